This design comes from an exercise in tuning for small area and a short achievable clock period on the open sky130 flow, not from production work. At most, simulation tests tie the RTL to the original design; equivalence was not proved. Order is by start time. A run may have started before the one above it ended, and the first run may already hold edits. The series may have gaps, and a smaller design here may also do less where the tests do not look. Only the layout flow was run in runs 2 to 4, 7, 8, 16 to 24, 26, 29, 30, 40, 44, 54 to 56, 59 to 64, 68 to 71, 76 to 79 and 87; the RTL was not checked for function there. No activity file was given, so power comes from the tool's default toggle rates.

File: flow/design.v
module gca_dlnv(
    input [31:0]    coord0,
    input [31:0]    coord1,
    input           ld,
    input           step,
    input           CLK,
    output          FC,
    output [20:0]   ADDR
);
    reg         [15:0] x0;
    reg         [15:0] y0;
    wire        [15:0] x1;
    wire        [15:0] y1;
    reg  signed [15:0] dx, dy;
    reg  signed [15:0] sx, sy;
    reg  signed [15:0] error;
    wire signed [15:0] e2;
    assign x1 = {5'b0, coord1[10:0]};
    assign y1 = {6'b0, coord1[20:11]};
    assign e2 = error <<< 1;
    assign ADDR = {y0[9:0], x0[10:0]};
    assign FC = !ld && (x0 == x1 && y0 == y1 || e2 >= dy && x0 == x1 || e2 <= dx && y0 == y1);
    always @(posedge CLK) begin
        if(ld) begin
            x0 <= {5'b0, coord0[10:0]};
            y0 <= {6'b0, coord0[20:11]};
            sx <= (x0 > x1) ? -16'd1 : 16'd1;
            sy <= (y0 > y1) ? -16'd1 : 16'd1;
            dx <= (x0 < x1) ? (x1 - x0) : (x0 - x1);
            dy <= (y1 < y0) ? (y1 - y0) : (y0 - y1);
            error <= dx + dy;
        end
        if(step && !ld) begin
            if(e2 >= dy) x0 <= x0 + sx;
            if(e2 <= dx) y0 <= y0 + sy;
            if(e2 >= dy && e2 <= dx)
                error <= error + dx + dy;
            else if(e2 >= dy)
                error <= error + dy;
            else if(e2 <= dx)
                error <= error + dx;
        end
    end
endmodule
File: flow/run.sh
#!/bin/bash
# synth_recipe.tcl (not shown) runs the flow's synth.tcl, then flattens the netlist and writes it again
# the make line also repeats each setting of config.mk as NAME=value (left out here)
make -C /OpenROAD-flow-scripts/flow DESIGN_CONFIG=/design/flow/config.mk WORK_HOME=/design/flow/orfs CLKGATE_MAP_FILE= SYNTH_SCRIPT=/design/flow/synth_recipe.tcl finish
File: flow/config.mk
export PLATFORM = sky130hd
export DESIGN_NAME = gca_dlnv
export DESIGN_NICKNAME = gca_dlnv
export VERILOG_FILES = /design/flow/design.v
export SDC_FILE = /design/flow/constraint.sdc
export NUM_CORES = 4
export LEC_CHECK = 0
export CAP_MARGIN = 20
export CORE_MARGIN = 2
export CORE_UTILIZATION = 40
export SLEW_MARGIN = 20
File: flow/constraint.sdc
create_clock -name core_clock -period 5.0 [get_ports {CLK}]
set_input_delay 1.0000 -clock core_clock [delete_from_list [all_inputs] [get_ports {CLK}]]
set_output_delay 1.0000 -clock core_clock [all_outputs]
set_load 0.01 [all_outputs]
==> results.sh, run 1 <==
export IMPL_hold_violations=0
export IMPL_n_fill_cell=2504
export IMPL_synth_seq_cells=81
export IMPL_ys_seq_area_frac=0.189
export IMPL_path_class="primary input to output port"
export IMPL_clock_sinks=81
export IMPL_crit_cells=10
export IMPL_hold_path_startpoint="x0[15]$_DFF_P_"
export IMPL_numCtsBuffers=9
export IMPL_ant_nets=0
export IMPL_r2r_end="error[14]$_DFF_P_"
export IMPL_die_h_microns=165
export IMPL_reg2reg_depth=17
export IMPL_slowest_delay_ns=0.56
export IMPL_r2r_slack_ns=0.65
export IMPL_yosysTopAreaCellShare=0.191
export IMPL_routabilityCongestion=0.874
export IMPL_drv_slew=0
export IMPL_worst_pin_slew_ns=0.737
export IMPL_num_rows=58
export IMPL_finalNetCount=1541
export IMPL_synth_cell_types=85
export IMPL_start_kind="primary input"
export IMPL_dp_hpwl_microns=21900
export IMPL_arrival_ns=3.53
export IMPL_crit_path_end_kind="output port"
export IMPL_wirelength_microns=27200
export IMPL_synth_most_common_cell="ha_1"
export IMPL_async_reset_ff_frac=0
export IMPL_layout_drive_gt1_share=0.0511
export IMPL_status="no timing/DRC/antenna violations"
export IMPL_crit_required_ns=4.00
export IMPL_synth_top_cell_by_area="ha_1"
export IMPL_grt_setup_unrepaired="no"
export IMPL_grt_max_degree=40
export IMPL_crit_slowest_cell="clkdlybuf4s50_1"
export IMPL_min_to="x0[15]$_DFF_P_"
export IMPL_antenna_found_initial=0
export IMPL_grt_overflow=0
export IMPL_wl_per_cell_microns=16.5
export IMPL_setup_violations_final=0
export IMPL_hp_class="flip-flop to flip-flop"
export IMPL_multiInputGateArea_sq_mm=0.00769
export IMPL_avgSynthCellArea_sq_um=8.20
export IMPL_ys_flop_type="dfxtp_1"
export IMPL_ff_latch_area_sq_mm=0.00196
export IMPL_use_met2=0.341
export IMPL_yosys_top_cells_area="ha_1 (19%), edfxtp_1 (9.9%), dfxtp_1 (9.1%), xnor2_1 (4.9%), a21oi_1 (4.6%)"
export IMPL_first_iter_violations=594
export IMPL_viasPerCell=5.59
export IMPL_ys_warn_count=1
export IMPL_grt_pass1_wl_microns=44900
export IMPL_hold_buffers=0
export IMPL_drcViolationCount=0
export IMPL_synth_edff_count=34
export IMPL_cp_common_cell="clkdlybuf4s50_1"
export IMPL_postCtsSetupRepairBufs=0
export IMPL_r2r_start="dx[0]$_DFFE_PP_"
export IMPL_synth_area_sq_mm=0.0104
export IMPL_syn_to_final_growth_pct=11.9
export IMPL_clkTransAtPathRegs_ns=0.07
export IMPL_tritoncts="yes"
export IMPL_groute_usage_overall=0.208
export IMPL_num_vias=9167
export IMPL_cts_max_level=3
export IMPL_gr_usage_met1=0.288
export IMPL_portBuffers=66
export IMPL_worstPathMaxFanout=7
export IMPL_clock_skew_ns=0.0124
export IMPL_yosys_top_cells_count="ha_1 (158), inv_1 (102), a21oi_1 (95), nor2_1 (83), nand2_1 (79)"
export IMPL_drv_cap=0
export IMPL_clk_latency_ns=0.36
export IMPL_hold_depth=2
export IMPL_critical_path_top_delay_family="buffers and inverters"
export IMPL_start_util=0.409
export IMPL_path_buf_inv=3
export IMPL_dieArea_sq_mm=0.0272
export IMPL_die_w_microns=165
export IMPL_syn_nets=1498
export IMPL_busiest_layer="met2"
export IMPL_relSlewSlack=0.508
export IMPL_io_pins=89
export IMPL_grt_pass1_vias=8880
export IMPL_fmax_mhz=221
export IMPL_ctsResizeCount=0
export IMPL_dr_pass1_iters=5
export IMPL_insertedDiodeCount=0
export IMPL_layout_min_cycle_time_ns=4.53
export IMPL_cts_root_buf="clkbuf_16"
export IMPL_core_area_sq_mm=0.0253
export IMPL_globalRouteMet3Util=0.0236
export IMPL_syn_inst=1263
export IMPL_cts_buffer_depth=2
export IMPL_finalCritPeriodShare=0.906
export IMPL_crit_path_cell_trace="clkdlybuf4s50_1 -> ha_1 -> and3_1 -> nand4_1 -> nor3_1 -> inv_1 -> nand2_1 -> a22oi_1 -> nor2_1 -> clkdlybuf4s50_1"
export IMPL_tns_ns=0
-- state kept, by name, indices dropped and copies added (netlist names) --
name   count
sx         1
sy         1
error     15
dy        16
dx        16
x0        16
y0        16
-- worst min-delay path: cells and delay by family, from the launching register on --
family             cells  cell delay [ns]
DFF                    1             0.35
AOI/OAI and AO/OA      2             0.14
-- layer usage --
metal / share of wire / routed length, microns / up-vias
met1: 0.50 / 13500 / 4250
met5: 0 / 0 / -
met4: 0.019 / 507 / 0
met2: 0.45 / 12200 / 195
met3: 0.036 / 965 / 32
li1: - / - / 4690
-- area by class of cell --
class	instances	area share
clock buffers	12	0.0231
clock inverters	4	0.00270
inverters	104	0.0337
multi-input cells	1022	0.664
flip-flops and latches	81	0.169
well taps	330	0.0356
repair buffers	88	0.0711
-- through the flow --
step / util / instances / cell area, sq um / hold WS [ns] / setup slack [ns]
after CTS: 0.457 / 1641 / 11600 / 0.533 / 0.484
final: 0.457 / 1641 / 11600 / 0.530 / 0.470
after global placement: 0.446 / 1625 / 11300 / 0.520 / 0.468
after floorplan: - / 1263 / 10400 / 0.487 / 1.24
after global routing: 0.457 / 1641 / 11600 / 0.594 / 0.308
after detailed placement: 0.446 / 1625 / 11300 / 0.523 / 0.484
-- how the worst max path moves through the flow --
stage | startpoint | to
detailed placement | coord1[16] | FC
finish | coord1[16] | FC
global placement | coord1[16] | FC
global route | coord1[16] | FC
floorplan | dx[0]$_DFFE_PP_ | error[14]$_DFF_P_
CTS | coord1[16] | FC
-- logic make-up after synthesis --
group                    count (synthesis)  share of synthesized area
multiplexers                            42                     0.0421
flip-flops                              81                      0.189
XOR/XNOR                                92                     0.0792
adder cells (fa/ha/maj)                168                      0.210
AND/OR/NAND/NOR                        323                      0.158
AO/OA/AOI/OAI                          397                      0.253
buffers and inverters                  160                     0.0682
-- cells in the final DEF, fill, tap and decap left out, types with 12 or more instances in the layout --
cell	instances
a21oi_1	95
nor2_1	83
buf_4	23
nand2_1	79
o21a_1	22
nor3_1	33
xor2_1	33
a31oi_1	12
nand3_1	15
clkdlybuf4s50_1	65
a211oi_1	23
edfxtp_1	34
dfxtp_1	47
o21bai_1	14
mux2i_1	38
ha_1	158
xnor2_1	58
a21o_1	51
inv_1	102
o21ai_1	37
nor2b_1	22
o21ai_0	54
nand2b_1	16
Power of run 1 is not shown: default switching activity piles up to over one toggle a cycle in this logic, so the estimate is an artifact.
==> run 2: changes to the inputs <==
==> flow/design.v (replaced) <==
module gca_dlnv(
    input [31:0]    coord0,
    input [31:0]    coord1,
    input           ld,
    input           step,
    input           CLK,
    output          FC,
    output [20:0]   ADDR
);
    wire [10:0] xs = coord0[10:0];
    wire [9:0]  ys = coord0[20:11];
    wire [10:0] x1 = coord1[10:0];
    wire [9:0]  y1 = coord1[20:11];
    reg  [10:0] x;
    reg  [9:0]  y;
    reg         sx, sy;      
    reg  [10:0] dx;          
    reg  [9:0]  dy;          
    reg  [12:0] err;         
    reg         eqx, eqy;    
    wire [13:0] e2 = {err, 1'b0};
    wire [13:0] t1 = e2 + {4'b0, dy};    
    wire [13:0] t2 = {3'b0, dx} - e2;    
    wire c1 = ~t1[13];
    wire c2 = ~t2[13];
    wire mx = step & c1;
    wire my = step & c2;
    wire [10:0] xn = ld ? xs : mx ? (sx ? x - 11'd1 : x + 11'd1) : x;
    wire [9:0]  yn = ld ? ys : my ? (sy ? y - 10'd1 : y + 10'd1) : y;
    assign ADDR = {y, x};
    assign FC = !ld && (eqx && (eqy || c1) || eqy && c2);
    always @(posedge CLK) begin
        x <= xn;
        y <= yn;
        eqx <= xn == x1;
        eqy <= yn == y1;
        if (ld) begin
            sx <= x > x1;
            sy <= y > y1;
            dx <= (x > x1) ? x - x1 : x1 - x;
            dy <= (y > y1) ? y - y1 : y1 - y;
            err <= {2'b0, dx} - {3'b0, dy};
        end else if (step) begin
            err <= err + (c1 ? -{3'b0, dy} : 13'd0) + (c2 ? {2'b0, dx} : 13'd0);
        end
    end
endmodule
==> run 2 against run 1 <==
Against the previous run:
- design area down 26%
- sequential cell count down 22
- sequential share of layout area is 1.1 points higher
- clock skew down 0.0056 ns
- highest routed layer unchanged
- critical path type is now flip-flop to flip-flop
- critical path depth up 9
- still clean on timing, DRC and antenna
- worst setup slack lost 0.24 ns
- clock-buffer cell count is 1 higher
- register-to-register slack got worse by 0.42 ns
- first-iteration DRC count shrank 56%
- hold slack improved by 0.12 ns
- non-clock buffer count down 3
==> results.sh, run 2 <==
export IMPL_status="no timing/DRC/antenna violations"
export IMPL_hold_depth=2
export IMPL_final_cell_area_sq_mm=0.00854
export IMPL_synth_area_sq_mm=0.00723
export IMPL_antenna_found_initial=0
export IMPL_drv_cap=0
export IMPL_hold_path_startpoint="x[2]$_DFF_P_"
export IMPL_clk_latency_ns=0.34
export IMPL_wirelength_microns=19600
export IMPL_utilization=0.479
export IMPL_ys_seq_area_frac=0.213
export IMPL_routabilityCongestion=0.901
export IMPL_die_w_microns=138
export IMPL_cts_max_level=3
export IMPL_largest_reg_flops=13
export IMPL_crit_path_cell_trace="buf_4 -> ha_1 -> nand4_1 -> a211oi_1 -> o21ai_2 -> buf_4 -> xnor2_1 -> a211oi_1 -> fa_1 -> ha_1 -> nor2b_1 -> o21ai_0 -> a21oi_1 -> o21ai_0 -> nand2b_1 -> a31oi_1 -> o21ai_1 -> xor2_1 -> a22o_1"
export IMPL_tritoncts="yes"
export IMPL_final_cell_mix="ha_1 (97), inv_1 (88), clkdlybuf4s50_1 (65)"
export IMPL_crit_slowest_cell="fa_1"
export IMPL_final_common_cell="ha_1"
export IMPL_whs_ns=0.651
export IMPL_r2r_end="err[11]$_DFFE_PP_"
export IMPL_insertedDiodeCount=0
export IMPL_grt_overflow=0
export IMPL_ys_warn_count=1
export IMPL_postCtsSetupRepairBufs=0
export IMPL_fin_cells=1152
export IMPL_n_fill_cell=1736
export IMPL_crit_required_ns=5.08
export IMPL_relSlewSlack=0.387
export IMPL_regMostFlops="err"
export IMPL_hold_buffers=0
export IMPL_finalWorstSetupSlack_ns=0.230
export IMPL_clock_skew_ns=0.00686
==> run 2: worst max-delay path by stage <==
stage | from | endpoint | slack, ns
after global placement | err[1]$_DFFE_PP_ | err[11]$_DFFE_PP_ | 0.19
after CTS | err[1]$_DFFE_PP_ | err[11]$_DFFE_PP_ | 0.07
final | err[7]$_DFFE_PP_ | err[11]$_DFFE_PP_ | 0.23
after floorplan | err[1]$_DFFE_PP_ | err[11]$_DFFE_PP_ | 0.64
after global routing | err[7]$_DFFE_PP_ | err[11]$_DFFE_PP_ | 0.03
after detailed placement | err[1]$_DFFE_PP_ | err[11]$_DFFE_PP_ | 0.12
==> run 2: kinds of logic after synthesis <==
kind of cell / synth area share
muxes: 0.0511
xor gates and xnor gates: 0.107
adders and majority gates: 0.221
AOI/OAI and AO/OA: 0.214
and+or+nand+nor: 0.137
DFF: 0.213
buffers and inverters: 0.0573
==> run 2: area by class of cell <==
class,count,area share
repair buffers,85,0.0935
clock buffers,13,0.0330
well taps,229,0.0335
flip-flops and latches,59,0.180
inverters,88,0.0387
multi-input cells,675,0.619
clock inverters,3,0.00220
Power of run 2 is not shown: the default activity estimate is doubtful for this run.
==> run 3: changes to the inputs <==
==> flow/design.v (replaced) <==
module gca_dlnv(
    input [31:0]    coord0,
    input [31:0]    coord1,
    input           ld,
    input           step,
    input           CLK,
    output          FC,
    output [20:0]   ADDR
);
    wire [10:0] xs = coord0[10:0];
    wire [9:0]  ys = coord0[20:11];
    wire [10:0] x1 = coord1[10:0];
    wire [9:0]  y1 = coord1[20:11];
    reg  [10:0] x;
    reg  [9:0]  y;
    reg         sx, sy;      
    reg  [10:0] dx;          
    reg  [9:0]  dy;          
    reg         xmaj;        
    reg  [11:0] h;           
    reg         eqx, eqy;    
    wire c = ~h[11];
    wire [10:0] msx = {11{sx}};
    wire [9:0]  msy = {10{sy}};
    wire [10:0] adx = (x1 ^ msx) + ~(x ^ msx) + 11'd1;
    wire [9:0]  ady = (y1 ^ msy) + ~(y ^ msy) + 10'd1;
    wire        cmp = dx >= {1'b0, dy};
    wire        sel = ld ? cmp : xmaj;
    wire [11:0] mn  = sel ? {2'b0, dy} : {1'b0, dx};    
    wire [11:0] mj  = sel ? {1'b0, dx} : {2'b0, dy};    
    wire [11:0] op1 = ld ? 12'd0 : h;
    wire [11:0] op3 = ld ? {1'b0, mj[11:1]} : (c ? mj : 12'd0);
    wire        cin = ld ? ~mj[0] : 1'b1;
    wire [11:0] hn  = op1 + mn + ~op3 + {11'd0, cin};
    wire mx = step & (xmaj | c);
    wire my = step & (~xmaj | c);
    wire [10:0] xn = ld ? xs : mx ? x + (sx ? 11'h7ff : 11'h001) : x;
    wire [9:0]  yn = ld ? ys : my ? y + (sy ? 10'h3ff : 10'h001) : y;
    assign ADDR = {y, x};
    assign FC = ~ld & (xmaj ? (eqx | (eqy & c)) : (eqy | (eqx & c)));
    always @(posedge CLK) begin
        x <= xn;
        y <= yn;
        eqx <= xn == x1;
        eqy <= yn == y1;
        if (ld) begin
            sx <= xs > x1;
            sy <= ys > y1;
            dx <= adx;
            dy <= ady;
            xmaj <= cmp;
        end
        if (ld | step)
            h <= hn;
    end
endmodule
==> run 3 against run 2 <==
Against the previous run:
- still clean on timing, DRC and antenna
- utilization up 1.1 points
- die area is 15% lower
- critical path depth rose by 3
- design area shrank 14%
- synthesized area down 16%
- sequential share of layout area is 2.8 points higher
- clock-buffer cell count decreased by 1
- hold slack lost 0.056 ns
- first-iteration DRC count decreased by 21%
- sequential cell count unchanged
- via count is 19% lower
- critical path type unchanged
- highest routed layer unchanged
==> results.sh, run 3 <==
export IMPL_grt_pass1_wl_microns=23200
export IMPL_reg2reg_depth=22
export IMPL_crit_path_end_kind="flip-flop"
export IMPL_ys_seq_area_frac=0.252
export IMPL_hold_buffers=0
export IMPL_num_rows=45
export IMPL_seq_cells=59
export IMPL_crit_path_cell_trace="inv_1 -> ha_1 -> nand2b_1 -> a21o_1 -> a21oi_1 -> o21ai_0 -> o31a_1 -> o21ai_2 -> inv_2 -> mux2i_2 -> o22ai_1 -> fa_1 -> inv_1 -> ha_1 -> a21o_1 -> a21oi_2 -> o21ai_0 -> a21oi_2 -> o21a_1 -> o21ai_1 -> o41ai_2 -> xnor2_1"
export IMPL_r2r_start="dx[0]$_DFFE_PP_"
export IMPL_regMostFlops="h"
export IMPL_wirelength_microns=14100
export IMPL_fmax_mhz=211
export IMPL_buf_share=0.108
export IMPL_first_iter_violations=206
export IMPL_clkTransAtPathRegs_ns=0.05
export IMPL_synth_compound_area_frac=0.170
export IMPL_hold_violations=0
export IMPL_finalCritPeriodShare=0.949
export IMPL_final_cell_mix="inv_1 (89), ha_1 (76), clkdlybuf4s50_1 (65)"
export IMPL_async_reset_ff_frac=0
export IMPL_yosys_top_cells_area="edfxtp_1 (17%), ha_1 (16%), dfxtp_1 (7.9%), xnor2_1 (7.1%), inv_1 (5.6%)"
export IMPL_postCtsSetupRepairBufs=0
export IMPL_multi_input_area_share=0.568
export IMPL_nClkBuffers=12
export IMPL_r2r_slack_ns=0.25
export IMPL_ys_flop_type="edfxtp_1"
export IMPL_whs_ns=0.595
export IMPL_synth_top_cell_by_area="edfxtp_1"
export IMPL_cts_root_buf="clkbuf_16"
export IMPL_relSlewSlack=0.354
export IMPL_path_buf_inv=3
export IMPL_clock_sinks=59
export IMPL_utilization=0.489
export IMPL_status="no timing/DRC/antenna violations"
-- run 3: per-layer routing --
| metal | up-vias | share of wire | GRT usage |
|---|---|---|---|
| li1 | 2605 | - | - |
| met5 | - | 0 | 0 |
| met3 | 20 | 0.037 | 0.0214 |
| met2 | 114 | 0.48 | 0.294 |
| met4 | 0 | 0.021 | 0.0711 |
| met1 | 2368 | 0.47 | 0.239 |
-- run 3: how the worst max path moves through the flow --
| stage | slack (ns) | cells past startpoint | start | end |
|---|---|---|---|---|
| final | 0.25 | 22 | dx[0]$_DFFE_PP_ | h[11]$_DFFE_PP_ |
| after global routing | 0.01 | 21 | dy[0]$_DFFE_PP_ | h[11]$_DFFE_PP_ |
| after CTS | 0.06 | 24 | dx[0]$_DFFE_PP_ | h[10]$_DFFE_PP_ |
| after detailed placement | -0.27 | 20 | ld | h[11]$_DFFE_PP_ |
| after global placement | -0.14 | 20 | ld | h[11]$_DFFE_PP_ |
| after floorplan | 0.02 | 19 | ld | h[11]$_DFFE_PP_ |
Power of run 3 is not shown: the default activity estimate is doubtful for this run.
==> run 4: changes to the inputs <==
--- a/flow/config.mk
+++ b/flow/config.mk
@@ -5,7 +5,9 @@
 export SDC_FILE = /design/flow/constraint.sdc
 export NUM_CORES = 4
 export LEC_CHECK = 0
+export ABC_CLOCK_PERIOD_IN_PS = 2500
 export CAP_MARGIN = 20
 export CORE_MARGIN = 2
 export CORE_UTILIZATION = 40
+export SETUP_SLACK_MARGIN = 2.5
 export SLEW_MARGIN = 20
==> run 4 against run 3 <==
Against the previous run:
- critical path depth is 1 lower
- first-iteration DRC count is 52% higher
- still clean on timing, DRC and antenna
- design area is 16% higher
- cell count is 4.9% higher
- die area stayed put
- worst setup slack better by 0.31 ns
- via count is 6.1% higher
- hold slack worse by 0.019 ns
==> results.sh, run 4 <==
export IMPL_first_iter_violations=313
export IMPL_largest_reg_flops=12
export IMPL_worst_pin_slew_ns=0.568
export IMPL_drv_cap=0
export IMPL_routabilityCongestion=0.864
export IMPL_drcViolationCount=0
export IMPL_cts_root_buf="clkbuf_16"
export IMPL_syn_nets=866
export IMPL_reg_top3="h (12), dx (11), x (11)"
export IMPL_yosys_top_cells_count="inv_1 (90), ha_1 (76), nand2_1 (57), xnor2_1 (49), o21ai_0 (46)"
export IMPL_utilization=0.566
export IMPL_whs_ns=0.576
export IMPL_regMostFlops="h"
export IMPL_fin_cells=1024
export IMPL_final_cell_area_sq_mm=0.00851
export IMPL_tap_cell_count=188
export IMPL_dieArea_sq_mm=0.0162
export IMPL_die_h_microns=127
export IMPL_gr_usage_met1=0.247
export IMPL_n_fill_cell=1285
export IMPL_worstPathMaxFanout=3
export IMPL_buf_share=0.156
export IMPL_synth_area_sq_mm=0.00608
export IMPL_num_vias=5421
export IMPL_hold_path_startpoint="y[5]$_DFF_P_"
export IMPL_grt_pass1_wl_microns=25400
export IMPL_r2r_start="dy[0]$_DFFE_PP_"
export IMPL_drv_slew=0
export IMPL_grt_pass1_vias=5433
export IMPL_crit_required_ns=5.08
export IMPL_yosysTopAreaCellShare=0.173
export IMPL_seq_share=0.180
export IMPL_dp_hpwl_microns=11500
export IMPL_status="no timing/DRC/antenna violations"
export IMPL_grt_overflow=0
export IMPL_synth_top_cell_by_area="edfxtp_1"
export IMPL_path_class="flip-flop to flip-flop"
export IMPL_synth_most_common_cell="inv_1"
export IMPL_clock_sinks=59
export IMPL_multiInputGateArea_sq_mm=0.00478
export IMPL_clkTransAtPathRegs_ns=0.05
export IMPL_start_kind="flip-flop"
export IMPL_slowest_delay_ns=0.55
export IMPL_place_ws_ns=0.0448
export IMPL_dr_pass1_iters=6
export IMPL_avgSynthCellArea_sq_um=8.61
export IMPL_crit_cells=21
export IMPL_groute_usage_overall=0.196
export IMPL_nClkBuffers=10
## run 4: cell types whose count changed in the layout (fill, tap and decap cells not counted), sizes merged
cell	before	now
dlygate4sd2	0	8
clkinv	3	4
clkdlybuf4s50	65	43
buf	20	74
dlymetal6s2s	0	3
clkdlybuf4s15	0	2
bufbuf	0	3
inv	90	89
clkinvlp	0	2
clkbuf	12	10
## run 4: kinds of logic (layout without fill, tap and decap cells)
kind of cell | Yosys count | in the layout | synth area share
AND/OR/NAND/NOR | 175 | 175 | 0.138
buffers and inverters | 110 | 239 | 0.0681
multiplexers | 25 | 25 | 0.0411
XOR/XNOR | 83 | 83 | 0.122
flip-flops | 59 | 59 | 0.252
adder cells (fa/ha/maj) | 92 | 92 | 0.209
AO/OA/AOI/OAI | 163 | 163 | 0.170
## run 4: what timing repair did
item,CTS,global route
pin swaps,60,52
buffers inserted,40,15
setup endpoints to repair,38,31
gates resized for setup,125,79
cloned,3,0
hold buffers,0,0
Power of run 4 is not shown: the default activity estimate is doubtful for this run.
==> run 5: changes to the inputs <==
==> flow/design.v (replaced) <==
module gca_dlnv(
    input [31:0]    coord0,
    input [31:0]    coord1,
    input           ld,
    input           step,
    input           CLK,
    output          FC,
    output [20:0]   ADDR
);
    wire [10:0] xs = coord0[10:0];
    wire [9:0]  ys = coord0[20:11];
    wire [10:0] x1 = coord1[10:0];
    wire [9:0]  y1 = coord1[20:11];
    reg  [10:0] x;
    reg  [9:0]  y;
    reg         sx, sy;      
    reg  [10:0] dx;          
    reg  [9:0]  dy;          
    reg         xmaj;        
    reg  [11:0] h;           
    reg         eqx, eqy;    
    wire c = ~h[11];
    wire [11:0] px = {1'b0, x1} - {1'b0, xs};
    wire [11:0] nx = {1'b0, xs} - {1'b0, x1};
    wire [10:0] py = {1'b0, y1} - {1'b0, ys};
    wire [10:0] ny = {1'b0, ys} - {1'b0, y1};
    wire [11:0] mn = xmaj ? {2'b0, dy} : {1'b0, dx};
    wire [11:0] mj = xmaj ? {1'b0, dx} : {2'b0, dy};
    wire [11:0] h0 = mn + ~{1'b0, mj[11:1]} + {11'd0, ~mj[0]};
    wire [11:0] hs = h + mn - (c ? mj : 12'd0);
    wire mx = step & (xmaj | c);
    wire my = step & (~xmaj | c);
    wire [10:0] xn = ld ? xs : mx ? x + (sx ? 11'h7ff : 11'h001) : x;
    wire [9:0]  yn = ld ? ys : my ? y + (sy ? 10'h3ff : 10'h001) : y;
    assign ADDR = {y, x};
    assign FC = ~ld & (xmaj ? eqx : eqy);
    always @(posedge CLK) begin
        x <= xn;
        y <= yn;
        eqx <= xn == x1;
        eqy <= yn == y1;
        if (ld) begin
            sx <= px[11];
            sy <= py[10];
            dx <= px[11] ? nx[10:0] : px[10:0];
            dy <= py[10] ? ny[9:0] : py[9:0];
            xmaj <= dx >= {1'b0, dy};
            h <= h0;
        end else if (step) begin
            h <= hs;
        end
    end
endmodule
==> flow/config.mk (replaced) <==
export PLATFORM = sky130hd
export DESIGN_NAME = gca_dlnv
export DESIGN_NICKNAME = gca_dlnv
export VERILOG_FILES = /design/flow/design.v
export SDC_FILE = /design/flow/constraint.sdc
export NUM_CORES = 4
export LEC_CHECK = 0
export CAP_MARGIN = 20
export CORE_MARGIN = 2
export CORE_UTILIZATION = 40
export SLEW_MARGIN = 20
==> run 5 against run 4 <==
Against the previous run:
- first-iteration DRC count down 10%
- register-to-register slack better by 0.38 ns
- synthesized area up 13%
- cell count up 5.2%
- largest cell class unchanged
- highest routed layer unchanged
- still clean on timing, DRC and antenna
- sequential share of layout area up 1.2 points
- non-clock buffer count down 61
- critical path depth down 9
- via count up 1.7%
- global-route usage down 1.5 points
==> results.sh, run 5 <==
export IMPL_status="no timing/DRC/antenna violations"
export IMPL_async_reset_ff_frac=0
export IMPL_r2r_end="h[11]$_DFFE_PP_"
export IMPL_start_util=0.404
export IMPL_synth_cell_types=73
export IMPL_wl_met2_microns=7300
export IMPL_groute_usage_overall=0.182
export IMPL_r2r_slack_ns=0.95
export IMPL_avgSynthCellArea_sq_um=8.73
export IMPL_crit_path_cell_trace="clkdlybuf4s50_1 -> inv_1 -> ha_1 -> nor2b_1 -> o31ai_1 -> a21oi_2 -> a31o_2 -> inv_6 -> mux2_1 -> a31oi_1 -> o221ai_1 -> a21o_1"
export IMPL_num_vias=5514
export IMPL_cts_buffer_depth=2
export IMPL_reg_top3="h (12), dx (11), x (11)"
export IMPL_synth_top_cell_by_area="ha_1"
export IMPL_final_common_cell="inv_1"
export IMPL_ys_seq_area_frac=0.224
export IMPL_top_layer="met4"
export IMPL_die_h_microns=135
export IMPL_slowest_delay_ns=0.60
export IMPL_ys_warn_count=1
export IMPL_synth_compound_area_frac=0.224
export IMPL_final_cell_mix="inv_1 (111), ha_1 (88), clkdlybuf4s50_1 (65)"
export IMPL_postCtsSetupRepairBufs=0
export IMPL_drv_cap=0
export IMPL_reg2reg_depth=15
export IMPL_insertedDiodeCount=0
export IMPL_muxShareOfSynthArea=0.0653
export IMPL_tns_ns=0
export IMPL_crit_path_end_kind="flip-flop"
export IMPL_crit_required_ns=5.09
export IMPL_first_iter_violations=281
export IMPL_synthAdderAreaFrac=0.215
export IMPL_grt_overflow=0
export IMPL_utilization=0.469
-- run 5: layout make-up --
type / count / area (sq um) / share of cell area
Inverter: 113 / 434 / 0.0542
Timing Repair Buffer: 72 / 701 / 0.0875
Clock inverter: 5 / 27.5 / 0.00344
Multi-Input combinational cell: 592 / 4780 / 0.597
Sequential cell: 59 / 1540 / 0.193
Clock buffer: 11 / 243 / 0.0303
Tap cell: 225 / 282 / 0.0352
-- run 5: power by group --
group,internal (uW),switching [uW]
sequential,721,109
clock,346,224
combinational,1270,1420
total,2340,1750
-- run 5: per-stage QoR --
| stage | hold slack (ns) | cells | setup WS (ns) | instance area [sq um] |
|---|---|---|---|---|
| floorplan | 0.544 | 790 | 1.02 | 6900 |
| global placement | 0.549 | 1061 | 0.609 | 7740 |
| detailed placement | 0.547 | 1061 | 0.585 | 7740 |
| CTS | 0.553 | 1077 | 0.845 | 8010 |
| global route | 0.595 | 1077 | 0.575 | 8010 |
| finish | 0.558 | 1077 | 0.945 | 8010 |
-- run 5: kinds of logic after synthesis --
logic type / Yosys count
compound gates: 233
mux: 44
simple gates: 140
flops: 59
fa+ha+maj: 107
buf+inv: 139
xor+xnor: 68
==> run 6: changes to the inputs <==
==> flow/flow/run.sh (new file) <==
#!/bin/bash
# Own layout flow: the standard ORFS flow (standard.sh) with
#  - ORFS's full/half-adder extraction turned off, so ABC maps the adders
#  - plain buffers on the ports instead of the delay cells ORFS picks
set -euo pipefail
export ADDER_MAP_FILE=
export BUFFER_PORTS_ARGS="-buffer_cell sky130_fd_sc_hd__buf_2"
bash standard.sh > standard.log 2>&1
==> flow/standard.sh (new file) <==
#!/bin/bash
# synth_recipe.tcl (not shown) runs the flow's synth.tcl, then flattens the netlist and writes it again
# the make line also repeats each setting of config.mk as NAME=value (left out here)
make -C /OpenROAD-flow-scripts/flow DESIGN_CONFIG=/design/flow/config.mk WORK_HOME=/design/flow/orfs CLKGATE_MAP_FILE= SYNTH_SCRIPT=/design/flow/synth_recipe.tcl "${@:-finish}"
removed: flow/run.sh
==> run 6 against run 5 <==
Against the previous run:
- via count increased by 23%
- register-to-register slack better by 0.42 ns
- design area grew 0.58%
- clock power up 9.1%
- worst setup slack better by 0.43 ns
- global-route usage increased by 1.3 points
==> results.sh, run 6 <==
export IMPL_regMostFlops="h"
export IMPL_seq_share=0.191
export IMPL_wl_per_cell_microns=15.4
export IMPL_slowest_delay_ns=0.58
export IMPL_async_reset_ff_frac=0
export IMPL_tap_cell_count=229
export IMPL_hp_class="flip-flop to flip-flop"
export IMPL_antenna_found_initial=0
export IMPL_die_h_microns=140
export IMPL_swShare=0.449
export IMPL_io_pins=89
export IMPL_postCtsSetupRepairBufs=0
export IMPL_yosys_top_cells_area="edfxtp_1 (15%), xnor2_1 (10%), dfxtp_1 (6.2%), nand2_1 (5.1%), o21ai_0 (4.3%)"
export IMPL_finalWorstSetupSlack_ns=1.37
export IMPL_drcViolationCount=0
export IMPL_num_vias=6757
export IMPL_portBuffers=66
export IMPL_status="no timing/DRC/antenna violations"
export IMPL_utilization=0.445
export IMPL_power_clock_uw=623
export IMPL_drv_cap=0
export IMPL_layout_min_cycle_time_ns=3.63
export IMPL_reg_top3="h (12), dx (11), x (11)"
export IMPL_start_kind="flip-flop"
export IMPL_ctsResizeCount=0
export IMPL_synth_edff_count=36
export IMPL_finalCritPeriodShare=0.725
export IMPL_first_iter_violations=421
export IMPL_ys_seq_area_frac=0.207
export IMPL_crit_path_end_kind="flip-flop"
export IMPL_ys_flop_type="edfxtp_1"
export IMPL_core_area_sq_mm=0.0181
export IMPL_fmax_mhz=276
export IMPL_use_met2=0.310
export IMPL_routabilityCongestion=0.863
export IMPL_relSlewSlack=0.379
export IMPL_pwr_share_clk=0.160
export IMPL_wl_met2_microns=8490
export IMPL_reg2reg_depth=11
export IMPL_synth_seq_cells=59
export IMPL_pg_comb_uw=2290
export IMPL_intPower_uw=2140
export IMPL_crit_slowest_cell="edfxtp_1"
export IMPL_final_cell_area_sq_mm=0.00805
export IMPL_grt_pass1_vias=6253
export IMPL_start_util=0.411
export IMPL_drv_slew=0
export IMPL_num_rows=49
export IMPL_viasPerCell=5.57
==> run 6: cell types whose count changed in the layout (fill, tap and decap cells not counted), moves of 18 or more <==
cell,before,now
xor2_1,13,31
o21ai_0,44,64
xnor2_1,53,87
nor2_1,29,85
nor2b_1,14,34
a21o_1,38,2
inv_1,111,40
nand2_1,45,101
clkdlybuf4s50_1,65,0
buf_2,1,65
maj3_1,0,24
fa_1,19,0
ha_1,88,0
==> run 6: worst paths after layout <==
path,start,end,slack [ns]
worst max-delay path,xmaj$_DFFE_PP_,h[11]$_DFFE_PP_,1.37
worst min-delay path,x[10]$_DFF_P_,x[10]$_DFF_P_,0.63
worst max register to register,xmaj$_DFFE_PP_,h[11]$_DFFE_PP_,1.37
worst min register to register,x[10]$_DFF_P_,x[10]$_DFF_P_,0.63
==> run 6: cell families after synthesis <==
| group | Yosys count | synth area share |
|---|---|---|
| AND/OR/NAND/NOR | 339 | 0.226 |
| AO/OA/AOI/OAI | 264 | 0.253 |
| XOR/XNOR | 119 | 0.141 |
| buffers and inverters | 104 | 0.0672 |
| flip-flops | 59 | 0.207 |
| multiplexers | 42 | 0.0641 |
| adder cells (fa/ha/maj) | 30 | 0.0414 |
==> run 7: changes to the inputs <==
--- a/flow/design.v
+++ b/flow/design.v
@@ -20,10 +20,10 @@
     reg  [11:0] h;           
     reg         eqx, eqy;    
     wire c = ~h[11];
-    wire [11:0] px = {1'b0, x1} - {1'b0, xs};
-    wire [11:0] nx = {1'b0, xs} - {1'b0, x1};
-    wire [10:0] py = {1'b0, y1} - {1'b0, ys};
-    wire [10:0] ny = {1'b0, ys} - {1'b0, y1};
+    wire [11:0] tx = {1'b0, x1} + {1'b0, ~xs};
+    wire [10:0] ty = {1'b0, y1} + {1'b0, ~ys};
+    wire [10:0] adx = tx[11] ? tx[10:0] + 11'd1 : ~tx[10:0];
+    wire [9:0]  ady = ty[10] ? ty[9:0] + 10'd1 : ~ty[9:0];
     wire [11:0] mn = xmaj ? {2'b0, dy} : {1'b0, dx};
     wire [11:0] mj = xmaj ? {1'b0, dx} : {2'b0, dy};
     wire [11:0] h0 = mn + ~{1'b0, mj[11:1]} + {11'd0, ~mj[0]};
@@ -40,10 +40,10 @@
         eqx <= xn == x1;
         eqy <= yn == y1;
         if (ld) begin
-            sx <= px[11];
-            sy <= py[10];
-            dx <= px[11] ? nx[10:0] : px[10:0];
-            dy <= py[10] ? ny[9:0] : py[9:0];
+            sx <= ~tx[11];
+            sy <= ~ty[10];
+            dx <= adx;
+            dy <= ady;
             xmaj <= dx >= {1'b0, dy};
             h <= h0;
         end else if (step) begin
--- a/flow/config.mk
+++ b/flow/config.mk
@@ -8,4 +8,6 @@
 export CAP_MARGIN = 20
 export CORE_MARGIN = 2
 export CORE_UTILIZATION = 40
+export CTS_BUF_LIST = sky130_fd_sc_hd__clkbuf_4 sky130_fd_sc_hd__clkbuf_8
+export SETUP_SLACK_MARGIN = 2.3
 export SLEW_MARGIN = 20
==> run 7 against run 6 <==
Against the previous run:
- still clean on timing, DRC and antenna
- non-clock buffer count increased by 81
- critical path type is now primary input to flip-flop
- clock skew decreased by 0.0042 ns
- design area is 7.5% higher
- sequential share of layout area fell by 1.3 points
- highest routed layer unchanged
- maximum frequency increased by 9.1%
- via count decreased by 6.8%
==> results.sh, run 7 <==
export IMPL_hold_violations=0
export IMPL_start_util=0.407
export IMPL_dieArea_sq_mm=0.0171
export IMPL_synthAdderAreaFrac=0.0449
export IMPL_hold_buffers=0
export IMPL_utilization=0.547
export IMPL_placed_cells=1082
export IMPL_arrival_ns=3.44
export IMPL_status="no timing/DRC/antenna violations"
export IMPL_synth_most_common_cell="xnor2_1"
export IMPL_use_met2=0.347
export IMPL_n_fill_cell=1438
export IMPL_multiInputGateArea_sq_mm=0.00531
export IMPL_antenna_found_initial=0
export IMPL_syn_inst=837
export IMPL_muxShareOfSynthArea=0.0600
export IMPL_insertedDiodeCount=0
export IMPL_ctsResizeCount=80
export IMPL_r2r_end="h[11]$_DFFE_PP_"
export IMPL_ant_nets=0
export IMPL_place_area_sq_mm=0.00714
export IMPL_synth_top_family_by_area="simple AND/OR/NAND/NOR gates"
export IMPL_final_cell_area_sq_mm=0.00866
export IMPL_viasPerCell=5.34
export IMPL_groute_usage_overall=0.206
export IMPL_start_kind="primary input"
export IMPL_grt_pass1_wl_microns=28000
export IMPL_routabilityCongestion=0.821
export IMPL_postCtsSetupRepairBufs=62
export IMPL_clkTransAtPathRegs_ns=0.08
export IMPL_hold_path_startpoint="y[8]$_DFF_P_"
export IMPL_portBuffers=66
export IMPL_drv_slew=0
export IMPL_finalCritPeriodShare=0.665
export IMPL_ys_flop_type="edfxtp_1"
export IMPL_synth_edff_count=36
export IMPL_setup_violations_final=0
export IMPL_clk_latency_ns=0.37
export IMPL_tns_ns=0
export IMPL_final_common_cell="xnor2_1"
export IMPL_wl_per_cell_microns=14.7
export IMPL_grt_overflow=0
export IMPL_seq_cells=59
export IMPL_buf_share=0.132
export IMPL_ys_seq_area_frac=0.239
export IMPL_r2r_slack_ns=1.68
export IMPL_multi_input_area_share=0.613
export IMPL_drcViolationCount=0
export IMPL_dp_hpwl_microns=11500
## run 7: cell types whose count changed after synthesis, moves of 9 or more
cell      delta
clkbuf_1     +9
o22ai_1     +10
nand3_1     -12
nand2_1     -22
nor2b_1     -19
buf_2       -14
o21ai_0     -18
a21oi_1     -17
## run 7: worst max path at each step
stage                          from               to  cells past startpoint
final                     coord0[0]  dx[9]$_DFFE_PP_                     14
after global routing      coord0[0]  dx[9]$_DFFE_PP_                     14
after CTS                 coord1[0]  dx[5]$_DFFE_PP_                     12
after detailed placement  coord0[0]  dx[5]$_DFFE_PP_                     12
after global placement    coord0[0]  dx[5]$_DFFE_PP_                     12
after floorplan           coord0[0]  dx[5]$_DFFE_PP_                     12
## run 7: report_power, final
part	leakage, uW	internal, uW	switching, uW
clock	0.000116	313	229
combinational	0.00279	1450	1390
sequential	0.000550	693	195
## run 7: critical path, stage by stage
cell       delay, ns
buf_6           0.09
and2b_4         0.29
nand2_4         0.08
a41oi_4         0.21
o2111ai_4       0.20
a31oi_4         0.28
nor3_2          0.07
a221oi_2        0.32
maj3_2          0.31
a21oi_4         0.11
buf_6           0.14
buf_6           0.12
nor2_2          0.11
xnor2_1         0.10
==> run 8: changes to the inputs <==
--- a/flow/config.mk
+++ b/flow/config.mk
@@ -8,6 +8,4 @@
 export CAP_MARGIN = 20
 export CORE_MARGIN = 2
 export CORE_UTILIZATION = 40
-export CTS_BUF_LIST = sky130_fd_sc_hd__clkbuf_4 sky130_fd_sc_hd__clkbuf_8
-export SETUP_SLACK_MARGIN = 2.3
 export SLEW_MARGIN = 20
==> run 8 against run 7 <==
Against the previous run:
- still clean
- sequential cell count did not move
- utilization fell by 9.1 points
- synthesized cell count did not move
- sequential share of layout area rose by 3.5 points
- worst setup slack got worse by 0.60 ns
- wire length fell by 12%
- clock skew rose by 0.0015 ns
- critical path depth fell by 2
- maximum frequency fell by 15%
- first-iteration DRC count fell by 21%
- global-route usage fell by 2.0 points
- via count fell by 8.1%
- critical path type unchanged
==> results.sh, run 8 <==
export IMPL_status="no timing/DRC/antenna violations"
export IMPL_wl_met2_microns=6730
export IMPL_yosys_top_cells_area="edfxtp_1 (17%), xnor2_1 (13%), dfxtp_1 (7.1%), nor2_1 (5.2%), xor2_1 (5.0%)"
export IMPL_start_kind="primary input"
export IMPL_ctsResizeCount=0
export IMPL_synth_xor_area_frac=0.175
export IMPL_clock_sinks=59
export IMPL_swShare=0.429
export IMPL_tritoncts="yes"
export IMPL_r2r_start="xmaj$_DFFE_PP_"
export IMPL_numCtsBuffers=9
export IMPL_ys_seq_area_frac=0.239
export IMPL_pg_comb_uw=2030
export IMPL_portBuffers=66
export IMPL_clkCellAreaFrac=0.0416
export IMPL_wirelength_microns=15300
export IMPL_start_util=0.407
export IMPL_syn_to_final_growth_pct=12.1
export IMPL_top_layer="met4"
export IMPL_synth_simple_area_share=0.223
export IMPL_path_class="primary input to flip-flop"
export IMPL_synth_area_sq_mm=0.00644
export IMPL_worst_pin_slew_ns=0.871
export IMPL_drcViolationCount=0
export IMPL_largest_reg_flops=12
export IMPL_antenna_found_initial=0
export IMPL_seq_cells=59
export IMPL_groute_usage_overall=0.186
export IMPL_synth_top_cell_by_area="edfxtp_1"
export IMPL_multiInputGateArea_sq_mm=0.00457
export IMPL_cts_buffer_depth=2
export IMPL_ys_flop_type="edfxtp_1"
export IMPL_synth_most_common_cell="xnor2_1"
export IMPL_tns_ns=0
export IMPL_clock_skew_ns=0.0123
export IMPL_core_area_sq_mm=0.0158
export IMPL_wl_met3_microns=522
export IMPL_reg_top3="h (12), dx (11), x (11)"
export IMPL_synth_seq_cells=59
export IMPL_grt_max_degree=51
export IMPL_largestClassByArea="multi-input combinational cells"
export IMPL_finalNetCount=945
export IMPL_final_common_cell="xnor2_1"
export IMPL_crit_slowest_cell="maj3_1"
export IMPL_regMostFlops="h"
export IMPL_nClkBuffers=13
export IMPL_pwr_share_clk=0.175
export IMPL_layout_min_cycle_time_ns=3.92
export IMPL_dieArea_sq_mm=0.0171
==> run 8: worst max path at each step <==
stage / to / slack [ns] / cells after the start
6_report: dx[5]$_DFFE_PP_ / 1.08 / 12
5_1_grt: h[11]$_DFFE_PP_ / 0.72 / 12
4_1_cts: h[11]$_DFFE_PP_ / 1.08 / 11
3_5_place_dp: dx[5]$_DFFE_PP_ / 0.75 / 12
3_3_place_gp: dx[5]$_DFFE_PP_ / 0.77 / 12
2_1_floorplan: dy[6]$_DFFE_PP_ / 1.17 / 12
==> run 8: per-stage QoR <==
step / std cells / worst slack, ns / hold slack, ns / instance area, sq um / util
2_1_floorplan: 837 / 1.17 / 0.639 / 6440 / -
3_3_place_gp: 1083 / 0.767 / 0.638 / 6920 / 0.437
3_5_place_dp: 1083 / 0.748 / 0.649 / 6920 / 0.437
4_1_cts: 1099 / 1.08 / 0.662 / 7220 / 0.456
5_1_grt: 1099 / 0.723 / 0.686 / 7220 / 0.456
6_report: 1099 / 1.08 / 0.667 / 7220 / 0.456
==> run 9: changes to the inputs <==
--- a/flow/design.v
+++ b/flow/design.v
@@ -20,10 +20,12 @@
     reg  [11:0] h;           
     reg         eqx, eqy;    
     wire c = ~h[11];
-    wire [11:0] tx = {1'b0, x1} + {1'b0, ~xs};
-    wire [10:0] ty = {1'b0, y1} + {1'b0, ~ys};
-    wire [10:0] adx = tx[11] ? tx[10:0] + 11'd1 : ~tx[10:0];
-    wire [9:0]  ady = ty[10] ? ty[9:0] + 10'd1 : ~ty[9:0];
+    wire [11:0] tx  = {1'b0, x1} + {1'b0, ~xs};
+    wire [10:0] ty  = {1'b0, y1} + {1'b0, ~ys};
+    wire [10:0] tx1 = x1 + ~xs + 11'd1;
+    wire [9:0]  ty1 = y1 + ~ys + 10'd1;
+    wire [10:0] adx = tx[11] ? tx1 : ~tx[10:0];
+    wire [9:0]  ady = ty[10] ? ty1 : ~ty[9:0];
     wire [11:0] mn = xmaj ? {2'b0, dy} : {1'b0, dx};
     wire [11:0] mj = xmaj ? {1'b0, dx} : {2'b0, dy};
     wire [11:0] h0 = mn + ~{1'b0, mj[11:1]} + {11'd0, ~mj[0]};
--- a/flow/config.mk
+++ b/flow/config.mk
@@ -8,4 +8,5 @@
 export CAP_MARGIN = 20
 export CORE_MARGIN = 2
 export CORE_UTILIZATION = 40
+export CTS_BUF_LIST = sky130_fd_sc_hd__clkbuf_4 sky130_fd_sc_hd__clkbuf_8
 export SLEW_MARGIN = 20
==> run 9 against run 8 <==
Against the previous run:
- global-route usage is 0.23 points higher
- sequential cell count stayed put
- design area grew 0.26%
- critical path type is now flip-flop to flip-flop
- wire length grew 8.5%
- still clean
- combinational power rose by 2%
- synthesized area increased by 3.2%
- clock power shrank 37%
- largest power group unchanged
==> results.sh, run 9 <==
export IMPL_status="no timing/DRC/antenna violations"
export IMPL_wirelength_microns=16600
export IMPL_cts_root_buf="clkbuf_8"
export IMPL_synth_cell_types=69
export IMPL_worstPathMaxFanout=19
export IMPL_routabilityCongestion=0.838
export IMPL_die_h_microns=133
export IMPL_crit_start="xmaj$_DFFE_PP_"
export IMPL_yosys_top_cells_count="xnor2_1 (91), nand2_1 (73), nor2_1 (71), o21ai_0 (54), a21oi_1 (45)"
export IMPL_gr_usage_met1=0.262
export IMPL_synth_compound_area_frac=0.229
export IMPL_min_to="x[10]$_DFF_P_"
export IMPL_portBuffers=66
export IMPL_reg2reg_depth=11
export IMPL_layout_drive_gt1_share=0.131
export IMPL_grt_overflow=0
export IMPL_ctsResizeCount=0
export IMPL_dieArea_sq_mm=0.0177
export IMPL_place_area_sq_mm=0.00707
export IMPL_globalRouteMet3Util=0.0253
export IMPL_core_area_sq_mm=0.0164
export IMPL_hp_class="flip-flop to flip-flop"
export IMPL_drv_cap=0
export IMPL_slowest_delay_ns=0.78
export IMPL_avgSynthCellArea_sq_um=7.85
export IMPL_cts_buffer_depth=2
export IMPL_finalCritPeriodShare=0.799
export IMPL_fmax_mhz=250
export IMPL_regMostFlops="h"
export IMPL_placed_cells=1089
export IMPL_clk_latency_ns=0.36
export IMPL_insertedDiodeCount=0
export IMPL_ys_warn_count=1
export IMPL_grt_max_degree=35
export IMPL_grt_setup_unrepaired="no"
export IMPL_finalNetCount=947
export IMPL_ys_seq_area_frac=0.232
export IMPL_num_rows=47
export IMPL_r2r_end="h[11]$_DFFE_PP_"
export IMPL_cp_common_cell="o31a_1"
export IMPL_hold_violations=0
export IMPL_num_vias=6069
export IMPL_tns_ns=0
export IMPL_arrival_ns=4.10
export IMPL_yosys_top_cells_area="edfxtp_1 (16%), xnor2_1 (12%), dfxtp_1 (6.9%), mux2i_1 (5.1%), xor2_1 (5.0%)"
export IMPL_critical_path_endpoint="h[11]$_DFFE_PP_"
export IMPL_final_cell_mix="xnor2_1 (91), nand2_1 (73), nor2_1 (71)"
export IMPL_clock_sinks=59
export IMPL_layout_min_cycle_time_ns=3.99
==> run 9: cell count changes after synthesis, moves of 7 or more <==
| cell | delta |
|---|---|
| nand2b_1 | -9 |
| nor2b_1 | +10 |
| buf_2 | +10 |
| nor2_1 | -18 |
| mux2i_1 | +10 |
| o21ai_0 | +8 |
| o22ai_1 | -7 |
==> run 9: cell type report <==
class | count | area, sq um
fillers | 1680 | 9170
multi-input cells | 695 | 4720
flip-flops and latches | 59 | 1540
repair buffers | 72 | 375
well taps | 220 | 275
inverters | 43 | 161
clock buffers | 9 | 124
clock inverters | 7 | 43.8
==> run 9: report_power, final <==
group          internal [uW]  switching (uW)  total, uW
clock                    178             219        397
sequential               686             226        912
combinational            935            1130       2070
total                   1800            1580       3380
==> run 9: critical path, delay by kind of cell (launching register included) <==
| kind | cells | cell delay [ns] |
|---|---|---|
| XOR/XNOR | 1 | 0.35 |
| AO/OA/AOI/OAI | 7 | 2.00 |
| multiplexers | 1 | 0.32 |
| flip-flops | 1 | 0.78 |
| AND/OR/NAND/NOR | 2 | 0.28 |
==> run 10: changes to the inputs <==
--- a/flow/config.mk
+++ b/flow/config.mk
@@ -9,4 +9,5 @@
 export CORE_MARGIN = 2
 export CORE_UTILIZATION = 40
 export CTS_BUF_LIST = sky130_fd_sc_hd__clkbuf_4 sky130_fd_sc_hd__clkbuf_8
+export SETUP_SLACK_MARGIN = 2.2
 export SLEW_MARGIN = 20
==> run 10 against run 9 <==
Against the previous run:
- global-route usage grew 1.6 points
- design area grew 17%
- critical path depth grew 2
- register-to-register slack gained 0.61 ns
- largest power group unchanged
==> results.sh, run 10 <==
export IMPL_num_vias=6437
export IMPL_arrival_ns=3.52
export IMPL_core_area_sq_mm=0.0164
export IMPL_fmax_mhz=294
export IMPL_grt_overflow=0
export IMPL_status="no timing/DRC/antenna violations"
export IMPL_clk_latency_ns=0.36
export IMPL_wirelength_microns=18300
export IMPL_synth_compound_area_frac=0.229
export IMPL_tns_ns=0
export IMPL_hp_class="flip-flop to flip-flop"
export IMPL_largest_reg_flops=12
export IMPL_critical_path_endpoint="dx[3]$_DFFE_PP_"
export IMPL_syn_nets=913
export IMPL_path_buf_inv=2
export IMPL_first_iter_violations=365
export IMPL_nClkBuffers=9
export IMPL_synth_simple_area_share=0.193
export IMPL_cts_root_buf="clkbuf_8"
export IMPL_crit_slowest_cell="maj3_2"
export IMPL_synth_cell_types=69
export IMPL_ff_latch_area_sq_mm=0.00154
export IMPL_grt_pass1_wl_microns=29600
export IMPL_min_to="x[10]$_DFF_P_"
export IMPL_yosys_top_cells_area="edfxtp_1 (16%), xnor2_1 (12%), dfxtp_1 (6.9%), mux2i_1 (5.1%), xor2_1 (5.0%)"
export IMPL_path_class="primary input to flip-flop"
export IMPL_syn_inst=846
export IMPL_viasPerCell=5.47
export IMPL_r2r_slack_ns=1.62
export IMPL_globalRouteMet3Util=0.0257
export IMPL_ant_nets=0
export IMPL_multiInputGateArea_sq_mm=0.00527
export IMPL_wl_per_cell_microns=15.6
export IMPL_final_cell_area_sq_mm=0.00850
[run 10: cell counts after synthesis]
Identical to the previous run, type by type.
[run 10: power breakdown]
group	total (uW)	internal (uW)	leakage (uW)	switching, uW
clock network	452	223	0.0000862	229
registers	884	685	0.000550	199
logic	2600	1260	0.00266	1340
[run 10: routing by layer]
layer  share of wire  up-vias  wire length [microns]
met1            0.46     3025                   8500
met5               0        -                      0
met4          0.0097        0                    178
met2            0.48      139                   8880
li1                -     3257                      -
met3           0.042       16                    762
[run 10: repair_timing]
| item | CTS | global route |
|---|---|---|
| hold buffers | 0 | 0 |
| resized for setup | 84 | 51 |
| gates cloned | 1 | 0 |
| setup buffers | 48 | 24 |
| hold endpoints to repair | 0 | 0 |
| setup endpoints to repair | 33 | 32 |
| pin swaps | 58 | 32 |
[run 10: per-stage QoR]
stage / utilization / std cells / hold WS, ns
3_5_place_dp: 0.440 / 1089 / 0.629
5_1_grt: 0.518 / 1177 / 0.690
6_report: 0.518 / 1177 / 0.647
2_1_floorplan: - / 846 / 0.636
4_1_cts: 0.494 / 1153 / 0.648
3_3_place_gp: 0.440 / 1089 / 0.624
==> run 11: changes to the inputs <==
==> flow/flow/run.sh (replaced) <==
#!/bin/bash
# Own layout flow: the standard ORFS flow (standard.sh) with
#  - ORFS's full/half-adder extraction turned off, so ABC maps the adders
#  - a shorter ABC mapping script (structural choices, then delay mapping)
#  - plain buffers on the ports instead of the delay cells ORFS picks
set -euo pipefail
here=$(pwd)
rm -rf "$here/scripts_mod"
cp -r "$FLOW_HOME/scripts" "$here/scripts_mod"
cp "$here/flow/abc_speed.script" "$here/scripts_mod/abc_speed.script"
export SCRIPTS_DIR="$here/scripts_mod"
export ADDER_MAP_FILE=
export BUFFER_PORTS_ARGS="-buffer_cell sky130_fd_sc_hd__buf_2"
bash standard.sh > standard.log 2>&1
==> flow/flow/abc_speed.script (new file) <==
&get -n
&st
&dch
&nf
&put
--- a/flow/config.mk
+++ b/flow/config.mk
@@ -9,5 +9,4 @@
 export CORE_MARGIN = 2
 export CORE_UTILIZATION = 40
 export CTS_BUF_LIST = sky130_fd_sc_hd__clkbuf_4 sky130_fd_sc_hd__clkbuf_8
-export SETUP_SLACK_MARGIN = 2.2
 export SLEW_MARGIN = 20
==> run 11 against run 10 <==
Against the previous run:
- non-clock buffer count shrank 73
- still clean on timing, DRC and antenna
- sequential share of layout area grew 5.3 points
- largest cell class unchanged
- utilization shrank 4.8 points
- hold slack lost 0.0098 ns
- global-route usage shrank 0.94 points
- synthesized area shrank 13%
- total power shrank 3.9%
- combinational power shrank 6%
- via count shrank 16%
- sequential power shrank 1%
- die area shrank 13%
- largest power group unchanged
- design area shrank 23%
==> results.sh, run 11 <==
export IMPL_dieArea_sq_mm=0.0154
export IMPL_synth_compound_area_frac=0.222
export IMPL_largest_reg_flops=12
export IMPL_wl_per_cell_microns=15.4
export IMPL_clock_skew_ns=0.0137
export IMPL_dp_hpwl_microns=11700
export IMPL_status="no timing/DRC/antenna violations"
export IMPL_insertedDiodeCount=0
export IMPL_ys_flop_type="edfxtp_1"
export IMPL_synth_cell_types=48
export IMPL_regMostFlops="h"
export IMPL_clkTransAtPathRegs_ns=0.08
export IMPL_final_cell_mix="o21ai_0 (78), nand2_1 (73), xnor2_1 (67)"
export IMPL_final_cell_area_sq_mm=0.00658
export IMPL_synth_edff_count=36
export IMPL_yosys_top_cells_count="o21ai_0 (79), nand2_1 (73), xnor2_1 (67), xor2_1 (63), a21oi_1 (61)"
export IMPL_crit_required_ns=5.11
export IMPL_wirelength_microns=15000
export IMPL_seq_cells=59
export IMPL_syn_nets=770
export IMPL_syn_to_final_growth_pct=13.7
export IMPL_yosysTopAreaCellShare=0.187
export IMPL_critical_path_top_delay_family="flip-flops"
export IMPL_crit_slowest_cell="edfxtp_1"
export IMPL_cts_buffer_depth=2
export IMPL_grt_pass1_wl_microns=24900
export IMPL_crit_path_cell_trace="buf_4 -> mux2i_1 -> xnor3_1 -> xor2_1 -> nand4_1 -> o221ai_1 -> a21oi_1 -> xnor2_1 -> mux2_1"
export IMPL_path_buf_inv=1
export IMPL_die_h_microns=124
export IMPL_hold_path_startpoint="x[10]$_DFF_P_"
export IMPL_num_vias=5407
export IMPL_inverters_excl_clock=25
export IMPL_ys_seq_area_frac=0.266
export IMPL_hold_depth=2
[run 11: cell count changes after synthesis, moves of 12 or more]
cell      change
a21oi_1      +16
buf_2        -15
clkbuf_1     -28
clkinv_1     +24
inv_1        -42
maj3_1       -14
nor2_1       -25
o21a_1       +12
o21ai_0      +25
xnor2_1      -24
xor2_1       +25
[run 11: layer usage]
metal  vias to the layer above  wire [microns]
met4                         0             240
li1                       2712               -
met3                        17             568
met5                         -               0
met1                      2541            7110
met2                       137            7030
[run 11: worst max path at each step]
stage	cells after the start	startpoint	endpoint	slack [ns]
2_1_floorplan	9	xmaj$_DFFE_PP_	h[10]$_DFFE_PP_	1.60
3_3_place_gp	8	coord0[8]	dx[8]$_DFFE_PP_	1.24
3_5_place_dp	9	coord0[1]	dx[8]$_DFFE_PP_	1.12
4_1_cts	9	xmaj$_DFFE_PP_	h[10]$_DFFE_PP_	1.33
5_1_grt	9	xmaj$_DFFE_PP_	h[10]$_DFFE_PP_	1.03
6_report	9	xmaj$_DFFE_PP_	h[10]$_DFFE_PP_	1.29
[run 11: power breakdown]
part	total, uW	switching, uW	internal [uW]
Sequential	875	166	709
Clock	466	219	247
Combinational	2440	1400	1040
==> run 12: changes to the inputs <==
--- a/flow/config.mk
+++ b/flow/config.mk
@@ -9,4 +9,5 @@
 export CORE_MARGIN = 2
 export CORE_UTILIZATION = 40
 export CTS_BUF_LIST = sky130_fd_sc_hd__clkbuf_4 sky130_fd_sc_hd__clkbuf_8
+export SETUP_SLACK_MARGIN = 2.3
 export SLEW_MARGIN = 20
==> run 12 against run 11 <==
Against the previous run:
- design area up 26%
- maximum frequency up 27%
- sequential cell count unchanged
- combinational power up 57%
- synthesized cell count unchanged
- first-iteration DRC count down 24%
- die area unchanged
- largest cell class unchanged
==> results.sh, run 12 <==
export IMPL_status="no timing/DRC/antenna violations"
export IMPL_ctsResizeCount=50
export IMPL_start_util=0.414
export IMPL_hold_path_startpoint="y[8]$_DFF_P_"
export IMPL_reg2reg_depth=11
export IMPL_syn_to_final_growth_pct=42.8
export IMPL_yosys_top_cells_count="o21ai_0 (79), nand2_1 (73), xnor2_1 (67), xor2_1 (63), a21oi_1 (61)"
export IMPL_layout_drive_gt1_share=0.324
export IMPL_use_met2=0.346
export IMPL_relSlewSlack=0.264
export IMPL_portBuffers=66
export IMPL_worst_pin_slew_ns=1.10
export IMPL_ys_warn_count=1
export IMPL_clock_sinks=59
export IMPL_groute_usage_overall=0.202
export IMPL_syn_inst=703
export IMPL_clkTransAtPathRegs_ns=0.07
export IMPL_drv_cap=0
export IMPL_r2r_end="h[10]$_DFFE_PP_"
export IMPL_hp_class="flip-flop to flip-flop"
export IMPL_met1Wirelength_microns=7880
export IMPL_cts_buffer_depth=2
export IMPL_ant_nets=0
export IMPL_slowest_delay_ns=0.42
export IMPL_die_w_microns=124
export IMPL_busiest_layer="met2"
export IMPL_wl_met3_microns=435
export IMPL_drv_slew=0
export IMPL_grt_pass1_vias=5405
export IMPL_grt_setup_unrepaired="yes"
export IMPL_min_to="y[8]$_DFF_P_"
export IMPL_ys_flop_type="edfxtp_1"
export IMPL_grt_pass1_wl_microns=25800
export IMPL_tritoncts="yes"
export IMPL_grt_max_degree=62
export IMPL_synth_most_common_cell="o21ai_0"
export IMPL_first_iter_violations=303
export IMPL_critical_path_top_delay_family="XOR/XNOR gates"
export IMPL_clk_latency_ns=0.36
export IMPL_largest_reg_flops=12
export IMPL_die_h_microns=124
export IMPL_layout_min_cycle_time_ns=2.93
export IMPL_num_vias=5662
export IMPL_worstPathMaxFanout=6
export IMPL_core_area_sq_mm=0.0140
export IMPL_regMostFlops="h"
export IMPL_postCtsSetupRepairBufs=16
export IMPL_hold_violations=0
export IMPL_drcViolationCount=0
-- run 12: cells by family after synthesis --
family                     count (synthesis)  synth area share
buffers and inverters                     25            0.0162
DFF                                       59             0.266
muxes                                     35            0.0618
xor gates and xnor gates                 139             0.232
and+or+nand+nor                          218             0.183
AOI/OAI and AO/OA                        216             0.222
adders and majority gates                 11            0.0190
-- run 12: metrics by stage --
stage	utilization	cells	worst slack [ns]	cell area, sq um	hold WS, ns
3_3_place_gp	0.479	953	1.89	6710	0.600
6_report	0.591	1031	2.07	8260	0.651
2_1_floorplan	-	703	1.72	6120	0.575
4_1_cts	0.527	986	2.14	7370	0.645
5_1_grt	0.591	1031	1.95	8260	0.708
3_5_place_dp	0.479	953	1.86	6710	0.620
-- run 12: layout make-up --
class	count	area, sq um	share of cell area
clock buffer	9	124	0.0150
clock inverter	7	90.1	0.0109
inverter	25	97.6	0.0118
multi-input combinational	621	5220	0.632
sequential	59	1540	0.187
tap	180	225	0.0273
timing repair buffer	130	962	0.116
-- run 12: power breakdown --
group,switching (uW),internal [uW],leakage (uW)
Sequential,161,710,0.000550
Combinational,1980,1840,0.00243
Clock,222,279,0.000110
Total,2360,2830,0.00309
==> run 13: changes to the inputs <==
--- a/flow/config.mk
+++ b/flow/config.mk
@@ -9,5 +9,5 @@
 export CORE_MARGIN = 2
 export CORE_UTILIZATION = 40
 export CTS_BUF_LIST = sky130_fd_sc_hd__clkbuf_4 sky130_fd_sc_hd__clkbuf_8
-export SETUP_SLACK_MARGIN = 2.3
+export SETUP_SLACK_MARGIN = 2.6
 export SLEW_MARGIN = 20
==> run 13 against run 12 <==
Against the previous run:
- worst setup slack improved by 0.070 ns
- synthesized cell count did not move
- global-route usage up 0.97 points
- cell count is 1.6% higher
- sequential power about the same
- non-clock buffer count rose by 17
- sequential cell count unchanged
- hold slack worse by 0.036 ns
==> results.sh, run 13 <==
export IMPL_status="no timing/DRC/antenna violations"
export IMPL_tritoncts="yes"
export IMPL_seq_share=0.175
export IMPL_intPower_uw=2620
export IMPL_clock_sinks=59
export IMPL_globalRouteMet3Util=0.0253
export IMPL_p_sw_uw=2190
export IMPL_drcViolationCount=0
export IMPL_layout_min_cycle_time_ns=2.86
export IMPL_gr_usage_met1=0.283
export IMPL_buffers=147
export IMPL_clk_latency_ns=0.35
export IMPL_core_area_sq_mm=0.0140
export IMPL_ys_warn_count=1
export IMPL_power_leader="combinational cells"
export IMPL_synth_top_family_by_area="XOR/XNOR gates"
export IMPL_clkTransAtPathRegs_ns=0.07
export IMPL_buf_share=0.139
export IMPL_crit_path_cell_trace="buf_12 -> mux2_4 -> nor3_4 -> nand2b_4 -> nand2_2 -> maj3_2 -> o221ai_2 -> a21oi_1 -> xnor2_1 -> mux2_1"
export IMPL_crit_required_ns=5.10
export IMPL_num_vias=5914
export IMPL_grt_max_degree=38
export IMPL_num_rows=43
export IMPL_grt_pass1_vias=5603
export IMPL_cts_root_buf="clkbuf_8"
export IMPL_slowest_delay_ns=0.43
export IMPL_wl_met3_microns=737
export IMPL_first_iter_violations=360
export IMPL_synth_most_common_cell="o21ai_0"
export IMPL_grt_pass1_wl_microns=27100
export IMPL_power_clock_uw=485
export IMPL_viasPerCell=5.65
export IMPL_setup_violations_final=0
export IMPL_ff_latch_area_sq_mm=0.00154
export IMPL_utilization=0.629
export IMPL_ys_flop_type="edfxtp_1"
export IMPL_regMostFlops="h"
export IMPL_tap_cell_count=180
export IMPL_finalCritPeriodShare=0.571
export IMPL_yosys_top_cells_area="edfxtp_1 (19%), xnor2_1 (10%), xor2_1 (9.5%), dfxtp_1 (8.0%), o21ai_0 (6.8%)"
export IMPL_hold_violations=0
export IMPL_path_buf_inv=1
export IMPL_use_met2=0.353
export IMPL_top_layer="met4"
export IMPL_hold_buffers=0
export IMPL_reg_top3="h (12), dx (11), x (11)"
export IMPL_comb_power_share=0.718
export IMPL_seq_cells=59
export IMPL_synth_xor_area_frac=0.232
[run 13: cell counts after synthesis]
Identical to the previous run, type by type.
[run 13: through the flow]
| stage | instance area [sq um] | total power (uW) | setup slack, ns | hold slack (ns) | std cells |
|---|---|---|---|---|---|
| after CTS | 8020 | 4480 | 2.17 | 0.609 | 1025 |
| after detailed placement | 6830 | 3470 | 1.28 | 0.601 | 952 |
| after global routing | 8800 | 5150 | 2.03 | 0.652 | 1047 |
| after global placement | 6830 | 3440 | 1.37 | 0.594 | 952 |
| final | 8800 | 4820 | 2.14 | 0.616 | 1047 |
| after floorplan | 6260 | 2940 | 1.72 | 0.575 | 703 |
[run 13: final timing paths]
| check | from | endpoint | slack [ns] | cells after the start |
|---|---|---|---|---|
| max | xmaj$_DFFE_PP_ | h[10]$_DFFE_PP_ | 2.14 | 10 |
| min | x[10]$_DFF_P_ | x[10]$_DFF_P_ | 0.62 | 2 |
| max reg2reg | xmaj$_DFFE_PP_ | h[10]$_DFFE_PP_ | 2.14 | 10 |
| min reg2reg | x[10]$_DFF_P_ | x[10]$_DFF_P_ | 0.62 | 2 |
==> run 14: changes to the inputs <==
--- a/flow/config.mk
+++ b/flow/config.mk
@@ -9,5 +9,5 @@
 export CORE_MARGIN = 2
 export CORE_UTILIZATION = 40
 export CTS_BUF_LIST = sky130_fd_sc_hd__clkbuf_4 sky130_fd_sc_hd__clkbuf_8
-export SETUP_SLACK_MARGIN = 2.6
+export SETUP_SLACK_MARGIN = 1.8
 export SLEW_MARGIN = 20
==> run 14 against run 13 <==
Against the previous run:
- clock skew is 0.0021 ns higher
- via count shrank 8.8%
- highest routed layer unchanged
- sequential share of layout area grew 5.2 points
- synthesized cell count is the same
- non-clock buffer count decreased by 70
- critical endpoint is now dx[8]$_DFFE_PP_
- synthesized area did not move
- utilization is 14 points lower
- sequential power shrank 2%
- register-to-register slack got worse by 0.17 ns
- cell count fell by 6.8%
==> results.sh, run 14 <==
export IMPL_start_kind="primary input"
export IMPL_hold_path_startpoint="x[10]$_DFF_P_"
export IMPL_tap_cell_count=180
export IMPL_relSlewSlack=0.303
export IMPL_met1Wirelength_microns=7090
export IMPL_dieArea_sq_mm=0.0154
export IMPL_largestClassByArea="multi-input combinational cells"
export IMPL_portBuffers=66
export IMPL_reg2reg_depth=9
export IMPL_status="no timing/DRC/antenna violations"
export IMPL_yosys_top_cells_count="o21ai_0 (79), nand2_1 (73), xnor2_1 (67), xor2_1 (63), a21oi_1 (61)"
export IMPL_finalWorstSetupSlack_ns=1.92
export IMPL_seq_cells=59
export IMPL_drcViolationCount=0
export IMPL_fmax_mhz=325
export IMPL_insertedDiodeCount=0
export IMPL_crit_required_ns=5.09
export IMPL_syn_nets=770
export IMPL_clock_skew_ns=0.0108
export IMPL_ctsResizeCount=1
export IMPL_ant_nets=0
export IMPL_finalNetCount=858
export IMPL_tritoncts="yes"
export IMPL_ys_seq_area_frac=0.266
export IMPL_num_rows=43
export IMPL_crit_path_end_kind="flip-flop"
export IMPL_clock_sinks=59
export IMPL_tns_ns=0
export IMPL_synth_most_common_cell="o21ai_0"
export IMPL_whs_ns=0.636
export IMPL_synth_cell_types=48
export IMPL_wl_met2_microns=7210
export IMPL_hold_depth=2
export IMPL_inverters_excl_clock=25
## run 14: cell types whose count changed in the layout (fill, tap and decap cells not counted), sizes merged
cell | before | now
clkbuf | 11 | 9
o2bb2ai | 2 | 1
clkinvlp | 0 | 1
clkinv | 29 | 28
buf | 145 | 77
## run 14: cells by family (layout without fill, tap and decap cells)
| kind of cell | count (synthesis) | count (layout) | synth area share |
|---|---|---|---|
| multiplexers | 35 | 35 | 0.0618 |
| AND/OR/NAND/NOR | 218 | 218 | 0.183 |
| adder cells (fa/ha/maj) | 11 | 11 | 0.0190 |
| AO/OA/AOI/OAI | 216 | 216 | 0.222 |
| flip-flops | 59 | 59 | 0.266 |
| buffers and inverters | 25 | 118 | 0.0162 |
| XOR/XNOR | 139 | 139 | 0.232 |
## run 14: worst max-delay path: stages
cell	delay, ns
buf_2	0.12
xnor2_1	0.54
nand4_1	0.22
nor4bb_1	0.39
or2_4	0.29
mux2_1	0.35
a21oi_1	0.15
xor2_1	0.10
## run 14: power breakdown
| part | switching [uW] | total [uW] | internal (uW) |
|---|---|---|---|
| Clock | 228 | 508 | 280 |
| Combinational | 1480 | 2600 | 1120 |
| Sequential | 147 | 856 | 709 |
==> run 15: changes to the inputs <==
--- a/flow/config.mk
+++ b/flow/config.mk
@@ -9,5 +9,5 @@
 export CORE_MARGIN = 2
 export CORE_UTILIZATION = 40
 export CTS_BUF_LIST = sky130_fd_sc_hd__clkbuf_4 sky130_fd_sc_hd__clkbuf_8
-export SETUP_SLACK_MARGIN = 1.8
+export SETUP_SLACK_MARGIN = 2.0
 export SLEW_MARGIN = 20
==> run 15 against run 14 <==
Against the previous run:
- still clean on timing, DRC and antenna
- clock skew is 0.0032 ns lower
- cell count is 1.5% higher
- synthesized cell count stayed put
- die area stayed put
- register-to-register slack better by 0.07 ns
- clock-buffer cell count is 3 higher
- combinational power is 13% higher
- hold slack worse by 0.019 ns
- utilization is 3.2 points higher
- global-route usage is 0.18 points lower
- sequential power is 0.6% higher
- critical path type is now flip-flop to flip-flop
- largest cell class unchanged
- highest routed layer unchanged
==> results.sh, run 15 <==
export IMPL_wl_met2_microns=7460
export IMPL_arrival_ns=3.07
export IMPL_final_common_cell="nand2_1"
export IMPL_total_power_uw=4410
export IMPL_synth_top_cell_by_area="edfxtp_1"
export IMPL_crit_path_cell_trace="buf_4 -> clkbuf_16 -> mux2i_4 -> xnor3_1 -> xor2_4 -> nand4_1 -> o221ai_2 -> a21oi_1 -> xnor2_1 -> mux2_1"
export IMPL_gr_usage_met1=0.262
export IMPL_muxShareOfSynthArea=0.0618
export IMPL_hold_path_startpoint="x[10]$_DFF_P_"
export IMPL_clk_latency_ns=0.36
export IMPL_status="no timing/DRC/antenna violations"
export IMPL_critical_path_top_delay_family="XOR/XNOR gates"
export IMPL_r2r_slack_ns=2.04
export IMPL_tns_ns=0
export IMPL_synth_area_sq_mm=0.00579
export IMPL_crit_start="xmaj$_DFFE_PP_"
export IMPL_dr_pass1_iters=5
export IMPL_place_area_sq_mm=0.00649
export IMPL_synth_top_family_by_area="XOR/XNOR gates"
export IMPL_yosys_top_cells_count="o21ai_0 (79), nand2_1 (73), xnor2_1 (67), xor2_1 (63), a21oi_1 (61)"
export IMPL_cts_buffer_depth=2
export IMPL_clock_sinks=59
export IMPL_reg_top3="h (12), dx (11), x (11)"
export IMPL_ctsResizeCount=5
export IMPL_wl_per_cell_microns=15.8
export IMPL_dp_hpwl_microns=11600
export IMPL_fmax_mhz=338
export IMPL_syn_inst=703
export IMPL_min_to="x[10]$_DFF_P_"
export IMPL_crit_path_end_kind="flip-flop"
export IMPL_final_cell_mix="nand2_1 (72), o21ai_0 (70), buf_2 (66)"
export IMPL_largest_reg_flops=12
export IMPL_cts_root_buf="clkbuf_8"
export IMPL_insertedDiodeCount=0
## run 15: cell counts after synthesis
No cell type changed its count.
## run 15: cell families after synthesis
logic type | after synthesis
xor gates and xnor gates | 139
AOI/OAI and AO/OA | 216
adders and majority gates | 11
and+or+nand+nor | 218
buffers and inverters | 25
DFF | 59
muxes | 35
## run 15: layout make-up
| type | instances | area (sq um) |
|---|---|---|
| fillers | 1366 | 6750 |
| flip-flops and latches | 59 | 1540 |
| well taps | 180 | 225 |
| clock buffers | 12 | 165 |
| repair buffers | 92 | 589 |
| multi-input cells | 619 | 4530 |
| inverters | 25 | 93.8 |
| clock inverters | 4 | 95.1 |
## run 15: metrics by stage
step | setup WS, ns | std cells | hold WS, ns
after floorplan | 1.72 | 703 | 0.575
after global placement | 1.58 | 953 | 0.600
after detailed placement | 1.55 | 953 | 0.613
after CTS | 1.94 | 974 | 0.627
after global routing | 1.93 | 991 | 0.659
final | 2.04 | 991 | 0.617
## run 15: power breakdown
part           switching [uW]  internal [uW]
logic                    1610           1340
registers                 152            709
clock network             222            372
total                    1990           2420
==> run 16: changes to the inputs <==
==> flow/design.v (replaced) <==
module gca_dlnv(
    input [31:0]    coord0,
    input [31:0]    coord1,
    input           ld,
    input           step,
    input           CLK,
    output          FC,
    output [20:0]   ADDR
);
    wire [10:0] xs = coord0[10:0];
    wire [9:0]  ys = coord0[20:11];
    wire [10:0] x1 = coord1[10:0];
    wire [9:0]  y1 = coord1[20:11];
    reg  [10:0] x;
    reg  [9:0]  y;
    reg         sx, sy;      
    reg  [10:0] dx;          
    reg  [9:0]  dy;          
    reg         xmaj;        
    reg         xmaj_n;      
    reg         xmaj_m;      
    reg  [11:0] h;           
    reg         eqx, eqy;    
    wire c = ~h[11];
    wire [11:0] tx  = {1'b0, x1} + {1'b0, ~xs};
    wire [10:0] ty  = {1'b0, y1} + {1'b0, ~ys};
    wire [10:0] tx1 = x1 + ~xs + 11'd1;
    wire [9:0]  ty1 = y1 + ~ys + 10'd1;
    wire [10:0] adx = tx[11] ? tx1 : ~tx[10:0];
    wire [9:0]  ady = ty[10] ? ty1 : ~ty[9:0];
    wire        cmp = dx >= {1'b0, dy};
    wire [11:0] mn = xmaj_m ? {2'b0, dy} : {1'b0, dx};
    wire [11:0] mj = xmaj_n ? {2'b0, dy} : {1'b0, dx};
    wire [11:0] h0 = mn + ~{1'b0, mj[11:1]} + {11'd0, ~mj[0]};
    wire        cxa = c & ~xmaj_n;
    wire        cxb = c & xmaj_n;
    wire [11:0] nm  = ~(({12{cxa}} & {1'b0, dx}) | ({12{cxb}} & {2'b0, dy}));
    wire [11:0] cs  = h ^ mn ^ nm;
    wire [11:0] cc  = (h & mn) | (h & nm) | (mn & nm);
    wire [11:0] hs  = cs + {cc[10:0], 1'b1};
    wire mx = step & ~ld & (xmaj | c);
    wire my = step & ~ld & (~xmaj | c);
    wire [10:0] wx = x ^ {11{sx}};
    wire [9:0]  wy = y ^ {10{sy}};
    wire [10:0] fx;
    wire [9:0]  fy;
    assign fx[0] = 1'b1;
    assign fy[0] = 1'b1;
    genvar i;
    generate
        for (i = 1; i < 11; i = i + 1) begin : gfx
            assign fx[i] = &wx[i-1:0];
        end
        for (i = 1; i < 10; i = i + 1) begin : gfy
            assign fy[i] = &wy[i-1:0];
        end
    endgenerate
    wire [10:0] ex = x ^ x1;
    wire [9:0]  ey = y ^ y1;
    wire eqx_hold = ~|ex;
    wire eqy_hold = ~|ey;
    wire eqx_step = ex == fx;
    wire eqy_step = ey == fy;
    assign ADDR = {y, x};
    assign FC = ~ld & (xmaj ? eqx : eqy);
    always @(posedge CLK) begin
        x <= ld ? xs : x ^ ({11{mx}} & fx);
        y <= ld ? ys : y ^ ({10{my}} & fy);
        eqx <= mx ? eqx_step : eqx_hold;
        eqy <= my ? eqy_step : eqy_hold;
        if (ld) begin
            sx <= ~tx[11];
            sy <= ~ty[10];
            dx <= adx;
            dy <= ady;
            xmaj <= cmp;
            xmaj_n <= ~cmp;
            xmaj_m <= cmp;
            h <= h0;
        end else if (step) begin
            h <= hs;
        end
    end
endmodule
--- a/flow/config.mk
+++ b/flow/config.mk
@@ -9,5 +9,5 @@
 export CORE_MARGIN = 2
 export CORE_UTILIZATION = 40
 export CTS_BUF_LIST = sky130_fd_sc_hd__clkbuf_4 sky130_fd_sc_hd__clkbuf_8
-export SETUP_SLACK_MARGIN = 2.0
+export SETUP_SLACK_MARGIN = 1.8
 export SLEW_MARGIN = 20
==> run 16 against run 15 <==
Against the previous run:
- maximum frequency down 5.9%
- synthesized cell count grew 2.8%
- cell count up 1.2%
- combinational power down 13%
- non-clock buffer count shrank 8
- sequential power decreased by 2.3%
- largest cell class unchanged
- utilization down 3.2 points
- worst setup slack worse by 0.19 ns
- first-iteration DRC count shrank 42%
- global-route usage fell by 0.19 points
- die area decreased by 1.7%
- register-to-register slack got worse by 0.19 ns
==> results.sh, run 16 <==
export IMPL_ys_warn_count=1
export IMPL_final_cell_area_sq_mm=0.00674
export IMPL_synth_cell_types=42
export IMPL_portBuffers=66
export IMPL_grt_setup_unrepaired="yes"
export IMPL_p_sw_uw=1840
export IMPL_seq_cells=60
export IMPL_cts_buffer_depth=2
export IMPL_place_area_sq_mm=0.00628
export IMPL_first_iter_violations=204
export IMPL_numCtsBuffers=9
export IMPL_layout_drive_gt1_share=0.152
export IMPL_wl_met2_microns=6740
export IMPL_path_class="flip-flop to flip-flop"
export IMPL_crit_start="xmaj_m$_DFFE_PP_"
export IMPL_swShare=0.482
export IMPL_wirelength_microns=14300
export IMPL_viasPerCell=5.28
export IMPL_total_power_uw=3810
export IMPL_placed_cells=970
export IMPL_seq_share=0.233
export IMPL_async_reset_ff_frac=0
export IMPL_crit_cells=9
export IMPL_setup_violations_final=0
export IMPL_num_rows=43
export IMPL_ff_latch_area_sq_mm=0.00157
export IMPL_worst_pin_slew_ns=1.03
export IMPL_status="no timing/DRC/antenna violations"
export IMPL_reg_top3="h (12), dx (11), x (11)"
export IMPL_regMostFlops="h"
export IMPL_crit_path_cell_trace="mux2_1 -> o22ai_1 -> a21boi_0 -> xnor2_1 -> nor4_1 -> clkinv_1 -> o211ai_1 -> xnor2_1 -> o21ai_0"
export IMPL_dp_hpwl_microns=11100
export IMPL_comb_power_share=0.673
export IMPL_busiest_layer="met2"
[run 16: cell count changes in the layout (fill, tap and decap cells not counted), moves of 5 or more]
cell,change
xnor2_1,+44
xnor3_1,-5
nand4_1,-5
o21a_1,-13
mux2i_4,-7
mux2_1,+6
nor2_1,+43
nand2_1,+20
nor2b_1,-11
mux2i_2,-6
a21oi_1,-17
[run 16: power by group through the flow]
stage	clock, uW	sequential, uW	combinational, uW
4_1_cts	420	843	2370
3_3_place_gp	0	852	2280
2_1_floorplan	0	831	1830
3_5_place_dp	0	861	2320
5_1_grt	437	861	2850
6_report	403	841	2570
[run 16: worst min-delay path by stage]
stage	end	slack [ns]
5_1_grt	y[9]$_DFF_P_	0.62
4_1_cts	y[9]$_DFF_P_	0.59
2_1_floorplan	xmaj_m$_DFFE_PP_	0.58
3_3_place_gp	y[9]$_DFF_P_	0.57
6_report	y[9]$_DFF_P_	0.58
3_5_place_dp	y[9]$_DFF_P_	0.58
[run 16: what timing repair did]
action,CTS,global route
endpoints found under the hold margin,0,0
gates cloned,0,0
endpoints found under the setup margin,12,26
pin swaps,2,2
setup buffers,13,4
resized for setup,1,27
==> run 17: changes to the inputs <==
--- a/flow/config.mk
+++ b/flow/config.mk
@@ -9,5 +9,5 @@
 export CORE_MARGIN = 2
 export CORE_UTILIZATION = 40
 export CTS_BUF_LIST = sky130_fd_sc_hd__clkbuf_4 sky130_fd_sc_hd__clkbuf_8
-export SETUP_SLACK_MARGIN = 1.8
+export SETUP_SLACK_MARGIN = 2.2
 export SLEW_MARGIN = 20
==> run 17 against run 16 <==
Against the previous run:
- sequential cell count unchanged
- register-to-register slack improved by 0.35 ns
- clock-buffer cell count decreased by 1
- utilization increased by 8.3 points
- synthesized area unchanged
- clock power increased by 11%
- critical path type unchanged
- highest routed layer unchanged
==> results.sh, run 17 <==
export IMPL_start_util=0.409
export IMPL_die_h_microns=123
export IMPL_pwr_share_clk=0.092
export IMPL_synth_compound_area_frac=0.169
export IMPL_syn_nets=790
export IMPL_status="no timing/DRC/antenna violations"
export IMPL_wl_met2_microns=7720
export IMPL_utilization=0.569
export IMPL_hp_class="flip-flop to flip-flop"
export IMPL_grt_overflow=0
export IMPL_fmax_mhz=357
export IMPL_hold_buffers=0
export IMPL_drv_cap=0
export IMPL_syn_inst=723
export IMPL_n_fill_cell=1274
export IMPL_reg_top3="h (12), dx (11), x (11)"
export IMPL_grt_pass1_vias=5164
export IMPL_crit_path_cell_trace="buf_4 -> mux2i_4 -> nor2_2 -> maj3_2 -> xnor2_4 -> nor2_1 -> a21o_1 -> a31oi_2 -> xnor2_1 -> o21ai_0"
export IMPL_io_pins=89
export IMPL_comb_power_share=0.734
export IMPL_die_w_microns=123
export IMPL_grt_max_degree=53
export IMPL_multiInputGateArea_sq_mm=0.00504
export IMPL_p_sw_uw=2330
export IMPL_met1Wirelength_microns=7050
export IMPL_portBuffers=66
export IMPL_power_leader="combinational cells"
export IMPL_regMostFlops="h"
export IMPL_avgSynthCellArea_sq_um=7.86
export IMPL_crit_start="xmaj_n$_DFFE_PP_"
export IMPL_tritoncts="yes"
export IMPL_use_met2=0.340
export IMPL_clock_skew_ns=0.00689
export IMPL_r2r_end="h[8]$_DFFE_PP_"
==> run 17: cell counts after synthesis <==
Identical to the previous run, type by type.
==> run 17: through the flow <==
stage | cell area [sq um] | power (uW) | hold WS, ns | setup slack, ns | cells
6_report | 7890 | 4890 | 0.596 | 2.20 | 1031
5_1_grt | 7890 | 5170 | 0.654 | 2.06 | 1031
4_1_cts | 7080 | 4090 | 0.598 | 2.10 | 1009
3_5_place_dp | 6460 | 3240 | 0.588 | 1.48 | 971
3_3_place_gp | 6460 | 3190 | 0.569 | 1.53 | 971
2_1_floorplan | 5890 | 2720 | 0.579 | 1.96 | 723
==> run 17: cell families (layout without fill, tap and decap cells) <==
kind of cell,after synthesis,in the layout
buf+inv,24,152
fa+ha+maj,4,4
compound gates,168,168
flops,60,60
simple gates,261,261
xor+xnor,176,176
mux,30,30
==> run 17: final cells by class <==
| type | count | area share |
|---|---|---|
| clock buffer | 12 | 0.0185 |
| inverter | 24 | 0.0114 |
| clock inverter | 3 | 0.00491 |
| timing repair buffer | 113 | 0.0986 |
| tap | 180 | 0.0285 |
| multi-input combinational | 639 | 0.639 |
| sequential | 60 | 0.199 |
==> run 18: changes to the inputs <==
--- a/flow/config.mk
+++ b/flow/config.mk
@@ -7,7 +7,8 @@
 export LEC_CHECK = 0
 export CAP_MARGIN = 20
 export CORE_MARGIN = 2
-export CORE_UTILIZATION = 40
+export CORE_UTILIZATION = 65
 export CTS_BUF_LIST = sky130_fd_sc_hd__clkbuf_4 sky130_fd_sc_hd__clkbuf_8
+export GPL_TIMING_DRIVEN = 1
 export SETUP_SLACK_MARGIN = 2.2
 export SLEW_MARGIN = 20
==> run 18 against run 17 <==
Against the previous run:
- die area is 37% lower
- still clean
- synthesized cell count stayed put
- hold slack better by 0.0030 ns
- via count rose by 22%
- non-clock buffer count increased by 18
- combinational power increased by 13%
- synthesized area unchanged
- utilization up 36 points
- clock-buffer cell count unchanged
- largest cell class unchanged
==> results.sh, run 18 <==
export IMPL_seq_cells=60
export IMPL_power_leader="combinational cells"
export IMPL_synth_most_common_cell="xnor2_1"
export IMPL_worst_pin_slew_ns=1.06
export IMPL_ys_flop_type="edfxtp_1"
export IMPL_first_iter_violations=998
export IMPL_cts_buffer_depth=2
export IMPL_groute_usage_overall=0.338
export IMPL_crit_cells=10
export IMPL_synth_seq_cells=60
export IMPL_ff_latch_area_sq_mm=0.00157
export IMPL_clock_sinks=60
export IMPL_synth_xor_area_frac=0.271
export IMPL_die_h_microns=97.5
export IMPL_ctsResizeCount=92
export IMPL_pg_comb_uw=4060
export IMPL_drv_cap=0
export IMPL_comb_power_share=0.730
export IMPL_multi_input_area_share=0.627
export IMPL_synth_area_sq_mm=0.00568
export IMPL_crit_path_cell_trace="buf_6 -> mux2i_2 -> nor2_2 -> xnor2_2 -> xnor2_2 -> o21ai_0 -> a21oi_1 -> o211ai_1 -> xnor2_1 -> o21ai_0"
export IMPL_syn_to_final_growth_pct=40.6
export IMPL_layout_min_cycle_time_ns=3.15
export IMPL_grt_setup_unrepaired="yes"
export IMPL_hold_buffers=0
export IMPL_intPower_uw=2810
export IMPL_num_vias=6690
export IMPL_largest_reg_flops=12
export IMPL_synth_top_cell_by_area="edfxtp_1"
export IMPL_clock_skew_ns=0.0164
export IMPL_seq_share=0.197
export IMPL_powerSeq_uw=865
export IMPL_critical_path_endpoint="h[9]$_DFFE_PP_"
export IMPL_cts_max_level=3
export IMPL_wirelength_microns=21800
export IMPL_numCtsBuffers=9
export IMPL_crit_required_ns=5.07
export IMPL_final_cell_mix="xnor2_1 (92), nand2_1 (90), nor2_1 (65)"
export IMPL_wl_per_cell_microns=22.3
export IMPL_start_util=0.661
export IMPL_grt_overflow=0
export IMPL_r2r_start="xmaj_n$_DFFE_PP_"
export IMPL_busiest_layer="met2"
export IMPL_viasPerCell=6.83
export IMPL_finalNetCount=933
export IMPL_clkCellAreaFrac=0.0349
export IMPL_reg2reg_depth=10
export IMPL_status="no timing/DRC/antenna violations"
export IMPL_dr_pass1_iters=8
-- run 18: metrics by stage --
stage                     worst slack (ns)  total power (uW)  hold slack (ns)  area (sq um)   util
after detailed placement              1.52              3220            0.580          6360  0.740
after global placement                1.52              3140            0.571          6360  0.740
after global routing                  1.78              5780            0.642          7990  0.930
after floorplan                       1.96              2720            0.579          5890      -
after CTS                             2.18              4450            0.596          7340  0.854
final                                 1.85              5570            0.599          7990  0.930
-- run 18: how the worst min path moves through the flow --
| stage | start | endpoint | slack [ns] | depth (start not counted) |
|---|---|---|---|---|
| 3_5_place_dp | x[10]$_DFF_P_ | x[10]$_DFF_P_ | 0.58 | 2 |
| 6_report | x[10]$_DFF_P_ | x[10]$_DFF_P_ | 0.60 | 2 |
| 3_3_place_gp | y[9]$_DFF_P_ | y[9]$_DFF_P_ | 0.57 | 2 |
| 2_1_floorplan | dx[10]$_DFFE_PP_ | xmaj_m$_DFFE_PP_ | 0.58 | 2 |
| 4_1_cts | y[9]$_DFF_P_ | y[9]$_DFF_P_ | 0.60 | 2 |
| 5_1_grt | y[9]$_DFF_P_ | y[9]$_DFF_P_ | 0.64 | 2 |
==> run 19: changes to the inputs <==
--- a/flow/design.v
+++ b/flow/design.v
@@ -21,7 +21,6 @@
     reg         xmaj_m;      
     reg  [11:0] h;           
     reg         eqx, eqy;    
-    wire c = ~h[11];
     wire [11:0] tx  = {1'b0, x1} + {1'b0, ~xs};
     wire [10:0] ty  = {1'b0, y1} + {1'b0, ~ys};
     wire [10:0] tx1 = x1 + ~xs + 11'd1;
@@ -29,17 +28,19 @@
     wire [10:0] adx = tx[11] ? tx1 : ~tx[10:0];
     wire [9:0]  ady = ty[10] ? ty1 : ~ty[9:0];
     wire        cmp = dx >= {1'b0, dy};
-    wire [11:0] mn = xmaj_m ? {2'b0, dy} : {1'b0, dx};
-    wire [11:0] mj = xmaj_n ? {2'b0, dy} : {1'b0, dx};
-    wire [11:0] h0 = mn + ~{1'b0, mj[11:1]} + {11'd0, ~mj[0]};
-    wire        cxa = c & ~xmaj_n;
-    wire        cxb = c & xmaj_n;
-    wire [11:0] nm  = ~(({12{cxa}} & {1'b0, dx}) | ({12{cxb}} & {2'b0, dy}));
-    wire [11:0] cs  = h ^ mn ^ nm;
-    wire [11:0] cc  = (h & mn) | (h & nm) | (mn & nm);
-    wire [11:0] hs  = cs + {cc[10:0], 1'b1};
-    wire mx = step & ~ld & (xmaj | c);
-    wire my = step & ~ld & (~xmaj | c);
+    wire gox = xmaj | h[11];         
+    wire goy = xmaj_n | ~h[11];      
+    wire [11:0] sa  = xmaj_m ? {2'b0, dy} : {3'b0, dy[9:1]};
+    wire [11:0] sb  = xmaj_m ? ~{2'b0, dx[10:1]} : ~{1'b0, dx};
+    wire        sci = xmaj_m ? ~dx[0] : dy[0];
+    wire [11:0] h0  = sa + sb + {11'd0, sci};
+    wire [11:0] pa = {2'b0, dy & {10{gox}}};
+    wire [11:0] pb = ~{1'b0, dx & {11{goy}}};
+    wire [11:0] cs = h ^ pa ^ pb;
+    wire [11:0] cc = (h & pa) | (h & pb) | (pa & pb);
+    wire [11:0] hs = cs + {cc[10:0], 1'b1};
+    wire mx = step & ~ld & gox;
+    wire my = step & ~ld & goy;
     wire [10:0] wx = x ^ {11{sx}};
     wire [9:0]  wy = y ^ {10{sy}};
     wire [10:0] fx;
--- a/flow/config.mk
+++ b/flow/config.mk
@@ -7,8 +7,7 @@
 export LEC_CHECK = 0
 export CAP_MARGIN = 20
 export CORE_MARGIN = 2
-export CORE_UTILIZATION = 65
+export CORE_UTILIZATION = 40
 export CTS_BUF_LIST = sky130_fd_sc_hd__clkbuf_4 sky130_fd_sc_hd__clkbuf_8
-export GPL_TIMING_DRIVEN = 1
-export SETUP_SLACK_MARGIN = 2.2
+export SETUP_SLACK_MARGIN = 1.8
 export SLEW_MARGIN = 20
==> run 19 against run 18 <==
Against the previous run:
- sequential power fell by 5.7%
- clock power down 32%
- maximum frequency is 1.6% higher
- non-clock buffer count shrank 53
- design area fell by 15%
- sequential cell count unchanged
- total power fell by 34%
- global-route usage is 15 points lower
- critical path depth shrank 1
- sequential share of layout area is 3.4 points higher
- cell count is 4.2% higher
- critical endpoint is now h[11]$_DFFE_PP_
==> results.sh, run 19 <==
export IMPL_synth_top_cell_by_area="edfxtp_1"
export IMPL_async_reset_ff_frac=0
export IMPL_crit_start="xmaj_m$_DFFE_PP_"
export IMPL_ff_latch_area_sq_mm=0.00157
export IMPL_hold_depth=2
export IMPL_final_common_cell="xnor2_1"
export IMPL_finalNetCount=898
export IMPL_reg_top3="h (12), dx (11), x (11)"
export IMPL_multiInputGateArea_sq_mm=0.00431
export IMPL_cts_root_buf="clkbuf_8"
export IMPL_insertedDiodeCount=0
export IMPL_avgSynthCellArea_sq_um=7.94
export IMPL_start_kind="flip-flop"
export IMPL_whs_ns=0.597
export IMPL_drcViolationCount=0
export IMPL_grt_pass1_wl_microns=24100
export IMPL_seq_cells=60
export IMPL_syn_inst=742
export IMPL_wirelength_microns=14700
export IMPL_multi_input_area_share=0.632
export IMPL_yosys_top_cells_area="edfxtp_1 (19%), xnor2_1 (18%), dfxtp_1 (7.8%), xor2_1 (7.7%), o21ai_0 (6.6%)"
export IMPL_dieArea_sq_mm=0.0157
export IMPL_r2r_slack_ns=1.90
export IMPL_syn_nets=809
export IMPL_yosys_top_cells_count="xnor2_1 (118), nand2_1 (89), o21ai_0 (78), nor2_1 (58), a21oi_1 (56)"
export IMPL_dp_hpwl_microns=11500
export IMPL_synth_seq_cells=60
export IMPL_num_rows=44
export IMPL_crit_required_ns=5.07
export IMPL_buf_share=0.0646
export IMPL_min_to="x[10]$_DFF_P_"
export IMPL_status="no timing/DRC/antenna violations"
export IMPL_portBuffers=66
export IMPL_tritoncts="yes"
-- run 19: cell count changes after synthesis, moves of 10 or more --
cell and delta:
mux2_1 -10, nor2_1 -29, nand2b_1 -10, mux2i_1 +10, a21oi_1 +15, nand3_1 +10, xor2_1 -11, nor2b_1 +14
-- run 19: power breakdown --
group,internal [uW],switching (uW)
registers,695,121
clock network,231,206
logic,995,1440
total,1920,1770
-- run 19: layer usage --
metal	part of all wire	up-vias	GRT usage	routed length, microns
li1	-	2828	-	-
met1	0.50	2485	0.253	7400
met2	0.46	93	0.305	6690
met3	0.027	15	0.0261	391
met4	0.013	0	0.0516	192
met5	0	-	0	0
-- run 19: metrics by stage --
stage | std cells | setup WS [ns]
finish | 1020 | 1.90
global route | 1020 | 1.77
CTS | 1013 | 1.80
detailed placement | 997 | 1.41
global placement | 997 | 1.40
floorplan | 742 | 1.79
-- run 19: worst max-delay path: stages (launching register included) --
cell	delay (ns)
edfxtp_1	0.54
buf_4	0.21
buf_4	0.23
or2_0	0.34
a31oi_1	0.41
xnor2_1	0.24
nor2_1	0.07
a211o_1	0.32
nor4_1	0.35
o31ai_1	0.12
==> run 20: changes to the inputs <==
--- a/flow/config.mk
+++ b/flow/config.mk
@@ -9,5 +9,5 @@
 export CORE_MARGIN = 2
 export CORE_UTILIZATION = 40
 export CTS_BUF_LIST = sky130_fd_sc_hd__clkbuf_4 sky130_fd_sc_hd__clkbuf_8
-export SETUP_SLACK_MARGIN = 1.8
+export SETUP_SLACK_MARGIN = 2.0
 export SLEW_MARGIN = 20
==> run 20 against run 19 <==
Against the previous run:
- synthesized area did not move
- wire length rose by 2.3%
- sequential power barely moved
- cell count rose by 2.4%
- sequential share of layout area fell by 1.1 points
- total power rose by 12%
- combinational power rose by 16%
- still clean
- maximum frequency rose by 3.0%
- critical path depth did not move
- via count rose by 2.2%
- die area did not move
- global-route usage barely moved
==> results.sh, run 20 <==
export IMPL_start_kind="flip-flop"
export IMPL_wl_per_cell_microns=14.4
export IMPL_path_class="flip-flop to flip-flop"
export IMPL_hold_buffers=0
export IMPL_die_w_microns=125
export IMPL_wirelength_microns=15000
export IMPL_finalNetCount=922
export IMPL_first_iter_violations=283
export IMPL_nClkBuffers=10
export IMPL_yosysTopAreaCellShare=0.188
export IMPL_cts_root_buf="clkbuf_8"
export IMPL_synth_compound_area_frac=0.199
export IMPL_portBuffers=66
export IMPL_final_common_cell="xnor2_1"
export IMPL_synth_most_common_cell="xnor2_1"
export IMPL_multiInputGateArea_sq_mm=0.00448
export IMPL_clock_skew_ns=0.0105
export IMPL_clock_sinks=60
export IMPL_synthAdderAreaFrac=0.0102
export IMPL_ys_warn_count=1
export IMPL_status="no timing/DRC/antenna violations"
export IMPL_finalCritPeriodShare=0.602
export IMPL_drv_cap=0
export IMPL_final_cell_mix="xnor2_1 (106), nand2_1 (89), buf_2 (65)"
export IMPL_io_pins=89
export IMPL_ys_flop_type="edfxtp_1"
export IMPL_globalRouteMet3Util=0.0223
export IMPL_top_layer="met4"
export IMPL_synth_cell_types=51
export IMPL_pg_comb_uw=2840
export IMPL_crit_path_end_kind="flip-flop"
export IMPL_buf_share=0.0841
export IMPL_use_met2=0.306
export IMPL_avgSynthCellArea_sq_um=7.94
export IMPL_synth_top_family_by_area="XOR/XNOR gates"
export IMPL_multi_input_cells=662
export IMPL_utilization=0.495
export IMPL_intPower_uw=2220
export IMPL_yosys_top_cells_area="edfxtp_1 (19%), xnor2_1 (18%), dfxtp_1 (7.8%), xor2_1 (7.7%), o21ai_0 (6.6%)"
export IMPL_tap_cell_count=184
export IMPL_crit_required_ns=5.08
export IMPL_drcViolationCount=0
export IMPL_muxShareOfSynthArea=0.0512
export IMPL_core_area_sq_mm=0.0145
export IMPL_path_buf_inv=1
export IMPL_clkCellAreaFrac=0.0295
export IMPL_grt_pass1_wl_microns=23900
export IMPL_multi_input_area_share=0.624
export IMPL_routabilityCongestion=0.836
run 20: cell types whose count changed in the layout (fill, tap and decap cells not counted), sizes merged:
| cell | change |
|---|---|
| clkinv | -1 |
| nand2b | +1 |
| bufinv | +1 |
| buf | +23 |
run 20: metrics by stage:
step                power [uW]  instance area [sq um]
floorplan                 2720                   5980
global placement          3230                   6580
detailed placement        3240                   6580
CTS                       3780                   6890
global route              4460                   7170
finish                    4140                   7170
run 20: path summary, 6_finish.rpt:
path / slack [ns] / end / startpoint / cells past startpoint
worst max-delay path: 1.99 / h[9]$_DFFE_PP_ / h[11]$_DFFE_PP_ / 9
worst min-delay path: 0.60 / x[10]$_DFF_P_ / x[10]$_DFF_P_ / 2
worst max register to register: 1.99 / h[9]$_DFFE_PP_ / h[11]$_DFFE_PP_ / 9
worst min register to register: 0.60 / x[10]$_DFF_P_ / x[10]$_DFF_P_ / 2
run 20: what timing repair did:
item	4_1_cts	5_1_grt
gates cloned	0	1
buffers inserted	9	21
gates resized for setup	7	27
pin swaps	0	3
endpoints found under the setup margin	19	26
endpoints found under the hold margin	0	0
==> run 21: changes to the inputs <==
--- a/flow/design.v
+++ b/flow/design.v
@@ -18,21 +18,16 @@
     reg  [9:0]  dy;          
     reg         xmaj;        
     reg         xmaj_n;      
-    reg         xmaj_m;      
     reg  [11:0] h;           
     reg         eqx, eqy;    
-    wire [11:0] tx  = {1'b0, x1} + {1'b0, ~xs};
-    wire [10:0] ty  = {1'b0, y1} + {1'b0, ~ys};
-    wire [10:0] tx1 = x1 + ~xs + 11'd1;
-    wire [9:0]  ty1 = y1 + ~ys + 10'd1;
-    wire [10:0] adx = tx[11] ? tx1 : ~tx[10:0];
-    wire [9:0]  ady = ty[10] ? ty1 : ~ty[9:0];
+    wire [11:0] tx = {1'b0, xs} + {1'b0, ~x1} + {11'd0, sx};
+    wire [10:0] ty = {1'b0, ys} + {1'b0, ~y1} + {10'd0, sy};
     wire        cmp = dx >= {1'b0, dy};
     wire gox = xmaj | h[11];         
     wire goy = xmaj_n | ~h[11];      
-    wire [11:0] sa  = xmaj_m ? {2'b0, dy} : {3'b0, dy[9:1]};
-    wire [11:0] sb  = xmaj_m ? ~{2'b0, dx[10:1]} : ~{1'b0, dx};
-    wire        sci = xmaj_m ? ~dx[0] : dy[0];
+    wire [11:0] sa  = cmp ? {2'b0, dy} : {3'b0, dy[9:1]};
+    wire [11:0] sb  = cmp ? ~{2'b0, dx[10:1]} : ~{1'b0, dx};
+    wire        sci = cmp ? ~dx[0] : dy[0];
     wire [11:0] h0  = sa + sb + {11'd0, sci};
     wire [11:0] pa = {2'b0, dy & {10{gox}}};
     wire [11:0] pb = ~{1'b0, dx & {11{goy}}};
@@ -70,13 +65,12 @@
         eqx <= mx ? eqx_step : eqx_hold;
         eqy <= my ? eqy_step : eqy_hold;
         if (ld) begin
-            sx <= ~tx[11];
-            sy <= ~ty[10];
-            dx <= adx;
-            dy <= ady;
+            sx <= tx[11];
+            sy <= ty[10];
+            dx <= tx[10:0] ^ {11{~sx}};
+            dy <= ty[9:0] ^ {10{~sy}};
             xmaj <= cmp;
             xmaj_n <= ~cmp;
-            xmaj_m <= cmp;
             h <= h0;
         end else if (step) begin
             h <= hs;
--- a/flow/config.mk
+++ b/flow/config.mk
@@ -9,5 +9,5 @@
 export CORE_MARGIN = 2
 export CORE_UTILIZATION = 40
 export CTS_BUF_LIST = sky130_fd_sc_hd__clkbuf_4 sky130_fd_sc_hd__clkbuf_8
-export SETUP_SLACK_MARGIN = 2.0
+export SETUP_SLACK_MARGIN = 1.8
 export SLEW_MARGIN = 20
==> run 21 against run 20 <==
Against the previous run:
- clock skew down 0.00085 ns
- synthesized cell count down 14%
- register-to-register slack worse by 0.24 ns
- sequential cell count unchanged
- critical endpoint is now h[10]$_DFFE_PP_
- still clean
- highest routed layer unchanged
- die area down 9.1%
==> results.sh, run 21 <==
export IMPL_tns_ns=0
export IMPL_comb_power_share=0.682
export IMPL_numCtsBuffers=9
export IMPL_clk_latency_ns=0.36
export IMPL_setup_violations_final=0
export IMPL_synth_edff_count=37
export IMPL_status="no timing/DRC/antenna violations"
export IMPL_cts_buffer_depth=2
export IMPL_yosys_top_cells_count="xnor2_1 (126), nand2_1 (77), xor2_1 (65), o21ai_0 (60), nor2_1 (42)"
export IMPL_use_met2=0.331
export IMPL_yosysTopAreaCellShare=0.208
export IMPL_wl_per_cell_microns=14.2
export IMPL_crit_slowest_cell="edfxtp_1"
export IMPL_groute_usage_overall=0.192
export IMPL_total_power_uw=3790
export IMPL_powerSeq_uw=813
export IMPL_p_sw_uw=1670
export IMPL_multiInputGateArea_sq_mm=0.00405
export IMPL_crit_required_ns=5.21
export IMPL_regMostFlops="h"
export IMPL_avgSynthCellArea_sq_um=8.41
export IMPL_grt_setup_unrepaired="yes"
export IMPL_hold_violations=0
export IMPL_yosys_top_cells_area="edfxtp_1 (21%), xnor2_1 (21%), xor2_1 (11%), dfxtp_1 (8.6%), o21ai_0 (5.6%)"
export IMPL_wirelength_microns=13600
export IMPL_syn_to_final_growth_pct=30.4
export IMPL_multi_input_area_share=0.581
export IMPL_muxShareOfSynthArea=0.0356
export IMPL_synthAdderAreaFrac=0.0206
export IMPL_worstPathMaxFanout=7
export IMPL_inverters_excl_clock=20
export IMPL_synth_most_common_cell="xnor2_1"
export IMPL_syn_inst=635
export IMPL_async_reset_ff_frac=0
export IMPL_grt_max_degree=59
export IMPL_synth_top_cell_by_area="edfxtp_1"
export IMPL_hold_buffers=0
export IMPL_multi_input_cells=555
export IMPL_dr_pass1_iters=4
export IMPL_globalRouteMet3Util=0.0309
export IMPL_synth_cell_types=42
export IMPL_fin_cells=955
export IMPL_largest_reg_flops=12
export IMPL_viasPerCell=5.06
export IMPL_antenna_found_initial=0
export IMPL_layout_drive_gt1_share=0.259
export IMPL_worst_pin_slew_ns=1.02
export IMPL_io_pins=89
export IMPL_p_seq_frac=0.215
[run 21: final timing paths]
check,from,end,slack [ns],cells after the start
max reg2reg,dx[0]$_DFFE_PP_,h[10]$_DFFE_PP_,1.75,13
min reg2reg,y[9]$_DFF_P_,y[9]$_DFF_P_,0.61,2
min,y[9]$_DFF_P_,y[9]$_DFF_P_,0.61,2
max,dx[0]$_DFFE_PP_,h[10]$_DFFE_PP_,1.75,13
[run 21: kinds of logic (layout without fill, tap and decap cells)]
family / Yosys count / after routing
simple gates: 208 / 208
xor+xnor: 191 / 191
compound gates: 127 / 127
flops: 60 / 60
buf+inv: 20 / 164
mux: 18 / 18
fa+ha+maj: 11 / 11
[run 21: repair_timing]
item                       in CTS  in global routing
setup endpoints to repair      10                 20
cloned                          2                  0
pin swaps                      23                 19
gates resized for setup        38                 35
setup buffers                  42                 12
hold endpoints to repair        0                  0
[run 21: layer usage]
layer,wire length [microns],part of all wire,up-vias
li1,-,-,2461
met2,6580,0.48,120
met4,359,0.026,0
met1,6140,0.45,2227
met3,520,0.038,29
met5,0,0,-
==> run 22: changes to the inputs <==
--- a/flow/flow/run.sh
+++ b/flow/flow/run.sh
@@ -10,5 +10,5 @@
 cp "$here/flow/abc_speed.script" "$here/scripts_mod/abc_speed.script"
 export SCRIPTS_DIR="$here/scripts_mod"
 export ADDER_MAP_FILE=
-export BUFFER_PORTS_ARGS="-buffer_cell sky130_fd_sc_hd__buf_2"
+export BUFFER_PORTS_ARGS="-buffer_cell sky130_fd_sc_hd__buf_1"
 bash standard.sh > standard.log 2>&1
==> run 22 against run 21 <==
Against the previous run:
- sequential power down 1%
- clock-buffer cell count up 3
- global-route usage down 0.86 points
- total power down 1.3%
- cell count down 1.2%
- clock power up 46%
- die area unchanged
- design area down 3.7%
- first-iteration DRC count down 24%
- critical path depth unchanged
==> results.sh, run 22 <==
export IMPL_status="no timing/DRC/antenna violations"
export IMPL_wl_met2_microns=6270
export IMPL_syn_to_final_growth_pct=25.6
export IMPL_intPower_uw=2170
export IMPL_powerSeq_uw=804
export IMPL_top_layer="met4"
export IMPL_groute_usage_overall=0.183
export IMPL_num_vias=4739
export IMPL_synth_top_family_by_area="XOR/XNOR gates"
export IMPL_gr_usage_met1=0.230
export IMPL_utilization=0.511
export IMPL_arrival_ns=3.49
export IMPL_crit_path_cell_trace="xnor2_2 -> nand4_1 -> a311oi_2 -> a211oi_4 -> buf_12 -> mux2_4 -> xor2_2 -> a22o_1 -> a31oi_4 -> o31a_1 -> o21ai_2 -> a211o_1 -> o21ai_1"
export IMPL_grt_max_degree=49
export IMPL_synth_simple_area_share=0.187
export IMPL_grt_pass1_vias=4600
export IMPL_regMostFlops="h"
export IMPL_path_class="flip-flop to flip-flop"
export IMPL_tritoncts="yes"
export IMPL_grt_overflow=0
export IMPL_dr_pass1_iters=4
export IMPL_hold_violations=0
export IMPL_wl_met3_microns=346
export IMPL_setup_violations_final=0
export IMPL_final_cell_mix="xnor2_1 (119), nand2_1 (77), buf_1 (63)"
export IMPL_drv_cap=0
export IMPL_synthAdderAreaFrac=0.0206
export IMPL_whs_ns=0.603
export IMPL_async_reset_ff_frac=0
export IMPL_start_util=0.406
export IMPL_io_pins=89
export IMPL_hp_class="flip-flop to flip-flop"
export IMPL_worstPathMaxFanout=10
export IMPL_start_kind="flip-flop"
export IMPL_syn_nets=702
export IMPL_finalCritPeriodShare=0.655
export IMPL_busiest_layer="met2"
export IMPL_dp_hpwl_microns=9600
export IMPL_power_clock_uw=571
export IMPL_p_sw_uw=1570
export IMPL_clkTransAtPathRegs_ns=0.07
export IMPL_ant_nets=0
export IMPL_placed_cells=884
export IMPL_first_iter_violations=180
export IMPL_synth_area_sq_mm=0.00534
export IMPL_comb_power_share=0.633
export IMPL_portBuffers=66
export IMPL_power_leader="combinational cells"
export IMPL_p_seq_frac=0.215
-- run 22: cell counts after synthesis --
Identical to the previous run, type by type.
-- run 22: timing repair --
item,CTS,global route
hold endpoints to repair,0,0
buffers inserted,35,9
pin swaps,15,12
resized for setup,22,17
hold buffers,0,0
gates cloned,0,0
setup endpoints to repair,13,17
-- run 22: final cells by class --
type | count | area (sq um)
Fill cell | 1261 | 6430
Timing Repair Buffer | 117 | 677
Sequential cell | 60 | 1570
Multi-Input combinational cell | 555 | 3910
Tap cell | 176 | 220
Clock buffer | 12 | 159
Clock inverter | 4 | 95.1
Inverter | 20 | 77.6
-- run 22: worst paths after layout --
check                                       end             from  cells past startpoint  slack [ns]
worst max-delay path            h[11]$_DFFE_PP_  dy[6]$_DFFE_PP_                     13        1.72
worst min-delay path              x[10]$_DFF_P_    x[10]$_DFF_P_                      2        0.60
worst max register to register  h[11]$_DFFE_PP_  dy[6]$_DFFE_PP_                     13        1.72
worst min register to register    x[10]$_DFF_P_    x[10]$_DFF_P_                      2        0.60
==> run 23: changes to the inputs <==
--- a/flow/design.v
+++ b/flow/design.v
@@ -18,16 +18,21 @@
     reg  [9:0]  dy;          
     reg         xmaj;        
     reg         xmaj_n;      
+    reg         xmaj_m;      
     reg  [11:0] h;           
     reg         eqx, eqy;    
-    wire [11:0] tx = {1'b0, xs} + {1'b0, ~x1} + {11'd0, sx};
-    wire [10:0] ty = {1'b0, ys} + {1'b0, ~y1} + {10'd0, sy};
+    wire [11:0] tx  = {1'b0, x1} + {1'b0, ~xs};
+    wire [10:0] ty  = {1'b0, y1} + {1'b0, ~ys};
+    wire [10:0] tx1 = x1 + ~xs + 11'd1;
+    wire [9:0]  ty1 = y1 + ~ys + 10'd1;
+    wire [10:0] adx = tx[11] ? tx1 : ~tx[10:0];
+    wire [9:0]  ady = ty[10] ? ty1 : ~ty[9:0];
     wire        cmp = dx >= {1'b0, dy};
     wire gox = xmaj | h[11];         
     wire goy = xmaj_n | ~h[11];      
-    wire [11:0] sa  = cmp ? {2'b0, dy} : {3'b0, dy[9:1]};
-    wire [11:0] sb  = cmp ? ~{2'b0, dx[10:1]} : ~{1'b0, dx};
-    wire        sci = cmp ? ~dx[0] : dy[0];
+    wire [11:0] sa  = xmaj_m ? {2'b0, dy} : {3'b0, dy[9:1]};
+    wire [11:0] sb  = xmaj_m ? ~{2'b0, dx[10:1]} : ~{1'b0, dx};
+    wire        sci = xmaj_m ? ~dx[0] : dy[0];
     wire [11:0] h0  = sa + sb + {11'd0, sci};
     wire [11:0] pa = {2'b0, dy & {10{gox}}};
     wire [11:0] pb = ~{1'b0, dx & {11{goy}}};
@@ -64,13 +69,14 @@
         y <= ld ? ys : y ^ ({10{my}} & fy);
         eqx <= mx ? eqx_step : eqx_hold;
         eqy <= my ? eqy_step : eqy_hold;
+        sx <= ~tx[11];
+        sy <= ~ty[10];
+        dx <= adx;
+        dy <= ady;
+        xmaj <= cmp;
+        xmaj_n <= ~cmp;
+        xmaj_m <= cmp;
         if (ld) begin
-            sx <= tx[11];
-            sy <= ty[10];
-            dx <= tx[10:0] ^ {11{~sx}};
-            dy <= ty[9:0] ^ {10{~sy}};
-            xmaj <= cmp;
-            xmaj_n <= ~cmp;
             h <= h0;
         end else if (step) begin
             h <= hs;
==> run 23 against run 22 <==
Against the previous run:
- design area decreased by 3.5%
- maximum frequency grew 6.1%
- worst setup slack better by 0.19 ns
- clock power down 26%
- register-to-register slack better by 0.19 ns
- synthesized cell count grew 17%
- critical endpoint unchanged
- via count up 13%
- sequential share of layout area fell by 3.0 points
- highest routed layer unchanged
- still clean on timing, DRC and antenna
- hold slack got worse by 0.0061 ns
- global-route usage increased by 1.2 points
- first-iteration DRC count up 52%
==> results.sh, run 23 <==
export IMPL_cts_max_level=3
export IMPL_start_kind="flip-flop"
export IMPL_placed_cells=993
export IMPL_slowest_delay_ns=0.74
export IMPL_status="no timing/DRC/antenna violations"
export IMPL_intPower_uw=2200
export IMPL_synth_cell_types=51
export IMPL_tritoncts="yes"
export IMPL_multi_input_area_share=0.667
export IMPL_crit_path_cell_trace="buf_12 -> nand2b_4 -> buf_4 -> a21oi_1 -> o21ai_0 -> xor2_2 -> a2111oi_0 -> o21a_1 -> o31a_1 -> o31ai_1"
export IMPL_die_h_microns=123
export IMPL_fmax_mhz=324
export IMPL_viasPerCell=5.29
export IMPL_layout_min_cycle_time_ns=3.09
export IMPL_grt_pass1_vias=4978
export IMPL_core_area_sq_mm=0.0138
export IMPL_tap_cell_count=180
export IMPL_clkTransAtPathRegs_ns=0.07
export IMPL_power_clock_uw=422
export IMPL_seq_share=0.205
export IMPL_tns_ns=0
export IMPL_groute_usage_overall=0.196
export IMPL_grt_pass1_wl_microns=23600
export IMPL_synth_edff_count=12
export IMPL_p_seq_frac=0.191
export IMPL_buf_share=0.0526
export IMPL_syn_inst=742
export IMPL_layout_drive_gt1_share=0.0444
export IMPL_power_leader="combinational cells"
export IMPL_crit_path_end_kind="flip-flop"
export IMPL_routabilityCongestion=0.856
export IMPL_setup_violations_final=0
export IMPL_largestClassByArea="multi-input combinational cells"
export IMPL_wirelength_microns=14200
export IMPL_synth_seq_cells=60
export IMPL_wl_per_cell_microns=14.0
export IMPL_powerSeq_uw=851
export IMPL_seq_cells=60
export IMPL_drv_cap=0
export IMPL_start_util=0.408
export IMPL_hold_violations=0
export IMPL_portBuffers=66
export IMPL_total_power_uw=4450
export IMPL_crit_required_ns=5.10
export IMPL_arrival_ns=3.18
export IMPL_ff_latch_area_sq_mm=0.00133
export IMPL_die_w_microns=123
export IMPL_inverters_excl_clock=21
export IMPL_drcViolationCount=0
run 23: changes by cell type after synthesis, sizes merged, moves of 6 or more:
| cell | before | now |
|---|---|---|
| edfxtp | 37 | 12 |
| a21oi | 29 | 56 |
| nor2 | 42 | 58 |
| nor4 | 2 | 13 |
| dfxtp | 23 | 48 |
| xnor2 | 126 | 118 |
| xor2 | 65 | 52 |
| mux2i | 10 | 29 |
| nand3 | 10 | 18 |
| o21ai | 60 | 78 |
| mux2 | 8 | 1 |
| nor2b | 21 | 27 |
| nand2 | 77 | 89 |
run 23: logic make-up after synthesis:
group	Yosys count	synth area share
AOI/OAI and AO/OA	198	0.208
adders and majority gates	6	0.0106
DFF	60	0.234
xor gates and xnor gates	170	0.264
buffers and inverters	21	0.0140
and+or+nand+nor	257	0.216
muxes	30	0.0534
run 23: metal layers:
metal	wire length, microns	vias up	GRT usage
met1	7040	2457	0.268
met5	0	-	0
li1	-	2806	-
met3	372	13	0.0214
met4	193	0	0.0625
met2	6630	90	0.321
run 23: what timing repair did:
action,in CTS,in global routing
buffers inserted,0,5
resized for setup,7,11
pin swaps,0,0
endpoints found under the setup margin,7,14
==> run 24: changes to the inputs <==
--- a/flow/flow/run.sh
+++ b/flow/flow/run.sh
@@ -10,5 +10,5 @@
 cp "$here/flow/abc_speed.script" "$here/scripts_mod/abc_speed.script"
 export SCRIPTS_DIR="$here/scripts_mod"
 export ADDER_MAP_FILE=
-export BUFFER_PORTS_ARGS="-buffer_cell sky130_fd_sc_hd__buf_1"
+export BUFFER_PORTS_ARGS="-buffer_cell sky130_fd_sc_hd__buf_2"
 bash standard.sh > standard.log 2>&1
==> run 24 against run 23 <==
Against the previous run:
- still clean
- hold slack better by 0.0026 ns
- total power is 2.2% higher
- non-clock buffer count is 1 lower
- clock-buffer cell count is 3 lower
- cell count hardly changed
- sequential cell count stayed put
- global-route usage is 0.059 points lower
- largest power group unchanged
- highest routed layer unchanged
==> results.sh, run 24 <==
export IMPL_finalNetCount=895
export IMPL_synth_xor_area_frac=0.264
export IMPL_relSlewSlack=0.426
export IMPL_comb_power_share=0.702
export IMPL_layout_min_cycle_time_ns=3.11
export IMPL_yosys_top_cells_count="xnor2_1 (118), nand2_1 (89), o21ai_0 (78), nor2_1 (58), a21oi_1 (56)"
export IMPL_crit_slowest_cell="edfxtp_1"
export IMPL_status="no timing/DRC/antenna violations"
export IMPL_r2r_slack_ns=1.89
export IMPL_synth_top_family_by_area="XOR/XNOR gates"
export IMPL_dieArea_sq_mm=0.0151
export IMPL_layout_drive_gt1_share=0.121
export IMPL_synth_cell_types=51
export IMPL_r2r_start="h[11]$_DFFE_PP_"
export IMPL_synth_edff_count=12
export IMPL_setup_violations_final=0
export IMPL_clk_latency_ns=0.35
export IMPL_synthAdderAreaFrac=0.0106
export IMPL_wl_per_cell_microns=14.2
export IMPL_grt_setup_unrepaired="yes"
export IMPL_syn_to_final_growth_pct=16.7
export IMPL_insertedDiodeCount=0
export IMPL_p_sw_uw=2260
export IMPL_placed_cells=993
export IMPL_die_w_microns=123
export IMPL_path_class="flip-flop to flip-flop"
export IMPL_numCtsBuffers=9
export IMPL_ys_warn_count=1
export IMPL_clock_skew_ns=0.00467
export IMPL_tns_ns=0
export IMPL_avgSynthCellArea_sq_um=7.61
export IMPL_pg_comb_uw=3190
export IMPL_ant_nets=0
export IMPL_routabilityCongestion=0.865
==> run 24: worst max path at each step <==
stage | from | to | slack [ns] | cells past startpoint
finish | h[11]$_DFFE_PP_ | h[9]$_DFFE_PP_ | 1.89 | 10
global route | xmaj_m$_DFF_P_ | h[9]$_DFFE_PP_ | 1.76 | 9
CTS | h[11]$_DFFE_PP_ | h[9]$_DFFE_PP_ | 1.83 | 8
detailed placement | h[11]$_DFFE_PP_ | h[10]$_DFFE_PP_ | 1.50 | 9
global placement | h[11]$_DFFE_PP_ | h[10]$_DFFE_PP_ | 1.51 | 9
floorplan | h[11]$_DFFE_PP_ | h[6]$_DFFE_PP_ | 1.96 | 8
==> run 24: repair_timing <==
item	CTS	global route
resized for setup	7	11
endpoints found under the hold margin	0	0
setup endpoints to repair	7	14
buffers inserted	0	4
hold buffers	0	0
==> run 24: worst min-delay path, delay by kind of cell (launching register included) <==
kind	cells	cell delay [ns]
flip-flops	1	0.34
AO/OA/AOI/OAI	1	0.07
XOR/XNOR	1	0.14
==> run 24: layer usage <==
metal  share of wire  track usage  wire [microns]
met3           0.030       0.0274             433
met4           0.018       0.0618             252
met5               0            0               0
met2            0.45        0.315            6550
met1            0.50        0.268            7170
==> run 25: changes to the inputs <==
--- a/flow/design.v
+++ b/flow/design.v
@@ -56,19 +56,15 @@
             assign fy[i] = &wy[i-1:0];
         end
     endgenerate
-    wire [10:0] ex = x ^ x1;
-    wire [9:0]  ey = y ^ y1;
-    wire eqx_hold = ~|ex;
-    wire eqy_hold = ~|ey;
-    wire eqx_step = ex == fx;
-    wire eqy_step = ey == fy;
+    wire [10:0] xn = ld ? xs : x ^ ({11{mx}} & fx);
+    wire [9:0]  yn = ld ? ys : y ^ ({10{my}} & fy);
     assign ADDR = {y, x};
     assign FC = ~ld & (xmaj ? eqx : eqy);
     always @(posedge CLK) begin
-        x <= ld ? xs : x ^ ({11{mx}} & fx);
-        y <= ld ? ys : y ^ ({10{my}} & fy);
-        eqx <= mx ? eqx_step : eqx_hold;
-        eqy <= my ? eqy_step : eqy_hold;
+        x <= xn;
+        y <= yn;
+        eqx <= xn == x1;
+        eqy <= yn == y1;
         sx <= ~tx[11];
         sy <= ~ty[10];
         dx <= adx;
--- a/flow/flow/run.sh
+++ b/flow/flow/run.sh
@@ -10,5 +10,5 @@
 cp "$here/flow/abc_speed.script" "$here/scripts_mod/abc_speed.script"
 export SCRIPTS_DIR="$here/scripts_mod"
 export ADDER_MAP_FILE=
-export BUFFER_PORTS_ARGS="-buffer_cell sky130_fd_sc_hd__buf_2"
+export BUFFER_PORTS_ARGS="-buffer_cell sky130_fd_sc_hd__buf_1"
 bash standard.sh > standard.log 2>&1
==> run 25 against run 24 <==
Against the previous run:
- still clean
- global-route usage rose by 0.31 points
- utilization down 0.32 points
- critical path depth did not move
- sequential cell count did not move
- total power down 1.2%
- synthesized area shrank 4.2%
- combinational power barely moved
- first-iteration DRC count increased by 6.0%
- synthesized cell count shrank 8.1%
- clock-buffer cell count did not move
- non-clock buffer count increased by 2
- largest power group unchanged
==> results.sh, run 25 <==
export IMPL_crit_slowest_cell="edfxtp_1"
export IMPL_grt_pass1_wl_microns=23300
export IMPL_synth_area_sq_mm=0.00541
export IMPL_syn_nets=749
export IMPL_finalCritPeriodShare=0.614
export IMPL_yosys_top_cells_count="xnor2_1 (95), o21ai_0 (64), xor2_1 (60), nand2_1 (59), nor2_1 (49)"
export IMPL_syn_to_final_growth_pct=15.8
export IMPL_groute_usage_overall=0.198
export IMPL_ys_seq_area_frac=0.244
export IMPL_start_kind="flip-flop"
export IMPL_relSlewSlack=0.378
export IMPL_fmax_mhz=326
export IMPL_tap_cell_count=176
export IMPL_buf_share=0.0527
export IMPL_finalNetCount=837
export IMPL_top_layer="met4"
export IMPL_arrival_ns=3.14
export IMPL_yosysTopAreaCellShare=0.178
export IMPL_tritoncts="yes"
export IMPL_p_seq_frac=0.194
export IMPL_wirelength_microns=13800
export IMPL_seq_share=0.212
export IMPL_layout_min_cycle_time_ns=3.07
export IMPL_antenna_found_initial=0
export IMPL_synth_seq_cells=60
export IMPL_setup_violations_final=0
export IMPL_multi_input_area_share=0.653
export IMPL_wl_per_cell_microns=14.5
export IMPL_synth_cell_types=48
export IMPL_seq_cells=60
export IMPL_intPower_uw=2300
export IMPL_worstPathMaxFanout=8
export IMPL_status="no timing/DRC/antenna violations"
export IMPL_num_rows=42
## run 25: path summary, 6_finish.rpt
check | start | end | cells after the start
worst max register to register | h[11]$_DFFE_PP_ | h[7]$_DFFE_PP_ | 10
worst min register to register | dx[10]$_DFF_P_ | xmaj_m$_DFF_P_ | 2
worst min-delay path | dx[10]$_DFF_P_ | xmaj_m$_DFF_P_ | 2
worst max-delay path | h[11]$_DFFE_PP_ | h[7]$_DFFE_PP_ | 10
## run 25: stage by stage
stage               power [uW]  hold WS, ns  utilization
finish                    4490        0.607        0.473
detailed placement        3890        0.592        0.448
floorplan                 3260        0.483            -
global route              4920        0.624        0.473
CTS                       4390        0.615        0.466
global placement          3860        0.590        0.448
## run 25: repair_timing
action | in CTS | in global routing
gates resized for setup | 4 | 22
buffers inserted | 5 | 0
setup endpoints to repair | 12 | 11
hold buffers | 0 | 0
pin swaps | 0 | 3
## run 25: cell families after synthesis
kind of cell / Yosys count / share of synthesized area
AOI/OAI and AO/OA: 172 / 0.192
buffers and inverters: 29 / 0.0201
adders and majority gates: 11 / 0.0204
xor gates and xnor gates: 155 / 0.251
DFF: 60 / 0.244
muxes: 41 / 0.0789
and+or+nand+nor: 214 / 0.194
==> run 26: changes to the inputs <==
--- a/flow/design.v
+++ b/flow/design.v
@@ -56,15 +56,19 @@
             assign fy[i] = &wy[i-1:0];
         end
     endgenerate
-    wire [10:0] xn = ld ? xs : x ^ ({11{mx}} & fx);
-    wire [9:0]  yn = ld ? ys : y ^ ({10{my}} & fy);
+    wire [10:0] ex = x ^ x1;
+    wire [9:0]  ey = y ^ y1;
+    wire eqx_hold = ~|ex;
+    wire eqy_hold = ~|ey;
+    wire eqx_step = ex == fx;
+    wire eqy_step = ey == fy;
     assign ADDR = {y, x};
     assign FC = ~ld & (xmaj ? eqx : eqy);
     always @(posedge CLK) begin
-        x <= xn;
-        y <= yn;
-        eqx <= xn == x1;
-        eqy <= yn == y1;
+        x <= ld ? xs : x ^ ({11{mx}} & fx);
+        y <= ld ? ys : y ^ ({10{my}} & fy);
+        eqx <= mx ? eqx_step : eqx_hold;
+        eqy <= my ? eqy_step : eqy_hold;
         sx <= ~tx[11];
         sy <= ~ty[10];
         dx <= adx;
--- a/flow/config.mk
+++ b/flow/config.mk
@@ -9,5 +9,5 @@
 export CORE_MARGIN = 2
 export CORE_UTILIZATION = 40
 export CTS_BUF_LIST = sky130_fd_sc_hd__clkbuf_4 sky130_fd_sc_hd__clkbuf_8
-export SETUP_SLACK_MARGIN = 1.8
+export SETUP_SLACK_MARGIN = 2.0
 export SLEW_MARGIN = 20
==> run 26 against run 25 <==
Against the previous run:
- first-iteration DRC count grew 4.7%
- clock power grew 9.7%
- sequential cell count is the same
- synthesized area grew 4.4%
- combinational power grew 8.2%
- wire length grew 3.4%
==> results.sh, run 26 <==
export IMPL_status="no timing/DRC/antenna violations"
export IMPL_place_ws_ns=1.38
export IMPL_synth_most_common_cell="xnor2_1"
export IMPL_wirelength_microns=14300
export IMPL_numCtsBuffers=9
export IMPL_swShare=0.492
export IMPL_synth_compound_area_frac=0.208
export IMPL_groute_usage_overall=0.198
export IMPL_worstPathMaxFanout=16
export IMPL_first_iter_violations=222
export IMPL_grt_pass1_wl_microns=23800
export IMPL_ys_seq_area_frac=0.234
export IMPL_crit_cells=9
export IMPL_synth_edff_count=12
export IMPL_insertedDiodeCount=0
export IMPL_dr_pass1_iters=5
export IMPL_p_seq_frac=0.179
export IMPL_synth_cell_types=51
export IMPL_cts_max_level=3
export IMPL_tritoncts="yes"
export IMPL_critical_path_top_delay_family="simple AND/OR/NAND/NOR gates"
export IMPL_num_rows=43
export IMPL_yosysTopAreaCellShare=0.183
export IMPL_io_pins=89
export IMPL_clock_sinks=60
export IMPL_fmax_mhz=341
export IMPL_yosys_top_cells_count="xnor2_1 (118), nand2_1 (89), o21ai_0 (78), nor2_1 (58), a21oi_1 (56)"
export IMPL_antenna_found_initial=0
export IMPL_powerSeq_uw=853
export IMPL_drcViolationCount=0
export IMPL_critical_path_endpoint="h[9]$_DFFE_PP_"
export IMPL_ys_warn_count=1
export IMPL_clkTransAtPathRegs_ns=0.07
export IMPL_path_class="flip-flop to flip-flop"
export IMPL_synth_area_sq_mm=0.00564
export IMPL_intPower_uw=2420
export IMPL_hp_class="flip-flop to flip-flop"
export IMPL_async_reset_ff_frac=0
export IMPL_ff_latch_area_sq_mm=0.00133
export IMPL_crit_required_ns=5.16
export IMPL_reg2reg_depth=9
export IMPL_final_common_cell="xnor2_1"
export IMPL_hold_path_startpoint="y[9]$_DFF_P_"
export IMPL_tns_ns=0
export IMPL_synthAdderAreaFrac=0.0106
export IMPL_clock_skew_ns=0.00779
export IMPL_start_kind="flip-flop"
export IMPL_whs_ns=0.594
export IMPL_p_sw_uw=2340
run 26: changes by cell type in the layout (fill, tap and decap cells not counted), sizes merged, moves of 9 or more:
cell / previous run / this run
o21ai: 64 / 78
nand2b: 29 / 15
nor2b: 16 / 27
clkinv: 32 / 23
nor2: 49 / 58
xnor2: 95 / 118
mux2: 13 / 1
nand2: 59 / 89
run 26: layout make-up:
class	instances	area share
clock buffers	10	0.0198
clock inverters	5	0.0117
inverters	21	0.0119
multi-input cells	661	0.672
flip-flops and latches	60	0.200
well taps	180	0.0339
repair buffers	76	0.0513
run 26: metrics by stage:
step	total power, uW	utilization	cell area, sq um
after CTS	4460	0.468	6470
final	4770	0.480	6640
after global routing	5190	0.480	6640
after detailed placement	3830	0.446	6160
after floorplan	3190	-	5660
after global placement	3820	0.446	6160
run 26: routing by layer:
layer | wire, microns | GRT usage | up-vias
li1 | - | - | 2798
met1 | 6960 | 0.270 | 2465
met2 | 6460 | 0.319 | 119
met3 | 521 | 0.0223 | 20
met4 | 348 | 0.0776 | 0
met5 | 0 | 0 | -
run 26: repair_timing:
item,in CTS,in global routing
buffers inserted,3,3
pin swaps,0,3
gates resized for setup,19,32
endpoints found under the setup margin,15,22
==> run 27: changes to the inputs <==
--- a/flow/design.v
+++ b/flow/design.v
@@ -56,19 +56,15 @@
             assign fy[i] = &wy[i-1:0];
         end
     endgenerate
-    wire [10:0] ex = x ^ x1;
-    wire [9:0]  ey = y ^ y1;
-    wire eqx_hold = ~|ex;
-    wire eqy_hold = ~|ey;
-    wire eqx_step = ex == fx;
-    wire eqy_step = ey == fy;
+    wire [10:0] xn = ld ? xs : x ^ ({11{mx}} & fx);
+    wire [9:0]  yn = ld ? ys : y ^ ({10{my}} & fy);
     assign ADDR = {y, x};
     assign FC = ~ld & (xmaj ? eqx : eqy);
     always @(posedge CLK) begin
-        x <= ld ? xs : x ^ ({11{mx}} & fx);
-        y <= ld ? ys : y ^ ({10{my}} & fy);
-        eqx <= mx ? eqx_step : eqx_hold;
-        eqy <= my ? eqy_step : eqy_hold;
+        x <= xn;
+        y <= yn;
+        eqx <= xn == x1;
+        eqy <= yn == y1;
         sx <= ~tx[11];
         sy <= ~ty[10];
         dx <= adx;
--- a/flow/flow/run.sh
+++ b/flow/flow/run.sh
@@ -3,6 +3,7 @@
 #  - ORFS's full/half-adder extraction turned off, so ABC maps the adders
 #  - a shorter ABC mapping script (structural choices, then delay mapping)
 #  - plain buffers on the ports instead of the delay cells ORFS picks
+#  - a clock tree with larger sink clusters and no dummy loads
 set -euo pipefail
 here=$(pwd)
 rm -rf "$here/scripts_mod"
@@ -11,4 +12,5 @@
 export SCRIPTS_DIR="$here/scripts_mod"
 export ADDER_MAP_FILE=
 export BUFFER_PORTS_ARGS="-buffer_cell sky130_fd_sc_hd__buf_1"
+export CTS_ARGS="-sink_clustering_enable -repair_clock_nets -dont_use_dummy_load -sink_clustering_size ${CTS_SINKS:-20} -buf_list {sky130_fd_sc_hd__clkbuf_4 sky130_fd_sc_hd__clkbuf_8}"
 bash standard.sh > standard.log 2>&1
--- a/flow/config.mk
+++ b/flow/config.mk
@@ -8,6 +8,5 @@
 export CAP_MARGIN = 20
 export CORE_MARGIN = 2
 export CORE_UTILIZATION = 40
-export CTS_BUF_LIST = sky130_fd_sc_hd__clkbuf_4 sky130_fd_sc_hd__clkbuf_8
-export SETUP_SLACK_MARGIN = 2.0
+export SETUP_SLACK_MARGIN = 1.8
 export SLEW_MARGIN = 20
==> run 27 against run 26 <==
Against the previous run:
- still clean
- non-clock buffer count unchanged
- via count decreased by 7.1%
- clock skew increased by 0.014 ns
==> results.sh, run 27 <==
export IMPL_wirelength_microns=13800
export IMPL_worst_pin_slew_ns=0.928
export IMPL_synth_top_cell_by_area="dfxtp_1"
export IMPL_crit_required_ns=5.05
export IMPL_final_cell_mix="xnor2_1 (90), buf_1 (66), o21ai_0 (62)"
export IMPL_arrival_ns=3.14
export IMPL_muxShareOfSynthArea=0.0789
export IMPL_cts_root_buf="clkbuf_8"
export IMPL_core_area_sq_mm=0.0132
export IMPL_io_pins=89
export IMPL_whs_ns=0.607
export IMPL_intPower_uw=2210
export IMPL_ys_warn_count=1
export IMPL_worstPathMaxFanout=10
export IMPL_groute_usage_overall=0.198
export IMPL_die_w_microns=120
export IMPL_place_ws_ns=1.30
export IMPL_yosysTopAreaCellShare=0.178
export IMPL_pwr_share_clk=0.076
export IMPL_ys_seq_area_frac=0.244
export IMPL_layout_drive_gt1_share=0.0495
export IMPL_synth_most_common_cell="xnor2_1"
export IMPL_ff_latch_area_sq_mm=0.00133
export IMPL_syn_nets=749
export IMPL_n_fill_cell=1359
export IMPL_syn_inst=682
export IMPL_utilization=0.467
export IMPL_drv_cap=0
export IMPL_wl_per_cell_microns=14.6
export IMPL_met1Wirelength_microns=6420
export IMPL_yosys_top_cells_count="xnor2_1 (95), o21ai_0 (64), xor2_1 (60), nand2_1 (59), nor2_1 (49)"
export IMPL_die_h_microns=120
export IMPL_cts_max_level=3
export IMPL_inverters_excl_clock=29
export IMPL_antenna_found_initial=0
export IMPL_multi_input_cells=593
export IMPL_finalCritPeriodShare=0.618
export IMPL_hold_violations=0
export IMPL_synth_seq_cells=60
export IMPL_final_cell_area_sq_mm=0.00619
export IMPL_tap_cell_count=176
export IMPL_synth_area_sq_mm=0.00541
export IMPL_first_iter_violations=196
export IMPL_routabilityCongestion=0.875
export IMPL_dp_hpwl_microns=10900
export IMPL_status="no timing/DRC/antenna violations"
export IMPL_multiInputGateArea_sq_mm=0.00409
export IMPL_synth_edff_count=12
export IMPL_clkCellAreaFrac=0.0200
[run 27: critical path: stages (launching register included)]
cell and delay (ns):
edfxtp_1 0.51, buf_4 0.23, o21a_1 0.20, xnor2_1 0.13, xnor2_1 0.28, xor2_2 0.18
a31o_1 0.30, or2_0 0.30, a311oi_1 0.37, xnor2_1 0.20, o21ai_0 0.10
[run 27: power by group through the flow]
stage | Combinational (uW) | Sequential, uW | Clock [uW]
2_1_floorplan | 2400 | 856 | 0
3_3_place_gp | 2990 | 875 | 0
3_5_place_dp | 3010 | 880 | 0
4_1_cts | 3070 | 862 | 345
5_1_grt | 3550 | 890 | 365
6_report | 3180 | 865 | 333
[run 27: path summary, 6_finish.rpt]
path	startpoint	endpoint	slack [ns]	cells past startpoint
setup / recovery	h[11]$_DFFE_PP_	h[7]$_DFFE_PP_	1.91	10
hold / removal	dx[10]$_DFF_P_	xmaj_m$_DFF_P_	0.61	2
setup reg to reg	h[11]$_DFFE_PP_	h[7]$_DFFE_PP_	1.91	10
hold reg to reg	dx[10]$_DFF_P_	xmaj_m$_DFF_P_	0.61	2
==> run 28: changes to the inputs <==
--- a/flow/config.mk
+++ b/flow/config.mk
@@ -8,5 +8,5 @@
 export CAP_MARGIN = 20
 export CORE_MARGIN = 2
 export CORE_UTILIZATION = 40
-export SETUP_SLACK_MARGIN = 1.8
+export SETUP_SLACK_MARGIN = 2.0
 export SLEW_MARGIN = 20
==> run 28 against run 27 <==
Against the previous run:
- utilization rose by 1.8 points
- synthesized cell count unchanged
- register-to-register slack improved by 0.15 ns
- total power is 5.1% higher
- design area grew 3.9%
- wire length is 1.6% higher
- via count up 2.2%
- sequential share of layout area decreased by 0.81 points
- critical endpoint unchanged
==> results.sh, run 28 <==
export IMPL_finalNetCount=843
export IMPL_busiest_layer="met2"
export IMPL_critical_path_top_delay_family="compound AO/OA/AOI/OAI gates"
export IMPL_die_w_microns=120
export IMPL_clock_skew_ns=0.0136
export IMPL_antenna_found_initial=0
export IMPL_worst_pin_slew_ns=0.953
export IMPL_syn_nets=749
export IMPL_cts_max_level=3
export IMPL_arrival_ns=3.02
export IMPL_layout_drive_gt1_share=0.0866
export IMPL_grt_max_degree=26
export IMPL_status="no timing/DRC/antenna violations"
export IMPL_syn_inst=682
export IMPL_wirelength_microns=14000
export IMPL_cp_common_cell="xnor2_1"
export IMPL_clock_sinks=60
export IMPL_worstPathMaxFanout=10
export IMPL_clk_latency_ns=0.35
export IMPL_layout_min_cycle_time_ns=2.94
export IMPL_wl_met3_microns=452
export IMPL_synth_compound_area_frac=0.192
export IMPL_place_area_sq_mm=0.00594
export IMPL_yosys_top_cells_area="dfxtp_1 (18%), xnor2_1 (15%), xor2_1 (9.7%), edfxtp_1 (6.7%), o21ai_0 (5.9%)"
export IMPL_io_pins=89
export IMPL_ys_flop_type="dfxtp_1"
export IMPL_grt_pass1_vias=5135
export IMPL_path_buf_inv=2
export IMPL_ctsResizeCount=15
export IMPL_drv_cap=0
export IMPL_hold_buffers=0
export IMPL_hp_class="flip-flop to flip-flop"
export IMPL_final_cell_area_sq_mm=0.00643
export IMPL_synth_edff_count=12
export IMPL_grt_overflow=0
export IMPL_postCtsSetupRepairBufs=5
export IMPL_muxShareOfSynthArea=0.0789
export IMPL_drcViolationCount=0
export IMPL_path_class="flip-flop to flip-flop"
export IMPL_synthAdderAreaFrac=0.0204
export IMPL_ys_seq_area_frac=0.244
export IMPL_regMostFlops="h"
export IMPL_fin_cells=950
export IMPL_synth_xor_area_frac=0.251
export IMPL_synth_area_sq_mm=0.00541
export IMPL_start_util=0.408
export IMPL_num_rows=42
export IMPL_finalCritPeriodShare=0.588
export IMPL_crit_path_end_kind="flip-flop"
run 28: cell counts after synthesis:
No cell type changed its count.
run 28: where the power goes:
part,switching [uW],internal (uW)
Sequential,148,700
Combinational,1940,1470
Clock,181,160
Total,2270,2330
run 28: worst paths after layout:
kind	from	to	cells past startpoint
hold reg to reg	dx[10]$_DFF_P_	xmaj_m$_DFF_P_	2
hold / removal	dx[10]$_DFF_P_	xmaj_m$_DFF_P_	2
setup reg to reg	h[11]$_DFFE_PP_	h[7]$_DFFE_PP_	11
setup / recovery	h[11]$_DFFE_PP_	h[7]$_DFFE_PP_	11
run 28: stage by stage:
stage          setup slack, ns  total power, uW  hold slack (ns)   util
3_5_place_dp              1.23             3890            0.603  0.448
5_1_grt                   1.93             5010            0.645  0.486
3_3_place_gp              1.23             3870            0.586  0.448
6_report                  2.06             4600            0.615  0.486
4_1_cts                   1.93             4310            0.624  0.466
2_1_floorplan             1.93             3260            0.483      -
run 28: final cells by class:
cell class	count	area (sq um)
Clock buffer	9	124
Fill cell	1354	6810
Inverter	29	109
Multi-Input combinational cell	594	4260
Sequential cell	60	1330
Tap cell	176	220
Timing Repair Buffer	82	392
==> run 29: changes to the inputs <==
--- a/flow/design.v
+++ b/flow/design.v
@@ -21,12 +21,29 @@
     reg         xmaj_m;      
     reg  [11:0] h;           
     reg         eqx, eqy;    
-    wire [11:0] tx  = {1'b0, x1} + {1'b0, ~xs};
-    wire [10:0] ty  = {1'b0, y1} + {1'b0, ~ys};
-    wire [10:0] tx1 = x1 + ~xs + 11'd1;
-    wire [9:0]  ty1 = y1 + ~ys + 10'd1;
-    wire [10:0] adx = tx[11] ? tx1 : ~tx[10:0];
-    wire [9:0]  ady = ty[10] ? ty1 : ~ty[9:0];
+    wire [10:0] px = ~(x1 ^ xs), gx = x1 & ~xs;
+    wire [9:0]  py = ~(y1 ^ ys), gy = y1 & ~ys;
+    wire [11:0] c0x, c1x;
+    wire [10:0] c0y, c1y;
+    assign c0x[0] = 1'b0;
+    assign c1x[0] = 1'b1;
+    assign c0y[0] = 1'b0;
+    assign c1y[0] = 1'b1;
+    genvar k;
+    generate
+        for (k = 0; k < 11; k = k + 1) begin : gcx
+            assign c0x[k+1] = gx[k] | (px[k] & c0x[k]);
+            assign c1x[k+1] = gx[k] | (px[k] & c1x[k]);
+        end
+        for (k = 0; k < 10; k = k + 1) begin : gcy
+            assign c0y[k+1] = gy[k] | (py[k] & c0y[k]);
+            assign c1y[k+1] = gy[k] | (py[k] & c1y[k]);
+        end
+    endgenerate
+    wire [10:0] adx = px ^ (c0x[11] ? c1x[10:0] : ~c0x[10:0]);
+    wire [9:0]  ady = py ^ (c0y[10] ? c1y[9:0] : ~c0y[9:0]);
+    wire [11:0] tx = {c0x[11], 11'd0};
+    wire [10:0] ty = {c0y[10], 10'd0};
     wire        cmp = dx >= {1'b0, dy};
     wire gox = xmaj | h[11];         
     wire goy = xmaj_n | ~h[11];      
==> run 29 against run 28 <==
Against the previous run:
- hold slack got worse by 0.0067 ns
- maximum frequency fell by 7.4%
- critical path depth rose by 1
- sequential power rose by 2%
- register-to-register slack got worse by 0.06 ns
- die area fell by 8.1%
- critical path type is now primary input to flip-flop
- critical endpoint is now dy[3]$_DFF_P_
==> results.sh, run 29 <==
export IMPL_status="no timing/DRC/antenna violations"
export IMPL_syn_nets=657
export IMPL_clk_latency_ns=0.35
export IMPL_reg2reg_depth=13
export IMPL_syn_to_final_growth_pct=37.3
export IMPL_cts_max_level=3
export IMPL_synth_compound_area_frac=0.161
export IMPL_start_util=0.411
export IMPL_core_area_sq_mm=0.0121
export IMPL_clkCellAreaFrac=0.0182
export IMPL_p_sw_uw=2080
export IMPL_tns_ns=0
export IMPL_first_iter_violations=170
export IMPL_clkTransAtPathRegs_ns=0.06
export IMPL_drv_cap=0
export IMPL_synthAdderAreaFrac=0.0202
export IMPL_async_reset_ff_frac=0
export IMPL_numCtsBuffers=9
export IMPL_fmax_mhz=315
export IMPL_multi_input_area_share=0.621
export IMPL_n_fill_cell=1065
export IMPL_layout_drive_gt1_share=0.254
export IMPL_worst_pin_slew_ns=0.954
export IMPL_path_class="primary input to flip-flop"
export IMPL_synth_top_family_by_area="XOR/XNOR gates"
export IMPL_synth_area_sq_mm=0.00496
export IMPL_yosys_top_cells_area="dfxtp_1 (19%), xnor2_1 (15%), xor2_1 (8.5%), mux2i_1 (7.9%), edfxtp_1 (7.3%)"
export IMPL_finalCritPeriodShare=0.635
export IMPL_grt_pass1_vias=4339
export IMPL_grt_overflow=0
export IMPL_buffers=124
export IMPL_largestClassByArea="multi-input combinational cells"
export IMPL_ys_seq_area_frac=0.267
export IMPL_synth_seq_cells=60
export IMPL_layout_min_cycle_time_ns=3.17
export IMPL_slowest_delay_ns=0.34
export IMPL_reg_top3="h (12), dx (11), x (11)"
export IMPL_viasPerCell=5.18
export IMPL_arrival_ns=3.40
export IMPL_die_w_microns=115
export IMPL_ys_flop_type="dfxtp_1"
export IMPL_syn_inst=590
export IMPL_num_rows=40
export IMPL_routabilityCongestion=0.799
export IMPL_io_pins=89
export IMPL_die_h_microns=115
export IMPL_synth_cell_types=44
export IMPL_multiInputGateArea_sq_mm=0.00423
export IMPL_groute_usage_overall=0.186
==> run 29: worst paths after layout <==
path,slack (ns),end,start
setup / recovery,1.83,dy[3]$_DFF_P_,coord0[11]
hold / removal,0.61,y[2]$_DFF_P_,y[2]$_DFF_P_
setup reg to reg,2.00,h[7]$_DFFE_PP_,h[11]$_DFFE_PP_
hold reg to reg,0.61,y[2]$_DFF_P_,y[2]$_DFF_P_
==> run 29: stage by stage <==
step,utilization,instance area (sq um),setup WS (ns)
2_1_floorplan,-,5090,1.82
5_1_grt,0.564,6800,1.77
3_5_place_dp,0.462,5570,1.29
6_report,0.564,6800,1.83
4_1_cts,0.497,6000,1.82
3_3_place_gp,0.462,5570,1.29
==> run 29: layer usage <==
metal  share of wire  global-route usage  vias up  wire length [microns]
met5               0                   0        -                      0
met4           0.019              0.0675        0                    253
met3           0.032              0.0295       21                    418
met2            0.50               0.319       85                   6570
met1            0.45               0.236     2190                   5880
li1                -                   -     2331                      -
==> run 29: repair_timing <==
action / CTS / global route
endpoints found under the setup margin: 29 / 30
gates resized for setup: 34 / 128
endpoints found under the hold margin: 0 / 0
gates cloned: 2 / 2
setup buffers: 21 / 33
pin swaps: 22 / 48
==> run 30: changes to the inputs <==
--- a/flow/design.v
+++ b/flow/design.v
@@ -23,23 +23,29 @@
     reg         eqx, eqy;    
     wire [10:0] px = ~(x1 ^ xs), gx = x1 & ~xs;
     wire [9:0]  py = ~(y1 ^ ys), gy = y1 & ~ys;
-    wire [11:0] c0x, c1x;
-    wire [10:0] c0y, c1y;
-    assign c0x[0] = 1'b0;
-    assign c1x[0] = 1'b1;
-    assign c0y[0] = 1'b0;
-    assign c1y[0] = 1'b1;
-    genvar k;
-    generate
-        for (k = 0; k < 11; k = k + 1) begin : gcx
-            assign c0x[k+1] = gx[k] | (px[k] & c0x[k]);
-            assign c1x[k+1] = gx[k] | (px[k] & c1x[k]);
+    function automatic [21:0] prefix11;
+        input [10:0] g, p;
+        reg   [10:0] G, P;
+        integer l, i, j;
+        begin
+            G = g;
+            P = p;
+            for (l = 0; l < 4; l = l + 1)
+                for (i = 10; i >= 0; i = i - 1)
+                    if ((i >> l) & 1) begin
+                        j = ((i >> l) << l) - 1;
+                        G[i] = G[i] | (P[i] & G[j]);
+                        P[i] = P[i] & P[j];
+                    end
+            prefix11 = {G, P};
         end
-        for (k = 0; k < 10; k = k + 1) begin : gcy
-            assign c0y[k+1] = gy[k] | (py[k] & c0y[k]);
-            assign c1y[k+1] = gy[k] | (py[k] & c1y[k]);
-        end
-    endgenerate
+    endfunction
+    wire [21:0] qx = prefix11(gx, px);
+    wire [21:0] qy = prefix11({1'b0, gy}, {1'b0, py});
+    wire [11:0] c0x = {qx[21:11], 1'b0};
+    wire [11:0] c1x = {qx[21:11] | qx[10:0], 1'b1};
+    wire [10:0] c0y = {qy[20:11], 1'b0};
+    wire [10:0] c1y = {qy[20:11] | qy[9:0], 1'b1};
     wire [10:0] adx = px ^ (c0x[11] ? c1x[10:0] : ~c0x[10:0]);
     wire [9:0]  ady = py ^ (c0y[10] ? c1y[9:0] : ~c0y[9:0]);
     wire [11:0] tx = {c0x[11], 11'd0};
==> run 30 against run 29 <==
Against the previous run:
- non-clock buffer count shrank 17
- highest routed layer unchanged
- critical path type unchanged
- wire length shrank 1.5%
- hold slack worse by 0.049 ns
- design area down 3.2%
- clock-buffer cell count unchanged
- register-to-register slack better by 0.06 ns
- die area up 3.8%
- maximum frequency increased by 7.4%
- sequential cell count stayed put
==> results.sh, run 30 <==
export IMPL_synth_area_sq_mm=0.00515
export IMPL_muxShareOfSynthArea=0.110
export IMPL_ys_seq_area_frac=0.256
export IMPL_place_ws_ns=1.37
export IMPL_wl_per_cell_microns=14.1
export IMPL_critical_path_top_delay_family="adder cells"
export IMPL_largest_reg_flops=12
export IMPL_syn_to_final_growth_pct=27.8
export IMPL_routabilityCongestion=0.877
export IMPL_worstPathMaxFanout=8
export IMPL_setup_violations_final=0
export IMPL_final_cell_area_sq_mm=0.00658
export IMPL_crit_slowest_cell="maj3_4"
export IMPL_finalCritPeriodShare=0.591
export IMPL_fmax_mhz=338
export IMPL_num_vias=4696
export IMPL_ant_nets=0
export IMPL_finalWorstSetupSlack_ns=2.05
export IMPL_place_area_sq_mm=0.00573
export IMPL_core_area_sq_mm=0.0126
export IMPL_whs_ns=0.560
export IMPL_ctsResizeCount=19
export IMPL_dp_hpwl_microns=9680
export IMPL_layout_drive_gt1_share=0.167
export IMPL_yosys_top_cells_count="xnor2_1 (102), nand2_1 (65), o21ai_0 (50), xor2_1 (50), dfxtp_1 (48)"
export IMPL_relSlewSlack=0.416
export IMPL_grt_pass1_vias=4505
export IMPL_postCtsSetupRepairBufs=11
export IMPL_final_common_cell="xnor2_1"
export IMPL_drv_slew=0
export IMPL_antenna_found_initial=0
export IMPL_slowest_delay_ns=0.41
export IMPL_synth_edff_count=12
export IMPL_hp_class="flip-flop to flip-flop"
export IMPL_grt_max_degree=50
export IMPL_die_h_microns=117
export IMPL_synthAdderAreaFrac=0.0291
export IMPL_synth_xor_area_frac=0.258
export IMPL_tritoncts="yes"
export IMPL_yosysTopAreaCellShare=0.187
export IMPL_synth_simple_area_share=0.176
export IMPL_placed_cells=872
export IMPL_clock_sinks=60
export IMPL_start_kind="primary input"
export IMPL_clk_latency_ns=0.34
export IMPL_worst_pin_slew_ns=0.876
export IMPL_groute_usage_overall=0.181
export IMPL_status="no timing/DRC/antenna violations"
export IMPL_ys_warn_count=1
run 30: changes by cell type in the layout (fill, tap and decap cells not counted), sizes merged, moves of 8 or more:
cell    before  now
o21ai       42   50
clkinv      24   32
a21oi       35   26
nor2        35   43
buf        121  104
nor2b       32   15
xnor2       84  102
nand2       44   65
run 30: cell type report:
| class | instances | area (sq um) | area share |
|---|---|---|---|
| multi-input cells | 539 | 4170 | 0.633 |
| flip-flops and latches | 60 | 1330 | 0.202 |
| repair buffers | 107 | 623 | 0.0946 |
| well taps | 172 | 215 | 0.0327 |
| clock buffers | 9 | 124 | 0.0188 |
| inverters | 33 | 124 | 0.0188 |
run 30: path summary, 6_finish.rpt:
| path | endpoint | from | slack [ns] | depth (start not counted) |
|---|---|---|---|---|
| max | dy[2]$_DFF_P_ | coord1[14] | 2.05 | 10 |
| min | xmaj_m$_DFF_P_ | dx[10]$_DFF_P_ | 0.56 | 2 |
| max reg2reg | h[9]$_DFFE_PP_ | h[11]$_DFFE_PP_ | 2.06 | 10 |
| min reg2reg | xmaj_m$_DFF_P_ | dx[10]$_DFF_P_ | 0.56 | 2 |
Power of run 30 is not shown: the default activity estimate is doubtful for this run.
==> run 31: changes to the inputs <==
--- a/flow/design.v
+++ b/flow/design.v
@@ -21,35 +21,12 @@
     reg         xmaj_m;      
     reg  [11:0] h;           
     reg         eqx, eqy;    
-    wire [10:0] px = ~(x1 ^ xs), gx = x1 & ~xs;
-    wire [9:0]  py = ~(y1 ^ ys), gy = y1 & ~ys;
-    function automatic [21:0] prefix11;
-        input [10:0] g, p;
-        reg   [10:0] G, P;
-        integer l, i, j;
-        begin
-            G = g;
-            P = p;
-            for (l = 0; l < 4; l = l + 1)
-                for (i = 10; i >= 0; i = i - 1)
-                    if ((i >> l) & 1) begin
-                        j = ((i >> l) << l) - 1;
-                        G[i] = G[i] | (P[i] & G[j]);
-                        P[i] = P[i] & P[j];
-                    end
-            prefix11 = {G, P};
-        end
-    endfunction
-    wire [21:0] qx = prefix11(gx, px);
-    wire [21:0] qy = prefix11({1'b0, gy}, {1'b0, py});
-    wire [11:0] c0x = {qx[21:11], 1'b0};
-    wire [11:0] c1x = {qx[21:11] | qx[10:0], 1'b1};
-    wire [10:0] c0y = {qy[20:11], 1'b0};
-    wire [10:0] c1y = {qy[20:11] | qy[9:0], 1'b1};
-    wire [10:0] adx = px ^ (c0x[11] ? c1x[10:0] : ~c0x[10:0]);
-    wire [9:0]  ady = py ^ (c0y[10] ? c1y[9:0] : ~c0y[9:0]);
-    wire [11:0] tx = {c0x[11], 11'd0};
-    wire [10:0] ty = {c0y[10], 10'd0};
+    wire [11:0] tx  = {1'b0, x1} + {1'b0, ~xs};
+    wire [10:0] ty  = {1'b0, y1} + {1'b0, ~ys};
+    wire [10:0] tx1 = x1 + ~xs + 11'd1;
+    wire [9:0]  ty1 = y1 + ~ys + 10'd1;
+    wire [10:0] adx = tx[11] ? tx1 : ~tx[10:0];
+    wire [9:0]  ady = ty[10] ? ty1 : ~ty[9:0];
     wire        cmp = dx >= {1'b0, dy};
     wire gox = xmaj | h[11];         
     wire goy = xmaj_n | ~h[11];      
--- a/flow/config.mk
+++ b/flow/config.mk
@@ -8,5 +8,5 @@
 export CAP_MARGIN = 20
 export CORE_MARGIN = 2
 export CORE_UTILIZATION = 40
-export SETUP_SLACK_MARGIN = 2.0
+export SETUP_SLACK_MARGIN = 2.2
 export SLEW_MARGIN = 20
==> run 31 against run 30 <==
Against the previous run:
- still clean
- first-iteration DRC count down 10%
- synthesized area up 5.0%
- worst setup slack better by 0.060 ns
- utilization down 0.70 points
- maximum frequency up 2.1%
- wire length up 13%
- die area up 4.8%
- clock-buffer cell count unchanged
- hold slack better by 0.045 ns
==> results.sh, run 31 <==
export IMPL_relSlewSlack=0.401
export IMPL_syn_nets=749
export IMPL_syn_to_final_growth_pct=26.1
export IMPL_r2r_slack_ns=2.18
export IMPL_die_h_microns=120
export IMPL_ctsResizeCount=38
export IMPL_viasPerCell=5.34
export IMPL_postCtsSetupRepairBufs=8
export IMPL_yosys_top_cells_area="dfxtp_1 (18%), xnor2_1 (15%), xor2_1 (9.7%), edfxtp_1 (6.7%), o21ai_0 (5.9%)"
export IMPL_critical_path_endpoint="eqx$_DFF_P_"
export IMPL_dr_pass1_iters=4
export IMPL_num_rows=42
export IMPL_hold_path_startpoint="y[2]$_DFF_P_"
export IMPL_tns_ns=0
export IMPL_ys_warn_count=1
export IMPL_worstPathMaxFanout=3
export IMPL_synth_xor_area_frac=0.251
export IMPL_synthAdderAreaFrac=0.0204
export IMPL_grt_pass1_vias=4919
export IMPL_crit_path_end_kind="flip-flop"
export IMPL_globalRouteMet3Util=0.0208
export IMPL_first_iter_violations=233
export IMPL_reg2reg_depth=12
export IMPL_drcViolationCount=0
export IMPL_synth_simple_area_share=0.194
export IMPL_clock_skew_ns=0.0134
export IMPL_core_area_sq_mm=0.0132
export IMPL_wl_per_cell_microns=15.2
export IMPL_clk_latency_ns=0.35
export IMPL_num_vias=5148
export IMPL_cts_buffer_depth=2
export IMPL_layout_min_cycle_time_ns=2.90
export IMPL_insertedDiodeCount=0
export IMPL_cts_root_buf="clkbuf_8"
export IMPL_busiest_layer="met2"
export IMPL_arrival_ns=3.15
export IMPL_ys_seq_area_frac=0.244
export IMPL_worst_pin_slew_ns=0.899
export IMPL_synth_seq_cells=60
export IMPL_die_w_microns=120
export IMPL_grt_max_degree=26
export IMPL_drv_cap=0
export IMPL_ys_flop_type="dfxtp_1"
export IMPL_final_cell_area_sq_mm=0.00682
export IMPL_utilization=0.515
export IMPL_clkTransAtPathRegs_ns=0.06
export IMPL_muxShareOfSynthArea=0.0789
export IMPL_status="no timing/DRC/antenna violations"
export IMPL_regMostFlops="h"
==> run 31: cell type report <==
class	instances	area, sq um	area share
sequential	60	1330	0.195
clock buffer	9	124	0.0182
tap	176	220	0.0323
timing repair buffer	94	507	0.0743
inverter	29	109	0.0160
multi-input combinational	596	4530	0.665
==> run 31: metal layers <==
| metal | part of all wire | wire length, microns | vias to the layer above |
|---|---|---|---|
| met5 | 0 | 0 | - |
| met4 | 0.022 | 316 | 0 |
| met3 | 0.031 | 452 | 22 |
| met2 | 0.49 | 7150 | 107 |
| met1 | 0.46 | 6730 | 2402 |
| li1 | - | - | 2617 |
==> run 31: critical path, cell delays in order <==
cell,delay [ns]
buf_1,0.09
buf_6,0.14
nor2b_4,0.13
o21ai_2,0.08
or4_4,0.49
xnor2_1,0.15
mux2_4,0.27
xor2_1,0.15
nor4_2,0.29
nand4_1,0.17
nor4_1,0.19
==> run 31: metrics by stage <==
stage,setup slack [ns],cells
3_5_place_dp,1.49,927
2_1_floorplan,2.17,682
3_3_place_gp,1.52,927
4_1_cts,2.09,946
6_report,2.10,964
5_1_grt,2.01,964
Power of run 31 is not shown: the default activity estimate is doubtful for this run.
==> run 32: changes to the inputs <==
--- a/flow/config.mk
+++ b/flow/config.mk
@@ -8,5 +8,5 @@
 export CAP_MARGIN = 20
 export CORE_MARGIN = 2
 export CORE_UTILIZATION = 40
-export SETUP_SLACK_MARGIN = 2.2
+export SETUP_SLACK_MARGIN = 2.4
 export SLEW_MARGIN = 20
==> run 32 against run 31 <==
Against the previous run:
- sequential cell count did not move
- die area did not move
- global-route usage rose by 2.0 points
- utilization rose by 6.1 points
- design area rose by 12%
- synthesized cell count did not move
- cell count rose by 3.9%
- register-to-register slack barely moved
- critical endpoint is now h[7]$_DFFE_PP_
- highest routed layer unchanged
==> results.sh, run 32 <==
export IMPL_status="no timing/DRC/antenna violations"
export IMPL_ant_nets=0
export IMPL_synth_simple_area_share=0.194
export IMPL_syn_to_final_growth_pct=40.9
export IMPL_cts_max_level=3
export IMPL_synth_most_common_cell="xnor2_1"
export IMPL_yosysTopAreaCellShare=0.178
export IMPL_dr_pass1_iters=5
export IMPL_dp_hpwl_microns=11000
export IMPL_crit_path_end_kind="flip-flop"
export IMPL_routabilityCongestion=0.890
export IMPL_viasPerCell=5.42
export IMPL_whs_ns=0.623
export IMPL_first_iter_violations=276
export IMPL_num_rows=42
export IMPL_die_w_microns=120
export IMPL_postCtsSetupRepairBufs=41
export IMPL_ctsResizeCount=99
export IMPL_core_area_sq_mm=0.0132
export IMPL_hp_class="flip-flop to flip-flop"
export IMPL_clk_latency_ns=0.35
export IMPL_grt_setup_unrepaired="yes"
export IMPL_groute_usage_overall=0.220
export IMPL_fin_cells=1002
export IMPL_drv_slew=0
export IMPL_insertedDiodeCount=0
export IMPL_layout_drive_gt1_share=0.287
export IMPL_regMostFlops="h"
export IMPL_synth_compound_area_frac=0.192
export IMPL_reg_top3="h (12), dx (11), x (11)"
export IMPL_synth_top_cell_by_area="dfxtp_1"
export IMPL_cts_root_buf="clkbuf_8"
export IMPL_grt_pass1_wl_microns=25600
export IMPL_numCtsBuffers=9
export IMPL_crit_start="h[11]$_DFFE_PP_"
export IMPL_clock_sinks=60
export IMPL_num_vias=5431
export IMPL_worst_pin_slew_ns=0.956
export IMPL_wl_per_cell_microns=16.2
export IMPL_place_ws_ns=1.30
export IMPL_ys_flop_type="dfxtp_1"
export IMPL_tns_ns=0
export IMPL_synth_area_sq_mm=0.00541
export IMPL_finalNetCount=895
export IMPL_antenna_found_initial=0
export IMPL_grt_max_degree=26
export IMPL_arrival_ns=2.92
export IMPL_ys_seq_area_frac=0.244
export IMPL_muxShareOfSynthArea=0.0789
-- run 32: worst paths after layout --
check / to / slack, ns / depth (start not counted)
max: h[7]$_DFFE_PP_ / 2.17 / 11
min: y[2]$_DFF_P_ / 0.62 / 2
max reg2reg: h[7]$_DFFE_PP_ / 2.17 / 11
min reg2reg: y[2]$_DFF_P_ / 0.62 / 2
-- run 32: layout make-up --
cell class | instances | area [sq um]
Sequential cell | 60 | 1330
Inverter | 29 | 111
Timing Repair Buffer | 133 | 886
Clock buffer | 9 | 124
Multi-Input combinational cell | 595 | 4950
Fill cell | 1187 | 5620
Tap cell | 176 | 220
-- run 32: critical path, cell delays in order (launching register included) --
cell      delay [ns]
edfxtp_1        0.44
buf_6           0.18
buf_6           0.12
o21a_1          0.19
xnor2_2         0.15
xnor2_2         0.16
xor2_2          0.19
a31o_1          0.30
or2_4           0.28
a311oi_2        0.28
xnor2_1         0.20
o21ai_1         0.08
-- run 32: routing by layer --
metal | vias up | routed length [microns] | track usage
met2 | 123 | 8030 | 0.378
met5 | - | 0 | 0
met3 | 39 | 519 | 0.0335
met4 | 0 | 352 | 0.0770
met1 | 2575 | 7300 | 0.281
li1 | 2694 | - | -
Power of run 32 is not shown: the default activity estimate is doubtful for this run.
==> run 33: changes to the inputs <==
==> flow/flow/abc_speed.script (replaced) <==
&get -n
&st
&dch
&nf
&put
buffer -c
topo
stime -c
upsize -c
dnsize -c
--- a/flow/config.mk
+++ b/flow/config.mk
@@ -8,5 +8,5 @@
 export CAP_MARGIN = 20
 export CORE_MARGIN = 2
 export CORE_UTILIZATION = 40
-export SETUP_SLACK_MARGIN = 2.4
+export SETUP_SLACK_MARGIN = 2.0
 export SLEW_MARGIN = 20
==> run 33 against run 32 <==
Against the previous run:
- critical path type is now primary input to flip-flop
- sequential share of layout area increased by 3.2 points
- synthesized cell count up 2.5%
- global-route usage decreased by 2.2 points
- largest cell class unchanged
- via count shrank 6.2%
- hold slack lost 0.075 ns
- design area is 16% lower
- clock-buffer cell count unchanged
- utilization is 11 points lower
- first-iteration DRC count decreased by 29%
- highest routed layer unchanged
==> results.sh, run 33 <==
export IMPL_status="no timing/DRC/antenna violations"
export IMPL_synth_most_common_cell="xnor2_1"
export IMPL_first_iter_violations=197
export IMPL_synth_compound_area_frac=0.190
export IMPL_synth_cell_types=66
export IMPL_largest_reg_flops=12
export IMPL_finalCritPeriodShare=0.584
export IMPL_utilization=0.466
export IMPL_grt_pass1_wl_microns=23800
export IMPL_final_cell_mix="xnor2_1 (82), buf_1 (66), nand2_1 (59)"
export IMPL_hold_violations=0
export IMPL_crit_required_ns=5.23
export IMPL_ctsResizeCount=11
export IMPL_fin_cells=947
export IMPL_grt_max_degree=40
export IMPL_worstPathMaxFanout=11
export IMPL_worst_pin_slew_ns=0.607
export IMPL_synth_top_cell_by_area="dfxtp_1"
export IMPL_routabilityCongestion=0.881
export IMPL_ys_seq_area_frac=0.235
export IMPL_synth_edff_count=12
export IMPL_synth_xor_area_frac=0.251
export IMPL_swShare=0.490
export IMPL_cts_max_level=3
export IMPL_placed_cells=931
export IMPL_dieArea_sq_mm=0.0150
export IMPL_clock_skew_ns=0.0159
export IMPL_cts_root_buf="clkbuf_8"
export IMPL_hold_buffers=0
export IMPL_avgSynthCellArea_sq_um=8.03
export IMPL_whs_ns=0.547
export IMPL_slowest_delay_ns=0.46
export IMPL_viasPerCell=5.38
export IMPL_yosys_top_cells_count="xnor2_1 (88), xor2_1 (60), nand2_1 (59), nor2_1 (49)"
[run 33: power groups by stage]
stage	logic (uW)	clock network (uW)	registers, uW
floorplan	2710	0	810
global placement	3160	0	908
detailed placement	3200	0	916
CTS	3300	350	884
global route	3850	370	886
finish	3490	341	869
[run 33: metal layers]
metal  vias to the layer above  wire length [microns]
met5                         -                      0
met4                         0                    295
met3                        23                    498
met2                       128                   6910
met1                      2376                   6780
li1                       2567                      -
[run 33: layout make-up]
class | count | share of cell area
inverters | 29 | 0.0174
well taps | 180 | 0.0351
multi-input cells | 593 | 0.666
flip-flops and latches | 60 | 0.207
clock buffers | 9 | 0.0193
repair buffers | 76 | 0.0554
[run 33: path summary, 6_finish.rpt]
check	from	end	depth (start not counted)
min reg2reg	dx[10]$_DFF_P_	xmaj_m$_DFF_P_	2
min	dx[10]$_DFF_P_	xmaj_m$_DFF_P_	2
max reg2reg	h[11]$_DFFE_PP_	h[7]$_DFFE_PP_	11
max	coord0[8]	dx[9]$_DFF_P_	10
[run 33: worst max-delay path, delay by kind of cell]
kind            cells  cell delay [ns]
compound gates      5             1.01
xor+xnor            2             0.61
buf+inv             2             0.41
simple gates        1             0.12
==> run 34: changes to the inputs <==
==> flow/flow/abc_speed.script (replaced) <==
&get -n
&st
&syn2
&dch
&nf
&put
==> run 34 against run 33 <==
Against the previous run:
- hold slack gained 0.075 ns
- cell count is 8.3% higher
- wire length grew 1.5%
- highest routed layer unchanged
- first-iteration DRC count rose by 36%
- non-clock buffer count up 6
- critical path depth is the same
- design area is 3.3% higher
- via count up 8.2%
- worst setup slack worse by 0.042 ns
- total power fell by 11%
==> results.sh, run 34 <==
export IMPL_status="no timing/DRC/antenna violations"
export IMPL_layout_drive_gt1_share=0.0674
export IMPL_final_common_cell="nand2_1"
export IMPL_postCtsSetupRepairBufs=4
export IMPL_synth_cell_types=58
export IMPL_relSlewSlack=0.277
export IMPL_grt_max_degree=63
export IMPL_grt_pass1_vias=5111
export IMPL_core_area_sq_mm=0.0139
export IMPL_use_met2=0.324
export IMPL_hold_buffers=0
export IMPL_dr_pass1_iters=5
export IMPL_cts_max_level=3
export IMPL_hp_class="flip-flop to flip-flop"
export IMPL_r2r_end="h[10]$_DFFE_PP_"
export IMPL_synth_edff_count=12
export IMPL_antenna_found_initial=0
export IMPL_clk_latency_ns=0.36
export IMPL_min_to="x[9]$_DFF_P_"
export IMPL_start_util=0.411
export IMPL_final_cell_mix="nand2_1 (93), xnor2_1 (70), buf_1 (65)"
export IMPL_wl_met3_microns=496
export IMPL_clock_skew_ns=0.0119
export IMPL_tritoncts="yes"
export IMPL_synth_seq_cells=60
export IMPL_reg_top3="h (12), dx (11), x (11)"
export IMPL_worstPathMaxFanout=13
export IMPL_fin_cells=1026
export IMPL_hold_violations=0
export IMPL_crit_cells=10
export IMPL_grt_setup_unrepaired="yes"
export IMPL_hold_path_startpoint="x[9]$_DFF_P_"
export IMPL_globalRouteMet3Util=0.0268
export IMPL_avgSynthCellArea_sq_um=7.56
export IMPL_place_ws_ns=1.31
export IMPL_hold_depth=2
export IMPL_slowest_delay_ns=0.42
export IMPL_start_kind="flip-flop"
export IMPL_crit_required_ns=5.10
export IMPL_portBuffers=66
export IMPL_finalCritPeriodShare=0.593
export IMPL_die_h_microns=123
export IMPL_top_layer="met4"
export IMPL_numCtsBuffers=9
export IMPL_drv_slew=0
export IMPL_placed_cells=1003
export IMPL_async_reset_ff_frac=0
export IMPL_gr_usage_met1=0.275
export IMPL_reg2reg_depth=10
[run 34: power by group]
| part | switching, uW | internal [uW] | total [uW] | leakage (uW) |
|---|---|---|---|---|
| sequential | 218 | 688 | 906 | 0.000526 |
| combinational | 1630 | 1290 | 2930 | 0.00182 |
| clock | 191 | 160 | 352 | 0.0000647 |
[run 34: final cells by class]
type	instances	share of cell area
tap	180	0.0340
sequential	60	0.201
clock buffer	9	0.0187
timing repair buffer	82	0.0588
inverter	23	0.0132
multi-input combinational	672	0.675
[run 34: cell families (layout without fill, tap and decap cells)]
logic type	Yosys count	in the layout	synth area share
buffers and inverters	23	114	0.0151
multiplexers	21	21	0.0373
XOR/XNOR	128	128	0.202
AND/OR/NAND/NOR	302	302	0.262
AO/OA/AOI/OAI	210	210	0.233
adder cells (fa/ha/maj)	11	11	0.0193
flip-flops	60	60	0.232
[run 34: metrics by stage]
step	utilization	instance area (sq um)	hold WS, ns	total power [uW]
floorplan	-	5720	0.643	2950
global placement	0.447	6210	0.627	3470
global route	0.477	6620	0.682	4540
CTS	0.465	6460	0.646	4020
finish	0.477	6620	0.623	4180
detailed placement	0.447	6210	0.631	3490
==> run 35: changes to the inputs <==
==> flow/design.v (replaced) <==
module gca_dlnv(
    input [31:0]    coord0,
    input [31:0]    coord1,
    input           ld,
    input           step,
    input           CLK,
    output          FC,
    output [20:0]   ADDR
);
    wire [10:0] xs = coord0[10:0];
    wire [9:0]  ys = coord0[20:11];
    wire [10:0] x1 = coord1[10:0];
    wire [9:0]  y1 = coord1[20:11];
    reg  [10:0] x;
    reg  [9:0]  y;
    reg         sx, sy;      
    reg  [10:0] dx;          
    reg  [9:0]  dy;          
    reg  [11:0] q;           
    reg         xmaj_n;      
    reg  [11:0] h;           
    reg         eqx, eqy;    
    wire xmaj = q[11];
    wire [11:0] tx  = {1'b0, x1} + {1'b0, ~xs};
    wire [10:0] ty  = {1'b0, y1} + {1'b0, ~ys};
    wire [10:0] tx1 = x1 + ~xs + 11'd1;
    wire [9:0]  ty1 = y1 + ~ys + 10'd1;
    wire [10:0] adx = tx[11] ? tx1 : ~tx[10:0];
    wire [9:0]  ady = ty[10] ? ty1 : ~ty[9:0];
    wire [11:0] qn = {2'b0, dy} - {1'b0, dx};
    wire [11:0] h0 = q + (xmaj_n ? ~{3'b0, dy[9:1]} : {2'b0, dx[10:1]});
    wire gox = xmaj | h[11];         
    wire goy = xmaj_n | ~h[11];      
    wire both = gox & goy;
    wire [11:0] sa = xmaj ? {2'b0, dy} : ~{1'b0, dx};
    wire [11:0] hs = h + (both ? q : sa) + {11'd0, ~both & xmaj_n};
    wire mx = step & gox;
    wire my = step & goy;
    wire [10:0] wx = x ^ {11{sx}};
    wire [9:0]  wy = y ^ {10{sy}};
    wire [10:0] fx;
    wire [9:0]  fy;
    assign fx[0] = 1'b1;
    assign fy[0] = 1'b1;
    genvar i;
    generate
        for (i = 1; i < 11; i = i + 1) begin : gfx
            assign fx[i] = &wx[i-1:0];
        end
        for (i = 1; i < 10; i = i + 1) begin : gfy
            assign fy[i] = &wy[i-1:0];
        end
    endgenerate
    wire [10:0] ex = x ^ x1;
    wire [9:0]  ey = y ^ y1;
    wire eqx_hold = ~|ex;
    wire eqy_hold = ~|ey;
    wire eqx_step = ex == fx;
    wire eqy_step = ey == fy;
    assign ADDR = {y, x};
    assign FC = ~ld & (xmaj ? eqx : eqy);
    always @(posedge CLK) begin
        x <= ld ? xs : x ^ ({11{mx}} & fx);
        y <= ld ? ys : y ^ ({10{my}} & fy);
        eqx <= (mx & ~ld) ? eqx_step : eqx_hold;
        eqy <= (my & ~ld) ? eqy_step : eqy_hold;
        sx <= ~tx[11];
        sy <= ~ty[10];
        dx <= adx;
        dy <= ady;
        q <= qn;
        xmaj_n <= ~qn[11];
        if (ld) begin
            h <= h0;
        end else if (step) begin
            h <= hs;
        end
    end
endmodule
==> flow/flow/abc_speed.script (replaced) <==
&get -n
&st
&dch
&nf
&put
==> run 35 against run 34 <==
Against the previous run:
- hold slack lost 0.15 ns
- still clean on timing, DRC and antenna
- synthesized cell count decreased by 1.5%
- first-iteration DRC count down 16%
- clock skew increased by 0.00056 ns
- clock-buffer cell count is the same
- sequential power rose by 15%
- global-route usage fell by 1.7 points
- non-clock buffer count rose by 2
- worst setup slack improved by 0.092 ns
- cell count fell by 0.78%
- wire length decreased by 9.2%
- sequential share of layout area grew 3.5 points
==> results.sh, run 35 <==
export IMPL_status="no timing/DRC/antenna violations"
export IMPL_intPower_uw=2160
export IMPL_fmax_mhz=348
export IMPL_place_ws_ns=1.39
export IMPL_die_h_microns=123
export IMPL_hold_path_startpoint="dy[0]$_DFF_P_"
export IMPL_drv_slew=0
export IMPL_clock_sinks=71
export IMPL_start_util=0.409
export IMPL_insertedDiodeCount=0
export IMPL_hold_violations=0
export IMPL_hold_depth=1
export IMPL_io_pins=89
export IMPL_reg_top3="h (12), q (12)"
export IMPL_num_rows=43
export IMPL_met1Wirelength_microns=6670
export IMPL_synth_most_common_cell="xnor2_1"
export IMPL_ys_flop_type="dfxtp_1"
export IMPL_crit_required_ns=5.27
export IMPL_final_cell_mix="xnor2_1 (103), nand2_1 (87), o21ai_0 (80)"
export IMPL_synth_seq_cells=71
export IMPL_dp_hpwl_microns=10400
export IMPL_r2r_slack_ns=2.20
export IMPL_use_met2=0.296
export IMPL_yosys_top_cells_area="dfxtp_1 (21%), xnor2_1 (16%), xor2_1 (10%), o21ai_0 (7.6%), edfxtp_1 (6.3%)"
export IMPL_globalRouteMet3Util=0.0244
export IMPL_drv_cap=0
export IMPL_dr_pass1_iters=6
export IMPL_r2r_start="h[11]$_DFFE_PP_"
export IMPL_portBuffers=66
export IMPL_syn_to_final_growth_pct=15.7
export IMPL_multiInputGateArea_sq_mm=0.00420
export IMPL_die_w_microns=123
export IMPL_clock_skew_ns=0.0124
export IMPL_synth_edff_count=12
export IMPL_synth_xor_area_frac=0.265
export IMPL_swShare=0.465
export IMPL_p_seq_frac=0.258
export IMPL_async_reset_ff_frac=0
export IMPL_yosysTopAreaCellShare=0.208
export IMPL_cts_root_buf="clkbuf_8"
export IMPL_synth_area_sq_mm=0.00568
export IMPL_r2r_end="h[11]$_DFFE_PP_"
export IMPL_comb_power_share=0.653
export IMPL_grt_pass1_vias=4841
export IMPL_antenna_found_initial=0
export IMPL_min_to="q[0]$_DFF_P_"
export IMPL_start_kind="primary input"
export IMPL_ctsResizeCount=10
run 35: cell count changes after synthesis, sizes merged, moves of 10 or more:
| cell | delta |
|---|---|
| dfxtp | +11 |
| xor2 | +14 |
| xnor2 | +32 |
| mux2i | -12 |
| o21ai | +24 |
| nor2 | +10 |
run 35: area by class of cell:
| class | count | share of cell area |
|---|---|---|
| multi-input combinational | 655 | 0.640 |
| tap | 180 | 0.0343 |
| clock buffer | 9 | 0.0189 |
| sequential | 71 | 0.236 |
| inverter | 19 | 0.0109 |
| timing repair buffer | 84 | 0.0604 |
run 35: worst max-delay path by stage:
stage | startpoint | cells after the start | end
final | coord1[11] | 10 | dy[8]$_DFF_P_
after global placement | h[11]$_DFFE_PP_ | 9 | h[11]$_DFFE_PP_
after CTS | h[11]$_DFFE_PP_ | 9 | h[11]$_DFFE_PP_
after global routing | coord1[11] | 10 | dy[8]$_DFF_P_
after detailed placement | h[11]$_DFFE_PP_ | 9 | h[11]$_DFFE_PP_
after floorplan | xmaj_n$_DFF_P_ | 9 | h[11]$_DFFE_PP_
==> run 36: changes to the inputs <==
--- a/flow/config.mk
+++ b/flow/config.mk
@@ -8,5 +8,5 @@
 export CAP_MARGIN = 20
 export CORE_MARGIN = 2
 export CORE_UTILIZATION = 40
-export SETUP_SLACK_MARGIN = 2.0
+export SETUP_SLACK_MARGIN = 2.5
 export SLEW_MARGIN = 20
==> run 36 against run 35 <==
Against the previous run:
- wire length rose by 18%
- clock-buffer cell count is the same
- register-to-register slack better by 0.13 ns
==> results.sh, run 36 <==
export IMPL_critical_path_top_delay_family="compound AO/OA/AOI/OAI gates"
export IMPL_clock_sinks=71
export IMPL_slowest_delay_ns=0.52
export IMPL_io_pins=89
export IMPL_ys_seq_area_frac=0.271
export IMPL_intPower_uw=2610
export IMPL_grt_pass1_vias=5437
export IMPL_pwr_share_clk=0.075
export IMPL_ys_warn_count=1
export IMPL_wl_met2_microns=8000
export IMPL_tns_ns=0
export IMPL_cts_root_buf="clkbuf_8"
export IMPL_p_sw_uw=2260
export IMPL_worstPathMaxFanout=5
export IMPL_syn_inst=744
export IMPL_die_w_microns=123
export IMPL_final_cell_area_sq_mm=0.00788
export IMPL_cts_max_level=3
export IMPL_syn_nets=811
export IMPL_avgSynthCellArea_sq_um=7.63
export IMPL_layout_min_cycle_time_ns=2.67
export IMPL_status="no timing/DRC/antenna violations"
export IMPL_drv_slew=0
export IMPL_synth_xor_area_frac=0.265
export IMPL_ys_flop_type="dfxtp_1"
export IMPL_power_clock_uw=366
export IMPL_hold_path_startpoint="dy[0]$_DFF_P_"
export IMPL_whs_ns=0.483
export IMPL_top_layer="met4"
export IMPL_async_reset_ff_frac=0
export IMPL_viasPerCell=5.34
export IMPL_gr_usage_met1=0.262
export IMPL_finalNetCount=957
export IMPL_swShare=0.463
export IMPL_wl_per_cell_microns=14.8
export IMPL_n_fill_cell=1264
export IMPL_dieArea_sq_mm=0.0152
export IMPL_hold_violations=0
export IMPL_place_ws_ns=1.67
export IMPL_synth_compound_area_frac=0.202
export IMPL_synth_cell_types=42
export IMPL_hp_class="flip-flop to flip-flop"
export IMPL_portBuffers=66
export IMPL_fin_cells=1068
export IMPL_path_class="flip-flop to flip-flop"
export IMPL_crit_slowest_cell="edfxtp_1"
export IMPL_layout_drive_gt1_share=0.249
export IMPL_total_power_uw=4870
export IMPL_num_vias=5699
[run 36: layout make-up]
cell class / count / area, sq um / area share
timing repair buffer: 134 / 1010 / 0.128
multi-input combinational: 655 / 4890 / 0.621
sequential: 71 / 1560 / 0.197
clock buffer: 9 / 124 / 0.0157
inverter: 19 / 75.1 / 0.00953
tap: 180 / 225 / 0.0286
[run 36: what timing repair did]
action,in CTS,in global routing
setup buffers,51,11
pin swaps,45,49
resized for setup,115,93
gates cloned,3,0
endpoints found under the hold margin,0,0
setup endpoints to repair,38,39
hold buffers,0,0
[run 36: cell families after synthesis]
logic type | after synthesis
XOR/XNOR | 172
AND/OR/NAND/NOR | 267
adder cells (fa/ha/maj) | 7
multiplexers | 9
flip-flops | 71
AO/OA/AOI/OAI | 199
buffers and inverters | 19
[run 36: worst paths after layout]
check                    end  slack (ns)  cells after the start
max          h[11]$_DFFE_PP_        2.33                      9
min             q[0]$_DFF_P_        0.48                      1
max reg2reg  h[11]$_DFFE_PP_        2.33                      9
min reg2reg     q[0]$_DFF_P_        0.48                      1
==> run 37: changes to the inputs <==
--- a/flow/config.mk
+++ b/flow/config.mk
@@ -8,5 +8,5 @@
 export CAP_MARGIN = 20
 export CORE_MARGIN = 2
 export CORE_UTILIZATION = 40
-export SETUP_SLACK_MARGIN = 2.5
+export SETUP_SLACK_MARGIN = 2.7
 export SLEW_MARGIN = 20
==> run 37 against run 36 <==
Against the previous run:
- sequential share of layout area down 0.40 points
- global-route usage fell by 0.25 points
- cell count is 0.75% higher
- wire length rose by 0.35%
- first-iteration DRC count decreased by 4.2%
- clock-buffer cell count did not move
- total power grew 6.3%
- sequential cell count did not move
- synthesized area stayed put
- maximum frequency decreased by 1.9%
- combinational power grew 9.0%
- sequential power about the same
==> results.sh, run 37 <==
export IMPL_ant_nets=0
export IMPL_intPower_uw=2800
export IMPL_hp_class="flip-flop to flip-flop"
export IMPL_synth_seq_cells=71
export IMPL_dieArea_sq_mm=0.0152
export IMPL_fmax_mhz=368
export IMPL_num_vias=5680
export IMPL_hold_violations=0
export IMPL_synth_compound_area_frac=0.202
export IMPL_crit_start="coord1[16]"
export IMPL_reg2reg_depth=11
export IMPL_drv_slew=0
export IMPL_ys_flop_type="dfxtp_1"
export IMPL_worst_pin_slew_ns=0.851
export IMPL_multi_input_area_share=0.622
export IMPL_nClkBuffers=9
export IMPL_grt_pass1_vias=5466
export IMPL_buffers=142
export IMPL_core_area_sq_mm=0.0139
export IMPL_final_cell_area_sq_mm=0.00806
export IMPL_power_clock_uw=357
export IMPL_status="no timing/DRC/antenna violations"
export IMPL_tap_cell_count=180
export IMPL_synth_edff_count=12
export IMPL_antenna_found_initial=0
export IMPL_place_area_sq_mm=0.00645
export IMPL_hold_buffers=0
export IMPL_syn_inst=744
export IMPL_ys_warn_count=1
export IMPL_fin_cells=1076
export IMPL_hold_path_startpoint="dy[0]$_DFF_P_"
export IMPL_pg_comb_uw=3750
export IMPL_insertedDiodeCount=0
export IMPL_yosys_top_cells_count="xnor2_1 (104), nand2_1 (87), o21ai_0 (86), nor2_1 (72), xor2_1 (68)"
## run 37: cell types whose count changed in the layout (fill, tap and decap cells not counted), sizes merged
cell      before  now
buf          129  139
bufbuf         1    0
clkbuf        13   12
clkinvlp       1    0
inv            0    1
## run 37: worst register-to-register path: stages (launching register included)
cell      delay (ns)
edfxtp_1        0.41
buf_6           0.15
buf_6           0.11
mux2_4          0.34
and2_4          0.19
o21ai_4         0.15
o21ai_4         0.10
a21o_1          0.23
a221oi_4        0.34
o21ai_1         0.12
xnor2_1         0.21
o21ai_1         0.08
## run 37: how the worst max path moves through the flow
stage	endpoint	slack, ns
5_1_grt	h[11]$_DFFE_PP_	2.22
6_report	dy[7]$_DFF_P_	2.28
2_1_floorplan	dx[6]$_DFF_P_	2.25
3_3_place_gp	dx[6]$_DFF_P_	1.70
3_5_place_dp	dx[6]$_DFF_P_	1.62
4_1_cts	h[6]$_DFFE_PP_	2.39
## run 37: metal layers
metal | global-route usage | vias up | routed length (microns)
met4 | 0.0668 | 0 | 340
met1 | 0.262 | 2648 | 7240
met5 | 0 | - | 0
met3 | 0.0281 | 29 | 505
li1 | - | 2882 | -
met2 | 0.360 | 121 | 7790
==> run 38: changes to the inputs <==
--- a/flow/config.mk
+++ b/flow/config.mk
@@ -8,5 +8,5 @@
 export CAP_MARGIN = 20
 export CORE_MARGIN = 2
 export CORE_UTILIZATION = 40
-export SETUP_SLACK_MARGIN = 2.7
+export SETUP_SLACK_MARGIN = 2.3
 export SLEW_MARGIN = 20
==> run 38 against run 37 <==
Against the previous run:
- cell count down 4.0%
- critical path depth decreased by 1
- register-to-register slack gained 0.03 ns
- clock skew shrank 0.0018 ns
- maximum frequency rose by 3.1%
- global-route usage shrank 1.1 points
- wire length down 10%
- sequential power about the same
- clock power is 4% higher
- largest power group unchanged
==> results.sh, run 38 <==
export IMPL_p_seq_frac=0.245
export IMPL_groute_usage_overall=0.195
export IMPL_powerSeq_uw=1070
export IMPL_worst_pin_slew_ns=0.999
export IMPL_io_pins=89
export IMPL_multiInputGateArea_sq_mm=0.00440
export IMPL_drv_slew=0
export IMPL_multi_input_area_share=0.635
export IMPL_path_class="primary input to flip-flop"
export IMPL_routabilityCongestion=0.919
export IMPL_whs_ns=0.481
export IMPL_ant_nets=0
export IMPL_comb_power_share=0.670
export IMPL_reg_top3="h (12), q (12)"
export IMPL_core_area_sq_mm=0.0139
export IMPL_yosys_top_cells_count="xnor2_1 (104), nand2_1 (87), o21ai_0 (86), nor2_1 (72), xor2_1 (68)"
export IMPL_synth_seq_cells=71
export IMPL_total_power_uw=4360
export IMPL_antenna_found_initial=0
export IMPL_syn_nets=811
export IMPL_swShare=0.465
export IMPL_avgSynthCellArea_sq_um=7.63
export IMPL_cts_buffer_depth=2
export IMPL_seq_share=0.224
export IMPL_status="no timing/DRC/antenna violations"
export IMPL_insertedDiodeCount=0
export IMPL_numCtsBuffers=9
export IMPL_seq_cells=71
export IMPL_drcViolationCount=0
export IMPL_hold_violations=0
export IMPL_viasPerCell=5.29
export IMPL_power_clock_uw=370
export IMPL_first_iter_violations=246
export IMPL_crit_path_end_kind="flip-flop"
export IMPL_n_fill_cell=1391
export IMPL_cts_root_buf="clkbuf_8"
export IMPL_synth_compound_area_frac=0.202
export IMPL_dp_hpwl_microns=10800
export IMPL_drv_cap=0
export IMPL_synth_xor_area_frac=0.265
export IMPL_relSlewSlack=0.334
export IMPL_async_reset_ff_frac=0
export IMPL_tns_ns=0
export IMPL_ff_latch_area_sq_mm=0.00155
export IMPL_pg_comb_uw=2920
export IMPL_critical_path_top_delay_family="compound AO/OA/AOI/OAI gates"
export IMPL_crit_slowest_cell="a211oi_2"
export IMPL_finalNetCount=922
export IMPL_final_cell_mix="xnor2_1 (101), nand2_1 (87), o21ai_0 (72)"
-- run 38: changes by cell type in the layout (fill, tap and decap cells not counted), sizes merged --
cell	previous run	this run
clkinv	18	19
mux2	3	2
buf	139	87
clkbuf	12	22
inv	1	0
-- run 38: final timing paths --
kind / end / depth (start not counted) / start
max: dy[9]$_DFF_P_ / 11 / coord1[14]
min: q[0]$_DFF_P_ / 1 / dy[0]$_DFF_P_
max reg2reg: h[11]$_DFFE_PP_ / 11 / h[11]$_DFFE_PP_
min reg2reg: q[0]$_DFF_P_ / 1 / dy[0]$_DFF_P_
-- run 38: per-layer routing --
metal  track usage  routed length (microns)
met5             0                        0
met4        0.0923                      323
met3        0.0263                      512
met2         0.333                     6780
met1         0.242                     6660
-- run 38: timing repair --
item,4_1_cts,5_1_grt
gates cloned,0,0
endpoints found under the setup margin,29,30
endpoints found under the hold margin,0,0
pin swaps,8,24
gates resized for setup,19,46
buffers inserted,17,13
-- run 38: per-stage QoR --
step                 util  instances
floorplan               -        744
global placement    0.457        994
detailed placement  0.457        994
CTS                 0.483       1020
global route        0.500       1033
finish              0.500       1033
==> run 39: changes to the inputs <==
--- a/flow/config.mk
+++ b/flow/config.mk
@@ -8,5 +8,5 @@
 export CAP_MARGIN = 20
 export CORE_MARGIN = 2
 export CORE_UTILIZATION = 40
-export SETUP_SLACK_MARGIN = 2.3
+export SETUP_SLACK_MARGIN = 2.2
 export SLEW_MARGIN = 20
==> run 39 against run 38 <==
Against the previous run:
- worst setup slack got worse by 0.098 ns
- utilization shrank 0.41 points
- clock-buffer cell count did not move
- design area shrank 0.81%
- non-clock buffer count is 2 lower
- still clean
==> results.sh, run 39 <==
export IMPL_cts_root_buf="clkbuf_8"
export IMPL_avgSynthCellArea_sq_um=7.63
export IMPL_ys_flop_type="dfxtp_1"
export IMPL_synth_top_family_by_area="XOR/XNOR gates"
export IMPL_final_cell_area_sq_mm=0.00688
export IMPL_core_area_sq_mm=0.0139
export IMPL_final_common_cell="xnor2_1"
export IMPL_r2r_start="h[11]$_DFFE_PP_"
export IMPL_pg_comb_uw=3010
export IMPL_comb_power_share=0.678
export IMPL_syn_inst=744
export IMPL_synth_edff_count=12
export IMPL_powerSeq_uw=1070
export IMPL_pwr_share_clk=0.080
export IMPL_relSlewSlack=0.429
export IMPL_seq_cells=71
export IMPL_status="no timing/DRC/antenna violations"
export IMPL_multiInputGateArea_sq_mm=0.00438
export IMPL_p_sw_uw=2060
export IMPL_viasPerCell=5.07
export IMPL_drcViolationCount=0
export IMPL_muxShareOfSynthArea=0.0163
export IMPL_routabilityCongestion=0.858
export IMPL_worst_pin_slew_ns=0.856
export IMPL_num_vias=5223
export IMPL_crit_required_ns=5.09
export IMPL_nClkBuffers=9
export IMPL_start_util=0.409
export IMPL_multi_input_area_share=0.636
export IMPL_cts_max_level=3
export IMPL_yosys_top_cells_area="dfxtp_1 (21%), xnor2_1 (16%), xor2_1 (10%), o21ai_0 (7.6%), edfxtp_1 (6.3%)"
export IMPL_reg_top3="h (12), q (12)"
export IMPL_swShare=0.465
export IMPL_grt_setup_unrepaired="yes"
export IMPL_tritoncts="yes"
export IMPL_final_cell_mix="xnor2_1 (103), nand2_1 (85), o21ai_0 (74)"
export IMPL_critical_path_top_delay_family="compound AO/OA/AOI/OAI gates"
export IMPL_power_clock_uw=356
export IMPL_synth_simple_area_share=0.220
export IMPL_clock_skew_ns=0.0211
export IMPL_synth_cell_types=42
export IMPL_tns_ns=0
export IMPL_r2r_slack_ns=2.27
export IMPL_buffers=98
export IMPL_drv_slew=0
export IMPL_synthAdderAreaFrac=0.0123
export IMPL_hold_buffers=0
export IMPL_crit_slowest_cell="edfxtp_1"
export IMPL_total_power_uw=4440
run 39: cell counts after synthesis:
Identical to the previous run, type by type.
run 39: metal layers:
| layer | up-vias | wire length (microns) | GRT usage |
|---|---|---|---|
| met5 | - | 0 | 0 |
| met4 | 0 | 184 | 0.0597 |
| met3 | 13 | 361 | 0.0212 |
| met2 | 87 | 6120 | 0.296 |
| met1 | 2337 | 6870 | 0.261 |
| li1 | 2786 | - | - |
run 39: path summary, 6_finish.rpt:
path / endpoint / cells after the start
setup / recovery: h[11]$_DFFE_PP_ / 9
hold / removal: q[0]$_DFF_P_ / 1
setup reg to reg: h[11]$_DFFE_PP_ / 9
hold reg to reg: q[0]$_DFF_P_ / 1
run 39: worst register-to-register path, stage by stage, from the launching register on:
cell	delay [ns]
edfxtp_1	0.51
mux2i_4	0.38
o211ai_1	0.17
and3_1	0.22
maj3_1	0.39
a31oi_4	0.23
o311ai_4	0.12
a21oi_2	0.20
xor2_1	0.17
o22ai_1	0.09
run 39: what timing repair did:
action,4_1_cts,5_1_grt
buffers inserted,12,16
resized for setup,22,43
endpoints found under the setup margin,25,23
pin swaps,5,19
==> run 40: changes to the inputs <==
--- a/flow/design.v
+++ b/flow/design.v
@@ -51,19 +51,15 @@
             assign fy[i] = &wy[i-1:0];
         end
     endgenerate
-    wire [10:0] ex = x ^ x1;
-    wire [9:0]  ey = y ^ y1;
-    wire eqx_hold = ~|ex;
-    wire eqy_hold = ~|ey;
-    wire eqx_step = ex == fx;
-    wire eqy_step = ey == fy;
+    wire [10:0] xn = ld ? xs : x ^ ({11{mx}} & fx);
+    wire [9:0]  yn = ld ? ys : y ^ ({10{my}} & fy);
     assign ADDR = {y, x};
     assign FC = ~ld & (xmaj ? eqx : eqy);
     always @(posedge CLK) begin
-        x <= ld ? xs : x ^ ({11{mx}} & fx);
-        y <= ld ? ys : y ^ ({10{my}} & fy);
-        eqx <= (mx & ~ld) ? eqx_step : eqx_hold;
-        eqy <= (my & ~ld) ? eqy_step : eqy_hold;
+        x <= xn;
+        y <= yn;
+        eqx <= xn == x1;
+        eqy <= yn == y1;
         sx <= ~tx[11];
         sy <= ~ty[10];
         dx <= adx;
--- a/flow/config.mk
+++ b/flow/config.mk
@@ -8,5 +8,5 @@
 export CAP_MARGIN = 20
 export CORE_MARGIN = 2
 export CORE_UTILIZATION = 40
-export SETUP_SLACK_MARGIN = 2.2
+export SETUP_SLACK_MARGIN = 2.3
 export SLEW_MARGIN = 20
==> run 40 against run 39 <==
Against the previous run:
- still clean on timing, DRC and antenna
- maximum frequency shrank 3.6%
- sequential power barely moved
- cell count fell by 4.9%
- total power is 0.98% higher
- synthesized cell count is 7.5% lower
- register-to-register slack got worse by 0.10 ns
- non-clock buffer count increased by 7
- design area rose by 2.9%
- critical path type unchanged
==> results.sh, run 40 <==
export IMPL_power_leader="combinational cells"
export IMPL_numCtsBuffers=9
export IMPL_num_rows=42
export IMPL_tritoncts="yes"
export IMPL_hold_depth=1
export IMPL_synth_cell_types=46
export IMPL_synth_compound_area_frac=0.199
export IMPL_arrival_ns=2.93
export IMPL_die_h_microns=122
export IMPL_grt_pass1_vias=4962
export IMPL_finalWorstSetupSlack_ns=2.16
export IMPL_path_buf_inv=2
export IMPL_top_layer="met4"
export IMPL_antenna_found_initial=0
export IMPL_wl_met2_microns=7080
export IMPL_portBuffers=66
export IMPL_hold_violations=0
export IMPL_clk_latency_ns=0.37
export IMPL_final_cell_area_sq_mm=0.00708
export IMPL_die_w_microns=122
export IMPL_ff_latch_area_sq_mm=0.00156
export IMPL_yosys_top_cells_count="xnor2_1 (96), nor2_1 (62), o21ai_0 (61), xor2_1 (60)"
export IMPL_path_class="flip-flop to flip-flop"
export IMPL_grt_pass1_wl_microns=23200
export IMPL_relSlewSlack=0.301
export IMPL_power_clock_uw=372
export IMPL_start_kind="flip-flop"
export IMPL_first_iter_violations=191
export IMPL_drv_cap=0
export IMPL_status="no timing/DRC/antenna violations"
export IMPL_crit_slowest_cell="edfxtp_1"
export IMPL_grt_max_degree=33
export IMPL_dp_hpwl_microns=10500
export IMPL_muxShareOfSynthArea=0.0482
export IMPL_n_fill_cell=1280
export IMPL_worst_pin_slew_ns=1.05
export IMPL_crit_path_end_kind="flip-flop"
export IMPL_cts_buffer_depth=2
export IMPL_layout_min_cycle_time_ns=2.84
export IMPL_critical_path_top_delay_family="compound AO/OA/AOI/OAI gates"
export IMPL_synth_area_sq_mm=0.00553
export IMPL_avgSynthCellArea_sq_um=8.04
export IMPL_insertedDiodeCount=0
export IMPL_syn_nets=755
export IMPL_syn_to_final_growth_pct=28.0
export IMPL_fin_cells=980
export IMPL_dieArea_sq_mm=0.0148
export IMPL_comb_power_share=0.680
export IMPL_hp_class="flip-flop to flip-flop"
## run 40: cell types whose count changed after synthesis, sizes merged, moves of 9 or more
cell / change
mux2: +11
nand2: -28
nor2: -10
nor2b: +9
o21ai: -25
## run 40: what timing repair did
| action | in CTS | in global routing |
|---|---|---|
| setup endpoints to repair | 26 | 28 |
| pin swaps | 8 | 29 |
| gates resized for setup | 33 | 94 |
| setup buffers | 15 | 22 |
| gates cloned | 2 | 1 |
| hold buffers | 0 | 0 |
## run 40: worst min-delay path by stage
stage | from | end | slack, ns
after detailed placement | dy[0]$_DFF_P_ | q[0]$_DFF_P_ | 0.47
after floorplan | dy[0]$_DFF_P_ | q[0]$_DFF_P_ | 0.44
final | dy[0]$_DFF_P_ | q[0]$_DFF_P_ | 0.49
after global routing | dy[0]$_DFF_P_ | q[0]$_DFF_P_ | 0.51
after CTS | dy[0]$_DFF_P_ | q[0]$_DFF_P_ | 0.50
after global placement | dy[0]$_DFF_P_ | q[0]$_DFF_P_ | 0.46
## run 40: area by class of cell
class | count | area share
tap | 176 | 0.0311
clock buffer | 9 | 0.0175
inverter | 21 | 0.0118
sequential | 71 | 0.220
multi-input combinational | 598 | 0.629
timing repair buffer | 105 | 0.0913
==> run 41: changes to the inputs <==
--- a/flow/design.v
+++ b/flow/design.v
@@ -51,15 +51,19 @@
             assign fy[i] = &wy[i-1:0];
         end
     endgenerate
-    wire [10:0] xn = ld ? xs : x ^ ({11{mx}} & fx);
-    wire [9:0]  yn = ld ? ys : y ^ ({10{my}} & fy);
+    wire [10:0] ex = x ^ x1;
+    wire [9:0]  ey = y ^ y1;
+    wire eqx_hold = ~|ex;
+    wire eqy_hold = ~|ey;
+    wire eqx_step = ex == fx;
+    wire eqy_step = ey == fy;
     assign ADDR = {y, x};
     assign FC = ~ld & (xmaj ? eqx : eqy);
     always @(posedge CLK) begin
-        x <= xn;
-        y <= yn;
-        eqx <= xn == x1;
-        eqy <= yn == y1;
+        x <= ld ? xs : x ^ ({11{mx}} & fx);
+        y <= ld ? ys : y ^ ({10{my}} & fy);
+        eqx <= (mx & ~ld) ? eqx_step : eqx_hold;
+        eqy <= (my & ~ld) ? eqy_step : eqy_hold;
         sx <= ~tx[11];
         sy <= ~ty[10];
         dx <= adx;
==> flow/flow/abc_speed.script (replaced) <==
&get -n
&st
&dch
&nf
&put
buffer -c
topo
stime -c
upsize -c
dnsize -c
==> run 41 against run 40 <==
Against the previous run:
- combinational power hardly changed
- hold slack worse by 0.022 ns
- utilization down 3.9 points
- die area is 8.4% higher
- clock skew shrank 0.0072 ns
- largest cell class unchanged
- still clean on timing, DRC and antenna
- highest routed layer unchanged
- synthesized cell count is 11% higher
- critical path type unchanged
==> results.sh, run 41 <==
export IMPL_synth_most_common_cell="xnor2_1"
export IMPL_ys_flop_type="dfxtp_1"
export IMPL_r2r_slack_ns=2.31
export IMPL_final_common_cell="xnor2_1"
export IMPL_arrival_ns=2.79
export IMPL_p_sw_uw=2100
export IMPL_ff_latch_area_sq_mm=0.00155
export IMPL_path_class="flip-flop to flip-flop"
export IMPL_power_clock_uw=368
export IMPL_die_h_microns=127
export IMPL_pg_comb_uw=3070
export IMPL_finalWorstSetupSlack_ns=2.31
export IMPL_clock_skew_ns=0.0119
export IMPL_grt_setup_unrepaired="yes"
export IMPL_layout_min_cycle_time_ns=2.69
export IMPL_tap_cell_count=184
export IMPL_min_to="q[0]$_DFF_P_"
export IMPL_status="no timing/DRC/antenna violations"
export IMPL_comb_power_share=0.683
export IMPL_dp_hpwl_microns=10600
export IMPL_clkCellAreaFrac=0.0173
export IMPL_cts_max_level=3
export IMPL_synth_area_sq_mm=0.00601
export IMPL_core_area_sq_mm=0.0146
export IMPL_power_leader="combinational cells"
export IMPL_cts_buffer_depth=2
export IMPL_place_ws_ns=1.58
export IMPL_dr_pass1_iters=5
export IMPL_clock_sinks=71
export IMPL_die_w_microns=127
export IMPL_first_iter_violations=221
export IMPL_powerSeq_uw=1060
export IMPL_tns_ns=0
export IMPL_synth_seq_cells=71
export IMPL_multi_input_cells=654
export IMPL_multiInputGateArea_sq_mm=0.00455
export IMPL_grt_max_degree=51
export IMPL_whs_ns=0.467
export IMPL_n_fill_cell=1395
export IMPL_pwr_share_clk=0.082
export IMPL_buffers=104
export IMPL_ant_nets=0
export IMPL_yosys_top_cells_area="dfxtp_1 (20%), xnor2_1 (15%), xor2_1 (9.5%), edfxtp_1 (6.0%), nand2_1 (5.3%)"
export IMPL_yosysTopAreaCellShare=0.196
export IMPL_seq_cells=71
export IMPL_avgSynthCellArea_sq_um=7.88
export IMPL_start_kind="flip-flop"
export IMPL_crit_path_end_kind="flip-flop"
export IMPL_synth_top_cell_by_area="dfxtp_1"
## run 41: per-layer routing
metal | vias to the layer above | GRT usage | wire length [microns]
met3 | 21 | 0.0228 | 476
li1 | 2803 | - | -
met5 | - | 0 | 0
met2 | 110 | 0.285 | 6550
met1 | 2416 | 0.241 | 6970
met4 | 0 | 0.0524 | 214
## run 41: worst max-delay path: stages, from the launching register on
cell and delay, ns:
edfxtp_1 0.50, mux2i_4 0.30, buf_12 0.14, o211ai_1 0.12, and3_1 0.22, maj3_2 0.32
a31oi_4 0.23, o311ai_4 0.14, a21oi_2 0.20, xor2_1 0.17, o22ai_1 0.09
## run 41: kinds of logic (layout without fill, tap and decap cells)
| family | after synthesis | in the layout | share of synthesized area |
|---|---|---|---|
| AO/OA/AOI/OAI | 199 | 199 | 0.211 |
| XOR/XNOR | 172 | 172 | 0.255 |
| adder cells (fa/ha/maj) | 7 | 7 | 0.0121 |
| buffers and inverters | 38 | 132 | 0.0314 |
| flip-flops | 71 | 71 | 0.256 |
| multiplexers | 9 | 9 | 0.0181 |
| AND/OR/NAND/NOR | 267 | 267 | 0.215 |
==> run 42: changes to the inputs <==
==> flow/flow/abc_speed.script (replaced) <==
&get -n
&st
&dch
&nf
&put
--- a/flow/config.mk
+++ b/flow/config.mk
@@ -7,6 +7,7 @@
 export LEC_CHECK = 0
 export CAP_MARGIN = 20
 export CORE_MARGIN = 2
-export CORE_UTILIZATION = 40
+export CORE_UTILIZATION = 55
+export PLACE_DENSITY = 0.75
 export SETUP_SLACK_MARGIN = 2.3
 export SLEW_MARGIN = 20
==> run 42 against run 41 <==
Against the previous run:
- combinational power is 6% higher
- total power increased by 4.0%
- die area is 30% lower
- critical endpoint is now h[10]$_DFFE_PP_
- critical path depth is 2 lower
- critical path type unchanged
- global-route usage rose by 8.3 points
- clock power down 3%
- non-clock buffer count increased by 4
==> results.sh, run 42 <==
export IMPL_crit_cells=8
export IMPL_utilization=0.695
export IMPL_synth_top_cell_by_area="dfxtp_1"
export IMPL_fin_cells=998
export IMPL_critical_path_top_delay_family="compound AO/OA/AOI/OAI gates"
export IMPL_path_buf_inv=0
export IMPL_p_sw_uw=2190
export IMPL_finalNetCount=931
export IMPL_critical_path_endpoint="h[10]$_DFFE_PP_"
export IMPL_synth_xor_area_frac=0.265
export IMPL_drcViolationCount=0
export IMPL_r2r_start="h[11]$_DFFE_PP_"
export IMPL_status="no timing/DRC/antenna violations"
export IMPL_intPower_uw=2490
export IMPL_path_class="flip-flop to flip-flop"
export IMPL_start_kind="flip-flop"
export IMPL_reg_top3="h (12), q (12)"
export IMPL_synth_edff_count=12
export IMPL_first_iter_violations=311
export IMPL_relSlewSlack=0.418
export IMPL_swShare=0.468
export IMPL_ys_warn_count=1
export IMPL_antenna_found_initial=0
export IMPL_die_w_microns=106
export IMPL_cts_max_level=3
export IMPL_min_to="q[0]$_DFF_P_"
export IMPL_hold_path_startpoint="dx[0]$_DFF_P_"
export IMPL_layout_drive_gt1_share=0.153
export IMPL_tns_ns=0
export IMPL_worstPathMaxFanout=7
export IMPL_wl_per_cell_microns=14.7
export IMPL_ys_flop_type="dfxtp_1"
export IMPL_ant_nets=0
export IMPL_clkTransAtPathRegs_ns=0.07
[run 42: area by class of cell]
class                      instances  area, sq um  area share
tap                              136          170      0.0241
inverter                          19         71.3      0.0101
multi-input combinational        655         4520       0.640
timing repair buffer             108          632      0.0893
clock buffer                       9          124      0.0175
sequential                        71         1550       0.219
[run 42: what timing repair did]
item	CTS	global route
hold buffers	0	0
endpoints found under the setup margin	26	28
hold endpoints to repair	0	0
setup buffers	13	24
resized for setup	23	66
gates cloned	0	2
pin swaps	8	34
[run 42: through the flow]
step | total power, uW | hold WS, ns | worst slack, ns | cell area, sq um
after floorplan | 3050 | 0.438 | 2.25 | 5830
after global placement | 3480 | 0.452 | 1.73 | 6280
after detailed placement | 3570 | 0.458 | 1.68 | 6280
after CTS | 4140 | 0.468 | 2.26 | 6620
after global routing | 5030 | 0.485 | 2.20 | 7070
final | 4680 | 0.471 | 2.28 | 7070
[run 42: layer usage]
layer	vias to the layer above	global-route usage	part of all wire
met3	35	0.0278	0.040
met4	0	0.121	0.024
met5	-	0	0
met2	173	0.446	0.50
met1	2639	0.321	0.44
li1	2814	-	-
==> run 43: changes to the inputs <==
--- a/flow/flow/run.sh
+++ b/flow/flow/run.sh
@@ -12,5 +12,5 @@
 export SCRIPTS_DIR="$here/scripts_mod"
 export ADDER_MAP_FILE=
 export BUFFER_PORTS_ARGS="-buffer_cell sky130_fd_sc_hd__buf_1"
-export CTS_ARGS="-sink_clustering_enable -repair_clock_nets -dont_use_dummy_load -sink_clustering_size ${CTS_SINKS:-20} -buf_list {sky130_fd_sc_hd__clkbuf_4 sky130_fd_sc_hd__clkbuf_8}"
+export CTS_ARGS="-sink_clustering_enable -repair_clock_nets -dont_use_dummy_load -sink_clustering_size 40 -sink_clustering_max_diameter 150 -buf_list {sky130_fd_sc_hd__clkbuf_4}"
 bash standard.sh > standard.log 2>&1
--- a/flow/config.mk
+++ b/flow/config.mk
@@ -7,7 +7,6 @@
 export LEC_CHECK = 0
 export CAP_MARGIN = 20
 export CORE_MARGIN = 2
-export CORE_UTILIZATION = 55
-export PLACE_DENSITY = 0.75
+export CORE_UTILIZATION = 40
 export SETUP_SLACK_MARGIN = 2.3
 export SLEW_MARGIN = 20
==> run 43 against run 42 <==
Against the previous run:
- total power down 8.2%
- non-clock buffer count down 10
- wire length down 3.1%
- worst setup slack better by 0.075 ns
- clock skew up 0.0051 ns
- via count down 3.8%
- register-to-register slack better by 0.08 ns
- maximum frequency up 2.8%
- still clean on timing, DRC and antenna
- largest cell class unchanged
==> results.sh, run 43 <==
export IMPL_finalCritPeriodShare=0.530
export IMPL_drv_cap=0
export IMPL_total_power_uw=4290
export IMPL_synth_top_cell_by_area="dfxtp_1"
export IMPL_wl_per_cell_microns=13.7
export IMPL_final_common_cell="xnor2_1"
export IMPL_synth_edff_count=12
export IMPL_syn_inst=744
export IMPL_synth_cell_types=42
export IMPL_clkTransAtPathRegs_ns=0.11
export IMPL_inverters_excl_clock=19
export IMPL_pg_comb_uw=2950
export IMPL_final_cell_mix="xnor2_1 (101), nand2_1 (86), o21ai_0 (73)"
export IMPL_finalNetCount=920
export IMPL_hold_path_startpoint="dy[0]$_DFF_P_"
export IMPL_core_area_sq_mm=0.0139
export IMPL_tns_ns=0
export IMPL_crit_cells=10
export IMPL_setup_violations_final=0
export IMPL_ant_nets=0
export IMPL_critical_path_endpoint="h[11]$_DFFE_PP_"
export IMPL_path_buf_inv=1
export IMPL_hold_depth=1
export IMPL_io_pins=89
export IMPL_status="no timing/DRC/antenna violations"
export IMPL_ctsResizeCount=17
export IMPL_portBuffers=66
export IMPL_crit_path_cell_trace="buf_6 -> mux2i_4 -> nor2_1 -> a21oi_2 -> xor2_1 -> a31oi_4 -> o311ai_2 -> a21oi_2 -> xor2_1 -> o22ai_1"
export IMPL_clock_skew_ns=0.0223
export IMPL_multi_input_cells=654
export IMPL_cts_max_level=3
export IMPL_multi_input_area_share=0.641
export IMPL_yosysTopAreaCellShare=0.208
export IMPL_cts_root_buf="clkbuf_4"
==> run 43: cell count changes in the layout (fill, tap and decap cells not counted), moves of 9 or more <==
cell	delta
clkbuf_4	+9
clkbuf_2	-14
buf_1	+14
clkbuf_8	-9
buf_4	-9
==> run 43: logic make-up after synthesis <==
family,after synthesis,share of synthesized area
and+or+nand+nor,267,0.220
adders and majority gates,7,0.0123
buffers and inverters,19,0.0126
muxes,9,0.0163
xor gates and xnor gates,172,0.265
DFF,71,0.271
AOI/OAI and AO/OA,199,0.202
==> run 43: stage by stage <==
step | cells | hold WS [ns] | cell area (sq um) | setup WS, ns
4_1_cts | 1015 | 0.490 | 6600 | 2.24
3_5_place_dp | 994 | 0.475 | 6340 | 1.65
2_1_floorplan | 744 | 0.438 | 5830 | 2.25
5_1_grt | 1032 | 0.509 | 6860 | 2.15
3_3_place_gp | 994 | 0.470 | 6340 | 1.69
6_report | 1032 | 0.486 | 6860 | 2.35
==> run 43: routing by layer <==
metal	track usage	vias up	wire length, microns
met5	0	-	0
met4	0.0909	0	342
met3	0.0244	18	622
met2	0.330	136	6690
met1	0.243	2494	6530
li1	-	2797	-
==> run 44: changes to the inputs <==
--- a/flow/design.v
+++ b/flow/design.v
@@ -17,10 +17,10 @@
     reg  [10:0] dx;          
     reg  [9:0]  dy;          
     reg  [11:0] q;           
-    reg         xmaj_n;      
     reg  [11:0] h;           
     reg         eqx, eqy;    
     wire xmaj = q[11];
+    wire xmaj_n = ~q[11];
     wire [11:0] tx  = {1'b0, x1} + {1'b0, ~xs};
     wire [10:0] ty  = {1'b0, y1} + {1'b0, ~ys};
     wire [10:0] tx1 = x1 + ~xs + 11'd1;
@@ -69,7 +69,6 @@
         dx <= adx;
         dy <= ady;
         q <= qn;
-        xmaj_n <= ~qn[11];
         if (ld) begin
             h <= h0;
         end else if (step) begin
--- a/flow/flow/run.sh
+++ b/flow/flow/run.sh
@@ -12,5 +12,5 @@
 export SCRIPTS_DIR="$here/scripts_mod"
 export ADDER_MAP_FILE=
 export BUFFER_PORTS_ARGS="-buffer_cell sky130_fd_sc_hd__buf_1"
-export CTS_ARGS="-sink_clustering_enable -repair_clock_nets -dont_use_dummy_load -sink_clustering_size 40 -sink_clustering_max_diameter 150 -buf_list {sky130_fd_sc_hd__clkbuf_4}"
+export CTS_ARGS="-sink_clustering_enable -repair_clock_nets -dont_use_dummy_load -sink_clustering_size ${CTS_SINKS:-20} -buf_list {sky130_fd_sc_hd__clkbuf_4 sky130_fd_sc_hd__clkbuf_8}"
 bash standard.sh > standard.log 2>&1
==> run 44 against run 43 <==
Against the previous run:
- still clean
- synthesized area is 0.37% lower
- die area is 0.37% lower
- clock-buffer cell count stayed put
- critical path depth is 1 lower
- maximum frequency is 3.4% lower
- register-to-register slack worse by 0.09 ns
- clock power is 32% higher
- combinational power is 6% higher
- utilization is 2.7 points higher
- non-clock buffer count is 4 higher
- global-route usage is 0.93 points higher
- critical endpoint is now h[10]$_DFFE_PP_
- largest cell class unchanged
==> results.sh, run 44 <==
export IMPL_tritoncts="yes"
export IMPL_r2r_slack_ns=2.26
export IMPL_critical_path_top_delay_family="compound AO/OA/AOI/OAI gates"
export IMPL_grt_max_degree=35
export IMPL_drv_slew=0
export IMPL_clock_sinks=70
export IMPL_whs_ns=0.489
export IMPL_hp_class="flip-flop to flip-flop"
export IMPL_finalCritPeriodShare=0.548
export IMPL_ant_nets=0
export IMPL_arrival_ns=2.85
export IMPL_die_w_microns=123
export IMPL_routabilityCongestion=0.878
export IMPL_total_power_uw=4550
export IMPL_viasPerCell=5.36
export IMPL_hold_buffers=0
export IMPL_final_cell_area_sq_mm=0.00720
export IMPL_gr_usage_met1=0.268
export IMPL_muxShareOfSynthArea=0.0142
export IMPL_synth_top_cell_by_area="dfxtp_1"
export IMPL_die_h_microns=123
export IMPL_drv_cap=0
export IMPL_cts_root_buf="clkbuf_8"
export IMPL_use_met2=0.343
export IMPL_hold_path_startpoint="dy[0]$_DFF_P_"
export IMPL_status="no timing/DRC/antenna violations"
export IMPL_cts_buffer_depth=2
export IMPL_synth_most_common_cell="xnor2_1"
export IMPL_first_iter_violations=214
export IMPL_async_reset_ff_frac=0
export IMPL_postCtsSetupRepairBufs=16
export IMPL_busiest_layer="met2"
export IMPL_hold_depth=1
export IMPL_ys_seq_area_frac=0.269
-- run 44: power by group --
part           internal, uW  switching, uW
Combinational          1500           1640
Clock                   161            207
Sequential              819            231
Total                  2480           2070
-- run 44: area by class of cell --
type                    count  area, sq um  area share
multi-input cells         626         4670       0.649
clock buffers               9          124      0.0172
flip-flops and latches     70         1530       0.212
well taps                 180          225      0.0313
inverters                  18         68.8     0.00956
repair buffers            102          581      0.0807
-- run 44: worst max-delay path by stage --
| stage | start | depth (start not counted) | endpoint | slack (ns) |
|---|---|---|---|---|
| floorplan | coord0[16] | 8 | dy[8]$_DFF_P_ | 2.28 |
| global placement | coord1[16] | 9 | dy[4]$_DFF_P_ | 1.77 |
| detailed placement | h[11]$_DFFE_PP_ | 8 | h[10]$_DFFE_PP_ | 1.78 |
| CTS | h[11]$_DFFE_PP_ | 10 | h[10]$_DFFE_PP_ | 2.24 |
| global route | h[11]$_DFFE_PP_ | 8 | h[10]$_DFFE_PP_ | 2.16 |
| finish | h[11]$_DFFE_PP_ | 9 | h[10]$_DFFE_PP_ | 2.26 |
==> run 45: changes to the inputs <==
--- a/flow/design.v
+++ b/flow/design.v
@@ -17,10 +17,10 @@
     reg  [10:0] dx;          
     reg  [9:0]  dy;          
     reg  [11:0] q;           
+    reg         xmaj_n;      
     reg  [11:0] h;           
     reg         eqx, eqy;    
     wire xmaj = q[11];
-    wire xmaj_n = ~q[11];
     wire [11:0] tx  = {1'b0, x1} + {1'b0, ~xs};
     wire [10:0] ty  = {1'b0, y1} + {1'b0, ~ys};
     wire [10:0] tx1 = x1 + ~xs + 11'd1;
@@ -69,6 +69,7 @@
         dx <= adx;
         dy <= ady;
         q <= qn;
+        xmaj_n <= ~qn[11];
         if (ld) begin
             h <= h0;
         end else if (step) begin
--- a/flow/config.mk
+++ b/flow/config.mk
@@ -10,3 +10,4 @@
 export CORE_UTILIZATION = 40
 export SETUP_SLACK_MARGIN = 2.3
 export SLEW_MARGIN = 20
+export TNS_END_PERCENT = 0
==> run 45 against run 44 <==
Against the previous run:
- still clean on timing, DRC and antenna
- first-iteration DRC count rose by 8.4%
- worst setup slack worse by 0.022 ns
- sequential share of layout area grew 1.6 points
- synthesized cell count rose by 4.3%
- critical path depth up 3
- design area fell by 5.7%
- combinational power is 7.7% lower
- critical endpoint is now dy[7]$_DFF_P_
- largest cell class unchanged
==> results.sh, run 45 <==
export IMPL_fmax_mhz=362
export IMPL_postCtsSetupRepairBufs=10
export IMPL_crit_required_ns=5.27
export IMPL_ant_nets=0
export IMPL_grt_overflow=0
export IMPL_placed_cells=994
export IMPL_ys_warn_count=1
export IMPL_reg2reg_depth=11
export IMPL_busiest_layer="met2"
export IMPL_routabilityCongestion=0.925
export IMPL_n_fill_cell=1401
export IMPL_portBuffers=66
export IMPL_dp_hpwl_microns=11000
export IMPL_power_clock_uw=368
export IMPL_critical_path_endpoint="dy[7]$_DFF_P_"
export IMPL_whs_ns=0.474
export IMPL_layout_drive_gt1_share=0.0889
export IMPL_syn_inst=744
export IMPL_yosys_top_cells_area="dfxtp_1 (21%), xnor2_1 (16%), xor2_1 (10%), o21ai_0 (7.6%), edfxtp_1 (6.3%)"
export IMPL_final_cell_mix="xnor2_1 (102), nand2_1 (87), o21ai_0 (78)"
export IMPL_relSlewSlack=0.326
export IMPL_total_power_uw=4340
export IMPL_place_area_sq_mm=0.00632
export IMPL_p_sw_uw=2040
export IMPL_tns_ns=0
export IMPL_wirelength_microns=14300
export IMPL_pg_comb_uw=2890
export IMPL_tritoncts="yes"
export IMPL_viasPerCell=5.25
export IMPL_die_h_microns=123
export IMPL_p_seq_frac=0.248
export IMPL_setup_violations_final=0
export IMPL_status="no timing/DRC/antenna violations"
export IMPL_utilization=0.489
export IMPL_grt_pass1_vias=5079
export IMPL_finalNetCount=913
export IMPL_synth_top_cell_by_area="dfxtp_1"
export IMPL_gr_usage_met1=0.250
export IMPL_ctsResizeCount=15
export IMPL_finalWorstSetupSlack_ns=2.24
export IMPL_multiInputGateArea_sq_mm=0.00434
export IMPL_use_met2=0.327
export IMPL_numCtsBuffers=9
export IMPL_r2r_end="h[11]$_DFFE_PP_"
export IMPL_ys_seq_area_frac=0.271
export IMPL_drv_slew=0
export IMPL_globalRouteMet3Util=0.0254
export IMPL_synth_edff_count=12
export IMPL_drv_cap=0
[run 45: cell count changes after synthesis, sizes merged, moves of 6 or more]
cell	before	now
o221a	8	0
o21a	12	3
or2	11	3
nor2	59	72
and3	1	8
o21ai	72	86
nand2	81	87
a21oi	35	53
nand2b	16	30
o211ai	3	12
nand3b	8	2
nand4	12	5
[run 45: worst max-delay path: stages]
cell      delay [ns]
buf_1           0.14
xor2_2          0.20
buf_4           0.16
nor2_1          0.17
nand2_1         0.11
o21ai_2         0.17
a211oi_2        0.10
o31ai_4         0.34
buf_12          0.16
mux2i_1         0.17
a31oi_1         0.07
xnor2_1         0.23
[run 45: cell families after synthesis]
kind of cell / count (synthesis) / share of synthesized area
buf+inv: 19 / 0.0126
simple gates: 267 / 0.220
flops: 71 / 0.271
compound gates: 199 / 0.202
xor+xnor: 172 / 0.265
mux: 9 / 0.0163
fa+ha+maj: 7 / 0.0123
[run 45: layout make-up]
cell class	instances	share of cell area
clock buffer	9	0.0182
inverter	19	0.0105
multi-input combinational	654	0.640
sequential	71	0.229
tap	180	0.0332
timing repair buffer	91	0.0697
==> run 46: changes to the inputs <==
--- a/flow/config.mk
+++ b/flow/config.mk
@@ -10,4 +10,4 @@
 export CORE_UTILIZATION = 40
 export SETUP_SLACK_MARGIN = 2.3
 export SLEW_MARGIN = 20
-export TNS_END_PERCENT = 0
+export TNS_END_PERCENT = 30
==> run 46 against run 45 <==
Against the previous run:
- wire length up 2.0%
- still clean on timing, DRC and antenna
- first-iteration DRC count up 22%
- die area unchanged
- sequential share of layout area down 0.98 points
- total power up 6.8%
- non-clock buffer count up 20
- maximum frequency up 1.2%
- sequential power about the same
- synthesized area unchanged
- cell count up 2.1%
- global-route usage up 0.51 points
==> results.sh, run 46 <==
export IMPL_clock_skew_ns=0.0234
export IMPL_reg_top3="h (12), q (12)"
export IMPL_multiInputGateArea_sq_mm=0.00447
export IMPL_tap_cell_count=180
export IMPL_pwr_share_clk=0.079
export IMPL_worst_pin_slew_ns=0.983
export IMPL_seq_cells=71
export IMPL_hp_class="flip-flop to flip-flop"
export IMPL_drcViolationCount=0
export IMPL_worstPathMaxFanout=8
export IMPL_buffers=111
export IMPL_first_iter_violations=283
export IMPL_synth_area_sq_mm=0.00568
export IMPL_io_pins=89
export IMPL_start_util=0.409
export IMPL_crit_required_ns=5.24
export IMPL_place_area_sq_mm=0.00632
export IMPL_intPower_uw=2490
export IMPL_ctsResizeCount=31
export IMPL_synth_edff_count=12
export IMPL_dp_hpwl_microns=11000
export IMPL_r2r_slack_ns=2.28
export IMPL_synth_seq_cells=71
export IMPL_fmax_mhz=366
export IMPL_grt_pass1_wl_microns=23900
export IMPL_gr_usage_met1=0.252
export IMPL_seq_share=0.219
export IMPL_ff_latch_area_sq_mm=0.00155
export IMPL_powerSeq_uw=1080
export IMPL_die_h_microns=123
export IMPL_yosysTopAreaCellShare=0.208
export IMPL_wirelength_microns=14600
export IMPL_total_power_uw=4630
export IMPL_ys_flop_type="dfxtp_1"
export IMPL_num_vias=5472
export IMPL_busiest_layer="met2"
export IMPL_p_sw_uw=2140
export IMPL_final_cell_area_sq_mm=0.00709
export IMPL_layout_min_cycle_time_ns=2.73
export IMPL_cts_root_buf="clkbuf_8"
export IMPL_die_w_microns=123
export IMPL_tns_ns=0
export IMPL_power_leader="combinational cells"
export IMPL_use_met2=0.341
export IMPL_finalNetCount=934
export IMPL_cts_buffer_depth=2
export IMPL_core_area_sq_mm=0.0139
export IMPL_synth_cell_types=42
export IMPL_status="no timing/DRC/antenna violations"
## run 46: changes by cell type in the layout (fill, tap and decap cells not counted), sizes merged
cell,before,now
mux2,2,3
clkbuf,10,17
buf,90,103
## run 46: final timing paths
check / from / to / depth (start not counted)
hold reg to reg: dy[0]$_DFF_P_ / q[0]$_DFF_P_ / 1
hold / removal: dy[0]$_DFF_P_ / q[0]$_DFF_P_ / 1
setup / recovery: coord0[2] / dx[9]$_DFF_P_ / 12
setup reg to reg: h[11]$_DFFE_PP_ / h[11]$_DFFE_PP_ / 11
## run 46: kinds of logic after synthesis
family                     Yosys count  share of synthesized area
AOI/OAI and AO/OA                  199                      0.202
xor gates and xnor gates           172                      0.265
adders and majority gates            7                     0.0123
buffers and inverters               19                     0.0126
DFF                                 71                      0.271
muxes                                9                     0.0163
and+or+nand+nor                    267                      0.220
## run 46: critical path: stages
cell and delay, ns:
buf_1 0.19, xor2_2 0.34, o21ai_2 0.11, a21oi_2 0.18, o21ai_2 0.10, a211oi_2 0.27, o31ai_4 0.09, buf_12 0.15
buf_4 0.16, a211oi_1 0.16, a21oi_1 0.08, xnor2_1 0.13
==> run 47: changes to the inputs <==
--- a/flow/design.v
+++ b/flow/design.v
@@ -21,14 +21,12 @@
     reg  [11:0] h;           
     reg         eqx, eqy;    
     wire xmaj = q[11];
-    wire [11:0] tx  = {1'b0, x1} + {1'b0, ~xs};
-    wire [10:0] ty  = {1'b0, y1} + {1'b0, ~ys};
-    wire [10:0] tx1 = x1 + ~xs + 11'd1;
-    wire [9:0]  ty1 = y1 + ~ys + 10'd1;
-    wire [10:0] adx = tx[11] ? tx1 : ~tx[10:0];
-    wire [9:0]  ady = ty[10] ? ty1 : ~ty[9:0];
-    wire [11:0] qn = {2'b0, dy} - {1'b0, dx};
-    wire [11:0] h0 = q + (xmaj_n ? ~{3'b0, dy[9:1]} : {2'b0, dx[10:1]});
+    wire [11:0] tx = {1'b0, xs} + {1'b0, ~x1} + {11'd0, sx};
+    wire [10:0] ty = {1'b0, ys} + {1'b0, ~y1} + {10'd0, sy};
+    wire [11:0] qn  = {2'b0, dy} - {1'b0, dx};
+    wire [11:0] h0x = {2'b0, dy} + ~{2'b0, dx[10:1]} + {11'd0, ~dx[0]};
+    wire [11:0] h0y = {3'b0, dy[9:1]} + ~{1'b0, dx} + {11'd0, dy[0]};
+    wire [11:0] h0  = qn[11] ? h0x : h0y;
     wire gox = xmaj | h[11];         
     wire goy = xmaj_n | ~h[11];      
     wire both = gox & goy;
@@ -64,10 +62,10 @@
         y <= ld ? ys : y ^ ({10{my}} & fy);
         eqx <= (mx & ~ld) ? eqx_step : eqx_hold;
         eqy <= (my & ~ld) ? eqy_step : eqy_hold;
-        sx <= ~tx[11];
-        sy <= ~ty[10];
-        dx <= adx;
-        dy <= ady;
+        sx <= tx[11];
+        sy <= ty[10];
+        dx <= tx[10:0] ^ {11{~sx}};
+        dy <= ty[9:0] ^ {10{~sy}};
         q <= qn;
         xmaj_n <= ~qn[11];
         if (ld) begin
--- a/flow/config.mk
+++ b/flow/config.mk
@@ -10,4 +10,3 @@
 export CORE_UTILIZATION = 40
 export SETUP_SLACK_MARGIN = 2.3
 export SLEW_MARGIN = 20
-export TNS_END_PERCENT = 30
==> run 47 against run 46 <==
Against the previous run:
- synthesized area is 0.97% higher
- non-clock buffer count decreased by 18
- sequential cell count unchanged
- clock power is 2% lower
- critical path depth fell by 3
- register-to-register slack better by 0.08 ns
- die area rose by 0.94%
- highest routed layer unchanged
==> results.sh, run 47 <==
export IMPL_status="no timing/DRC/antenna violations"
export IMPL_powerSeq_uw=1100
export IMPL_dieArea_sq_mm=0.0153
export IMPL_path_buf_inv=1
export IMPL_arrival_ns=2.74
export IMPL_worstPathMaxFanout=6
export IMPL_die_w_microns=124
export IMPL_relSlewSlack=0.357
export IMPL_start_util=0.412
export IMPL_postCtsSetupRepairBufs=8
export IMPL_p_sw_uw=2140
export IMPL_power_clock_uw=358
export IMPL_grt_overflow=0
export IMPL_async_reset_ff_frac=0
export IMPL_top_layer="met4"
export IMPL_yosys_top_cells_count="xnor2_1 (143), xor2_1 (71), nand2_1 (69), o21ai_0 (66), dfxtp_1 (59)"
export IMPL_layout_drive_gt1_share=0.0993
export IMPL_final_cell_mix="xnor2_1 (141), xor2_1 (69), nand2_1 (68)"
export IMPL_numCtsBuffers=9
export IMPL_finalCritPeriodShare=0.529
export IMPL_ant_nets=0
export IMPL_ys_warn_count=1
export IMPL_whs_ns=0.530
export IMPL_busiest_layer="met2"
export IMPL_ys_flop_type="dfxtp_1"
export IMPL_finalNetCount=885
export IMPL_clk_latency_ns=0.36
export IMPL_comb_power_share=0.683
export IMPL_synth_top_cell_by_area="xnor2_1"
export IMPL_multiInputGateArea_sq_mm=0.00437
export IMPL_num_rows=43
export IMPL_cts_root_buf="clkbuf_8"
export IMPL_pg_comb_uw=3140
export IMPL_insertedDiodeCount=0
export IMPL_synth_cell_types=42
export IMPL_groute_usage_overall=0.189
export IMPL_fin_cells=996
export IMPL_ctsResizeCount=28
export IMPL_swShare=0.466
export IMPL_drv_cap=0
export IMPL_pwr_share_clk=0.078
export IMPL_place_area_sq_mm=0.00626
export IMPL_finalWorstSetupSlack_ns=2.36
export IMPL_viasPerCell=5.07
export IMPL_wl_met3_microns=465
export IMPL_first_iter_violations=209
export IMPL_dr_pass1_iters=4
export IMPL_clock_skew_ns=0.0183
export IMPL_yosysTopAreaCellShare=0.218
run 47: logic make-up (layout without fill, tap and decap cells):
logic type               after synthesis  after routing  share of synthesized area
buffers and inverters                 24            126                     0.0157
XOR/XNOR                             215            215                      0.331
flip-flops                            71             71                      0.269
multiplexers                           3              4                    0.00545
AO/OA/AOI/OAI                        160            160                      0.165
AND/OR/NAND/NOR                      226            226                      0.189
adder cells (fa/ha/maj)               14             14                     0.0244
run 47: path summary, 6_finish.rpt:
path	start	endpoint	slack, ns	depth (start not counted)
hold / removal	dx[0]$_DFF_P_	q[0]$_DFF_P_	0.53	1
setup reg to reg	dy[0]$_DFF_P_	h[10]$_DFFE_PP_	2.36	9
setup / recovery	dy[0]$_DFF_P_	h[10]$_DFFE_PP_	2.36	9
hold reg to reg	dx[0]$_DFF_P_	q[0]$_DFF_P_	0.53	1
run 47: cell type report:
cell class                      count  area share
Clock buffer                        9      0.0181
Tap cell                          180      0.0329
Inverter                           24      0.0135
Multi-Input combinational cell    619       0.639
Sequential cell                    71       0.227
Timing Repair Buffer               93      0.0701
==> run 48: changes to the inputs <==
--- a/flow/config.mk
+++ b/flow/config.mk
@@ -8,5 +8,5 @@
 export CAP_MARGIN = 20
 export CORE_MARGIN = 2
 export CORE_UTILIZATION = 40
-export SETUP_SLACK_MARGIN = 2.3
+export SETUP_SLACK_MARGIN = 2.5
 export SLEW_MARGIN = 20
==> run 48 against run 47 <==
Against the previous run:
- still clean
- cell count rose by 1.3%
- sequential power about the same
- via count up 2.5%
- critical path depth increased by 1
==> results.sh, run 48 <==
export IMPL_drv_slew=0
export IMPL_relSlewSlack=0.294
export IMPL_crit_slowest_cell="mux2i_4"
export IMPL_clk_latency_ns=0.36
export IMPL_hold_violations=0
export IMPL_fmax_mhz=382
export IMPL_ys_flop_type="dfxtp_1"
export IMPL_status="no timing/DRC/antenna violations"
export IMPL_core_area_sq_mm=0.0139
export IMPL_synth_cell_types=42
export IMPL_syn_to_final_growth_pct=24.1
export IMPL_syn_inst=713
export IMPL_seq_share=0.220
export IMPL_synth_top_cell_by_area="xnor2_1"
export IMPL_finalWorstSetupSlack_ns=2.38
export IMPL_hold_path_startpoint="dx[0]$_DFF_P_"
export IMPL_antenna_found_initial=0
export IMPL_grt_setup_unrepaired="yes"
export IMPL_finalCritPeriodShare=0.524
export IMPL_swShare=0.463
export IMPL_crit_start="h[11]$_DFFE_PP_"
export IMPL_reg2reg_depth=10
export IMPL_pwr_share_clk=0.077
export IMPL_syn_nets=780
export IMPL_buffers=106
export IMPL_drcViolationCount=0
export IMPL_clock_skew_ns=0.0186
export IMPL_buf_share=0.0876
export IMPL_dp_hpwl_microns=10400
export IMPL_fin_cells=1009
export IMPL_power_clock_uw=362
export IMPL_final_cell_area_sq_mm=0.00712
export IMPL_critical_path_endpoint="h[11]$_DFFE_PP_"
export IMPL_ant_nets=0
export IMPL_yosys_top_cells_area="xnor2_1 (22%), dfxtp_1 (21%), xor2_1 (11%), edfxtp_1 (6.3%), o21ai_0 (5.8%)"
export IMPL_utilization=0.511
export IMPL_grt_pass1_vias=4974
export IMPL_tritoncts="yes"
export IMPL_comb_power_share=0.691
export IMPL_use_met2=0.329
export IMPL_insertedDiodeCount=0
export IMPL_drv_cap=0
export IMPL_cts_root_buf="clkbuf_8"
export IMPL_hp_class="flip-flop to flip-flop"
export IMPL_wirelength_microns=14400
export IMPL_power_leader="combinational cells"
export IMPL_globalRouteMet3Util=0.0220
export IMPL_cts_buffer_depth=2
export IMPL_finalNetCount=898
-- run 48: worst reg2reg max path: stages, from the launching register on --
cell and delay [ns]:
edfxtp_1 0.34, buf_6 0.14, mux2i_4 0.38, o211ai_1 0.22, o211a_1 0.18, maj3_2 0.34
a31oi_4 0.24, o311ai_4 0.13, a21oi_2 0.17, xor2_1 0.15, o21ai_0 0.08
-- run 48: cell families after synthesis --
logic type,share of synthesized area
AO/OA/AOI/OAI,0.165
flip-flops,0.269
XOR/XNOR,0.331
multiplexers,0.00545
buffers and inverters,0.0157
adder cells (fa/ha/maj),0.0244
AND/OR/NAND/NOR,0.189
-- run 48: repair_timing --
item | 4_1_cts | 5_1_grt
buffers inserted | 23 | 15
cloned | 1 | 0
resized for setup | 56 | 48
setup endpoints to repair | 29 | 27
pin swaps | 22 | 29
-- run 48: routing by layer --
| metal | wire length, microns | part of all wire |
|---|---|---|
| met1 | 6560 | 0.46 |
| met2 | 7010 | 0.49 |
| met3 | 391 | 0.027 |
| met4 | 437 | 0.030 |
| met5 | 0 | 0 |
==> run 49: changes to the inputs <==
--- a/flow/flow/run.sh
+++ b/flow/flow/run.sh
@@ -12,5 +12,5 @@
 export SCRIPTS_DIR="$here/scripts_mod"
 export ADDER_MAP_FILE=
 export BUFFER_PORTS_ARGS="-buffer_cell sky130_fd_sc_hd__buf_1"
-export CTS_ARGS="-sink_clustering_enable -repair_clock_nets -dont_use_dummy_load -sink_clustering_size ${CTS_SINKS:-20} -buf_list {sky130_fd_sc_hd__clkbuf_4 sky130_fd_sc_hd__clkbuf_8}"
+export CTS_ARGS="-sink_clustering_enable -repair_clock_nets -dont_use_dummy_load -sink_clustering_size 40 -sink_clustering_max_diameter 150 -buf_list {sky130_fd_sc_hd__clkbuf_4}"
 bash standard.sh > standard.log 2>&1
--- a/flow/config.mk
+++ b/flow/config.mk
@@ -8,5 +8,5 @@
 export CAP_MARGIN = 20
 export CORE_MARGIN = 2
 export CORE_UTILIZATION = 40
-export SETUP_SLACK_MARGIN = 2.5
+export SETUP_SLACK_MARGIN = 2.3
 export SLEW_MARGIN = 20
==> run 49 against run 48 <==
Against the previous run:
- worst setup slack lost 0.022 ns
- sequential cell count is the same
- wire length fell by 4.8%
- sequential power is essentially flat
- register-to-register slack worse by 0.02 ns
- cell count decreased by 1.5%
- utilization fell by 2.8 points
- design area decreased by 5.5%
- combinational power decreased by 6%
- largest power group unchanged
==> results.sh, run 49 <==
export IMPL_synth_cell_types=42
export IMPL_synth_simple_area_share=0.189
export IMPL_clock_skew_ns=0.0322
export IMPL_tap_cell_count=180
export IMPL_grt_overflow=0
export IMPL_io_pins=89
export IMPL_start_kind="flip-flop"
export IMPL_antenna_found_initial=0
export IMPL_num_rows=43
export IMPL_setup_violations_final=0
export IMPL_path_buf_inv=1
export IMPL_synth_top_family_by_area="XOR/XNOR gates"
export IMPL_die_h_microns=124
export IMPL_critical_path_endpoint="h[10]$_DFFE_PP_"
export IMPL_pg_comb_uw=3060
export IMPL_tritoncts="yes"
export IMPL_portBuffers=66
export IMPL_first_iter_violations=210
export IMPL_status="no timing/DRC/antenna violations"
export IMPL_synthAdderAreaFrac=0.0244
export IMPL_crit_path_cell_trace="clkinv_1 -> maj3_1 -> o311ai_4 -> a21o_1 -> a21oi_1 -> o31ai_2 -> a21oi_1 -> o211ai_1 -> o21ai_0"
export IMPL_grt_setup_unrepaired="yes"
export IMPL_inverters_excl_clock=24
export IMPL_power_clock_uw=275
export IMPL_cts_max_level=3
export IMPL_cts_root_buf="clkbuf_4"
export IMPL_drcViolationCount=0
export IMPL_routabilityCongestion=0.848
export IMPL_cp_common_cell="a21oi_1"
export IMPL_synth_xor_area_frac=0.331
export IMPL_reg2reg_depth=9
export IMPL_ys_flop_type="dfxtp_1"
export IMPL_synth_edff_count=12
export IMPL_die_w_microns=124
export IMPL_multiInputGateArea_sq_mm=0.00431
export IMPL_crit_required_ns=5.17
export IMPL_intPower_uw=2340
export IMPL_layout_drive_gt1_share=0.0921
export IMPL_ant_nets=0
export IMPL_syn_inst=713
export IMPL_ff_latch_area_sq_mm=0.00156
export IMPL_clock_sinks=71
export IMPL_hold_violations=0
export IMPL_utilization=0.483
export IMPL_comb_power_share=0.691
export IMPL_clkTransAtPathRegs_ns=0.12
export IMPL_p_sw_uw=2080
export IMPL_relSlewSlack=0.380
export IMPL_yosys_top_cells_area="xnor2_1 (22%), dfxtp_1 (21%), xor2_1 (11%), edfxtp_1 (6.3%), o21ai_0 (5.8%)"
[run 49: changes by cell type in the layout (fill, tap and decap cells not counted), moves of 6 or more]
cell | before | now
buf_1 | 56 | 65
buf_4 | 37 | 20
clkbuf_4 | 0 | 9
clkbuf_8 | 9 | 1
dfxtp_1 | 47 | 53
dfxtp_2 | 9 | 3
[run 49: per-layer routing]
layer  vias up  global-route usage  part of all wire
li1       2628                   -                 -
met5         -                   0                 0
met1      2300               0.245              0.47
met2        77               0.323              0.49
met3        13              0.0238             0.031
met4         0              0.0661             0.013
[run 49: through the flow]
| step | cells | area (sq um) | total power [uW] |
|---|---|---|---|
| 2_1_floorplan | 713 | 5760 | 3060 |
| 4_1_cts | 980 | 6510 | 4160 |
| 6_report | 994 | 6730 | 4420 |
| 3_5_place_dp | 962 | 6260 | 3610 |
| 5_1_grt | 994 | 6730 | 4800 |
| 3_3_place_gp | 962 | 6260 | 3560 |
[run 49: repair_timing]
action,4_1_cts,5_1_grt
buffers inserted,8,14
resized for setup,25,36
cloned,1,0
pin swaps,5,14
setup endpoints to repair,15,18
==> run 50: changes to the inputs <==
--- a/flow/flow/run.sh
+++ b/flow/flow/run.sh
@@ -1,6 +1,7 @@
 #!/bin/bash
 # Own layout flow: the standard ORFS flow (standard.sh) with
 #  - ORFS's full/half-adder extraction turned off, so ABC maps the adders
+#  - Yosys's own Brent-Kung carry lookahead instead of ORFS's Kogge-Stone map
 #  - a shorter ABC mapping script (structural choices, then delay mapping)
 #  - plain buffers on the ports instead of the delay cells ORFS picks
 #  - a clock tree with larger sink clusters and no dummy loads
@@ -11,6 +12,7 @@
 cp "$here/flow/abc_speed.script" "$here/scripts_mod/abc_speed.script"
 export SCRIPTS_DIR="$here/scripts_mod"
 export ADDER_MAP_FILE=
+export SYNTH_OPERATIONS_ARGS="-booth"
 export BUFFER_PORTS_ARGS="-buffer_cell sky130_fd_sc_hd__buf_1"
 export CTS_ARGS="-sink_clustering_enable -repair_clock_nets -dont_use_dummy_load -sink_clustering_size 40 -sink_clustering_max_diameter 150 -buf_list {sky130_fd_sc_hd__clkbuf_4}"
 bash standard.sh > standard.log 2>&1
==> run 50 against run 49 <==
Against the previous run:
- still clean
- register-to-register slack worse by 0.33 ns
- clock power down 1%
- wire length down 5.0%
- total power down 2.5%
- design area down 2.0%
- die area down 6.4%
- clock skew about the same
- via count down 7.1%
- sequential power about the same
- maximum frequency down 11%
- critical endpoint is now h[6]$_DFFE_PP_
==> results.sh, run 50 <==
export IMPL_pg_comb_uw=2940
export IMPL_grt_setup_unrepaired="yes"
export IMPL_final_cell_area_sq_mm=0.00660
export IMPL_finalNetCount=827
export IMPL_core_area_sq_mm=0.0131
export IMPL_synth_compound_area_frac=0.135
export IMPL_insertedDiodeCount=0
export IMPL_hold_violations=0
export IMPL_ant_nets=0
export IMPL_layout_drive_gt1_share=0.146
export IMPL_drv_cap=0
export IMPL_async_reset_ff_frac=0
export IMPL_synth_most_common_cell="xnor2_1"
export IMPL_reg_top3="h (12), q (12)"
export IMPL_synth_cell_types=38
export IMPL_numCtsBuffers=9
export IMPL_wl_met3_microns=324
export IMPL_portBuffers=66
export IMPL_p_seq_frac=0.256
export IMPL_path_class="flip-flop to flip-flop"
export IMPL_synthAdderAreaFrac=0.0411
export IMPL_io_pins=89
export IMPL_layout_min_cycle_time_ns=2.98
export IMPL_die_h_microns=120
export IMPL_top_layer="met4"
export IMPL_grt_pass1_wl_microns=21800
export IMPL_met1Wirelength_microns=5950
export IMPL_ys_flop_type="dfxtp_1"
export IMPL_whs_ns=0.512
export IMPL_grt_max_degree=36
export IMPL_groute_usage_overall=0.187
export IMPL_die_w_microns=120
export IMPL_num_rows=42
export IMPL_clock_skew_ns=0.0321
export IMPL_tns_ns=0
export IMPL_arrival_ns=3.13
export IMPL_status="no timing/DRC/antenna violations"
export IMPL_powerSeq_uw=1100
export IMPL_routabilityCongestion=0.821
export IMPL_synth_edff_count=12
export IMPL_synth_simple_area_share=0.152
export IMPL_syn_nets=716
export IMPL_dieArea_sq_mm=0.0143
export IMPL_slowest_delay_ns=0.43
export IMPL_start_util=0.407
export IMPL_cts_root_buf="clkbuf_4"
export IMPL_crit_path_cell_trace="nor2b_4 -> maj3_2 -> maj3_2 -> maj3_2 -> o21ai_4 -> a21oi_2 -> maj3_2 -> a211o_4 -> o21ai_1 -> o22ai_1"
export IMPL_critical_path_top_delay_family="adder cells"
export IMPL_clk_latency_ns=0.44
==> run 50: layout make-up <==
class                           count  area [sq um]  share of cell area
Multi-Input combinational cell    544          4070               0.617
Sequential cell                    71          1560               0.237
Timing Repair Buffer               98           532              0.0806
Tap cell                          176           220              0.0334
Inverter                           36           148              0.0224
Clock buffer                        9          67.6              0.0102
==> run 50: path summary, 6_finish.rpt <==
| kind | start | endpoint | slack, ns | cells past startpoint |
|---|---|---|---|---|
| min | dy[0]$_DFF_P_ | q[0]$_DFF_P_ | 0.51 | 1 |
| min reg2reg | dy[0]$_DFF_P_ | q[0]$_DFF_P_ | 0.51 | 1 |
| max reg2reg | dx[0]$_DFF_P_ | h[6]$_DFFE_PP_ | 2.02 | 10 |
| max | dx[0]$_DFF_P_ | h[6]$_DFFE_PP_ | 2.02 | 10 |
==> run 50: stage by stage <==
step | worst slack [ns] | utilization
6_report | 2.02 | 0.502
5_1_grt | 1.82 | 0.502
4_1_cts | 1.98 | 0.483
3_5_place_dp | 1.40 | 0.458
3_3_place_gp | 1.45 | 0.458
2_1_floorplan | 1.99 | -
==> run 51: changes to the inputs <==
--- a/flow/config.mk
+++ b/flow/config.mk
@@ -8,5 +8,5 @@
 export CAP_MARGIN = 20
 export CORE_MARGIN = 2
 export CORE_UTILIZATION = 40
-export SETUP_SLACK_MARGIN = 2.3
+export SETUP_SLACK_MARGIN = 2.1
 export SLEW_MARGIN = 20
==> run 51 against run 50 <==
Against the previous run:
- highest routed layer unchanged
- cell count unchanged
- die area unchanged
- first-iteration DRC count increased by 8.5%
- sequential share of layout area increased by 0.67 points
- clock power about the same
- synthesized area unchanged
- combinational power about the same
- worst setup slack got worse by 0.088 ns
- maximum frequency decreased by 2.9%
- critical path type unchanged
- design area decreased by 2.7%
- clock-buffer cell count unchanged
- via count increased by 0.51%
==> results.sh, run 51 <==
export IMPL_p_sw_uw=1950
export IMPL_intPower_uw=2370
export IMPL_status="no timing/DRC/antenna violations"
export IMPL_worst_pin_slew_ns=0.927
export IMPL_tritoncts="yes"
export IMPL_synth_cell_types=38
export IMPL_yosys_top_cells_area="xnor2_1 (24%), dfxtp_1 (22%), xor2_1 (12%), edfxtp_1 (6.7%), o21ai_0 (6.2%)"
export IMPL_crit_start="h[11]$_DFFE_PP_"
export IMPL_dieArea_sq_mm=0.0143
export IMPL_r2r_end="h[11]$_DFFE_PP_"
export IMPL_final_cell_mix="xnor2_1 (143), xor2_1 (71), buf_1 (65)"
export IMPL_avgSynthCellArea_sq_um=8.25
export IMPL_start_util=0.407
export IMPL_dp_hpwl_microns=9320
export IMPL_first_iter_violations=102
export IMPL_path_class="flip-flop to flip-flop"
export IMPL_reg_top3="h (12), q (12)"
export IMPL_hold_violations=0
export IMPL_routabilityCongestion=0.854
export IMPL_ys_flop_type="dfxtp_1"
export IMPL_synth_compound_area_frac=0.135
export IMPL_synth_seq_cells=71
export IMPL_comb_power_share=0.678
export IMPL_tns_ns=0
export IMPL_cts_buffer_depth=2
export IMPL_clock_sinks=71
export IMPL_final_cell_area_sq_mm=0.00642
export IMPL_viasPerCell=5.02
export IMPL_total_power_uw=4320
export IMPL_hold_path_startpoint="dy[0]$_DFF_P_"
export IMPL_die_w_microns=120
export IMPL_io_pins=89
export IMPL_async_reset_ff_frac=0
export IMPL_die_h_microns=120
==> run 51: cell count changes in the layout (fill, tap and decap cells not counted), sizes merged <==
cell | previous run | this run
inv | 0 | 1
diode | 0 | 1
clkbuf | 13 | 10
buf | 94 | 95
==> run 51: routing by layer <==
layer	global-route usage	wire length [microns]	up-vias
met1	0.221	5750	2210
li1	-	-	2402
met4	0.0669	195	0
met3	0.0190	256	13
met2	0.323	6340	61
met5	0	0	-
==> run 51: final cells by class <==
| class | count | area, sq um |
|---|---|---|
| multi-input cells | 544 | 3930 |
| diodes | 1 | 2.50 |
| flip-flops and latches | 71 | 1560 |
| fillers | 1344 | 6720 |
| inverters | 36 | 143 |
| well taps | 176 | 220 |
| repair buffers | 96 | 489 |
| repair inverters | 1 | 8.76 |
| clock buffers | 9 | 67.6 |
==> run 51: power by group through the flow <==
stage | Combinational, uW | Sequential [uW] | Clock [uW]
6_report | 2930 | 1120 | 273
2_1_floorplan | 1930 | 1070 | 0
3_5_place_dp | 2360 | 1120 | 0
4_1_cts | 2720 | 1120 | 281
3_3_place_gp | 2300 | 1110 | 0
5_1_grt | 3220 | 1150 | 300
==> run 52: changes to the inputs <==
==> flow/flow/run.sh (replaced) <==
#!/bin/bash
# Own layout flow: the standard ORFS flow (standard.sh) with
#  - ORFS's full/half-adder extraction turned off, so ABC maps the adders
#  - a shorter ABC mapping script (structural choices, then delay mapping)
#  - plain buffers on the ports instead of the delay cells ORFS picks
#  - a clock tree with larger sink clusters and no dummy loads
set -euo pipefail
here=$(pwd)
rm -rf "$here/scripts_mod"
cp -r "$FLOW_HOME/scripts" "$here/scripts_mod"
cp "$here/flow/abc_speed.script" "$here/scripts_mod/abc_speed.script"
export SCRIPTS_DIR="$here/scripts_mod"
export ADDER_MAP_FILE=
export BUFFER_PORTS_ARGS="-buffer_cell sky130_fd_sc_hd__buf_1"
export CTS_ARGS="-sink_clustering_enable -repair_clock_nets -dont_use_dummy_load -sink_clustering_size 40 -sink_clustering_max_diameter 150 -buf_list {sky130_fd_sc_hd__clkbuf_4}"
bash standard.sh > standard.log 2>&1
--- a/flow/config.mk
+++ b/flow/config.mk
@@ -8,5 +8,5 @@
 export CAP_MARGIN = 20
 export CORE_MARGIN = 2
 export CORE_UTILIZATION = 40
-export SETUP_SLACK_MARGIN = 2.1
+export SETUP_SLACK_MARGIN = 2.2
 export SLEW_MARGIN = 20
==> run 52 against run 51 <==
Against the previous run:
- sequential cell count unchanged
- critical path depth down 8
- design area up 3.6%
- largest cell class unchanged
- largest power group unchanged
- highest routed layer unchanged
==> results.sh, run 52 <==
export IMPL_status="no timing/DRC/antenna violations"
export IMPL_utilization=0.477
export IMPL_num_rows=43
export IMPL_tns_ns=0
export IMPL_grt_pass1_wl_microns=23500
export IMPL_hold_depth=1
export IMPL_wl_met3_microns=466
export IMPL_total_power_uw=4370
export IMPL_drcViolationCount=0
export IMPL_top_layer="met4"
export IMPL_drv_cap=0
export IMPL_numCtsBuffers=9
export IMPL_antenna_found_initial=0
export IMPL_final_cell_area_sq_mm=0.00665
export IMPL_largestClassByArea="multi-input combinational cells"
export IMPL_hold_path_startpoint="dx[0]$_DFF_P_"
export IMPL_busiest_layer="met2"
export IMPL_yosysTopAreaCellShare=0.218
export IMPL_synth_area_sq_mm=0.00573
export IMPL_start_kind="primary input"
export IMPL_worstPathMaxFanout=40
export IMPL_io_pins=89
export IMPL_finalWorstSetupSlack_ns=2.29
export IMPL_place_ws_ns=1.44
export IMPL_grt_pass1_vias=4897
export IMPL_slowest_delay_ns=0.24
export IMPL_gr_usage_met1=0.254
export IMPL_grt_max_degree=41
export IMPL_synth_most_common_cell="xnor2_1"
export IMPL_synth_cell_types=42
export IMPL_crit_required_ns=4.00
export IMPL_layout_min_cycle_time_ns=2.71
export IMPL_ff_latch_area_sq_mm=0.00155
export IMPL_pwr_share_clk=0.061
export IMPL_whs_ns=0.533
export IMPL_dieArea_sq_mm=0.0153
export IMPL_use_met2=0.330
export IMPL_final_common_cell="xnor2_1"
export IMPL_drv_slew=0
export IMPL_clkCellAreaFrac=0.0102
export IMPL_dr_pass1_iters=4
export IMPL_p_seq_frac=0.251
export IMPL_nClkBuffers=9
export IMPL_die_w_microns=124
export IMPL_intPower_uw=2290
export IMPL_hp_class="flip-flop to flip-flop"
export IMPL_cts_root_buf="clkbuf_4"
export IMPL_worst_pin_slew_ns=0.990
export IMPL_crit_start="ld"
[run 52: cell types whose count changed after synthesis, moves of 6 or more]
cell      delta
a21oi_1     +21
clkinv_1    -12
maj3_1       -8
nand2_1     +11
nand2b_1    +18
nand3_1      +9
nor2b_1     +14
o22ai_1      -6
[run 52: kinds of logic after synthesis]
family | count (synthesis) | synth area share
and+or+nand+nor | 226 | 0.189
xor gates and xnor gates | 215 | 0.331
AOI/OAI and AO/OA | 160 | 0.165
DFF | 71 | 0.269
buffers and inverters | 24 | 0.0157
adders and majority gates | 14 | 0.0244
muxes | 3 | 0.00545
[run 52: timing repair]
item | CTS | global route
gates resized for setup | 17 | 25
gates cloned | 1 | 0
setup buffers | 8 | 9
endpoints found under the setup margin | 14 | 17
pin swaps | 2 | 5
[run 52: power by group through the flow]
stage | sequential [uW] | combinational, uW | clock (uW)
2_1_floorplan | 1060 | 2000 | 0
3_3_place_gp | 1090 | 2460 | 0
3_5_place_dp | 1110 | 2510 | 0
4_1_cts | 1090 | 2730 | 281
5_1_grt | 1130 | 3340 | 302
6_report | 1100 | 3010 | 266
==> run 53: changes to the inputs <==
--- a/flow/config.mk
+++ b/flow/config.mk
@@ -8,5 +8,5 @@
 export CAP_MARGIN = 20
 export CORE_MARGIN = 2
 export CORE_UTILIZATION = 40
-export SETUP_SLACK_MARGIN = 2.2
+export SETUP_SLACK_MARGIN = 2.4
 export SLEW_MARGIN = 20
==> run 53 against run 52 <==
Against the previous run:
- sequential share of layout area is 0.48 points lower
- total power is 2.3% higher
- hold slack worse by 0.024 ns
- highest routed layer unchanged
- still clean
- via count grew 0.47%
==> results.sh, run 53 <==
export IMPL_status="no timing/DRC/antenna violations"
export IMPL_fin_cells=1002
export IMPL_clkTransAtPathRegs_ns=0.11
export IMPL_reg_top3="h (12), q (12)"
export IMPL_antenna_found_initial=0
export IMPL_grt_pass1_vias=4996
export IMPL_final_cell_area_sq_mm=0.00685
export IMPL_hold_path_startpoint="dx[0]$_DFF_P_"
export IMPL_dr_pass1_iters=4
export IMPL_cts_max_level=3
export IMPL_synth_edff_count=12
export IMPL_drv_cap=0
export IMPL_critical_path_endpoint="h[11]$_DFFE_PP_"
export IMPL_core_area_sq_mm=0.0139
export IMPL_synth_simple_area_share=0.189
export IMPL_path_class="flip-flop to flip-flop"
export IMPL_synth_cell_types=42
export IMPL_numCtsBuffers=9
export IMPL_grt_setup_unrepaired="yes"
export IMPL_clk_latency_ns=0.44
export IMPL_layout_min_cycle_time_ns=2.64
export IMPL_crit_slowest_cell="edfxtp_1"
export IMPL_r2r_start="h[11]$_DFFE_PP_"
export IMPL_clock_skew_ns=0.0372
export IMPL_fmax_mhz=379
export IMPL_insertedDiodeCount=0
export IMPL_final_cell_mix="xnor2_1 (141), nand2_1 (69), xor2_1 (67)"
export IMPL_dp_hpwl_microns=10700
export IMPL_dieArea_sq_mm=0.0153
export IMPL_synth_compound_area_frac=0.165
export IMPL_finalCritPeriodShare=0.527
export IMPL_worstPathMaxFanout=8
export IMPL_ys_warn_count=1
export IMPL_ant_nets=0
export IMPL_num_rows=43
export IMPL_ctsResizeCount=38
export IMPL_syn_to_final_growth_pct=19.5
export IMPL_drcViolationCount=0
export IMPL_syn_inst=713
export IMPL_async_reset_ff_frac=0
export IMPL_arrival_ns=2.81
export IMPL_finalNetCount=891
export IMPL_critical_path_top_delay_family="compound AO/OA/AOI/OAI gates"
export IMPL_whs_ns=0.509
export IMPL_synth_seq_cells=71
export IMPL_min_to="q[0]$_DFF_P_"
export IMPL_wl_per_cell_microns=14.5
export IMPL_hold_depth=1
export IMPL_die_w_microns=124
==> run 53: layer usage <==
metal  wire [microns]  vias to the layer above  track usage  share of wire
li1                 -                     2655            -              -
met1             6800                     2318        0.244           0.47
met2             7050                       89        0.340           0.49
met3              431                       21       0.0307          0.030
met4              204                        0       0.0469          0.014
met5                0                        -            0              0
==> run 53: cell type report <==
cell class / instances / area, sq um / share of cell area
Multi-Input combinational cell: 620 / 4370 / 0.638
Sequential cell: 71 / 1570 / 0.228
Timing Repair Buffer: 98 / 517 / 0.0754
Tap cell: 180 / 225 / 0.0329
Inverter: 24 / 108 / 0.0157
Clock buffer: 9 / 67.6 / 0.00986
==> run 53: logic make-up (layout without fill, tap and decap cells) <==
kind of cell / count (synthesis) / in the layout
simple gates: 226 / 226
buf+inv: 24 / 131
fa+ha+maj: 14 / 14
xor+xnor: 215 / 215
compound gates: 160 / 161
mux: 3 / 4
flops: 71 / 71
==> run 53: power breakdown <==
group	switching [uW]	internal [uW]
clock network	192	83.6
logic	1660	1430
registers	276	832
==> run 54: changes to the inputs <==
--- a/flow/design.v
+++ b/flow/design.v
@@ -21,16 +21,19 @@
     reg  [11:0] h;           
     reg         eqx, eqy;    
     wire xmaj = q[11];
-    wire [11:0] tx = {1'b0, xs} + {1'b0, ~x1} + {11'd0, sx};
-    wire [10:0] ty = {1'b0, ys} + {1'b0, ~y1} + {10'd0, sy};
-    wire [11:0] qn  = {2'b0, dy} - {1'b0, dx};
-    wire [11:0] h0x = {2'b0, dy} + ~{2'b0, dx[10:1]} + {11'd0, ~dx[0]};
-    wire [11:0] h0y = {3'b0, dy[9:1]} + ~{1'b0, dx} + {11'd0, dy[0]};
-    wire [11:0] h0  = qn[11] ? h0x : h0y;
+    wire [11:0] tx  = {1'b0, x1} + {1'b0, ~xs};
+    wire [10:0] ty  = {1'b0, y1} + {1'b0, ~ys};
+    wire [10:0] tx1 = x1 + ~xs + 11'd1;
+    wire [9:0]  ty1 = y1 + ~ys + 10'd1;
+    wire [10:0] adx = tx[11] ? tx1 : ~tx[10:0];
+    wire [9:0]  ady = ty[10] ? ty1 : ~ty[9:0];
+    wire [11:0] qn = {2'b0, dy} - {1'b0, dx};
+    wire [11:0] sa = xmaj ? {2'b0, dy} : ~{1'b0, dx};
+    wire [12:0] h2 = {q[11], q} + {sa[11], sa};
+    wire [11:0] h0 = h2[12:1];
     wire gox = xmaj | h[11];         
     wire goy = xmaj_n | ~h[11];      
     wire both = gox & goy;
-    wire [11:0] sa = xmaj ? {2'b0, dy} : ~{1'b0, dx};
     wire [11:0] hs = h + (both ? q : sa) + {11'd0, ~both & xmaj_n};
     wire mx = step & gox;
     wire my = step & goy;
@@ -62,10 +65,10 @@
         y <= ld ? ys : y ^ ({10{my}} & fy);
         eqx <= (mx & ~ld) ? eqx_step : eqx_hold;
         eqy <= (my & ~ld) ? eqy_step : eqy_hold;
-        sx <= tx[11];
-        sy <= ty[10];
-        dx <= tx[10:0] ^ {11{~sx}};
-        dy <= ty[9:0] ^ {10{~sy}};
+        sx <= ~tx[11];
+        sy <= ~ty[10];
+        dx <= adx;
+        dy <= ady;
         q <= qn;
         xmaj_n <= ~qn[11];
         if (ld) begin
--- a/flow/config.mk
+++ b/flow/config.mk
@@ -8,5 +8,5 @@
 export CAP_MARGIN = 20
 export CORE_MARGIN = 2
 export CORE_UTILIZATION = 40
-export SETUP_SLACK_MARGIN = 2.4
+export SETUP_SLACK_MARGIN = 2.3
 export SLEW_MARGIN = 20
==> run 54 against run 53 <==
Against the previous run:
- design area is 0.13% lower
- worst setup slack got worse by 0.081 ns
- total power down 4.3%
- clock-buffer cell count unchanged
- hold slack got worse by 0.030 ns
- synthesized area shrank 1.9%
- largest cell class unchanged
- global-route usage increased by 0.22 points
- utilization is 0.32 points higher
- clock power grew 1%
- non-clock buffer count unchanged
- maximum frequency decreased by 3.0%
- critical endpoint is now h[10]$_DFFE_PP_
- sequential cell count unchanged
- still clean
==> results.sh, run 54 <==
export IMPL_grt_pass1_wl_microns=23300
export IMPL_reg_top3="h (12), q (12)"
export IMPL_layout_min_cycle_time_ns=2.72
export IMPL_finalNetCount=901
export IMPL_clkCellAreaFrac=0.00987
export IMPL_grt_overflow=0
export IMPL_routabilityCongestion=0.877
export IMPL_grt_pass1_vias=4968
export IMPL_buf_share=0.0772
export IMPL_start_kind="flip-flop"
export IMPL_grt_setup_unrepaired="yes"
export IMPL_num_rows=43
export IMPL_synth_simple_area_share=0.216
export IMPL_synth_seq_cells=71
export IMPL_min_to="q[0]$_DFF_P_"
export IMPL_wirelength_microns=14000
export IMPL_layout_drive_gt1_share=0.124
export IMPL_buffers=98
export IMPL_muxShareOfSynthArea=0.0198
export IMPL_synthAdderAreaFrac=0.00890
export IMPL_dr_pass1_iters=5
export IMPL_cts_buffer_depth=2
export IMPL_worstPathMaxFanout=4
export IMPL_synth_cell_types=46
export IMPL_inverters_excl_clock=14
export IMPL_slowest_delay_ns=0.49
export IMPL_setup_violations_final=0
export IMPL_hp_class="flip-flop to flip-flop"
export IMPL_synth_area_sq_mm=0.00563
export IMPL_status="no timing/DRC/antenna violations"
export IMPL_worst_pin_slew_ns=0.856
export IMPL_ys_warn_count=1
export IMPL_async_reset_ff_frac=0
export IMPL_clkTransAtPathRegs_ns=0.09
export IMPL_tns_ns=0
export IMPL_finalCritPeriodShare=0.544
export IMPL_wl_per_cell_microns=13.8
export IMPL_ctsResizeCount=17
export IMPL_portBuffers=66
export IMPL_viasPerCell=5.16
export IMPL_fmax_mhz=368
export IMPL_placed_cells=974
export IMPL_num_vias=5221
export IMPL_synth_most_common_cell="xnor2_1"
export IMPL_io_pins=89
export IMPL_arrival_ns=2.89
export IMPL_total_power_uw=4280
export IMPL_relSlewSlack=0.429
export IMPL_crit_path_end_kind="flip-flop"
## run 54: changes by cell type in the layout (fill, tap and decap cells not counted), moves of 8 or more
cell | before | now
xnor2_1 | 141 | 114
xor2_1 | 67 | 48
nand2_1 | 69 | 83
a21oi_1 | 29 | 42
nor2b_1 | 27 | 16
and2_0 | 3 | 12
o21ai_0 | 56 | 65
clkinv_1 | 22 | 14
## run 54: stage by stage
| step | hold WS, ns | utilization | worst slack [ns] |
|---|---|---|---|
| floorplan | 0.438 | - | 2.25 |
| global placement | 0.466 | 0.458 | 1.66 |
| detailed placement | 0.464 | 0.458 | 1.65 |
| CTS | 0.479 | 0.477 | 2.17 |
| global route | 0.511 | 0.495 | 2.19 |
| finish | 0.479 | 0.495 | 2.28 |
## run 54: power breakdown
group	internal, uW	leakage [uW]	switching [uW]
clock	83.7	0.0000414	195
combinational	1370	0.00172	1590
sequential	824	0.000620	212
total	2280	0.00238	2000
## run 54: per-layer routing
metal  wire, microns  vias to the layer above  track usage
met1            6900                     2400        0.262
met3             419                       13       0.0242
met2            6490                       75        0.323
met4             177                        0       0.0618
met5               0                        -            0
li1                -                     2733            -
==> run 55: changes to the inputs <==
--- a/flow/design.v
+++ b/flow/design.v
@@ -63,8 +63,8 @@
     always @(posedge CLK) begin
         x <= ld ? xs : x ^ ({11{mx}} & fx);
         y <= ld ? ys : y ^ ({10{my}} & fy);
-        eqx <= (mx & ~ld) ? eqx_step : eqx_hold;
-        eqy <= (my & ~ld) ? eqy_step : eqy_hold;
+        eqx <= (step & ~ld) ? eqx_step : eqx_hold;
+        eqy <= (step & ~ld) ? eqy_step : eqy_hold;
         sx <= ~tx[11];
         sy <= ~ty[10];
         dx <= adx;
==> run 55 against run 54 <==
Against the previous run:
- still clean
- first-iteration DRC count grew 4.1%
- non-clock buffer count grew 1
- combinational power grew 1%
- die area is essentially flat
- largest cell class unchanged
==> results.sh, run 55 <==
export IMPL_tns_ns=0
export IMPL_hp_class="flip-flop to flip-flop"
export IMPL_buf_share=0.0761
export IMPL_dieArea_sq_mm=0.0150
export IMPL_num_rows=43
export IMPL_buffers=99
export IMPL_start_kind="flip-flop"
export IMPL_layout_min_cycle_time_ns=2.72
export IMPL_viasPerCell=5.20
export IMPL_critical_path_endpoint="h[10]$_DFFE_PP_"
export IMPL_synth_xor_area_frac=0.265
export IMPL_portBuffers=66
export IMPL_place_ws_ns=1.77
export IMPL_clk_latency_ns=0.46
export IMPL_die_w_microns=123
export IMPL_slowest_delay_ns=0.48
export IMPL_p_seq_frac=0.239
export IMPL_synth_area_sq_mm=0.00562
export IMPL_async_reset_ff_frac=0
export IMPL_num_vias=5281
export IMPL_synth_edff_count=12
export IMPL_grt_overflow=0
export IMPL_crit_cells=9
export IMPL_relSlewSlack=0.436
export IMPL_path_class="flip-flop to flip-flop"
export IMPL_arrival_ns=2.89
export IMPL_reg2reg_depth=9
export IMPL_status="no timing/DRC/antenna violations"
export IMPL_intPower_uw=2270
export IMPL_numCtsBuffers=9
export IMPL_crit_required_ns=5.17
export IMPL_groute_usage_overall=0.191
export IMPL_ys_flop_type="dfxtp_1"
export IMPL_routabilityCongestion=0.877
export IMPL_multiInputGateArea_sq_mm=0.00439
export IMPL_final_common_cell="xnor2_1"
export IMPL_ff_latch_area_sq_mm=0.00155
export IMPL_tap_cell_count=180
export IMPL_synth_cell_types=45
export IMPL_inverters_excl_clock=19
export IMPL_power_clock_uw=286
export IMPL_whs_ns=0.484
export IMPL_hold_violations=0
export IMPL_synth_compound_area_frac=0.195
export IMPL_clock_sinks=71
export IMPL_multi_input_cells=637
export IMPL_final_cell_area_sq_mm=0.00683
export IMPL_clock_skew_ns=0.0244
export IMPL_yosysTopAreaCellShare=0.210
-- run 55: worst min path at each step --
stage	startpoint	end	slack, ns	cells after the start
finish	dy[0]$_DFF_P_	q[0]$_DFF_P_	0.48	1
global route	dy[0]$_DFF_P_	q[0]$_DFF_P_	0.52	1
CTS	dy[0]$_DFF_P_	q[0]$_DFF_P_	0.48	1
detailed placement	dy[0]$_DFF_P_	q[0]$_DFF_P_	0.47	1
global placement	dy[0]$_DFF_P_	q[0]$_DFF_P_	0.46	1
floorplan	dy[0]$_DFF_P_	q[0]$_DFF_P_	0.44	1
-- run 55: cells by family (layout without fill, tap and decap cells) --
group	after synthesis	in the layout
compound gates	182	183
xor+xnor	170	170
fa+ha+maj	7	7
simple gates	264	264
mux	12	13
flops	71	71
buf+inv	19	127
-- run 55: what timing repair did --
item,in CTS,in global routing
endpoints found under the setup margin,13,29
gates resized for setup,21,64
gates cloned,0,3
setup buffers,7,24
pin swaps,1,23
-- run 55: metal layers --
metal,wire (microns),track usage
met3,532,0.0325
met4,297,0.0747
met2,6850,0.324
met5,0,0
met1,6890,0.242
==> run 56: changes to the inputs <==
--- a/flow/design.v
+++ b/flow/design.v
@@ -21,19 +21,16 @@
     reg  [11:0] h;           
     reg         eqx, eqy;    
     wire xmaj = q[11];
-    wire [11:0] tx  = {1'b0, x1} + {1'b0, ~xs};
-    wire [10:0] ty  = {1'b0, y1} + {1'b0, ~ys};
-    wire [10:0] tx1 = x1 + ~xs + 11'd1;
-    wire [9:0]  ty1 = y1 + ~ys + 10'd1;
-    wire [10:0] adx = tx[11] ? tx1 : ~tx[10:0];
-    wire [9:0]  ady = ty[10] ? ty1 : ~ty[9:0];
-    wire [11:0] qn = {2'b0, dy} - {1'b0, dx};
-    wire [11:0] sa = xmaj ? {2'b0, dy} : ~{1'b0, dx};
-    wire [12:0] h2 = {q[11], q} + {sa[11], sa};
-    wire [11:0] h0 = h2[12:1];
+    wire [11:0] tx = {1'b0, xs} + {1'b0, ~x1} + {11'd0, sx};
+    wire [10:0] ty = {1'b0, ys} + {1'b0, ~y1} + {10'd0, sy};
+    wire [11:0] qn  = {2'b0, dy} - {1'b0, dx};
+    wire [11:0] h0x = {2'b0, dy} + ~{2'b0, dx[10:1]} + {11'd0, ~dx[0]};
+    wire [11:0] h0y = {3'b0, dy[9:1]} + ~{1'b0, dx} + {11'd0, dy[0]};
+    wire [11:0] h0  = qn[11] ? h0x : h0y;
     wire gox = xmaj | h[11];         
     wire goy = xmaj_n | ~h[11];      
     wire both = gox & goy;
+    wire [11:0] sa = xmaj ? {2'b0, dy} : ~{1'b0, dx};
     wire [11:0] hs = h + (both ? q : sa) + {11'd0, ~both & xmaj_n};
     wire mx = step & gox;
     wire my = step & goy;
@@ -65,10 +62,10 @@
         y <= ld ? ys : y ^ ({10{my}} & fy);
         eqx <= (step & ~ld) ? eqx_step : eqx_hold;
         eqy <= (step & ~ld) ? eqy_step : eqy_hold;
-        sx <= ~tx[11];
-        sy <= ~ty[10];
-        dx <= adx;
-        dy <= ady;
+        sx <= tx[11];
+        sy <= ty[10];
+        dx <= tx[10:0] ^ {11{~sx}};
+        dy <= ty[9:0] ^ {10{~sy}};
         q <= qn;
         xmaj_n <= ~qn[11];
         if (ld) begin
==> run 56 against run 55 <==
Against the previous run:
- clock skew rose by 0.011 ns
- via count shrank 1.6%
- critical path type unchanged
- combinational power is 13% higher
- sequential share of layout area shrank 0.51 points
==> results.sh, run 56 <==
export IMPL_setup_violations_final=0
export IMPL_clk_latency_ns=0.45
export IMPL_place_ws_ns=1.54
export IMPL_place_area_sq_mm=0.00630
export IMPL_muxShareOfSynthArea=0.00719
export IMPL_grt_pass1_vias=5060
export IMPL_worst_pin_slew_ns=0.924
export IMPL_hp_class="flip-flop to flip-flop"
export IMPL_path_class="flip-flop to flip-flop"
export IMPL_routabilityCongestion=0.872
export IMPL_status="no timing/DRC/antenna violations"
export IMPL_hold_buffers=0
export IMPL_avgSynthCellArea_sq_um=8.00
export IMPL_yosys_top_cells_area="dfxtp_1 (21%), xnor2_1 (20%), xor2_1 (13%), edfxtp_1 (6.3%), o21ai_0 (5.7%)"
export IMPL_ys_warn_count=1
export IMPL_drv_slew=0
export IMPL_ant_nets=0
export IMPL_final_cell_mix="xnor2_1 (125), xor2_1 (82), nand2_1 (72)"
export IMPL_fmax_mhz=378
export IMPL_cts_buffer_depth=2
export IMPL_crit_slowest_cell="edfxtp_1"
export IMPL_placed_cells=968
export IMPL_finalNetCount=901
export IMPL_tns_ns=0
export IMPL_synth_edff_count=12
export IMPL_grt_setup_unrepaired="yes"
export IMPL_start_util=0.412
export IMPL_dr_pass1_iters=4
export IMPL_clock_skew_ns=0.0356
export IMPL_viasPerCell=5.14
export IMPL_utilization=0.502
export IMPL_hold_path_startpoint="dy[0]$_DFF_P_"
export IMPL_dp_hpwl_microns=10700
export IMPL_numCtsBuffers=9
export IMPL_crit_path_cell_trace="buf_6 -> mux2i_4 -> buf_6 -> buf_12 -> buf_6 -> mux2i_4 -> nor2_1 -> maj3_1 -> a211oi_2 -> xor2_1 -> o21ai_1"
export IMPL_ys_flop_type="dfxtp_1"
export IMPL_crit_cells=11
export IMPL_worstPathMaxFanout=6
export IMPL_syn_to_final_growth_pct=21.6
export IMPL_wirelength_microns=14500
export IMPL_async_reset_ff_frac=0
export IMPL_finalCritPeriodShare=0.529
export IMPL_reg_top3="h (12), q (12)"
export IMPL_synth_xor_area_frac=0.326
export IMPL_num_rows=43
export IMPL_pwr_share_clk=0.057
export IMPL_hold_depth=1
export IMPL_num_vias=5198
export IMPL_relSlewSlack=0.384
## run 56: repair_timing
action | CTS | global route
pin swaps | 17 | 17
resized for setup | 51 | 36
setup endpoints to repair | 15 | 19
buffers inserted | 22 | 11
gates cloned | 1 | 1
## run 56: layer usage
layer | vias up | wire length, microns | track usage
met2 | 93 | 7140 | 0.328
li1 | 2667 | - | -
met1 | 2418 | 6710 | 0.261
met4 | 0 | 180 | 0.0589
met5 | - | 0 | 0
met3 | 20 | 459 | 0.0270
## run 56: cell type report
cell class | count | area, sq um
multi-input cells | 623 | 4460
well taps | 180 | 225
clock buffers | 9 | 67.6
fillers | 1358 | 6950
repair buffers | 103 | 579
flip-flops and latches | 71 | 1550
inverters | 26 | 103
## run 56: power by group through the flow
| stage | sequential [uW] | clock (uW) | combinational [uW] |
|---|---|---|---|
| 6_report | 1090 | 271 | 3380 |
| 5_1_grt | 1120 | 301 | 3700 |
| 4_1_cts | 1100 | 284 | 3040 |
| 3_5_place_dp | 1100 | 0 | 2490 |
| 3_3_place_gp | 1090 | 0 | 2440 |
| 2_1_floorplan | 1050 | 0 | 1980 |
==> run 57: changes to the inputs <==
--- a/flow/design.v
+++ b/flow/design.v
@@ -60,8 +60,8 @@
     always @(posedge CLK) begin
         x <= ld ? xs : x ^ ({11{mx}} & fx);
         y <= ld ? ys : y ^ ({10{my}} & fy);
-        eqx <= (step & ~ld) ? eqx_step : eqx_hold;
-        eqy <= (step & ~ld) ? eqy_step : eqy_hold;
+        eqx <= (mx & ~ld) ? eqx_step : eqx_hold;
+        eqy <= (my & ~ld) ? eqy_step : eqy_hold;
         sx <= tx[11];
         sy <= ty[10];
         dx <= tx[10:0] ^ {11{~sx}};
==> flow/flow/abc_speed.script (replaced) <==
&get -n
&st
&dch -f
&nf
&put
==> run 57 against run 56 <==
Against the previous run:
- register-to-register slack got worse by 0.04 ns
- combinational power is 5% lower
- sequential power rose by 4%
- clock power up 2%
- critical endpoint unchanged
- worst setup slack lost 0.038 ns
- critical path depth fell by 1
- still clean on timing, DRC and antenna
- wire length is 1.0% lower
==> results.sh, run 57 <==
export IMPL_finalCritPeriodShare=0.537
export IMPL_utilization=0.492
export IMPL_yosys_top_cells_area="xnor2_1 (21%), dfxtp_1 (21%), xor2_1 (12%), edfxtp_1 (6.3%), o21ai_0 (5.6%)"
export IMPL_grt_pass1_vias=5007
export IMPL_num_vias=5215
export IMPL_crit_path_cell_trace="buf_6 -> mux2i_4 -> o211ai_1 -> o211a_1 -> maj3_2 -> a31oi_4 -> o221ai_4 -> a211oi_2 -> xor2_1 -> o21ai_1"
export IMPL_ys_flop_type="dfxtp_1"
export IMPL_drcViolationCount=0
export IMPL_ys_warn_count=1
export IMPL_synth_edff_count=12
export IMPL_fmax_mhz=373
export IMPL_viasPerCell=5.26
export IMPL_whs_ns=0.531
export IMPL_crit_required_ns=5.18
export IMPL_arrival_ns=2.86
export IMPL_ant_nets=0
export IMPL_dr_pass1_iters=7
export IMPL_globalRouteMet3Util=0.0244
export IMPL_status="no timing/DRC/antenna violations"
export IMPL_drv_slew=0
export IMPL_finalWorstSetupSlack_ns=2.32
export IMPL_cts_root_buf="clkbuf_4"
export IMPL_hold_buffers=0
export IMPL_clock_sinks=71
export IMPL_antenna_found_initial=0
export IMPL_syn_to_final_growth_pct=19.8
export IMPL_reg_top3="h (12), q (12)"
export IMPL_top_layer="met4"
export IMPL_syn_nets=775
export IMPL_wl_per_cell_microns=14.5
export IMPL_crit_path_end_kind="flip-flop"
export IMPL_path_class="flip-flop to flip-flop"
export IMPL_groute_usage_overall=0.194
export IMPL_wirelength_microns=14300
==> run 57: final cells by class <==
| type | count | area [sq um] |
|---|---|---|
| multi-input combinational | 613 | 4390 |
| timing repair buffer | 94 | 489 |
| tap | 180 | 225 |
| sequential | 71 | 1560 |
| fill | 1357 | 7050 |
| inverter | 25 | 95.1 |
| clock buffer | 9 | 67.6 |
==> run 57: timing repair <==
action / 4_1_cts / 5_1_grt
setup buffers: 11 / 11
gates cloned: 1 / 0
gates resized for setup: 24 / 54
pin swaps: 5 / 18
setup endpoints to repair: 14 / 21
==> run 57: path summary, 6_finish.rpt <==
path | from | end | slack, ns | cells after the start
max | h[11]$_DFFE_PP_ | h[11]$_DFFE_PP_ | 2.32 | 10
min | dy[0]$_DFF_P_ | q[0]$_DFF_P_ | 0.53 | 1
max reg2reg | h[11]$_DFFE_PP_ | h[11]$_DFFE_PP_ | 2.32 | 10
min reg2reg | dy[0]$_DFF_P_ | q[0]$_DFF_P_ | 0.53 | 1
==> run 57: where the power goes <==
group | switching, uW | total, uW | internal (uW)
Combinational | 1750 | 3220 | 1470
Clock | 193 | 277 | 83.7
Sequential | 290 | 1130 | 836
==> run 58: changes to the inputs <==
==> flow/flow/abc_speed.script (replaced) <==
&get -n
&st
&synch2
&nf
&st
&dch
&nf
&put
==> run 58 against run 57 <==
Against the previous run:
- first-iteration DRC count is 2.0% lower
- register-to-register slack worse by 0.08 ns
- clock-buffer cell count unchanged
- global-route usage grew 0.23 points
- synthesized cell count increased by 7.6%
- clock power about the same
- sequential cell count stayed put
- sequential share of layout area shrank 0.45 points
- critical path depth unchanged
- synthesized area up 4.7%
- critical endpoint is now h[9]$_DFFE_PP_
==> results.sh, run 58 <==
export IMPL_swShare=0.476
export IMPL_layout_drive_gt1_share=0.107
export IMPL_insertedDiodeCount=0
export IMPL_status="no timing/DRC/antenna violations"
export IMPL_r2r_slack_ns=2.23
export IMPL_hold_buffers=0
export IMPL_intPower_uw=2210
export IMPL_pwr_share_clk=0.066
export IMPL_synth_xor_area_frac=0.262
export IMPL_fin_cells=1043
export IMPL_comb_power_share=0.670
export IMPL_synth_simple_area_share=0.232
export IMPL_cts_buffer_depth=2
export IMPL_grt_pass1_wl_microns=25300
export IMPL_routabilityCongestion=0.880
export IMPL_cp_common_cell="o211ai_1"
export IMPL_syn_nets=829
export IMPL_tns_ns=0
export IMPL_n_fill_cell=1443
export IMPL_cts_root_buf="clkbuf_4"
export IMPL_wl_per_cell_microns=14.4
export IMPL_gr_usage_met1=0.256
export IMPL_grt_pass1_vias=5187
export IMPL_critical_path_endpoint="h[9]$_DFFE_PP_"
export IMPL_num_vias=5403
export IMPL_r2r_end="h[9]$_DFFE_PP_"
export IMPL_pg_comb_uw=2830
export IMPL_yosys_top_cells_area="dfxtp_1 (20%), xnor2_1 (18%), xor2_1 (8.5%), edfxtp_1 (6.0%), nand2_1 (5.0%)"
export IMPL_synth_edff_count=12
export IMPL_synth_top_family_by_area="XOR/XNOR gates"
export IMPL_grt_max_degree=35
export IMPL_crit_start="h[11]$_DFFE_PP_"
export IMPL_total_power_uw=4220
export IMPL_setup_violations_final=0
export IMPL_synth_top_cell_by_area="dfxtp_1"
export IMPL_synthAdderAreaFrac=0.0335
export IMPL_worstPathMaxFanout=7
export IMPL_min_to="x[10]$_DFF_P_"
export IMPL_wirelength_microns=15100
export IMPL_synth_cell_types=54
export IMPL_utilization=0.480
export IMPL_finalCritPeriodShare=0.553
export IMPL_whs_ns=0.603
export IMPL_crit_required_ns=5.29
export IMPL_dr_pass1_iters=4
export IMPL_place_area_sq_mm=0.00654
export IMPL_syn_inst=762
export IMPL_worst_pin_slew_ns=0.956
export IMPL_grt_overflow=0
## run 58: changes by cell type in the layout (fill, tap and decap cells not counted), moves of 6 or more
cell      delta
xor2_1      -21
nor2b_1      +6
nand2_1     +16
clkinv_1     +6
o21ai_0      -7
xnor2_1     -11
a21oi_1     +11
nand2b_1    +22
## run 58: kinds of logic after synthesis
group	count (synthesis)
compound gates	173
simple gates	282
flops	71
fa+ha+maj	20
buf+inv	30
xor+xnor	179
mux	7
## run 58: per-layer routing
layer / wire (microns) / share of wire / vias to the layer above
li1: - / - / 2865
met2: 7060 / 0.47 / 83
met4: 278 / 0.018 / 0
met3: 473 / 0.031 / 17
met5: 0 / 0 / -
met1: 7240 / 0.48 / 2438
## run 58: worst max-delay path: cells and delay by family, from the launching register on
family	cells	cell delay, ns
buf+inv	2	0.31
mux	1	0.34
simple gates	1	0.24
compound gates	5	1.03
xor+xnor	1	0.28
flops	1	0.40
## run 58: layout make-up
class / count / area share
clock buffers: 9 / 0.00964
inverters: 30 / 0.0161
multi-input cells: 663 / 0.657
flip-flops and latches: 71 / 0.224
well taps: 184 / 0.0329
repair buffers: 86 / 0.0607
==> run 59: changes to the inputs <==
--- a/flow/design.v
+++ b/flow/design.v
@@ -21,17 +21,20 @@
     reg  [11:0] h;           
     reg         eqx, eqy;    
     wire xmaj = q[11];
-    wire [11:0] tx = {1'b0, xs} + {1'b0, ~x1} + {11'd0, sx};
-    wire [10:0] ty = {1'b0, ys} + {1'b0, ~y1} + {10'd0, sy};
-    wire [11:0] qn  = {2'b0, dy} - {1'b0, dx};
-    wire [11:0] h0x = {2'b0, dy} + ~{2'b0, dx[10:1]} + {11'd0, ~dx[0]};
-    wire [11:0] h0y = {3'b0, dy[9:1]} + ~{1'b0, dx} + {11'd0, dy[0]};
-    wire [11:0] h0  = qn[11] ? h0x : h0y;
+    wire [11:0] tx  = {1'b0, x1} + {1'b0, ~xs};
+    wire [10:0] ty  = {1'b0, y1} + {1'b0, ~ys};
+    wire [10:0] tx1 = x1 + ~xs + 11'd1;
+    wire [9:0]  ty1 = y1 + ~ys + 10'd1;
+    wire [10:0] adx = tx[11] ? tx1 : ~tx[10:0];
+    wire [9:0]  ady = ty[10] ? ty1 : ~ty[9:0];
+    wire [11:0] qn = {2'b0, dy} - {1'b0, dx};
+    wire [11:0] sa = xmaj ? {2'b0, dy} : ~{1'b0, dx};
     wire gox = xmaj | h[11];         
     wire goy = xmaj_n | ~h[11];      
     wire both = gox & goy;
-    wire [11:0] sa = xmaj ? {2'b0, dy} : ~{1'b0, dx};
-    wire [11:0] hs = h + (both ? q : sa) + {11'd0, ~both & xmaj_n};
+    wire [12:0] aa = ld ? {sa[11], sa} : {h[11], h};
+    wire [11:0] mm = (ld | both) ? q : sa;
+    wire [12:0] sum = aa + {mm[11], mm} + {12'd0, ~ld & ~both & xmaj_n};
     wire mx = step & gox;
     wire my = step & goy;
     wire [10:0] wx = x ^ {11{sx}};
@@ -60,18 +63,18 @@
     always @(posedge CLK) begin
         x <= ld ? xs : x ^ ({11{mx}} & fx);
         y <= ld ? ys : y ^ ({10{my}} & fy);
-        eqx <= (mx & ~ld) ? eqx_step : eqx_hold;
-        eqy <= (my & ~ld) ? eqy_step : eqy_hold;
-        sx <= tx[11];
-        sy <= ty[10];
-        dx <= tx[10:0] ^ {11{~sx}};
-        dy <= ty[9:0] ^ {10{~sy}};
+        eqx <= (step & ~ld) ? eqx_step : eqx_hold;
+        eqy <= (step & ~ld) ? eqy_step : eqy_hold;
+        sx <= ~tx[11];
+        sy <= ~ty[10];
+        dx <= adx;
+        dy <= ady;
         q <= qn;
         xmaj_n <= ~qn[11];
         if (ld) begin
-            h <= h0;
+            h <= sum[12:1];
         end else if (step) begin
-            h <= hs;
+            h <= sum[11:0];
         end
     end
 endmodule
==> flow/flow/abc_speed.script (replaced) <==
&get -n
&st
&dch
&nf
&put
--- a/flow/config.mk
+++ b/flow/config.mk
@@ -8,5 +8,5 @@
 export CAP_MARGIN = 20
 export CORE_MARGIN = 2
 export CORE_UTILIZATION = 40
-export SETUP_SLACK_MARGIN = 2.3
+export SETUP_SLACK_MARGIN = 2.1
 export SLEW_MARGIN = 20
==> run 59 against run 58 <==
Against the previous run:
- non-clock buffer count increased by 6
- design area down 8.4%
- register-to-register slack worse by 0.15 ns
- cell count is 9.6% lower
- wire length decreased by 13%
- hold slack got worse by 0.12 ns
- worst setup slack worse by 0.15 ns
- critical path type unchanged
- total power decreased by 16%
- critical path depth unchanged
- first-iteration DRC count shrank 27%
- maximum frequency down 5.1%
- synthesized cell count shrank 13%
==> results.sh, run 59 <==
export IMPL_status="no timing/DRC/antenna violations"
export IMPL_fmax_mhz=343
export IMPL_synth_most_common_cell="xnor2_1"
export IMPL_comb_power_share=0.648
export IMPL_wirelength_microns=13000
export IMPL_synth_edff_count=12
export IMPL_numCtsBuffers=9
export IMPL_p_sw_uw=1580
export IMPL_placed_cells=909
export IMPL_place_ws_ns=1.09
export IMPL_synth_top_cell_by_area="dfxtp_1"
export IMPL_p_seq_frac=0.275
export IMPL_dr_pass1_iters=4
export IMPL_cp_common_cell="mux2_4"
export IMPL_num_vias=4904
export IMPL_ff_latch_area_sq_mm=0.00155
export IMPL_cts_root_buf="clkbuf_4"
export IMPL_portBuffers=66
export IMPL_die_w_microns=119
export IMPL_hold_buffers=0
export IMPL_synth_area_sq_mm=0.00530
export IMPL_utilization=0.491
export IMPL_multiInputGateArea_sq_mm=0.00406
export IMPL_worstPathMaxFanout=4
export IMPL_groute_usage_overall=0.185
export IMPL_pg_comb_uw=2310
export IMPL_pwr_share_clk=0.078
export IMPL_crit_required_ns=5.15
export IMPL_die_h_microns=119
export IMPL_worst_pin_slew_ns=0.991
export IMPL_num_rows=42
export IMPL_yosys_top_cells_area="dfxtp_1 (22%), xnor2_1 (17%), xor2_1 (8.6%), edfxtp_1 (6.8%), nand2_1 (6.0%)"
export IMPL_swShare=0.443
export IMPL_arrival_ns=3.06
export IMPL_clock_sinks=71
export IMPL_wl_met3_microns=343
export IMPL_drv_slew=0
export IMPL_hold_violations=0
export IMPL_routabilityCongestion=0.891
export IMPL_layout_min_cycle_time_ns=2.92
export IMPL_ys_warn_count=1
export IMPL_power_leader="combinational cells"
export IMPL_tritoncts="yes"
export IMPL_setup_violations_final=0
export IMPL_critical_path_top_delay_family="multiplexers"
export IMPL_crit_slowest_cell="edfxtp_1"
export IMPL_io_pins=89
export IMPL_grt_overflow=0
export IMPL_dieArea_sq_mm=0.0142
-- run 59: layout make-up --
type	instances	share of cell area
flip-flops and latches	71	0.241
repair buffers	92	0.0744
well taps	176	0.0343
inverters	12	0.00760
diodes	1	0.000390
multi-input cells	582	0.632
clock buffers	9	0.0105
-- run 59: routing by layer --
layer  vias up  GRT usage
met1      2285      0.239
li1       2514          -
met5         -          0
met2        88      0.310
met3        17     0.0263
met4         0     0.0737
-- run 59: worst paths after layout --
path                                       from             end  slack, ns  cells past startpoint
worst max-delay path            h[11]$_DFFE_PP_  h[9]$_DFFE_PP_       2.08                     10
worst min-delay path              dy[0]$_DFF_P_    q[0]$_DFF_P_       0.48                      1
worst max register to register  h[11]$_DFFE_PP_  h[9]$_DFFE_PP_       2.08                     10
worst min register to register    dy[0]$_DFF_P_    q[0]$_DFF_P_       0.48                      1
-- run 59: cells by family (layout without fill, tap and decap cells) --
group	count (synthesis)	count (layout)	synth area share
DFF	71	71	0.291
and+or+nand+nor	240	240	0.216
muxes	13	13	0.0260
xor gates and xnor gates	154	154	0.255
adders and majority gates	8	8	0.0151
AOI/OAI and AO/OA	167	167	0.189
other	0	1	0
buffers and inverters	12	113	0.00850
==> run 60: changes to the inputs <==
--- a/flow/design.v
+++ b/flow/design.v
@@ -21,20 +21,18 @@
     reg  [11:0] h;           
     reg         eqx, eqy;    
     wire xmaj = q[11];
-    wire [11:0] tx  = {1'b0, x1} + {1'b0, ~xs};
-    wire [10:0] ty  = {1'b0, y1} + {1'b0, ~ys};
-    wire [10:0] tx1 = x1 + ~xs + 11'd1;
-    wire [9:0]  ty1 = y1 + ~ys + 10'd1;
-    wire [10:0] adx = tx[11] ? tx1 : ~tx[10:0];
-    wire [9:0]  ady = ty[10] ? ty1 : ~ty[9:0];
-    wire [11:0] qn = {2'b0, dy} - {1'b0, dx};
-    wire [11:0] sa = xmaj ? {2'b0, dy} : ~{1'b0, dx};
+    wire [11:0] tx = {1'b0, xs} + {1'b0, ~x1} + {11'd0, sx};
+    wire [10:0] ty = {1'b0, ys} + {1'b0, ~y1} + {10'd0, sy};
+    wire [11:0] qn  = {2'b0, dy} - {1'b0, dx};
+    wire [11:0] h0x = {2'b0, dy} + ~{2'b0, dx[10:1]} + {11'd0, ~dx[0]};
+    wire [11:0] h0y = {3'b0, dy[9:1]} + ~{1'b0, dx} + {11'd0, dy[0]};
+    wire [11:0] h0  = qn[11] ? h0x : h0y;
     wire gox = xmaj | h[11];         
     wire goy = xmaj_n | ~h[11];      
     wire both = gox & goy;
-    wire [12:0] aa = ld ? {sa[11], sa} : {h[11], h};
-    wire [11:0] mm = (ld | both) ? q : sa;
-    wire [12:0] sum = aa + {mm[11], mm} + {12'd0, ~ld & ~both & xmaj_n};
+    wire [11:0] sa = xmaj ? {2'b0, dy} : ~{1'b0, dx};
+    wire [11:0] hm = both ? q : sa;
+    wire [11:0] hs = h + (hm & {12{step}}) + {11'd0, step & ~both & xmaj_n};
     wire mx = step & gox;
     wire my = step & goy;
     wire [10:0] wx = x ^ {11{sx}};
@@ -63,18 +61,14 @@
     always @(posedge CLK) begin
         x <= ld ? xs : x ^ ({11{mx}} & fx);
         y <= ld ? ys : y ^ ({10{my}} & fy);
-        eqx <= (step & ~ld) ? eqx_step : eqx_hold;
-        eqy <= (step & ~ld) ? eqy_step : eqy_hold;
-        sx <= ~tx[11];
-        sy <= ~ty[10];
-        dx <= adx;
-        dy <= ady;
+        eqx <= (mx & ~ld) ? eqx_step : eqx_hold;
+        eqy <= (my & ~ld) ? eqy_step : eqy_hold;
+        sx <= tx[11];
+        sy <= ty[10];
+        dx <= tx[10:0] ^ {11{~sx}};
+        dy <= ty[9:0] ^ {10{~sy}};
         q <= qn;
         xmaj_n <= ~qn[11];
-        if (ld) begin
-            h <= sum[12:1];
-        end else if (step) begin
-            h <= sum[11:0];
-        end
+        h <= ld ? h0 : hs;
     end
 endmodule
--- a/flow/flow/run.sh
+++ b/flow/flow/run.sh
@@ -12,5 +12,5 @@
 export SCRIPTS_DIR="$here/scripts_mod"
 export ADDER_MAP_FILE=
 export BUFFER_PORTS_ARGS="-buffer_cell sky130_fd_sc_hd__buf_1"
-export CTS_ARGS="-sink_clustering_enable -repair_clock_nets -dont_use_dummy_load -sink_clustering_size 40 -sink_clustering_max_diameter 150 -buf_list {sky130_fd_sc_hd__clkbuf_4}"
+export CTS_ARGS="-sink_clustering_enable -repair_clock_nets -dont_use_dummy_load -sink_clustering_size ${CTS_SINKS:-20} -buf_list {sky130_fd_sc_hd__clkbuf_4 sky130_fd_sc_hd__clkbuf_8}"
 bash standard.sh > standard.log 2>&1
--- a/flow/config.mk
+++ b/flow/config.mk
@@ -8,5 +8,5 @@
 export CAP_MARGIN = 20
 export CORE_MARGIN = 2
 export CORE_UTILIZATION = 40
-export SETUP_SLACK_MARGIN = 2.1
+export SETUP_SLACK_MARGIN = 2.3
 export SLEW_MARGIN = 20
==> run 60 against run 59 <==
Against the previous run:
- clock skew is 0.011 ns lower
- non-clock buffer count is 4 higher
- wire length is 10% higher
- clock-buffer cell count stayed put
- hold slack better by 0.083 ns
- synthesized cell count is 6.9% higher
- sequential power is 9% higher
- worst setup slack better by 0.25 ns
- global-route usage is 1.0 points higher
- clock power is 27% higher
- synthesized area is 6.4% higher
- critical path type unchanged
- critical endpoint is now h[2]$_DFF_P_
- largest cell class unchanged
==> results.sh, run 60 <==
export IMPL_grt_setup_unrepaired="yes"
export IMPL_layout_min_cycle_time_ns=2.67
export IMPL_pwr_share_clk=0.088
export IMPL_place_area_sq_mm=0.00621
export IMPL_synth_seq_cells=71
export IMPL_buffers=96
export IMPL_top_layer="met4"
export IMPL_buf_share=0.0756
export IMPL_reg_top3="h (12), q (12)"
export IMPL_final_cell_area_sq_mm=0.00684
export IMPL_multiInputGateArea_sq_mm=0.00443
export IMPL_finalCritPeriodShare=0.534
export IMPL_io_pins=89
export IMPL_cts_root_buf="clkbuf_8"
export IMPL_setup_violations_final=0
export IMPL_status="no timing/DRC/antenna violations"
export IMPL_ys_flop_type="dfxtp_1"
export IMPL_insertedDiodeCount=0
export IMPL_viasPerCell=5.26
export IMPL_worstPathMaxFanout=12
export IMPL_nClkBuffers=9
export IMPL_multi_input_cells=621
export IMPL_busiest_layer="met2"
export IMPL_final_common_cell="xnor2_1"
export IMPL_drcViolationCount=0
export IMPL_portBuffers=66
export IMPL_ys_seq_area_frac=0.252
export IMPL_fmax_mhz=375
export IMPL_layout_drive_gt1_share=0.114
export IMPL_syn_to_final_growth_pct=21.3
export IMPL_critical_path_top_delay_family="compound AO/OA/AOI/OAI gates"
export IMPL_drv_cap=0
export IMPL_placed_cells=962
export IMPL_intPower_uw=2140
export IMPL_antenna_found_initial=0
export IMPL_wl_met3_microns=416
export IMPL_crit_path_cell_trace="xor2_2 -> or4b_4 -> o221ai_4 -> a31o_1 -> nand2_1 -> a311oi_4 -> buf_6 -> clkinv_4 -> o21ai_1 -> a21oi_1 -> a21o_1"
export IMPL_dr_pass1_iters=4
export IMPL_seq_cells=71
export IMPL_synth_edff_count=0
export IMPL_num_vias=5244
export IMPL_finalWorstSetupSlack_ns=2.33
export IMPL_die_h_microns=123
export IMPL_hp_class="flip-flop to flip-flop"
export IMPL_wl_met2_microns=6980
export IMPL_n_fill_cell=1323
export IMPL_relSlewSlack=0.449
export IMPL_synth_area_sq_mm=0.00564
export IMPL_wirelength_microns=14300
[run 60: changes by cell type in the layout (fill, tap and decap cells not counted), sizes merged, moves of 7 or more]
| cell | previous run | this run |
|---|---|---|
| dfxtp | 59 | 71 |
| clkinv | 11 | 20 |
| xnor2 | 102 | 127 |
| o211ai | 4 | 16 |
| xor2 | 52 | 86 |
| nand2 | 84 | 65 |
| edfxtp | 12 | 0 |
| a21oi | 45 | 25 |
| o21ai | 61 | 68 |
[run 60: power by group through the flow]
stage | clock, uW | combinational (uW) | sequential (uW)
floorplan | 0 | 1690 | 1010
CTS | 370 | 2340 | 1050
global route | 394 | 2840 | 1100
global placement | 0 | 2080 | 1060
finish | 353 | 2590 | 1070
detailed placement | 0 | 2120 | 1070
[run 60: final timing paths]
path	startpoint	endpoint	depth (start not counted)
max	dx[3]$_DFF_P_	h[2]$_DFF_P_	11
min	dy[0]$_DFF_P_	q[0]$_DFF_P_	1
max reg2reg	dx[3]$_DFF_P_	h[2]$_DFF_P_	11
min reg2reg	dy[0]$_DFF_P_	q[0]$_DFF_P_	1
==> run 61: changes to the inputs <==
--- a/flow/flow/run.sh
+++ b/flow/flow/run.sh
@@ -12,5 +12,5 @@
 export SCRIPTS_DIR="$here/scripts_mod"
 export ADDER_MAP_FILE=
 export BUFFER_PORTS_ARGS="-buffer_cell sky130_fd_sc_hd__buf_1"
-export CTS_ARGS="-sink_clustering_enable -repair_clock_nets -dont_use_dummy_load -sink_clustering_size ${CTS_SINKS:-20} -buf_list {sky130_fd_sc_hd__clkbuf_4 sky130_fd_sc_hd__clkbuf_8}"
+export CTS_ARGS="-sink_clustering_enable -repair_clock_nets -dont_use_dummy_load -sink_clustering_size 40 -sink_clustering_max_diameter 150 -buf_list {sky130_fd_sc_hd__clkbuf_4}"
 bash standard.sh > standard.log 2>&1
==> run 61 against run 60 <==
Against the previous run:
- largest power group unchanged
- via count fell by 0.63%
- sequential share of layout area grew 0.33 points
- die area unchanged
- still clean
- largest cell class unchanged
- register-to-register slack improved by 0.04 ns
- utilization is 0.67 points lower
- sequential cell count stayed put
==> results.sh, run 61 <==
export IMPL_synth_most_common_cell="xnor2_1"
export IMPL_syn_inst=711
export IMPL_ys_flop_type="dfxtp_1"
export IMPL_avgSynthCellArea_sq_um=7.93
export IMPL_r2r_slack_ns=2.37
export IMPL_top_layer="met4"
export IMPL_crit_cells=10
export IMPL_reg2reg_depth=10
export IMPL_crit_required_ns=5.30
export IMPL_syn_to_final_growth_pct=19.7
export IMPL_path_class="flip-flop to flip-flop"
export IMPL_synth_area_sq_mm=0.00564
export IMPL_final_cell_mix="xnor2_1 (125), xor2_1 (80), buf_1 (65)"
export IMPL_place_area_sq_mm=0.00621
export IMPL_tritoncts="yes"
export IMPL_setup_violations_final=0
export IMPL_hold_buffers=0
export IMPL_hold_path_startpoint="dy[0]$_DFF_P_"
export IMPL_r2r_start="h[11]$_DFF_P_"
export IMPL_min_to="q[0]$_DFF_P_"
export IMPL_met1Wirelength_microns=6720
export IMPL_place_ws_ns=1.50
export IMPL_grt_overflow=0
export IMPL_die_h_microns=123
export IMPL_layout_drive_gt1_share=0.105
export IMPL_grt_pass1_vias=5025
export IMPL_relSlewSlack=0.464
export IMPL_p_sw_uw=1830
export IMPL_crit_start="h[11]$_DFF_P_"
export IMPL_total_power_uw=3890
export IMPL_power_leader="combinational cells"
export IMPL_fin_cells=998
export IMPL_final_cell_area_sq_mm=0.00675
export IMPL_finalWorstSetupSlack_ns=2.37
export IMPL_yosysTopAreaCellShare=0.252
export IMPL_r2r_end="h[10]$_DFF_P_"
export IMPL_status="no timing/DRC/antenna violations"
export IMPL_die_w_microns=123
export IMPL_crit_path_end_kind="flip-flop"
export IMPL_powerSeq_uw=1040
export IMPL_wl_per_cell_microns=14.2
export IMPL_gr_usage_met1=0.251
export IMPL_pg_comb_uw=2580
export IMPL_routabilityCongestion=0.904
export IMPL_busiest_layer="met2"
export IMPL_clk_latency_ns=0.45
export IMPL_p_seq_frac=0.269
export IMPL_num_rows=43
export IMPL_yosys_top_cells_area="dfxtp_1 (25%), xnor2_1 (20%), xor2_1 (13%), o21ai_0 (6.0%), nand2_1 (4.3%)"
## run 61: cell counts after synthesis
Identical to the previous run, type by type.
## run 61: what timing repair did
| item | in CTS | in global routing |
|---|---|---|
| setup endpoints to repair | 14 | 20 |
| cloned | 1 | 0 |
| pin swaps | 4 | 8 |
| resized for setup | 32 | 36 |
| buffers inserted | 15 | 10 |
## run 61: logic make-up (layout without fill, tap and decap cells)
family / after synthesis / count (layout) / synth area share
AO/OA/AOI/OAI: 162 / 162 / 0.178
XOR/XNOR: 213 / 213 / 0.331
adder cells (fa/ha/maj): 14 / 14 / 0.0249
buffers and inverters: 20 / 125 / 0.0133
flip-flops: 71 / 71 / 0.252
multiplexers: 2 / 3 / 0.00355
other: 0 / 1 / 0
AND/OR/NAND/NOR: 229 / 229 / 0.198
## run 61: final cells by class
cell class                 instances  area, sq um
timing repair buffer              96          522
antenna                            1         2.50
inverter                          20         82.6
sequential                        71         1460
clock buffer                       9         67.6
tap                              180          225
multi-input combinational        621         4380
fill                            1342         7080
==> run 62: changes to the inputs <==
--- a/flow/flow/run.sh
+++ b/flow/flow/run.sh
@@ -12,5 +12,5 @@
 export SCRIPTS_DIR="$here/scripts_mod"
 export ADDER_MAP_FILE=
 export BUFFER_PORTS_ARGS="-buffer_cell sky130_fd_sc_hd__buf_1"
-export CTS_ARGS="-sink_clustering_enable -repair_clock_nets -dont_use_dummy_load -sink_clustering_size 40 -sink_clustering_max_diameter 150 -buf_list {sky130_fd_sc_hd__clkbuf_4}"
+export CTS_ARGS="-sink_clustering_enable -repair_clock_nets -dont_use_dummy_load -sink_clustering_size 16 -buf_list {sky130_fd_sc_hd__clkbuf_4}"
 bash standard.sh > standard.log 2>&1
==> run 62 against run 61 <==
Against the previous run:
- clock power about the same
- worst setup slack unchanged
- maximum frequency unchanged
- sequential share of layout area is the same
- cell count is the same
- synthesized cell count unchanged
- critical path depth is the same
- combinational power barely moved
- critical endpoint unchanged
==> results.sh, run 62 <==
export IMPL_drv_cap=0
export IMPL_grt_pass1_vias=5025
export IMPL_num_vias=5211
export IMPL_clock_skew_ns=0.0423
export IMPL_final_cell_mix="xnor2_1 (125), xor2_1 (80), buf_1 (65)"
export IMPL_fin_cells=998
export IMPL_clkTransAtPathRegs_ns=0.10
export IMPL_dieArea_sq_mm=0.0151
export IMPL_layout_drive_gt1_share=0.105
export IMPL_final_cell_area_sq_mm=0.00675
export IMPL_grt_max_degree=39
export IMPL_tritoncts="yes"
export IMPL_syn_nets=778
export IMPL_synthAdderAreaFrac=0.0249
export IMPL_synth_cell_types=45
export IMPL_start_kind="flip-flop"
export IMPL_dp_hpwl_microns=10400
export IMPL_portBuffers=66
export IMPL_top_layer="met4"
export IMPL_crit_path_end_kind="flip-flop"
export IMPL_finalCritPeriodShare=0.525
export IMPL_muxShareOfSynthArea=0.00355
export IMPL_crit_slowest_cell="or4_4"
export IMPL_viasPerCell=5.22
export IMPL_cts_buffer_depth=2
export IMPL_finalNetCount=886
export IMPL_n_fill_cell=1342
export IMPL_globalRouteMet3Util=0.0246
export IMPL_gr_usage_met1=0.251
export IMPL_crit_required_ns=5.30
export IMPL_synth_xor_area_frac=0.331
export IMPL_yosysTopAreaCellShare=0.252
export IMPL_io_pins=89
export IMPL_layout_min_cycle_time_ns=2.63
export IMPL_avgSynthCellArea_sq_um=7.93
export IMPL_crit_path_cell_trace="mux2i_4 -> buf_4 -> or2_0 -> and4_1 -> or2_4 -> or4_4 -> o221ai_4 -> a21oi_2 -> xnor2_1 -> o21ai_1"
export IMPL_groute_usage_overall=0.197
export IMPL_core_area_sq_mm=0.0138
export IMPL_drcViolationCount=0
export IMPL_reg_top3="h (12), q (12)"
export IMPL_grt_overflow=0
export IMPL_utilization=0.488
export IMPL_synth_top_cell_by_area="dfxtp_1"
export IMPL_final_common_cell="xnor2_1"
export IMPL_p_sw_uw=1830
export IMPL_synth_most_common_cell="xnor2_1"
export IMPL_wl_per_cell_microns=14.2
export IMPL_syn_to_final_growth_pct=19.7
export IMPL_status="no timing/DRC/antenna violations"
==> run 62: power by group through the flow <==
stage          clock network (uW)  logic, uW  registers, uW
3_3_place_gp                    0       2080           1060
3_5_place_dp                    0       2120           1070
2_1_floorplan                   0       1690           1010
6_report                      264       2580           1040
5_1_grt                       305       2840           1080
4_1_cts                       283       2360           1040
==> run 62: final cells by class <==
type	instances	area [sq um]	share of cell area
multi-input combinational	621	4380	0.650
sequential	71	1460	0.217
timing repair buffer	96	522	0.0773
tap	180	225	0.0334
inverter	20	82.6	0.0122
clock buffer	9	67.6	0.0100
antenna	1	2.50	0.000371
==> run 62: worst paths after layout <==
check / from / to / cells past startpoint
setup / recovery: h[11]$_DFF_P_ / h[10]$_DFF_P_ / 10
hold / removal: dy[0]$_DFF_P_ / q[0]$_DFF_P_ / 1
setup reg to reg: h[11]$_DFF_P_ / h[10]$_DFF_P_ / 10
hold reg to reg: dy[0]$_DFF_P_ / q[0]$_DFF_P_ / 1
==> run 62: cells by family after synthesis <==
logic type | Yosys count
AOI/OAI and AO/OA | 162
DFF | 71
and+or+nand+nor | 229
xor gates and xnor gates | 213
muxes | 2
adders and majority gates | 14
buffers and inverters | 20
==> run 63: changes to the inputs <==
--- a/flow/flow/run.sh
+++ b/flow/flow/run.sh
@@ -12,5 +12,5 @@
 export SCRIPTS_DIR="$here/scripts_mod"
 export ADDER_MAP_FILE=
 export BUFFER_PORTS_ARGS="-buffer_cell sky130_fd_sc_hd__buf_1"
-export CTS_ARGS="-sink_clustering_enable -repair_clock_nets -dont_use_dummy_load -sink_clustering_size 16 -buf_list {sky130_fd_sc_hd__clkbuf_4}"
+export CTS_ARGS="-sink_clustering_enable -repair_clock_nets -dont_use_dummy_load -sink_clustering_size 16 -root_buf sky130_fd_sc_hd__clkbuf_8 -buf_list {sky130_fd_sc_hd__clkbuf_4}"
 bash standard.sh > standard.log 2>&1
--- a/flow/config.mk
+++ b/flow/config.mk
@@ -8,5 +8,5 @@
 export CAP_MARGIN = 20
 export CORE_MARGIN = 2
 export CORE_UTILIZATION = 40
-export SETUP_SLACK_MARGIN = 2.3
+export SETUP_SLACK_MARGIN = 2.2
 export SLEW_MARGIN = 20
==> run 63 against run 62 <==
Against the previous run:
- synthesized area unchanged
- hold slack improved by 0.0044 ns
- clock power is 34% higher
- via count decreased by 0.15%
- critical endpoint is now h[4]$_DFF_P_
- largest power group unchanged
- highest routed layer unchanged
==> results.sh, run 63 <==
export IMPL_cts_buffer_depth=2
export IMPL_synth_edff_count=0
export IMPL_worst_pin_slew_ns=0.469
export IMPL_place_ws_ns=1.28
export IMPL_numCtsBuffers=9
export IMPL_hold_path_startpoint="dy[0]$_DFF_P_"
export IMPL_hold_buffers=0
export IMPL_grt_setup_unrepaired="yes"
export IMPL_grt_overflow=0
export IMPL_finalCritPeriodShare=0.550
export IMPL_status="no timing/DRC/antenna violations"
export IMPL_grt_pass1_wl_microns=22900
export IMPL_reg_top3="h (12), q (12)"
export IMPL_portBuffers=66
export IMPL_ys_seq_area_frac=0.252
export IMPL_syn_inst=711
export IMPL_ctsResizeCount=24
export IMPL_avgSynthCellArea_sq_um=7.93
export IMPL_final_cell_mix="xnor2_1 (125), xor2_1 (79), nand2_1 (63), buf_1 (63), o21ai_0 (62)"
export IMPL_grt_max_degree=41
export IMPL_ant_nets=0
export IMPL_r2r_slack_ns=2.25
export IMPL_clock_skew_ns=0.0337
export IMPL_cts_max_level=3
export IMPL_ys_warn_count=1
export IMPL_synth_simple_area_share=0.198
export IMPL_die_h_microns=123
export IMPL_clk_latency_ns=0.36
export IMPL_hp_class="flip-flop to flip-flop"
export IMPL_crit_required_ns=5.23
export IMPL_multiInputGateArea_sq_mm=0.00440
export IMPL_drv_slew=0
export IMPL_wl_met3_microns=473
export IMPL_drv_cap=0
export IMPL_top_layer="met4"
export IMPL_wirelength_microns=14200
export IMPL_synth_top_cell_by_area="dfxtp_1"
export IMPL_tritoncts="yes"
export IMPL_dieArea_sq_mm=0.0151
export IMPL_clkTransAtPathRegs_ns=0.07
export IMPL_synth_top_family_by_area="XOR/XNOR gates"
export IMPL_final_cell_area_sq_mm=0.00678
export IMPL_place_area_sq_mm=0.00619
export IMPL_n_fill_cell=1352
export IMPL_num_vias=5203
export IMPL_die_w_microns=123
export IMPL_synth_area_sq_mm=0.00564
export IMPL_worstPathMaxFanout=8
export IMPL_grt_pass1_vias=4948
## run 63: kinds of logic after synthesis
| kind of cell | count (synthesis) |
|---|---|
| compound gates | 162 |
| xor+xnor | 213 |
| fa+ha+maj | 14 |
| buf+inv | 20 |
| flops | 71 |
| mux | 2 |
| simple gates | 229 |
## run 63: critical path: stages, from the launching register on
cell,delay (ns)
dfxtp_4,0.38
xor2_1,0.23
or4b_4,0.56
o221ai_4,0.21
a31o_1,0.24
nand2_2,0.09
a311oi_4,0.32
buf_6,0.19
buf_4,0.13
nand2_1,0.04
o211ai_1,0.12
o21ai_0,0.11
## run 63: final cells by class
cell class,instances,share of cell area
multi-input cells,622,0.648
flip-flops and latches,71,0.214
repair buffers,96,0.0738
well taps,180,0.0332
clock buffers,9,0.0183
inverters,20,0.0122
## run 63: routing by layer
metal,vias to the layer above,track usage
li1,2672,-
met1,2386,0.238
met2,111,0.328
met3,34,0.0228
met4,0,0.0783
met5,-,0
## run 63: report_power, final
part	switching [uW]	internal (uW)	leakage (uW)
combinational	1380	1170	0.00169
clock	194	160	0.0000647
sequential	279	785	0.000600
==> run 64: changes to the inputs <==
--- a/flow/config.mk
+++ b/flow/config.mk
@@ -8,5 +8,5 @@
 export CAP_MARGIN = 20
 export CORE_MARGIN = 2
 export CORE_UTILIZATION = 40
-export SETUP_SLACK_MARGIN = 2.2
+export SETUP_SLACK_MARGIN = 2.3
 export SLEW_MARGIN = 20
==> run 64 against run 63 <==
Against the previous run:
- utilization is 0.40 points higher
- cell count is 0.10% lower
- clock skew is 0.0062 ns lower
- critical path depth stayed put
- total power is 1.1% higher
- sequential share of layout area is 0.081 points lower
- maximum frequency is 3.0% higher
- critical endpoint is now h[2]$_DFF_P_
==> results.sh, run 64 <==
export IMPL_clk_latency_ns=0.36
export IMPL_grt_overflow=0
export IMPL_final_cell_area_sq_mm=0.00684
export IMPL_worstPathMaxFanout=12
export IMPL_ys_warn_count=1
export IMPL_syn_nets=778
export IMPL_finalNetCount=886
export IMPL_yosys_top_cells_area="dfxtp_1 (25%), xnor2_1 (20%), xor2_1 (13%), o21ai_0 (6.0%), nand2_1 (4.3%)"
export IMPL_syn_inst=711
export IMPL_crit_path_end_kind="flip-flop"
export IMPL_viasPerCell=5.26
export IMPL_async_reset_ff_frac=0
export IMPL_numCtsBuffers=9
export IMPL_final_common_cell="xnor2_1"
export IMPL_first_iter_violations=229
export IMPL_reg_top3="h (12), q (12)"
export IMPL_drv_cap=0
export IMPL_synth_area_sq_mm=0.00564
export IMPL_r2r_start="dx[3]$_DFF_P_"
export IMPL_slowest_delay_ns=0.54
export IMPL_hold_depth=1
export IMPL_io_pins=89
export IMPL_synth_edff_count=0
export IMPL_yosys_top_cells_count="xnor2_1 (127), xor2_1 (86), dfxtp_1 (71), o21ai_0 (68), nand2_1 (65)"
export IMPL_cts_max_level=3
export IMPL_yosysTopAreaCellShare=0.252
export IMPL_clock_sinks=71
export IMPL_relSlewSlack=0.449
export IMPL_place_area_sq_mm=0.00621
export IMPL_drcViolationCount=0
export IMPL_tns_ns=0
export IMPL_arrival_ns=2.91
export IMPL_synth_cell_types=45
export IMPL_n_fill_cell=1323
export IMPL_start_kind="flip-flop"
export IMPL_avgSynthCellArea_sq_um=7.93
export IMPL_synth_most_common_cell="xnor2_1"
export IMPL_num_vias=5244
export IMPL_crit_required_ns=5.24
export IMPL_multiInputGateArea_sq_mm=0.00443
export IMPL_place_ws_ns=1.50
export IMPL_critical_path_endpoint="h[2]$_DFF_P_"
export IMPL_placed_cells=962
export IMPL_synth_top_cell_by_area="dfxtp_1"
export IMPL_finalCritPeriodShare=0.534
export IMPL_dp_hpwl_microns=10400
export IMPL_r2r_slack_ns=2.33
export IMPL_postCtsSetupRepairBufs=12
export IMPL_status="no timing/DRC/antenna violations"
[run 64: cell count changes in the layout (fill, tap and decap cells not counted), sizes merged]
cell | previous run | this run
clkinv | 19 | 20
inv | 1 | 0
mux2i | 4 | 3
[run 64: routing by layer]
| metal | up-vias | part of all wire | global-route usage |
|---|---|---|---|
| met3 | 18 | 0.029 | 0.0251 |
| met4 | 0 | 0.018 | 0.0841 |
| met1 | 2453 | 0.47 | 0.251 |
| met2 | 96 | 0.49 | 0.327 |
| met5 | - | 0 | 0 |
| li1 | 2677 | - | - |
[run 64: where the power goes]
part / internal [uW] / switching (uW)
combinational: 1190 / 1390
clock: 160 / 192
sequential: 788 / 280
total: 2140 / 1870
[run 64: area by class of cell]
type | count | area share
multi-input cells | 621 | 0.648
flip-flops and latches | 71 | 0.214
repair buffers | 96 | 0.0756
well taps | 180 | 0.0329
clock buffers | 9 | 0.0181
inverters | 20 | 0.0117
[run 64: kinds of logic after synthesis]
kind of cell / synth area share
and+or+nand+nor: 0.198
xor gates and xnor gates: 0.331
AOI/OAI and AO/OA: 0.178
DFF: 0.252
buffers and inverters: 0.0133
adders and majority gates: 0.0249
muxes: 0.00355
==> run 65: changes to the inputs <==
--- a/flow/design.v
+++ b/flow/design.v
@@ -31,8 +31,7 @@
     wire goy = xmaj_n | ~h[11];      
     wire both = gox & goy;
     wire [11:0] sa = xmaj ? {2'b0, dy} : ~{1'b0, dx};
-    wire [11:0] hm = both ? q : sa;
-    wire [11:0] hs = h + (hm & {12{step}}) + {11'd0, step & ~both & xmaj_n};
+    wire [11:0] hs = h + (both ? q : sa) + {11'd0, ~both & xmaj_n};
     wire mx = step & gox;
     wire my = step & goy;
     wire [10:0] wx = x ^ {11{sx}};
@@ -69,6 +68,10 @@
         dy <= ty[9:0] ^ {10{~sy}};
         q <= qn;
         xmaj_n <= ~qn[11];
-        h <= ld ? h0 : hs;
+        if (ld) begin
+            h <= h0;
+        end else if (step) begin
+            h <= hs;
+        end
     end
 endmodule
==> run 65 against run 64 <==
Against the previous run:
- sequential cell count unchanged
- worst setup slack better by 0.024 ns
- cell count down 0.10%
==> results.sh, run 65 <==
export IMPL_synth_most_common_cell="xnor2_1"
export IMPL_yosys_top_cells_count="xnor2_1 (143), xor2_1 (71), nand2_1 (69), o21ai_0 (66), dfxtp_1 (59)"
export IMPL_synth_simple_area_share=0.189
export IMPL_portBuffers=66
export IMPL_critical_path_top_delay_family="compound AO/OA/AOI/OAI gates"
export IMPL_wl_met2_microns=6680
export IMPL_cts_buffer_depth=2
export IMPL_status="no timing/DRC/antenna violations"
export IMPL_finalCritPeriodShare=0.529
export IMPL_globalRouteMet3Util=0.0334
export IMPL_min_to="q[0]$_DFF_P_"
export IMPL_ant_nets=0
export IMPL_wl_met3_microns=465
export IMPL_grt_max_degree=45
export IMPL_num_rows=43
export IMPL_syn_to_final_growth_pct=19.2
export IMPL_avgSynthCellArea_sq_um=8.04
export IMPL_r2r_slack_ns=2.36
export IMPL_layout_min_cycle_time_ns=2.64
export IMPL_ys_warn_count=1
export IMPL_worst_pin_slew_ns=0.964
export IMPL_pg_comb_uw=3140
export IMPL_drcViolationCount=0
export IMPL_hold_buffers=0
export IMPL_die_w_microns=124
export IMPL_grt_pass1_wl_microns=22700
export IMPL_syn_inst=713
export IMPL_total_power_uw=4590
export IMPL_swShare=0.466
export IMPL_insertedDiodeCount=0
export IMPL_hp_class="flip-flop to flip-flop"
export IMPL_path_class="flip-flop to flip-flop"
export IMPL_io_pins=89
export IMPL_drv_slew=0
export IMPL_path_buf_inv=1
export IMPL_p_sw_uw=2140
export IMPL_p_seq_frac=0.239
export IMPL_core_area_sq_mm=0.0139
export IMPL_gr_usage_met1=0.241
export IMPL_synth_edff_count=12
export IMPL_clock_skew_ns=0.0183
export IMPL_crit_required_ns=5.09
export IMPL_grt_overflow=0
export IMPL_placed_cells=962
export IMPL_start_util=0.412
export IMPL_dieArea_sq_mm=0.0153
export IMPL_wirelength_microns=13800
export IMPL_top_layer="met4"
export IMPL_met1Wirelength_microns=6490
==> run 65: cell types whose count changed after synthesis, moves of 4 or more <==
cell,change
dfxtp_1,-12
a21oi_1,+10
nand2_1,+4
clkinv_1,+4
nand2b_1,+5
edfxtp_1,+12
o2111ai_1,-4
or2_0,-9
xor2_1,-15
xnor2_1,+16
nor2b_1,+5
o31ai_1,+4
==> run 65: worst max-delay path by stage <==
stage | end | slack [ns]
3_3_place_gp | h[11]$_DFFE_PP_ | 1.55
6_report | h[10]$_DFFE_PP_ | 2.36
5_1_grt | h[10]$_DFFE_PP_ | 2.26
3_5_place_dp | h[11]$_DFFE_PP_ | 1.52
4_1_cts | h[11]$_DFFE_PP_ | 2.30
2_1_floorplan | h[11]$_DFFE_PP_ | 2.27
==> run 65: layout make-up <==
| type | instances | area, sq um | area share |
|---|---|---|---|
| multi-input cells | 619 | 4370 | 0.639 |
| flip-flops and latches | 71 | 1550 | 0.227 |
| well taps | 180 | 225 | 0.0329 |
| inverters | 24 | 92.6 | 0.0135 |
| repair buffers | 93 | 479 | 0.0701 |
| clock buffers | 9 | 124 | 0.0181 |
==> run 66: changes to the inputs <==
--- a/flow/config.mk
+++ b/flow/config.mk
@@ -8,5 +8,5 @@
 export CAP_MARGIN = 20
 export CORE_MARGIN = 2
 export CORE_UTILIZATION = 40
-export SETUP_SLACK_MARGIN = 2.3
+export SETUP_SLACK_MARGIN = 2.2
 export SLEW_MARGIN = 20
==> run 66 against run 65 <==
Against the previous run:
- sequential cell count stayed put
- sequential power hardly changed
- synthesized cell count stayed put
- global-route usage is 0.65 points higher
- die area stayed put
==> results.sh, run 66 <==
export IMPL_worstPathMaxFanout=5
export IMPL_utilization=0.479
export IMPL_comb_power_share=0.669
export IMPL_p_sw_uw=2040
export IMPL_clk_latency_ns=0.35
export IMPL_routabilityCongestion=0.884
export IMPL_start_kind="flip-flop"
export IMPL_layout_min_cycle_time_ns=2.73
export IMPL_num_vias=5026
export IMPL_groute_usage_overall=0.195
export IMPL_layout_drive_gt1_share=0.0741
export IMPL_grt_pass1_vias=4921
export IMPL_drv_cap=0
export IMPL_die_w_microns=124
export IMPL_r2r_slack_ns=2.27
export IMPL_pg_comb_uw=2920
export IMPL_synth_area_sq_mm=0.00573
export IMPL_min_to="q[0]$_DFF_P_"
export IMPL_power_leader="combinational cells"
export IMPL_n_fill_cell=1376
export IMPL_num_rows=43
export IMPL_syn_inst=713
export IMPL_yosys_top_cells_count="xnor2_1 (143), xor2_1 (71), nand2_1 (69), o21ai_0 (66), dfxtp_1 (59)"
export IMPL_placed_cells=964
export IMPL_syn_nets=780
export IMPL_start_util=0.412
export IMPL_grt_max_degree=41
export IMPL_tns_ns=0
export IMPL_ys_flop_type="dfxtp_1"
export IMPL_numCtsBuffers=9
export IMPL_status="no timing/DRC/antenna violations"
export IMPL_synth_xor_area_frac=0.331
export IMPL_avgSynthCellArea_sq_um=8.04
export IMPL_ys_warn_count=1
export IMPL_first_iter_violations=263
export IMPL_cts_root_buf="clkbuf_8"
export IMPL_grt_setup_unrepaired="yes"
export IMPL_final_common_cell="xnor2_1"
export IMPL_setup_violations_final=0
export IMPL_grt_pass1_wl_microns=23600
export IMPL_whs_ns=0.560
export IMPL_intPower_uw=2320
export IMPL_path_class="flip-flop to flip-flop"
export IMPL_place_area_sq_mm=0.00626
export IMPL_fin_cells=990
export IMPL_syn_to_final_growth_pct=16.3
export IMPL_synth_compound_area_frac=0.165
export IMPL_hold_violations=0
export IMPL_arrival_ns=2.82
-- run 66: cell counts after synthesis --
Identical to the previous run, type by type.
-- run 66: layout make-up --
type,instances,area [sq um],area share
well taps,180,225,0.0338
clock buffers,9,124,0.0186
multi-input cells,619,4260,0.638
flip-flops and latches,71,1550,0.232
inverters,24,92.6,0.0139
repair buffers,87,424,0.0636
-- run 66: per-layer routing --
| layer | wire (microns) | global-route usage | up-vias |
|---|---|---|---|
| li1 | - | - | 2632 |
| met1 | 6620 | 0.256 | 2296 |
| met2 | 6630 | 0.331 | 83 |
| met3 | 436 | 0.0229 | 15 |
| met4 | 208 | 0.0710 | 0 |
| met5 | 0 | 0 | - |
-- run 66: worst max-delay path, cell delays in order, from the launching register on --
cell      delay [ns]
edfxtp_1        0.36
buf_4           0.18
buf_4           0.17
mux2i_4         0.22
a21oi_1         0.38
xor2_1          0.30
and2_0          0.24
nand2_1         0.07
o21ai_0         0.27
xnor2_1         0.18
o22ai_1         0.10
-- run 66: what timing repair did --
item                       4_1_cts  5_1_grt
pin swaps                        2        5
setup endpoints to repair       17       15
gates resized for setup         19       19
buffers inserted                 8        8
gates cloned                     1        0
==> run 67: changes to the inputs <==
--- a/flow/config.mk
+++ b/flow/config.mk
@@ -8,5 +8,5 @@
 export CAP_MARGIN = 20
 export CORE_MARGIN = 2
 export CORE_UTILIZATION = 40
-export SETUP_SLACK_MARGIN = 2.2
+export SETUP_SLACK_MARGIN = 2.4
 export SLEW_MARGIN = 20
==> run 67 against run 66 <==
Against the previous run:
- still clean
- wire length increased by 4.3%
- cell count increased by 1.9%
- design area rose by 4.7%
- worst setup slack better by 0.065 ns
- critical path depth is 1 higher
- sequential power is essentially flat
- global-route usage decreased by 0.56 points
==> results.sh, run 67 <==
export IMPL_synth_compound_area_frac=0.165
export IMPL_yosys_top_cells_area="xnor2_1 (22%), dfxtp_1 (21%), xor2_1 (11%), edfxtp_1 (6.3%), o21ai_0 (5.8%)"
export IMPL_crit_required_ns=5.09
export IMPL_core_area_sq_mm=0.0139
export IMPL_synth_cell_types=42
export IMPL_total_power_uw=4590
export IMPL_syn_to_final_growth_pct=21.8
export IMPL_ys_flop_type="dfxtp_1"
export IMPL_critical_path_top_delay_family="compound AO/OA/AOI/OAI gates"
export IMPL_intPower_uw=2450
export IMPL_clk_latency_ns=0.36
export IMPL_dieArea_sq_mm=0.0153
export IMPL_p_seq_frac=0.241
export IMPL_synth_seq_cells=71
export IMPL_whs_ns=0.508
export IMPL_crit_path_end_kind="flip-flop"
export IMPL_wl_per_cell_microns=14.4
export IMPL_dr_pass1_iters=4
export IMPL_grt_pass1_vias=4972
export IMPL_num_rows=43
export IMPL_start_util=0.412
export IMPL_die_w_microns=124
export IMPL_layout_min_cycle_time_ns=2.66
export IMPL_slowest_delay_ns=0.40
export IMPL_first_iter_violations=227
export IMPL_synth_edff_count=12
export IMPL_crit_path_cell_trace="buf_6 -> mux2i_4 -> buf_12 -> o211ai_1 -> o21ai_1 -> xnor2_2 -> a31oi_4 -> o311ai_4 -> a21oi_2 -> xor2_1 -> o21ai_0"
export IMPL_grt_max_degree=42
export IMPL_syn_inst=713
export IMPL_synth_top_family_by_area="XOR/XNOR gates"
export IMPL_crit_slowest_cell="edfxtp_1"
export IMPL_worst_pin_slew_ns=0.958
export IMPL_cts_root_buf="clkbuf_8"
export IMPL_status="no timing/DRC/antenna violations"
==> run 67: cell counts after synthesis <==
No cell type changed its count.
==> run 67: layer usage <==
metal  vias up  global-route usage
met3        18              0.0288
met1      2352               0.241
li1       2667                   -
met5         -                   0
met4         0              0.0476
met2        73               0.336
==> run 67: worst reg2reg max path: stages (launching register included) <==
cell      delay [ns]
edfxtp_1        0.40
buf_6           0.16
mux2i_4         0.19
buf_12          0.16
o211ai_1        0.14
o21ai_1         0.18
xnor2_2         0.30
a31oi_4         0.17
o311ai_4        0.34
a21oi_2         0.10
xor2_1          0.15
o21ai_0         0.09
==> run 67: worst paths after layout <==
kind / endpoint / start / slack [ns]
max: h[11]$_DFFE_PP_ / h[11]$_DFFE_PP_ / 2.34
min: q[0]$_DFF_P_ / dx[0]$_DFF_P_ / 0.51
max reg2reg: h[11]$_DFFE_PP_ / h[11]$_DFFE_PP_ / 2.34
min reg2reg: q[0]$_DFF_P_ / dx[0]$_DFF_P_ / 0.51
==> run 67: timing repair <==
item                                   CTS  global route
endpoints found under the hold margin    0             0
pin swaps                               18            27
setup endpoints to repair               24            23
gates resized for setup                 39            35
cloned                                   1             1
buffers inserted                        16            20
==> run 68: changes to the inputs <==
--- a/flow/design.v
+++ b/flow/design.v
@@ -31,7 +31,8 @@
     wire goy = xmaj_n | ~h[11];      
     wire both = gox & goy;
     wire [11:0] sa = xmaj ? {2'b0, dy} : ~{1'b0, dx};
-    wire [11:0] hs = h + (both ? q : sa) + {11'd0, ~both & xmaj_n};
+    wire [11:0] hm = both ? q : sa;
+    wire [11:0] hs = h + (hm & {12{step}}) + {11'd0, step & ~both & xmaj_n};
     wire mx = step & gox;
     wire my = step & goy;
     wire [10:0] wx = x ^ {11{sx}};
@@ -68,10 +69,6 @@
         dy <= ty[9:0] ^ {10{~sy}};
         q <= qn;
         xmaj_n <= ~qn[11];
-        if (ld) begin
-            h <= h0;
-        end else if (step) begin
-            h <= hs;
-        end
+        h <= ld ? h0 : hs;
     end
 endmodule
==> run 68 against run 67 <==
Against the previous run:
- still clean
- cell count grew 0.69%
- design area rose by 2.1%
- clock power decreased by 1%
- register-to-register slack gained 0.04 ns
- sequential share of layout area decreased by 1.7 points
- synthesized area fell by 1.7%
- clock-buffer cell count is the same
- critical endpoint is now h[11]$_DFF_P_
- highest routed layer unchanged
==> results.sh, run 68 <==
export IMPL_status="no timing/DRC/antenna violations"
export IMPL_setup_violations_final=0
export IMPL_multiInputGateArea_sq_mm=0.00451
export IMPL_cts_root_buf="clkbuf_8"
export IMPL_swShare=0.462
export IMPL_avgSynthCellArea_sq_um=7.93
export IMPL_routabilityCongestion=0.849
export IMPL_drcViolationCount=0
export IMPL_start_kind="flip-flop"
export IMPL_synth_seq_cells=71
export IMPL_intPower_uw=2280
export IMPL_worst_pin_slew_ns=0.878
export IMPL_finalNetCount=905
export IMPL_cts_max_level=3
export IMPL_synth_simple_area_share=0.198
export IMPL_p_seq_frac=0.248
export IMPL_nClkBuffers=9
export IMPL_relSlewSlack=0.408
export IMPL_total_power_uw=4240
export IMPL_syn_inst=711
export IMPL_numCtsBuffers=9
export IMPL_ys_warn_count=1
export IMPL_syn_to_final_growth_pct=26.5
export IMPL_wl_met2_microns=7380
export IMPL_ys_flop_type="dfxtp_1"
export IMPL_cts_buffer_depth=2
export IMPL_crit_path_cell_trace="mux2i_4 -> buf_6 -> or2_1 -> and4_1 -> or2_4 -> buf_4 -> nor4_1 -> a221oi_2 -> o21ai_1 -> xor2_1 -> o21ai_1"
export IMPL_ff_latch_area_sq_mm=0.00147
export IMPL_arrival_ns=2.84
export IMPL_drv_slew=0
export IMPL_clk_latency_ns=0.37
export IMPL_dr_pass1_iters=5
export IMPL_finalCritPeriodShare=0.524
export IMPL_wl_per_cell_microns=14.9
export IMPL_power_leader="combinational cells"
export IMPL_met1Wirelength_microns=6780
export IMPL_viasPerCell=5.24
export IMPL_synth_area_sq_mm=0.00564
export IMPL_first_iter_violations=231
export IMPL_seq_cells=71
export IMPL_reg_top3="h (12), q (12)"
export IMPL_synth_top_cell_by_area="dfxtp_1"
export IMPL_place_area_sq_mm=0.00624
export IMPL_grt_overflow=0
export IMPL_yosys_top_cells_count="xnor2_1 (127), xor2_1 (86), dfxtp_1 (71), o21ai_0 (68), nand2_1 (65)"
export IMPL_synth_xor_area_frac=0.331
export IMPL_clock_skew_ns=0.0250
export IMPL_syn_nets=778
export IMPL_drv_cap=0
## run 68: changes by cell type after synthesis, moves of 4 or more
| cell | before | now |
|---|---|---|
| o31ai_1 | 6 | 2 |
| o2111ai_1 | 0 | 4 |
| a21oi_1 | 35 | 25 |
| or2_0 | 2 | 11 |
| clkinv_1 | 24 | 20 |
| edfxtp_1 | 12 | 0 |
| xor2_1 | 71 | 86 |
| nand2_1 | 69 | 65 |
| nand2b_1 | 33 | 28 |
| nor2b_1 | 27 | 22 |
| xnor2_1 | 143 | 127 |
| dfxtp_1 | 59 | 71 |
## run 68: final timing paths
kind	startpoint	endpoint	slack (ns)	depth (start not counted)
max reg2reg	h[11]$_DFF_P_	h[11]$_DFF_P_	2.38	11
max	h[11]$_DFF_P_	h[11]$_DFF_P_	2.38	11
min reg2reg	dy[0]$_DFF_P_	q[0]$_DFF_P_	0.52	1
min	dy[0]$_DFF_P_	q[0]$_DFF_P_	0.52	1
## run 68: repair_timing
action	4_1_cts	5_1_grt
pin swaps	13	21
resized for setup	51	53
hold buffers	0	0
gates cloned	2	0
endpoints found under the setup margin	19	24
buffers inserted	25	19
==> run 69: changes to the inputs <==
--- a/flow/design.v
+++ b/flow/design.v
@@ -61,8 +61,8 @@
     always @(posedge CLK) begin
         x <= ld ? xs : x ^ ({11{mx}} & fx);
         y <= ld ? ys : y ^ ({10{my}} & fy);
-        eqx <= (mx & ~ld) ? eqx_step : eqx_hold;
-        eqy <= (my & ~ld) ? eqy_step : eqy_hold;
+        eqx <= (step & ~ld) ? eqx_step : eqx_hold;
+        eqy <= (step & ~ld) ? eqy_step : eqy_hold;
         sx <= tx[11];
         sy <= ty[10];
         dx <= tx[10:0] ^ {11{~sx}};
--- a/flow/config.mk
+++ b/flow/config.mk
@@ -8,5 +8,5 @@
 export CAP_MARGIN = 20
 export CORE_MARGIN = 2
 export CORE_UTILIZATION = 40
-export SETUP_SLACK_MARGIN = 2.4
+export SETUP_SLACK_MARGIN = 2.3
 export SLEW_MARGIN = 20
==> run 69 against run 68 <==
Against the previous run:
- still clean
- non-clock buffer count shrank 10
- critical path depth shrank 8
- maximum frequency down 1.9%
- clock-buffer cell count is the same
- sequential share of layout area grew 0.51 points
- largest cell class unchanged
==> results.sh, run 69 <==
export IMPL_reg_top3="h (12), q (12)"
export IMPL_total_power_uw=4030
export IMPL_grt_setup_unrepaired="yes"
export IMPL_async_reset_ff_frac=0
export IMPL_relSlewSlack=0.697
export IMPL_finalNetCount=895
export IMPL_ys_warn_count=1
export IMPL_status="no timing/DRC/antenna violations"
export IMPL_viasPerCell=5.22
export IMPL_dp_hpwl_microns=10600
export IMPL_finalWorstSetupSlack_ns=2.33
export IMPL_dieArea_sq_mm=0.0150
export IMPL_grt_pass1_vias=5154
export IMPL_hold_buffers=0
export IMPL_fmax_mhz=374
export IMPL_grt_max_degree=41
export IMPL_hold_violations=0
export IMPL_min_to="q[0]$_DFF_P_"
export IMPL_tns_ns=0
export IMPL_fin_cells=1006
export IMPL_cts_buffer_depth=2
export IMPL_place_area_sq_mm=0.00618
export IMPL_avgSynthCellArea_sq_um=7.89
export IMPL_drv_slew=0
export IMPL_num_vias=5255
export IMPL_critical_path_endpoint="FC"
export IMPL_crit_start="ld"
export IMPL_yosysTopAreaCellShare=0.254
export IMPL_whs_ns=0.558
export IMPL_r2r_slack_ns=2.37
export IMPL_layout_min_cycle_time_ns=2.67
export IMPL_syn_nets=777
export IMPL_die_h_microns=122
export IMPL_hold_path_startpoint="dy[0]$_DFF_P_"
export IMPL_crit_slowest_cell="clkbuf_4"
export IMPL_yosys_top_cells_count="xnor2_1 (135), xor2_1 (75), o21ai_0 (73), dfxtp_1 (71), nand2_1 (69)"
export IMPL_crit_required_ns=4.00
export IMPL_synth_cell_types=43
export IMPL_final_cell_area_sq_mm=0.00693
export IMPL_cts_root_buf="clkbuf_8"
export IMPL_wl_per_cell_microns=14.5
export IMPL_hp_class="flip-flop to flip-flop"
export IMPL_crit_path_cell_trace="clkbuf_4 -> nor2_1 -> buf_1"
export IMPL_n_fill_cell=1364
export IMPL_setup_violations_final=0
export IMPL_syn_to_final_growth_pct=23.8
export IMPL_grt_pass1_wl_microns=23900
export IMPL_syn_inst=710
export IMPL_synth_edff_count=0
[run 69: where the power goes]
| group | internal (uW) | total, uW | switching (uW) |
|---|---|---|---|
| sequential | 787 | 1050 | 267 |
| combinational | 1220 | 2620 | 1400 |
| clock | 161 | 352 | 191 |
[run 69: cell families after synthesis]
| family | after synthesis | synth area share |
|---|---|---|
| compound gates | 164 | 0.177 |
| xor+xnor | 210 | 0.328 |
| fa+ha+maj | 14 | 0.0250 |
| buf+inv | 21 | 0.0141 |
| flops | 71 | 0.254 |
| mux | 2 | 0.00357 |
| simple gates | 228 | 0.198 |
[run 69: final cells by class]
class / count / area [sq um] / area share
Timing Repair Buffer: 105 / 593 / 0.0855
Inverter: 21 / 86.3 / 0.0125
Multi-Input combinational cell: 620 / 4440 / 0.640
Sequential cell: 71 / 1470 / 0.212
Tap cell: 180 / 225 / 0.0325
Clock buffer: 9 / 124 / 0.0179
[run 69: worst max-delay path, delay by kind of cell]
family,cells,cell delay (ns)
buffers and inverters,2,0.45
AND/OR/NAND/NOR,1,0.21
[run 69: layer usage]
layer  wire [microns]  global-route usage
met5                0                   0
met4              172              0.0754
met3              550              0.0242
met2             7220               0.349
met1             6620               0.248
==> run 70: changes to the inputs <==
--- a/flow/config.mk
+++ b/flow/config.mk
@@ -8,5 +8,5 @@
 export CAP_MARGIN = 20
 export CORE_MARGIN = 2
 export CORE_UTILIZATION = 40
-export SETUP_SLACK_MARGIN = 2.3
+export SETUP_SLACK_MARGIN = 2.2
 export SLEW_MARGIN = 20
==> run 70 against run 69 <==
Against the previous run:
- still clean
- non-clock buffer count down 18
- wire length down 2.0%
- clock skew is 0.0068 ns higher
- clock power rose by 3%
- total power shrank 4.8%
- synthesized area is the same
- hold slack better by 0.0083 ns
- register-to-register slack worse by 0.10 ns
- sequential cell count did not move
- critical endpoint unchanged
- largest power group unchanged
- highest routed layer unchanged
==> results.sh, run 70 <==
export IMPL_r2r_end="h[10]$_DFF_P_"
export IMPL_min_to="q[0]$_DFF_P_"
export IMPL_muxShareOfSynthArea=0.00357
export IMPL_syn_inst=710
export IMPL_cts_max_level=3
export IMPL_hold_depth=1
export IMPL_numCtsBuffers=9
export IMPL_start_kind="primary input"
export IMPL_synth_cell_types=43
export IMPL_final_cell_mix="xnor2_1 (133), xor2_1 (72), nand2_1 (68)"
export IMPL_grt_pass1_vias=5128
export IMPL_slowest_delay_ns=0.25
export IMPL_synth_area_sq_mm=0.00560
export IMPL_fin_cells=988
export IMPL_final_common_cell="xnor2_1"
export IMPL_grt_overflow=0
export IMPL_drv_cap=0
export IMPL_finalWorstSetupSlack_ns=2.24
export IMPL_start_util=0.407
export IMPL_insertedDiodeCount=0
export IMPL_pwr_share_clk=0.094
export IMPL_place_area_sq_mm=0.00615
export IMPL_relSlewSlack=0.663
export IMPL_grt_pass1_wl_microns=23800
export IMPL_num_rows=43
export IMPL_antenna_found_initial=0
export IMPL_ant_nets=0
export IMPL_clk_latency_ns=0.36
export IMPL_clkTransAtPathRegs_ns=0.07
export IMPL_cts_buffer_depth=2
export IMPL_core_area_sq_mm=0.0138
export IMPL_synth_xor_area_frac=0.328
export IMPL_dieArea_sq_mm=0.0150
export IMPL_postCtsSetupRepairBufs=9
export IMPL_r2r_slack_ns=2.27
export IMPL_power_clock_uw=362
export IMPL_die_h_microns=122
export IMPL_path_buf_inv=3
export IMPL_portBuffers=66
export IMPL_yosys_top_cells_count="xnor2_1 (135), xor2_1 (75), o21ai_0 (73), dfxtp_1 (71), nand2_1 (69)"
export IMPL_status="no timing/DRC/antenna violations"
export IMPL_synth_top_family_by_area="XOR/XNOR gates"
export IMPL_r2r_start="h[11]$_DFF_P_"
export IMPL_groute_usage_overall=0.198
export IMPL_layout_min_cycle_time_ns=2.76
export IMPL_drv_slew=0
export IMPL_whs_ns=0.566
export IMPL_p_seq_frac=0.278
export IMPL_swShare=0.468
-- run 70: area by class of cell --
| cell class | count | area (sq um) | area share |
|---|---|---|---|
| well taps | 180 | 225 | 0.0338 |
| inverters | 21 | 83.8 | 0.0126 |
| clock buffers | 9 | 124 | 0.0186 |
| flip-flops and latches | 71 | 1460 | 0.219 |
| multi-input cells | 620 | 4340 | 0.651 |
| repair buffers | 87 | 433 | 0.0649 |
-- run 70: layer usage --
metal / vias up / wire length [microns] / global-route usage / share of wire
li1: 2653 / - / - / -
met4: 0 / 185 / 0.0611 / 0.013
met2: 101 / 7120 / 0.346 / 0.50
met3: 15 / 476 / 0.0344 / 0.033
met1: 2446 / 6490 / 0.248 / 0.45
met5: - / 0 / 0 / 0
-- run 70: worst max-delay path by stage --
stage,startpoint,cells past startpoint,to
6_report,ld,4,FC
5_1_grt,h[11]$_DFF_P_,10,h[11]$_DFF_P_
4_1_cts,dx[0]$_DFF_P_,9,h[11]$_DFF_P_
3_5_place_dp,step,9,h[11]$_DFF_P_
3_3_place_gp,step,9,h[11]$_DFF_P_
2_1_floorplan,h[11]$_DFF_P_,9,h[10]$_DFF_P_
==> run 71: changes to the inputs <==
--- a/flow/config.mk
+++ b/flow/config.mk
@@ -8,5 +8,5 @@
 export CAP_MARGIN = 20
 export CORE_MARGIN = 2
 export CORE_UTILIZATION = 40
-export SETUP_SLACK_MARGIN = 2.2
+export SETUP_SLACK_MARGIN = 2.4
 export SLEW_MARGIN = 20
==> run 71 against run 70 <==
Against the previous run:
- cell count grew 3.5%
- utilization grew 4.4 points
- design area grew 9.1%
- first-iteration DRC count shrank 20%
==> results.sh, run 71 <==
export IMPL_status="no timing/DRC/antenna violations"
export IMPL_worst_pin_slew_ns=0.499
export IMPL_final_common_cell="xnor2_1"
export IMPL_use_met2=0.374
export IMPL_layout_min_cycle_time_ns=2.58
export IMPL_wl_per_cell_microns=15.0
export IMPL_setup_violations_final=0
export IMPL_whs_ns=0.526
export IMPL_arrival_ns=2.83
export IMPL_tap_cell_count=180
export IMPL_hp_class="flip-flop to flip-flop"
export IMPL_grt_overflow=0
export IMPL_hold_buffers=0
export IMPL_numCtsBuffers=9
export IMPL_fmax_mhz=388
export IMPL_reg_top3="h (12), q (12)"
export IMPL_groute_usage_overall=0.214
export IMPL_hold_violations=0
export IMPL_clock_sinks=71
export IMPL_n_fill_cell=1333
export IMPL_cts_max_level=3
export IMPL_viasPerCell=5.27
export IMPL_yosysTopAreaCellShare=0.254
export IMPL_multi_input_cells=620
export IMPL_io_pins=89
export IMPL_antenna_found_initial=0
export IMPL_drv_slew=0
export IMPL_slowest_delay_ns=0.55
export IMPL_cts_buffer_depth=2
export IMPL_synth_edff_count=0
export IMPL_ctsResizeCount=54
export IMPL_met1Wirelength_microns=6820
export IMPL_multiInputGateArea_sq_mm=0.00454
export IMPL_gr_usage_met1=0.267
export IMPL_portBuffers=66
export IMPL_async_reset_ff_frac=0
export IMPL_grt_pass1_vias=5303
export IMPL_wl_met2_microns=7560
export IMPL_finalCritPeriodShare=0.515
export IMPL_core_area_sq_mm=0.0138
export IMPL_path_class="primary input to flip-flop"
export IMPL_synth_top_cell_by_area="dfxtp_1"
export IMPL_clkTransAtPathRegs_ns=0.07
export IMPL_num_rows=43
export IMPL_clkCellAreaFrac=0.0170
export IMPL_top_layer="met4"
export IMPL_buf_share=0.114
export IMPL_relSlewSlack=0.665
export IMPL_syn_inst=710
run 71: cell counts after synthesis:
No cell type changed its count.
run 71: through the flow:
step	util	instance area, sq um	power, uW	cells
floorplan	-	5730	2720	710
global placement	0.452	6230	3140	959
detailed placement	0.452	6230	3190	959
CTS	0.504	6950	3950	1003
global route	0.528	7280	4500	1023
finish	0.528	7280	4170	1023
run 71: cells by family (layout without fill, tap and decap cells):
family          count (synthesis)  count (layout)  synth area share
simple gates                  228             228             0.198
xor+xnor                      210             210             0.328
compound gates                164             164             0.177
flops                          71              71             0.254
buf+inv                        21             152            0.0141
fa+ha+maj                      14              14            0.0250
mux                             2               4           0.00357
run 71: path summary, 6_finish.rpt:
check	startpoint	end	slack (ns)	depth (start not counted)
max	step	h[10]$_DFF_P_	2.42	9
min	dy[0]$_DFF_P_	q[0]$_DFF_P_	0.53	1
max reg2reg	h[11]$_DFF_P_	h[10]$_DFF_P_	2.43	10
min reg2reg	dy[0]$_DFF_P_	q[0]$_DFF_P_	0.53	1
run 71: report_power, final:
group / internal (uW) / switching [uW] / total, uW
Sequential: 788 / 258 / 1050
Combinational: 1300 / 1480 / 2770
Clock: 160 / 193 / 354
Total: 2250 / 1930 / 4170
==> run 72: changes to the inputs <==
--- a/flow/design.v
+++ b/flow/design.v
@@ -31,8 +31,7 @@
     wire goy = xmaj_n | ~h[11];      
     wire both = gox & goy;
     wire [11:0] sa = xmaj ? {2'b0, dy} : ~{1'b0, dx};
-    wire [11:0] hm = both ? q : sa;
-    wire [11:0] hs = h + (hm & {12{step}}) + {11'd0, step & ~both & xmaj_n};
+    wire [11:0] hs = h + (both ? q : sa) + {11'd0, ~both & xmaj_n};
     wire mx = step & gox;
     wire my = step & goy;
     wire [10:0] wx = x ^ {11{sx}};
@@ -61,14 +60,18 @@
     always @(posedge CLK) begin
         x <= ld ? xs : x ^ ({11{mx}} & fx);
         y <= ld ? ys : y ^ ({10{my}} & fy);
-        eqx <= (step & ~ld) ? eqx_step : eqx_hold;
-        eqy <= (step & ~ld) ? eqy_step : eqy_hold;
+        eqx <= (mx & ~ld) ? eqx_step : eqx_hold;
+        eqy <= (my & ~ld) ? eqy_step : eqy_hold;
         sx <= tx[11];
         sy <= ty[10];
         dx <= tx[10:0] ^ {11{~sx}};
         dy <= ty[9:0] ^ {10{~sy}};
         q <= qn;
         xmaj_n <= ~qn[11];
-        h <= ld ? h0 : hs;
+        if (ld) begin
+            h <= h0;
+        end else if (step) begin
+            h <= hs;
+        end
     end
 endmodule
--- a/flow/flow/run.sh
+++ b/flow/flow/run.sh
@@ -12,5 +12,5 @@
 export SCRIPTS_DIR="$here/scripts_mod"
 export ADDER_MAP_FILE=
 export BUFFER_PORTS_ARGS="-buffer_cell sky130_fd_sc_hd__buf_1"
-export CTS_ARGS="-sink_clustering_enable -repair_clock_nets -dont_use_dummy_load -sink_clustering_size 16 -root_buf sky130_fd_sc_hd__clkbuf_8 -buf_list {sky130_fd_sc_hd__clkbuf_4}"
+export CTS_ARGS="-sink_clustering_enable -repair_clock_nets -dont_use_dummy_load -sink_clustering_size 16 -root_buf sky130_fd_sc_hd__clkbuf_8 -tree_buf sky130_fd_sc_hd__clkbuf_4 -buf_list {sky130_fd_sc_hd__clkbuf_4}"
 bash standard.sh > standard.log 2>&1
--- a/flow/config.mk
+++ b/flow/config.mk
@@ -8,5 +8,5 @@
 export CAP_MARGIN = 20
 export CORE_MARGIN = 2
 export CORE_UTILIZATION = 40
-export SETUP_SLACK_MARGIN = 2.4
+export SETUP_SLACK_MARGIN = 2.2
 export SLEW_MARGIN = 20
==> run 72 against run 71 <==
Against the previous run:
- still clean on timing, DRC and antenna
- synthesized cell count is 0.42% higher
- maximum frequency is 5.5% lower
- total power is 4.6% higher
- utilization is 5.0 points lower
- highest routed layer unchanged
- critical path depth is 1 higher
- clock skew is 0.00066 ns higher
- critical endpoint is now h[8]$_DFFE_PP_
- combinational power is 5% higher
==> results.sh, run 72 <==
export IMPL_avgSynthCellArea_sq_um=8.04
export IMPL_grt_overflow=0
export IMPL_synthAdderAreaFrac=0.0244
export IMPL_tritoncts="yes"
export IMPL_globalRouteMet3Util=0.0229
export IMPL_synth_edff_count=12
export IMPL_cts_max_level=3
export IMPL_clkTransAtPathRegs_ns=0.07
export IMPL_synth_area_sq_mm=0.00573
export IMPL_final_cell_area_sq_mm=0.00667
export IMPL_gr_usage_met1=0.256
export IMPL_io_pins=89
export IMPL_n_fill_cell=1376
export IMPL_synth_seq_cells=71
export IMPL_grt_pass1_vias=4921
export IMPL_portBuffers=66
export IMPL_clock_sinks=71
export IMPL_status="no timing/DRC/antenna violations"
export IMPL_syn_to_final_growth_pct=16.3
export IMPL_synth_compound_area_frac=0.165
export IMPL_utilization=0.479
export IMPL_finalCritPeriodShare=0.545
export IMPL_critical_path_top_delay_family="compound AO/OA/AOI/OAI gates"
export IMPL_fin_cells=990
export IMPL_hold_buffers=0
export IMPL_crit_start="h[11]$_DFFE_PP_"
export IMPL_ys_flop_type="dfxtp_1"
export IMPL_groute_usage_overall=0.195
export IMPL_yosysTopAreaCellShare=0.218
export IMPL_worstPathMaxFanout=5
export IMPL_crit_path_cell_trace="buf_4 -> buf_4 -> mux2i_4 -> a21oi_1 -> xor2_1 -> and2_0 -> nand2_1 -> o21ai_0 -> xnor2_1 -> o22ai_1"
export IMPL_total_power_uw=4360
export IMPL_path_class="flip-flop to flip-flop"
export IMPL_wl_met2_microns=6630
## run 72: logic make-up after synthesis
logic type	count (synthesis)
simple gates	226
xor+xnor	215
fa+ha+maj	14
flops	71
compound gates	160
mux	3
buf+inv	24
## run 72: repair_timing
| item | CTS | global route |
|---|---|---|
| setup endpoints to repair | 17 | 15 |
| resized for setup | 19 | 19 |
| pin swaps | 2 | 5 |
| setup buffers | 8 | 8 |
| cloned | 1 | 0 |
| endpoints found under the hold margin | 0 | 0 |
## run 72: final cells by class
cell class              instances  area [sq um]  area share
well taps                     180           225      0.0338
flip-flops and latches         71          1550       0.232
inverters                      24          92.6      0.0139
repair buffers                 87           424      0.0636
multi-input cells             619          4260       0.638
clock buffers                   9           124      0.0186
## run 72: path summary, 6_finish.rpt
path                          to  slack, ns
hold reg to reg     q[0]$_DFF_P_       0.56
setup reg to reg  h[8]$_DFFE_PP_       2.27
setup / recovery  h[8]$_DFFE_PP_       2.27
hold / removal      q[0]$_DFF_P_       0.56
## run 72: where the power goes
part	internal [uW]	total, uW	switching, uW
Clock	160	352	191
Sequential	830	1090	263
Combinational	1330	2920	1590
==> run 73: changes to the inputs <==
--- a/flow/config.mk
+++ b/flow/config.mk
@@ -8,5 +8,5 @@
 export CAP_MARGIN = 20
 export CORE_MARGIN = 2
 export CORE_UTILIZATION = 40
-export SETUP_SLACK_MARGIN = 2.2
+export SETUP_SLACK_MARGIN = 2.3
 export SLEW_MARGIN = 20
==> run 73 against run 72 <==
Against the previous run:
- via count grew 0.40%
- cell count grew 0.61%
- still clean
- critical path depth shrank 1
- clock skew shrank 0.0041 ns
- first-iteration DRC count shrank 21%
- hold slack lost 0.030 ns
- wire length shrank 0.93%
- sequential share of layout area shrank 0.58 points
==> results.sh, run 73 <==
export IMPL_synth_top_family_by_area="XOR/XNOR gates"
export IMPL_cts_max_level=3
export IMPL_ctsResizeCount=28
export IMPL_ys_warn_count=1
export IMPL_muxShareOfSynthArea=0.00545
export IMPL_clk_latency_ns=0.36
export IMPL_synth_xor_area_frac=0.331
export IMPL_utilization=0.491
export IMPL_fin_cells=996
export IMPL_async_reset_ff_frac=0
export IMPL_place_ws_ns=1.52
export IMPL_power_clock_uw=358
export IMPL_grt_setup_unrepaired="yes"
export IMPL_tritoncts="yes"
export IMPL_powerSeq_uw=1100
export IMPL_layout_drive_gt1_share=0.0993
export IMPL_synth_cell_types=42
export IMPL_dp_hpwl_microns=10500
export IMPL_swShare=0.466
export IMPL_die_w_microns=124
export IMPL_seq_share=0.227
export IMPL_inverters_excl_clock=24
export IMPL_drv_cap=0
export IMPL_num_rows=43
export IMPL_die_h_microns=124
export IMPL_cts_root_buf="clkbuf_8"
export IMPL_path_buf_inv=1
export IMPL_status="no timing/DRC/antenna violations"
export IMPL_tap_cell_count=180
export IMPL_n_fill_cell=1346
export IMPL_antenna_found_initial=0
export IMPL_wirelength_microns=13800
export IMPL_dr_pass1_iters=4
export IMPL_p_seq_frac=0.239
export IMPL_reg_top3="h (12), q (12)"
export IMPL_finalWorstSetupSlack_ns=2.36
export IMPL_dieArea_sq_mm=0.0153
export IMPL_synth_simple_area_share=0.189
export IMPL_yosys_top_cells_count="xnor2_1 (143), xor2_1 (71), nand2_1 (69), o21ai_0 (66), dfxtp_1 (59)"
export IMPL_r2r_slack_ns=2.36
export IMPL_start_util=0.412
export IMPL_largestClassByArea="multi-input combinational cells"
export IMPL_total_power_uw=4590
export IMPL_first_iter_violations=209
export IMPL_buffers=93
export IMPL_drv_slew=0
export IMPL_viasPerCell=5.07
export IMPL_tns_ns=0
export IMPL_routabilityCongestion=0.848
## run 73: cell counts after synthesis
No cell type changed its count.
## run 73: worst max path at each step
stage / slack, ns / depth (start not counted) / start / end
floorplan: 2.27 / 9 / h[11]$_DFFE_PP_ / h[11]$_DFFE_PP_
global placement: 1.55 / 9 / h[11]$_DFFE_PP_ / h[11]$_DFFE_PP_
detailed placement: 1.52 / 9 / h[11]$_DFFE_PP_ / h[11]$_DFFE_PP_
CTS: 2.30 / 11 / h[11]$_DFFE_PP_ / h[11]$_DFFE_PP_
global route: 2.26 / 11 / h[11]$_DFFE_PP_ / h[10]$_DFFE_PP_
finish: 2.36 / 9 / dy[0]$_DFF_P_ / h[10]$_DFFE_PP_
## run 73: per-layer routing
| metal | wire length (microns) | track usage |
|---|---|---|
| met2 | 6680 | 0.326 |
| met3 | 465 | 0.0334 |
| met5 | 0 | 0 |
| met4 | 140 | 0.0540 |
| met1 | 6490 | 0.241 |
## run 73: cells by family after synthesis
group / after synthesis
xor gates and xnor gates: 215
and+or+nand+nor: 226
adders and majority gates: 14
muxes: 3
AOI/OAI and AO/OA: 160
DFF: 71
buffers and inverters: 24
==> run 74: changes to the inputs <==
--- a/flow/config.mk
+++ b/flow/config.mk
@@ -8,5 +8,5 @@
 export CAP_MARGIN = 20
 export CORE_MARGIN = 2
 export CORE_UTILIZATION = 40
-export SETUP_SLACK_MARGIN = 2.3
+export SETUP_SLACK_MARGIN = 2.1
 export SLEW_MARGIN = 20
==> run 74 against run 73 <==
Against the previous run:
- critical path depth up 1
- maximum frequency is 4.6% lower
- utilization fell by 1.9 points
- largest cell class unchanged
- critical path type unchanged
- still clean on timing, DRC and antenna
==> results.sh, run 74 <==
export IMPL_status="no timing/DRC/antenna violations"
export IMPL_tritoncts="yes"
export IMPL_postCtsSetupRepairBufs=4
export IMPL_drv_cap=0
export IMPL_clk_latency_ns=0.35
export IMPL_clock_skew_ns=0.0165
export IMPL_r2r_slack_ns=2.23
export IMPL_relSlewSlack=0.395
export IMPL_finalCritPeriodShare=0.554
export IMPL_wirelength_microns=13500
export IMPL_portBuffers=66
export IMPL_seq_share=0.235
export IMPL_yosysTopAreaCellShare=0.218
export IMPL_path_class="flip-flop to flip-flop"
export IMPL_crit_slowest_cell="mux2i_4"
export IMPL_synth_top_cell_by_area="xnor2_1"
export IMPL_ys_flop_type="dfxtp_1"
export IMPL_async_reset_ff_frac=0
export IMPL_antenna_found_initial=0
export IMPL_busiest_layer="met2"
export IMPL_powerSeq_uw=1070
export IMPL_synth_compound_area_frac=0.165
export IMPL_pwr_share_clk=0.084
export IMPL_ff_latch_area_sq_mm=0.00155
export IMPL_inverters_excl_clock=24
export IMPL_hold_violations=0
export IMPL_power_clock_uw=357
export IMPL_grt_pass1_wl_microns=22600
export IMPL_swShare=0.474
export IMPL_numCtsBuffers=9
export IMPL_synth_top_family_by_area="XOR/XNOR gates"
export IMPL_intPower_uw=2240
export IMPL_n_fill_cell=1365
export IMPL_gr_usage_met1=0.241
export IMPL_power_leader="combinational cells"
export IMPL_multiInputGateArea_sq_mm=0.00425
export IMPL_synth_area_sq_mm=0.00573
export IMPL_whs_ns=0.549
export IMPL_die_h_microns=124
export IMPL_core_area_sq_mm=0.0139
export IMPL_multi_input_cells=619
export IMPL_synthAdderAreaFrac=0.0244
export IMPL_insertedDiodeCount=0
export IMPL_groute_usage_overall=0.186
export IMPL_crit_path_end_kind="flip-flop"
export IMPL_synth_simple_area_share=0.189
export IMPL_num_vias=4950
export IMPL_clkCellAreaFrac=0.0188
export IMPL_seq_cells=71
run 74: path summary, 6_finish.rpt:
path	startpoint	endpoint	depth (start not counted)
setup / recovery	h[11]$_DFFE_PP_	h[9]$_DFFE_PP_	10
hold / removal	dy[0]$_DFF_P_	q[0]$_DFF_P_	1
setup reg to reg	h[11]$_DFFE_PP_	h[9]$_DFFE_PP_	10
hold reg to reg	dy[0]$_DFF_P_	q[0]$_DFF_P_	1
run 74: worst max-delay path: cells and delay by family (launching register included):
kind / cells / cell delay, ns
flip-flops: 1 / 0.33
XOR/XNOR: 1 / 0.15
AO/OA/AOI/OAI: 6 / 1.05
multiplexers: 1 / 0.40
buffers and inverters: 1 / 0.19
adder cells (fa/ha/maj): 1 / 0.40
run 74: stage by stage:
stage               instances  total power [uW]   util  cell area, sq um
floorplan                 713              3050      -              5750
global placement          963              3560  0.449              6250
detailed placement        963              3610  0.449              6250
CTS                       977              4090  0.465              6470
global route              979              4630  0.472              6570
finish                    979              4250  0.472              6570
run 74: routing by layer:
metal	up-vias	routed length, microns
met5	-	0
met4	0	190
met3	16	378
met2	77	6610
met1	2252	6320
li1	2605	-
==> run 75: changes to the inputs <==
--- a/flow/config.mk
+++ b/flow/config.mk
@@ -8,5 +8,5 @@
 export CAP_MARGIN = 20
 export CORE_MARGIN = 2
 export CORE_UTILIZATION = 40
-export SETUP_SLACK_MARGIN = 2.1
+export SETUP_SLACK_MARGIN = 2.4
 export SLEW_MARGIN = 20
==> run 75 against run 74 <==
Against the previous run:
- synthesized area unchanged
- die area is the same
- design area increased by 6.3%
- clock power barely moved
- combinational power grew 11%
- clock-buffer cell count is the same
- critical endpoint is now h[11]$_DFFE_PP_
- utilization increased by 3.0 points
- register-to-register slack improved by 0.11 ns
- sequential cell count did not move
- first-iteration DRC count rose by 22%
- synthesized cell count is the same
- cell count is 3.1% higher
==> results.sh, run 75 <==
export IMPL_reg_top3="h (12), q (12)"
export IMPL_crit_path_end_kind="flip-flop"
export IMPL_antenna_found_initial=0
export IMPL_muxShareOfSynthArea=0.00545
export IMPL_start_util=0.412
export IMPL_drv_slew=0
export IMPL_cts_buffer_depth=2
export IMPL_grt_pass1_wl_microns=23100
export IMPL_groute_usage_overall=0.190
export IMPL_busiest_layer="met2"
export IMPL_crit_slowest_cell="edfxtp_1"
export IMPL_viasPerCell=5.06
export IMPL_crit_path_cell_trace="buf_6 -> mux2i_4 -> buf_12 -> o211ai_1 -> o21ai_1 -> xnor2_2 -> a31oi_4 -> o311ai_4 -> a21oi_2 -> xor2_1 -> o21ai_0"
export IMPL_yosys_top_cells_area="xnor2_1 (22%), dfxtp_1 (21%), xor2_1 (11%), edfxtp_1 (6.3%), o21ai_0 (5.8%)"
export IMPL_path_class="flip-flop to flip-flop"
export IMPL_p_sw_uw=2140
export IMPL_core_area_sq_mm=0.0139
export IMPL_wl_met2_microns=7110
export IMPL_utilization=0.501
export IMPL_portBuffers=66
export IMPL_nClkBuffers=9
export IMPL_grt_setup_unrepaired="yes"
export IMPL_final_cell_mix="xnor2_1 (140), nand2_1 (69), xor2_1 (67)"
export IMPL_synth_cell_types=42
export IMPL_finalNetCount=898
export IMPL_whs_ns=0.508
export IMPL_cts_root_buf="clkbuf_8"
export IMPL_num_rows=43
export IMPL_dr_pass1_iters=4
export IMPL_top_layer="met4"
export IMPL_buf_share=0.0824
export IMPL_hold_path_startpoint="dx[0]$_DFF_P_"
export IMPL_status="no timing/DRC/antenna violations"
export IMPL_n_fill_cell=1344
[run 75: cell types whose count changed in the layout (fill, tap and decap cells not counted), moves of 3 or more]
cell      previous run  this run
maj3_2               0         4
buf_1               65        59
buf_4                9        35
xor2_2               1         4
o21ai_1              0        12
dfxtp_1             56        52
xor2_1              70        67
maj3_1              14        10
o21ai_0             64        52
dfxtp_4              0         5
clkbuf_2             0         5
[run 75: power groups by stage]
stage	registers, uW	clock network [uW]	logic (uW)
finish	1110	358	3130
global route	1140	387	3420
CTS	1100	369	2910
detailed placement	1120	0	2510
global placement	1100	0	2460
floorplan	1060	0	2010
[run 75: logic make-up after synthesis]
kind of cell / count (synthesis)
and+or+nand+nor: 226
xor gates and xnor gates: 215
AOI/OAI and AO/OA: 160
DFF: 71
buffers and inverters: 24
adders and majority gates: 14
muxes: 3
[run 75: per-stage QoR]
step / cell area (sq um) / worst slack (ns) / total power [uW] / std cells
CTS: 6710 / 2.38 / 4390 / 988
detailed placement: 6280 / 1.65 / 3620 / 962
global placement: 6280 / 1.70 / 3570 / 962
global route: 6990 / 2.26 / 4950 / 1009
floorplan: 5790 / 2.37 / 3070 / 713
finish: 6990 / 2.34 / 4590 / 1009
==> run 76: changes to the inputs <==
--- a/flow/design.v
+++ b/flow/design.v
@@ -17,10 +17,10 @@
     reg  [10:0] dx;          
     reg  [9:0]  dy;          
     reg  [11:0] q;           
-    reg         xmaj_n;      
     reg  [11:0] h;           
     reg         eqx, eqy;    
     wire xmaj = q[11];
+    wire xmaj_n = ~q[11];
     wire [11:0] tx = {1'b0, xs} + {1'b0, ~x1} + {11'd0, sx};
     wire [10:0] ty = {1'b0, ys} + {1'b0, ~y1} + {10'd0, sy};
     wire [11:0] qn  = {2'b0, dy} - {1'b0, dx};
@@ -67,7 +67,6 @@
         dx <= tx[10:0] ^ {11{~sx}};
         dy <= ty[9:0] ^ {10{~sy}};
         q <= qn;
-        xmaj_n <= ~qn[11];
         if (ld) begin
             h <= h0;
         end else if (step) begin
--- a/flow/flow/run.sh
+++ b/flow/flow/run.sh
@@ -12,5 +12,5 @@
 export SCRIPTS_DIR="$here/scripts_mod"
 export ADDER_MAP_FILE=
 export BUFFER_PORTS_ARGS="-buffer_cell sky130_fd_sc_hd__buf_1"
-export CTS_ARGS="-sink_clustering_enable -repair_clock_nets -dont_use_dummy_load -sink_clustering_size 16 -root_buf sky130_fd_sc_hd__clkbuf_8 -tree_buf sky130_fd_sc_hd__clkbuf_4 -buf_list {sky130_fd_sc_hd__clkbuf_4}"
+export CTS_ARGS="-sink_clustering_enable -repair_clock_nets -dont_use_dummy_load -sink_clustering_size 16 -root_buf sky130_fd_sc_hd__clkbuf_8 -buf_list {sky130_fd_sc_hd__clkbuf_4}"
 bash standard.sh > standard.log 2>&1
--- a/flow/config.mk
+++ b/flow/config.mk
@@ -8,5 +8,5 @@
 export CAP_MARGIN = 20
 export CORE_MARGIN = 2
 export CORE_UTILIZATION = 40
-export SETUP_SLACK_MARGIN = 2.4
+export SETUP_SLACK_MARGIN = 2.3
 export SLEW_MARGIN = 20
==> run 76 against run 75 <==
Against the previous run:
- sequential share of layout area down 0.29 points
- critical path type unchanged
- non-clock buffer count down 3
- critical path depth unchanged
- critical endpoint is now h[8]$_DFFE_PP_
==> results.sh, run 76 <==
export IMPL_start_kind="flip-flop"
export IMPL_hold_path_startpoint="dx[0]$_DFF_P_"
export IMPL_finalCritPeriodShare=0.523
export IMPL_yosysTopAreaCellShare=0.212
export IMPL_utilization=0.505
export IMPL_ys_seq_area_frac=0.267
export IMPL_p_sw_uw=2300
export IMPL_crit_required_ns=5.09
export IMPL_cts_root_buf="clkbuf_8"
export IMPL_die_h_microns=123
export IMPL_arrival_ns=2.70
export IMPL_min_to="q[0]$_DFF_P_"
export IMPL_synth_seq_cells=70
export IMPL_avgSynthCellArea_sq_um=8.25
export IMPL_crit_path_cell_trace="buf_6 -> buf_6 -> or3b_4 -> o211ai_1 -> xor2_2 -> buf_4 -> o21bai_4 -> a21o_1 -> a31oi_4 -> xnor2_2 -> o22ai_1"
export IMPL_numCtsBuffers=9
export IMPL_power_clock_uw=357
export IMPL_dieArea_sq_mm=0.0152
export IMPL_synth_top_cell_by_area="xnor2_1"
export IMPL_status="no timing/DRC/antenna violations"
export IMPL_wl_met2_microns=7060
export IMPL_use_met2=0.335
export IMPL_ys_flop_type="dfxtp_1"
export IMPL_groute_usage_overall=0.191
export IMPL_relSlewSlack=0.399
export IMPL_comb_power_share=0.707
export IMPL_num_rows=43
export IMPL_grt_max_degree=39
export IMPL_first_iter_violations=249
export IMPL_ant_nets=0
export IMPL_slowest_delay_ns=0.38
export IMPL_place_area_sq_mm=0.00625
export IMPL_tritoncts="yes"
export IMPL_crit_start="h[11]$_DFFE_PP_"
export IMPL_final_cell_area_sq_mm=0.00701
export IMPL_io_pins=89
export IMPL_hold_depth=1
export IMPL_busiest_layer="met2"
export IMPL_total_power_uw=5020
export IMPL_swShare=0.459
export IMPL_finalNetCount=871
export IMPL_layout_min_cycle_time_ns=2.61
export IMPL_final_common_cell="xnor2_1"
export IMPL_grt_overflow=0
export IMPL_synth_area_sq_mm=0.00569
export IMPL_crit_slowest_cell="edfxtp_1"
export IMPL_critical_path_endpoint="h[8]$_DFFE_PP_"
export IMPL_clock_sinks=70
export IMPL_dr_pass1_iters=6
[run 76: cell type report]
cell class / instances / area [sq um] / share of cell area
repair buffers: 102 / 533 / 0.0760
clock buffers: 9 / 124 / 0.0177
inverters: 27 / 105 / 0.0150
flip-flops and latches: 70 / 1550 / 0.221
repair inverters: 1 / 7.51 / 0.00107
multi-input cells: 593 / 4470 / 0.637
well taps: 180 / 225 / 0.0321
[run 76: what timing repair did]
action                     CTS  global route
gates resized for setup     19            61
hold buffers                 0             0
pin swaps                    9            21
setup buffers               14            19
gates cloned                 0             1
setup endpoints to repair   16            15
[run 76: stage by stage]
step / hold slack [ns] / std cells
3_5_place_dp: 0.518 / 939
2_1_floorplan: 0.487 / 690
3_3_place_gp: 0.511 / 939
6_report: 0.542 / 982
4_1_cts: 0.555 / 962
5_1_grt: 0.563 / 982
[run 76: logic make-up after synthesis]
group / Yosys count / share of synthesized area
AOI/OAI and AO/OA: 147 / 0.163
xor gates and xnor gates: 214 / 0.332
adders and majority gates: 18 / 0.0317
buffers and inverters: 27 / 0.0178
DFF: 70 / 0.267
muxes: 2 / 0.00352
and+or+nand+nor: 212 / 0.185
==> run 77: changes to the inputs <==
--- a/flow/config.mk
+++ b/flow/config.mk
@@ -8,5 +8,5 @@
 export CAP_MARGIN = 20
 export CORE_MARGIN = 2
 export CORE_UTILIZATION = 40
-export SETUP_SLACK_MARGIN = 2.3
+export SETUP_SLACK_MARGIN = 2.2
 export SLEW_MARGIN = 20
==> run 77 against run 76 <==
Against the previous run:
- still clean on timing, DRC and antenna
- via count increased by 0.50%
- sequential cell count unchanged
- combinational power shrank 9.6%
- first-iteration DRC count shrank 12%
- hold slack worse by 0.0078 ns
- utilization is 1.4 points lower
- design area shrank 2.7%
- wire length down 2.1%
- synthesized area stayed put
- clock skew down 0.0019 ns
- critical endpoint is now eqy$_DFF_P_
==> results.sh, run 77 <==
export IMPL_grt_max_degree=49
export IMPL_dr_pass1_iters=4
export IMPL_hold_path_startpoint="dx[10]$_DFF_P_"
export IMPL_cts_max_level=3
export IMPL_relSlewSlack=0.423
export IMPL_drcViolationCount=0
export IMPL_n_fill_cell=1388
export IMPL_hold_violations=0
export IMPL_drv_cap=0
export IMPL_crit_path_cell_trace="buf_4 -> xnor2_1 -> nor3_2 -> nand2_2 -> nor3_4 -> xnor2_1 -> or4_1 -> or4_1 -> o21ai_0"
export IMPL_crit_slowest_cell="or4_1"
export IMPL_path_class="flip-flop to flip-flop"
export IMPL_status="no timing/DRC/antenna violations"
export IMPL_yosys_top_cells_area="xnor2_1 (21%), dfxtp_1 (20%), xor2_1 (12%), edfxtp_1 (6.3%), o21ai_0 (5.3%)"
export IMPL_worstPathMaxFanout=14
export IMPL_core_area_sq_mm=0.0139
export IMPL_slowest_delay_ns=0.54
export IMPL_grt_setup_unrepaired="yes"
export IMPL_avgSynthCellArea_sq_um=8.25
export IMPL_insertedDiodeCount=0
export IMPL_grt_pass1_vias=4873
export IMPL_grt_overflow=0
export IMPL_synth_top_cell_by_area="xnor2_1"
export IMPL_yosysTopAreaCellShare=0.212
export IMPL_crit_required_ns=5.28
export IMPL_fmax_mhz=359
export IMPL_finalCritPeriodShare=0.557
export IMPL_crit_start="sy$_DFF_P_"
export IMPL_synth_seq_cells=70
export IMPL_min_to="q[10]$_DFF_P_"
export IMPL_crit_path_end_kind="flip-flop"
export IMPL_start_util=0.410
export IMPL_hold_depth=1
export IMPL_whs_ns=0.535
run 77: layer usage:
layer / vias to the layer above / GRT usage / wire (microns)
met5: - / 0 / 0
met3: 17 / 0.0175 / 388
met4: 0 / 0.0795 / 245
met2: 87 / 0.334 / 6980
li1: 2611 / - / -
met1: 2339 / 0.245 / 6430
run 77: what timing repair did:
action,in CTS,in global routing
setup endpoints to repair,15,16
buffers inserted,8,24
endpoints found under the hold margin,0,0
pin swaps,3,17
resized for setup,18,37
run 77: metrics by stage:
stage	instances	cell area, sq um	power, uW	worst slack [ns]
global placement	940	6230	3580	1.70
CTS	957	6530	4240	1.99
global route	981	6820	5050	2.10
finish	981	6820	4650	2.22
detailed placement	940	6230	3660	1.66
floorplan	690	5730	3090	2.16
run 77: power breakdown:
group / internal, uW / switching [uW] / leakage [uW]
registers: 826 / 248 / 0.000612
logic: 1530 / 1690 / 0.00169
clock network: 161 / 200 / 0.0000647
run 77: cell type report:
cell class	instances	area, sq um	share of cell area
Inverter	27	105	0.0154
Multi-Input combinational cell	593	4280	0.627
Timing Repair Buffer	102	552	0.0809
Clock buffer	9	124	0.0182
Sequential cell	70	1540	0.225
Tap cell	180	225	0.0330
==> run 78: changes to the inputs <==
--- a/flow/design.v
+++ b/flow/design.v
@@ -17,12 +17,14 @@
     reg  [10:0] dx;          
     reg  [9:0]  dy;          
     reg  [11:0] q;           
+    reg         xmaj_n;      
     reg  [11:0] h;           
     reg         eqx, eqy;    
     wire xmaj = q[11];
-    wire xmaj_n = ~q[11];
-    wire [11:0] tx = {1'b0, xs} + {1'b0, ~x1} + {11'd0, sx};
-    wire [10:0] ty = {1'b0, ys} + {1'b0, ~y1} + {10'd0, sy};
+    wire        gx = ({1'b0, xs} + {1'b0, ~x1}) >> 11;
+    wire        gy = ({1'b0, ys} + {1'b0, ~y1}) >> 10;
+    wire [10:0] tx = xs + ~x1 + {10'd0, sx};
+    wire [9:0]  ty = ys + ~y1 + {9'd0, sy};
     wire [11:0] qn  = {2'b0, dy} - {1'b0, dx};
     wire [11:0] h0x = {2'b0, dy} + ~{2'b0, dx[10:1]} + {11'd0, ~dx[0]};
     wire [11:0] h0y = {3'b0, dy[9:1]} + ~{1'b0, dx} + {11'd0, dy[0]};
@@ -62,11 +64,12 @@
         y <= ld ? ys : y ^ ({10{my}} & fy);
         eqx <= (mx & ~ld) ? eqx_step : eqx_hold;
         eqy <= (my & ~ld) ? eqy_step : eqy_hold;
-        sx <= tx[11];
-        sy <= ty[10];
-        dx <= tx[10:0] ^ {11{~sx}};
-        dy <= ty[9:0] ^ {10{~sy}};
+        sx <= gx;
+        sy <= gy;
+        dx <= tx ^ {11{~sx}};
+        dy <= ty ^ {10{~sy}};
         q <= qn;
+        xmaj_n <= ~qn[11];
         if (ld) begin
             h <= h0;
         end else if (step) begin
--- a/flow/config.mk
+++ b/flow/config.mk
@@ -8,5 +8,5 @@
 export CAP_MARGIN = 20
 export CORE_MARGIN = 2
 export CORE_UTILIZATION = 40
-export SETUP_SLACK_MARGIN = 2.2
+export SETUP_SLACK_MARGIN = 2.3
 export SLEW_MARGIN = 20
==> run 78 against run 77 <==
Against the previous run:
- design area up 0.79%
- highest routed layer unchanged
- still clean on timing, DRC and antenna
- register-to-register slack about the same
- clock power about the same
- non-clock buffer count down 7
- worst setup slack better by 0.0021 ns
==> results.sh, run 78 <==
export IMPL_hp_class="flip-flop to flip-flop"
export IMPL_synth_edff_count=12
export IMPL_syn_inst=745
export IMPL_intPower_uw=2490
export IMPL_first_iter_violations=150
export IMPL_p_sw_uw=2180
export IMPL_dr_pass1_iters=4
export IMPL_io_pins=89
export IMPL_grt_setup_unrepaired="yes"
export IMPL_synth_seq_cells=71
export IMPL_wl_met3_microns=478
export IMPL_avgSynthCellArea_sq_um=7.82
export IMPL_clock_skew_ns=0.0141
export IMPL_grt_pass1_wl_microns=22800
export IMPL_portBuffers=66
export IMPL_status="no timing/DRC/antenna violations"
export IMPL_ys_flop_type="dfxtp_1"
export IMPL_dp_hpwl_microns=10600
export IMPL_path_class="flip-flop to flip-flop"
export IMPL_worst_pin_slew_ns=0.915
export IMPL_synthAdderAreaFrac=0.0155
export IMPL_utilization=0.479
export IMPL_tns_ns=0
export IMPL_layout_drive_gt1_share=0.0895
export IMPL_crit_required_ns=5.09
export IMPL_antenna_found_initial=0
export IMPL_arrival_ns=2.88
export IMPL_fin_cells=1033
export IMPL_layout_min_cycle_time_ns=2.78
export IMPL_start_kind="flip-flop"
export IMPL_numCtsBuffers=9
export IMPL_drv_cap=0
export IMPL_top_layer="met4"
export IMPL_slowest_delay_ns=0.53
export IMPL_yosysTopAreaCellShare=0.209
export IMPL_muxShareOfSynthArea=0.00537
export IMPL_r2r_end="h[6]$_DFFE_PP_"
export IMPL_placed_cells=1000
export IMPL_final_cell_area_sq_mm=0.00688
export IMPL_r2r_slack_ns=2.22
export IMPL_num_vias=5190
export IMPL_crit_cells=10
export IMPL_hold_violations=0
export IMPL_hold_depth=1
export IMPL_groute_usage_overall=0.177
export IMPL_setup_violations_final=0
export IMPL_syn_nets=812
export IMPL_dieArea_sq_mm=0.0156
export IMPL_hold_buffers=0
run 78: changes by cell type after synthesis, moves of 6 or more:
cell	delta
nor2_1	+18
a21oi_1	+16
nor2b_1	+14
nand2_1	+13
o21ai_0	+11
maj3_1	-9
nand2b_1	+9
o22ai_1	+6
run 78: power groups by stage:
stage | combinational [uW] | sequential, uW | clock (uW)
after floorplan | 2030 | 1050 | 0
after global placement | 2560 | 1090 | 0
after detailed placement | 2570 | 1090 | 0
after CTS | 2830 | 1080 | 373
after global routing | 3560 | 1120 | 399
final | 3220 | 1090 | 362
run 78: layout make-up:
| cell class | instances | area [sq um] | area share |
|---|---|---|---|
| Inverter | 22 | 82.6 | 0.0120 |
| Timing Repair Buffer | 95 | 477 | 0.0693 |
| Clock buffer | 9 | 124 | 0.0180 |
| Tap cell | 184 | 230 | 0.0335 |
| Sequential cell | 71 | 1550 | 0.225 |
| Multi-Input combinational cell | 652 | 4420 | 0.643 |
run 78: metal layers:
layer / up-vias / GRT usage
met1: 2347 / 0.245
met5: - / 0
met2: 78 / 0.292
li1: 2754 / -
met4: 0 / 0.0364
met3: 11 / 0.0279
==> run 79: changes to the inputs <==
--- a/flow/flow/run.sh
+++ b/flow/flow/run.sh
@@ -12,5 +12,5 @@
 export SCRIPTS_DIR="$here/scripts_mod"
 export ADDER_MAP_FILE=
 export BUFFER_PORTS_ARGS="-buffer_cell sky130_fd_sc_hd__buf_1"
-export CTS_ARGS="-sink_clustering_enable -repair_clock_nets -dont_use_dummy_load -sink_clustering_size 16 -root_buf sky130_fd_sc_hd__clkbuf_8 -buf_list {sky130_fd_sc_hd__clkbuf_4}"
+export CTS_ARGS="-sink_clustering_enable -repair_clock_nets -dont_use_dummy_load -sink_clustering_size 40 -sink_clustering_max_diameter 150 -buf_list {sky130_fd_sc_hd__clkbuf_4}"
 bash standard.sh > standard.log 2>&1
==> run 79 against run 78 <==
Against the previous run:
- still clean
- cell count down 0.19%
- design area down 0.86%
- worst setup slack better by 0.0097 ns
- sequential cell count unchanged
- wire length down 0.47%
- register-to-register slack about the same
- clock power down 25%
- clock skew up 0.015 ns
- via count down 0.73%
- utilization down 0.41 points
- sequential power about the same
==> results.sh, run 79 <==
export IMPL_reg_top3="h (12), q (12)"
export IMPL_synth_cell_types=42
export IMPL_multi_input_cells=652
export IMPL_routabilityCongestion=0.841
export IMPL_fmax_mhz=361
export IMPL_largestClassByArea="multi-input combinational cells"
export IMPL_synth_top_family_by_area="XOR/XNOR gates"
export IMPL_die_h_microns=125
export IMPL_synth_edff_count=12
export IMPL_finalNetCount=916
export IMPL_final_cell_mix="xnor2_1 (136), nand2_1 (83), xor2_1 (69)"
export IMPL_final_common_cell="xnor2_1"
export IMPL_top_layer="met4"
export IMPL_syn_nets=812
export IMPL_finalWorstSetupSlack_ns=2.23
export IMPL_portBuffers=66
export IMPL_seq_share=0.227
export IMPL_inverters_excl_clock=22
export IMPL_synth_seq_cells=71
export IMPL_yosys_top_cells_count="xnor2_1 (139), nand2_1 (84), o21ai_0 (71), xor2_1 (70), nor2_1 (60)"
export IMPL_synth_simple_area_share=0.213
export IMPL_setup_violations_final=0
export IMPL_clock_skew_ns=0.0294
export IMPL_muxShareOfSynthArea=0.00537
export IMPL_drv_slew=0
export IMPL_layout_min_cycle_time_ns=2.77
export IMPL_status="no timing/DRC/antenna violations"
export IMPL_async_reset_ff_frac=0
export IMPL_wirelength_microns=13900
export IMPL_numCtsBuffers=9
export IMPL_start_util=0.406
export IMPL_cts_root_buf="clkbuf_4"
export IMPL_ys_seq_area_frac=0.264
export IMPL_place_area_sq_mm=0.00636
export IMPL_clkTransAtPathRegs_ns=0.11
export IMPL_buffers=93
export IMPL_crit_path_end_kind="flip-flop"
export IMPL_die_w_microns=125
export IMPL_syn_to_final_growth_pct=17.0
export IMPL_yosysTopAreaCellShare=0.209
export IMPL_synth_compound_area_frac=0.174
export IMPL_fin_cells=1031
export IMPL_ff_latch_area_sq_mm=0.00155
export IMPL_start_kind="flip-flop"
export IMPL_dr_pass1_iters=4
export IMPL_groute_usage_overall=0.178
export IMPL_gr_usage_met1=0.246
export IMPL_nClkBuffers=9
export IMPL_insertedDiodeCount=0
-- run 79: cell counts after synthesis --
Identical to the previous run, type by type.
-- run 79: path summary, 6_finish.rpt --
check,end,from,depth (start not counted),slack (ns)
setup / recovery,h[6]$_DFFE_PP_,h[11]$_DFFE_PP_,10,2.23
setup reg to reg,h[6]$_DFFE_PP_,h[11]$_DFFE_PP_,10,2.23
hold reg to reg,q[0]$_DFF_P_,dy[0]$_DFF_P_,1,0.55
hold / removal,q[0]$_DFF_P_,dy[0]$_DFF_P_,1,0.55
-- run 79: timing repair --
action,in CTS,in global routing
buffers inserted,12,10
pin swaps,6,21
setup endpoints to repair,10,16
hold buffers,0,0
gates resized for setup,22,42
-- run 79: power breakdown --
part	switching (uW)	internal (uW)	total (uW)
sequential	261	828	1090
combinational	1710	1510	3220
clock	189	83.8	273
total	2160	2420	4580
-- run 79: logic make-up after synthesis --
logic type	Yosys count
and+or+nand+nor	259
buffers and inverters	22
muxes	3
DFF	71
adders and majority gates	9
AOI/OAI and AO/OA	172
xor gates and xnor gates	209
==> run 80: changes to the inputs <==
--- a/flow/design.v
+++ b/flow/design.v
@@ -21,14 +21,14 @@
     reg  [11:0] h;           
     reg         eqx, eqy;    
     wire xmaj = q[11];
-    wire        gx = ({1'b0, xs} + {1'b0, ~x1}) >> 11;
-    wire        gy = ({1'b0, ys} + {1'b0, ~y1}) >> 10;
-    wire [10:0] tx = xs + ~x1 + {10'd0, sx};
-    wire [9:0]  ty = ys + ~y1 + {9'd0, sy};
-    wire [11:0] qn  = {2'b0, dy} - {1'b0, dx};
-    wire [11:0] h0x = {2'b0, dy} + ~{2'b0, dx[10:1]} + {11'd0, ~dx[0]};
-    wire [11:0] h0y = {3'b0, dy[9:1]} + ~{1'b0, dx} + {11'd0, dy[0]};
-    wire [11:0] h0  = qn[11] ? h0x : h0y;
+    wire [11:0] tx  = {1'b0, x1} + {1'b0, ~xs};
+    wire [10:0] ty  = {1'b0, y1} + {1'b0, ~ys};
+    wire [10:0] tx1 = x1 + ~xs + 11'd1;
+    wire [9:0]  ty1 = y1 + ~ys + 10'd1;
+    wire [10:0] adx = tx[11] ? tx1 : ~tx[10:0];
+    wire [9:0]  ady = ty[10] ? ty1 : ~ty[9:0];
+    wire [11:0] qn = {2'b0, dy} - {1'b0, dx};
+    wire [11:0] h0 = q + (xmaj_n ? ~{3'b0, dy[9:1]} : {2'b0, dx[10:1]});
     wire gox = xmaj | h[11];         
     wire goy = xmaj_n | ~h[11];      
     wire both = gox & goy;
@@ -64,10 +64,10 @@
         y <= ld ? ys : y ^ ({10{my}} & fy);
         eqx <= (mx & ~ld) ? eqx_step : eqx_hold;
         eqy <= (my & ~ld) ? eqy_step : eqy_hold;
-        sx <= gx;
-        sy <= gy;
-        dx <= tx ^ {11{~sx}};
-        dy <= ty ^ {10{~sy}};
+        sx <= ~tx[11];
+        sy <= ~ty[10];
+        dx <= adx;
+        dy <= ady;
         q <= qn;
         xmaj_n <= ~qn[11];
         if (ld) begin
--- a/flow/config.mk
+++ b/flow/config.mk
@@ -8,5 +8,5 @@
 export CAP_MARGIN = 20
 export CORE_MARGIN = 2
 export CORE_UTILIZATION = 40
-export SETUP_SLACK_MARGIN = 2.3
+export SETUP_SLACK_MARGIN = 2.2
 export SLEW_MARGIN = 20
==> run 80 against run 79 <==
Against the previous run:
- total power fell by 7.8%
- maximum frequency rose by 2.2%
- first-iteration DRC count rose by 43%
- critical path depth did not move
- worst setup slack improved by 0.060 ns
- synthesized cell count fell by 0.13%
- largest power group unchanged
==> results.sh, run 80 <==
export IMPL_comb_power_share=0.683
export IMPL_dr_pass1_iters=6
export IMPL_hold_depth=1
export IMPL_globalRouteMet3Util=0.0198
export IMPL_wl_met3_microns=373
export IMPL_arrival_ns=2.89
export IMPL_portBuffers=66
export IMPL_top_layer="met4"
export IMPL_grt_setup_unrepaired="yes"
export IMPL_busiest_layer="met2"
export IMPL_dieArea_sq_mm=0.0152
export IMPL_antenna_found_initial=0
export IMPL_reg2reg_depth=10
export IMPL_hold_path_startpoint="dy[0]$_DFF_P_"
export IMPL_die_h_microns=123
export IMPL_grt_pass1_wl_microns=22400
export IMPL_cts_buffer_depth=2
export IMPL_path_buf_inv=1
export IMPL_synth_edff_count=12
export IMPL_hold_violations=0
export IMPL_path_class="flip-flop to flip-flop"
export IMPL_start_kind="flip-flop"
export IMPL_utilization=0.485
export IMPL_grt_max_degree=33
export IMPL_yosysTopAreaCellShare=0.208
export IMPL_status="no timing/DRC/antenna violations"
export IMPL_r2r_end="h[11]$_DFFE_PP_"
export IMPL_async_reset_ff_frac=0
export IMPL_placed_cells=994
export IMPL_postCtsSetupRepairBufs=9
export IMPL_ys_seq_area_frac=0.271
export IMPL_power_clock_uw=272
export IMPL_critical_path_endpoint="h[11]$_DFFE_PP_"
export IMPL_drv_cap=0
export IMPL_met1Wirelength_microns=6850
export IMPL_syn_to_final_growth_pct=18.6
export IMPL_cts_root_buf="clkbuf_4"
export IMPL_ys_warn_count=1
export IMPL_cp_common_cell="xor2_1"
export IMPL_worstPathMaxFanout=12
export IMPL_wl_per_cell_microns=13.2
export IMPL_final_cell_area_sq_mm=0.00674
export IMPL_dp_hpwl_microns=10500
export IMPL_io_pins=89
export IMPL_ant_nets=0
export IMPL_first_iter_violations=209
export IMPL_drcViolationCount=0
export IMPL_use_met2=0.293
export IMPL_synthAdderAreaFrac=0.0123
[run 80: changes by cell type in the layout (fill, tap and decap cells not counted), moves of 5 or more]
cell,change
mux2i_1,+5
nor2_1,+10
xor2_2,+9
and3_1,+6
o22ai_1,-5
o21ai_0,+13
a21oi_1,+12
nor2b_1,-13
xor2_1,-10
xnor2_1,-33
[run 80: cells by family (layout without fill, tap and decap cells)]
kind of cell,Yosys count,after routing
flops,71,71
xor+xnor,172,172
simple gates,267,267
compound gates,199,199
mux,9,9
buf+inv,19,121
fa+ha+maj,7,7
[run 80: per-stage QoR]
| stage | worst slack, ns | hold WS (ns) |
|---|---|---|
| floorplan | 2.20 | 0.438 |
| global placement | 1.61 | 0.466 |
| detailed placement | 1.60 | 0.468 |
| CTS | 2.12 | 0.482 |
| global route | 2.15 | 0.507 |
| finish | 2.29 | 0.476 |
[run 80: cell type report]
cell class                      count  area, sq um
Clock buffer                        9         67.6
Fill cell                        1437         7140
Inverter                           19         71.3
Multi-Input combinational cell    654         4340
Sequential cell                    71         1550
Tap cell                          180          225
Timing Repair Buffer               93          485
==> run 81: changes to the inputs <==
--- a/flow/config.mk
+++ b/flow/config.mk
@@ -8,5 +8,5 @@
 export CAP_MARGIN = 20
 export CORE_MARGIN = 2
 export CORE_UTILIZATION = 40
-export SETUP_SLACK_MARGIN = 2.2
+export SETUP_SLACK_MARGIN = 2.4
 export SLEW_MARGIN = 20
==> run 81 against run 80 <==
Against the previous run:
- still clean on timing, DRC and antenna
- die area unchanged
- utilization increased by 4.8 points
- via count increased by 7.1%
- clock skew decreased by 0.0062 ns
- combinational power increased by 19%
- non-clock buffer count increased by 31
- global-route usage increased by 0.93 points
- largest power group unchanged
==> results.sh, run 81 <==
export IMPL_p_seq_frac=0.223
export IMPL_dp_hpwl_microns=10700
export IMPL_groute_usage_overall=0.194
export IMPL_placed_cells=994
export IMPL_intPower_uw=2580
export IMPL_yosysTopAreaCellShare=0.208
export IMPL_relSlewSlack=0.422
export IMPL_drv_cap=0
export IMPL_total_power_uw=4780
export IMPL_setup_violations_final=0
export IMPL_finalWorstSetupSlack_ns=2.32
export IMPL_comb_power_share=0.719
export IMPL_wl_met2_microns=7300
export IMPL_drv_slew=0
export IMPL_ys_seq_area_frac=0.271
export IMPL_cts_buffer_depth=2
export IMPL_status="no timing/DRC/antenna violations"
export IMPL_r2r_end="h[11]$_DFFE_PP_"
export IMPL_place_ws_ns=1.65
export IMPL_powerSeq_uw=1070
export IMPL_final_cell_mix="xnor2_1 (101), nand2_1 (82), o21ai_0 (66)"
export IMPL_synth_seq_cells=71
export IMPL_p_sw_uw=2200
export IMPL_synth_cell_types=42
export IMPL_fin_cells=1057
export IMPL_ctsResizeCount=37
export IMPL_clock_sinks=71
export IMPL_pwr_share_clk=0.057
export IMPL_io_pins=89
export IMPL_grt_pass1_vias=5153
export IMPL_ys_flop_type="dfxtp_1"
export IMPL_finalNetCount=946
export IMPL_path_buf_inv=2
export IMPL_first_iter_violations=283
export IMPL_layout_min_cycle_time_ns=2.68
export IMPL_min_to="q[0]$_DFF_P_"
export IMPL_die_h_microns=123
export IMPL_clock_skew_ns=0.0253
export IMPL_power_leader="combinational cells"
export IMPL_synth_edff_count=12
export IMPL_hold_path_startpoint="dy[0]$_DFF_P_"
export IMPL_cts_root_buf="clkbuf_4"
export IMPL_layout_drive_gt1_share=0.198
export IMPL_finalCritPeriodShare=0.536
export IMPL_final_cell_area_sq_mm=0.00740
export IMPL_syn_to_final_growth_pct=30.2
export IMPL_pg_comb_uw=3440
export IMPL_crit_start="h[11]$_DFFE_PP_"
export IMPL_syn_inst=744
run 81: cell counts after synthesis:
Identical to the previous run, type by type.
run 81: worst max-delay path by stage:
stage                                 end  slack [ns]  cells after the start
after detailed placement    dx[6]$_DFF_P_        1.65                     10
after global placement      dx[6]$_DFF_P_        1.69                     10
final                     h[11]$_DFFE_PP_        2.32                     11
after floorplan             dx[6]$_DFF_P_        2.25                      9
after CTS                 h[11]$_DFFE_PP_        2.32                     10
after global routing      h[11]$_DFFE_PP_        2.16                     11
run 81: logic make-up after synthesis:
group	count (synthesis)	synth area share
flops	71	0.271
simple gates	267	0.220
fa+ha+maj	7	0.0123
xor+xnor	172	0.265
mux	9	0.0163
compound gates	199	0.202
buf+inv	19	0.0126
run 81: per-layer routing:
layer,vias up,track usage
met3,16,0.0318
met5,-,0
met1,2594,0.250
li1,2842,-
met4,0,0.0511
met2,106,0.334
run 81: area by class of cell:
type	count	area [sq um]
well taps	180	225
multi-input cells	654	4620
clock buffers	9	67.6
repair buffers	124	857
fillers	1339	6480
inverters	19	71.3
flip-flops and latches	71	1550
==> run 82: changes to the inputs <==
--- a/flow/design.v
+++ b/flow/design.v
@@ -33,7 +33,8 @@
     wire goy = xmaj_n | ~h[11];      
     wire both = gox & goy;
     wire [11:0] sa = xmaj ? {2'b0, dy} : ~{1'b0, dx};
-    wire [11:0] hs = h + (both ? q : sa) + {11'd0, ~both & xmaj_n};
+    wire [11:0] hm = both ? q : sa;
+    wire [11:0] hs = h + (hm & {12{step}}) + {11'd0, step & ~both & xmaj_n};
     wire mx = step & gox;
     wire my = step & goy;
     wire [10:0] wx = x ^ {11{sx}};
@@ -70,10 +71,6 @@
         dy <= ady;
         q <= qn;
         xmaj_n <= ~qn[11];
-        if (ld) begin
-            h <= h0;
-        end else if (step) begin
-            h <= hs;
-        end
+        h <= ld ? h0 : hs;
     end
 endmodule
--- a/flow/config.mk
+++ b/flow/config.mk
@@ -8,5 +8,5 @@
 export CAP_MARGIN = 20
 export CORE_MARGIN = 2
 export CORE_UTILIZATION = 40
-export SETUP_SLACK_MARGIN = 2.4
+export SETUP_SLACK_MARGIN = 2.3
 export SLEW_MARGIN = 20
==> run 82 against run 81 <==
Against the previous run:
- first-iteration DRC count is 4.9% lower
- register-to-register slack better by 0.06 ns
- maximum frequency is 1.5% higher
- synthesized cell count is 1.1% lower
- critical path type is now primary input to flip-flop
- utilization is 4.4 points lower
- wire length is 1.1% lower
- design area is 8.9% lower
- clock-buffer cell count stayed put
- synthesized area is 1.3% lower
- critical path depth is 1 lower
==> results.sh, run 82 <==
export IMPL_power_leader="combinational cells"
export IMPL_synth_cell_types=44
export IMPL_cts_max_level=3
export IMPL_tns_ns=0
export IMPL_nClkBuffers=9
export IMPL_yosysTopAreaCellShare=0.253
export IMPL_ant_nets=0
export IMPL_total_power_uw=3820
export IMPL_ctsResizeCount=20
export IMPL_largestClassByArea="multi-input combinational cells"
export IMPL_layout_min_cycle_time_ns=2.64
export IMPL_multi_input_cells=656
export IMPL_fin_cells=1023
export IMPL_num_vias=5456
export IMPL_routabilityCongestion=0.887
export IMPL_comb_power_share=0.671
export IMPL_insertedDiodeCount=0
export IMPL_drv_slew=0
export IMPL_ys_seq_area_frac=0.253
export IMPL_n_fill_cell=1417
export IMPL_reg_top3="h (12), q (12)"
export IMPL_p_seq_frac=0.256
export IMPL_fmax_mhz=379
export IMPL_hold_violations=0
export IMPL_io_pins=89
export IMPL_drcViolationCount=0
export IMPL_final_common_cell="xnor2_1"
export IMPL_die_w_microns=122
export IMPL_wirelength_microns=14600
export IMPL_dr_pass1_iters=5
export IMPL_arrival_ns=3.00
export IMPL_finalNetCount=912
export IMPL_num_rows=43
export IMPL_utilization=0.489
export IMPL_path_buf_inv=1
export IMPL_crit_slowest_cell="mux2_1"
export IMPL_whs_ns=0.494
export IMPL_status="no timing/DRC/antenna violations"
export IMPL_min_to="q[0]$_DFF_P_"
export IMPL_hp_class="flip-flop to flip-flop"
export IMPL_cts_buffer_depth=2
export IMPL_postCtsSetupRepairBufs=8
export IMPL_finalCritPeriodShare=0.528
export IMPL_numCtsBuffers=9
export IMPL_reg2reg_depth=8
export IMPL_core_area_sq_mm=0.0138
export IMPL_r2r_end="h[6]$_DFF_P_"
export IMPL_grt_max_degree=66
export IMPL_clock_skew_ns=0.0250
run 82: changes by cell type in the layout (fill, tap and decap cells not counted), sizes merged, moves of 10 or more:
| cell | previous run | this run |
|---|---|---|
| dfxtp | 59 | 71 |
| buf | 107 | 94 |
| clkbuf | 26 | 11 |
| o21ai | 86 | 66 |
| a21oi | 53 | 43 |
| xor2 | 68 | 57 |
| or2 | 3 | 13 |
| edfxtp | 12 | 0 |
run 82: cell families (layout without fill, tap and decap cells):
| group | Yosys count | in the layout | synth area share |
|---|---|---|---|
| compound gates | 180 | 180 | 0.196 |
| xor+xnor | 169 | 169 | 0.264 |
| fa+ha+maj | 6 | 6 | 0.0107 |
| buf+inv | 11 | 116 | 0.00736 |
| flops | 71 | 71 | 0.253 |
| mux | 11 | 13 | 0.0203 |
| simple gates | 288 | 288 | 0.248 |
run 82: metal layers:
layer  vias up  track usage  share of wire
li1       2809            -              -
met1      2509        0.256           0.47
met2       124        0.336           0.48
met3        14       0.0483          0.039
met4         0       0.0453          0.011
met5         -            0              0
==> run 83: changes to the inputs <==
--- a/flow/config.mk
+++ b/flow/config.mk
@@ -8,5 +8,5 @@
 export CAP_MARGIN = 20
 export CORE_MARGIN = 2
 export CORE_UTILIZATION = 40
-export SETUP_SLACK_MARGIN = 2.3
+export SETUP_SLACK_MARGIN = 2.4
 export SLEW_MARGIN = 20
==> run 83 against run 82 <==
Against the previous run:
- clock power barely moved
- maximum frequency is 1.1% higher
- total power rose by 1.5%
- sequential cell count stayed put
- utilization increased by 0.69 points
- non-clock buffer count grew 6
- combinational power rose by 2%
- design area grew 1.4%
- synthesized area is the same
- sequential share of layout area down 0.21 points
- synthesized cell count did not move
- critical endpoint is now h[6]$_DFF_P_
==> results.sh, run 83 <==
export IMPL_status="no timing/DRC/antenna violations"
export IMPL_hold_path_startpoint="dy[0]$_DFF_P_"
export IMPL_crit_slowest_cell="or4_4"
export IMPL_reg2reg_depth=9
export IMPL_layout_min_cycle_time_ns=2.61
export IMPL_crit_path_cell_trace="mux2i_4 -> buf_4 -> nand2b_1 -> a31oi_1 -> or2_4 -> or4_4 -> o221ai_4 -> xnor2_1 -> mux2_1"
export IMPL_slowest_delay_ns=0.50
export IMPL_power_clock_uw=276
export IMPL_whs_ns=0.503
export IMPL_syn_to_final_growth_pct=21.9
export IMPL_yosysTopAreaCellShare=0.253
export IMPL_numCtsBuffers=9
export IMPL_pg_comb_uw=2620
export IMPL_powerSeq_uw=978
export IMPL_min_to="q[0]$_DFF_P_"
export IMPL_hp_class="flip-flop to flip-flop"
export IMPL_cts_buffer_depth=2
export IMPL_ys_warn_count=1
export IMPL_synth_area_sq_mm=0.00561
export IMPL_r2r_slack_ns=2.39
export IMPL_r2r_end="h[6]$_DFF_P_"
export IMPL_wl_per_cell_microns=14.4
export IMPL_crit_start="h[11]$_DFF_P_"
export IMPL_syn_nets=803
export IMPL_ant_nets=0
export IMPL_fin_cells=1029
export IMPL_crit_path_end_kind="flip-flop"
export IMPL_tritoncts="yes"
export IMPL_grt_max_degree=66
export IMPL_utilization=0.496
export IMPL_intPower_uw=2080
export IMPL_power_leader="combinational cells"
export IMPL_swShare=0.464
export IMPL_crit_required_ns=5.34
-- run 83: cell counts after synthesis --
No cell type changed its count.
-- run 83: metal layers --
| layer | GRT usage | vias up | share of wire |
|---|---|---|---|
| met5 | 0 | - | 0 |
| met4 | 0.0539 | 0 | 0.0093 |
| met3 | 0.0432 | 14 | 0.040 |
| met2 | 0.355 | 112 | 0.49 |
| met1 | 0.259 | 2543 | 0.46 |
| li1 | - | 2805 | - |
-- run 83: timing repair --
item                                    CTS  global route
endpoints found under the setup margin   27            17
pin swaps                                18            20
gates cloned                              2             0
endpoints found under the hold margin     0             0
hold buffers                              0             0
gates resized for setup                  36            22
setup buffers                            22            12
-- run 83: cell type report --
cell class,count,share of cell area
Clock buffer,9,0.00988
Inverter,11,0.00622
Multi-Input combinational cell,656,0.659
Sequential cell,71,0.211
Tap cell,180,0.0329
Timing Repair Buffer,102,0.0813
-- run 83: worst max-delay path, delay by kind of cell, from the launching register on --
kind | cells | cell delay (ns)
compound gates | 2 | 0.30
simple gates | 3 | 0.91
xor+xnor | 1 | 0.11
mux | 2 | 0.62
flops | 1 | 0.41
buf+inv | 1 | 0.17
==> run 84: changes to the inputs <==
--- a/flow/config.mk
+++ b/flow/config.mk
@@ -8,5 +8,5 @@
 export CAP_MARGIN = 20
 export CORE_MARGIN = 2
 export CORE_UTILIZATION = 40
-export SETUP_SLACK_MARGIN = 2.4
+export SETUP_SLACK_MARGIN = 2.2
 export SLEW_MARGIN = 20
==> run 84 against run 83 <==
Against the previous run:
- total power is 8.1% lower
- critical path depth grew 1
- still clean
- wire length down 7.8%
- highest routed layer unchanged
- utilization down 2.5 points
- hold slack got worse by 0.021 ns
- synthesized cell count unchanged
- worst setup slack got worse by 0.10 ns
- global-route usage decreased by 1.7 points
- combinational power down 12%
- largest power group unchanged
==> results.sh, run 84 <==
export IMPL_globalRouteMet3Util=0.0497
export IMPL_arrival_ns=3.03
export IMPL_placed_cells=985
export IMPL_start_kind="flip-flop"
export IMPL_wirelength_microns=13700
export IMPL_path_class="flip-flop to flip-flop"
export IMPL_finalNetCount=892
export IMPL_status="no timing/DRC/antenna violations"
export IMPL_clk_latency_ns=0.43
export IMPL_ctsResizeCount=17
export IMPL_ys_flop_type="dfxtp_1"
export IMPL_hold_buffers=0
export IMPL_finalCritPeriodShare=0.543
export IMPL_syn_inst=736
export IMPL_place_ws_ns=1.59
export IMPL_utilization=0.471
export IMPL_drv_cap=0
export IMPL_grt_pass1_vias=4895
export IMPL_synthAdderAreaFrac=0.0107
export IMPL_yosys_top_cells_count="xnor2_1 (112), nand2_1 (83), dfxtp_1 (71), nor2_1 (71), o21ai_0 (66)"
export IMPL_wl_per_cell_microns=13.6
export IMPL_slowest_delay_ns=0.42
export IMPL_busiest_layer="met2"
export IMPL_crit_path_end_kind="flip-flop"
export IMPL_synth_seq_cells=71
export IMPL_dr_pass1_iters=4
export IMPL_synth_xor_area_frac=0.264
export IMPL_hold_violations=0
export IMPL_critical_path_top_delay_family="compound AO/OA/AOI/OAI gates"
export IMPL_synth_compound_area_frac=0.196
export IMPL_fin_cells=1003
export IMPL_antenna_found_initial=0
export IMPL_cts_buffer_depth=2
export IMPL_synth_most_common_cell="xnor2_1"
export IMPL_p_sw_uw=1660
export IMPL_intPower_uw=1900
export IMPL_crit_required_ns=5.32
export IMPL_core_area_sq_mm=0.0138
export IMPL_synth_area_sq_mm=0.00561
export IMPL_die_w_microns=122
export IMPL_synth_simple_area_share=0.248
export IMPL_final_cell_mix="xnor2_1 (109), nand2_1 (82), nor2_1 (71)"
export IMPL_worst_pin_slew_ns=0.542
export IMPL_groute_usage_overall=0.189
export IMPL_clkTransAtPathRegs_ns=0.11
export IMPL_first_iter_violations=305
export IMPL_finalWorstSetupSlack_ns=2.28
export IMPL_cts_root_buf="clkbuf_4"
export IMPL_grt_overflow=0
==> run 84: cell counts after synthesis <==
Identical to the previous run, type by type.
==> run 84: final timing paths <==
path                         to     startpoint  depth (start not counted)
setup / recovery  h[11]$_DFF_P_  h[11]$_DFF_P_                         10
hold / removal     q[0]$_DFF_P_  dy[0]$_DFF_P_                          1
setup reg to reg  h[11]$_DFF_P_  h[11]$_DFF_P_                         10
hold reg to reg    q[0]$_DFF_P_  dy[0]$_DFF_P_                          1
==> run 84: power by group through the flow <==
| stage | combinational (uW) | clock, uW | sequential, uW |
|---|---|---|---|
| after floorplan | 1700 | 0 | 960 |
| after global placement | 2060 | 0 | 1010 |
| after detailed placement | 2080 | 0 | 1010 |
| after CTS | 2150 | 289 | 1010 |
| after global routing | 2580 | 312 | 1020 |
| final | 2300 | 267 | 990 |
==> run 84: cell type report <==
| cell class | instances | area [sq um] |
|---|---|---|
| Timing Repair Buffer | 77 | 363 |
| Fill cell | 1419 | 7290 |
| Clock buffer | 9 | 67.6 |
| Inverter | 11 | 45.0 |
| Sequential cell | 71 | 1440 |
| Tap cell | 180 | 225 |
| Multi-Input combinational cell | 655 | 4350 |
==> run 85: changes to the inputs <==
--- a/flow/config.mk
+++ b/flow/config.mk
@@ -8,5 +8,5 @@
 export CAP_MARGIN = 20
 export CORE_MARGIN = 2
 export CORE_UTILIZATION = 40
-export SETUP_SLACK_MARGIN = 2.2
+export SETUP_SLACK_MARGIN = 2.0
 export SLEW_MARGIN = 20
==> run 85 against run 84 <==
Against the previous run:
- maximum frequency is 4.3% lower
- sequential share of layout area is 0.47 points higher
- worst setup slack worse by 0.12 ns
- critical path depth is 1 lower
- die area stayed put
- clock power is 1% higher
- wire length is 1.3% lower
==> results.sh, run 85 <==
export IMPL_ant_nets=0
export IMPL_portBuffers=66
export IMPL_syn_inst=736
export IMPL_powerSeq_uw=976
export IMPL_ff_latch_area_sq_mm=0.00143
export IMPL_status="no timing/DRC/antenna violations"
export IMPL_viasPerCell=5.15
export IMPL_swShare=0.466
export IMPL_use_met2=0.302
export IMPL_fin_cells=998
export IMPL_inverters_excl_clock=11
export IMPL_utilization=0.458
export IMPL_wl_per_cell_microns=13.5
export IMPL_clkTransAtPathRegs_ns=0.10
export IMPL_place_ws_ns=1.47
export IMPL_grt_pass1_vias=4816
export IMPL_pg_comb_uw=2200
export IMPL_setup_violations_final=0
export IMPL_crit_path_cell_trace="mux2i_4 -> o211ai_1 -> and4_1 -> or2_0 -> or4_1 -> o221ai_2 -> a21oi_1 -> xnor2_1 -> mux2i_1"
export IMPL_globalRouteMet3Util=0.0455
export IMPL_grt_overflow=0
export IMPL_placed_cells=986
export IMPL_numCtsBuffers=9
export IMPL_synth_area_sq_mm=0.00561
export IMPL_ys_warn_count=1
export IMPL_num_rows=43
export IMPL_multi_input_cells=655
export IMPL_nClkBuffers=9
export IMPL_start_util=0.407
export IMPL_pwr_share_clk=0.078
export IMPL_p_seq_frac=0.283
export IMPL_intPower_uw=1840
export IMPL_gr_usage_met1=0.257
export IMPL_crit_required_ns=5.32
export IMPL_drv_cap=0
export IMPL_tap_cell_count=180
export IMPL_buffers=72
export IMPL_relSlewSlack=0.517
export IMPL_wl_met3_microns=520
export IMPL_path_buf_inv=0
export IMPL_worstPathMaxFanout=6
export IMPL_synth_top_family_by_area="XOR/XNOR gates"
export IMPL_synth_simple_area_share=0.248
export IMPL_yosys_top_cells_area="dfxtp_1 (25%), xnor2_1 (17%), xor2_1 (8.9%), o21ai_0 (5.9%), nand2_1 (5.6%)"
export IMPL_crit_cells=9
export IMPL_r2r_start="h[11]$_DFF_P_"
export IMPL_synth_top_cell_by_area="dfxtp_1"
export IMPL_syn_to_final_growth_pct=12.4
export IMPL_start_kind="flip-flop"
-- run 85: changes by cell type in the layout (fill, tap and decap cells not counted), moves of 3 or more --
cell	change
clkbuf_2	-5
buf_4	-4
dfxtp_1	+4
o21ai_0	+3
buf_1	+7
-- run 85: worst register-to-register path, delay by kind of cell, from the launching register on --
kind | cells | cell delay, ns
AO/OA/AOI/OAI | 3 | 0.52
XOR/XNOR | 1 | 0.19
flip-flops | 1 | 0.47
multiplexers | 2 | 0.42
AND/OR/NAND/NOR | 3 | 1.13
-- run 85: how the worst max path moves through the flow --
stage / end / startpoint
2_1_floorplan: h[6]$_DFF_P_ / xmaj_n$_DFF_P_
3_3_place_gp: h[10]$_DFF_P_ / xmaj_n$_DFF_P_
3_5_place_dp: h[10]$_DFF_P_ / xmaj_n$_DFF_P_
4_1_cts: h[10]$_DFF_P_ / q[11]$_DFF_P_
5_1_grt: h[8]$_DFF_P_ / h[11]$_DFF_P_
6_report: h[10]$_DFF_P_ / h[11]$_DFF_P_
-- run 85: what timing repair did --
action	in CTS	in global routing
buffers inserted	2	0
cloned	1	0
pin swaps	0	0
setup endpoints to repair	8	13
gates resized for setup	3	13
==> run 86: changes to the inputs <==
--- a/flow/config.mk
+++ b/flow/config.mk
@@ -8,5 +8,5 @@
 export CAP_MARGIN = 20
 export CORE_MARGIN = 2
 export CORE_UTILIZATION = 40
-export SETUP_SLACK_MARGIN = 2.0
+export SETUP_SLACK_MARGIN = 2.1
 export SLEW_MARGIN = 20
==> run 86 against run 85 <==
Against the previous run:
- first-iteration DRC count rose by 14%
- critical path type is now primary input to output port
- die area did not move
- combinational power barely moved
- cell count rose by 0.20%
- critical path depth fell by 6
- non-clock buffer count rose by 2
- register-to-register slack improved by 0.08 ns
- utilization rose by 0.39 points
- synthesized area did not move
- design area rose by 0.85%
==> results.sh, run 86 <==
export IMPL_viasPerCell=5.20
export IMPL_layout_drive_gt1_share=0.0512
export IMPL_dr_pass1_iters=5
export IMPL_die_h_microns=122
export IMPL_reg2reg_depth=9
export IMPL_synth_xor_area_frac=0.264
export IMPL_core_area_sq_mm=0.0138
export IMPL_synth_top_cell_by_area="dfxtp_1"
export IMPL_setup_violations_final=0
export IMPL_status="no timing/DRC/antenna violations"
export IMPL_muxShareOfSynthArea=0.0203
export IMPL_portBuffers=66
export IMPL_critical_path_top_delay_family="buffers and inverters"
export IMPL_crit_start="ld"
export IMPL_crit_cells=3
export IMPL_reg_top3="h (12), q (12)"
export IMPL_powerSeq_uw=995
export IMPL_syn_inst=736
export IMPL_drv_slew=0
export IMPL_yosys_top_cells_count="xnor2_1 (112), nand2_1 (83), dfxtp_1 (71), nor2_1 (71), o21ai_0 (66)"
export IMPL_hold_path_startpoint="dy[0]$_DFF_P_"
export IMPL_syn_to_final_growth_pct=13.4
export IMPL_async_reset_ff_frac=0
export IMPL_slowest_delay_ns=0.55
export IMPL_synth_most_common_cell="xnor2_1"
export IMPL_crit_path_cell_trace="clkbuf_2 -> nor2_1 -> buf_1"
export IMPL_path_buf_inv=2
export IMPL_multiInputGateArea_sq_mm=0.00427
export IMPL_antenna_found_initial=0
export IMPL_finalCritPeriodShare=0.563
export IMPL_hold_buffers=0
export IMPL_syn_nets=803
export IMPL_ant_nets=0
export IMPL_cts_root_buf="clkbuf_4"
-- run 86: cell counts after synthesis --
No cell type changed its count.
-- run 86: final cells by class --
type / count / area share
Inverter: 11 / 0.00708
Multi-Input combinational cell: 655 / 0.672
Tap cell: 180 / 0.0354
Sequential cell: 71 / 0.226
Timing Repair Buffer: 74 / 0.0492
Clock buffer: 9 / 0.0106
-- run 86: routing by layer --
metal	vias to the layer above	global-route usage	share of wire	wire length (microns)
met1	2361	0.253	0.50	6730
met2	76	0.307	0.46	6220
met4	0	0.0345	0.0073	99
li1	2758	-	-	-
met3	8	0.0460	0.037	498
met5	-	0	0	0
-- run 86: per-stage QoR --
step                utilization  setup WS [ns]  instance area, sq um  hold slack, ns
finish                    0.462           2.19                  6360           0.491
global route              0.462           2.03                  6360           0.501
CTS                       0.454           2.07                  6250           0.486
detailed placement        0.444           1.53                  6120           0.472
global placement          0.444           1.53                  6120           0.466
floorplan                     -           2.15                  5630           0.445
-- run 86: cells by family after synthesis --
group                      after synthesis
AOI/OAI and AO/OA                      180
xor gates and xnor gates               169
adders and majority gates                6
buffers and inverters                   11
DFF                                     71
muxes                                   11
and+or+nand+nor                        288
==> run 87: changes to the inputs <==
--- a/flow/design.v
+++ b/flow/design.v
@@ -28,11 +28,12 @@
     wire [10:0] adx = tx[11] ? tx1 : ~tx[10:0];
     wire [9:0]  ady = ty[10] ? ty1 : ~ty[9:0];
     wire [11:0] qn = {2'b0, dy} - {1'b0, dx};
-    wire [11:0] h0 = q + (xmaj_n ? ~{3'b0, dy[9:1]} : {2'b0, dx[10:1]});
+    wire [11:0] sa = xmaj ? {2'b0, dy} : ~{1'b0, dx};
+    wire [12:0] h2 = {q[11], q} + {sa[11], sa};
+    wire [11:0] h0 = h2[12:1];
     wire gox = xmaj | h[11];         
     wire goy = xmaj_n | ~h[11];      
     wire both = gox & goy;
-    wire [11:0] sa = xmaj ? {2'b0, dy} : ~{1'b0, dx};
     wire [11:0] hm = both ? q : sa;
     wire [11:0] hs = h + (hm & {12{step}}) + {11'd0, step & ~both & xmaj_n};
     wire mx = step & gox;
--- a/flow/config.mk
+++ b/flow/config.mk
@@ -8,5 +8,5 @@
 export CAP_MARGIN = 20
 export CORE_MARGIN = 2
 export CORE_UTILIZATION = 40
-export SETUP_SLACK_MARGIN = 2.1
+export SETUP_SLACK_MARGIN = 2.2
 export SLEW_MARGIN = 20
==> run 87 against run 86 <==
Against the previous run:
- clock-buffer cell count unchanged
- sequential share of layout area decreased by 0.64 points
- die area decreased by 0.93%
- design area increased by 3.2%
- worst setup slack gained 0.10 ns
- non-clock buffer count is 10 higher
- wire length up 5.1%
- hold slack gained 0.0034 ns
- critical path type unchanged
- largest cell class unchanged
- largest power group unchanged
- highest routed layer unchanged
==> results.sh, run 87 <==
export IMPL_num_rows=43
export IMPL_die_h_microns=122
export IMPL_multiInputGateArea_sq_mm=0.00440
export IMPL_final_common_cell="xnor2_1"
export IMPL_finalCritPeriodShare=0.542
export IMPL_synth_xor_area_frac=0.263
export IMPL_cts_max_level=3
export IMPL_num_vias=5317
export IMPL_finalNetCount=893
export IMPL_hold_depth=1
export IMPL_synthAdderAreaFrac=0.0126
export IMPL_crit_path_end_kind="output port"
export IMPL_busiest_layer="met2"
export IMPL_grt_overflow=0
export IMPL_use_met2=0.322
export IMPL_groute_usage_overall=0.191
export IMPL_ant_nets=0
export IMPL_place_ws_ns=1.63
export IMPL_tritoncts="yes"
export IMPL_crit_required_ns=4.00
export IMPL_synth_seq_cells=71
export IMPL_gr_usage_met1=0.242
export IMPL_globalRouteMet3Util=0.0286
export IMPL_start_util=0.405
export IMPL_numCtsBuffers=9
export IMPL_synth_most_common_cell="xnor2_1"
export IMPL_wl_per_cell_microns=14.2
export IMPL_dr_pass1_iters=4
export IMPL_grt_pass1_vias=4941
export IMPL_layout_drive_gt1_share=0.0886
export IMPL_status="no timing/DRC/antenna violations"
export IMPL_fmax_mhz=369
export IMPL_worst_pin_slew_ns=0.776
export IMPL_setup_violations_final=0
[run 87: cell families (layout without fill, tap and decap cells)]
kind of cell | after synthesis | count (layout)
buffers and inverters | 12 | 105
AND/OR/NAND/NOR | 277 | 277
adder cells (fa/ha/maj) | 7 | 7
XOR/XNOR | 167 | 167
other | 0 | 1
flip-flops | 71 | 71
multiplexers | 8 | 10
AO/OA/AOI/OAI | 185 | 187
[run 87: critical path, stage by stage]
cell	delay (ns)
buf_2	0.43
nor2_1	0.10
buf_1	0.16
[run 87: area by class of cell]
class,instances,area share
sequential,71,0.219
tap,180,0.0343
timing repair buffer,84,0.0587
inverter,12,0.00686
clock buffer,9,0.0103
antenna,1,0.000381
multi-input combinational,648,0.670
[run 87: where the power goes]
| part | internal, uW | leakage [uW] | switching [uW] |
|---|---|---|---|
| combinational | 966 | 0.00163 | 1200 |
| clock | 83.7 | 0.0000414 | 193 |
| sequential | 760 | 0.000599 | 222 |
| total | 1810 | 0.00227 | 1620 |
[run 87: timing repair]
item                                    CTS  global route
endpoints found under the setup margin   19            30
pin swaps                                 4             5
setup buffers                             5            10
resized for setup                        14            39
gates cloned                              3             1
==> run 88: changes to the inputs <==
--- a/flow/design.v
+++ b/flow/design.v
@@ -28,12 +28,11 @@
     wire [10:0] adx = tx[11] ? tx1 : ~tx[10:0];
     wire [9:0]  ady = ty[10] ? ty1 : ~ty[9:0];
     wire [11:0] qn = {2'b0, dy} - {1'b0, dx};
-    wire [11:0] sa = xmaj ? {2'b0, dy} : ~{1'b0, dx};
-    wire [12:0] h2 = {q[11], q} + {sa[11], sa};
-    wire [11:0] h0 = h2[12:1];
+    wire [11:0] h0 = q + (xmaj_n ? ~{3'b0, dy[9:1]} : {2'b0, dx[10:1]});
     wire gox = xmaj | h[11];         
     wire goy = xmaj_n | ~h[11];      
     wire both = gox & goy;
+    wire [11:0] sa = xmaj ? {2'b0, dy} : ~{1'b0, dx};
     wire [11:0] hm = both ? q : sa;
     wire [11:0] hs = h + (hm & {12{step}}) + {11'd0, step & ~both & xmaj_n};
     wire mx = step & gox;
--- a/flow/config.mk
+++ b/flow/config.mk
@@ -8,5 +8,6 @@
 export CAP_MARGIN = 20
 export CORE_MARGIN = 2
 export CORE_UTILIZATION = 40
+export GPL_ROUTABILITY_DRIVEN = 0
 export SETUP_SLACK_MARGIN = 2.2
 export SLEW_MARGIN = 20
==> run 88 against run 87 <==
Against the previous run:
- via count is 1.9% lower
- non-clock buffer count fell by 7
- clock power fell by 4%
- die area grew 0.94%
- design area shrank 1.2%
- synthesized cell count is 1.2% higher
- utilization is 0.75 points lower
- global-route usage fell by 0.25 points
- clock skew is 0.0039 ns lower
- largest power group unchanged
==> results.sh, run 88 <==
export IMPL_status="no timing/DRC/antenna violations"
export IMPL_insertedDiodeCount=0
export IMPL_arrival_ns=3.03
export IMPL_start_util=0.407
export IMPL_whs_ns=0.481
export IMPL_placed_cells=985
export IMPL_n_fill_cell=1419
export IMPL_synth_simple_area_share=0.248
export IMPL_synth_cell_types=44
export IMPL_postCtsSetupRepairBufs=2
export IMPL_io_pins=89
export IMPL_hold_path_startpoint="dy[0]$_DFF_P_"
export IMPL_swShare=0.466
export IMPL_p_sw_uw=1660
export IMPL_drcViolationCount=0
export IMPL_portBuffers=66
export IMPL_layout_min_cycle_time_ns=2.72
export IMPL_muxShareOfSynthArea=0.0203
export IMPL_met1Wirelength_microns=6800
export IMPL_cts_max_level=3
export IMPL_fin_cells=1003
export IMPL_grt_pass1_wl_microns=22500
export IMPL_final_common_cell="xnor2_1"
export IMPL_wl_met2_microns=6230
export IMPL_finalCritPeriodShare=0.543
export IMPL_ant_nets=0
export IMPL_finalWorstSetupSlack_ns=2.28
export IMPL_intPower_uw=1900
export IMPL_tns_ns=0
export IMPL_use_met2=0.307
export IMPL_top_layer="met4"
export IMPL_avgSynthCellArea_sq_um=7.62
export IMPL_setup_violations_final=0
export IMPL_fmax_mhz=368
export IMPL_final_cell_mix="xnor2_1 (109), nand2_1 (82), nor2_1 (71)"
export IMPL_layout_drive_gt1_share=0.0790
export IMPL_syn_nets=803
export IMPL_synth_edff_count=0
export IMPL_place_area_sq_mm=0.00614
export IMPL_finalNetCount=892
export IMPL_yosys_top_cells_area="dfxtp_1 (25%), xnor2_1 (17%), xor2_1 (8.9%), o21ai_0 (5.9%), nand2_1 (5.6%)"
export IMPL_reg_top3="h (12), q (12)"
export IMPL_start_kind="flip-flop"
export IMPL_path_buf_inv=1
export IMPL_synth_xor_area_frac=0.264
export IMPL_first_iter_violations=305
export IMPL_syn_to_final_growth_pct=15.6
export IMPL_groute_usage_overall=0.189
export IMPL_syn_inst=736
[run 88: cell count changes after synthesis, sizes merged, moves of 5 or more]
cell	change
xnor2	+13
o21ai	-12
nor2	+11
xor2	-11
nand2b	+8
nor4	-6
a21oi	+5
a31oi	-5
nor3	+5
o211ai	+5
[run 88: area by class of cell]
cell class / instances / area (sq um) / share of cell area
well taps: 180 / 225 / 0.0347
flip-flops and latches: 71 / 1440 / 0.221
inverters: 11 / 45.0 / 0.00695
clock buffers: 9 / 67.6 / 0.0104
multi-input cells: 655 / 4350 / 0.670
repair buffers: 77 / 363 / 0.0560
[run 88: final timing paths]
path                   end  slack, ns  depth (start not counted)
max          h[11]$_DFF_P_       2.28                         10
max reg2reg  h[11]$_DFF_P_       2.28                         10
min           q[0]$_DFF_P_       0.48                          1
min reg2reg   q[0]$_DFF_P_       0.48                          1
[run 88: worst reg2reg max path: stages (launching register included)]
cell	delay, ns
dfxtp_4	0.40
mux2i_4	0.32
buf_12	0.16
o211ai_1	0.11
a31o_1	0.26
nor2b_1	0.15
a311o_1	0.42
a221oi_2	0.34
o21ai_0	0.18
xor2_1	0.18
mux2i_1	0.08
==> run 89: changes to the inputs <==
--- a/flow/config.mk
+++ b/flow/config.mk
@@ -8,6 +8,6 @@
 export CAP_MARGIN = 20
 export CORE_MARGIN = 2
 export CORE_UTILIZATION = 40
-export GPL_ROUTABILITY_DRIVEN = 0
+export GPL_TIMING_DRIVEN = 1
 export SETUP_SLACK_MARGIN = 2.2
 export SLEW_MARGIN = 20
==> run 89 against run 88 <==
Against the previous run:
- total power is the same
- via count unchanged
- design area did not move
- global-route usage unchanged
- clock skew unchanged
- critical path type unchanged
==> results.sh, run 89 <==
export IMPL_yosys_top_cells_area="dfxtp_1 (25%), xnor2_1 (17%), xor2_1 (8.9%), o21ai_0 (5.9%), nand2_1 (5.6%)"
export IMPL_status="no timing/DRC/antenna violations"
export IMPL_synth_edff_count=0
export IMPL_final_cell_area_sq_mm=0.00648
export IMPL_top_layer="met4"
export IMPL_synthAdderAreaFrac=0.0107
export IMPL_muxShareOfSynthArea=0.0203
export IMPL_postCtsSetupRepairBufs=2
export IMPL_synth_seq_cells=71
export IMPL_wl_per_cell_microns=13.6
export IMPL_synth_xor_area_frac=0.264
export IMPL_r2r_slack_ns=2.28
export IMPL_routabilityCongestion=0.864
export IMPL_wl_met2_microns=6230
export IMPL_io_pins=89
export IMPL_n_fill_cell=1419
export IMPL_drv_cap=0
export IMPL_intPower_uw=1900
export IMPL_syn_nets=803
export IMPL_syn_to_final_growth_pct=15.6
export IMPL_grt_setup_unrepaired="yes"
export IMPL_reg2reg_depth=10
export IMPL_grt_overflow=0
export IMPL_place_ws_ns=1.59
export IMPL_nClkBuffers=9
export IMPL_core_area_sq_mm=0.0138
export IMPL_setup_violations_final=0
export IMPL_hold_path_startpoint="dy[0]$_DFF_P_"
export IMPL_inverters_excl_clock=11
export IMPL_hold_buffers=0
export IMPL_ctsResizeCount=17
export IMPL_async_reset_ff_frac=0
export IMPL_min_to="q[0]$_DFF_P_"
export IMPL_wl_met3_microns=476
export IMPL_busiest_layer="met2"
export IMPL_synth_compound_area_frac=0.196
export IMPL_tns_ns=0
export IMPL_wirelength_microns=13700
export IMPL_clk_latency_ns=0.43
export IMPL_crit_start="h[11]$_DFF_P_"
export IMPL_buf_share=0.0560
export IMPL_die_w_microns=122
export IMPL_crit_required_ns=5.32
export IMPL_grt_pass1_wl_microns=22500
export IMPL_clkCellAreaFrac=0.0104
export IMPL_final_cell_mix="xnor2_1 (109), nand2_1 (82), nor2_1 (71)"
export IMPL_dp_hpwl_microns=10500
export IMPL_synth_simple_area_share=0.248
export IMPL_gr_usage_met1=0.248
-- run 89: cell counts after synthesis --
Identical to the previous run, type by type.
-- run 89: power groups by stage --
stage | Clock, uW | Sequential [uW] | Combinational (uW)
floorplan | 0 | 960 | 1700
global placement | 0 | 1010 | 2060
detailed placement | 0 | 1010 | 2080
CTS | 289 | 1010 | 2150
global route | 312 | 1020 | 2580
finish | 267 | 990 | 2300
-- run 89: worst max-delay path, stage by stage (launching register included) --
cell      delay, ns
dfxtp_4        0.40
mux2i_4        0.32
buf_12         0.16
o211ai_1       0.11
a31o_1         0.26
nor2b_1        0.15
a311o_1        0.42
a221oi_2       0.34
o21ai_0        0.18
xor2_1         0.18
mux2i_1        0.08
-- run 89: metrics by stage --
step | util | cells | hold WS (ns) | total power (uW)
5_1_grt | 0.471 | 1003 | 0.523 | 3910
3_3_place_gp | 0.446 | 985 | 0.466 | 3070
2_1_floorplan | - | 736 | 0.445 | 2660
6_report | 0.471 | 1003 | 0.481 | 3560
4_1_cts | 0.459 | 997 | 0.486 | 3450
3_5_place_dp | 0.446 | 985 | 0.470 | 3080
==> run 90: changes to the inputs <==
--- a/flow/config.mk
+++ b/flow/config.mk
@@ -7,7 +7,6 @@
 export LEC_CHECK = 0
 export CAP_MARGIN = 20
 export CORE_MARGIN = 2
-export CORE_UTILIZATION = 40
-export GPL_TIMING_DRIVEN = 1
+export CORE_UTILIZATION = 30
 export SETUP_SLACK_MARGIN = 2.2
 export SLEW_MARGIN = 20
==> run 90 against run 89 <==
Against the previous run:
- non-clock buffer count up 8
- utilization down 11 points
- hold slack worse by 0.016 ns
- clock skew up 0.0046 ns
- combinational power about the same
- via count up 2.4%
- sequential cell count unchanged
- cell count up 6.3%
- largest power group unchanged
==> results.sh, run 90 <==
export IMPL_status="no timing/DRC/antenna violations"
export IMPL_first_iter_violations=290
export IMPL_r2r_end="h[6]$_DFF_P_"
export IMPL_pg_comb_uw=2320
export IMPL_drcViolationCount=0
export IMPL_die_h_microns=141
export IMPL_grt_setup_unrepaired="yes"
export IMPL_final_cell_area_sq_mm=0.00660
export IMPL_drv_cap=0
export IMPL_p_seq_frac=0.276
export IMPL_critical_path_top_delay_family="simple AND/OR/NAND/NOR gates"
export IMPL_hold_buffers=0
export IMPL_place_area_sq_mm=0.00620
export IMPL_worstPathMaxFanout=7
export IMPL_clk_latency_ns=0.46
export IMPL_total_power_uw=3590
export IMPL_synthAdderAreaFrac=0.0107
export IMPL_muxShareOfSynthArea=0.0203
export IMPL_avgSynthCellArea_sq_um=7.62
export IMPL_die_w_microns=141
export IMPL_layout_drive_gt1_share=0.0818
export IMPL_synth_compound_area_frac=0.196
export IMPL_busiest_layer="met2"
export IMPL_r2r_start="h[11]$_DFF_P_"
export IMPL_clkTransAtPathRegs_ns=0.12
export IMPL_clock_skew_ns=0.0291
export IMPL_core_area_sq_mm=0.0185
export IMPL_synth_most_common_cell="xnor2_1"
export IMPL_layout_min_cycle_time_ns=2.69
export IMPL_syn_to_final_growth_pct=17.6
export IMPL_crit_slowest_cell="or4_4"
export IMPL_portBuffers=66
export IMPL_num_rows=50
export IMPL_yosys_top_cells_area="dfxtp_1 (25%), xnor2_1 (17%), xor2_1 (8.9%), o21ai_0 (5.9%), nand2_1 (5.6%)"
export IMPL_arrival_ns=3.04
export IMPL_hold_violations=0
export IMPL_dieArea_sq_mm=0.0198
export IMPL_final_cell_mix="xnor2_1 (109), nand2_1 (82), nor2_1 (71)"
export IMPL_reg2reg_depth=8
export IMPL_drv_slew=0
export IMPL_wl_per_cell_microns=13.4
export IMPL_synth_top_cell_by_area="dfxtp_1"
export IMPL_setup_violations_final=0
export IMPL_hp_class="flip-flop to flip-flop"
export IMPL_swShare=0.466
export IMPL_pwr_share_clk=0.078
export IMPL_crit_path_end_kind="flip-flop"
export IMPL_min_to="q[0]$_DFF_P_"
export IMPL_power_clock_uw=279
run 90: cell counts after synthesis:
No cell type changed its count.
run 90: final cells by class:
class	instances	area, sq um
fill	2010	11900
multi-input combinational	655	4340
sequential	71	1440
timing repair buffer	85	414
tap	234	293
clock buffer	9	67.6
inverter	11	41.3
antenna	1	2.50
run 90: worst max-delay path by stage:
| stage | from | depth (start not counted) | slack [ns] | endpoint |
|---|---|---|---|---|
| finish | h[11]$_DFF_P_ | 8 | 2.31 | h[6]$_DFF_P_ |
| global route | coord1[2] | 10 | 2.11 | dx[8]$_DFF_P_ |
| CTS | coord1[4] | 10 | 2.20 | dx[8]$_DFF_P_ |
| detailed placement | step | 9 | 1.23 | h[11]$_DFF_P_ |
| global placement | step | 9 | 1.25 | h[11]$_DFF_P_ |
| floorplan | coord0[13] | 9 | 2.20 | dy[8]$_DFF_P_ |
run 90: what timing repair did:
item / 4_1_cts / 5_1_grt
setup endpoints to repair: 15 / 20
cloned: 1 / 0
hold endpoints to repair: 0 / 0
setup buffers: 4 / 13
resized for setup: 20 / 33
pin swaps: 3 / 13

[separate check: timing with driven ports]
In the flow no input, the clock included, has a driving cell. The finished layouts below were timed again as built, in two steps. Step 1 sets driving cells, clkbuf_16 on the clock port and buf_2 on the other inputs (assumed; they add their load-dependent delay and slew). Step 2 times the ports against the registers' clock, not the clock port: input delays grow and output delays shrink by t, the midpoint of the rising clock arrivals with the driver on. a / b / c = no drivers / after step 1 / after step 2; a / b = the first two.
run | t (ns) | setup slack, ns | worst setup path at the end | worst data-port slew with drivers (ns) | pins driven straight from the clock port
run 1 | 0.402 | 0.470 / 0.448 / 0.448 | input to output | 0.04 | 1
run 2 | 0.374 | 0.230 / 0.230 / 0.230 | register to register | 0.03 | 1
run 3 | 0.371 | 0.253 / 0.253 / 0.005 | input to register | 0.03 | 1
run 4 | 0.379 | 0.566 / 0.566 / 0.225 | input to register | 0.05 | 1
run 5 | 0.368 | 0.945 / 0.949 / 0.595 | input to register | 0.04 | 1
run 6 | 0.388 | 1.373 / 1.373 / 1.085 | input to register | 0.04 | 1
run 7 | 0.401 | 1.675 / 1.671 / 1.269 | input to register | 0.06 | 1
run 8 | 0.378 | 1.079 / 1.081 / 0.716 | input to register | 0.04 | 1
run 9 | 0.389 | 1.007 / 1.007 / 0.885 | input to register | 0.04 | 1
run 10 | 0.391 | 1.602 / 1.595 / 1.205 | input to register | 0.05 | 1
run 11 | 0.388 | 1.291 / 1.291 / 1.062 | input to register | 0.04 | 1
run 12 | 0.395 | 2.074 / 2.074 / 1.987 | input to register | 0.03 | 1
run 13 | 0.387 | 2.144 / 2.144 / 2.019 | input to register | 0.07 | 1
run 14 | 0.398 | 1.921 / 1.935 / 1.538 | input to register | 0.04 | 1
run 15 | 0.391 | 2.039 / 2.039 / 1.723 | input to register | 0.03 | 1
run 16 | 0.376 | 1.854 / 1.854 / 1.571 | input to register | 0.03 | 1
run 17 | 0.389 | 2.200 / 2.200 / 1.847 | input to register | 0.04 | 1
run 18 | 0.383 | 1.850 / 1.850 / 1.664 | input to register | 0.06 | 1
run 19 | 0.374 | 1.898 / 1.898 / 1.576 | input to register | 0.03 | 1
run 20 | 0.386 | 1.988 / 1.988 / 1.792 | input to register | 0.03 | 1
run 21 | 0.383 | 1.747 / 1.747 / 1.547 | input to register | 0.03 | 1
run 22 | 0.389 | 1.724 / 1.724 / 1.539 | input to register | 0.04 | 1
run 23 | 0.382 | 1.913 / 1.913 / 1.743 | input to register | 0.03 | 1
run 24 | 0.379 | 1.893 / 1.893 / 1.775 | input to register | 0.03 | 1
run 25 | 0.369 | 1.931 / 1.931 / 1.617 | input to register | 0.05 | 1
run 26 | 0.378 | 2.070 / 2.070 / 1.849 | input to register | 0.03 | 1
run 27 | 0.360 | 1.912 / 1.912 / 1.631 | input to register | 0.05 | 1
run 28 | 0.377 | 2.061 / 2.061 / 1.776 | input to register | 0.03 | 1
run 29 | 0.376 | 1.827 / 1.816 / 1.441 | input to register | 0.06 | 1
run 30 | 0.364 | 2.045 / 2.047 / 1.683 | input to register | 0.05 | 1
run 31 | 0.380 | 2.105 / 2.119 / 1.739 | input to register | 0.04 | 1
run 32 | 0.367 | 2.170 / 2.170 / 1.908 | input to register | 0.05 | 1
run 33 | 0.372 | 2.078 / 2.084 / 1.712 | input to register | 0.04 | 1
run 34 | 0.387 | 2.036 / 2.036 / 1.785 | input to register | 0.03 | 1
run 35 | 0.384 | 2.128 / 2.140 / 1.756 | input to register | 0.04 | 1
run 36 | 0.398 | 2.334 / 2.334 / 1.964 | input to register | 0.05 | 1
run 37 | 0.366 | 2.283 / 2.277 / 1.910 | input to register | 0.05 | 1
run 38 | 0.389 | 2.365 / 2.373 / 1.988 | input to register | 0.04 | 1
run 39 | 0.375 | 2.267 / 2.267 / 1.948 | input to register | 0.03 | 1
run 40 | 0.396 | 2.165 / 2.165 / 1.908 | input to register | 0.05 | 1
run 41 | 0.387 | 2.310 / 2.310 / 1.954 | input to register | 0.04 | 1
run 42 | 0.390 | 2.277 / 2.277 / 1.960 | input to register | 0.04 | 1
run 43 | 0.462 | 2.352 / 2.352 / 1.948 | input to register | 0.04 | 1
run 44 | 0.393 | 2.260 / 2.260 / 1.976 | input to register | 0.04 | 1
run 45 | 0.388 | 2.239 / 2.247 / 1.860 | input to register | 0.04 | 1
run 46 | 0.387 | 2.271 / 2.280 / 1.895 | input to register | 0.04 | 1
run 47 | 0.383 | 2.355 / 2.355 / 2.012 | input to register | 0.04 | 1
run 48 | 0.386 | 2.379 / 2.379 / 2.166 | input to register | 0.06 | 1
run 49 | 0.457 | 2.357 / 2.357 / 1.984 | input to register | 0.04 | 1
run 50 | 0.452 | 2.023 / 2.023 / 1.960 | input to register | 0.05 | 1
run 51 | 0.448 | 1.935 / 1.935 / 1.846 | input to register | 0.04 | 1
run 52 | 0.446 | 2.286 / 2.265 / 1.954 | input to register | 0.03 | 1
run 53 | 0.454 | 2.363 / 2.363 / 2.078 | input to register | 0.04 | 1
run 54 | 0.460 | 2.282 / 2.282 / 1.999 | input to register | 0.03 | 1
run 55 | 0.479 | 2.282 / 2.282 / 1.931 | input to register | 0.03 | 1
run 56 | 0.461 | 2.355 / 2.355 / 1.943 | input to register | 0.04 | 1
run 57 | 0.458 | 2.317 / 2.317 / 1.957 | input to register | 0.03 | 1
run 58 | 0.467 | 2.235 / 2.235 / 1.990 | input to register | 0.03 | 1
run 59 | 0.458 | 2.085 / 2.085 / 1.646 | input to register | 0.05 | 1
run 60 | 0.384 | 2.331 / 2.331 / 2.019 | input to register | 0.04 | 1
run 61 | 0.463 | 2.374 / 2.374 / 1.963 | input to register | 0.04 | 1
run 62 | 0.463 | 2.374 / 2.374 / 1.963 | input to register | 0.04 | 1
run 63 | 0.379 | 2.250 / 2.250 / 1.879 | input to register | 0.03 | 1
run 64 | 0.384 | 2.331 / 2.331 / 2.019 | input to register | 0.04 | 1
run 65 | 0.383 | 2.355 / 2.355 / 2.012 | input to register | 0.04 | 1
run 66 | 0.376 | 2.273 / 2.265 / 2.007 | input to register | 0.03 | 1
run 67 | 0.378 | 2.339 / 2.339 / 2.022 | input to register | 0.03 | 1
run 68 | 0.390 | 2.381 / 2.381 / 2.012 | input to register | 0.05 | 1
run 69 | 0.371 | 2.329 / 2.308 / 2.015 | input to register | 0.04 | 1
run 70 | 0.383 | 2.241 / 2.220 / 1.876 | input to register | 0.03 | 1
run 71 | 0.392 | 2.423 / 2.429 / 2.040 | input to register | 0.04 | 1
run 72 | 0.376 | 2.273 / 2.265 / 2.007 | input to register | 0.03 | 1
run 73 | 0.383 | 2.355 / 2.355 / 2.012 | input to register | 0.04 | 1
run 74 | 0.373 | 2.229 / 2.228 / 1.943 | input to register | 0.05 | 1
run 75 | 0.378 | 2.339 / 2.339 / 2.022 | input to register | 0.03 | 1
run 76 | 0.383 | 2.387 / 2.364 / 2.019 | input to register | 0.04 | 1
run 77 | 0.384 | 2.215 / 2.215 / 1.950 | input to register | 0.03 | 1
run 78 | 0.376 | 2.217 / 2.217 / 2.103 | input to register | 0.03 | 1
run 79 | 0.442 | 2.227 / 2.227 / 2.100 | input to register | 0.03 | 1
run 80 | 0.441 | 2.287 / 2.287 / 1.873 | input to register | 0.03 | 1
run 81 | 0.444 | 2.318 / 2.318 / 1.936 | input to register | 0.06 | 1
run 82 | 0.461 | 2.358 / 2.368 / 1.908 | input to register | 0.03 | 1
run 83 | 0.467 | 2.387 / 2.387 / 2.015 | input to register | 0.03 | 1
run 84 | 0.454 | 2.285 / 2.285 / 1.844 | input to register | 0.04 | 1
run 85 | 0.455 | 2.161 / 2.157 / 1.736 | input to register | 0.04 | 1
run 86 | 0.460 | 2.186 / 2.164 / 1.797 | input to register | 0.04 | 1
run 87 | 0.459 | 2.288 / 2.262 / 1.891 | input to register | 0.03 | 1
run 88 | 0.454 | 2.285 / 2.285 / 1.844 | input to register | 0.04 | 1
run 89 | 0.454 | 2.285 / 2.285 / 1.844 | input to register | 0.04 | 1
run 90 | 0.474 | 2.306 / 2.306 / 1.867 | input to register | 0.05 | 1
After both steps every run listed still meets setup and hold. The setup slack of run 82, which loses most, moves by +0.010 ns with the drivers and by -0.450 ns with both steps.
